Source: an optimization exercise on an open RTL-to-GDS flow (aim: small area and a short achievable clock period). Production flows keep margins and buffers that such runs may drop. Where RTL was checked, it was by simulation tests only, not by an equivalence proof against the original. Runs are listed by start time; runs that overlapped did not see each other's results, and the first one shown may already differ from the original design. Not every run is shown, and edits may drop behaviour that the tests do not exercise. For runs 1, 2, 4, 7, 8, 13 to 16, 20 to 28, 35 to 37 and 40, only the layout was checked, not whether the RTL still works. No activity file was given, so power comes from the tool's default toggle rates.

<file path="design/flow/design.v">
`timescale 1ns / 1ps
module filter(
    clock,
    reset,
    Data_In,
    Data_Out
    );
    parameter taps        = 32;
    parameter num_bits    = 8;
    parameter input_size  = 8;
    parameter output_size = (2*num_bits) + 1;
    input clock,
          reset;
    input  [input_size - 1:0] Data_In;
    output [output_size - 1:0] Data_Out;
    parameter h0  = 8'b0000_0011;
    parameter h1  = 8'b0000_0010;
    parameter h2  = 8'b0000_0001;
    parameter h3  = 8'b0000_0000;
    parameter h4  = 8'b0000_0000;
    parameter h5  = 8'b0000_0000;
    parameter h6  = 8'b0000_0000;
    parameter h7  = 8'b0000_0000;
    parameter h8  = 8'b0000_0000;
    parameter h9  = 8'b0000_0000;
    parameter h10 = 8'b0000_0100;
    parameter h11 = 8'b0000_1100;
    parameter h12 = 8'b0001_0101;
    parameter h13 = 8'b0001_1110;
    parameter h14 = 8'b0010_0101;
    parameter h15 = 8'b0010_1001;
    parameter h16 = 8'b00101001;
    parameter h17 = 8'b0010_0101;
    parameter h18 = 8'b0001_1110;
    parameter h19 = 8'b0001_0101;
    parameter h20 = 8'b0000_1100;
    parameter h21 = 8'b0000_0100;
    parameter h22 = 8'b0000_0000;
    parameter h23 = 8'b0000_0000;
    parameter h24 = 8'b0000_0000;
    parameter h25 = 8'b0000_0000;
    parameter h26 = 8'b0000_0000;
    parameter h27 = 8'b0000_0000;
    parameter h28 = 8'b0000_0000;
    parameter h29 = 8'b0000_0001;
    parameter h30 = 8'b0000_0010;
    parameter h31 = 8'b0000_0011;
    reg [output_size - 1:0] FIR [1:taps-1];
    assign Data_Out = h0  * Data_In +
                      h1  * FIR[1]  +
                      h2  * FIR[2]  +
                      h3  * FIR[3]  +
                      h4  * FIR[4]  +
                      h5  * FIR[5]  +
                      h6  * FIR[6]  +
                      h7  * FIR[7]  +
                      h8  * FIR[8]  +
                      h9  * FIR[9]  +
                      h10 * FIR[10] +
                      h11 * FIR[11] +
                      h12 * FIR[12] +
                      h13 * FIR[13] +
                      h14 * FIR[14] +
                      h15 * FIR[15] +
                      h16 * FIR[16] +
                      h17 * FIR[17] +
                      h18 * FIR[18] +
                      h19 * FIR[19] +
                      h20 * FIR[20] +
                      h21 * FIR[21] +
                      h22 * FIR[22] +
                      h23 * FIR[23] +
                      h24 * FIR[24] +
                      h25 * FIR[25] +
                      h26 * FIR[26] +
                      h27 * FIR[27] +
                      h28 * FIR[28] +
                      h29 * FIR[29] +
                      h30 * FIR[30] +
                      h31 * FIR[31];
    integer i;
    always @ (posedge clock) begin
        if (reset) begin  
            for (i = 0; i <= taps; i = i + 1) FIR[i] <= 0; 
        end
        else begin
            FIR[1] <= Data_In;
            for (i = 2; i <= taps; i = i + 1) FIR [i] <= FIR[i - 1];
        end
    end                
endmodule
</file>
<file path="design/flow/run.sh">
#!/bin/bash
# synth_recipe.tcl (not shown) runs the flow's synth.tcl, then flattens the netlist and writes it again
# the make line also repeats each setting of config.mk as NAME=value (left out here)
make -C /OpenROAD-flow-scripts/flow DESIGN_CONFIG=/design/flow/config.mk WORK_HOME=/design/flow/orfs CLKGATE_MAP_FILE= SYNTH_SCRIPT=/design/flow/synth_recipe.tcl finish
</file>
<file path="design/flow/config.mk">
export PLATFORM = sky130hd
export DESIGN_NAME = filter
export DESIGN_NICKNAME = filter
export VERILOG_FILES = /design/flow/design.v
export SDC_FILE = /design/flow/constraint.sdc
export NUM_CORES = 4
export LEC_CHECK = 0
export CAP_MARGIN = 20
export CORE_MARGIN = 2
export CORE_UTILIZATION = 40
export SLEW_MARGIN = 20
</file>
<file path="design/flow/constraint.sdc">
create_clock -name core_clock -period 12.5 [get_ports {clock}]
set_input_delay 2.5000 -clock core_clock [delete_from_list [all_inputs] [get_ports {clock}]]
set_output_delay 2.5000 -clock core_clock [all_outputs]
set_load 0.01 [all_outputs]
</file>
==> results of run 1 <==
worst reg2reg max path, delay by kind of cell (launching register included):
kind,cells,cell delay (ps)
flops,1,470
simple gates,1,210
buf+inv,1,170
stage by stage:
step	instances	instance area [µm²]	hold slack [ps]	util, %	worst slack (ps)
detailed placement	2133	18000	422	42.6	9.23
floorplan	1594	17100	414	-	1320
global route	2187	19100	442	45.4	42.5
finish	2187	19100	428	45.4	439
CTS	2186	19000	434	45.1	2.65
global placement	2133	18000	415	42.6	8.37
area by class of cell:
| cell class | instances | area, µm² | area share, % |
|---|---|---|---|
| well taps | 539 | 674 | 3.53 |
| inverters | 412 | 1550 | 8.09 |
| flip-flops and latches | 248 | 4970 | 26.0 |
| multi-input cells | 906 | 10600 | 55.4 |
| repair buffers | 31 | 325 | 1.70 |
| clock inverters | 16 | 258 | 1.35 |
| clock buffers | 35 | 747 | 3.91 |
cell usage after synthesis:
master                       n
sky130_fd_sc_hd__or4b_1      1
sky130_fd_sc_hd__nand3_1     3
sky130_fd_sc_hd__mux2i_1     1
sky130_fd_sc_hd__o41a_1      1
sky130_fd_sc_hd__a211oi_1    7
sky130_fd_sc_hd__a2111o_1    1
sky130_fd_sc_hd__o311ai_0    1
sky130_fd_sc_hd__a22oi_1     1
sky130_fd_sc_hd__buf_2       1
sky130_fd_sc_hd__nor2b_1   184
sky130_fd_sc_hd__o41ai_1     2
sky130_fd_sc_hd__inv_1     412
sky130_fd_sc_hd__o311a_1     2
sky130_fd_sc_hd__o211ai_1    2
sky130_fd_sc_hd__xor2_1     20
sky130_fd_sc_hd__nor4_1      1
sky130_fd_sc_hd__and2_1      1
sky130_fd_sc_hd__nand2b_1    6
sky130_fd_sc_hd__nor2_1     87
sky130_fd_sc_hd__mux2_2      1
sky130_fd_sc_hd__a21boi_0    1
sky130_fd_sc_hd__o21ai_2     1
sky130_fd_sc_hd__nand4_1     4
sky130_fd_sc_hd__nor3_1      7
sky130_fd_sc_hd__clkbuf_1   27
sky130_fd_sc_hd__o22ai_1     2
sky130_fd_sc_hd__o31ai_1     2
sky130_fd_sc_hd__a211o_1     2
sky130_fd_sc_hd__o21a_1      7
sky130_fd_sc_hd__o41ai_2     2
sky130_fd_sc_hd__a21oi_2     1
sky130_fd_sc_hd__o21ai_0    16
sky130_fd_sc_hd__nand2_1    17
sky130_fd_sc_hd__fa_1      269
sky130_fd_sc_hd__a21o_1     16
sky130_fd_sc_hd__xnor2_1    15
sky130_fd_sc_hd__a311oi_1    2
sky130_fd_sc_hd__a21oi_1    17
sky130_fd_sc_hd__dfxtp_1   248
sky130_fd_sc_hd__and3_1      3
sky130_fd_sc_hd__o21bai_1    3
sky130_fd_sc_hd__ha_1      197
metal layers:
| layer | global-route usage, % | share of wire [%] | up-vias |
|---|---|---|---|
| met1 | 23.5 | 47 | 4784 |
| met3 | 1.59 | 3.1 | 32 |
| li1 | - | - | 4798 |
| met4 | 3.84 | 1.7 | 0 |
| met2 | 28.3 | 49 | 127 |
| met5 | 0 | 0 | - |
worst min-delay path by stage:
stage	start	endpoint	slack (ps)	cells after the start
2_1_floorplan	FIR[9][0]	FIR[10][0]	410	1
3_3_place_gp	FIR[25][5]	FIR[26][5]	420	1
3_5_place_dp	FIR[28][6]	FIR[29][6]	420	1
4_1_cts	FIR[7][3]	FIR[8][3]	430	1
5_1_grt	FIR[9][7]	FIR[10][7]	440	1
6_report	FIR[7][3]	FIR[8][3]	430	1
power by group:
group | switching [µW] | leakage, µW | total [µW] | internal (µW)
clock | 351 | 0.000493 | 900 | 549
combinational | 159 | 0.00674 | 280 | 121
sequential | 1.18 | 0.00200 | 796 | 794
placed cells by master, fill, tap and decap left out, types with 4 or more instances in the layout:
cell type and count:
sky130_fd_sc_hd__dfxtp_2 5, sky130_fd_sc_hd__a21oi_1 16, sky130_fd_sc_hd__inv_1 408, sky130_fd_sc_hd__xor2_1 20
sky130_fd_sc_hd__a211oi_1 6, sky130_fd_sc_hd__inv_2 4, sky130_fd_sc_hd__clkinv_2 8, sky130_fd_sc_hd__bufinv_16 6
sky130_fd_sc_hd__nor2_1 84, sky130_fd_sc_hd__xnor2_1 13, sky130_fd_sc_hd__clkdlybuf4s50_1 17, sky130_fd_sc_hd__nor2b_1 184
sky130_fd_sc_hd__ha_1 192, sky130_fd_sc_hd__nand2_1 17, sky130_fd_sc_hd__buf_4 4, sky130_fd_sc_hd__o21ai_0 16
sky130_fd_sc_hd__dfxtp_1 243, sky130_fd_sc_hd__clkbuf_1 5, sky130_fd_sc_hd__nor3_1 7, sky130_fd_sc_hd__a21o_1 16
sky130_fd_sc_hd__fa_1 269, sky130_fd_sc_hd__nand4_1 4, sky130_fd_sc_hd__o21a_1 6, sky130_fd_sc_hd__clkbuf_16 28
sky130_fd_sc_hd__nand2b_1 6, sky130_fd_sc_hd__dlymetal6s2s_1 8
cells by family after synthesis:
group           share of synthesized area, %
fa+ha+maj                               45.9
mux                                    0.124
xor+xnor                                1.79
simple gates                            9.91
compound gates                          3.65
flops                                   29.0
buf+inv                                 9.66
timing repair:
action | in CTS | in global routing
setup endpoints to repair | 5 | 8
setup buffers | 2 | 1
gates resized for setup | 8 | 30
pin swaps | 3 | 5
==> parameters.txt, run 1 <==
Parameter                              Value

Critical path
  Type of element launching the critical path    register
  Timing endpoint of the critical path    Data_Out[15]
  Critical path capture point type    primary output
  Endpoint required time on the critical path    roughly 10000 ps
  Data arrival at the endpoint of the critical path    9560 ps
  R2R setup slack    11560 ps
  Worst Path Max Fanout    5
  Slowest library cell on the worst path    sky130_fd_sc_hd__fa_1
  Cell family with most CP delay    adder cells
  Worst setup path start    FIR[13][0]
  Number of cells on the worst reg-to-reg path    2
  Cell count along the critical path    27
  Worst reg2reg path endpoint    FIR[14][6]
  Delay of the slowest critical-path stage    600 ps
  Crit path kind    reg -> out
  Launching point of the worst reg2reg path    FIR[13][6]
  Total buffers and inverters traversed by the critical path    5
  Most repeated library cell on the critical path    sky130_fd_sc_hd__fa_1

STA
  Actual slew at the worst max-slew pin    942 ps
  Unrepaired setup endpoints after global routing    false
  Post-route fraction of the period consumed by the critical path    between 90% and 100%
  Total setup violations reported at the end of the flow    0
  Final hold violations    0
  Max frequency    82.9 MHz
  Max-slew headroom    37.2%
  Final Slew Violations    0
  Post-Route Setup TNS    0 ps
  Max Clock Skew    8.52 ps
  Final critical delay including setup and external delays    about 12000 ps

Yosys
  Count of distinct cell types in the synthesized netlist    between 40 and 50
  Number of synthesized register bits    248
  Cell types occupying the most area after synthesis    sky130_fd_sc_hd__fa_1 31%, sky130_fd_sc_hd__dfxtp_1 29%, sky130_fd_sc_hd__ha_1 14%
  Fraction of post-synthesis cell area in the top cell type by area    31.5%
  Cells after synthesis    1594
  Count of yosys warnings during synthesis    2
  Mean post-synth cell area    between 10 and 15 µm²
  Sequential area share after synthesis    29.0%
  Cell accounting for the most synthesized area    sky130_fd_sc_hd__fa_1
  Post-Syn Area    between 0.015 and 0.02 mm²

Finish
  Inserted Diodes    0
  Max reg flops    248
  Filler cell count    3919
  Net count, final    2103
  Largest registers    FIR: 248 flops
  Area added between synthesis and finish    11.7%
  Proportion of layout cells with a drive suffix above 1    4.98%
  Register with the most flip-flops    FIR

Worst hold path
  Min-delay worst type    reg -> reg

Placement
  Final HPWL DP    27700 µm
  Global placer's final weighted congestion    0.918
  Number of buffers inserted by port buffering    26

Routing
  Routed length per instance    15.9 µm
  Post-route DRC    0
  ANT nets after route    0
  Via-to-Cell Ratio    4.45
  Number of iterations in the first detailed-routing pass    5
  Total length of routed wires    34800 µm
  DRC marker count from the first detailed-route iteration    378
  Routed via count    9741

Clock network
  Number of hold-repair buffers added at the cts stage    0
  H-tree depth    1
  Clock sink total    roughly 250
  Number of buffers on the longest clock path    3
  TritonCTS clock tree    built
  Clock buffer count from CTS    28
  Clock transition at the registers of the reported paths    roughly 70 ps
  Clk Tree Root Cell    sky130_fd_sc_hd__clkbuf_16
  Clock latency on the worst-skew pair    570 ps

Power and ir drop
  Post-layout total power    1980 µW
  Ratio of total power to cell area    ~100 mW/mm²
  Leakage power    0.00924 µW
  Largest voltage drop on the vdd net    0.102 mV

Outcome
  Outcome  timing/DRC/antenna clean

Floorplan
  Vertical extent of the die    ~210 µm
  Die area    ~0.044 mm²
  Number of rows in the core area    75
  Initial core utilization    40.6%
  Number of placed I/O pins    27
  Placeable core region    between 0.04 and 0.05 mm²
  Die outline width    211 µm

Global route
  First-pass GRT wire length    57500 µm
  Vias in the first global route    10700
  Initial antenna violation count    0
  Total global routing track utilization    16.8%
  Total overflow reported by the global router    0
  Largest net degree at the start of global routing    141

Job
  Maximum Capacitance Violations    0
==> inputs of run 2 (changes only) <==
==> design/flow/design.v (replaced) <==
`timescale 1ns / 1ps
module filter(
    clock,
    reset,
    Data_In,
    Data_Out
    );
    input clock,
          reset;
    input  [7:0] Data_In;
    output [16:0] Data_Out;
    reg  [7:0] x1;
    reg  [7:0] x2;
    reg  [7:0] x3;
    reg  [7:0] x4;
    reg  [7:0] x5;
    reg  [7:0] x6;
    reg  [7:0] x7;
    reg  [7:0] x8;
    reg  [7:0] x9;
    reg  [7:0] x10;
    reg  [7:0] x11;
    reg  [7:0] x12;
    reg  [7:0] x13;
    reg  [7:0] x14;
    reg  [7:0] x15;
    reg  [7:0] x16;
    reg  [7:0] x17;
    reg  [7:0] x18;
    reg  [7:0] x19;
    reg  [7:0] x20;
    reg  [7:0] x21;
    reg  [7:0] x22;
    reg  [7:0] x23;
    reg  [7:0] x24;
    reg  [7:0] x25;
    reg  [7:0] x26;
    reg  [7:0] x27;
    reg  [7:0] x28;
    reg  [7:0] x29;
    reg  [7:0] x30;
    reg  [4:0] age;      
    reg  [16:0] S;       
    always @(posedge clock) begin
        x1 <= Data_In;
        x2 <= x1;
        x3 <= x2;
        x4 <= x3;
        x5 <= x4;
        x6 <= x5;
        x7 <= x6;
        x8 <= x7;
        x9 <= x8;
        x10 <= x9;
        x11 <= x10;
        x12 <= x11;
        x13 <= x12;
        x14 <= x13;
        x15 <= x14;
        x16 <= x15;
        x17 <= x16;
        x18 <= x17;
        x19 <= x18;
        x20 <= x19;
        x21 <= x20;
        x22 <= x21;
        x23 <= x22;
        x24 <= x23;
        x25 <= x24;
        x26 <= x25;
        x27 <= x26;
        x28 <= x27;
        x29 <= x28;
        x30 <= x29;
        if (reset) age <= 5'd0;
        else if (age != 5'd31) age <= age + 5'd1;
    end
    wire [7:0] xm1 = x1 & {8{age >= 5'd1}};
    wire [7:0] xm9 = x9 & {8{age >= 5'd9}};
    wire [7:0] xm10 = x10 & {8{age >= 5'd10}};
    wire [7:0] xm11 = x11 & {8{age >= 5'd11}};
    wire [7:0] xm12 = x12 & {8{age >= 5'd12}};
    wire [7:0] xm13 = x13 & {8{age >= 5'd13}};
    wire [7:0] xm14 = x14 & {8{age >= 5'd14}};
    wire [7:0] xm15 = x15 & {8{age >= 5'd15}};
    wire [7:0] xm16 = x16 & {8{age >= 5'd16}};
    wire [7:0] xm17 = x17 & {8{age >= 5'd17}};
    wire [7:0] xm18 = x18 & {8{age >= 5'd18}};
    wire [7:0] xm19 = x19 & {8{age >= 5'd19}};
    wire [7:0] xm20 = x20 & {8{age >= 5'd20}};
    wire [7:0] xm28 = x28 & {8{age >= 5'd28}};
    wire [7:0] xm29 = x29 & {8{age >= 5'd29}};
    wire [7:0] xm30 = x30 & {8{age >= 5'd30}};
    wire s1;
    wire c2;
    wire s4;
    wire c5;
    wire s7;
    wire c8;
    wire s10;
    wire c11;
    wire s13;
    wire c14;
    wire s16;
    wire c17;
    wire s19;
    wire c20;
    wire s22;
    wire c23;
    wire s25;
    wire c26;
    wire s28;
    wire c29;
    wire s31;
    wire c32;
    wire s34;
    wire c35;
    wire s37;
    wire c38;
    wire s40;
    wire c41;
    wire s43;
    wire c44;
    wire s46;
    wire c47;
    wire s49;
    wire c50;
    wire s52;
    wire c53;
    wire s55;
    wire c56;
    wire s58;
    wire c59;
    wire s61;
    wire c62;
    wire s64;
    wire c65;
    wire s67;
    wire c68;
    wire s70;
    wire c71;
    wire n73;
    wire n74;
    wire n75;
    wire n76;
    wire n77;
    wire n78;
    wire n79;
    wire n80;
    wire n81;
    wire s82;
    wire c83;
    wire s85;
    wire c86;
    wire s88;
    wire c89;
    wire s91;
    wire c92;
    wire s94;
    wire c95;
    wire s97;
    wire c98;
    wire s100;
    wire c101;
    wire s103;
    wire c104;
    wire s106;
    wire c107;
    wire s109;
    wire c110;
    wire s112;
    wire c113;
    wire s115;
    wire c116;
    wire s118;
    wire c119;
    wire s121;
    wire c122;
    wire s124;
    wire c125;
    wire s127;
    wire c128;
    wire s130;
    wire c131;
    wire s133;
    wire c134;
    wire s136;
    wire c137;
    wire s139;
    wire c140;
    wire s142;
    wire c143;
    wire s145;
    wire c146;
    wire s148;
    wire c149;
    wire s151;
    wire c152;
    wire s154;
    wire c155;
    wire s157;
    wire c158;
    wire s160;
    wire c161;
    wire s163;
    wire c164;
    wire s166;
    wire c167;
    wire s169;
    wire c170;
    wire s172;
    wire c173;
    wire s175;
    wire c176;
    wire s178;
    wire c179;
    wire s181;
    wire c182;
    wire s184;
    wire c185;
    wire s187;
    wire c188;
    wire s190;
    wire c191;
    wire s193;
    wire c194;
    wire s196;
    wire c197;
    wire s199;
    wire c200;
    wire s202;
    wire c203;
    wire s205;
    wire c206;
    wire s208;
    wire c209;
    wire s211;
    wire c212;
    wire s214;
    wire c215;
    wire s217;
    wire c218;
    wire s220;
    wire c221;
    wire s223;
    wire c224;
    wire s226;
    wire c227;
    wire s229;
    wire c230;
    wire s232;
    wire c233;
    wire s235;
    wire c236;
    wire s238;
    wire c239;
    wire s241;
    wire c242;
    wire s244;
    wire c245;
    wire s247;
    wire c248;
    wire s250;
    wire c251;
    wire s253;
    wire c254;
    wire s256;
    wire c257;
    wire s259;
    wire c260;
    wire s262;
    wire c263;
    wire s265;
    wire c266;
    wire s268;
    wire c269;
    wire s271;
    wire c272;
    wire s274;
    wire c275;
    wire s277;
    wire c278;
    wire s280;
    wire c281;
    wire s283;
    wire c284;
    wire s286;
    wire c287;
    wire s289;
    wire c290;
    wire s292;
    wire c293;
    wire s295;
    wire c296;
    wire s298;
    wire c299;
    wire s301;
    wire c302;
    wire s304;
    wire c305;
    wire s307;
    wire c308;
    wire s310;
    wire c311;
    wire s313;
    wire c314;
    wire s316;
    wire c317;
    wire s319;
    wire c320;
    wire s322;
    wire c323;
    wire s325;
    wire c326;
    wire s328;
    wire c329;
    wire s331;
    wire c332;
    wire s334;
    wire c335;
    wire s337;
    wire c338;
    wire s340;
    wire c341;
    wire s343;
    wire c344;
    wire s346;
    wire c347;
    wire s349;
    wire c350;
    wire s352;
    wire c353;
    wire s355;
    wire c356;
    wire s358;
    wire c359;
    wire s361;
    wire c362;
    wire s364;
    wire c365;
    wire s367;
    wire c368;
    wire s370;
    wire c371;
    wire s373;
    wire c374;
    wire s376;
    wire c377;
    wire s379;
    wire c380;
    wire s382;
    wire c383;
    wire s385;
    wire c386;
    wire s388;
    wire c389;
    wire s391;
    wire c392;
    wire s394;
    wire c395;
    wire s397;
    wire c398;
    wire s400;
    wire c401;
    wire s403;
    wire c404;
    wire s406;
    wire c407;
    wire s409;
    wire c410;
    wire s412;
    wire c413;
    wire s415;
    wire c416;
    wire s418;
    wire c419;
    wire s421;
    wire c422;
    wire s424;
    wire c425;
    wire s427;
    wire c428;
    wire s430;
    wire c431;
    wire s433;
    wire c434;
    wire s436;
    wire c437;
    wire s439;
    wire c440;
    wire s442;
    wire c443;
    wire s445;
    wire c446;
    wire s448;
    wire c449;
    wire s451;
    wire c452;
    wire s454;
    wire c455;
    wire s457;
    wire c458;
    wire s460;
    wire c461;
    wire s463;
    wire c464;
    wire s466;
    wire c467;
    wire s469;
    wire c470;
    wire s472;
    wire c473;
    wire s475;
    wire c476;
    wire s478;
    wire c479;
    wire s481;
    wire c482;
    wire s484;
    wire c485;
    wire s487;
    wire c488;
    wire s490;
    wire c491;
    wire s493;
    wire c494;
    wire s496;
    wire c497;
    wire s499;
    wire c500;
    wire s502;
    wire c503;
    wire s505;
    wire c506;
    wire s508;
    wire c509;
    wire s511;
    wire c512;
    wire s514;
    wire c515;
    wire s517;
    wire c518;
    wire s520;
    wire c521;
    wire s523;
    wire c524;
    wire s526;
    wire c527;
    wire s529;
    wire c530;
    wire s532;
    wire c533;
    wire s535;
    wire c536;
    wire s538;
    wire c539;
    wire s541;
    wire c542;
    wire s544;
    wire c545;
    wire s547;
    wire c548;
    wire s550;
    wire c551;
    wire s553;
    wire c554;
    wire s556;
    wire c557;
    wire s559;
    wire c560;
    wire s562;
    wire c563;
    wire s565;
    wire c566;
    wire s568;
    wire c569;
    wire s571;
    wire c572;
    wire s574;
    wire c575;
    wire s577;
    wire c578;
    wire s580;
    wire c581;
    wire s583;
    wire c584;
    wire s586;
    wire c587;
    wire s589;
    wire c590;
    wire s592;
    wire c593;
    wire s595;
    wire c596;
    wire s598;
    wire c599;
    wire s601;
    wire c602;
    wire s604;
    wire c605;
    wire s607;
    wire c608;
    wire s610;
    wire c611;
    wire s613;
    wire c614;
    wire s616;
    wire c617;
    wire s619;
    wire c620;
    fir_ha u3 (.a(xm10[0]), .b(xm19[0]), .s(s1), .co(c2));
    fir_fa u6 (.a(xm10[1]), .b(xm19[1]), .c(c2), .s(s4), .co(c5));
    fir_fa u9 (.a(xm10[2]), .b(xm19[2]), .c(c5), .s(s7), .co(c8));
    fir_fa u12 (.a(xm10[3]), .b(xm19[3]), .c(c8), .s(s10), .co(c11));
    fir_fa u15 (.a(xm10[4]), .b(xm19[4]), .c(c11), .s(s13), .co(c14));
    fir_fa u18 (.a(xm10[5]), .b(xm19[5]), .c(c14), .s(s16), .co(c17));
    fir_fa u21 (.a(xm10[6]), .b(xm19[6]), .c(c17), .s(s19), .co(c20));
    fir_fa u24 (.a(xm10[7]), .b(xm19[7]), .c(c20), .s(s22), .co(c23));
    fir_ha u27 (.a(xm11[0]), .b(xm18[0]), .s(s25), .co(c26));
    fir_fa u30 (.a(xm11[1]), .b(xm18[1]), .c(c26), .s(s28), .co(c29));
    fir_fa u33 (.a(xm11[2]), .b(xm18[2]), .c(c29), .s(s31), .co(c32));
    fir_fa u36 (.a(xm11[3]), .b(xm18[3]), .c(c32), .s(s34), .co(c35));
    fir_fa u39 (.a(xm11[4]), .b(xm18[4]), .c(c35), .s(s37), .co(c38));
    fir_fa u42 (.a(xm11[5]), .b(xm18[5]), .c(c38), .s(s40), .co(c41));
    fir_fa u45 (.a(xm11[6]), .b(xm18[6]), .c(c41), .s(s43), .co(c44));
    fir_fa u48 (.a(xm11[7]), .b(xm18[7]), .c(c44), .s(s46), .co(c47));
    fir_ha u51 (.a(xm12[0]), .b(xm17[0]), .s(s49), .co(c50));
    fir_fa u54 (.a(xm12[1]), .b(xm17[1]), .c(c50), .s(s52), .co(c53));
    fir_fa u57 (.a(xm12[2]), .b(xm17[2]), .c(c53), .s(s55), .co(c56));
    fir_fa u60 (.a(xm12[3]), .b(xm17[3]), .c(c56), .s(s58), .co(c59));
    fir_fa u63 (.a(xm12[4]), .b(xm17[4]), .c(c59), .s(s61), .co(c62));
    fir_fa u66 (.a(xm12[5]), .b(xm17[5]), .c(c62), .s(s64), .co(c65));
    fir_fa u69 (.a(xm12[6]), .b(xm17[6]), .c(c65), .s(s67), .co(c68));
    fir_fa u72 (.a(xm12[7]), .b(xm17[7]), .c(c68), .s(s70), .co(c71));
    assign n73 = ~s49;
    assign n74 = ~s52;
    assign n75 = ~s55;
    assign n76 = ~s58;
    assign n77 = ~s61;
    assign n78 = ~s64;
    assign n79 = ~s67;
    assign n80 = ~s70;
    assign n81 = ~c71;
    fir_ha u84 (.a(xm13[0]), .b(xm16[0]), .s(s82), .co(c83));
    fir_fa u87 (.a(xm13[1]), .b(xm16[1]), .c(c83), .s(s85), .co(c86));
    fir_fa u90 (.a(xm13[2]), .b(xm16[2]), .c(c86), .s(s88), .co(c89));
    fir_fa u93 (.a(xm13[3]), .b(xm16[3]), .c(c89), .s(s91), .co(c92));
    fir_fa u96 (.a(xm13[4]), .b(xm16[4]), .c(c92), .s(s94), .co(c95));
    fir_fa u99 (.a(xm13[5]), .b(xm16[5]), .c(c95), .s(s97), .co(c98));
    fir_fa u102 (.a(xm13[6]), .b(xm16[6]), .c(c98), .s(s100), .co(c101));
    fir_fa u105 (.a(xm13[7]), .b(xm16[7]), .c(c101), .s(s103), .co(c104));
    fir_ha u108 (.a(xm14[0]), .b(xm15[0]), .s(s106), .co(c107));
    fir_fa u111 (.a(xm14[1]), .b(xm15[1]), .c(c107), .s(s109), .co(c110));
    fir_fa u114 (.a(xm14[2]), .b(xm15[2]), .c(c110), .s(s112), .co(c113));
    fir_fa u117 (.a(xm14[3]), .b(xm15[3]), .c(c113), .s(s115), .co(c116));
    fir_fa u120 (.a(xm14[4]), .b(xm15[4]), .c(c116), .s(s118), .co(c119));
    fir_fa u123 (.a(xm14[5]), .b(xm15[5]), .c(c119), .s(s121), .co(c122));
    fir_fa u126 (.a(xm14[6]), .b(xm15[6]), .c(c122), .s(s124), .co(c125));
    fir_fa u129 (.a(xm14[7]), .b(xm15[7]), .c(c125), .s(s127), .co(c128));
    fir_fa u132 (.a(xm1[0]), .b(xm28[0]), .c(xm30[0]), .s(s130), .co(c131));
    fir_fa u135 (.a(s25), .b(s82), .c(s106), .s(s133), .co(c134));
    fir_fa u138 (.a(1'b1), .b(xm1[1]), .c(xm28[1]), .s(s136), .co(c137));
    fir_fa u141 (.a(xm29[0]), .b(xm30[1]), .c(xm30[0]), .s(s139), .co(c140));
    fir_fa u144 (.a(c131), .b(n73), .c(s136), .s(s142), .co(c143));
    fir_fa u147 (.a(s139), .b(s28), .c(s85), .s(s145), .co(c146));
    fir_fa u150 (.a(s109), .b(c134), .c(s142), .s(s148), .co(c149));
    fir_fa u153 (.a(s145), .b(s148), .c(Data_In[0]), .s(s151), .co(c152));
    fir_fa u156 (.a(xm1[2]), .b(xm9[0]), .c(xm20[0]), .s(s154), .co(c155));
    fir_fa u159 (.a(xm28[2]), .b(xm29[1]), .c(xm30[2]), .s(s157), .co(c158));
    fir_fa u162 (.a(xm30[1]), .b(s1), .c(s25), .s(s160), .co(c161));
    fir_fa u165 (.a(s82), .b(c137), .c(c140), .s(s163), .co(c164));
    fir_fa u168 (.a(s154), .b(s157), .c(s160), .s(s166), .co(c167));
    fir_fa u171 (.a(n74), .b(s163), .c(c143), .s(s169), .co(c170));
    fir_fa u174 (.a(s31), .b(s88), .c(s112), .s(s172), .co(c173));
    fir_fa u177 (.a(c146), .b(s166), .c(c149), .s(s175), .co(c176));
    fir_fa u180 (.a(s169), .b(s172), .c(s175), .s(s178), .co(c179));
    fir_fa u183 (.a(Data_In[1]), .b(c152), .c(s178), .s(s181), .co(c182));
    fir_fa u186 (.a(xm1[3]), .b(xm9[1]), .c(xm20[1]), .s(s184), .co(c185));
    fir_fa u189 (.a(xm28[3]), .b(xm29[2]), .c(xm30[3]), .s(s187), .co(c188));
    fir_fa u192 (.a(xm30[2]), .b(s1), .c(s106), .s(s190), .co(c191));
    fir_fa u195 (.a(c155), .b(c158), .c(s184), .s(s193), .co(c194));
    fir_fa u198 (.a(s187), .b(s4), .c(s28), .s(s196), .co(c197));
    fir_fa u201 (.a(s85), .b(c161), .c(s190), .s(s199), .co(c200));
    fir_fa u204 (.a(c164), .b(s193), .c(c167), .s(s202), .co(c203));
    fir_fa u207 (.a(s196), .b(n75), .c(s199), .s(s205), .co(c206));
    fir_fa u210 (.a(c170), .b(s34), .c(s91), .s(s208), .co(c209));
    fir_fa u213 (.a(s115), .b(c173), .c(s202), .s(s211), .co(c212));
    fir_fa u216 (.a(s205), .b(c176), .c(Data_In[2]), .s(s214), .co(c215));
    fir_fa u219 (.a(s208), .b(s211), .c(c179), .s(s217), .co(c218));
    fir_fa u222 (.a(s214), .b(c182), .c(s217), .s(s220), .co(c221));
    fir_fa u225 (.a(xm1[4]), .b(xm9[2]), .c(xm20[2]), .s(s223), .co(c224));
    fir_fa u228 (.a(xm28[4]), .b(xm29[3]), .c(xm30[4]), .s(s226), .co(c227));
    fir_fa u231 (.a(xm30[3]), .b(s25), .c(c185), .s(s229), .co(c230));
    fir_fa u234 (.a(c188), .b(s223), .c(s226), .s(s232), .co(c233));
    fir_fa u237 (.a(s4), .b(s109), .c(c191), .s(s235), .co(c236));
    fir_fa u240 (.a(s229), .b(c194), .c(s232), .s(s238), .co(c239));
    fir_fa u243 (.a(s7), .b(s31), .c(s88), .s(s241), .co(c242));
    fir_fa u246 (.a(c197), .b(c200), .c(s235), .s(s244), .co(c245));
    fir_fa u249 (.a(s238), .b(c203), .c(s241), .s(s247), .co(c248));
    fir_fa u252 (.a(n76), .b(c206), .c(s244), .s(s250), .co(c251));
    fir_fa u255 (.a(Data_In[3]), .b(s37), .c(s94), .s(s253), .co(c254));
    fir_fa u258 (.a(s118), .b(c209), .c(c212), .s(s256), .co(c257));
    fir_fa u261 (.a(s247), .b(s250), .c(c215), .s(s259), .co(c260));
    fir_fa u264 (.a(s253), .b(s256), .c(c218), .s(s262), .co(c263));
    fir_fa u267 (.a(s259), .b(s262), .c(c221), .s(s265), .co(c266));
    fir_fa u270 (.a(xm1[5]), .b(xm9[3]), .c(xm20[3]), .s(s268), .co(c269));
    fir_fa u273 (.a(xm28[5]), .b(xm29[4]), .c(xm30[5]), .s(s271), .co(c272));
    fir_fa u276 (.a(xm30[4]), .b(s49), .c(s82), .s(s274), .co(c275));
    fir_fa u279 (.a(s106), .b(c224), .c(c227), .s(s277), .co(c278));
    fir_fa u282 (.a(s268), .b(s271), .c(s28), .s(s280), .co(c281));
    fir_fa u285 (.a(s274), .b(c230), .c(s277), .s(s283), .co(c284));
    fir_fa u288 (.a(c233), .b(s7), .c(s112), .s(s286), .co(c287));
    fir_fa u291 (.a(c236), .b(s280), .c(c239), .s(s289), .co(c290));
    fir_fa u294 (.a(s283), .b(s10), .c(s34), .s(s292), .co(c293));
    fir_fa u297 (.a(s91), .b(c242), .c(c245), .s(s295), .co(c296));
    fir_fa u300 (.a(s286), .b(s289), .c(Data_In[4]), .s(s298), .co(c299));
    fir_fa u303 (.a(c248), .b(s292), .c(n77), .s(s301), .co(c302));
    fir_fa u306 (.a(c251), .b(s295), .c(s298), .s(s304), .co(c305));
    fir_fa u309 (.a(s40), .b(s97), .c(s121), .s(s307), .co(c308));
    fir_fa u312 (.a(c254), .b(c257), .c(s301), .s(s310), .co(c311));
    fir_fa u315 (.a(c260), .b(s304), .c(s307), .s(s313), .co(c314));
    fir_fa u318 (.a(s310), .b(c263), .c(s313), .s(s316), .co(c317));
    fir_fa u321 (.a(xm1[6]), .b(xm9[4]), .c(xm20[4]), .s(s319), .co(c320));
    fir_fa u324 (.a(xm28[6]), .b(xm29[5]), .c(xm30[6]), .s(s322), .co(c323));
    fir_fa u327 (.a(xm30[5]), .b(c269), .c(c272), .s(s325), .co(c326));
    fir_fa u330 (.a(s319), .b(s322), .c(s52), .s(s328), .co(c329));
    fir_fa u333 (.a(s85), .b(s109), .c(c275), .s(s331), .co(c332));
    fir_fa u336 (.a(c278), .b(s325), .c(s31), .s(s334), .co(c335));
    fir_fa u339 (.a(c281), .b(s328), .c(s331), .s(s337), .co(c338));
    fir_fa u342 (.a(c284), .b(s10), .c(s115), .s(s340), .co(c341));
    fir_fa u345 (.a(c287), .b(s334), .c(s337), .s(s343), .co(c344));
    fir_fa u348 (.a(c290), .b(Data_In[5]), .c(s13), .s(s346), .co(c347));
    fir_fa u351 (.a(s37), .b(s94), .c(c293), .s(s349), .co(c350));
    fir_fa u354 (.a(c296), .b(s340), .c(s343), .s(s352), .co(c353));
    fir_fa u357 (.a(c299), .b(s346), .c(s349), .s(s355), .co(c356));
    fir_fa u360 (.a(n78), .b(c302), .c(s352), .s(s358), .co(c359));
    fir_fa u363 (.a(c305), .b(s43), .c(s100), .s(s361), .co(c362));
    fir_fa u366 (.a(s124), .b(c308), .c(s355), .s(s364), .co(c365));
    fir_fa u369 (.a(c311), .b(s358), .c(c314), .s(s367), .co(c368));
    fir_fa u372 (.a(s361), .b(s364), .c(c317), .s(s370), .co(c371));
    fir_fa u375 (.a(xm1[7]), .b(xm9[5]), .c(xm20[5]), .s(s373), .co(c374));
    fir_fa u378 (.a(xm28[7]), .b(xm29[6]), .c(xm30[7]), .s(s376), .co(c377));
    fir_fa u381 (.a(xm30[6]), .b(c320), .c(c323), .s(s379), .co(c380));
    fir_fa u384 (.a(s373), .b(s376), .c(c326), .s(s382), .co(c383));
    fir_fa u387 (.a(s379), .b(s55), .c(s88), .s(s385), .co(c386));
    fir_fa u390 (.a(s112), .b(c329), .c(c332), .s(s388), .co(c389));
    fir_fa u393 (.a(s382), .b(s34), .c(c335), .s(s391), .co(c392));
    fir_fa u396 (.a(c338), .b(s385), .c(s388), .s(s394), .co(c395));
    fir_fa u399 (.a(Data_In[6]), .b(s13), .c(s118), .s(s397), .co(c398));
    fir_fa u402 (.a(c341), .b(s391), .c(c344), .s(s400), .co(c401));
    fir_fa u405 (.a(s394), .b(s16), .c(s40), .s(s403), .co(c404));
    fir_fa u408 (.a(s97), .b(c347), .c(c350), .s(s406), .co(c407));
    fir_fa u411 (.a(s397), .b(c353), .c(s400), .s(s409), .co(c410));
    fir_fa u414 (.a(c356), .b(s403), .c(s406), .s(s412), .co(c413));
    fir_fa u417 (.a(n79), .b(c359), .c(s409), .s(s415), .co(c416));
    fir_fa u420 (.a(s46), .b(s103), .c(s127), .s(s418), .co(c419));
    fir_fa u423 (.a(c362), .b(s412), .c(c365), .s(s421), .co(c422));
    fir_fa u426 (.a(s415), .b(s418), .c(c368), .s(s424), .co(c425));
    fir_fa u429 (.a(s421), .b(c371), .c(s424), .s(s427), .co(c428));
    fir_fa u432 (.a(xm9[6]), .b(xm20[6]), .c(xm29[7]), .s(s430), .co(c431));
    fir_fa u435 (.a(xm30[7]), .b(c374), .c(c377), .s(s433), .co(c434));
    fir_fa u438 (.a(s430), .b(c380), .c(s433), .s(s436), .co(c437));
    fir_fa u441 (.a(c383), .b(s436), .c(s58), .s(s439), .co(c440));
    fir_fa u444 (.a(s91), .b(s115), .c(c386), .s(s442), .co(c443));
    fir_fa u447 (.a(c389), .b(Data_In[7]), .c(s37), .s(s445), .co(c446));
    fir_fa u450 (.a(c392), .b(c395), .c(s439), .s(s448), .co(c449));
    fir_fa u453 (.a(s442), .b(s16), .c(s121), .s(s451), .co(c452));
    fir_fa u456 (.a(c398), .b(s445), .c(c401), .s(s454), .co(c455));
    fir_fa u459 (.a(s448), .b(s19), .c(s43), .s(s457), .co(c458));
    fir_fa u462 (.a(s100), .b(c404), .c(c407), .s(s460), .co(c461));
    fir_fa u465 (.a(s451), .b(c410), .c(s454), .s(s463), .co(c464));
    fir_fa u468 (.a(c47), .b(c104), .c(c128), .s(s466), .co(c467));
    fir_fa u471 (.a(c413), .b(s457), .c(s460), .s(s469), .co(c470));
    fir_fa u474 (.a(n80), .b(s463), .c(c416), .s(s472), .co(c473));
    fir_fa u477 (.a(c419), .b(s466), .c(s469), .s(s475), .co(c476));
    fir_fa u480 (.a(c422), .b(s472), .c(c425), .s(s478), .co(c479));
    fir_fa u483 (.a(s475), .b(c428), .c(s478), .s(s481), .co(c482));
    fir_fa u486 (.a(xm9[7]), .b(xm20[7]), .c(c431), .s(s484), .co(c485));
    fir_fa u489 (.a(c434), .b(s484), .c(c437), .s(s487), .co(c488));
    fir_fa u492 (.a(s487), .b(s61), .c(s94), .s(s490), .co(c491));
    fir_fa u495 (.a(s118), .b(c440), .c(c443), .s(s493), .co(c494));
    fir_fa u498 (.a(s40), .b(c446), .c(c449), .s(s496), .co(c497));
    fir_fa u501 (.a(s490), .b(s493), .c(s19), .s(s499), .co(c500));
    fir_fa u504 (.a(s124), .b(c452), .c(c455), .s(s502), .co(c503));
    fir_fa u507 (.a(s496), .b(s22), .c(s46), .s(s505), .co(c506));
    fir_fa u510 (.a(s103), .b(c458), .c(c461), .s(s508), .co(c509));
    fir_fa u513 (.a(n81), .b(s499), .c(c464), .s(s511), .co(c512));
    fir_fa u516 (.a(s502), .b(c467), .c(s505), .s(s514), .co(c515));
    fir_fa u519 (.a(c470), .b(s508), .c(s511), .s(s517), .co(c518));
    fir_fa u522 (.a(c473), .b(s514), .c(c476), .s(s520), .co(c521));
    fir_fa u525 (.a(s517), .b(c479), .c(s520), .s(s523), .co(c524));
    fir_fa u528 (.a(1'b1), .b(c485), .c(c488), .s(s526), .co(c527));
    fir_fa u531 (.a(s526), .b(s64), .c(s97), .s(s529), .co(c530));
    fir_fa u534 (.a(s121), .b(c491), .c(c494), .s(s532), .co(c533));
    fir_fa u537 (.a(s43), .b(c497), .c(s529), .s(s535), .co(c536));
    fir_fa u540 (.a(s532), .b(c23), .c(c47), .s(s538), .co(c539));
    fir_fa u543 (.a(c104), .b(s22), .c(s127), .s(s541), .co(c542));
    fir_fa u546 (.a(c500), .b(s535), .c(c503), .s(s544), .co(c545));
    fir_fa u549 (.a(c506), .b(s538), .c(c509), .s(s547), .co(c548));
    fir_fa u552 (.a(s541), .b(c512), .c(s544), .s(s550), .co(c551));
    fir_fa u555 (.a(c515), .b(s547), .c(c518), .s(s553), .co(c554));
    fir_fa u558 (.a(s550), .b(c521), .c(s553), .s(s556), .co(c557));
    fir_fa u561 (.a(1'b1), .b(c527), .c(s67), .s(s559), .co(c560));
    fir_fa u564 (.a(s100), .b(s124), .c(c530), .s(s562), .co(c563));
    fir_fa u567 (.a(c533), .b(c23), .c(c128), .s(s565), .co(c566));
    fir_fa u570 (.a(s46), .b(c536), .c(s559), .s(s568), .co(c569));
    fir_fa u573 (.a(s562), .b(c539), .c(c542), .s(s571), .co(c572));
    fir_fa u576 (.a(s565), .b(s568), .c(c545), .s(s574), .co(c575));
    fir_fa u579 (.a(c548), .b(s571), .c(c551), .s(s577), .co(c578));
    fir_fa u582 (.a(s574), .b(c554), .c(s577), .s(s580), .co(c581));
    fir_fa u585 (.a(1'b1), .b(c47), .c(s70), .s(s583), .co(c584));
    fir_fa u588 (.a(s103), .b(s127), .c(c560), .s(s586), .co(c587));
    fir_fa u591 (.a(c563), .b(c566), .c(s583), .s(s589), .co(c590));
    fir_fa u594 (.a(c569), .b(s586), .c(c572), .s(s592), .co(c593));
    fir_fa u597 (.a(s589), .b(c575), .c(s592), .s(s595), .co(c596));
    fir_fa u600 (.a(c578), .b(s595), .c(c581), .s(s598), .co(c599));
    fir_fa u603 (.a(1'b1), .b(c71), .c(c104), .s(s601), .co(c602));
    fir_fa u606 (.a(c128), .b(c584), .c(s601), .s(s604), .co(c605));
    fir_fa u609 (.a(c587), .b(c590), .c(s604), .s(s607), .co(c608));
    fir_fa u612 (.a(c593), .b(s607), .c(c596), .s(s610), .co(c611));
    fir_fa u615 (.a(1'b1), .b(c602), .c(c605), .s(s613), .co(c614));
    fir_fa u618 (.a(c608), .b(s613), .c(c611), .s(s616), .co(c617));
    fir_fa u621 (.a(1'b1), .b(c614), .c(c617), .s(s619), .co(c620));
    wire [16:0] rowA = {1'b1, s619, s616, c599, s598, c557, c524, c482, s481, s427, s367, c266, s265, s220, s181, s151, s130};
    wire [16:0] rowB = {c620, 1'b0, 1'b0, s610, 1'b0, s580, s556, s523, 1'b0, 1'b0, s370, s316, 1'b0, 1'b0, 1'b0, 1'b0, s133};
    wire [16:0] S_next = rowA + rowB;
    always @(posedge clock) begin
        if (reset) S <= 17'd0;
        else       S <= S_next;
    end
    assign Data_Out = S + {Data_In, 1'b0} + Data_In;
endmodule
module fir_fa(input a, input b, input c, output s, output co);
    assign s = a ^ b ^ c;
    assign co = (a & b) | (a & c) | (b & c);
endmodule
module fir_ha(input a, input b, output s, output co);
    assign s = a ^ b;
    assign co = a & b;
endmodule
--- a/design/flow/config.mk
+++ b/design/flow/config.mk
@@ -10,2 +10,3 @@
 export CORE_UTILIZATION = 40
 export SLEW_MARGIN = 20
+export SYNTH_HIERARCHICAL = 1
==> run 2 against run 1 <==
Effect of this change: die area fell by 31%; critical endpoint is now S[16]; combinational power rose by 46%; still clean on timing, DRC and antenna; largest power group is now sequential cells; utilization rose by 0.75 points.
==> parameters.txt, run 2 <==
Parameter                              Value

STA
  Unrepaired setup endpoints after global routing    false (unchanged)
  Max-slew headroom    30.9% (was 37.2%)
  Post-route fraction of the period consumed by the critical path    73.2% (was 96.5%)
  Total setup violations reported at the end of the flow    0 (unchanged)
  Max frequency    109 MHz (was 82.9 MHz)
  Final hold violations    0 (unchanged)
  Final critical delay including setup and external delays    9150 ps (was 12060 ps)
  Final WS setup    3350 ps (was 439 ps)
  Actual slew at the worst max-slew pin    1030 ps (was 942 ps)
  Final Slew Violations    0 (unchanged)
  Max Clock Skew    15.2 ps (was 8.52 ps)
  Post-Route Setup TNS    0 ps (unchanged)

Yosys
  Count of yosys warnings during synthesis    7 (was 2)
  Fraction of post-synthesis cell area in the top cell type by area    45.0% (was 31.5%)
  Most common cell in the netlist    sky130_fd_sc_hd__dfxtp_1 (was sky130_fd_sc_hd__inv_1)
  Cell types occupying the most area after synthesis    sky130_fd_sc_hd__dfxtp_1 45%, sky130_fd_sc_hd__fa_1 36%, sky130_fd_sc_hd__ha_1 3.1% (was sky130_fd_sc_hd__fa_1 31%, sky130_fd_sc_hd__dfxtp_1 29%, sky130_fd_sc_hd__ha_1 14%)
  Cell accounting for the most synthesized area    sky130_fd_sc_hd__dfxtp_1 (was sky130_fd_sc_hd__fa_1)
  Sequential area share after synthesis    45.0% (was 29.0%)
  Ys async rst share    0% (unchanged)
  Most used DFF post-synth    sky130_fd_sc_hd__dfxtp_1 (unchanged)
  Mean post-synth cell area    14.3 µm² (was 10.7 µm²)
  Post-Syn Area    0.0116 mm² (was 0.0171 mm²)
  Number of synthesized register bits    262 (was 248)
  Number of flops mapped to enable cells by yosys    0 (unchanged)
  Most used standard cells in the synthesized netlist    262 x sky130_fd_sc_hd__dfxtp_1, 207 x sky130_fd_sc_hd__fa_1, 56 x sky130_fd_sc_hd__and2_1 (was 412 x sky130_fd_sc_hd__inv_1, 269 x sky130_fd_sc_hd__fa_1, 248 x sky130_fd_sc_hd__dfxtp_1)
  Count of distinct cell types in the synthesized netlist    41 (was 42)
  Cells after synthesis    816 (was 1594)

Routing
  Routed length per instance    17.1 µm (was 15.9 µm)
  ANT nets after route    0 (unchanged)
  Total length of routed wires    21700 µm (was 34800 µm)
  Routed via count    5720 (was 9741)
  Post-route DRC    0 (unchanged)
  Via-to-Cell Ratio    4.51 (was 4.45)
  Number of iterations in the first detailed-routing pass    4 (was 5)
  DRC marker count from the first detailed-route iteration    273 (was 378)

Floorplan
  Die area    0.0305 mm² (was 0.0445 mm²)
  Number of placed I/O pins    27 (unchanged)
  Initial core utilization    40.6% (about the same)
  Number of rows in the core area    62 (was 75)
  Placeable core region    0.0287 mm² (was 0.0421 mm²)
  Die outline width    175 µm (was 211 µm)
  Vertical extent of the die    175 µm (was 211 µm)

Global route
  Total overflow reported by the global router    0 (unchanged)
  Vias in the first global route    6219 (was 10700)
  First-pass GRT wire length    35600 µm (was 57500 µm)
  Largest net degree at the start of global routing    29 (was 141)
  Total global routing track utilization    15.3% (was 16.8%)
  Initial antenna violation count    0 (unchanged)

Critical path
  Slowest library cell on the worst path    sky130_fd_sc_hd__dfxtp_1 (was sky130_fd_sc_hd__fa_1)
  Type of element launching the critical path    register (unchanged)
  Critical path capture point type    register (was primary output)
  Most repeated library cell on the critical path    sky130_fd_sc_hd__fa_1 (unchanged)
  Worst Path Max Fanout    18 (was 5)
  Delay of the slowest critical-path stage    680 ps (was 600 ps)
  Data arrival at the endpoint of the critical path    9560 ps (about the same)
  Crit path kind    reg -> reg (was reg -> out)
  Endpoint required time on the critical path    12910 ps (was 10000 ps)
  Cell-by-cell trace of the critical path    inv_1, ha_1, nor2_1, nand2_1, a31oi_2, nor2b_1, ha_1, fa_1, fa_1, fa_1, fa_1, fa_1, fa_1, fa_1, fa_1, fa_1, fa_1, fa_1, fa_1, fa_1, fa_1, nand4_1, o21ai_1, mux2_1
  Total buffers and inverters traversed by the critical path    1 (was 5)
  Cell family with most CP delay    adder cells (unchanged)

Finish
  Area added between synthesis and finish    13.7% (was 11.7%)
  Filler cell count    2553 (was 3919)
  Number of non-filler instances in the completed layout    1269 (was 2187)
  Net count, final    1113 (was 2103)
  Max reg flops    17 (was 248)
  Register with the most flip-flops    S (was FIR)
  Most frequent standard cell in the layout excluding fill and tap cells    sky130_fd_sc_hd__dfxtp_1 (was sky130_fd_sc_hd__inv_1)
  Proportion of layout cells with a drive suffix above 1    6.21% (was 4.98%)
  Inserted Diodes    0 (unchanged)
  Most frequent cells in the layout    262 x sky130_fd_sc_hd__dfxtp_1, 207 x sky130_fd_sc_hd__fa_1, 56 x sky130_fd_sc_hd__and2_1 (was 408 x sky130_fd_sc_hd__inv_1, 269 x sky130_fd_sc_hd__fa_1, 243 x sky130_fd_sc_hd__dfxtp_1)

Clock network
  TritonCTS clock tree    built (unchanged)
  Clock buffer count from CTS    27 (was 28)
  Post-CTS resize count    0 (was 8)
  Clock latency on the worst-skew pair    530 ps (was 570 ps)
  Clock transition at the registers of the reported paths    60 ps (was 70 ps)
  Number of buffers on the longest clock path    3 (unchanged)
  Buffers inserted by post-CTS timing repair    0 (was 2)
  Clk Tree Root Cell    sky130_fd_sc_hd__clkbuf_16 (unchanged)
  H-tree depth    1 (unchanged)
  Number of hold-repair buffers added at the cts stage    0 (unchanged)
  Clock sink total    262 (was 248)

Worst hold path
  Min-delay worst type    reg -> reg (unchanged)

Placement
  Final HPWL DP    18000 µm (was 27700 µm)
  Worst slack, placed    3340 ps (was 9.23 ps)
  Number of buffers inserted by port buffering    26 (unchanged)
  Placed Cells    1222 (was 2133)
  Global placer's final weighted congestion    0.835 (was 0.918)

Power and ir drop
  Leakage power    0.00606 µW (was 0.00924 µW)
  Ratio of total power to cell area    159 mW/mm² (was 103 mW/mm²)
  Post-layout total power    2110 µW (was 1980 µW)
  Largest voltage drop on the vdd net    0.101 mV (was 0.102 mV)

Outcome
  Outcome  timing/DRC/antenna clean (unchanged)

Job
  Maximum Capacitance Violations    0 (unchanged)
run 2: layout make-up:
cell class | count | area (µm²) | share of cell area [%]
repair buffers | 26 | 260 | 1.97
multi-input cells | 531 | 6310 | 47.7
clock buffers | 34 | 732 | 5.53
clock inverters | 13 | 140 | 1.06
well taps | 384 | 480 | 3.63
inverters | 19 | 71.3 | 0.539
flip-flops and latches | 262 | 5250 | 39.6
run 2: Yosys stat by module, one instance, submodules excluded:
module	area, µm²	flops+latches
fir_ha	12.5	0
fir_fa	20.0	0
filter	7600	262
run 2: report_power, final:
part	total, µW	switching [µW]	internal, µW
Clock	780	322	458
Combinational	409	205	204
Sequential	920	27.0	893
Total	2110	555	1550
run 2: per-stage QoR:
step	utilization, %	cell area (µm²)	hold slack, ps
after floorplan	-	11700	310
after global placement	43.1	12400	310
after detailed placement	43.1	12400	312
after CTS	46.1	13200	320
after global routing	46.1	13200	324
final	46.1	13200	319
run 2: worst paths after layout:
check	startpoint	slack, ps	endpoint	depth (start not counted)
hold / removal	x24[7]	320	x25[7]	0
setup / recovery	age[1]	3350	S[16]	24
setup reg to reg	age[1]	3350	S[16]	24
hold reg to reg	x24[7]	320	x25[7]	0
run 2: routing by layer:
| layer | GRT usage, % | wire, µm | vias to the layer above |
|---|---|---|---|
| li1 | - | - | 2689 |
| met1 | 22.4 | 10200 | 2908 |
| met2 | 23.9 | 10200 | 89 |
| met3 | 2.57 | 812 | 34 |
| met4 | 3.68 | 523 | 0 |
| met5 | 0 | 0 | - |
run 2: kinds of logic (layout without fill, tap and decap cells):
group / count (synthesis) / count (layout) / synth area share (%)
flops: 262 / 262 / 45.0
fa+ha+maj: 236 / 236 / 38.7
simple gates: 216 / 216 / 10.7
compound gates: 42 / 42 / 2.25
buf+inv: 29 / 92 / 0.956
xor+xnor: 27 / 27 / 2.03
mux: 3 / 3 / 0.290
other cells: 1 / 7 / 0.0322
==> inputs of run 3 (changes only) <==
==> design/flow/design.v (replaced) <==
`timescale 1ns / 1ps
module filter(
    clock,
    reset,
    Data_In,
    Data_Out
    );
    input clock,
          reset;
    input  [7:0] Data_In;
    output [16:0] Data_Out;
    reg  [7:0] x1;
    reg  [7:0] x2;
    reg  [7:0] x3;
    reg  [7:0] x4;
    reg  [7:0] x5;
    reg  [7:0] x6;
    reg  [7:0] x7;
    reg  [7:0] x8;
    reg  [7:0] x9;
    reg  [7:0] x10;
    reg  [7:0] x11;
    reg  [7:0] x12;
    reg  [7:0] x13;
    reg  [7:0] x14;
    reg  [7:0] x15;
    reg  [7:0] x16;
    reg  [7:0] x17;
    reg  [7:0] x18;
    reg  [7:0] x19;
    reg  [7:0] x20;
    reg  [7:0] x21;
    reg  [7:0] x22;
    reg  [7:0] x23;
    reg  [7:0] x24;
    reg  [7:0] x25;
    reg  [7:0] x26;
    reg  [7:0] x27;
    reg  [7:0] x28;
    reg  [7:0] x29;
    reg  [7:0] x30;
    reg  [4:0] age;      
    reg  [16:0] S;       
    always @(posedge clock) begin
        x1 <= reset ? 8'd0 : Data_In;
        x2 <= x1;
        x3 <= x2;
        x4 <= x3;
        x5 <= x4;
        x6 <= x5;
        x7 <= x6;
        x8 <= x7;
        x9 <= (reset || age < 5'd8) ? 8'd0 : x8;
        x10 <= reset ? 8'd0 : x9;
        x11 <= reset ? 8'd0 : x10;
        x12 <= reset ? 8'd0 : x11;
        x13 <= reset ? 8'd0 : x12;
        x14 <= reset ? 8'd0 : x13;
        x15 <= reset ? 8'd0 : x14;
        x16 <= reset ? 8'd0 : x15;
        x17 <= reset ? 8'd0 : x16;
        x18 <= reset ? 8'd0 : x17;
        x19 <= reset ? 8'd0 : x18;
        x20 <= reset ? 8'd0 : x19;
        x21 <= x20;
        x22 <= x21;
        x23 <= x22;
        x24 <= x23;
        x25 <= x24;
        x26 <= x25;
        x27 <= x26;
        x28 <= (reset || age < 5'd27) ? 8'd0 : x27;
        x29 <= reset ? 8'd0 : x28;
        x30 <= reset ? 8'd0 : x29;
        if (reset) age <= 5'd0;
        else if (age != 5'd31) age <= age + 5'd1;
    end
    wire s1;
    wire c2;
    wire s4;
    wire c5;
    wire s7;
    wire c8;
    wire s10;
    wire c11;
    wire s13;
    wire c14;
    wire s16;
    wire c17;
    wire s19;
    wire c20;
    wire s22;
    wire c23;
    wire s25;
    wire c26;
    wire s28;
    wire c29;
    wire s31;
    wire c32;
    wire s34;
    wire c35;
    wire s37;
    wire c38;
    wire s40;
    wire c41;
    wire s43;
    wire c44;
    wire s46;
    wire c47;
    wire s49;
    wire c50;
    wire s52;
    wire c53;
    wire s55;
    wire c56;
    wire s58;
    wire c59;
    wire s61;
    wire c62;
    wire s64;
    wire c65;
    wire s67;
    wire c68;
    wire s70;
    wire c71;
    wire n73;
    wire n74;
    wire n75;
    wire n76;
    wire n77;
    wire n78;
    wire n79;
    wire n80;
    wire n81;
    wire s82;
    wire c83;
    wire s85;
    wire c86;
    wire s88;
    wire c89;
    wire s91;
    wire c92;
    wire s94;
    wire c95;
    wire s97;
    wire c98;
    wire s100;
    wire c101;
    wire s103;
    wire c104;
    wire s106;
    wire c107;
    wire s109;
    wire c110;
    wire s112;
    wire c113;
    wire s115;
    wire c116;
    wire s118;
    wire c119;
    wire s121;
    wire c122;
    wire s124;
    wire c125;
    wire s127;
    wire c128;
    wire s130;
    wire c131;
    wire s133;
    wire c134;
    wire s136;
    wire c137;
    wire s139;
    wire c140;
    wire s142;
    wire c143;
    wire s145;
    wire c146;
    wire s148;
    wire c149;
    wire s151;
    wire c152;
    wire s154;
    wire c155;
    wire s157;
    wire c158;
    wire s160;
    wire c161;
    wire s163;
    wire c164;
    wire s166;
    wire c167;
    wire s169;
    wire c170;
    wire s172;
    wire c173;
    wire s175;
    wire c176;
    wire s178;
    wire c179;
    wire s181;
    wire c182;
    wire s184;
    wire c185;
    wire s187;
    wire c188;
    wire s190;
    wire c191;
    wire s193;
    wire c194;
    wire s196;
    wire c197;
    wire s199;
    wire c200;
    wire s202;
    wire c203;
    wire s205;
    wire c206;
    wire s208;
    wire c209;
    wire s211;
    wire c212;
    wire s214;
    wire c215;
    wire s217;
    wire c218;
    wire s220;
    wire c221;
    wire s223;
    wire c224;
    wire s226;
    wire c227;
    wire s229;
    wire c230;
    wire s232;
    wire c233;
    wire s235;
    wire c236;
    wire s238;
    wire c239;
    wire s241;
    wire c242;
    wire s244;
    wire c245;
    wire s247;
    wire c248;
    wire s250;
    wire c251;
    wire s253;
    wire c254;
    wire s256;
    wire c257;
    wire s259;
    wire c260;
    wire s262;
    wire c263;
    wire s265;
    wire c266;
    wire s268;
    wire c269;
    wire s271;
    wire c272;
    wire s274;
    wire c275;
    wire s277;
    wire c278;
    wire s280;
    wire c281;
    wire s283;
    wire c284;
    wire s286;
    wire c287;
    wire s289;
    wire c290;
    wire s292;
    wire c293;
    wire s295;
    wire c296;
    wire s298;
    wire c299;
    wire s301;
    wire c302;
    wire s304;
    wire c305;
    wire s307;
    wire c308;
    wire s310;
    wire c311;
    wire s313;
    wire c314;
    wire s316;
    wire c317;
    wire s319;
    wire c320;
    wire s322;
    wire c323;
    wire s325;
    wire c326;
    wire s328;
    wire c329;
    wire s331;
    wire c332;
    wire s334;
    wire c335;
    wire s337;
    wire c338;
    wire s340;
    wire c341;
    wire s343;
    wire c344;
    wire s346;
    wire c347;
    wire s349;
    wire c350;
    wire s352;
    wire c353;
    wire s355;
    wire c356;
    wire s358;
    wire c359;
    wire s361;
    wire c362;
    wire s364;
    wire c365;
    wire s367;
    wire c368;
    wire s370;
    wire c371;
    wire s373;
    wire c374;
    wire s376;
    wire c377;
    wire s379;
    wire c380;
    wire s382;
    wire c383;
    wire s385;
    wire c386;
    wire s388;
    wire c389;
    wire s391;
    wire c392;
    wire s394;
    wire c395;
    wire s397;
    wire c398;
    wire s400;
    wire c401;
    wire s403;
    wire c404;
    wire s406;
    wire c407;
    wire s409;
    wire c410;
    wire s412;
    wire c413;
    wire s415;
    wire c416;
    wire s418;
    wire c419;
    wire s421;
    wire c422;
    wire s424;
    wire c425;
    wire s427;
    wire c428;
    wire s430;
    wire c431;
    wire s433;
    wire c434;
    wire s436;
    wire c437;
    wire s439;
    wire c440;
    wire s442;
    wire c443;
    wire s445;
    wire c446;
    wire s448;
    wire c449;
    wire s451;
    wire c452;
    wire s454;
    wire c455;
    wire s457;
    wire c458;
    wire s460;
    wire c461;
    wire s463;
    wire c464;
    wire s466;
    wire c467;
    wire s469;
    wire c470;
    wire s472;
    wire c473;
    wire s475;
    wire c476;
    wire s478;
    wire c479;
    wire s481;
    wire c482;
    wire s484;
    wire c485;
    wire s487;
    wire c488;
    wire s490;
    wire c491;
    wire s493;
    wire c494;
    wire s496;
    wire c497;
    wire s499;
    wire c500;
    wire s502;
    wire c503;
    wire s505;
    wire c506;
    wire s508;
    wire c509;
    wire s511;
    wire c512;
    wire s514;
    wire c515;
    wire s517;
    wire c518;
    wire s520;
    wire c521;
    wire s523;
    wire c524;
    wire s526;
    wire c527;
    wire s529;
    wire c530;
    wire s532;
    wire c533;
    wire s535;
    wire c536;
    wire s538;
    wire c539;
    wire s541;
    wire c542;
    wire s544;
    wire c545;
    wire s547;
    wire c548;
    wire s550;
    wire c551;
    wire s553;
    wire c554;
    wire s556;
    wire c557;
    wire s559;
    wire c560;
    wire s562;
    wire c563;
    wire s565;
    wire c566;
    wire s568;
    wire c569;
    wire s571;
    wire c572;
    wire s574;
    wire c575;
    wire s577;
    wire c578;
    wire s580;
    wire c581;
    wire s583;
    wire c584;
    wire s586;
    wire c587;
    wire s589;
    wire c590;
    wire s592;
    wire c593;
    wire s595;
    wire c596;
    wire s598;
    wire c599;
    wire s601;
    wire c602;
    wire s604;
    wire c605;
    wire s607;
    wire c608;
    wire s610;
    wire c611;
    wire s613;
    wire c614;
    wire s616;
    wire c617;
    wire s619;
    wire c620;
    fir_ha u3 (.a(x10[0]), .b(x19[0]), .s(s1), .co(c2));
    fir_fa u6 (.a(x10[1]), .b(x19[1]), .c(c2), .s(s4), .co(c5));
    fir_fa u9 (.a(x10[2]), .b(x19[2]), .c(c5), .s(s7), .co(c8));
    fir_fa u12 (.a(x10[3]), .b(x19[3]), .c(c8), .s(s10), .co(c11));
    fir_fa u15 (.a(x10[4]), .b(x19[4]), .c(c11), .s(s13), .co(c14));
    fir_fa u18 (.a(x10[5]), .b(x19[5]), .c(c14), .s(s16), .co(c17));
    fir_fa u21 (.a(x10[6]), .b(x19[6]), .c(c17), .s(s19), .co(c20));
    fir_fa u24 (.a(x10[7]), .b(x19[7]), .c(c20), .s(s22), .co(c23));
    fir_ha u27 (.a(x11[0]), .b(x18[0]), .s(s25), .co(c26));
    fir_fa u30 (.a(x11[1]), .b(x18[1]), .c(c26), .s(s28), .co(c29));
    fir_fa u33 (.a(x11[2]), .b(x18[2]), .c(c29), .s(s31), .co(c32));
    fir_fa u36 (.a(x11[3]), .b(x18[3]), .c(c32), .s(s34), .co(c35));
    fir_fa u39 (.a(x11[4]), .b(x18[4]), .c(c35), .s(s37), .co(c38));
    fir_fa u42 (.a(x11[5]), .b(x18[5]), .c(c38), .s(s40), .co(c41));
    fir_fa u45 (.a(x11[6]), .b(x18[6]), .c(c41), .s(s43), .co(c44));
    fir_fa u48 (.a(x11[7]), .b(x18[7]), .c(c44), .s(s46), .co(c47));
    fir_ha u51 (.a(x12[0]), .b(x17[0]), .s(s49), .co(c50));
    fir_fa u54 (.a(x12[1]), .b(x17[1]), .c(c50), .s(s52), .co(c53));
    fir_fa u57 (.a(x12[2]), .b(x17[2]), .c(c53), .s(s55), .co(c56));
    fir_fa u60 (.a(x12[3]), .b(x17[3]), .c(c56), .s(s58), .co(c59));
    fir_fa u63 (.a(x12[4]), .b(x17[4]), .c(c59), .s(s61), .co(c62));
    fir_fa u66 (.a(x12[5]), .b(x17[5]), .c(c62), .s(s64), .co(c65));
    fir_fa u69 (.a(x12[6]), .b(x17[6]), .c(c65), .s(s67), .co(c68));
    fir_fa u72 (.a(x12[7]), .b(x17[7]), .c(c68), .s(s70), .co(c71));
    assign n73 = ~s49;
    assign n74 = ~s52;
    assign n75 = ~s55;
    assign n76 = ~s58;
    assign n77 = ~s61;
    assign n78 = ~s64;
    assign n79 = ~s67;
    assign n80 = ~s70;
    assign n81 = ~c71;
    fir_ha u84 (.a(x13[0]), .b(x16[0]), .s(s82), .co(c83));
    fir_fa u87 (.a(x13[1]), .b(x16[1]), .c(c83), .s(s85), .co(c86));
    fir_fa u90 (.a(x13[2]), .b(x16[2]), .c(c86), .s(s88), .co(c89));
    fir_fa u93 (.a(x13[3]), .b(x16[3]), .c(c89), .s(s91), .co(c92));
    fir_fa u96 (.a(x13[4]), .b(x16[4]), .c(c92), .s(s94), .co(c95));
    fir_fa u99 (.a(x13[5]), .b(x16[5]), .c(c95), .s(s97), .co(c98));
    fir_fa u102 (.a(x13[6]), .b(x16[6]), .c(c98), .s(s100), .co(c101));
    fir_fa u105 (.a(x13[7]), .b(x16[7]), .c(c101), .s(s103), .co(c104));
    fir_ha u108 (.a(x14[0]), .b(x15[0]), .s(s106), .co(c107));
    fir_fa u111 (.a(x14[1]), .b(x15[1]), .c(c107), .s(s109), .co(c110));
    fir_fa u114 (.a(x14[2]), .b(x15[2]), .c(c110), .s(s112), .co(c113));
    fir_fa u117 (.a(x14[3]), .b(x15[3]), .c(c113), .s(s115), .co(c116));
    fir_fa u120 (.a(x14[4]), .b(x15[4]), .c(c116), .s(s118), .co(c119));
    fir_fa u123 (.a(x14[5]), .b(x15[5]), .c(c119), .s(s121), .co(c122));
    fir_fa u126 (.a(x14[6]), .b(x15[6]), .c(c122), .s(s124), .co(c125));
    fir_fa u129 (.a(x14[7]), .b(x15[7]), .c(c125), .s(s127), .co(c128));
    fir_fa u132 (.a(x1[0]), .b(x28[0]), .c(x30[0]), .s(s130), .co(c131));
    fir_fa u135 (.a(s25), .b(s82), .c(s106), .s(s133), .co(c134));
    fir_fa u138 (.a(1'b1), .b(x1[1]), .c(x28[1]), .s(s136), .co(c137));
    fir_fa u141 (.a(x29[0]), .b(x30[1]), .c(x30[0]), .s(s139), .co(c140));
    fir_fa u144 (.a(n73), .b(c131), .c(s136), .s(s142), .co(c143));
    fir_fa u147 (.a(s139), .b(s28), .c(s85), .s(s145), .co(c146));
    fir_fa u150 (.a(s109), .b(c134), .c(s142), .s(s148), .co(c149));
    fir_fa u153 (.a(s145), .b(s148), .c(Data_In[0]), .s(s151), .co(c152));
    fir_fa u156 (.a(x1[2]), .b(x9[0]), .c(x20[0]), .s(s154), .co(c155));
    fir_fa u159 (.a(x28[2]), .b(x29[1]), .c(x30[2]), .s(s157), .co(c158));
    fir_fa u162 (.a(x30[1]), .b(s1), .c(s25), .s(s160), .co(c161));
    fir_fa u165 (.a(s82), .b(c137), .c(c140), .s(s163), .co(c164));
    fir_fa u168 (.a(s154), .b(s157), .c(s160), .s(s166), .co(c167));
    fir_fa u171 (.a(n74), .b(c143), .c(s163), .s(s169), .co(c170));
    fir_fa u174 (.a(c146), .b(s31), .c(s88), .s(s172), .co(c173));
    fir_fa u177 (.a(s112), .b(s166), .c(c149), .s(s175), .co(c176));
    fir_fa u180 (.a(s169), .b(s172), .c(s175), .s(s178), .co(c179));
    fir_fa u183 (.a(s178), .b(Data_In[1]), .c(c152), .s(s181), .co(c182));
    fir_fa u186 (.a(x1[3]), .b(x9[1]), .c(x20[1]), .s(s184), .co(c185));
    fir_fa u189 (.a(x28[3]), .b(x29[2]), .c(x30[3]), .s(s187), .co(c188));
    fir_fa u192 (.a(x30[2]), .b(s1), .c(s106), .s(s190), .co(c191));
    fir_fa u195 (.a(c155), .b(c158), .c(s184), .s(s193), .co(c194));
    fir_fa u198 (.a(s187), .b(s4), .c(s28), .s(s196), .co(c197));
    fir_fa u201 (.a(s85), .b(c161), .c(s190), .s(s199), .co(c200));
    fir_fa u204 (.a(c164), .b(s193), .c(s196), .s(s202), .co(c203));
    fir_fa u207 (.a(c167), .b(s199), .c(n75), .s(s205), .co(c206));
    fir_fa u210 (.a(c170), .b(s34), .c(s91), .s(s208), .co(c209));
    fir_fa u213 (.a(s115), .b(c173), .c(s202), .s(s211), .co(c212));
    fir_fa u216 (.a(s205), .b(c176), .c(s208), .s(s214), .co(c215));
    fir_fa u219 (.a(s211), .b(c179), .c(s214), .s(s217), .co(c218));
    fir_fa u222 (.a(Data_In[2]), .b(s217), .c(c182), .s(s220), .co(c221));
    fir_fa u225 (.a(x1[4]), .b(x9[2]), .c(x20[2]), .s(s223), .co(c224));
    fir_fa u228 (.a(x28[4]), .b(x29[3]), .c(x30[4]), .s(s226), .co(c227));
    fir_fa u231 (.a(x30[3]), .b(s25), .c(c185), .s(s229), .co(c230));
    fir_fa u234 (.a(c188), .b(s223), .c(s226), .s(s232), .co(c233));
    fir_fa u237 (.a(s4), .b(s109), .c(c191), .s(s235), .co(c236));
    fir_fa u240 (.a(c194), .b(s229), .c(s232), .s(s238), .co(c239));
    fir_fa u243 (.a(c197), .b(s7), .c(s31), .s(s241), .co(c242));
    fir_fa u246 (.a(s88), .b(s235), .c(c200), .s(s244), .co(c245));
    fir_fa u249 (.a(s238), .b(c203), .c(s241), .s(s247), .co(c248));
    fir_fa u252 (.a(n76), .b(c206), .c(s244), .s(s250), .co(c251));
    fir_fa u255 (.a(s37), .b(s94), .c(s118), .s(s253), .co(c254));
    fir_fa u258 (.a(c209), .b(c212), .c(s247), .s(s256), .co(c257));
    fir_fa u261 (.a(s250), .b(c215), .c(s253), .s(s259), .co(c260));
    fir_fa u264 (.a(Data_In[3]), .b(s256), .c(c218), .s(s262), .co(c263));
    fir_fa u267 (.a(s259), .b(s262), .c(c221), .s(s265), .co(c266));
    fir_fa u270 (.a(x1[5]), .b(x9[3]), .c(x20[3]), .s(s268), .co(c269));
    fir_fa u273 (.a(x28[5]), .b(x29[4]), .c(x30[5]), .s(s271), .co(c272));
    fir_fa u276 (.a(x30[4]), .b(s49), .c(s82), .s(s274), .co(c275));
    fir_fa u279 (.a(s106), .b(c224), .c(c227), .s(s277), .co(c278));
    fir_fa u282 (.a(s268), .b(s271), .c(s28), .s(s280), .co(c281));
    fir_fa u285 (.a(s274), .b(c230), .c(c233), .s(s283), .co(c284));
    fir_fa u288 (.a(s277), .b(c236), .c(s7), .s(s286), .co(c287));
    fir_fa u291 (.a(s112), .b(s280), .c(c239), .s(s289), .co(c290));
    fir_fa u294 (.a(s283), .b(s10), .c(s34), .s(s292), .co(c293));
    fir_fa u297 (.a(s91), .b(c242), .c(c245), .s(s295), .co(c296));
    fir_fa u300 (.a(s286), .b(s289), .c(c248), .s(s298), .co(c299));
    fir_fa u303 (.a(s292), .b(n77), .c(c251), .s(s301), .co(c302));
    fir_fa u306 (.a(s295), .b(s40), .c(s97), .s(s304), .co(c305));
    fir_fa u309 (.a(s121), .b(c254), .c(c257), .s(s307), .co(c308));
    fir_fa u312 (.a(s298), .b(Data_In[4]), .c(s301), .s(s310), .co(c311));
    fir_fa u315 (.a(c260), .b(s304), .c(s307), .s(s313), .co(c314));
    fir_fa u318 (.a(s310), .b(c263), .c(s313), .s(s316), .co(c317));
    fir_fa u321 (.a(x1[6]), .b(x9[4]), .c(x20[4]), .s(s319), .co(c320));
    fir_fa u324 (.a(x28[6]), .b(x29[5]), .c(x30[6]), .s(s322), .co(c323));
    fir_fa u327 (.a(x30[5]), .b(c269), .c(c272), .s(s325), .co(c326));
    fir_fa u330 (.a(s319), .b(s322), .c(s52), .s(s328), .co(c329));
    fir_fa u333 (.a(s85), .b(s109), .c(c275), .s(s331), .co(c332));
    fir_fa u336 (.a(c278), .b(s325), .c(c281), .s(s334), .co(c335));
    fir_fa u339 (.a(s31), .b(s328), .c(s331), .s(s337), .co(c338));
    fir_fa u342 (.a(c284), .b(s10), .c(s115), .s(s340), .co(c341));
    fir_fa u345 (.a(c287), .b(s334), .c(s337), .s(s343), .co(c344));
    fir_fa u348 (.a(c290), .b(s13), .c(s37), .s(s346), .co(c347));
    fir_fa u351 (.a(s94), .b(c293), .c(c296), .s(s349), .co(c350));
    fir_fa u354 (.a(s340), .b(s343), .c(c299), .s(s352), .co(c353));
    fir_fa u357 (.a(s346), .b(n78), .c(c302), .s(s355), .co(c356));
    fir_fa u360 (.a(s349), .b(Data_In[5]), .c(s43), .s(s358), .co(c359));
    fir_fa u363 (.a(s100), .b(s124), .c(c305), .s(s361), .co(c362));
    fir_fa u366 (.a(c308), .b(s352), .c(c311), .s(s364), .co(c365));
    fir_fa u369 (.a(s355), .b(s358), .c(s361), .s(s367), .co(c368));
    fir_fa u372 (.a(c314), .b(s364), .c(s367), .s(s370), .co(c371));
    fir_fa u375 (.a(x1[7]), .b(x9[5]), .c(x20[5]), .s(s373), .co(c374));
    fir_fa u378 (.a(x28[7]), .b(x29[6]), .c(x30[7]), .s(s376), .co(c377));
    fir_fa u381 (.a(x30[6]), .b(c320), .c(c323), .s(s379), .co(c380));
    fir_fa u384 (.a(s373), .b(s376), .c(c326), .s(s382), .co(c383));
    fir_fa u387 (.a(s379), .b(c329), .c(c332), .s(s385), .co(c386));
    fir_fa u390 (.a(s55), .b(s88), .c(s112), .s(s388), .co(c389));
    fir_fa u393 (.a(s382), .b(c335), .c(s34), .s(s391), .co(c392));
    fir_fa u396 (.a(s385), .b(c338), .c(s388), .s(s394), .co(c395));
    fir_fa u399 (.a(s13), .b(s118), .c(c341), .s(s397), .co(c398));
    fir_fa u402 (.a(s391), .b(c344), .c(s394), .s(s400), .co(c401));
    fir_fa u405 (.a(s16), .b(s40), .c(s97), .s(s403), .co(c404));
    fir_fa u408 (.a(c347), .b(c350), .c(s397), .s(s406), .co(c407));
    fir_fa u411 (.a(Data_In[6]), .b(s400), .c(c353), .s(s409), .co(c410));
    fir_fa u414 (.a(s403), .b(n79), .c(c356), .s(s412), .co(c413));
    fir_fa u417 (.a(s406), .b(s46), .c(s103), .s(s415), .co(c416));
    fir_fa u420 (.a(s127), .b(c359), .c(c362), .s(s418), .co(c419));
    fir_fa u423 (.a(s409), .b(c365), .c(s412), .s(s421), .co(c422));
    fir_fa u426 (.a(c368), .b(s415), .c(s418), .s(s424), .co(c425));
    fir_fa u429 (.a(s421), .b(c371), .c(s424), .s(s427), .co(c428));
    fir_fa u432 (.a(x9[6]), .b(x20[6]), .c(x29[7]), .s(s430), .co(c431));
    fir_fa u435 (.a(x30[7]), .b(c374), .c(c377), .s(s433), .co(c434));
    fir_fa u438 (.a(s430), .b(c380), .c(s433), .s(s436), .co(c437));
    fir_fa u441 (.a(c383), .b(s436), .c(c386), .s(s439), .co(c440));
    fir_fa u444 (.a(s58), .b(s91), .c(s115), .s(s442), .co(c443));
    fir_fa u447 (.a(c389), .b(s37), .c(c392), .s(s445), .co(c446));
    fir_fa u450 (.a(c395), .b(s439), .c(s442), .s(s448), .co(c449));
    fir_fa u453 (.a(s16), .b(s121), .c(c398), .s(s451), .co(c452));
    fir_fa u456 (.a(s445), .b(c401), .c(s448), .s(s454), .co(c455));
    fir_fa u459 (.a(Data_In[7]), .b(s19), .c(s43), .s(s457), .co(c458));
    fir_fa u462 (.a(s100), .b(c404), .c(c407), .s(s460), .co(c461));
    fir_fa u465 (.a(s451), .b(s454), .c(c47), .s(s463), .co(c464));
    fir_fa u468 (.a(c104), .b(c128), .c(c410), .s(s466), .co(c467));
    fir_fa u471 (.a(s457), .b(n80), .c(c413), .s(s469), .co(c470));
    fir_fa u474 (.a(s460), .b(c416), .c(c419), .s(s472), .co(c473));
    fir_fa u477 (.a(s463), .b(s466), .c(s469), .s(s475), .co(c476));
    fir_fa u480 (.a(c422), .b(s472), .c(c425), .s(s478), .co(c479));
    fir_fa u483 (.a(s475), .b(c428), .c(s478), .s(s481), .co(c482));
    fir_fa u486 (.a(x9[7]), .b(x20[7]), .c(c431), .s(s484), .co(c485));
    fir_fa u489 (.a(c434), .b(s484), .c(c437), .s(s487), .co(c488));
    fir_fa u492 (.a(s487), .b(c440), .c(s61), .s(s490), .co(c491));
    fir_fa u495 (.a(s94), .b(s118), .c(c443), .s(s493), .co(c494));
    fir_fa u498 (.a(s40), .b(c446), .c(c449), .s(s496), .co(c497));
    fir_fa u501 (.a(s490), .b(s493), .c(s19), .s(s499), .co(c500));
    fir_fa u504 (.a(s124), .b(c452), .c(c455), .s(s502), .co(c503));
    fir_fa u507 (.a(s496), .b(s22), .c(s46), .s(s505), .co(c506));
    fir_fa u510 (.a(s103), .b(c458), .c(n81), .s(s508), .co(c509));
    fir_fa u513 (.a(c461), .b(s499), .c(s502), .s(s511), .co(c512));
    fir_fa u516 (.a(c464), .b(c467), .c(s505), .s(s514), .co(c515));
    fir_fa u519 (.a(c470), .b(s508), .c(s511), .s(s517), .co(c518));
    fir_fa u522 (.a(c473), .b(s514), .c(c476), .s(s520), .co(c521));
    fir_fa u525 (.a(s517), .b(c479), .c(s520), .s(s523), .co(c524));
    fir_fa u528 (.a(1'b1), .b(c485), .c(c488), .s(s526), .co(c527));
    fir_fa u531 (.a(s526), .b(s64), .c(s97), .s(s529), .co(c530));
    fir_fa u534 (.a(s121), .b(c491), .c(c494), .s(s532), .co(c533));
    fir_fa u537 (.a(s43), .b(c497), .c(s529), .s(s535), .co(c536));
    fir_fa u540 (.a(s532), .b(c23), .c(c47), .s(s538), .co(c539));
    fir_fa u543 (.a(c104), .b(s22), .c(s127), .s(s541), .co(c542));
    fir_fa u546 (.a(c500), .b(c503), .c(s535), .s(s544), .co(c545));
    fir_fa u549 (.a(c506), .b(s538), .c(c509), .s(s547), .co(c548));
    fir_fa u552 (.a(s541), .b(c512), .c(s544), .s(s550), .co(c551));
    fir_fa u555 (.a(c515), .b(s547), .c(c518), .s(s553), .co(c554));
    fir_fa u558 (.a(s550), .b(c521), .c(s553), .s(s556), .co(c557));
    fir_fa u561 (.a(1'b1), .b(c527), .c(s67), .s(s559), .co(c560));
    fir_fa u564 (.a(s100), .b(s124), .c(c530), .s(s562), .co(c563));
    fir_fa u567 (.a(c533), .b(c23), .c(c128), .s(s565), .co(c566));
    fir_fa u570 (.a(s46), .b(c536), .c(s559), .s(s568), .co(c569));
    fir_fa u573 (.a(s562), .b(c539), .c(c542), .s(s571), .co(c572));
    fir_fa u576 (.a(s565), .b(s568), .c(c545), .s(s574), .co(c575));
    fir_fa u579 (.a(c548), .b(s571), .c(c551), .s(s577), .co(c578));
    fir_fa u582 (.a(s574), .b(c554), .c(s577), .s(s580), .co(c581));
    fir_fa u585 (.a(1'b1), .b(c47), .c(s70), .s(s583), .co(c584));
    fir_fa u588 (.a(s103), .b(s127), .c(c560), .s(s586), .co(c587));
    fir_fa u591 (.a(c563), .b(c566), .c(c569), .s(s589), .co(c590));
    fir_fa u594 (.a(s583), .b(s586), .c(c572), .s(s592), .co(c593));
    fir_fa u597 (.a(s589), .b(c575), .c(s592), .s(s595), .co(c596));
    fir_fa u600 (.a(c578), .b(s595), .c(c581), .s(s598), .co(c599));
    fir_fa u603 (.a(1'b1), .b(c71), .c(c104), .s(s601), .co(c602));
    fir_fa u606 (.a(c128), .b(c584), .c(c587), .s(s604), .co(c605));
    fir_fa u609 (.a(s601), .b(s604), .c(c590), .s(s607), .co(c608));
    fir_fa u612 (.a(c593), .b(s607), .c(c596), .s(s610), .co(c611));
    fir_fa u615 (.a(1'b1), .b(c602), .c(c605), .s(s613), .co(c614));
    fir_fa u618 (.a(s613), .b(c608), .c(c611), .s(s616), .co(c617));
    fir_fa u621 (.a(1'b1), .b(c614), .c(c617), .s(s619), .co(c620));
    wire [16:0] rowA = {1'b1, s619, s616, c599, s598, c557, c524, c482, s481, s427, c317, c266, s265, s220, s181, s151, s130};
    wire [16:0] rowB = {c620, 1'b0, 1'b0, s610, 1'b0, s580, s556, s523, 1'b0, 1'b0, s370, s316, 1'b0, 1'b0, 1'b0, 1'b0, s133};
    wire [16:0] S_next = rowA + rowB;
    always @(posedge clock) begin
        if (reset) S <= 17'd0;
        else       S <= S_next;
    end
    assign Data_Out = S + {Data_In, 1'b0} + Data_In;
endmodule
module fir_fa(input a, input b, input c, output s, output co);
    assign s = a ^ b ^ c;
    assign co = (a & b) | (a & c) | (b & c);
endmodule
module fir_ha(input a, input b, output s, output co);
    assign s = a ^ b;
    assign co = a & b;
endmodule
==> run 3 against run 2 <==
Effect of this change: clock power rose by 6.7%; first-iteration DRC count fell by 5.5%; clock-buffer cell count rose by 1; sequential power fell by 5.5%; synthesized cell count fell by 2.6%; area after synthesis fell by 1.2%; worst setup slack improved by 900 ps; critical path type is now in -> out; critical endpoint is now Data_Out[11].
==> parameters.txt, run 3 <==
Parameter                              Value

Placement
  Number of buffers inserted by port buffering    26 (unchanged)
  Placed Cells    1198 (was 1222)
  Final HPWL DP    15600 µm (was 18000 µm)
  Global placer's final weighted congestion    0.801 (was 0.835)
  Worst slack, placed    4240 ps (was 3340 ps)

Yosys
  Ys async rst share    0% (unchanged)
  Cells after synthesis    795 (was 816)
  Count of distinct cell types in the synthesized netlist    38 (was 41)
  Fraction of post-synthesis cell area in the top cell type by area    45.6% (was 45.0%)
  Most used standard cells in the synthesized netlist    262 x sky130_fd_sc_hd__dfxtp_1, 207 x sky130_fd_sc_hd__fa_1, 116 x sky130_fd_sc_hd__nor2b_1 (was 262 x sky130_fd_sc_hd__dfxtp_1, 207 x sky130_fd_sc_hd__fa_1, 56 x sky130_fd_sc_hd__and2_1)
  Post-Syn Area    0.0115 mm² (was 0.0116 mm²)
  Number of flops mapped to enable cells by yosys    0 (unchanged)
  Cell types occupying the most area after synthesis    sky130_fd_sc_hd__dfxtp_1 46%, sky130_fd_sc_hd__fa_1 36%, sky130_fd_sc_hd__nor2b_1 6.3% (was sky130_fd_sc_hd__dfxtp_1 45%, sky130_fd_sc_hd__fa_1 36%, sky130_fd_sc_hd__ha_1 3.1%)
  Cell accounting for the most synthesized area    sky130_fd_sc_hd__dfxtp_1 (unchanged)
  Number of synthesized register bits    262 (unchanged)
  Most common cell in the netlist    sky130_fd_sc_hd__dfxtp_1 (unchanged)
  Most used DFF post-synth    sky130_fd_sc_hd__dfxtp_1 (unchanged)
  Mean post-synth cell area    14.5 µm² (was 14.3 µm²)
  Sequential area share after synthesis    45.6% (was 45.0%)
  Count of yosys warnings during synthesis    7 (unchanged)

Critical path
  Crit path kind    in -> out (was reg -> reg)
  Critical path capture point type    primary output (was register)
  Endpoint required time on the critical path    10000 ps (was 12910 ps)
  Cell family with most CP delay    buffers and inverters (was adder cells)
  Number of cells on the worst reg-to-reg path    18 (was 24)
  Worst reg2reg path endpoint    S[15] (was S[16])
  R2R setup slack    5250 ps (was 3350 ps)
  Type of element launching the critical path    primary input (was register)
  Cell-by-cell trace of the critical path    clkdlybuf4s50_1, inv_1, fa_1, inv_1, ha_1, fa_1, a21o_1, a31o_1, a31o_1, nand2_1, xnor2_1, clkdlybuf4s50_1 (was inv_1, ha_1, nor2_1, nand2_1, a31oi_2, nor2b_1, ha_1, fa_1, fa_1, fa_1, fa_1, fa_1, fa_1, fa_1, fa_1, fa_1, fa_1, fa_1, fa_1, fa_1, fa_1, nand4_1, o21ai_1, mux2_1)
  Worst Path Max Fanout    3 (was 18)
  Slowest library cell on the worst path    sky130_fd_sc_hd__clkdlybuf4s50_1 (was sky130_fd_sc_hd__dfxtp_1)
  Delay of the slowest critical-path stage    560 ps (was 680 ps)
  Total buffers and inverters traversed by the critical path    4 (was 1)
  Launching point of the worst reg2reg path    x13[0] (was age[1])
  Data arrival at the endpoint of the critical path    5750 ps (was 9560 ps)

STA
  Unrepaired setup endpoints after global routing    false (unchanged)
  Total setup violations reported at the end of the flow    0 (unchanged)
  Final critical delay including setup and external delays    8250 ps (was 9150 ps)
  Max Clock Skew    11.8 ps (was 15.2 ps)
  Final WS setup    4250 ps (was 3350 ps)
  Max-slew headroom    45.7% (was 30.9%)
  Actual slew at the worst max-slew pin    811 ps (was 1030 ps)
  Post-route fraction of the period consumed by the critical path    66.0% (was 73.2%)
  Max frequency    121 MHz (was 109 MHz)
  Final Slew Violations    0 (unchanged)
  Post-Route Setup TNS    0 ps (unchanged)
  Final hold violations    0 (unchanged)

Floorplan
  Die outline width    174 µm (was 175 µm)
  Number of placed I/O pins    27 (unchanged)
  Initial core utilization    40.3% (was 40.6%)
  Placeable core region    0.0285 mm² (was 0.0287 mm²)
  Die area    0.0301 mm² (was 0.0305 mm²)
  Number of rows in the core area    62 (unchanged)
  Vertical extent of the die    174 µm (was 175 µm)

Clock network
  Number of buffers on the longest clock path    3 (unchanged)
  Post-CTS resize count    0 (unchanged)
  Clock latency on the worst-skew pair    530 ps (about the same)
  Clock buffer count from CTS    26 (was 27)
  Clock sink total    262 (unchanged)
  Clock transition at the registers of the reported paths    60 ps (about the same)
  Number of hold-repair buffers added at the cts stage    0 (unchanged)
  Buffers inserted by post-CTS timing repair    0 (unchanged)
  Clk Tree Root Cell    sky130_fd_sc_hd__clkbuf_16 (unchanged)
  H-tree depth    1 (unchanged)
  TritonCTS clock tree    built (unchanged)

Job
  Maximum Capacitance Violations    0 (unchanged)

Routing
  Number of iterations in the first detailed-routing pass    7 (was 4)
  DRC marker count from the first detailed-route iteration    258 (was 273)
  Via-to-Cell Ratio    4.39 (was 4.51)
  Total length of routed wires    19300 µm (was 21700 µm)
  Routed length per instance    15.5 µm (was 17.1 µm)
  Post-route DRC    0 (unchanged)
  Routed via count    5471 (was 5720)
  ANT nets after route    0 (unchanged)

Finish
  Combined flip-flop and latch cell area    0.00525 mm² (unchanged)
  Multi-input combinational cell area    0.00615 mm² (was 0.00631 mm²)
  Most frequent standard cell in the layout excluding fill and tap cells    sky130_fd_sc_hd__dfxtp_1 (unchanged)
  Number of non-filler instances in the completed layout    1245 (was 1269)
  Max reg flops    17 (unchanged)
  Proportion of layout cells with a drive suffix above 1    5.81% (was 6.21%)
  Inserted Diodes    0 (unchanged)
  Net count, final    1085 (was 1113)
  Most frequent cells in the layout    262 x sky130_fd_sc_hd__dfxtp_1, 207 x sky130_fd_sc_hd__fa_1, 116 x sky130_fd_sc_hd__nor2b_1 (was 262 x sky130_fd_sc_hd__dfxtp_1, 207 x sky130_fd_sc_hd__fa_1, 56 x sky130_fd_sc_hd__and2_1)
  Area added between synthesis and finish    14.3% (was 13.7%)
  Filler cell count    2603 (was 2553)
  Register with the most flip-flops    S (unchanged)

Worst hold path
  End point of the most critical hold path    x3[1] (was x25[7])
  Min-delay worst type    reg -> reg (unchanged)
  Hold Crit Depth    0 (unchanged)
  Hold path startpoint    x2[1] (was x24[7])

Outcome
  Outcome  timing/DRC/antenna clean (unchanged)

Power and ir drop
  Leakage power    0.00593 µW (was 0.00606 µW)
  Ratio of total power to cell area    151 mW/mm² (was 159 mW/mm²)
  Largest voltage drop on the vdd net    0.181 mV (was 0.101 mV)

Global route
  Total overflow reported by the global router    0 (unchanged)
  First-pass GRT wire length    33100 µm (was 35600 µm)
  Total global routing track utilization    14.1% (was 15.3%)
  Vias in the first global route    6046 (was 6219)
  Initial antenna violation count    0 (unchanged)
  Largest net degree at the start of global routing    49 (was 29)
## run 3: metrics by stage
stage	area (µm²)	power [µW]	utilization (%)	hold slack (ps)
final	13200	1980	46.1	322
after global routing	13200	2080	46.1	328
after CTS	13200	2010	46.1	322
after detailed placement	12200	1170	42.8	312
after global placement	12200	1170	42.8	310
after floorplan	11500	1070	-	310
## run 3: final cells by class
class                      count  share of cell area [%]
sequential                   262                    39.9
clock buffer                  35                    5.74
timing repair buffer          29                    2.13
tap                          384                    3.65
inverter                      18                   0.514
clock inverter                12                    1.35
multi-input combinational    505                    46.7
## run 3: worst max path at each step
stage	startpoint	endpoint	slack, ps	depth (start not counted)
2_1_floorplan	Data_In[0]	Data_Out[11]	5480	10
3_3_place_gp	Data_In[1]	Data_Out[11]	4270	12
3_5_place_dp	Data_In[1]	Data_Out[11]	4240	12
4_1_cts	Data_In[1]	Data_Out[11]	4230	12
5_1_grt	Data_In[1]	Data_Out[13]	4070	12
6_report	Data_In[1]	Data_Out[11]	4250	12
## run 3: cell families (layout without fill, tap and decap cells)
family | count (synthesis) | after routing | share of synthesized area (%)
buffers and inverters | 34 | 94 | 1.17
AND/OR/NAND/NOR | 199 | 199 | 9.90
multiplexers | 5 | 5 | 0.468
XOR/XNOR | 28 | 28 | 2.13
adder cells (fa/ha/maj) | 233 | 233 | 38.8
other | 1 | 7 | 0.0326
flip-flops | 262 | 262 | 45.6
AO/OA/AOI/OAI | 33 | 33 | 1.87
## run 3: layer usage
layer,part of all wire [%],GRT usage (%),vias up
li1,-,-,2584
met1,49,20.9,2806
met2,46,21.8,47
met3,2.6,2.13,34
met4,2.3,3.68,0
met5,0,0,-
## run 3: modules after synthesis (local to each module, per instance)
module | cells inside | times used
fir_fa | 1 | 199
filter | 591 | 1
fir_ha | 1 | 5
## run 3: power by group
part	switching, µW	internal, µW	total [µW]
clock	323	509	832
combinational	141	142	283
sequential	11.2	857	869
total	475	1510	1980
==> inputs of run 4 (changes only) <==
==> design/flow/design.v (replaced) <==
`timescale 1ns / 1ps
module filter(
    clock,
    reset,
    Data_In,
    Data_Out
    );
    input clock,
          reset;
    input  [7:0] Data_In;
    output [16:0] Data_Out;
    reg  [7:0] x1;
    reg  [7:0] x2;
    reg  [7:0] x3;
    reg  [7:0] x4;
    reg  [7:0] x5;
    reg  [7:0] x6;
    reg  [7:0] x7;
    reg  [7:0] x8;
    reg  [7:0] x9;
    reg  [7:0] x10;
    reg  [7:0] x11;
    reg  [7:0] x12;
    reg  [7:0] x13;
    reg  [7:0] x14;
    reg  [7:0] x15;
    reg  [7:0] x16;
    reg  [7:0] x17;
    reg  [7:0] x18;
    reg  [7:0] x19;
    reg  [7:0] x20;
    reg  [7:0] x21;
    reg  [7:0] x22;
    reg  [7:0] x23;
    reg  [7:0] x24;
    reg  [7:0] x25;
    reg  [7:0] x26;
    reg  [7:0] x27;
    reg  [7:0] x28;
    reg  [7:0] x29;
    reg  [7:0] x30;
    reg  [4:0] age;      
    reg  [16:0] S;       
    always @(posedge clock) begin
        x1 <= reset ? 8'd0 : Data_In;
        x2 <= x1;
        x3 <= x2;
        x4 <= x3;
        x5 <= x4;
        x6 <= x5;
        x7 <= x6;
        x8 <= x7;
        x9 <= (reset || age < 5'd8) ? 8'd0 : x8;
        x10 <= reset ? 8'd0 : x9;
        x11 <= reset ? 8'd0 : x10;
        x12 <= reset ? 8'd0 : x11;
        x13 <= reset ? 8'd0 : x12;
        x14 <= reset ? 8'd0 : x13;
        x15 <= reset ? 8'd0 : x14;
        x16 <= reset ? 8'd0 : x15;
        x17 <= reset ? 8'd0 : x16;
        x18 <= reset ? 8'd0 : x17;
        x19 <= reset ? 8'd0 : x18;
        x20 <= reset ? 8'd0 : x19;
        x21 <= x20;
        x22 <= x21;
        x23 <= x22;
        x24 <= x23;
        x25 <= x24;
        x26 <= x25;
        x27 <= x26;
        x28 <= (reset || age < 5'd27) ? 8'd0 : x27;
        x29 <= reset ? 8'd0 : x28;
        x30 <= reset ? 8'd0 : x29;
        if (reset) age <= 5'd0;
        else if (age != 5'd31) age <= age + 5'd1;
    end
    wire s1;
    wire c2;
    wire s4;
    wire c5;
    wire s7;
    wire c8;
    wire s10;
    wire c11;
    wire s13;
    wire c14;
    wire s16;
    wire c17;
    wire s19;
    wire c20;
    wire s22;
    wire c23;
    wire s25;
    wire c26;
    wire s28;
    wire c29;
    wire s31;
    wire c32;
    wire s34;
    wire c35;
    wire s37;
    wire c38;
    wire s40;
    wire c41;
    wire s43;
    wire c44;
    wire s46;
    wire c47;
    wire s49;
    wire c50;
    wire s52;
    wire c53;
    wire s55;
    wire c56;
    wire s58;
    wire c59;
    wire n61;
    wire n62;
    wire n63;
    wire n64;
    wire n65;
    wire s66;
    wire c67;
    wire s69;
    wire c70;
    wire s72;
    wire c73;
    wire s75;
    wire c76;
    wire n78;
    wire n79;
    wire n80;
    wire n81;
    wire n82;
    wire s83;
    wire c84;
    wire s86;
    wire c87;
    wire s89;
    wire c90;
    wire s92;
    wire c93;
    wire s95;
    wire c96;
    wire s98;
    wire c99;
    wire s101;
    wire c102;
    wire s104;
    wire c105;
    wire s107;
    wire c108;
    wire s110;
    wire c111;
    wire s113;
    wire c114;
    wire s116;
    wire c117;
    wire s119;
    wire c120;
    wire s122;
    wire c123;
    wire s125;
    wire c126;
    wire s128;
    wire c129;
    wire s131;
    wire c132;
    wire s134;
    wire c135;
    wire s137;
    wire c138;
    wire s140;
    wire c141;
    wire s143;
    wire c144;
    wire s146;
    wire c147;
    wire s149;
    wire c150;
    wire s152;
    wire c153;
    wire s155;
    wire c156;
    wire s158;
    wire c159;
    wire s161;
    wire c162;
    wire s164;
    wire c165;
    wire s167;
    wire c168;
    wire s170;
    wire c171;
    wire s173;
    wire c174;
    wire s176;
    wire c177;
    wire s179;
    wire c180;
    wire s182;
    wire c183;
    wire s185;
    wire c186;
    wire s188;
    wire c189;
    wire s191;
    wire c192;
    wire s194;
    wire c195;
    wire s197;
    wire c198;
    wire s200;
    wire c201;
    wire s203;
    wire c204;
    wire s206;
    wire c207;
    wire s209;
    wire c210;
    wire s212;
    wire c213;
    wire s215;
    wire c216;
    wire s218;
    wire c219;
    wire s221;
    wire c222;
    wire s224;
    wire c225;
    wire s227;
    wire c228;
    wire s230;
    wire c231;
    wire s233;
    wire c234;
    wire s236;
    wire c237;
    wire s239;
    wire c240;
    wire s242;
    wire c243;
    wire s245;
    wire c246;
    wire s248;
    wire c249;
    wire s251;
    wire c252;
    wire s254;
    wire c255;
    wire s257;
    wire c258;
    wire s260;
    wire c261;
    wire s263;
    wire c264;
    wire s266;
    wire c267;
    wire s269;
    wire c270;
    wire s272;
    wire c273;
    wire s275;
    wire c276;
    wire s278;
    wire c279;
    wire s281;
    wire c282;
    wire s284;
    wire c285;
    wire s287;
    wire c288;
    wire s290;
    wire c291;
    wire s293;
    wire c294;
    wire s296;
    wire c297;
    wire s299;
    wire c300;
    wire s302;
    wire c303;
    wire s305;
    wire c306;
    wire s308;
    wire c309;
    wire s311;
    wire c312;
    wire s314;
    wire c315;
    wire s317;
    wire c318;
    wire s320;
    wire c321;
    wire s323;
    wire c324;
    wire s326;
    wire c327;
    wire s329;
    wire c330;
    wire s332;
    wire c333;
    wire s335;
    wire c336;
    wire s338;
    wire c339;
    wire s341;
    wire c342;
    wire s344;
    wire c345;
    wire s347;
    wire c348;
    wire s350;
    wire c351;
    wire s353;
    wire c354;
    wire s356;
    wire c357;
    wire s359;
    wire c360;
    wire s362;
    wire c363;
    wire s365;
    wire c366;
    wire s368;
    wire c369;
    wire s371;
    wire c372;
    wire s374;
    wire c375;
    wire s377;
    wire c378;
    wire s380;
    wire c381;
    wire s383;
    wire c384;
    wire s386;
    wire c387;
    wire s389;
    wire c390;
    wire s392;
    wire c393;
    wire s395;
    wire c396;
    wire s398;
    wire c399;
    wire s401;
    wire c402;
    wire s404;
    wire c405;
    wire s407;
    wire c408;
    wire s410;
    wire c411;
    wire s413;
    wire c414;
    wire s416;
    wire c417;
    wire s419;
    wire c420;
    wire s422;
    wire c423;
    wire s425;
    wire c426;
    wire s428;
    wire c429;
    wire s431;
    wire c432;
    wire s434;
    wire c435;
    wire s437;
    wire c438;
    wire s440;
    wire c441;
    wire s443;
    wire c444;
    wire s446;
    wire c447;
    wire s449;
    wire c450;
    wire s452;
    wire c453;
    wire s455;
    wire c456;
    wire s458;
    wire c459;
    wire s461;
    wire c462;
    wire s464;
    wire c465;
    wire s467;
    wire c468;
    wire s470;
    wire c471;
    wire s473;
    wire c474;
    wire s476;
    wire c477;
    wire s479;
    wire c480;
    wire s482;
    wire c483;
    wire s485;
    wire c486;
    wire s488;
    wire c489;
    wire s491;
    wire c492;
    wire s494;
    wire c495;
    wire s497;
    wire c498;
    wire s500;
    wire c501;
    wire s503;
    wire c504;
    wire s506;
    wire c507;
    wire s509;
    wire c510;
    wire s512;
    wire c513;
    wire s515;
    wire c516;
    wire s518;
    wire c519;
    wire s521;
    wire c522;
    wire s524;
    wire c525;
    wire s527;
    wire c528;
    wire s530;
    wire c531;
    wire s533;
    wire c534;
    wire s536;
    wire c537;
    wire s539;
    wire c540;
    wire s542;
    wire c543;
    wire s545;
    wire c546;
    wire s548;
    wire c549;
    wire s551;
    wire c552;
    wire s554;
    wire c555;
    wire s557;
    wire c558;
    wire s560;
    wire c561;
    wire s563;
    wire c564;
    wire s566;
    wire c567;
    wire s569;
    wire c570;
    wire s572;
    wire c573;
    wire s575;
    wire c576;
    wire s578;
    wire c579;
    wire s581;
    wire c582;
    wire s584;
    wire c585;
    wire s587;
    wire c588;
    wire s590;
    wire c591;
    wire s593;
    wire c594;
    wire s596;
    wire c597;
    wire s599;
    wire c600;
    wire s602;
    wire c603;
    wire s605;
    wire c606;
    wire s608;
    wire c609;
    wire s611;
    wire c612;
    wire s614;
    wire c615;
    wire s617;
    wire c618;
    wire s620;
    wire c621;
    wire s623;
    wire c624;
    wire s626;
    wire c627;
    wire s629;
    wire c630;
    wire s632;
    wire c633;
    wire s635;
    wire c636;
    wire s638;
    wire c639;
    wire s641;
    wire c642;
    wire s644;
    wire c645;
    wire s647;
    wire c648;
    wire s650;
    wire c651;
    wire s653;
    wire c654;
    wire s656;
    wire c657;
    wire s659;
    wire c660;
    wire s662;
    wire c663;
    wire s665;
    wire c666;
    wire s668;
    wire c669;
    fir_ha u3 (.a(x10[0]), .b(x19[0]), .s(s1), .co(c2));
    fir_fa u6 (.a(x10[1]), .b(x19[1]), .c(c2), .s(s4), .co(c5));
    fir_fa u9 (.a(x10[2]), .b(x19[2]), .c(c5), .s(s7), .co(c8));
    fir_fa u12 (.a(x10[3]), .b(x19[3]), .c(c8), .s(s10), .co(c11));
    fir_ha u15 (.a(x10[4]), .b(x19[4]), .s(s13), .co(c14));
    fir_fa u18 (.a(x10[5]), .b(x19[5]), .c(c14), .s(s16), .co(c17));
    fir_fa u21 (.a(x10[6]), .b(x19[6]), .c(c17), .s(s19), .co(c20));
    fir_fa u24 (.a(x10[7]), .b(x19[7]), .c(c20), .s(s22), .co(c23));
    fir_ha u27 (.a(x11[0]), .b(x18[0]), .s(s25), .co(c26));
    fir_fa u30 (.a(x11[1]), .b(x18[1]), .c(c26), .s(s28), .co(c29));
    fir_fa u33 (.a(x11[2]), .b(x18[2]), .c(c29), .s(s31), .co(c32));
    fir_fa u36 (.a(x11[3]), .b(x18[3]), .c(c32), .s(s34), .co(c35));
    fir_ha u39 (.a(x11[4]), .b(x18[4]), .s(s37), .co(c38));
    fir_fa u42 (.a(x11[5]), .b(x18[5]), .c(c38), .s(s40), .co(c41));
    fir_fa u45 (.a(x11[6]), .b(x18[6]), .c(c41), .s(s43), .co(c44));
    fir_fa u48 (.a(x11[7]), .b(x18[7]), .c(c44), .s(s46), .co(c47));
    fir_ha u51 (.a(x12[0]), .b(x17[0]), .s(s49), .co(c50));
    fir_fa u54 (.a(x12[1]), .b(x17[1]), .c(c50), .s(s52), .co(c53));
    fir_fa u57 (.a(x12[2]), .b(x17[2]), .c(c53), .s(s55), .co(c56));
    fir_fa u60 (.a(x12[3]), .b(x17[3]), .c(c56), .s(s58), .co(c59));
    assign n61 = ~s49;
    assign n62 = ~s52;
    assign n63 = ~s55;
    assign n64 = ~s58;
    assign n65 = ~c59;
    fir_ha u68 (.a(x12[4]), .b(x17[4]), .s(s66), .co(c67));
    fir_fa u71 (.a(x12[5]), .b(x17[5]), .c(c67), .s(s69), .co(c70));
    fir_fa u74 (.a(x12[6]), .b(x17[6]), .c(c70), .s(s72), .co(c73));
    fir_fa u77 (.a(x12[7]), .b(x17[7]), .c(c73), .s(s75), .co(c76));
    assign n78 = ~s66;
    assign n79 = ~s69;
    assign n80 = ~s72;
    assign n81 = ~s75;
    assign n82 = ~c76;
    fir_ha u85 (.a(x13[0]), .b(x16[0]), .s(s83), .co(c84));
    fir_fa u88 (.a(x13[1]), .b(x16[1]), .c(c84), .s(s86), .co(c87));
    fir_fa u91 (.a(x13[2]), .b(x16[2]), .c(c87), .s(s89), .co(c90));
    fir_fa u94 (.a(x13[3]), .b(x16[3]), .c(c90), .s(s92), .co(c93));
    fir_ha u97 (.a(x13[4]), .b(x16[4]), .s(s95), .co(c96));
    fir_fa u100 (.a(x13[5]), .b(x16[5]), .c(c96), .s(s98), .co(c99));
    fir_fa u103 (.a(x13[6]), .b(x16[6]), .c(c99), .s(s101), .co(c102));
    fir_fa u106 (.a(x13[7]), .b(x16[7]), .c(c102), .s(s104), .co(c105));
    fir_ha u109 (.a(x14[0]), .b(x15[0]), .s(s107), .co(c108));
    fir_fa u112 (.a(x14[1]), .b(x15[1]), .c(c108), .s(s110), .co(c111));
    fir_fa u115 (.a(x14[2]), .b(x15[2]), .c(c111), .s(s113), .co(c114));
    fir_fa u118 (.a(x14[3]), .b(x15[3]), .c(c114), .s(s116), .co(c117));
    fir_ha u121 (.a(x14[4]), .b(x15[4]), .s(s119), .co(c120));
    fir_fa u124 (.a(x14[5]), .b(x15[5]), .c(c120), .s(s122), .co(c123));
    fir_fa u127 (.a(x14[6]), .b(x15[6]), .c(c123), .s(s125), .co(c126));
    fir_fa u130 (.a(x14[7]), .b(x15[7]), .c(c126), .s(s128), .co(c129));
    fir_fa u133 (.a(x1[0]), .b(x28[0]), .c(x30[0]), .s(s131), .co(c132));
    fir_fa u136 (.a(s25), .b(s83), .c(s107), .s(s134), .co(c135));
    fir_fa u139 (.a(1'b1), .b(x1[1]), .c(x28[1]), .s(s137), .co(c138));
    fir_fa u142 (.a(x29[0]), .b(x30[1]), .c(x30[0]), .s(s140), .co(c141));
    fir_fa u145 (.a(n61), .b(c132), .c(s137), .s(s143), .co(c144));
    fir_fa u148 (.a(s140), .b(s28), .c(s86), .s(s146), .co(c147));
    fir_fa u151 (.a(s110), .b(c135), .c(s143), .s(s149), .co(c150));
    fir_fa u154 (.a(s146), .b(s149), .c(Data_In[0]), .s(s152), .co(c153));
    fir_fa u157 (.a(x1[2]), .b(x9[0]), .c(x20[0]), .s(s155), .co(c156));
    fir_fa u160 (.a(x28[2]), .b(x29[1]), .c(x30[2]), .s(s158), .co(c159));
    fir_fa u163 (.a(x30[1]), .b(s1), .c(s25), .s(s161), .co(c162));
    fir_fa u166 (.a(s83), .b(c138), .c(c141), .s(s164), .co(c165));
    fir_fa u169 (.a(s155), .b(s158), .c(s161), .s(s167), .co(c168));
    fir_fa u172 (.a(n62), .b(c144), .c(s164), .s(s170), .co(c171));
    fir_fa u175 (.a(c147), .b(s31), .c(s89), .s(s173), .co(c174));
    fir_fa u178 (.a(s113), .b(s167), .c(c150), .s(s176), .co(c177));
    fir_fa u181 (.a(s170), .b(s173), .c(s176), .s(s179), .co(c180));
    fir_fa u184 (.a(s179), .b(Data_In[1]), .c(c153), .s(s182), .co(c183));
    fir_fa u187 (.a(x1[3]), .b(x9[1]), .c(x20[1]), .s(s185), .co(c186));
    fir_fa u190 (.a(x28[3]), .b(x29[2]), .c(x30[3]), .s(s188), .co(c189));
    fir_fa u193 (.a(x30[2]), .b(s1), .c(s107), .s(s191), .co(c192));
    fir_fa u196 (.a(c156), .b(c159), .c(s185), .s(s194), .co(c195));
    fir_fa u199 (.a(s188), .b(s4), .c(s28), .s(s197), .co(c198));
    fir_fa u202 (.a(s86), .b(c162), .c(s191), .s(s200), .co(c201));
    fir_fa u205 (.a(c165), .b(s194), .c(s197), .s(s203), .co(c204));
    fir_fa u208 (.a(c168), .b(s200), .c(n63), .s(s206), .co(c207));
    fir_fa u211 (.a(c171), .b(s34), .c(s92), .s(s209), .co(c210));
    fir_fa u214 (.a(s116), .b(c174), .c(s203), .s(s212), .co(c213));
    fir_fa u217 (.a(s206), .b(c177), .c(s209), .s(s215), .co(c216));
    fir_fa u220 (.a(s212), .b(c180), .c(s215), .s(s218), .co(c219));
    fir_fa u223 (.a(Data_In[2]), .b(s218), .c(c183), .s(s221), .co(c222));
    fir_fa u226 (.a(x1[4]), .b(x9[2]), .c(x20[2]), .s(s224), .co(c225));
    fir_fa u229 (.a(x28[4]), .b(x29[3]), .c(x30[4]), .s(s227), .co(c228));
    fir_fa u232 (.a(x30[3]), .b(s25), .c(s37), .s(s230), .co(c231));
    fir_fa u235 (.a(s95), .b(s119), .c(c186), .s(s233), .co(c234));
    fir_fa u238 (.a(c189), .b(s224), .c(s227), .s(s236), .co(c237));
    fir_fa u241 (.a(s4), .b(s110), .c(c192), .s(s239), .co(c240));
    fir_fa u244 (.a(s230), .b(c195), .c(s233), .s(s242), .co(c243));
    fir_fa u247 (.a(s236), .b(c198), .c(s7), .s(s245), .co(c246));
    fir_fa u250 (.a(s31), .b(s89), .c(s239), .s(s248), .co(c249));
    fir_fa u253 (.a(c201), .b(s242), .c(c35), .s(s251), .co(c252));
    fir_fa u256 (.a(c93), .b(c117), .c(c204), .s(s254), .co(c255));
    fir_fa u259 (.a(s245), .b(n64), .c(s248), .s(s257), .co(c258));
    fir_fa u262 (.a(c207), .b(c210), .c(s251), .s(s260), .co(c261));
    fir_fa u265 (.a(c213), .b(s254), .c(s257), .s(s263), .co(c264));
    fir_fa u268 (.a(c216), .b(s260), .c(Data_In[3]), .s(s266), .co(c267));
    fir_fa u271 (.a(s263), .b(c219), .c(s266), .s(s269), .co(c270));
    fir_fa u274 (.a(1'b1), .b(x1[5]), .c(x9[3]), .s(s272), .co(c273));
    fir_fa u277 (.a(x20[3]), .b(x28[5]), .c(x29[4]), .s(s275), .co(c276));
    fir_fa u280 (.a(x30[5]), .b(x30[4]), .c(s49), .s(s278), .co(c279));
    fir_fa u283 (.a(s83), .b(s107), .c(n78), .s(s281), .co(c282));
    fir_fa u286 (.a(c225), .b(c228), .c(s272), .s(s284), .co(c285));
    fir_fa u289 (.a(s275), .b(s28), .c(s40), .s(s287), .co(c288));
    fir_fa u292 (.a(s98), .b(s122), .c(c231), .s(s290), .co(c291));
    fir_fa u295 (.a(s278), .b(c234), .c(c237), .s(s293), .co(c294));
    fir_fa u298 (.a(s281), .b(s284), .c(c240), .s(s296), .co(c297));
    fir_fa u301 (.a(s7), .b(s113), .c(s287), .s(s299), .co(c300));
    fir_fa u304 (.a(s290), .b(c243), .c(s293), .s(s302), .co(c303));
    fir_fa u307 (.a(s10), .b(s34), .c(s92), .s(s305), .co(c306));
    fir_fa u310 (.a(c246), .b(s296), .c(n65), .s(s308), .co(c309));
    fir_fa u313 (.a(c249), .b(s299), .c(s302), .s(s311), .co(c312));
    fir_fa u316 (.a(c252), .b(c255), .c(s305), .s(s314), .co(c315));
    fir_fa u319 (.a(c258), .b(s308), .c(s311), .s(s317), .co(c318));
    fir_fa u322 (.a(c261), .b(s314), .c(Data_In[4]), .s(s320), .co(c321));
    fir_fa u325 (.a(c264), .b(s317), .c(c267), .s(s323), .co(c324));
    fir_fa u328 (.a(s320), .b(c270), .c(s323), .s(s326), .co(c327));
    fir_fa u331 (.a(1'b1), .b(x1[6]), .c(x9[4]), .s(s329), .co(c330));
    fir_fa u334 (.a(x20[4]), .b(x28[6]), .c(x29[5]), .s(s332), .co(c333));
    fir_fa u337 (.a(x30[6]), .b(x30[5]), .c(s13), .s(s335), .co(c336));
    fir_fa u340 (.a(s37), .b(s95), .c(c273), .s(s338), .co(c339));
    fir_fa u343 (.a(c276), .b(s329), .c(s332), .s(s341), .co(c342));
    fir_fa u346 (.a(s52), .b(s86), .c(s110), .s(s344), .co(c345));
    fir_fa u349 (.a(c279), .b(s335), .c(n79), .s(s347), .co(c348));
    fir_fa u352 (.a(c282), .b(c285), .c(s338), .s(s350), .co(c351));
    fir_fa u355 (.a(s341), .b(c288), .c(c291), .s(s353), .co(c354));
    fir_fa u358 (.a(s31), .b(s43), .c(s101), .s(s356), .co(c357));
    fir_fa u361 (.a(s125), .b(s344), .c(s347), .s(s359), .co(c360));
    fir_fa u364 (.a(c294), .b(s350), .c(c11), .s(s362), .co(c363));
    fir_fa u367 (.a(c35), .b(c93), .c(c297), .s(s365), .co(c366));
    fir_fa u370 (.a(s10), .b(s116), .c(s353), .s(s368), .co(c369));
    fir_fa u373 (.a(c300), .b(s356), .c(c303), .s(s371), .co(c372));
    fir_fa u376 (.a(s359), .b(c306), .c(s362), .s(s374), .co(c375));
    fir_fa u379 (.a(c309), .b(s365), .c(s368), .s(s377), .co(c378));
    fir_fa u382 (.a(c312), .b(s371), .c(c315), .s(s380), .co(c381));
    fir_fa u385 (.a(s374), .b(Data_In[5]), .c(s377), .s(s383), .co(c384));
    fir_fa u388 (.a(c318), .b(s380), .c(c321), .s(s386), .co(c387));
    fir_fa u391 (.a(s383), .b(c324), .c(s386), .s(s389), .co(c390));
    fir_fa u394 (.a(1'b1), .b(x1[7]), .c(x9[5]), .s(s392), .co(c393));
    fir_fa u397 (.a(x20[5]), .b(x28[7]), .c(x29[6]), .s(s395), .co(c396));
    fir_fa u400 (.a(x30[7]), .b(x30[6]), .c(s13), .s(s398), .co(c399));
    fir_fa u403 (.a(s119), .b(c330), .c(c333), .s(s401), .co(c402));
    fir_fa u406 (.a(s392), .b(s395), .c(s16), .s(s404), .co(c405));
    fir_fa u409 (.a(s40), .b(s98), .c(c336), .s(s407), .co(c408));
    fir_fa u412 (.a(s398), .b(c339), .c(c342), .s(s410), .co(c411));
    fir_fa u415 (.a(s401), .b(c345), .c(s55), .s(s413), .co(c414));
    fir_fa u418 (.a(s89), .b(s113), .c(s404), .s(s416), .co(c417));
    fir_fa u421 (.a(s407), .b(c348), .c(n80), .s(s419), .co(c420));
    fir_fa u424 (.a(c351), .b(s410), .c(c11), .s(s422), .co(c423));
    fir_fa u427 (.a(c117), .b(c354), .c(s34), .s(s425), .co(c426));
    fir_fa u430 (.a(s46), .b(s104), .c(s128), .s(s428), .co(c429));
    fir_fa u433 (.a(c357), .b(s413), .c(s416), .s(s431), .co(c432));
    fir_fa u436 (.a(c360), .b(s419), .c(c363), .s(s434), .co(c435));
    fir_fa u439 (.a(c366), .b(s422), .c(c369), .s(s437), .co(c438));
    fir_fa u442 (.a(s425), .b(s428), .c(s431), .s(s440), .co(c441));
    fir_fa u445 (.a(c372), .b(c375), .c(s434), .s(s443), .co(c444));
    fir_fa u448 (.a(c378), .b(s437), .c(Data_In[6]), .s(s446), .co(c447));
    fir_fa u451 (.a(s440), .b(c381), .c(s443), .s(s449), .co(c450));
    fir_fa u454 (.a(c384), .b(s446), .c(s449), .s(s452), .co(c453));
    fir_fa u457 (.a(c387), .b(s452), .c(c390), .s(s455), .co(c456));
    fir_fa u460 (.a(1'b1), .b(x9[6]), .c(x20[6]), .s(s458), .co(c459));
    fir_fa u463 (.a(x29[7]), .b(x30[7]), .c(s37), .s(s461), .co(c462));
    fir_fa u466 (.a(c393), .b(c396), .c(s458), .s(s464), .co(c465));
    fir_fa u469 (.a(s16), .b(s122), .c(c399), .s(s467), .co(c468));
    fir_fa u472 (.a(s461), .b(c402), .c(s464), .s(s470), .co(c471));
    fir_fa u475 (.a(c405), .b(c408), .c(s19), .s(s473), .co(c474));
    fir_fa u478 (.a(s43), .b(s101), .c(s467), .s(s476), .co(c477));
    fir_fa u481 (.a(c411), .b(s470), .c(c35), .s(s479), .co(c480));
    fir_fa u484 (.a(c47), .b(c105), .c(c129), .s(s482), .co(c483));
    fir_fa u487 (.a(s58), .b(s92), .c(s116), .s(s485), .co(c486));
    fir_fa u490 (.a(c414), .b(c417), .c(s473), .s(s488), .co(c489));
    fir_fa u493 (.a(n81), .b(s476), .c(c420), .s(s491), .co(c492));
    fir_fa u496 (.a(c423), .b(c426), .c(c429), .s(s494), .co(c495));
    fir_fa u499 (.a(s479), .b(s482), .c(s485), .s(s497), .co(c498));
    fir_fa u502 (.a(c432), .b(s488), .c(s491), .s(s500), .co(c501));
    fir_fa u505 (.a(c435), .b(c438), .c(s494), .s(s503), .co(c504));
    fir_fa u508 (.a(s497), .b(Data_In[7]), .c(c441), .s(s506), .co(c507));
    fir_fa u511 (.a(s500), .b(c444), .c(s503), .s(s509), .co(c510));
    fir_fa u514 (.a(c447), .b(s506), .c(c450), .s(s512), .co(c513));
    fir_fa u517 (.a(s509), .b(s512), .c(c453), .s(s515), .co(c516));
    fir_fa u520 (.a(1'b1), .b(x9[7]), .c(x20[7]), .s(s518), .co(c519));
    fir_fa u523 (.a(s66), .b(s95), .c(s119), .s(s521), .co(c522));
    fir_fa u526 (.a(c459), .b(s518), .c(s40), .s(s524), .co(c525));
    fir_fa u529 (.a(c462), .b(s521), .c(c465), .s(s527), .co(c528));
    fir_fa u532 (.a(c468), .b(s19), .c(s125), .s(s530), .co(c531));
    fir_fa u535 (.a(s524), .b(c471), .c(s527), .s(s533), .co(c534));
    fir_fa u538 (.a(c59), .b(c93), .c(c117), .s(s536), .co(c537));
    fir_fa u541 (.a(s22), .b(s46), .c(s104), .s(s539), .co(c540));
    fir_fa u544 (.a(c474), .b(n82), .c(c477), .s(s542), .co(c543));
    fir_fa u547 (.a(s530), .b(s533), .c(c480), .s(s545), .co(c546));
    fir_fa u550 (.a(c483), .b(c486), .c(s536), .s(s548), .co(c549));
    fir_fa u553 (.a(c489), .b(s539), .c(c492), .s(s551), .co(c552));
    fir_fa u556 (.a(s542), .b(c495), .c(s545), .s(s554), .co(c555));
    fir_fa u559 (.a(c498), .b(s548), .c(c501), .s(s557), .co(c558));
    fir_fa u562 (.a(s551), .b(c504), .c(s554), .s(s560), .co(c561));
    fir_fa u565 (.a(c507), .b(s557), .c(c510), .s(s563), .co(c564));
    fir_fa u568 (.a(s560), .b(c513), .c(s563), .s(s566), .co(c567));
    fir_fa u571 (.a(c519), .b(s69), .c(s98), .s(s569), .co(c570));
    fir_fa u574 (.a(s122), .b(c522), .c(c525), .s(s572), .co(c573));
    fir_fa u577 (.a(s43), .b(s569), .c(c528), .s(s575), .co(c576));
    fir_fa u580 (.a(c23), .b(c47), .c(c105), .s(s578), .co(c579));
    fir_fa u583 (.a(s22), .b(s128), .c(c531), .s(s581), .co(c582));
    fir_fa u586 (.a(s572), .b(c534), .c(s575), .s(s584), .co(c585));
    fir_fa u589 (.a(c537), .b(c540), .c(s578), .s(s587), .co(c588));
    fir_fa u592 (.a(c543), .b(s581), .c(s584), .s(s590), .co(c591));
    fir_fa u595 (.a(c546), .b(c549), .c(s587), .s(s593), .co(c594));
    fir_fa u598 (.a(c552), .b(s590), .c(c555), .s(s596), .co(c597));
    fir_fa u601 (.a(s593), .b(c558), .c(c561), .s(s599), .co(c600));
    fir_fa u604 (.a(s596), .b(s599), .c(c564), .s(s602), .co(c603));
    fir_fa u607 (.a(1'b1), .b(c570), .c(s72), .s(s605), .co(c606));
    fir_fa u610 (.a(s101), .b(s125), .c(c23), .s(s608), .co(c609));
    fir_fa u613 (.a(c129), .b(c573), .c(s46), .s(s611), .co(c612));
    fir_fa u616 (.a(s605), .b(c576), .c(c579), .s(s614), .co(c615));
    fir_fa u619 (.a(c582), .b(s608), .c(s611), .s(s617), .co(c618));
    fir_fa u622 (.a(c585), .b(c588), .c(s614), .s(s620), .co(c621));
    fir_fa u625 (.a(s617), .b(c591), .c(c594), .s(s623), .co(c624));
    fir_fa u628 (.a(s620), .b(c597), .c(s623), .s(s626), .co(c627));
    fir_fa u631 (.a(c600), .b(s626), .c(c603), .s(s629), .co(c630));
    fir_fa u634 (.a(1'b1), .b(c47), .c(s75), .s(s632), .co(c633));
    fir_fa u637 (.a(s104), .b(s128), .c(c606), .s(s635), .co(c636));
    fir_fa u640 (.a(c609), .b(c612), .c(s632), .s(s638), .co(c639));
    fir_fa u643 (.a(s635), .b(c615), .c(c618), .s(s641), .co(c642));
    fir_fa u646 (.a(s638), .b(c621), .c(s641), .s(s644), .co(c645));
    fir_fa u649 (.a(c624), .b(s644), .c(c627), .s(s647), .co(c648));
    fir_fa u652 (.a(1'b1), .b(c76), .c(c105), .s(s650), .co(c651));
    fir_fa u655 (.a(c129), .b(c633), .c(c636), .s(s653), .co(c654));
    fir_fa u658 (.a(s650), .b(c639), .c(s653), .s(s656), .co(c657));
    fir_fa u661 (.a(c642), .b(s656), .c(c645), .s(s659), .co(c660));
    fir_fa u664 (.a(1'b1), .b(c651), .c(c654), .s(s662), .co(c663));
    fir_fa u667 (.a(c657), .b(s662), .c(c660), .s(s665), .co(c666));
    fir_fa u670 (.a(1'b1), .b(c663), .c(c666), .s(s668), .co(c669));
    wire [16:0] rowA = {1'b1, s668, s665, c648, c630, s629, c567, c516, c456, s455, c327, s326, c222, s221, s182, s152, s131};
    wire [16:0] rowB = {c669, 1'b0, 1'b0, s659, s647, 1'b0, s602, s566, s515, 1'b0, s389, 1'b0, s269, 1'b0, 1'b0, 1'b0, s134};
    wire [16:0] S_next = rowA + rowB;
    always @(posedge clock) begin
        if (reset) S <= 17'd0;
        else       S <= S_next;
    end
    assign Data_Out = S + {Data_In, 1'b0} + Data_In;
endmodule
module fir_fa(input a, input b, input c, output s, output co);
    assign s = a ^ b ^ c;
    assign co = (a & b) | (a & c) | (b & c);
endmodule
module fir_ha(input a, input b, output s, output co);
    assign s = a ^ b;
    assign co = a & b;
endmodule
==> run 4 against run 3 <==
Effect of this change: cell count rose by 2.8%; combinational power rose by 35%; fmax fell by 3.0%; clock power rose by 1%; power rose by 5.8%; via count rose by 4.5%; clock-buffer cell count fell by 3; area after synthesis rose by 3.3%; first-iteration DRC count fell by 26%; utilization fell by 0.050 points; critical path depth did not move; largest power group unchanged; highest routed layer unchanged.
==> parameters.txt, run 4 <==
Parameter                              Value

Critical path
  Critical path capture point type    primary output (unchanged)
  Timing endpoint of the critical path    Data_Out[15] (was Data_Out[11])
  Launching point of the worst reg2reg path    x11[0] (was x13[0])
  R2R setup slack    6080 ps (was 5250 ps)
  Endpoint required time on the critical path    10000 ps (about the same)
  Data arrival at the endpoint of the critical path    6000 ps (was 5750 ps)
  Type of element launching the critical path    primary input (unchanged)
  Worst reg2reg path endpoint    S[15] (unchanged)
  Crit path kind    in -> out (unchanged)
  Worst setup path start    Data_In[0] (was Data_In[1])
  Worst Path Max Fanout    4 (was 3)
  Number of cells on the worst reg-to-reg path    17 (was 18)

Power and ir drop
  Clock Power Share    40.1% (was 41.9%)
  Logic gate share of total power    18.2% (was 14.3%)
  Switching power    532 µW (was 475 µW)
  Leakage power    0.00609 µW (was 0.00593 µW)
  Switch share    25.3% (was 23.9%)
  Total internal power    1570 µW (was 1510 µW)
  Ratio of total power to cell area    155 mW/mm² (was 151 mW/mm²)
  Largest voltage drop on the vdd net    0.106 mV (was 0.181 mV)
  Sequential cell fraction of total power    41.8% (was 43.8%)

Clock network
  Clock latency on the worst-skew pair    530 ps (about the same)
  Buffers inserted by post-CTS timing repair    0 (unchanged)
  TritonCTS clock tree    built (unchanged)
  Clock sink total    262 (unchanged)
  Number of buffers on the longest clock path    3 (unchanged)
  Clock buffer count from CTS    26 (unchanged)
  Post-CTS resize count    0 (unchanged)
  Number of hold-repair buffers added at the cts stage    0 (unchanged)
  H-tree depth    1 (unchanged)
  Clock transition at the registers of the reported paths    60 ps (about the same)
  Clk Tree Root Cell    sky130_fd_sc_hd__clkbuf_16 (unchanged)

STA
  Post-route fraction of the period consumed by the critical path    68.0% (was 66.0%)
  Unrepaired setup endpoints after global routing    false (unchanged)
  Final Slew Violations    0 (unchanged)
  Max frequency    118 MHz (was 121 MHz)
  Max-slew headroom    40.5% (was 45.7%)
  Post-Route Setup TNS    0 ps (unchanged)
  Max Clock Skew    11.9 ps (was 11.8 ps)
  Final critical delay including setup and external delays    8500 ps (was 8250 ps)
  Final hold violations    0 (unchanged)
  Final WS setup    4000 ps (was 4250 ps)
  Actual slew at the worst max-slew pin    885 ps (was 811 ps)
  Total setup violations reported at the end of the flow    0 (unchanged)

Global route
  First-pass GRT wire length    33800 µm (was 33100 µm)
  Vias in the first global route    6205 (was 6046)
  Total overflow reported by the global router    0 (unchanged)
  Largest net degree at the start of global routing    79 (was 49)
  Total global routing track utilization    14.2% (was 14.1%)
  Initial antenna violation count    0 (unchanged)

Floorplan
  Initial core utilization    40.3% (about the same)
  Number of placed I/O pins    27 (unchanged)
  Vertical extent of the die    176 µm (was 174 µm)
  Number of rows in the core area    63 (was 62)
  Placeable core region    0.0295 mm² (was 0.0285 mm²)
  Die outline width    176 µm (was 174 µm)
  Die area    0.0311 mm² (was 0.0301 mm²)

Finish
  Inserted Diodes    0 (unchanged)
  Register with the most flip-flops    S (unchanged)
  Filler cell count    2634 (was 2603)
  Proportion of layout cells with a drive suffix above 1    6.63% (was 5.81%)
  Most frequent cells in the layout    262 x sky130_fd_sc_hd__dfxtp_1, 218 x sky130_fd_sc_hd__fa_1, 118 x sky130_fd_sc_hd__nor2b_1 (was 262 x sky130_fd_sc_hd__dfxtp_1, 207 x sky130_fd_sc_hd__fa_1, 116 x sky130_fd_sc_hd__nor2b_1)
  Number of non-filler instances in the completed layout    1280 (was 1245)
  Max reg flops    17 (unchanged)
  Most frequent standard cell in the layout excluding fill and tap cells    sky130_fd_sc_hd__dfxtp_1 (unchanged)
  Net count, final    1130 (was 1085)
  Area added between synthesis and finish    14.2% (was 14.3%)

Yosys
  Cell types occupying the most area after synthesis    sky130_fd_sc_hd__dfxtp_1 44%, sky130_fd_sc_hd__fa_1 37%, sky130_fd_sc_hd__nor2b_1 6.2% (was sky130_fd_sc_hd__dfxtp_1 46%, sky130_fd_sc_hd__fa_1 36%, sky130_fd_sc_hd__nor2b_1 6.3%)
  Cells after synthesis    820 (was 795)
  Number of synthesized register bits    262 (unchanged)
  Most used standard cells in the synthesized netlist    262 x sky130_fd_sc_hd__dfxtp_1, 218 x sky130_fd_sc_hd__fa_1, 118 x sky130_fd_sc_hd__nor2b_1 (was 262 x sky130_fd_sc_hd__dfxtp_1, 207 x sky130_fd_sc_hd__fa_1, 116 x sky130_fd_sc_hd__nor2b_1)
  Count of yosys warnings during synthesis    7 (unchanged)
  Most used DFF post-synth    sky130_fd_sc_hd__dfxtp_1 (unchanged)
  Post-Syn Area    0.0119 mm² (was 0.0115 mm²)
  Sequential area share after synthesis    44.1% (was 45.6%)
  Fraction of post-synthesis cell area in the top cell type by area    44.1% (was 45.6%)
  Count of distinct cell types in the synthesized netlist    40 (was 38)
  Cell accounting for the most synthesized area    sky130_fd_sc_hd__dfxtp_1 (unchanged)
  Number of flops mapped to enable cells by yosys    0 (unchanged)
  Ys async rst share    0% (unchanged)
  Mean post-synth cell area    14.5 µm² (about the same)
  Most common cell in the netlist    sky130_fd_sc_hd__dfxtp_1 (unchanged)

Routing
  ANT nets after route    0 (unchanged)
  Number of iterations in the first detailed-routing pass    4 (was 7)
  Post-route DRC    0 (unchanged)
  Via-to-Cell Ratio    4.47 (was 4.39)
  DRC marker count from the first detailed-route iteration    190 (was 258)
  Total length of routed wires    20200 µm (was 19300 µm)
  Routed via count    5716 (was 5471)
  Routed length per instance    15.8 µm (was 15.5 µm)

Placement
  Final HPWL DP    16100 µm (was 15600 µm)
  Worst slack, placed    4000 ps (was 4240 ps)
  Global placer's final weighted congestion    0.799 (was 0.801)
  Placed Cells    1232 (was 1198)
  Number of buffers inserted by port buffering    26 (unchanged)

Worst hold path
  Hold path startpoint    x26[6] (was x2[1])
  Min-delay worst type    reg -> reg (unchanged)

Outcome
  Outcome  timing/DRC/antenna clean (unchanged)

Job
  Maximum Capacitance Violations    0 (unchanged)
[run 4: layout make-up]
type / instances / area [µm²] / area share [%]
Inverter: 17 / 63.8 / 0.470
Tap cell: 390 / 488 / 3.60
Sequential cell: 262 / 5250 / 38.7
Multi-Input combinational cell: 536 / 6560 / 48.3
Clock inverter: 16 / 230 / 1.70
Clock buffer: 32 / 723 / 5.33
Timing Repair Buffer: 27 / 265 / 1.95
[run 4: power groups by stage]
stage                     combinational (µW)  clock (µW)  sequential [µW]
after floorplan                          263           0              890
after global placement                   379           0              895
after detailed placement                 383           0              895
after CTS                                385         865              877
after global routing                     426         902              879
final                                    381         841              876
[run 4: worst max-delay path, stage by stage]
cell	delay, ps
sky130_fd_sc_hd__clkdlybuf4s50_1	560
sky130_fd_sc_hd__inv_1	100
sky130_fd_sc_hd__fa_1	510
sky130_fd_sc_hd__inv_1	40
sky130_fd_sc_hd__ha_1	220
sky130_fd_sc_hd__fa_1	450
sky130_fd_sc_hd__a211oi_2	260
sky130_fd_sc_hd__nor3_1	120
sky130_fd_sc_hd__o31a_1	330
sky130_fd_sc_hd__o21ai_0	210
sky130_fd_sc_hd__xnor2_1	140
sky130_fd_sc_hd__clkdlybuf4s50_1	550
[run 4: modules after synthesis, one instance, submodules excluded]
module	area, µm²	cells inside	copies in the design	flops+latches
fir_fa	20.0	1	210	0
filter	7550	600	1	262
fir_ha	12.5	1	10	0
[run 4: per-layer routing]
| layer | share of wire, % | wire [µm] | GRT usage (%) |
|---|---|---|---|
| met5 | 0 | 0 | 0 |
| met4 | 1.9 | 382 | 3.17 |
| met3 | 3.2 | 648 | 2.30 |
| met2 | 46 | 9270 | 21.7 |
| met1 | 49 | 9890 | 21.2 |
[run 4: kinds of logic (layout without fill, tap and decap cells)]
group	count (synthesis)	count (layout)	share of synthesized area (%)
buffers and inverters	32	92	1.01
AND/OR/NAND/NOR	196	196	9.47
multiplexers	5	5	0.484
AO/OA/AOI/OAI	47	47	2.78
other	1	11	0.0316
adder cells (fa/ha/maj)	250	250	40.1
flip-flops	262	262	44.1
XOR/XNOR	27	27	1.99
[run 4: worst min path at each step]
| stage | end | slack (ps) | cells after the start |
|---|---|---|---|
| finish | x27[6] | 320 | 0 |
| floorplan | x22[0] | 310 | 0 |
| global route | x24[0] | 330 | 0 |
| global placement | x24[0] | 310 | 0 |
| CTS | x27[6] | 320 | 0 |
| detailed placement | x23[6] | 310 | 0 |
[run 4: metrics by stage]
stage          hold slack (ps)  cell area [µm²]  utilization, %  power, µW
2_1_floorplan              310            11900               -       1150
3_3_place_gp               310            12600            42.8       1270
3_5_place_dp               312            12600            42.8       1280
4_1_cts                    323            13600            46.0       2130
5_1_grt                    330            13600            46.0       2210
6_report                   324            13600            46.0       2100
==> inputs of run 5 (changes only) <==
==> design/flow/design.v: back to that of run 3 <==
--- a/design/flow/config.mk
+++ b/design/flow/config.mk
@@ -9,4 +9,5 @@
 export CORE_MARGIN = 2
 export CORE_UTILIZATION = 40
+export SETUP_SLACK_MARGIN = 5
 export SLEW_MARGIN = 20
 export SYNTH_HIERARCHICAL = 1
==> run 5 against run 4 <==
Effect of this change: cell area fell by 2.1%; via count is 3.8% lower; worst setup slack better by 1100 ps; clock power is 1% lower; fmax up 15%; combinational power fell by 21%; area after synthesis down 3.2%; cell count down 2.2%; largest power group unchanged.
==> parameters.txt, run 5 <==
Parameter                              Value

Routing
  Routed via count    5498 (was 5716)
  ANT nets after route    0 (unchanged)
  Via-to-Cell Ratio    4.39 (was 4.47)
  Post-route DRC    0 (unchanged)
  Total length of routed wires    19600 µm (was 20200 µm)
  Number of iterations in the first detailed-routing pass    7 (was 4)
  Routed length per instance    15.7 µm (was 15.8 µm)
  DRC marker count from the first detailed-route iteration    254 (was 190)

Finish
  Register with the most flip-flops    S (unchanged)
  Most frequent standard cell in the layout excluding fill and tap cells    sky130_fd_sc_hd__dfxtp_1 (unchanged)
  Max reg flops    17 (unchanged)
  Net count, final    1092 (was 1130)
  Utilization after layout    46.5% (was 46.0%)
  Most frequent cells in the layout    262 x sky130_fd_sc_hd__dfxtp_1, 201 x sky130_fd_sc_hd__fa_1, 116 x sky130_fd_sc_hd__nor2b_1 (was 262 x sky130_fd_sc_hd__dfxtp_1, 218 x sky130_fd_sc_hd__fa_1, 118 x sky130_fd_sc_hd__nor2b_1)
  Area added between synthesis and finish    15.5% (was 14.2%)
  Proportion of layout cells with a drive suffix above 1    10.0% (was 6.63%)
  Inserted Diodes    0 (unchanged)

Yosys
  Most common cell in the netlist    sky130_fd_sc_hd__dfxtp_1 (unchanged)
  Cells after synthesis    795 (was 820)
  Count of distinct cell types in the synthesized netlist    38 (was 40)
  Sequential area share after synthesis    45.6% (was 44.1%)
  Mean post-synth cell area    14.5 µm² (about the same)
  Ys async rst share    0% (unchanged)
  Fraction of post-synthesis cell area in the top cell type by area    45.6% (was 44.1%)
  Number of flops mapped to enable cells by yosys    0 (unchanged)
  Number of synthesized register bits    262 (unchanged)
  Post-Syn Area    0.0115 mm² (was 0.0119 mm²)
  Cell types occupying the most area after synthesis    sky130_fd_sc_hd__dfxtp_1 46%, sky130_fd_sc_hd__fa_1 36%, sky130_fd_sc_hd__nor2b_1 6.3% (was sky130_fd_sc_hd__dfxtp_1 44%, sky130_fd_sc_hd__fa_1 37%, sky130_fd_sc_hd__nor2b_1 6.2%)
  Most used DFF post-synth    sky130_fd_sc_hd__dfxtp_1 (unchanged)
  Most used standard cells in the synthesized netlist    262 x sky130_fd_sc_hd__dfxtp_1, 207 x sky130_fd_sc_hd__fa_1, 116 x sky130_fd_sc_hd__nor2b_1 (was 262 x sky130_fd_sc_hd__dfxtp_1, 218 x sky130_fd_sc_hd__fa_1, 118 x sky130_fd_sc_hd__nor2b_1)
  Cell accounting for the most synthesized area    sky130_fd_sc_hd__dfxtp_1 (unchanged)
  Count of yosys warnings during synthesis    7 (unchanged)

Power and ir drop
  Switching power    487 µW (was 532 µW)
  Clock Power Share    41.6% (was 40.1%)
  Total internal power    1520 µW (was 1570 µW)
  Sequential cell fraction of total power    43.4% (was 41.8%)
  Logic gate share of total power    15.1% (was 18.2%)
  Largest voltage drop on the vdd net    0.181 mV (was 0.106 mV)
  Ratio of total power to cell area    151 mW/mm² (was 155 mW/mm²)
  Switch share    24.3% (was 25.3%)
  Leakage power    0.00600 µW (was 0.00609 µW)

STA
  Total setup violations reported at the end of the flow    0 (unchanged)
  Final critical delay including setup and external delays    7430 ps (was 8500 ps)
  Post-route fraction of the period consumed by the critical path    59.4% (was 68.0%)
  Actual slew at the worst max-slew pin    814 ps (was 885 ps)
  Max frequency    135 MHz (was 118 MHz)
  Post-Route Setup TNS    0 ps (unchanged)
  Worst-case hold slack    322 ps (was 324 ps)
  Final Slew Violations    0 (unchanged)
  Max Clock Skew    12.7 ps (was 11.9 ps)
  Final hold violations    0 (unchanged)
  Unrepaired setup endpoints after global routing    true (was false)
  Max-slew headroom    45.5% (was 40.5%)

Clock network
  Clock buffer count from CTS    26 (unchanged)
  Clock sink total    262 (unchanged)
  Clk Tree Root Cell    sky130_fd_sc_hd__clkbuf_16 (unchanged)
  H-tree depth    1 (unchanged)
  TritonCTS clock tree    built (unchanged)
  Number of hold-repair buffers added at the cts stage    0 (unchanged)
  Clock latency on the worst-skew pair    530 ps (about the same)
  Clock transition at the registers of the reported paths    60 ps (about the same)
  Number of buffers on the longest clock path    3 (unchanged)

Worst hold path
  Hold path startpoint    x21[5] (was x26[6])
  Hold Crit Depth    0 (unchanged)
  Min-delay worst type    reg -> reg (unchanged)
  End point of the most critical hold path    x22[5] (was x27[6])

Global route
  Total overflow reported by the global router    0 (unchanged)
  Initial antenna violation count    0 (unchanged)
  Vias in the first global route    6112 (was 6205)
  First-pass GRT wire length    33400 µm (was 33800 µm)
  Largest net degree at the start of global routing    49 (was 79)
  Total global routing track utilization    14.2% (about the same)

Floorplan
  Vertical extent of the die    174 µm (was 176 µm)
  Placeable core region    0.0285 mm² (was 0.0295 mm²)
  Die area    0.0301 mm² (was 0.0311 mm²)
  Number of placed I/O pins    27 (unchanged)
  Die outline width    174 µm (was 176 µm)
  Initial core utilization    40.3% (about the same)
  Number of rows in the core area    62 (was 63)

Job
  Maximum Capacitance Violations    0 (unchanged)

Critical path
  Worst reg2reg path endpoint    S[16] (was S[15])
  Endpoint required time on the critical path    10000 ps (about the same)
  Number of cells on the worst reg-to-reg path    18 (was 17)
  Launching point of the worst reg2reg path    x14[0] (was x11[0])
  Crit path kind    in -> out (unchanged)
  Type of element launching the critical path    primary input (unchanged)
  Worst Path Max Fanout    4 (unchanged)
  Critical path capture point type    primary output (unchanged)
  R2R setup slack    5300 ps (was 6080 ps)
  Data arrival at the endpoint of the critical path    4930 ps (was 6000 ps)

Placement
  Global placer's final weighted congestion    0.801 (was 0.799)
  Final HPWL DP    15600 µm (was 16100 µm)
  Number of buffers inserted by port buffering    26 (unchanged)

Outcome
  Outcome  timing/DRC/antenna clean (unchanged)
[run 5: cell count changes after synthesis, moves of 4 or more]
| cell | change |
|---|---|
| sky130_fd_sc_hd__ha_1 | -6 |
| sky130_fd_sc_hd__nor2_1 | -4 |
| sky130_fd_sc_hd__fa_1 | -11 |
| sky130_fd_sc_hd__o21ai_0 | -5 |
| sky130_fd_sc_hd__nand2_1 | +6 |
[run 5: area by class of cell]
cell class / instances / area, µm²
Multi-Input combinational cell: 505 / 6250
Sequential cell: 262 / 5250
Clock inverter: 12 / 178
Inverter: 18 / 67.6
Fill cell: 2584 / 15300
Timing Repair Buffer: 36 / 309
Tap cell: 384 / 480
Clock buffer: 35 / 756
[run 5: worst max-delay path, stage by stage]
cell                              delay [ps]
sky130_fd_sc_hd__clkdlybuf4s15_2         240
sky130_fd_sc_hd__fa_2                    580
sky130_fd_sc_hd__ha_1                    240
sky130_fd_sc_hd__a21oi_2                 180
sky130_fd_sc_hd__o211ai_1                190
sky130_fd_sc_hd__buf_4                   180
sky130_fd_sc_hd__buf_4                   130
sky130_fd_sc_hd__nor4_2                  160
sky130_fd_sc_hd__nor3_1                   90
sky130_fd_sc_hd__xor2_1                  140
sky130_fd_sc_hd__dlygate4sd2_1           290
[run 5: modules after synthesis, one instance, submodules excluded]
| module | flops+latches | cells |
|---|---|---|
| fir_fa | 0 | 1 |
| filter | 262 | 591 |
| fir_ha | 0 | 1 |
[run 5: timing repair]
item,CTS,global route
resized for setup,49,19
buffers inserted,3,4
setup endpoints to repair,13,12
pin swaps,4,11
[run 5: cell families (layout without fill, tap and decap cells)]
kind of cell / Yosys count / in the layout / synth area share (%)
AOI/OAI and AO/OA: 33 / 33 / 1.87
muxes: 5 / 5 / 0.468
adders and majority gates: 233 / 233 / 38.8
and+or+nand+nor: 199 / 199 / 9.90
buffers and inverters: 34 / 101 / 1.17
DFF: 262 / 262 / 45.6
other: 1 / 7 / 0.0326
xor gates and xnor gates: 28 / 28 / 2.13
[run 5: metrics by stage]
stage	power, µW	instance area, µm²	worst slack (ps)	instances
2_1_floorplan	1070	11500	5480	801
3_3_place_gp	1170	12200	4270	1198
3_5_place_dp	1170	12200	4240	1198
4_1_cts	2020	13200	5000	1248
5_1_grt	2100	13300	4950	1252
6_report	2000	13300	5070	1252
[run 5: worst max path at each step]
| stage | start | endpoint | slack (ps) | depth (start not counted) |
|---|---|---|---|---|
| 2_1_floorplan | Data_In[0] | Data_Out[11] | 5480 | 10 |
| 3_3_place_gp | Data_In[1] | Data_Out[11] | 4270 | 12 |
| 3_5_place_dp | Data_In[1] | Data_Out[11] | 4240 | 12 |
| 4_1_cts | Data_In[3] | Data_Out[6] | 5000 | 10 |
| 5_1_grt | Data_In[3] | Data_Out[10] | 4950 | 9 |
| 6_report | Data_In[2] | Data_Out[8] | 5070 | 11 |
[run 5: power by group through the flow]
stage          sequential (µW)  clock (µW)  combinational [µW]
4_1_cts                    869         855                 297
3_3_place_gp               888           0                 282
5_1_grt                    871         889                 337
3_5_place_dp               888           0                 286
2_1_floorplan              884           0                 191
6_report                   869         832                 302
[run 5: per-layer routing]
| layer | routed length (µm) | up-vias | track usage (%) |
|---|---|---|---|
| li1 | - | 2597 | - |
| met1 | 9520 | 2823 | 21.0 |
| met2 | 9190 | 44 | 22.0 |
| met3 | 469 | 34 | 2.13 |
| met4 | 447 | 0 | 3.68 |
| met5 | 0 | - | 0 |
==> inputs of run 6 (changes only) <==
--- a/design/flow/config.mk
+++ b/design/flow/config.mk
@@ -9,5 +9,5 @@
 export CORE_MARGIN = 2
 export CORE_UTILIZATION = 40
-export SETUP_SLACK_MARGIN = 5
+export CTS_BUF_LIST = sky130_fd_sc_hd__clkbuf_4
 export SLEW_MARGIN = 20
 export SYNTH_HIERARCHICAL = 1
==> run 6 against run 5 <==
Effect of this change: utilization down 0.85 points; synthesized cell count did not move; largest cell class unchanged; power fell by 7.9%; first-iteration DRC count is 17% lower; wire length is 0.69% higher; worst hold slack got worse by 13 ps; non-clock buffer count decreased by 7; clock power down 17%; clock skew is 50 ps higher; sequential cell count is the same; cell area decreased by 1.8%; combinational power decreased by 6%; largest power group unchanged; still clean on timing, DRC and antenna.
==> parameters.txt, run 6 <==
Parameter                              Value

Outcome
  Outcome  timing/DRC/antenna clean (unchanged)

Routing
  Post-route DRC    0 (unchanged)
  Via-to-Cell Ratio    4.37 (was 4.39)
  Routed via count    5743 (was 5498)
  Routed length per instance    15.0 µm (was 15.7 µm)
  Total length of routed wires    19800 µm (was 19600 µm)
  Number of iterations in the first detailed-routing pass    5 (was 7)
  ANT nets after route    0 (unchanged)
  DRC marker count from the first detailed-route iteration    211 (was 254)

Critical path
  Launching point of the worst reg2reg path    x13[0] (was x14[0])
  Worst setup path start    Data_In[1] (was Data_In[2])
  Number of cells on the worst reg-to-reg path    18 (unchanged)
  Crit path kind    in -> out (unchanged)
  Endpoint required time on the critical path    10000 ps (about the same)
  R2R setup slack    5220 ps (was 5300 ps)
  Worst Path Max Fanout    3 (was 4)
  Type of element launching the critical path    primary input (unchanged)
  Timing endpoint of the critical path    Data_Out[11] (was Data_Out[8])
  Critical path capture point type    primary output (unchanged)
  Data arrival at the endpoint of the critical path    5750 ps (was 4930 ps)
  Worst reg2reg path endpoint    S[15] (was S[16])

Yosys
  Cell accounting for the most synthesized area    sky130_fd_sc_hd__dfxtp_1 (unchanged)
  Cells after synthesis    795 (unchanged)
  Ys async rst share    0% (unchanged)
  Most common cell in the netlist    sky130_fd_sc_hd__dfxtp_1 (unchanged)
  Fraction of post-synthesis cell area in the top cell type by area    45.6% (unchanged)
  Mean post-synth cell area    14.5 µm² (unchanged)
  Cell types occupying the most area after synthesis    sky130_fd_sc_hd__dfxtp_1 46%, sky130_fd_sc_hd__fa_1 36%, sky130_fd_sc_hd__nor2b_1 6.3% (unchanged)
  Count of yosys warnings during synthesis    7 (unchanged)
  Number of synthesized register bits    262 (unchanged)
  Sequential area share after synthesis    45.6% (unchanged)
  Count of distinct cell types in the synthesized netlist    38 (unchanged)
  Most used standard cells in the synthesized netlist    262 x sky130_fd_sc_hd__dfxtp_1, 207 x sky130_fd_sc_hd__fa_1, 116 x sky130_fd_sc_hd__nor2b_1 (unchanged)
  Post-Syn Area    0.0115 mm² (unchanged)
  Number of flops mapped to enable cells by yosys    0 (unchanged)
  Most used DFF post-synth    sky130_fd_sc_hd__dfxtp_1 (unchanged)

Clock network
  Number of buffers on the longest clock path    3 (unchanged)
  Clk Tree Root Cell    sky130_fd_sc_hd__clkbuf_4 (was sky130_fd_sc_hd__clkbuf_16)
  Post-CTS resize count    0 (was 49)
  Clock latency on the worst-skew pair    660 ps (was 530 ps)
  Clock buffer count from CTS    66 (was 26)
  Number of hold-repair buffers added at the cts stage    0 (unchanged)
  H-tree depth    3 (was 1)
  Clock sink total    262 (unchanged)
  Clock transition at the registers of the reported paths    60 ps (about the same)
  Buffers inserted by post-CTS timing repair    0 (was 3)
  TritonCTS clock tree    built (unchanged)

STA
  Max frequency    121 MHz (was 135 MHz)
  Post-Route Setup TNS    0 ps (unchanged)
  Unrepaired setup endpoints after global routing    false (was true)
  Max Clock Skew    62.7 ps (was 12.7 ps)
  Actual slew at the worst max-slew pin    844 ps (was 814 ps)
  Final WS setup    4250 ps (was 5070 ps)
  Total setup violations reported at the end of the flow    0 (unchanged)
  Final Slew Violations    0 (unchanged)
  Final hold violations    0 (unchanged)
  Post-route fraction of the period consumed by the critical path    66.0% (was 59.4%)
  Max-slew headroom    43.5% (was 45.5%)
  Final critical delay including setup and external delays    8250 ps (was 7430 ps)

Global route
  Total overflow reported by the global router    0 (unchanged)
  Total global routing track utilization    14.6% (was 14.2%)
  Vias in the first global route    6393 (was 6112)
  First-pass GRT wire length    34000 µm (was 33400 µm)
  Initial antenna violation count    2 (was 0)
  Largest net degree at the start of global routing    49 (unchanged)

Floorplan
  Die area    0.0301 mm² (unchanged)
  Placeable core region    0.0285 mm² (unchanged)
  Number of rows in the core area    62 (unchanged)
  Die outline width    174 µm (unchanged)
  Initial core utilization    40.3% (unchanged)
  Number of placed I/O pins    27 (unchanged)
  Vertical extent of the die    174 µm (unchanged)

Finish
  Filler cell count    2652 (was 2584)
  Most frequent standard cell in the layout excluding fill and tap cells    sky130_fd_sc_hd__dfxtp_1 (unchanged)
  Multi-input combinational cell area    0.00615 mm² (was 0.00625 mm²)
  Most frequent cells in the layout    262 x sky130_fd_sc_hd__dfxtp_1, 207 x sky130_fd_sc_hd__fa_1, 116 x sky130_fd_sc_hd__nor2b_1 (was 262 x sky130_fd_sc_hd__dfxtp_1, 201 x sky130_fd_sc_hd__fa_1, 116 x sky130_fd_sc_hd__nor2b_1)
  Max reg flops    17 (unchanged)
  Net count, final    1125 (was 1092)
  Register with the most flip-flops    S (unchanged)
  Proportion of layout cells with a drive suffix above 1    11.5% (was 10.0%)
  Area added between synthesis and finish    13.3% (was 15.5%)
  Combined flip-flop and latch cell area    0.00525 mm² (unchanged)

Placement
  Final HPWL DP    15600 µm (unchanged)
  Global placer's final weighted congestion    0.801 (unchanged)
  Number of buffers inserted by port buffering    26 (unchanged)
  Worst slack, placed    4240 ps (unchanged)

Power and ir drop
  Ratio of total power to cell area    142 mW/mm² (was 151 mW/mm²)
  Leakage power    0.00597 µW (was 0.00600 µW)
  Largest voltage drop on the vdd net    0.0774 mV (was 0.181 mV)
  Post-layout total power    1850 µW (was 2000 µW)

Worst hold path
  Min-delay worst type    reg -> reg (unchanged)

Job
  Maximum Capacitance Violations    0 (unchanged)
run 6: through the flow:
| stage | instance area, µm² | cells | hold slack, ps | utilization, % |
|---|---|---|---|---|
| floorplan | 11500 | 801 | 310 | - |
| global placement | 12200 | 1198 | 310 | 42.8 |
| detailed placement | 12200 | 1198 | 312 | 42.8 |
| CTS | 13000 | 1313 | 311 | 45.7 |
| global route | 13000 | 1315 | 315 | 45.7 |
| finish | 13000 | 1315 | 309 | 45.7 |
run 6: worst max-delay path: stages:
cell and delay, ps:
sky130_fd_sc_hd__clkdlybuf4s50_1 550, sky130_fd_sc_hd__inv_1 90, sky130_fd_sc_hd__fa_1 480, sky130_fd_sc_hd__inv_1 40, sky130_fd_sc_hd__ha_1 220, sky130_fd_sc_hd__fa_1 410, sky130_fd_sc_hd__a21o_1 200, sky130_fd_sc_hd__a31o_1 240
sky130_fd_sc_hd__a31o_1 260, sky130_fd_sc_hd__nand2_1 90, sky130_fd_sc_hd__xnor2_1 110, sky130_fd_sc_hd__clkdlybuf4s50_1 560
run 6: logic make-up after synthesis:
group,count (synthesis),synth area share (%)
buffers and inverters,34,1.17
AOI/OAI and AO/OA,33,1.87
and+or+nand+nor,199,9.90
DFF,262,45.6
adders and majority gates,233,38.8
other,1,0.0326
xor gates and xnor gates,28,2.13
muxes,5,0.468
run 6: cell type report:
| cell class | count | area share, % |
|---|---|---|
| tap | 384 | 3.68 |
| antenna | 2 | 0.0384 |
| multi-input combinational | 505 | 47.2 |
| sequential | 262 | 40.2 |
| timing repair buffer | 29 | 2.15 |
| clock inverter | 23 | 0.940 |
| clock buffer | 92 | 5.30 |
| inverter | 18 | 0.518 |
run 6: Yosys stat by module, one instance, submodules excluded:
module	area [µm²]	flip-flops and latches	times used
fir_fa	20.0	0	199
fir_ha	12.5	0	5
filter	7460	262	1
run 6: how the worst min path moves through the flow:
stage,startpoint,depth (start not counted),slack (ps),endpoint
after global routing,x6[5],0,320,x7[5]
after CTS,x7[4],0,310,x8[4]
after global placement,x25[4],0,310,x26[4]
final,x2[0],0,310,x3[0]
after detailed placement,x21[6],0,310,x22[6]
after floorplan,x21[0],0,310,x22[0]
run 6: metal layers:
metal	up-vias	part of all wire (%)	track usage, %
li1	2704	-	-
met1	2925	47	20.5
met2	82	47	22.1
met3	32	3.8	3.79
met4	0	2.0	5.29
met5	-	0	0
run 6: power by group:
group          internal, µW  switching, µW  total [µW]
clock network           363            331         694
registers               857           11.1         868
logic                   142            141         283
total                  1360            483        1850
==> inputs of run 7 (changes only) <==
--- a/design/flow/design.v
+++ b/design/flow/design.v
@@ -713,5 +713,59 @@
         else       S <= S_next;
     end
-    assign Data_Out = S + {Data_In, 1'b0} + Data_In;
+    wire [9:0] oa, ob;
+    assign oa[0] = S[0] ^ Data_In[0];
+    assign ob[0] = 1'b0;
+    assign ob[1] = S[0] & Data_In[0];
+    genvar gi;
+    generate for (gi = 1; gi < 8; gi = gi + 1) begin : csa
+        assign oa[gi] = S[gi] ^ Data_In[gi] ^ Data_In[gi-1];
+        assign ob[gi+1] = (S[gi] & Data_In[gi]) | (S[gi] & Data_In[gi-1]) | (Data_In[gi] & Data_In[gi-1]);
+    end endgenerate
+    assign oa[8] = S[8] ^ Data_In[7];
+    assign oa[9] = S[9];
+    assign ob[9] = S[8] & Data_In[7];
+    wire [9:0] g = oa & ob;
+    wire [9:0] p = oa ^ ob;
+    wire G0_2 = g[2] | (p[2] & g[1]);
+    wire P0_2 = p[2] & p[1];
+    wire G0_4 = g[4] | (p[4] & g[3]);
+    wire P0_4 = p[4] & p[3];
+    wire G0_6 = g[6] | (p[6] & g[5]);
+    wire P0_6 = p[6] & p[5];
+    wire G0_8 = g[8] | (p[8] & g[7]);
+    wire P0_8 = p[8] & p[7];
+    wire G1_3 = g[3] | (p[3] & G0_2);
+    wire P1_3 = p[3] & P0_2;
+    wire G1_4 = G0_4 | (P0_4 & G0_2);
+    wire P1_4 = P0_4 & P0_2;
+    wire G1_7 = g[7] | (p[7] & G0_6);
+    wire P1_7 = p[7] & P0_6;
+    wire G1_8 = G0_8 | (P0_8 & G0_6);
+    wire P1_8 = P0_8 & P0_6;
+    wire G2_5 = g[5] | (p[5] & G1_4);
+    wire P2_5 = p[5] & P1_4;
+    wire G2_6 = G0_6 | (P0_6 & G1_4);
+    wire P2_6 = P0_6 & P1_4;
+    wire G2_7 = G1_7 | (P1_7 & G1_4);
+    wire P2_7 = P1_7 & P1_4;
+    wire G2_8 = G1_8 | (P1_8 & G1_4);
+    wire P2_8 = P1_8 & P1_4;
+    wire G3_9 = g[9] | (p[9] & G2_8);
+    wire P3_9 = p[9] & P2_8;
+    wire [10:0] cy;   
+    assign cy[1:0] = 2'b00;
+    assign cy[2] = g[1];
+    assign cy[3] = G0_2;
+    assign cy[4] = G1_3;
+    assign cy[5] = G1_4;
+    assign cy[6] = G2_5;
+    assign cy[7] = G2_6;
+    assign cy[8] = G2_7;
+    assign cy[9] = G2_8;
+    assign cy[10] = G3_9;
+    assign Data_Out[0] = oa[0];
+    assign Data_Out[9:1] = p[9:1] ^ cy[9:1];
+    wire [6:0] hi_inc = S[16:10] + 7'd1;
+    assign Data_Out[16:10] = cy[10] ? hi_inc : S[16:10];
 endmodule
 module fir_fa(input a, input b, input c, output s, output co);
--- a/design/flow/config.mk
+++ b/design/flow/config.mk
@@ -10,4 +10,5 @@
 export CORE_UTILIZATION = 40
 export CTS_BUF_LIST = sky130_fd_sc_hd__clkbuf_4
+export SETUP_SLACK_MARGIN = 5
 export SLEW_MARGIN = 20
 export SYNTH_HIERARCHICAL = 1
==> run 7 against run 6 <==
Effect of this change: power down 0.81%; area after synthesis decreased by 0.42%; critical path depth is 2 higher; sequential share of layout area is 0.070 points higher; utilization rose by 0.79 points; still clean on timing, DRC and antenna; worst setup slack better by 340 ps; synthesized cell count shrank 2.6%; critical path type unchanged; worst hold slack got worse by 17 ps; fmax up 4.3%.
==> parameters.txt, run 7 <==
Parameter                              Value

Yosys
  Most used standard cells in the synthesized netlist    262 x sky130_fd_sc_hd__dfxtp_1, 210 x sky130_fd_sc_hd__fa_1, 116 x sky130_fd_sc_hd__nor2b_1 (was 262 x sky130_fd_sc_hd__dfxtp_1, 207 x sky130_fd_sc_hd__fa_1, 116 x sky130_fd_sc_hd__nor2b_1)
  Fraction of post-synthesis cell area in the top cell type by area    45.8% (was 45.6%)
  Cell types occupying the most area after synthesis    sky130_fd_sc_hd__dfxtp_1 46%, sky130_fd_sc_hd__fa_1 37%, sky130_fd_sc_hd__nor2b_1 6.3% (was sky130_fd_sc_hd__dfxtp_1 46%, sky130_fd_sc_hd__fa_1 36%, sky130_fd_sc_hd__nor2b_1 6.3%)
  Ys async rst share    0% (unchanged)
  Sequential area share after synthesis    45.8% (was 45.6%)
  Number of synthesized register bits    262 (unchanged)
  Count of distinct cell types in the synthesized netlist    41 (was 38)
  Post-Syn Area    0.0115 mm² (about the same)
  Count of yosys warnings during synthesis    7 (unchanged)
  Most common cell in the netlist    sky130_fd_sc_hd__dfxtp_1 (unchanged)
  Most used DFF post-synth    sky130_fd_sc_hd__dfxtp_1 (unchanged)
  Cell accounting for the most synthesized area    sky130_fd_sc_hd__dfxtp_1 (unchanged)
  Number of flops mapped to enable cells by yosys    0 (unchanged)
  Cells after synthesis    774 (was 795)
  Mean post-synth cell area    14.8 µm² (was 14.5 µm²)

STA
  Post-Route Setup TNS    0 ps (unchanged)
  Total setup violations reported at the end of the flow    0 (unchanged)
  Post-route fraction of the period consumed by the critical path    63.3% (was 66.0%)
  Unrepaired setup endpoints after global routing    true (was false)
  Final Slew Violations    0 (unchanged)
  Max frequency    126 MHz (was 121 MHz)
  Final hold violations    0 (unchanged)
  Worst-case hold slack    292 ps (was 309 ps)
  Max-slew headroom    38.9% (was 43.5%)
  Actual slew at the worst max-slew pin    917 ps (was 844 ps)
  Final critical delay including setup and external delays    7910 ps (was 8250 ps)
  Max Clock Skew    49.3 ps (was 62.7 ps)

Finish
  Net count, final    1111 (was 1125)
  Most frequent cells in the layout    262 x sky130_fd_sc_hd__dfxtp_1, 205 x sky130_fd_sc_hd__fa_1, 116 x sky130_fd_sc_hd__nor2b_1 (was 262 x sky130_fd_sc_hd__dfxtp_1, 207 x sky130_fd_sc_hd__fa_1, 116 x sky130_fd_sc_hd__nor2b_1)
  Proportion of layout cells with a drive suffix above 1    15.7% (was 11.5%)
  Register with the most flip-flops    S (unchanged)
  Max reg flops    17 (unchanged)
  Most frequent standard cell in the layout excluding fill and tap cells    sky130_fd_sc_hd__dfxtp_1 (unchanged)
  Area added between synthesis and finish    13.6% (was 13.3%)
  Number of non-filler instances in the completed layout    1289 (was 1315)

Global route
  Initial antenna violation count    1 (was 2)
  Total overflow reported by the global router    0 (unchanged)
  Largest net degree at the start of global routing    91 (was 49)
  Total global routing track utilization    14.2% (was 14.6%)
  First-pass GRT wire length    32900 µm (was 34000 µm)
  Vias in the first global route    6272 (was 6393)

Critical path
  Critical path capture point type    primary output (unchanged)
  Data arrival at the endpoint of the critical path    5410 ps (was 5750 ps)
  Slowest library cell on the worst path    sky130_fd_sc_hd__fa_1 (was sky130_fd_sc_hd__clkdlybuf4s50_1)
  Crit path kind    in -> out (unchanged)
  Worst setup path start    Data_In[0] (was Data_In[1])
  R2R setup slack    5210 ps (was 5220 ps)
  Worst reg2reg path endpoint    S[16] (was S[15])
  Timing endpoint of the critical path    Data_Out[16] (was Data_Out[11])
  Worst Path Max Fanout    5 (was 3)
  Endpoint required time on the critical path    10000 ps (about the same)
  Most repeated library cell on the critical path    sky130_fd_sc_hd__fa_2
  Launching point of the worst reg2reg path    x12[0] (was x13[0])
  Delay of the slowest critical-path stage    470 ps (was 560 ps)
  Cell-by-cell trace of the critical path    buf_8, fa_1, ha_2, fa_2, a21o_1, a22o_1, o31a_1, o21ai_1, nand2b_1, fa_2, nand4_1, nor2_2, xor2_1, buf_2 (was clkdlybuf4s50_1, inv_1, fa_1, inv_1, ha_1, fa_1, a21o_1, a31o_1, a31o_1, nand2_1, xnor2_1, clkdlybuf4s50_1)
  Type of element launching the critical path    primary input (unchanged)
  Number of cells on the worst reg-to-reg path    17 (was 18)

Power and ir drop
  Leakage power    0.00596 µW (was 0.00597 µW)
  Switching power    465 µW (was 483 µW)
  Logic gate share of total power    13.6% (was 15.3%)
  Total internal power    1370 µW (was 1360 µW)
  Sequential cell fraction of total power    47.4% (was 47.0%)
  Largest voltage drop on the vdd net    0.0928 mV (was 0.0774 mV)
  Ratio of total power to cell area    141 mW/mm² (was 142 mW/mm²)
  Switch share    25.4% (was 26.2%)
  Clock Power Share    38.9% (was 37.6%)

Routing
  Length of routed met2 wiring    9170 µm (was 9310 µm)
  Highest signal layer in the routed design    met4 (unchanged)
  ANT nets after route    0 (unchanged)
  Routed via count    5562 (was 5743)
  Metal1 wirelength    9080 µm (was 9310 µm)
  Routed wire length on met3    648 µm (was 757 µm)
  Total length of routed wires    19300 µm (was 19800 µm)
  Number of iterations in the first detailed-routing pass    4 (was 5)
  Routed length per instance    15.0 µm (about the same)
  Via-to-Cell Ratio    4.31 (was 4.37)
  DRC marker count from the first detailed-route iteration    170 (was 211)
  Post-route DRC    0 (unchanged)

Placement
  Number of buffers inserted by port buffering    26 (unchanged)
  Global placer's final weighted congestion    0.793 (was 0.801)
  Placed Cells    1171 (was 1198)
  Final HPWL DP    15200 µm (was 15600 µm)

Clock network
  Clock latency on the worst-skew pair    670 ps (was 660 ps)
  Number of hold-repair buffers added at the cts stage    0 (unchanged)
  Number of buffers on the longest clock path    3 (unchanged)
  Clock sink total    262 (unchanged)
  Clock transition at the registers of the reported paths    60 ps (about the same)
  Clk Tree Root Cell    sky130_fd_sc_hd__clkbuf_4 (unchanged)
  TritonCTS clock tree    built (unchanged)
  H-tree depth    3 (unchanged)
  Clock buffer count from CTS    67 (was 66)

Outcome
  Outcome  timing/DRC/antenna clean (unchanged)

Floorplan
  Die outline width    173 µm (was 174 µm)
  Initial core utilization    40.9% (was 40.3%)
  Die area    0.0300 mm² (was 0.0301 mm²)
  Number of rows in the core area    61 (was 62)
  Number of placed I/O pins    27 (unchanged)
  Vertical extent of the die    173 µm (was 174 µm)
  Placeable core region    0.0280 mm² (was 0.0285 mm²)

Worst hold path
  Min-delay worst type    reg -> reg (unchanged)

Job
  Maximum Capacitance Violations    0 (unchanged)
==> run 7: cell types whose count changed in the layout (fill, tap and decap cells not counted), moves of 3 or more <==
cell / delta
sky130_fd_sc_hd__clkdlybuf4s50_1: -17
sky130_fd_sc_hd__buf_2: +10
sky130_fd_sc_hd__a21oi_1: -7
sky130_fd_sc_hd__nand2_1: -7
sky130_fd_sc_hd__fa_2: +5
sky130_fd_sc_hd__nand3_1: -5
sky130_fd_sc_hd__xnor2_1: -4
sky130_fd_sc_hd__and3_1: -3
sky130_fd_sc_hd__buf_4: +3
sky130_fd_sc_hd__clkinv_1: -3
sky130_fd_sc_hd__inv_1: +3
sky130_fd_sc_hd__nand4_1: +3
==> run 7: cell families after synthesis <==
family          Yosys count  share of synthesized area, %
flops                   262                          45.8
compound gates           24                          1.62
buf+inv                  36                          1.18
xor+xnor                 23                          1.76
mux                       6                         0.633
fa+ha+maj               235                          39.4
simple gates            187                          9.58
other cells               1                        0.0327
==> run 7: how the worst min path moves through the flow <==
stage,start,to,slack (ps),depth (start not counted)
floorplan,x21[0],x22[0],310,0
global placement,x2[1],x3[1],310,0
detailed placement,x22[4],x23[4],310,0
CTS,x21[2],x22[2],280,0
global route,x21[2],x22[2],280,0
finish,x21[2],x22[2],290,0
==> run 7: timing repair <==
item	CTS	global route
pin swaps	14	13
endpoints found under the setup margin	14	13
setup buffers	3	1
gates resized for setup	61	8
gates cloned	0	0
==> run 7: final cells by class <==
| cell class | instances | area [µm²] |
|---|---|---|
| fillers | 2559 | 15000 |
| multi-input cells | 482 | 6120 |
| flip-flops and latches | 262 | 5250 |
| clock buffers | 92 | 691 |
| well taps | 378 | 473 |
| repair buffers | 32 | 262 |
| clock inverters | 21 | 149 |
| inverters | 21 | 78.8 |
| diodes | 1 | 2.50 |
==> run 7: critical path, delay by kind of cell <==
family	cells	cell delay [ps]
and+or+nand+nor	3	300
adders and majority gates	4	1440
buffers and inverters	2	240
xor gates and xnor gates	1	150
AOI/OAI and AO/OA	4	780
==> run 7: Yosys stat by module, one instance, submodules excluded <==
module	copies in the design	cells inside
filter	1	570
fir_fa	199	1
fir_ha	5	1
==> run 7: layer usage <==
layer,GRT usage (%),vias up
li1,-,2627
met1,19.3,2831
met2,21.8,74
met3,3.62,30
met4,5.93,0
met5,0,-
==> run 7: power groups by stage <==
stage | sequential [µW] | clock (µW) | combinational, µW
after global routing | 871 | 788 | 279
after global placement | 888 | 0 | 255
after floorplan | 884 | 0 | 168
after CTS | 869 | 747 | 255
after detailed placement | 888 | 0 | 258
final | 868 | 713 | 249
==> run 7: metrics by stage <==
| stage | setup slack [ps] | total power (µW) | utilization (%) | cell area [µm²] |
|---|---|---|---|---|
| floorplan | 4930 | 1050 | - | 11500 |
| global placement | 3760 | 1140 | 43.5 | 12200 |
| detailed placement | 3720 | 1150 | 43.5 | 12200 |
| CTS | 4500 | 1870 | 46.4 | 13000 |
| global route | 4400 | 1940 | 46.5 | 13000 |
| finish | 4590 | 1830 | 46.5 | 13000 |
## Run 8: large edit since run 7, in outline
design/flow/design.v: 778 -> 828 lines; modules unchanged: 2
  filter: edited, 769 -> 819 lines, shown in part
==> module filter, changes in run 8, first 101 of 1213 lines <==
@@ -115,386 +115,419 @@
     wire s58;
     wire c59;
-    wire s61;
-    wire c62;
-    wire s64;
-    wire c65;
-    wire s67;
-    wire c68;
-    wire s70;
-    wire c71;
-    wire n73;
-    wire n74;
-    wire n75;
-    wire n76;
-    wire n77;
+    wire n61;
+    wire n62;
+    wire n63;
+    wire n64;
+    wire n65;
+    wire s66;
+    wire c67;
+    wire s69;
+    wire c70;
+    wire s72;
+    wire c73;
+    wire s75;
+    wire c76;
     wire n78;
     wire n79;
     wire n80;
     wire n81;
-    wire s82;
-    wire c83;
-    wire s85;
-    wire c86;
-    wire s88;
-    wire c89;
-    wire s91;
-    wire c92;
-    wire s94;
-    wire c95;
-    wire s97;
-    wire c98;
-    wire s100;
-    wire c101;
-    wire s103;
-    wire c104;
-    wire s106;
-    wire c107;
-    wire s109;
-    wire c110;
-    wire s112;
-    wire c113;
-    wire s115;
-    wire c116;
-    wire s118;
-    wire c119;
-    wire s121;
-    wire c122;
-    wire s124;
-    wire c125;
-    wire s127;
-    wire c128;
-    wire s130;
-    wire c131;
-    wire s133;
-    wire c134;
-    wire s136;
-    wire c137;
-    wire s139;
-    wire c140;
-    wire s142;
-    wire c143;
-    wire s145;
-    wire c146;
-    wire s148;
-    wire c149;
-    wire s151;
-    wire c152;
-    wire s154;
-    wire c155;
-    wire s157;
-    wire c158;
-    wire s160;
-    wire c161;
-    wire s163;
-    wire c164;
-    wire s166;
-    wire c167;
-    wire s169;
-    wire c170;
-    wire s172;
-    wire c173;
-    wire s175;
-    wire c176;
-    wire s178;
-    wire c179;
-    wire s181;
-    wire c182;
==> run 8 against run 7 <==
Effect of this change: still clean on timing, DRC and antenna; synthesized cell count up 3.6%; clock-buffer cell count up 6; cell count up 3.3%; die area increased by 2.8%; non-clock buffer count decreased by 1; register-to-register slack improved by 830 ps; largest power group unchanged.
==> parameters.txt, run 8 <==
Parameter                              Value

Finish
  Number of non-filler instances in the completed layout    1332 (was 1289)
  Register with the most flip-flops    S (unchanged)
  Most frequent cells in the layout    262 x sky130_fd_sc_hd__dfxtp_1, 219 x sky130_fd_sc_hd__fa_1, 115 x sky130_fd_sc_hd__nor2b_1 (was 262 x sky130_fd_sc_hd__dfxtp_1, 205 x sky130_fd_sc_hd__fa_1, 116 x sky130_fd_sc_hd__nor2b_1)
  Combined flip-flop and latch cell area    0.00525 mm² (unchanged)
  Net count, final    1157 (was 1111)
  Proportion of layout cells with a drive suffix above 1    15.2% (was 15.7%)
  Most frequent standard cell in the layout excluding fill and tap cells    sky130_fd_sc_hd__dfxtp_1 (unchanged)
  Post-route cell area    0.0134 mm² (was 0.0130 mm²)
  Multi-input combinational cell area    0.00647 mm² (was 0.00612 mm²)
  Max reg flops    17 (unchanged)
  Filler cell count    2646 (was 2559)
  Area added between synthesis and finish    13.7% (was 13.6%)

Critical path
  Worst Path Max Fanout    4 (was 5)
  Type of element launching the critical path    primary input (unchanged)
  Data arrival at the endpoint of the critical path    5460 ps (was 5410 ps)
  Critical path capture point type    primary output (unchanged)
  Endpoint required time on the critical path    10000 ps (about the same)
  Crit path kind    in -> out (unchanged)

STA
  Max Clock Skew    59.1 ps (was 49.3 ps)
  Actual slew at the worst max-slew pin    849 ps (was 917 ps)
  Max frequency    126 MHz (about the same)
  Final critical delay including setup and external delays    7960 ps (was 7910 ps)
  Post-Route Setup TNS    0 ps (unchanged)
  Post-route fraction of the period consumed by the critical path    63.7% (was 63.3%)
  Unrepaired setup endpoints after global routing    true (unchanged)
  Final hold violations    0 (unchanged)
  Total setup violations reported at the end of the flow    0 (unchanged)
  Final Slew Violations    0 (unchanged)
  Max-slew headroom    43.4% (was 38.9%)

Global route
  Met2 Use GR    22.2% (was 21.8%)
  Vias in the first global route    6666 (was 6272)
  Total global routing track utilization    14.8% (was 14.2%)
  Total overflow reported by the global router    0 (unchanged)
  Global-route track usage on met3    3.85% (was 3.62%)
  Largest net degree at the start of global routing    79 (was 91)
  First-pass GRT wire length    34700 µm (was 32900 µm)
  Grt met1 use    20.8% (was 19.3%)
  GRT busiest layer    met2 (unchanged)
  Initial antenna violation count    2 (was 1)

Power and ir drop
  Post-layout total power    1950 µW (was 1830 µW)
  Ratio of total power to cell area    146 mW/mm² (was 141 mW/mm²)
  Leakage power    0.00613 µW (was 0.00596 µW)
  Largest voltage drop on the vdd net    0.0774 mV (was 0.0928 mV)

Floorplan
  Die area    0.0308 mm² (was 0.0300 mm²)
  Number of rows in the core area    62 (was 61)
  Placeable core region    0.0289 mm² (was 0.0280 mm²)
  Die outline width    176 µm (was 173 µm)
  Vertical extent of the die    176 µm (was 173 µm)
  Initial core utilization    40.8% (was 40.9%)
  Number of placed I/O pins    27 (unchanged)

Yosys
  Fraction of the mapped netlist area in adder cells    40.8% (was 39.4%)
  Most common cell in the netlist    sky130_fd_sc_hd__dfxtp_1 (unchanged)
  Count of yosys warnings during synthesis    7 (unchanged)
  Cell accounting for the most synthesized area    sky130_fd_sc_hd__dfxtp_1 (unchanged)
  Largest family of logic cells by synthesized area    adder cells (unchanged)
  Fraction of post-synthesis cell area in the top cell type by area    44.5% (was 45.8%)
  XOR/XNOR Fraction of Synth Area    1.64% (was 1.76%)
  Mux share of post-synthesis cell area    0.361% (was 0.633%)
  Post-Syn Area    0.0118 mm² (was 0.0115 mm²)
  Count of distinct cell types in the synthesized netlist    41 (unchanged)
  Cells after synthesis    802 (was 774)
  Most used DFF post-synth    sky130_fd_sc_hd__dfxtp_1 (unchanged)
  Sequential area share after synthesis    44.5% (was 45.8%)
  Most used standard cells in the synthesized netlist    262 x sky130_fd_sc_hd__dfxtp_1, 221 x sky130_fd_sc_hd__fa_1, 115 x sky130_fd_sc_hd__nor2b_1 (was 262 x sky130_fd_sc_hd__dfxtp_1, 210 x sky130_fd_sc_hd__fa_1, 116 x sky130_fd_sc_hd__nor2b_1)
  Number of synthesized register bits    262 (unchanged)
  Simple-gate share of the synthesized area    9.29% (was 9.58%)
  Cell types occupying the most area after synthesis    sky130_fd_sc_hd__dfxtp_1 45%, sky130_fd_sc_hd__fa_1 38%, sky130_fd_sc_hd__nor2b_1 6.1% (was sky130_fd_sc_hd__dfxtp_1 46%, sky130_fd_sc_hd__fa_1 37%, sky130_fd_sc_hd__nor2b_1 6.3%)
  Ys async rst share    0% (unchanged)
  Synth Area in Compound Gates    2.03% (was 1.62%)
  Number of flops mapped to enable cells by yosys    0 (unchanged)
  Mean post-synth cell area    14.7 µm² (was 14.8 µm²)

Routing
  Via-to-Cell Ratio    4.37 (was 4.31)
  Routed length per instance    15.5 µm (was 15.0 µm)
  Post-route DRC    0 (unchanged)
  Number of iterations in the first detailed-routing pass    4 (unchanged)
  ANT nets after route    0 (unchanged)
  DRC marker count from the first detailed-route iteration    255 (was 170)
  Total length of routed wires    20700 µm (was 19300 µm)
  Routed via count    5827 (was 5562)

Outcome
  Outcome  timing/DRC/antenna clean (unchanged)

Placement
  Placed Cells    1207 (was 1171)
  Cell area after placement    0.0125 mm² (was 0.0122 mm²)
  Final HPWL DP    15900 µm (was 15200 µm)
  Global placer's final weighted congestion    0.775 (was 0.793)
  Number of buffers inserted by port buffering    26 (unchanged)

Clock network
  H-tree depth    3 (unchanged)
  Clock transition at the registers of the reported paths    70 ps (was 60 ps)
  Number of hold-repair buffers added at the cts stage    0 (unchanged)
  Clk Tree Root Cell    sky130_fd_sc_hd__clkbuf_4 (unchanged)
  Clock latency on the worst-skew pair    660 ps (was 670 ps)
  Number of buffers on the longest clock path    3 (unchanged)
  TritonCTS clock tree    built (unchanged)
  Clock buffer count from CTS    66 (was 67)
  Clock sink total    262 (unchanged)

Job
  Maximum Capacitance Violations    0 (unchanged)

Worst hold path
  Min-delay worst type    reg -> reg (unchanged)
-- run 8: cell count changes in the layout (fill, tap and decap cells not counted), moves of 4 or more --
cell | previous run | this run
sky130_fd_sc_hd__fa_1 | 205 | 219
sky130_fd_sc_hd__clkbuf_4 | 92 | 98
sky130_fd_sc_hd__ha_1 | 24 | 29
sky130_fd_sc_hd__conb_1 | 7 | 11
-- run 8: per-stage QoR --
step                hold slack [ps]  setup WS [ps]  util, %
floorplan                       310           4930        -
global placement                310           3630     43.4
detailed placement              312           3620     43.4
CTS                             311           4530     46.4
global route                    317           4400     46.4
finish                          304           4540     46.4
-- run 8: Yosys stat by module, one instance, submodules excluded --
module / cells / times used
filter: 582 / 1
fir_fa: 1 / 210
fir_ha: 1 / 10
-- run 8: per-layer routing --
layer | part of all wire (%) | vias up | wire length (µm)
li1 | - | 2741 | -
met4 | 1.8 | 0 | 375
met2 | 47 | 91 | 9740
met3 | 4.8 | 32 | 990
met1 | 46 | 2963 | 9560
met5 | 0 | - | 0
-- run 8: final timing paths --
kind | from | to | slack [ps] | cells after the start
max reg2reg | x11[0] | S[16] | 6040 | 17
max | Data_In[0] | Data_Out[16] | 4540 | 14
min reg2reg | x7[0] | x8[0] | 300 | 0
min | x7[0] | x8[0] | 300 | 0
-- run 8: worst max-delay path, cell delays in order --
cell,delay [ps]
sky130_fd_sc_hd__buf_8,100
sky130_fd_sc_hd__fa_1,470
sky130_fd_sc_hd__ha_2,190
sky130_fd_sc_hd__fa_2,350
sky130_fd_sc_hd__a21o_1,180
sky130_fd_sc_hd__a22o_1,210
sky130_fd_sc_hd__o31a_1,280
sky130_fd_sc_hd__o21ai_1,140
sky130_fd_sc_hd__nand2b_1,100
sky130_fd_sc_hd__fa_2,400
sky130_fd_sc_hd__and3_4,170
sky130_fd_sc_hd__nand4_1,110
sky130_fd_sc_hd__xnor2_2,120
sky130_fd_sc_hd__buf_2,140
-- run 8: final cells by class --
type	count	share of cell area, %
Antenna cell	2	0.0374
Clock buffer	98	5.49
Clock inverter	21	0.924
Inverter	24	0.672
Multi-Input combinational cell	510	48.3
Sequential cell	262	39.1
Tap cell	384	3.59
Timing Repair Buffer	31	1.87
-- run 8: cells by family after synthesis --
family,count (synthesis)
other,1
multiplexers,4
XOR/XNOR,22
AO/OA/AOI/OAI,33
buffers and inverters,40
flip-flops,262
adder cells (fa/ha/maj),252
AND/OR/NAND/NOR,188
-- run 8: timing repair --
action / in CTS / in global routing
pin swaps: 9 / 5
endpoints found under the hold margin: 0 / 0
gates resized for setup: 62 / 7
buffers inserted: 4 / 0
setup endpoints to repair: 14 / 10
-- run 8: power by group --
group / leakage (µW) / internal [µW] / switching, µW / total [µW]
logic: 0.00349 / 174 / 185 / 359
clock network: 0.000502 / 383 / 336 / 719
registers: 0.00213 / 861 / 15.1 / 876
total: 0.00613 / 1420 / 536 / 1950
==> inputs of run 9 (changes only) <==
==> design/flow/design.v: back to that of run 3 <==
==> design/flow/flow/run.sh (new file) <==
#!/bin/bash
set -euo pipefail
export SETUP_SLACK_MARGIN=6.5
bash standard.sh > standard.log 2>&1
==> design/flow/standard.sh (new file) <==
#!/bin/bash
# synth_recipe.tcl (not shown) runs the flow's synth.tcl, then flattens the netlist and writes it again
# the make line also repeats each setting of config.mk as NAME=value (left out here)
make -C /OpenROAD-flow-scripts/flow DESIGN_CONFIG=/design/flow/config.mk WORK_HOME=/design/flow/orfs CLKGATE_MAP_FILE= SYNTH_SCRIPT=/design/flow/synth_recipe.tcl "${@:-finish}"
--- a/design/flow/config.mk
+++ b/design/flow/config.mk
@@ -10,5 +10,4 @@
 export CORE_UTILIZATION = 40
 export CTS_BUF_LIST = sky130_fd_sc_hd__clkbuf_4
-export SETUP_SLACK_MARGIN = 5
 export SLEW_MARGIN = 20
 export SYNTH_HIERARCHICAL = 1
removed: design/flow/run.sh
==> run 9 against run 8 <==
Effect of this change: via count increased by 2.0%; cell count increased by 1.8%; die area decreased by 2.3%; power decreased by 1.2%; cell area increased by 4.5%; synthesized cell count decreased by 0.87%; critical path depth decreased by 2; worst setup slack improved by 710 ps; non-clock buffer count increased by 46; first-iteration DRC count decreased by 7.5%; sequential cell count unchanged; critical path type unchanged; largest power group unchanged.
==> parameters.txt, run 9 <==
Parameter                              Value

Outcome
  Outcome  timing/DRC/antenna clean (unchanged)

Critical path
  Type of element launching the critical path    primary input (unchanged)
  R2R setup slack    5630 ps (was 6040 ps)
  Data arrival at the endpoint of the critical path    4740 ps (was 5460 ps)
  Endpoint required time on the critical path    10000 ps (about the same)
  Slowest library cell on the worst path    sky130_fd_sc_hd__fa_1 (unchanged)
  Cell-by-cell trace of the critical path    buf_8, inv_4, fa_1, inv_2, ha_4, fa_2, a21o_1, a31o_1, a31o_4, nand2_2, xnor2_2, buf_2 (was buf_8, fa_1, ha_2, fa_2, a21o_1, a22o_1, o31a_1, o21ai_1, nand2b_1, fa_2, and3_4, nand4_1, xnor2_2, buf_2)
  Crit path kind    in -> out (unchanged)
  Delay of the slowest critical-path stage    520 ps (was 470 ps)
  Total buffers and inverters traversed by the critical path    4 (was 2)
  Critical path capture point type    primary output (unchanged)
  Worst Path Max Fanout    3 (was 4)
  Cell family with most CP delay    adder cells (unchanged)

Power and ir drop
  Leakage power    0.00610 µW (was 0.00613 µW)
  Ratio of total power to cell area    138 mW/mm² (was 146 mW/mm²)
  Largest voltage drop on the vdd net    0.0736 mV (was 0.0774 mV)

Routing
  Metal1 wirelength    9710 µm (was 9560 µm)
  Via-to-Cell Ratio    4.38 (was 4.37)
  Post-route DRC    0 (unchanged)
  Routed wire length on met3    802 µm (was 990 µm)
  Total length of routed wires    21100 µm (was 20700 µm)
  DRC marker count from the first detailed-route iteration    236 (was 255)
  Routed via count    5941 (was 5827)
  Highest signal layer in the routed design    met4 (unchanged)
  Routed length per instance    15.6 µm (was 15.5 µm)
  Length of routed met2 wiring    10200 µm (was 9740 µm)
  ANT nets after route    0 (unchanged)
  Number of iterations in the first detailed-routing pass    4 (unchanged)

Global route
  Vias in the first global route    6679 (was 6666)
  Largest net degree at the start of global routing    82 (was 79)
  Initial antenna violation count    1 (was 2)
  Total overflow reported by the global router    0 (unchanged)
  Total global routing track utilization    15.2% (was 14.8%)
  First-pass GRT wire length    35100 µm (was 34700 µm)

Placement
  Global placer's final weighted congestion    0.819 (was 0.775)
  Final HPWL DP    15800 µm (was 15900 µm)
  Number of buffers inserted by port buffering    26 (unchanged)
  Placed Cells    1198 (was 1207)

Floorplan
  Vertical extent of the die    174 µm (was 176 µm)
  Initial core utilization    40.3% (was 40.8%)
  Placeable core region    0.0285 mm² (was 0.0289 mm²)
  Die outline width    174 µm (was 176 µm)
  Die area    0.0301 mm² (was 0.0308 mm²)
  Number of rows in the core area    62 (unchanged)
  Number of placed I/O pins    27 (unchanged)

Yosys
  Cells after synthesis    795 (was 802)
  Number of synthesized register bits    262 (unchanged)
  Fraction of post-synthesis cell area in the top cell type by area    45.6% (was 44.5%)
  Count of distinct cell types in the synthesized netlist    38 (was 41)
  Post-Syn Area    0.0115 mm² (was 0.0118 mm²)
  Cell types occupying the most area after synthesis    sky130_fd_sc_hd__dfxtp_1 46%, sky130_fd_sc_hd__fa_1 36%, sky130_fd_sc_hd__nor2b_1 6.3% (was sky130_fd_sc_hd__dfxtp_1 45%, sky130_fd_sc_hd__fa_1 38%, sky130_fd_sc_hd__nor2b_1 6.1%)
  Most used standard cells in the synthesized netlist    262 x sky130_fd_sc_hd__dfxtp_1, 207 x sky130_fd_sc_hd__fa_1, 116 x sky130_fd_sc_hd__nor2b_1 (was 262 x sky130_fd_sc_hd__dfxtp_1, 221 x sky130_fd_sc_hd__fa_1, 115 x sky130_fd_sc_hd__nor2b_1)
  Count of yosys warnings during synthesis    7 (unchanged)
  Mean post-synth cell area    14.5 µm² (was 14.7 µm²)
  Ys async rst share    0% (unchanged)
  Most common cell in the netlist    sky130_fd_sc_hd__dfxtp_1 (unchanged)
  Most used DFF post-synth    sky130_fd_sc_hd__dfxtp_1 (unchanged)
  Cell accounting for the most synthesized area    sky130_fd_sc_hd__dfxtp_1 (unchanged)
  Number of flops mapped to enable cells by yosys    0 (unchanged)
  Sequential area share after synthesis    45.6% (was 44.5%)

Clock network
  H-tree depth    3 (unchanged)
  Clock sink total    262 (unchanged)
  Clk Tree Root Cell    sky130_fd_sc_hd__clkbuf_4 (unchanged)
  Clock buffer count from CTS    66 (unchanged)
  Clock latency on the worst-skew pair    670 ps (was 660 ps)
  Clock transition at the registers of the reported paths    60 ps (was 70 ps)
  TritonCTS clock tree    built (unchanged)
  Number of buffers on the longest clock path    3 (unchanged)

Finish
  Utilization after layout    49.0% (was 46.4%)
  Register with the most flip-flops    S (unchanged)
  Max reg flops    17 (unchanged)
  Number of non-filler instances in the completed layout    1356 (was 1332)
  Proportion of layout cells with a drive suffix above 1    33.8% (was 15.2%)
  Most frequent cells in the layout    250 x sky130_fd_sc_hd__dfxtp_1, 116 x sky130_fd_sc_hd__nor2b_1, 115 x sky130_fd_sc_hd__fa_1 (was 262 x sky130_fd_sc_hd__dfxtp_1, 219 x sky130_fd_sc_hd__fa_1, 115 x sky130_fd_sc_hd__nor2b_1)
  Most frequent standard cell in the layout excluding fill and tap cells    sky130_fd_sc_hd__dfxtp_1 (unchanged)
  Area added between synthesis and finish    21.7% (was 13.7%)
  Net count, final    1173 (was 1157)
  Filler cell count    2552 (was 2646)
  Combined flip-flop and latch cell area    0.00526 mm² (was 0.00525 mm²)
  Multi-input combinational cell area    0.00677 mm² (was 0.00647 mm²)

STA
  Unrepaired setup endpoints after global routing    true (unchanged)
  Final Slew Violations    0 (unchanged)
  Final hold violations    0 (unchanged)
  Max Clock Skew    47.2 ps (was 59.1 ps)
  Post-route fraction of the period consumed by the critical path    58.0% (was 63.7%)
  Actual slew at the worst max-slew pin    803 ps (was 849 ps)
  Final critical delay including setup and external delays    7240 ps (was 7960 ps)
  Max frequency    138 MHz (was 126 MHz)
  Total setup violations reported at the end of the flow    0 (unchanged)
  Max-slew headroom    46.5% (was 43.4%)
  Post-Route Setup TNS    0 ps (unchanged)

Job
  Maximum Capacitance Violations    0 (unchanged)

Worst hold path
  Min-delay worst type    reg -> reg (unchanged)
[run 9: cell types whose count changed in the layout (fill, tap and decap cells not counted), moves of 8 or more]
cell,before,now
sky130_fd_sc_hd__buf_4,6,40
sky130_fd_sc_hd__ha_4,1,14
sky130_fd_sc_hd__dfxtp_1,262,250
sky130_fd_sc_hd__clkbuf_4,98,89
sky130_fd_sc_hd__buf_6,2,14
sky130_fd_sc_hd__inv_1,23,15
sky130_fd_sc_hd__fa_2,2,92
sky130_fd_sc_hd__fa_1,219,115
sky130_fd_sc_hd__ha_1,29,11
sky130_fd_sc_hd__dfxtp_2,0,12
[run 9: where the power goes]
part	internal, µW	switching, µW
clock	351	332
combinational	191	188
sequential	857	11.9
[run 9: path summary, 6_finish.rpt]
path,to,depth (start not counted),start
max,Data_Out[15],12,Data_In[0]
min,x6[4],0,x5[4]
max reg2reg,S[16],18,x16[0]
min reg2reg,x6[4],0,x5[4]
[run 9: logic make-up after synthesis]
group | share of synthesized area (%)
buffers and inverters | 1.17
AOI/OAI and AO/OA | 1.87
adders and majority gates | 38.8
muxes | 0.468
and+or+nand+nor | 9.90
xor gates and xnor gates | 2.13
other | 0.0326
DFF | 45.6
[run 9: stage by stage]
stage,total power [µW],hold WS (ps),instance area (µm²),worst slack (ps)
floorplan,1090,310,11700,5620
global placement,1180,310,12400,4300
detailed placement,1190,312,12400,4230
CTS,1930,310,13800,5260
global route,2040,316,14000,5180
finish,1930,309,14000,5260
[run 9: area by class of cell]
class	instances	share of cell area (%)
clock buffer	89	4.77
timing repair buffer	77	4.55
sequential	262	37.6
inverter	18	0.554
antenna	1	0.0179
multi-input combinational	505	48.3
tap	384	3.43
clock inverter	20	0.786
[run 9: repair_timing]
action	4_1_cts	5_1_grt
setup endpoints to repair	26	24
gates resized for setup	217	36
hold buffers	0	0
pin swaps	62	47
buffers inserted	38	10
[run 9: per-module statistics from Yosys (local to each module, per instance)]
module  cells inside  times used  flip-flops and latches
filter           591           1                     262
fir_ha             1           5                       0
fir_fa             1         199                       0
[run 9: per-layer routing]
layer | track usage, % | vias to the layer above
met5 | 0 | -
met4 | 5.50 | 0
met3 | 3.55 | 38
met2 | 23.4 | 102
met1 | 21.1 | 3011
li1 | - | 2790
==> inputs of run 10 (changes only) <==
==> design/flow/run.sh (new file) <==
#!/bin/bash
# synth_recipe.tcl (not shown) runs the flow's synth.tcl, then flattens the netlist and writes it again
# the make line also repeats each setting of config.mk as NAME=value (left out here)
make -C /OpenROAD-flow-scripts/flow DESIGN_CONFIG=/design/flow/config.mk WORK_HOME=/design/flow/orfs CLKGATE_MAP_FILE= SYNTH_SCRIPT=/design/flow/synth_recipe.tcl finish
--- a/design/flow/config.mk
+++ b/design/flow/config.mk
@@ -6,8 +6,10 @@
 export NUM_CORES = 4
 export LEC_CHECK = 0
+export ABC_CLOCK_PERIOD_IN_PS = 3000
 export CAP_MARGIN = 20
 export CORE_MARGIN = 2
 export CORE_UTILIZATION = 40
 export CTS_BUF_LIST = sky130_fd_sc_hd__clkbuf_4
+export SETUP_SLACK_MARGIN = 5
 export SLEW_MARGIN = 20
 export SYNTH_HIERARCHICAL = 1
removed: design/flow/flow/run.sh
removed: design/flow/standard.sh
==> run 10 against run 9 <==
Effect of this change: still clean on timing, DRC and antenna; cell count fell by 2.7%; sequential share of layout area rose by 2.4 points; utilization fell by 3.1 points; combinational power fell by 23%; power fell by 4.0%; non-clock buffer count fell by 43; area after synthesis did not move; clock power rose by 1%; register-to-register slack got worse by 360 ps; die area did not move; worst setup slack got worse by 120 ps; largest cell class unchanged.
==> parameters.txt, run 10 <==
Parameter                              Value

Clock network
  H-tree depth    3 (unchanged)
  Clock buffer count from CTS    66 (unchanged)
  Clock latency on the worst-skew pair    660 ps (was 670 ps)
  Clock transition at the registers of the reported paths    60 ps (about the same)
  Number of buffers on the longest clock path    3 (unchanged)
  Number of hold-repair buffers added at the cts stage    0 (unchanged)
  Clk Tree Root Cell    sky130_fd_sc_hd__clkbuf_4 (unchanged)
  Clock sink total    262 (unchanged)
  TritonCTS clock tree    built (unchanged)

Yosys
  Post-Syn Area    0.0115 mm² (unchanged)
  Ys async rst share    0% (unchanged)
  Most common cell in the netlist    sky130_fd_sc_hd__dfxtp_1 (unchanged)
  Mean post-synth cell area    14.5 µm² (unchanged)
  Fraction of post-synthesis cell area in the top cell type by area    45.6% (unchanged)
  Count of distinct cell types in the synthesized netlist    38 (unchanged)
  Cell types occupying the most area after synthesis    sky130_fd_sc_hd__dfxtp_1 46%, sky130_fd_sc_hd__fa_1 36%, sky130_fd_sc_hd__nor2b_1 6.3% (unchanged)
  Cell accounting for the most synthesized area    sky130_fd_sc_hd__dfxtp_1 (unchanged)
  Sequential area share after synthesis    45.6% (unchanged)
  Most used DFF post-synth    sky130_fd_sc_hd__dfxtp_1 (unchanged)
  Number of synthesized register bits    262 (unchanged)
  Cells after synthesis    795 (unchanged)
  Count of yosys warnings during synthesis    7 (unchanged)
  Most used standard cells in the synthesized netlist    262 x sky130_fd_sc_hd__dfxtp_1, 207 x sky130_fd_sc_hd__fa_1, 116 x sky130_fd_sc_hd__nor2b_1 (unchanged)
  Number of flops mapped to enable cells by yosys    0 (unchanged)

Finish
  Proportion of layout cells with a drive suffix above 1    15.1% (was 33.8%)
  Max reg flops    17 (unchanged)
  Filler cell count    2642 (was 2552)
  Most frequent standard cell in the layout excluding fill and tap cells    sky130_fd_sc_hd__dfxtp_1 (unchanged)
  Combined flip-flop and latch cell area    0.00525 mm² (was 0.00526 mm²)
  Area added between synthesis and finish    14.0% (was 21.7%)
  Net count, final    1130 (was 1173)
  Most frequent cells in the layout    262 x sky130_fd_sc_hd__dfxtp_1, 203 x sky130_fd_sc_hd__fa_1, 116 x sky130_fd_sc_hd__nor2b_1 (was 250 x sky130_fd_sc_hd__dfxtp_1, 116 x sky130_fd_sc_hd__nor2b_1, 115 x sky130_fd_sc_hd__fa_1)
  Register with the most flip-flops    S (unchanged)
  Utilization after layout    46.0% (was 49.0%)
  Multi-input combinational cell area    0.00622 mm² (was 0.00677 mm²)

Power and ir drop
  Ratio of total power to cell area    141 mW/mm² (was 138 mW/mm²)
  Largest voltage drop on the vdd net    0.0774 mV (was 0.0736 mV)
  Post-layout total power    1860 µW (was 1930 µW)
  Leakage power    0.00603 µW (was 0.00610 µW)

Critical path
  Launching point of the worst reg2reg path    x11[0] (was x16[0])
  Worst setup path start    Data_In[0] (unchanged)
  Worst Path Max Fanout    3 (unchanged)
  Timing endpoint of the critical path    Data_Out[9] (was Data_Out[15])
  Worst reg2reg path endpoint    S[15] (was S[16])
  R2R setup slack    5270 ps (was 5630 ps)
  Endpoint required time on the critical path    10000 ps (about the same)
  Type of element launching the critical path    primary input (unchanged)
  Data arrival at the endpoint of the critical path    4870 ps (was 4740 ps)
  Number of cells on the worst reg-to-reg path    18 (unchanged)
  Critical path capture point type    primary output (unchanged)
  Crit path kind    in -> out (unchanged)

STA
  Unrepaired setup endpoints after global routing    false (was true)
  Max Clock Skew    62.0 ps (was 47.2 ps)
  Actual slew at the worst max-slew pin    819 ps (was 803 ps)
  Final critical delay including setup and external delays    7370 ps (was 7240 ps)
  Max-slew headroom    45.2% (was 46.5%)
  Final hold violations    0 (unchanged)
  Post-Route Setup TNS    0 ps (unchanged)
  Worst-case hold slack    309 ps (about the same)
  Post-route fraction of the period consumed by the critical path    58.9% (was 58.0%)
  Final Slew Violations    0 (unchanged)
  Max frequency    136 MHz (was 138 MHz)
  Total setup violations reported at the end of the flow    0 (unchanged)

Routing
  Routed length per instance    15.1 µm (was 15.6 µm)
  Post-route DRC    0 (unchanged)
  Number of iterations in the first detailed-routing pass    4 (unchanged)
  ANT nets after route    0 (unchanged)
  Routed via count    5779 (was 5941)
  DRC marker count from the first detailed-route iteration    214 (was 236)
  Total length of routed wires    19900 µm (was 21100 µm)
  Via-to-Cell Ratio    4.38 (about the same)

Global route
  Largest net degree at the start of global routing    49 (was 82)
  Total overflow reported by the global router    0 (unchanged)
  Global-route track usage on met3    3.79% (was 3.55%)
  Grt met1 use    20.7% (was 21.1%)
  Initial antenna violation count    2 (was 1)
  First-pass GRT wire length    34300 µm (was 35100 µm)
  Met2 Use GR    22.3% (was 23.4%)
  GRT busiest layer    met2 (unchanged)
  Total global routing track utilization    14.8% (was 15.2%)
  Vias in the first global route    6467 (was 6679)

Floorplan
  Die outline width    174 µm (unchanged)
  Placeable core region    0.0285 mm² (unchanged)
  Die area    0.0301 mm² (unchanged)
  Number of rows in the core area    62 (unchanged)
  Vertical extent of the die    174 µm (unchanged)
  Number of placed I/O pins    27 (unchanged)
  Initial core utilization    40.3% (unchanged)

Placement
  Final HPWL DP    15600 µm (was 15800 µm)
  Number of buffers inserted by port buffering    26 (unchanged)
  Global placer's final weighted congestion    0.801 (was 0.819)

Worst hold path
  Min-delay worst type    reg -> reg (unchanged)

Outcome
  Outcome  timing/DRC/antenna clean (unchanged)

Job
  Maximum Capacitance Violations    0 (unchanged)
## run 10: cell counts after synthesis
Identical to the previous run, type by type.
## run 10: layout make-up
| cell class | count | area share [%] |
|---|---|---|
| Sequential cell | 262 | 40.0 |
| Tap cell | 384 | 3.66 |
| Timing Repair Buffer | 34 | 2.20 |
| Clock inverter | 23 | 0.935 |
| Clock buffer | 92 | 5.27 |
| Antenna cell | 2 | 0.0382 |
| Multi-Input combinational cell | 505 | 47.4 |
| Inverter | 18 | 0.515 |
## run 10: Yosys stat by module, one instance, submodules excluded
module  copies in the design  cell area (µm²)  cells  flip-flops and latches
filter                     1             7460    591                     262
fir_fa                   199             20.0      1                       0
fir_ha                     5             12.5      1                       0
## run 10: worst min path at each step
stage	slack (ps)	endpoint	cells past startpoint	startpoint
floorplan	310	x22[0]	0	x21[0]
global placement	310	x26[4]	0	x25[4]
detailed placement	310	x22[6]	0	x21[6]
CTS	310	x8[4]	0	x7[4]
global route	320	x7[5]	0	x6[5]
finish	310	x3[0]	0	x2[0]
## run 10: timing repair
item                                   in CTS  in global routing
buffers inserted                            3                  2
pin swaps                                   4                 11
gates resized for setup                    49                 20
cloned                                      0                  0
endpoints found under the hold margin       0                  0
setup endpoints to repair                  13                 12
## run 10: cell families (layout without fill, tap and decap cells)
family          after synthesis  in the layout  share of synthesized area [%]
compound gates               33             33                           1.87
buf+inv                      34            167                           1.17
other cells                   1              9                         0.0326
simple gates                199            199                           9.90
flops                       262            262                           45.6
xor+xnor                     28             28                           2.13
fa+ha+maj                   233            233                           38.8
mux                           5              5                          0.468
## run 10: through the flow
stage,worst slack (ps),instance area (µm²),std cells
global route,5000,13100,1320
floorplan,5480,11500,801
global placement,4270,12200,1198
finish,5130,13100,1320
detailed placement,4240,12200,1198
CTS,5000,13100,1316
## run 10: layer usage
metal	wire length, µm	share of wire (%)
met1	9290	47
met5	0	0
met4	391	2.0
met2	9400	47
met3	832	4.2
## run 10: where the power goes
part	internal, µW	total [µW]	leakage (µW)	switching, µW
combinational	143	293	0.00341	150
sequential	857	868	0.00213	11.1
clock	363	694	0.000492	331
total	1360	1860	0.00603	493
## run 10: critical path, stage by stage
cell,delay [ps]
sky130_fd_sc_hd__clkdlybuf4s15_2,210
sky130_fd_sc_hd__inv_2,50
sky130_fd_sc_hd__fa_1,490
sky130_fd_sc_hd__inv_1,40
sky130_fd_sc_hd__ha_2,200
sky130_fd_sc_hd__fa_2,360
sky130_fd_sc_hd__a21o_1,220
sky130_fd_sc_hd__a31o_1,210
sky130_fd_sc_hd__a21oi_1,180
sky130_fd_sc_hd__xnor2_1,130
sky130_fd_sc_hd__dlygate4sd2_1,280
==> inputs of run 11 (changes only) <==
--- a/design/flow/config.mk
+++ b/design/flow/config.mk
@@ -10,5 +10,7 @@
 export CORE_MARGIN = 2
 export CORE_UTILIZATION = 40
-export CTS_BUF_LIST = sky130_fd_sc_hd__clkbuf_4
+export CTS_BUF_LIST = sky130_fd_sc_hd__clkbuf_16
+export CTS_CLUSTER_DIAMETER = 100
+export CTS_CLUSTER_SIZE = 25
 export SETUP_SLACK_MARGIN = 5
 export SLEW_MARGIN = 20
==> run 11 against run 10 <==
Effect of this change: still clean; cell area decreased by 2.9%; fmax decreased by 0.91%; first-iteration DRC count increased by 14%; sequential power about the same; utilization decreased by 1.3 points; combinational power about the same; synthesized cell count unchanged; worst setup slack got worse by 68 ps; register-to-register slack about the same; largest cell class unchanged.
==> parameters.txt, run 11 <==
Parameter                              Value

Yosys
  Number of synthesized register bits    262 (unchanged)
  Fraction of post-synthesis cell area in the top cell type by area    45.6% (unchanged)
  Count of distinct cell types in the synthesized netlist    38 (unchanged)
  XOR/XNOR Fraction of Synth Area    2.13% (unchanged)
  Sequential area share after synthesis    45.6% (unchanged)
  Count of yosys warnings during synthesis    7 (unchanged)
  Cell types occupying the most area after synthesis    sky130_fd_sc_hd__dfxtp_1 46%, sky130_fd_sc_hd__fa_1 36%, sky130_fd_sc_hd__nor2b_1 6.3% (unchanged)
  Fraction of the mapped netlist area in adder cells    38.8% (unchanged)
  Synth Area in Compound Gates    1.87% (unchanged)
  Mean post-synth cell area    14.5 µm² (unchanged)
  Simple-gate share of the synthesized area    9.90% (unchanged)
  Most common cell in the netlist    sky130_fd_sc_hd__dfxtp_1 (unchanged)
  Most used DFF post-synth    sky130_fd_sc_hd__dfxtp_1 (unchanged)
  Largest family of logic cells by synthesized area    adder cells (unchanged)
  Post-Syn Area    0.0115 mm² (unchanged)
  Ys async rst share    0% (unchanged)
  Cell accounting for the most synthesized area    sky130_fd_sc_hd__dfxtp_1 (unchanged)
  Most used standard cells in the synthesized netlist    262 x sky130_fd_sc_hd__dfxtp_1, 207 x sky130_fd_sc_hd__fa_1, 116 x sky130_fd_sc_hd__nor2b_1 (unchanged)
  Number of flops mapped to enable cells by yosys    0 (unchanged)
  Cells after synthesis    795 (unchanged)
  Mux share of post-synthesis cell area    0.468% (unchanged)

Routing
  Number of iterations in the first detailed-routing pass    4 (unchanged)
  ANT nets after route    0 (unchanged)
  Routed via count    5382 (was 5779)
  Total length of routed wires    19200 µm (was 19900 µm)
  Post-route DRC    0 (unchanged)
  DRC marker count from the first detailed-route iteration    245 (was 214)
  Via-to-Cell Ratio    4.40 (was 4.38)
  Routed length per instance    15.7 µm (was 15.1 µm)

Finish
  Net count, final    1080 (was 1130)
  Filler cell count    2633 (was 2642)
  Combined flip-flop and latch cell area    0.00525 mm² (unchanged)
  Most frequent cells in the layout    262 x sky130_fd_sc_hd__dfxtp_1, 201 x sky130_fd_sc_hd__fa_1, 116 x sky130_fd_sc_hd__nor2b_1 (was 262 x sky130_fd_sc_hd__dfxtp_1, 203 x sky130_fd_sc_hd__fa_1, 116 x sky130_fd_sc_hd__nor2b_1)
  Post-route cell area    0.0127 mm² (was 0.0131 mm²)
  Most frequent standard cell in the layout excluding fill and tap cells    sky130_fd_sc_hd__dfxtp_1 (unchanged)
  Register with the most flip-flops    S (unchanged)
  Inserted Diodes    0 (was 2)
  Multi-input combinational cell area    0.00622 mm² (about the same)
  Proportion of layout cells with a drive suffix above 1    6.80% (was 15.1%)
  Area added between synthesis and finish    10.7% (was 14.0%)
  Max reg flops    17 (unchanged)

Power and ir drop
  Largest voltage drop on the vdd net    0.0738 mV (was 0.0774 mV)
  Ratio of total power to cell area    130 mW/mm² (was 141 mW/mm²)
  Post-layout total power    1660 µW (was 1860 µW)
  Leakage power    0.00575 µW (was 0.00603 µW)

Critical path
  Number of cells on the worst reg-to-reg path    18 (unchanged)
  Most repeated library cell on the critical path    sky130_fd_sc_hd__buf_4
  Delay of the slowest critical-path stage    540 ps (was 490 ps)
  Cell-by-cell trace of the critical path    clkdlybuf4s15_2, fa_1, ha_4, nand3_1, o211ai_1, buf_4, buf_4, nor4_1, nor3_1, xor2_1, clkdlybuf4s15_1 (was clkdlybuf4s15_2, inv_2, fa_1, inv_1, ha_2, fa_2, a21o_1, a31o_1, a21oi_1, xnor2_1, dlygate4sd2_1)
  R2R setup slack    5260 ps (was 5270 ps)
  Data arrival at the endpoint of the critical path    4930 ps (was 4870 ps)
  Type of element launching the critical path    primary input (unchanged)
  Slowest library cell on the worst path    sky130_fd_sc_hd__fa_1 (unchanged)
  Crit path kind    in -> out (unchanged)
  Worst Path Max Fanout    6 (was 3)
  Critical path capture point type    primary output (unchanged)
  Endpoint required time on the critical path    10000 ps (about the same)
  Worst setup path start    Data_In[4] (was Data_In[0])
  Launching point of the worst reg2reg path    x14[0] (was x11[0])
  Worst reg2reg path endpoint    S[16] (was S[15])
  Timing endpoint of the critical path    Data_Out[8] (was Data_Out[9])

STA
  Max-slew headroom    45.0% (was 45.2%)
  Total setup violations reported at the end of the flow    0 (unchanged)
  Final critical delay including setup and external delays    7430 ps (was 7370 ps)
  Final WS setup    5070 ps (was 5130 ps)
  Post-Route Setup TNS    0 ps (unchanged)
  Worst-case hold slack    320 ps (was 309 ps)
  Final hold violations    0 (unchanged)
  Final Slew Violations    0 (unchanged)
  Post-route fraction of the period consumed by the critical path    59.5% (was 58.9%)
  Max frequency    135 MHz (was 136 MHz)
  Unrepaired setup endpoints after global routing    true (was false)
  Actual slew at the worst max-slew pin    822 ps (was 819 ps)
  Max Clock Skew    29.4 ps (was 62.0 ps)

Clock network
  TritonCTS clock tree    built (unchanged)
  Number of buffers on the longest clock path    3 (unchanged)
  Clk Tree Root Cell    sky130_fd_sc_hd__clkbuf_16 (was sky130_fd_sc_hd__clkbuf_4)
  H-tree depth    1 (was 3)
  Clock transition at the registers of the reported paths    90 ps (was 60 ps)
  Clock buffer count from CTS    15 (was 66)
  Clock latency on the worst-skew pair    490 ps (was 660 ps)
  Clock sink total    262 (unchanged)

Placement
  Worst slack, placed    4240 ps (unchanged)
  Cell area after placement    0.0122 mm² (unchanged)
  Number of buffers inserted by port buffering    26 (unchanged)
  Global placer's final weighted congestion    0.801 (unchanged)
  Final HPWL DP    15600 µm (unchanged)

Floorplan
  Die outline width    174 µm (unchanged)
  Die area    0.0301 mm² (unchanged)
  Initial core utilization    40.3% (unchanged)
  Number of rows in the core area    62 (unchanged)
  Placeable core region    0.0285 mm² (unchanged)
  Number of placed I/O pins    27 (unchanged)
  Vertical extent of the die    174 µm (unchanged)

Worst hold path
  Min-delay worst type    reg -> reg (unchanged)

Job
  Maximum Capacitance Violations    0 (unchanged)

Global route
  Largest net degree at the start of global routing    49 (unchanged)
  Initial antenna violation count    0 (was 2)
  Total overflow reported by the global router    0 (unchanged)
  First-pass GRT wire length    33000 µm (was 34300 µm)
  Total global routing track utilization    14.0% (was 14.8%)
  Vias in the first global route    5994 (was 6467)

Outcome
  Outcome  timing/DRC/antenna clean (unchanged)
## run 11: cell counts after synthesis
Identical to the previous run, type by type.
## run 11: final cells by class
| type | instances | area share [%] |
|---|---|---|
| Clock inverter | 3 | 0.354 |
| Timing Repair Buffer | 35 | 2.42 |
| Sequential cell | 262 | 41.2 |
| Tap cell | 384 | 3.77 |
| Clock buffer | 15 | 2.95 |
| Multi-Input combinational cell | 505 | 48.8 |
| Inverter | 18 | 0.530 |
## run 11: metal layers
metal  share of wire, %  track usage (%)
met5                  0                0
met4                1.7             3.12
met3                2.5             1.93
met2                 47             22.1
met1                 49             20.8
## run 11: cells by family after synthesis
group | Yosys count
XOR/XNOR | 28
adder cells (fa/ha/maj) | 233
multiplexers | 5
other | 1
flip-flops | 262
AND/OR/NAND/NOR | 199
AO/OA/AOI/OAI | 33
buffers and inverters | 34
## run 11: where the power goes
| part | total, µW | internal, µW | switching, µW |
|---|---|---|---|
| registers | 868 | 857 | 11.0 |
| logic | 296 | 146 | 151 |
| clock network | 494 | 224 | 269 |
| total | 1660 | 1230 | 431 |
## run 11: critical path, delay by kind of cell
kind,cells,cell delay (ps)
compound gates,1,330
xor+xnor,1,160
fa+ha+maj,2,860
buf+inv,4,770
simple gates,3,320
## run 11: worst min path at each step
stage          startpoint     end  slack (ps)  depth (start not counted)
3_5_place_dp       x21[6]  x22[6]         310                          0
4_1_cts             x6[5]   x7[5]         320                          0
2_1_floorplan      x21[0]  x22[0]         310                          0
3_3_place_gp       x25[4]  x26[4]         310                          0
6_report            x6[5]   x7[5]         320                          0
5_1_grt             x6[5]   x7[5]         330                          0
## run 11: timing repair
item	4_1_cts	5_1_grt
setup endpoints to repair	13	12
setup buffers	3	3
resized for setup	49	19
pin swaps	4	12
hold endpoints to repair	0	0
hold buffers	0	0
## run 11: per-module statistics from Yosys (local to each module, per instance)
module  area (µm²)  cells inside  flops+latches  copies in the design
filter        7460           591            262                     1
fir_ha        12.5             1              0                     5
fir_fa        20.0             1              0                   199
## run 11: through the flow
stage          utilization (%)  cells
6_report                  44.6   1222
5_1_grt                   44.6   1222
4_1_cts                   44.5   1219
3_5_place_dp              42.8   1198
3_3_place_gp              42.8   1198
2_1_floorplan                -    801
==> inputs of run 12 (changes only) <==
--- a/design/flow/config.mk
+++ b/design/flow/config.mk
@@ -10,7 +10,7 @@
 export CORE_MARGIN = 2
 export CORE_UTILIZATION = 40
-export CTS_BUF_LIST = sky130_fd_sc_hd__clkbuf_16
-export CTS_CLUSTER_DIAMETER = 100
-export CTS_CLUSTER_SIZE = 25
+export CTS_BUF_LIST = sky130_fd_sc_hd__clkbuf_8
+export CTS_CLUSTER_DIAMETER = 60
+export CTS_CLUSTER_SIZE = 14
 export SETUP_SLACK_MARGIN = 5
 export SLEW_MARGIN = 20
==> run 12 against run 11 <==
Effect of this change: fmax rose by 0.12%; wire length rose by 1.0%; critical path depth fell by 2; still clean on timing, DRC and antenna; cell area fell by 0.14%; critical endpoint is now Data_Out[10]; cell count rose by 0.98%; critical path type unchanged.
==> parameters.txt, run 12 <==
Parameter                              Value

Yosys
  Cells after synthesis    795 (unchanged)
  Cell accounting for the most synthesized area    sky130_fd_sc_hd__dfxtp_1 (unchanged)
  Mean post-synth cell area    14.5 µm² (unchanged)
  Most used standard cells in the synthesized netlist    262 x sky130_fd_sc_hd__dfxtp_1, 207 x sky130_fd_sc_hd__fa_1, 116 x sky130_fd_sc_hd__nor2b_1 (unchanged)
  Mux share of post-synthesis cell area    0.468% (unchanged)
  Most used DFF post-synth    sky130_fd_sc_hd__dfxtp_1 (unchanged)
  Ys async rst share    0% (unchanged)
  Count of yosys warnings during synthesis    7 (unchanged)
  Synth Area in Compound Gates    1.87% (unchanged)
  Fraction of the mapped netlist area in adder cells    38.8% (unchanged)
  Number of flops mapped to enable cells by yosys    0 (unchanged)
  Number of synthesized register bits    262 (unchanged)
  Cell types occupying the most area after synthesis    sky130_fd_sc_hd__dfxtp_1 46%, sky130_fd_sc_hd__fa_1 36%, sky130_fd_sc_hd__nor2b_1 6.3% (unchanged)
  Most common cell in the netlist    sky130_fd_sc_hd__dfxtp_1 (unchanged)
  Count of distinct cell types in the synthesized netlist    38 (unchanged)
  XOR/XNOR Fraction of Synth Area    2.13% (unchanged)
  Sequential area share after synthesis    45.6% (unchanged)
  Largest family of logic cells by synthesized area    adder cells (unchanged)
  Simple-gate share of the synthesized area    9.90% (unchanged)
  Fraction of post-synthesis cell area in the top cell type by area    45.6% (unchanged)
  Post-Syn Area    0.0115 mm² (unchanged)

Floorplan
  Placeable core region    0.0285 mm² (unchanged)
  Number of placed I/O pins    27 (unchanged)
  Number of rows in the core area    62 (unchanged)
  Initial core utilization    40.3% (unchanged)
  Die outline width    174 µm (unchanged)
  Die area    0.0301 mm² (unchanged)
  Vertical extent of the die    174 µm (unchanged)

Power and ir drop
  Largest voltage drop on the vdd net    0.0846 mV (was 0.0738 mV)
  Switch share    26.6% (was 26.0%)
  Sequential cell fraction of total power    53.5% (was 52.3%)
  Switching power    432 µW (was 431 µW)
  Logic gate share of total power    18.6% (was 17.9%)
  Leakage power    0.00573 µW (was 0.00575 µW)
  Ratio of total power to cell area    128 mW/mm² (was 130 mW/mm²)
  Total internal power    1190 µW (was 1230 µW)
  Clock Power Share    27.9% (was 29.8%)

Clock network
  Clk Tree Root Cell    sky130_fd_sc_hd__clkbuf_8 (was sky130_fd_sc_hd__clkbuf_16)
  Number of buffers on the longest clock path    3 (unchanged)
  Clock latency on the worst-skew pair    550 ps (was 490 ps)
  TritonCTS clock tree    built (unchanged)
  H-tree depth    1 (unchanged)
  Clock sink total    262 (unchanged)
  Clock transition at the registers of the reported paths    90 ps (about the same)
  Clock buffer count from CTS    24 (was 15)

Critical path
  Data arrival at the endpoint of the critical path    4930 ps (about the same)
  Worst Path Max Fanout    5 (was 6)
  Launching point of the worst reg2reg path    x10[0] (was x14[0])
  Worst reg2reg path endpoint    S[16] (unchanged)
  Cell family with most CP delay    adder cells (unchanged)
  Cell-by-cell trace of the critical path    clkdlybuf4s15_2, fa_1, ha_4, nand3_1, o211ai_1, nand2_2, nand2_1, xor2_1, clkdlybuf4s50_1 (was clkdlybuf4s15_2, fa_1, ha_4, nand3_1, o211ai_1, buf_4, buf_4, nor4_1, nor3_1, xor2_1, clkdlybuf4s15_1)
  Endpoint required time on the critical path    10000 ps (about the same)
  R2R setup slack    5290 ps (was 5260 ps)
  Type of element launching the critical path    primary input (unchanged)
  Slowest library cell on the worst path    sky130_fd_sc_hd__clkdlybuf4s50_1 (was sky130_fd_sc_hd__fa_1)
  Total buffers and inverters traversed by the critical path    2 (was 4)
  Crit path kind    in -> out (unchanged)
  Critical path capture point type    primary output (unchanged)
  Delay of the slowest critical-path stage    550 ps (was 540 ps)
  Number of cells on the worst reg-to-reg path    18 (unchanged)

STA
  Actual slew at the worst max-slew pin    853 ps (was 822 ps)
  Max-slew headroom    42.9% (was 45.0%)
  Max Clock Skew    21.7 ps (was 29.4 ps)
  Final Slew Violations    0 (unchanged)
  Total setup violations reported at the end of the flow    0 (unchanged)
  Max frequency    135 MHz (about the same)
  Unrepaired setup endpoints after global routing    true (unchanged)
  Final hold violations    0 (unchanged)
  Post-Route Setup TNS    0 ps (unchanged)
  Final critical delay including setup and external delays    7430 ps (about the same)
  Post-route fraction of the period consumed by the critical path    59.4% (was 59.5%)

Routing
  Total length of routed wires    19400 µm (was 19200 µm)
  Routed via count    5470 (was 5382)
  DRC marker count from the first detailed-route iteration    253 (was 245)
  ANT nets after route    0 (unchanged)
  Post-route DRC    0 (unchanged)
  Routed length per instance    15.7 µm (about the same)
  Number of iterations in the first detailed-routing pass    4 (unchanged)
  Via-to-Cell Ratio    4.43 (was 4.40)

Placement
  Number of buffers inserted by port buffering    26 (unchanged)
  Global placer's final weighted congestion    0.801 (unchanged)
  Final HPWL DP    15600 µm (unchanged)

Worst hold path
  Hold Crit Depth    0 (unchanged)
  End point of the most critical hold path    x24[5] (was x7[5])
  Min-delay worst type    reg -> reg (unchanged)
  Hold path startpoint    x23[5] (was x6[5])

Job
  Maximum Capacitance Violations    0 (unchanged)

Global route
  Largest net degree at the start of global routing    49 (unchanged)
  Total global routing track utilization    14.1% (was 14.0%)
  Vias in the first global route    6098 (was 5994)
  First-pass GRT wire length    33300 µm (was 33000 µm)
  Initial antenna violation count    0 (unchanged)
  Total overflow reported by the global router    0 (unchanged)

Finish
  Proportion of layout cells with a drive suffix above 1    8.35% (was 6.80%)
  Area added between synthesis and finish    10.6% (was 10.7%)
  Most frequent standard cell in the layout excluding fill and tap cells    sky130_fd_sc_hd__dfxtp_1 (unchanged)
  Max reg flops    17 (unchanged)
  Net count, final    1089 (was 1080)
  Inserted Diodes    0 (unchanged)
  Most frequent cells in the layout    262 x sky130_fd_sc_hd__dfxtp_1, 202 x sky130_fd_sc_hd__fa_1, 116 x sky130_fd_sc_hd__nor2b_1 (was 262 x sky130_fd_sc_hd__dfxtp_1, 201 x sky130_fd_sc_hd__fa_1, 116 x sky130_fd_sc_hd__nor2b_1)
  Utilization after layout    44.6% (about the same)
  Register with the most flip-flops    S (unchanged)

Outcome
  Outcome  timing/DRC/antenna clean (unchanged)
run 12: changes by cell type in the layout (fill, tap and decap cells not counted), sizes merged:
cell           change
clkbuf            +10
clkdlybuf4s15      -3
dlygate4sd2        +3
inv                +2
clkdlybuf4s50      +1
clkinv             -1
clkinvlp           +1
dlymetal6s2s       -1
run 12: kinds of logic (layout without fill, tap and decap cells):
kind of cell    count (synthesis)  count (layout)
mux                             5               5
simple gates                  199             199
buf+inv                        34              83
other cells                     1               7
xor+xnor                       28              28
compound gates                 33              33
flops                         262             262
fa+ha+maj                     233             233
run 12: worst reg2reg max path, cell delays in order (launching register included):
cell and delay [ps]:
sky130_fd_sc_hd__dfxtp_1 320, sky130_fd_sc_hd__ha_1 220, sky130_fd_sc_hd__fa_1 430, sky130_fd_sc_hd__fa_1 430, sky130_fd_sc_hd__fa_1 400, sky130_fd_sc_hd__fa_1 410
sky130_fd_sc_hd__fa_1 390, sky130_fd_sc_hd__fa_1 400, sky130_fd_sc_hd__fa_1 530, sky130_fd_sc_hd__fa_1 450, sky130_fd_sc_hd__fa_1 390, sky130_fd_sc_hd__fa_1 460
sky130_fd_sc_hd__fa_1 390, sky130_fd_sc_hd__fa_1 380, sky130_fd_sc_hd__fa_1 380, sky130_fd_sc_hd__fa_1 550, sky130_fd_sc_hd__nand4_1 100, sky130_fd_sc_hd__o21ai_1 150
sky130_fd_sc_hd__mux2_1 330
run 12: power by group through the flow:
stage	combinational [µW]	sequential [µW]	clock, µW
floorplan	191	884	0
detailed placement	286	888	0
global route	337	871	509
finish	302	867	453
CTS	297	868	477
global placement	282	888	0
run 12: how the worst max path moves through the flow:
stage | start | endpoint | slack [ps] | cells past startpoint
6_report | Data_In[3] | Data_Out[10] | 5070 | 9
5_1_grt | Data_In[3] | Data_Out[10] | 4950 | 9
4_1_cts | Data_In[3] | Data_Out[6] | 5000 | 10
3_5_place_dp | Data_In[1] | Data_Out[11] | 4240 | 12
3_3_place_gp | Data_In[1] | Data_Out[11] | 4270 | 12
2_1_floorplan | Data_In[0] | Data_Out[11] | 5480 | 10
run 12: modules after synthesis (local to each module, per instance):
module,area (µm²),flip-flops and latches,cells inside,times used
filter,7460,262,591,1
fir_fa,20.0,0,1,199
fir_ha,12.5,0,1,5
run 12: repair_timing:
item                                    CTS  global route
hold buffers                              0             0
setup buffers                             3             3
gates resized for setup                  49            18
endpoints found under the setup margin   13            12
pin swaps                                 4            10
run 12: through the flow:
step	setup slack [ps]	instance area (µm²)	hold WS, ps	instances	power [µW]
after floorplan	5480	11500	310	801	1070
after CTS	5000	12700	328	1231	1640
after global routing	4950	12700	333	1234	1720
after detailed placement	4240	12200	312	1198	1170
after global placement	4270	12200	310	1198	1170
final	5070	12700	325	1234	1620
run 12: layout make-up:
cell class / instances / area [µm²]
Multi-Input combinational cell: 505 / 6250
Sequential cell: 262 / 5250
Inverter: 18 / 67.6
Clock buffer: 25 / 344
Clock inverter: 5 / 38.8
Fill cell: 2632 / 15800
Tap cell: 384 / 480
Timing Repair Buffer: 35 / 302
run 12: metal layers:
metal	vias to the layer above	wire length, µm	GRT usage [%]
li1	2571	-	-
met1	2830	9340	20.8
met2	44	9220	22.1
met3	25	425	2.04
met4	0	418	3.68
met5	-	0	0
==> inputs of run 13 (changes only) <==
==> design/flow/design.v: back to that of run 4 <==
==> design/flow/flow/run.sh (new file) <==
#!/bin/bash
# The standard layout (standard.sh), except that the port buffers are
# sky130_fd_sc_hd__buf_2 cells instead of the flow's default choice of buffer.
# standard.sh's output goes to standard.log; ORFS's own logs are under orfs/logs.
set -euo pipefail
export BUFFER_PORTS_ARGS="-buffer_cell sky130_fd_sc_hd__buf_2"
bash standard.sh > standard.log 2>&1
==> design/flow/standard.sh (new file) <==
#!/bin/bash
# synth_recipe.tcl (not shown) runs the flow's synth.tcl, then flattens the netlist and writes it again
# the make line also repeats each setting of config.mk as NAME=value (left out here)
make -C /OpenROAD-flow-scripts/flow DESIGN_CONFIG=/design/flow/config.mk WORK_HOME=/design/flow/orfs CLKGATE_MAP_FILE= SYNTH_SCRIPT=/design/flow/synth_recipe.tcl "${@:-finish}"
removed: design/flow/run.sh
==> run 13 against run 12 <==
Effect of this change: cell count rose by 2.6%; sequential share of layout area fell by 0.70 points; first-iteration DRC count fell by 16%; fmax barely moved; still clean on timing, DRC and antenna; die area rose by 3.2%; power rose by 2.5%; wire length rose by 4.3%.
==> parameters.txt, run 13 <==
Parameter                              Value

Outcome
  Outcome  timing/DRC/antenna clean (unchanged)

Yosys
  Post-Syn Area    0.0119 mm² (was 0.0115 mm²)
  Count of distinct cell types in the synthesized netlist    40 (was 38)
  Most used DFF post-synth    sky130_fd_sc_hd__dfxtp_1 (unchanged)
  Number of flops mapped to enable cells by yosys    0 (unchanged)
  Most used standard cells in the synthesized netlist    262 x sky130_fd_sc_hd__dfxtp_1, 218 x sky130_fd_sc_hd__fa_1, 118 x sky130_fd_sc_hd__nor2b_1 (was 262 x sky130_fd_sc_hd__dfxtp_1, 207 x sky130_fd_sc_hd__fa_1, 116 x sky130_fd_sc_hd__nor2b_1)
  Most common cell in the netlist    sky130_fd_sc_hd__dfxtp_1 (unchanged)
  Ys async rst share    0% (unchanged)
  Fraction of post-synthesis cell area in the top cell type by area    44.1% (was 45.6%)
  Cells after synthesis    820 (was 795)
  Mean post-synth cell area    14.5 µm² (about the same)
  Cell types occupying the most area after synthesis    sky130_fd_sc_hd__dfxtp_1 44%, sky130_fd_sc_hd__fa_1 37%, sky130_fd_sc_hd__nor2b_1 6.2% (was sky130_fd_sc_hd__dfxtp_1 46%, sky130_fd_sc_hd__fa_1 36%, sky130_fd_sc_hd__nor2b_1 6.3%)
  Cell accounting for the most synthesized area    sky130_fd_sc_hd__dfxtp_1 (unchanged)
  Count of yosys warnings during synthesis    7 (unchanged)
  Sequential area share after synthesis    44.1% (was 45.6%)
  Number of synthesized register bits    262 (unchanged)

Power and ir drop
  Logic gate share of total power    21.3% (was 18.6%)
  Post-layout total power    1660 µW (was 1620 µW)
  Switch share    28.5% (was 26.6%)
  Clock Power Share    26.0% (was 27.9%)
  Largest voltage drop on the vdd net    0.0674 mV (was 0.0846 mV)
  Leakage power    0.00584 µW (was 0.00573 µW)
  Total internal power    1190 µW (about the same)
  Sequential cell fraction of total power    52.6% (was 53.5%)
  Switching power    473 µW (was 432 µW)
  Ratio of total power to cell area    128 mW/mm² (about the same)

Routing
  Routed wire length on met3    647 µm (was 425 µm)
  Length of routed met2 wiring    9320 µm (was 9220 µm)
  Post-route DRC    0 (unchanged)
  Highest signal layer in the routed design    met4 (unchanged)
  DRC marker count from the first detailed-route iteration    213 (was 253)
  Routed length per instance    16.0 µm (was 15.7 µm)
  Metal1 wirelength    9890 µm (was 9340 µm)
  ANT nets after route    0 (unchanged)
  Via-to-Cell Ratio    4.51 (was 4.43)
  Total length of routed wires    20200 µm (was 19400 µm)
  Number of iterations in the first detailed-routing pass    4 (unchanged)
  Routed via count    5707 (was 5470)

Critical path
  Number of cells on the worst reg-to-reg path    17 (was 18)
  Delay of the slowest critical-path stage    500 ps (was 550 ps)
  R2R setup slack    6060 ps (was 5290 ps)
  Total buffers and inverters traversed by the critical path    4 (was 2)
  Critical path capture point type    primary output (unchanged)
  Data arrival at the endpoint of the critical path    4930 ps (about the same)
  Launching point of the worst reg2reg path    x18[0] (was x10[0])
  Slowest library cell on the worst path    sky130_fd_sc_hd__fa_1 (was sky130_fd_sc_hd__clkdlybuf4s50_1)
  Worst Path Max Fanout    4 (was 5)
  Crit path kind    in -> out (unchanged)
  Type of element launching the critical path    primary input (unchanged)
  Endpoint required time on the critical path    10000 ps (about the same)
  Cell family with most CP delay    adder cells (unchanged)
  Cell count along the critical path    12 (was 9)
  Cell-by-cell trace of the critical path    buf_8, inv_4, fa_1, inv_1, ha_2, fa_2, a211oi_4, nor3_2, o31a_1, o2111ai_2, xnor2_1, buf_2 (was clkdlybuf4s15_2, fa_1, ha_4, nand3_1, o211ai_1, nand2_2, nand2_1, xor2_1, clkdlybuf4s50_1)
  Worst reg2reg path endpoint    S[16] (unchanged)

Placement
  Global placer's final weighted congestion    0.803 (was 0.801)
  Number of buffers inserted by port buffering    26 (unchanged)
  Final HPWL DP    16100 µm (was 15600 µm)

Worst hold path
  Hold path startpoint    x21[4] (was x23[5])
  End point of the most critical hold path    x22[4] (was x24[5])
  Min-delay worst type    reg -> reg (unchanged)
  Hold Crit Depth    0 (unchanged)

STA
  Final Slew Violations    0 (unchanged)
  Total setup violations reported at the end of the flow    0 (unchanged)
  Post-Route Setup TNS    0 ps (unchanged)
  Final hold violations    0 (unchanged)
  Final critical delay including setup and external delays    7430 ps (about the same)
  Actual slew at the worst max-slew pin    738 ps (was 853 ps)
  Max-slew headroom    50.6% (was 42.9%)
  Max Clock Skew    15.1 ps (was 21.7 ps)
  Unrepaired setup endpoints after global routing    false (was true)
  Max frequency    135 MHz (about the same)
  Post-route fraction of the period consumed by the critical path    59.5% (was 59.4%)

Global route
  Total overflow reported by the global router    0 (unchanged)
  Largest net degree at the start of global routing    74 (was 49)
  Vias in the first global route    6227 (was 6098)
  Total global routing track utilization    14.1% (about the same)
  Initial antenna violation count    0 (unchanged)
  First-pass GRT wire length    33700 µm (was 33300 µm)

Finish
  Multi-input combinational cell area    0.00659 mm² (was 0.00625 mm²)
  Net count, final    1133 (was 1089)
  Proportion of layout cells with a drive suffix above 1    9.13% (was 8.35%)
  Register with the most flip-flops    S (unchanged)
  Area added between synthesis and finish    8.92% (was 10.6%)
  Most frequent cells in the layout    262 x sky130_fd_sc_hd__dfxtp_1, 217 x sky130_fd_sc_hd__fa_1, 118 x sky130_fd_sc_hd__nor2b_1 (was 262 x sky130_fd_sc_hd__dfxtp_1, 202 x sky130_fd_sc_hd__fa_1, 116 x sky130_fd_sc_hd__nor2b_1)
  Filler cell count    2719 (was 2632)
  Max reg flops    17 (unchanged)
  Inserted Diodes    0 (unchanged)
  Most frequent standard cell in the layout excluding fill and tap cells    sky130_fd_sc_hd__dfxtp_1 (unchanged)
  Combined flip-flop and latch cell area    0.00525 mm² (unchanged)

Clock network
  Clock buffer count from CTS    23 (was 24)
  Clock transition at the registers of the reported paths    90 ps (about the same)
  Clock sink total    262 (unchanged)
  Clock latency on the worst-skew pair    540 ps (was 550 ps)
  Number of hold-repair buffers added at the cts stage    0 (unchanged)
  H-tree depth    1 (unchanged)
  Number of buffers on the longest clock path    3 (unchanged)
  Clk Tree Root Cell    sky130_fd_sc_hd__clkbuf_8 (unchanged)
  TritonCTS clock tree    built (unchanged)

Floorplan
  Die area    0.0311 mm² (was 0.0301 mm²)
  Initial core utilization    40.3% (about the same)
  Number of rows in the core area    63 (was 62)
  Placeable core region    0.0295 mm² (was 0.0285 mm²)
  Die outline width    176 µm (was 174 µm)
  Number of placed I/O pins    27 (unchanged)
  Vertical extent of the die    176 µm (was 174 µm)

Job
  Maximum Capacitance Violations    0 (unchanged)
[run 13: cell count changes after synthesis, moves of 3 or more]
| cell | previous run | this run |
|---|---|---|
| sky130_fd_sc_hd__a211oi_1 | 0 | 3 |
| sky130_fd_sc_hd__nor2_1 | 26 | 30 |
| sky130_fd_sc_hd__o21ai_0 | 1 | 6 |
| sky130_fd_sc_hd__mux2_1 | 3 | 0 |
| sky130_fd_sc_hd__a31oi_1 | 3 | 6 |
| sky130_fd_sc_hd__ha_1 | 26 | 32 |
| sky130_fd_sc_hd__nand2_1 | 13 | 7 |
| sky130_fd_sc_hd__fa_1 | 207 | 218 |
[run 13: modules after synthesis (local to each module, per instance)]
module / flops+latches / cells inside / area (µm²) / copies in the design
filter: 262 / 600 / 7550 / 1
fir_fa: 0 / 1 / 20.0 / 210
fir_ha: 0 / 1 / 12.5 / 10
[run 13: metrics by stage]
step | util [%] | hold slack (ps) | area [µm²] | setup slack (ps) | cells
final | 43.9 | 322 | 12900 | 5070 | 1266
after global routing | 43.9 | 334 | 12900 | 5000 | 1266
after CTS | 43.7 | 325 | 12900 | 5000 | 1262
after detailed placement | 42.4 | 312 | 12500 | 4890 | 1232
after global placement | 42.4 | 310 | 12500 | 4920 | 1232
after floorplan | - | 310 | 11900 | 5300 | 830
[run 13: metal layers]
metal  up-vias  track usage [%]
met5         -                0
met3        26             2.28
met2        60             21.6
li1       2671                -
met4         0             3.48
met1      2950             21.2
[run 13: logic make-up (layout without fill, tap and decap cells)]
family / Yosys count / count (layout) / synth area share (%)
AOI/OAI and AO/OA: 47 / 47 / 2.78
xor gates and xnor gates: 27 / 27 / 1.99
adders and majority gates: 250 / 250 / 40.1
buffers and inverters: 32 / 78 / 1.01
DFF: 262 / 262 / 44.1
muxes: 5 / 5 / 0.484
other: 1 / 11 / 0.0316
and+or+nand+nor: 196 / 196 / 9.47
[run 13: how the worst max path moves through the flow]
stage | from | endpoint
after global placement | Data_In[0] | Data_Out[13]
final | Data_In[1] | Data_Out[13]
after floorplan | Data_In[0] | Data_Out[13]
after CTS | Data_In[0] | Data_Out[13]
after global routing | Data_In[1] | Data_Out[13]
after detailed placement | Data_In[0] | Data_Out[13]
[run 13: cell type report]
| type | instances | share of cell area (%) |
|---|---|---|
| Multi-Input combinational cell | 536 | 50.9 |
| Sequential cell | 262 | 40.5 |
| Tap cell | 390 | 3.77 |
| Clock buffer | 23 | 2.45 |
| Timing Repair Buffer | 33 | 1.56 |
| Inverter | 17 | 0.512 |
| Clock inverter | 5 | 0.261 |
[run 13: timing repair]
item                                    4_1_cts  5_1_grt
endpoints found under the setup margin        3        4
pin swaps                                     4        7
gates resized for setup                       5       12
buffers inserted                              2        4
[run 13: power groups by stage]
stage / sequential [µW] / combinational (µW) / clock, µW
detailed placement: 894 / 345 / 0
floorplan: 890 / 263 / 0
CTS: 876 / 351 / 454
global route: 879 / 399 / 489
global placement: 895 / 341 / 0
finish: 875 / 355 / 433
==> inputs of run 14 (changes only) <==
--- a/design/flow/design.v
+++ b/design/flow/design.v
@@ -763,5 +763,8 @@
         else       S <= S_next;
     end
-    assign Data_Out = S + {Data_In, 1'b0} + Data_In;
+    fir_out u_out (.s(S), .d(Data_In), .y(Data_Out));
+endmodule
+module fir_out(input [16:0] s, input [7:0] d, output [16:0] y);
+    assign y = s + {d, 1'b0} + d;
 endmodule
 module fir_fa(input a, input b, input c, output s, output co);
==> design/flow/flow/run.sh (replaced) <==
#!/bin/bash
# The standard layout (standard.sh) with two changes: synthesis runs
# flow/synth.tcl (synth_recipe.tcl, but no adder-cell extraction in the output
# adder module), and the port buffers are sky130_fd_sc_hd__buf_2 cells.
# Logs: standard.log here; ORFS's own logs under orfs/logs.
set -euo pipefail
export BUFFER_PORTS_ARGS="-buffer_cell sky130_fd_sc_hd__buf_2"
sed "s#SYNTH_SCRIPT=[^ ]*#SYNTH_SCRIPT=$PWD/flow/synth.tcl#" standard.sh > own_standard.sh
grep -q "SYNTH_SCRIPT=$PWD/flow/synth.tcl" own_standard.sh
bash own_standard.sh > standard.log 2>&1
==> design/flow/flow/synth.tcl (new file) <==
# synth_recipe.tcl (the standard synthesis), except that full and half adders
# are not extracted from the output adder module fir_out, which is left to ABC.
proc synth {args} { yosys synth -nofsm -noshare {*}$args }
proc extract_fa {args} { yosys extract_fa {*}$args filter fir_fa fir_ha }
source $::env(SCRIPTS_DIR)/synth.tcl
# left out here: clear keep_hierarchy, flatten, clean up, hide names made inside functions, write 1_2_yosys.v
==> run 14 against run 13 <==
Effect of this change: still clean; register-to-register slack gained 30 ps; power grew 6.1%; clock power grew 11%; cell area grew 5.3%; clock skew shrank 0.51 ps; fmax grew 1.7%; largest cell class unchanged; highest routed layer unchanged.
==> parameters.txt, run 14 <==
Parameter                              Value

Outcome
  Outcome  timing/DRC/antenna clean (unchanged)

Yosys
  Most used standard cells in the synthesized netlist    262 x sky130_fd_sc_hd__dfxtp_1, 210 x sky130_fd_sc_hd__fa_1, 121 x sky130_fd_sc_hd__nor2b_1 (was 262 x sky130_fd_sc_hd__dfxtp_1, 218 x sky130_fd_sc_hd__fa_1, 118 x sky130_fd_sc_hd__nor2b_1)
  Most used DFF post-synth    sky130_fd_sc_hd__dfxtp_1 (unchanged)
  Sequential area share after synthesis    41.3% (was 44.1%)
  Most common cell in the netlist    sky130_fd_sc_hd__dfxtp_1 (unchanged)
  Post-Syn Area    0.0127 mm² (was 0.0119 mm²)
  Number of flops mapped to enable cells by yosys    0 (unchanged)
  Synth Area in Compound Gates    5.44% (was 2.78%)
  Count of yosys warnings during synthesis    7 (unchanged)
  Mean post-synth cell area    13.0 µm² (was 14.5 µm²)
  XOR/XNOR Fraction of Synth Area    3.29% (was 1.99%)
  Cell types occupying the most area after synthesis    sky130_fd_sc_hd__dfxtp_1 41%, sky130_fd_sc_hd__fa_1 33%, sky130_fd_sc_hd__nor2b_1 6.0% (was sky130_fd_sc_hd__dfxtp_1 44%, sky130_fd_sc_hd__fa_1 37%, sky130_fd_sc_hd__nor2b_1 6.2%)
  Cell accounting for the most synthesized area    sky130_fd_sc_hd__dfxtp_1 (unchanged)
  Count of distinct cell types in the synthesized netlist    71 (was 40)
  Mux share of post-synthesis cell area    0.858% (was 0.484%)
  Number of synthesized register bits    262 (unchanged)
  Cells after synthesis    976 (was 820)
  Fraction of post-synthesis cell area in the top cell type by area    41.3% (was 44.1%)
  Simple-gate share of the synthesized area    11.9% (was 9.47%)
  Largest family of logic cells by synthesized area    adder cells (unchanged)
  Ys async rst share    0% (unchanged)
  Fraction of the mapped netlist area in adder cells    35.2% (was 40.1%)

Clock network
  Clock transition at the registers of the reported paths    90 ps (about the same)
  Clock sink total    262 (unchanged)
  Buffers inserted by post-CTS timing repair    0 (was 2)
  Number of hold-repair buffers added at the cts stage    0 (unchanged)
  Clk Tree Root Cell    sky130_fd_sc_hd__clkbuf_8 (unchanged)
  Post-CTS resize count    0 (was 5)
  H-tree depth    1 (unchanged)
  Clock buffer count from CTS    24 (was 23)
  Clock latency on the worst-skew pair    550 ps (was 540 ps)
  TritonCTS clock tree    built (unchanged)
  Number of buffers on the longest clock path    3 (unchanged)

STA
  Worst-case hold slack    318 ps (was 322 ps)
  Max frequency    137 MHz (was 135 MHz)
  Final hold violations    0 (unchanged)
  Final critical delay including setup and external delays    7310 ps (was 7430 ps)
  Post-route fraction of the period consumed by the critical path    58.5% (was 59.5%)
  Final Slew Violations    0 (unchanged)
  Max Clock Skew    14.5 ps (was 15.1 ps)
  Actual slew at the worst max-slew pin    982 ps (was 738 ps)
  Total setup violations reported at the end of the flow    0 (unchanged)
  Unrepaired setup endpoints after global routing    false (unchanged)
  Post-Route Setup TNS    0 ps (unchanged)
  Max-slew headroom    34.1% (was 50.6%)

Power and ir drop
  Switching power    527 µW (was 473 µW)
  Switch share    29.9% (was 28.5%)
  Logic gate share of total power    21.9% (was 21.3%)
  Total internal power    1240 µW (was 1190 µW)
  Ratio of total power to cell area    129 mW/mm² (was 128 mW/mm²)
  Largest voltage drop on the vdd net    0.0745 mV (was 0.0674 mV)
  Leakage power    0.00597 µW (was 0.00584 µW)
  Sequential cell fraction of total power    50.9% (was 52.6%)
  Clock Power Share    27.2% (was 26.0%)

Floorplan
  Die area    0.0332 mm² (was 0.0311 mm²)
  Number of placed I/O pins    27 (unchanged)
  Initial core utilization    40.4% (was 40.3%)
  Vertical extent of the die    182 µm (was 176 µm)
  Number of rows in the core area    65 (was 63)
  Placeable core region    0.0314 mm² (was 0.0295 mm²)
  Die outline width    182 µm (was 176 µm)

Critical path
  Endpoint required time on the critical path    10000 ps (about the same)
  Type of element launching the critical path    primary input (unchanged)
  Data arrival at the endpoint of the critical path    4810 ps (was 4930 ps)
  Worst Path Max Fanout    19 (was 4)
  Crit path kind    in -> out (unchanged)
  Critical path capture point type    primary output (unchanged)

Global route
  First-pass GRT wire length    36900 µm (was 33700 µm)
  Total global routing track utilization    14.0% (was 14.1%)
  Initial antenna violation count    0 (unchanged)
  Vias in the first global route    7052 (was 6227)
  Largest net degree at the start of global routing    75 (was 74)
  Total overflow reported by the global router    0 (unchanged)

Placement
  Number of buffers inserted by port buffering    26 (unchanged)
  Global placer's final weighted congestion    0.797 (was 0.803)
  Final HPWL DP    17000 µm (was 16100 µm)

Routing
  Routed via count    6694 (was 5707)
  Total length of routed wires    21900 µm (was 20200 µm)
  ANT nets after route    0 (unchanged)
  Via-to-Cell Ratio    4.74 (was 4.51)
  Number of iterations in the first detailed-routing pass    4 (unchanged)
  Post-route DRC    0 (unchanged)
  Routed length per instance    15.5 µm (was 16.0 µm)
  DRC marker count from the first detailed-route iteration    339 (was 213)

Finish
  Inserted Diodes    0 (unchanged)
  Register with the most flip-flops    S (unchanged)
  Net count, final    1245 (was 1133)
  Most frequent cells in the layout    262 x sky130_fd_sc_hd__dfxtp_1, 210 x sky130_fd_sc_hd__fa_1, 121 x sky130_fd_sc_hd__nor2b_1 (was 262 x sky130_fd_sc_hd__dfxtp_1, 217 x sky130_fd_sc_hd__fa_1, 118 x sky130_fd_sc_hd__nor2b_1)
  Area added between synthesis and finish    7.38% (was 8.92%)
  Filler cell count    2927 (was 2719)
  Max reg flops    17 (unchanged)
  Most frequent standard cell in the layout excluding fill and tap cells    sky130_fd_sc_hd__dfxtp_1 (unchanged)
  Proportion of layout cells with a drive suffix above 1    7.52% (was 9.13%)

Job
  Maximum Capacitance Violations    0 (unchanged)

Worst hold path
  Min-delay worst type    reg -> reg (unchanged)
run 14: path summary, 6_finish.rpt:
path / end / from / cells past startpoint / slack (ps)
worst min-delay path: x27[2] / x26[2] / 0 / 320
worst max-delay path: Data_Out[13] / Data_In[2] / 9 / 5190
worst min register to register: x27[2] / x26[2] / 0 / 320
worst max register to register: S[16] / x11[0] / 17 / 6090
run 14: area by class of cell:
class                           instances  area [µm²]  share of cell area (%)
Clock buffer                           25         344                    2.53
Multi-Input combinational cell        669        7240                    53.2
Sequential cell                       262        5250                    38.5
Tap cell                              402         503                    3.69
Clock inverter                          7        75.1                   0.551
Inverter                               20        75.1                   0.551
Timing Repair Buffer                   27         140                    1.03
run 14: Yosys stat by module (local to each module, per instance):
module   copies in the design  flip-flops and latches
fir_fa                    210                       0
fir_ha                     10                       0
filter                      1                     262
fir_out                     1                       0
run 14: stage by stage:
step                utilization, %  total power, µW  cell area (µm²)  setup slack, ps  cells
floorplan                        -             1210            12700             5770    986
global placement              42.1             1300            13200             5300   1380
detailed placement            42.1             1310            13200             5200   1380
CTS                           43.4             1790            13600             5180   1412
global route                  43.4             1870            13600             5030   1412
finish                        43.4             1760            13600             5190   1412
run 14: critical path: stages:
cell                      delay [ps]
sky130_fd_sc_hd__buf_2           220
sky130_fd_sc_hd__o21ai_0         390
sky130_fd_sc_hd__o21ai_0         200
sky130_fd_sc_hd__a211o_1         330
sky130_fd_sc_hd__nor4_2          540
sky130_fd_sc_hd__o31ai_4         200
sky130_fd_sc_hd__nand3_1         140
sky130_fd_sc_hd__xnor2_1         120
sky130_fd_sc_hd__buf_2           150
run 14: power groups by stage:
stage | Clock [µW] | Combinational [µW] | Sequential (µW)
2_1_floorplan | 0 | 321 | 892
3_3_place_gp | 0 | 383 | 917
3_5_place_dp | 0 | 388 | 917
4_1_cts | 498 | 391 | 898
5_1_grt | 533 | 435 | 904
6_report | 479 | 386 | 898
run 14: metal layers:
| metal | vias up | wire length, µm | GRT usage [%] | part of all wire (%) |
|---|---|---|---|---|
| li1 | 3192 | - | - | - |
| met1 | 3410 | 10900 | 21.2 | 50 |
| met2 | 65 | 10100 | 21.6 | 46 |
| met3 | 27 | 567 | 1.92 | 2.6 |
| met4 | 0 | 350 | 2.97 | 1.6 |
| met5 | - | 0 | 0 | 0 |
run 14: cells by family after synthesis:
| family | count (synthesis) |
|---|---|
| muxes | 10 |
| DFF | 262 |
| and+or+nand+nor | 269 |
| xor gates and xnor gates | 46 |
| adders and majority gates | 231 |
| other | 1 |
| buffers and inverters | 55 |
| AOI/OAI and AO/OA | 102 |
==> inputs of run 15 (changes only) <==
--- a/design/flow/design.v
+++ b/design/flow/design.v
@@ -766,5 +766,59 @@
 endmodule
 module fir_out(input [16:0] s, input [7:0] d, output [16:0] y);
-    assign y = s + {d, 1'b0} + d;
+    wire [9:0] oa, ob;
+    assign oa[0] = s[0] ^ d[0];
+    assign ob[0] = 1'b0;
+    assign ob[1] = s[0] & d[0];
+    genvar gi;
+    generate for (gi = 1; gi < 8; gi = gi + 1) begin : csa
+        assign oa[gi] = s[gi] ^ d[gi] ^ d[gi-1];
+        assign ob[gi+1] = (s[gi] & d[gi]) | (s[gi] & d[gi-1]) | (d[gi] & d[gi-1]);
+    end endgenerate
+    assign oa[8] = s[8] ^ d[7];
+    assign oa[9] = s[9];
+    assign ob[9] = s[8] & d[7];
+    wire [9:0] g = oa & ob;
+    wire [9:0] p = oa ^ ob;
+    wire G0_2 = g[2] | (p[2] & g[1]);
+    wire P0_2 = p[2] & p[1];
+    wire G0_4 = g[4] | (p[4] & g[3]);
+    wire P0_4 = p[4] & p[3];
+    wire G0_6 = g[6] | (p[6] & g[5]);
+    wire P0_6 = p[6] & p[5];
+    wire G0_8 = g[8] | (p[8] & g[7]);
+    wire P0_8 = p[8] & p[7];
+    wire G1_3 = g[3] | (p[3] & G0_2);
+    wire P1_3 = p[3] & P0_2;
+    wire G1_4 = G0_4 | (P0_4 & G0_2);
+    wire P1_4 = P0_4 & P0_2;
+    wire G1_7 = g[7] | (p[7] & G0_6);
+    wire P1_7 = p[7] & P0_6;
+    wire G1_8 = G0_8 | (P0_8 & G0_6);
+    wire P1_8 = P0_8 & P0_6;
+    wire G2_5 = g[5] | (p[5] & G1_4);
+    wire P2_5 = p[5] & P1_4;
+    wire G2_6 = G0_6 | (P0_6 & G1_4);
+    wire P2_6 = P0_6 & P1_4;
+    wire G2_7 = G1_7 | (P1_7 & G1_4);
+    wire P2_7 = P1_7 & P1_4;
+    wire G2_8 = G1_8 | (P1_8 & G1_4);
+    wire P2_8 = P1_8 & P1_4;
+    wire G3_9 = g[9] | (p[9] & G2_8);
+    wire P3_9 = p[9] & P2_8;
+    wire [10:0] cy;   
+    assign cy[1:0] = 2'b00;
+    assign cy[2] = g[1];
+    assign cy[3] = G0_2;
+    assign cy[4] = G1_3;
+    assign cy[5] = G1_4;
+    assign cy[6] = G2_5;
+    assign cy[7] = G2_6;
+    assign cy[8] = G2_7;
+    assign cy[9] = G2_8;
+    assign cy[10] = G3_9;
+    assign y[0] = oa[0];
+    assign y[9:1] = p[9:1] ^ cy[9:1];
+    wire [6:0] hi_inc = s[16:10] + 7'd1;
+    assign y[16:10] = cy[10] ? hi_inc : s[16:10];
 endmodule
 module fir_fa(input a, input b, input c, output s, output co);
==> run 15 against run 14 <==
Effect of this change: critical path depth grew 1; largest power group unchanged; sequential share of layout area grew 0.67 points; non-clock buffer count grew 1; worst hold slack gained 5.0 ps; global-route usage shrank 0.10 points; sequential cell count is the same; synthesized cell count shrank 4.0%; utilization grew 0.37 points.
==> parameters.txt, run 15 <==
Parameter                              Value

Floorplan
  Number of rows in the core area    64 (was 65)
  Placeable core region    0.0306 mm² (was 0.0314 mm²)
  Die area    0.0326 mm² (was 0.0332 mm²)
  Vertical extent of the die    180 µm (was 182 µm)
  Number of placed I/O pins    27 (unchanged)
  Initial core utilization    40.7% (was 40.4%)
  Die outline width    180 µm (was 182 µm)

Finish
  Most frequent cells in the layout    262 x sky130_fd_sc_hd__dfxtp_1, 210 x sky130_fd_sc_hd__fa_1, 123 x sky130_fd_sc_hd__nor2b_1 (was 262 x sky130_fd_sc_hd__dfxtp_1, 210 x sky130_fd_sc_hd__fa_1, 121 x sky130_fd_sc_hd__nor2b_1)
  Net count, final    1210 (was 1245)
  Area added between synthesis and finish    7.52% (was 7.38%)
  Filler cell count    2851 (was 2927)
  Register with the most flip-flops    S (unchanged)
  Multi-input combinational cell area    0.00704 mm² (was 0.00724 mm²)
  Max reg flops    17 (unchanged)
  Utilization after layout    43.8% (was 43.4%)
  Number of non-filler instances in the completed layout    1370 (was 1412)
  Most frequent standard cell in the layout excluding fill and tap cells    sky130_fd_sc_hd__dfxtp_1 (unchanged)
  Proportion of layout cells with a drive suffix above 1    7.71% (was 7.52%)
  Combined flip-flop and latch cell area    0.00525 mm² (unchanged)

Global route
  First-pass GRT wire length    36100 µm (was 36900 µm)
  Total global routing track utilization    13.9% (was 14.0%)
  Initial antenna violation count    0 (unchanged)
  Total overflow reported by the global router    0 (unchanged)
  Largest net degree at the start of global routing    60 (was 75)
  Vias in the first global route    6777 (was 7052)

Clock network
  Number of buffers on the longest clock path    3 (unchanged)
  Buffers inserted by post-CTS timing repair    0 (unchanged)
  Clock latency on the worst-skew pair    570 ps (was 550 ps)
  Post-CTS resize count    0 (unchanged)
  Number of hold-repair buffers added at the cts stage    0 (unchanged)
  Clock buffer count from CTS    24 (unchanged)
  Clock sink total    262 (unchanged)
  Clk Tree Root Cell    sky130_fd_sc_hd__clkbuf_8 (unchanged)
  Clock transition at the registers of the reported paths    90 ps (about the same)
  TritonCTS clock tree    built (unchanged)
  H-tree depth    1 (unchanged)

Placement
  Worst slack, placed    5300 ps (was 5200 ps)
  Final HPWL DP    16900 µm (was 17000 µm)
  Placed Cells    1339 (was 1380)
  Global placer's final weighted congestion    0.813 (was 0.797)
  Number of buffers inserted by port buffering    26 (unchanged)

Yosys
  Mean post-synth cell area    13.3 µm² (was 13.0 µm²)
  Largest family of logic cells by synthesized area    adder cells (unchanged)
  Cells after synthesis    937 (was 976)
  Fraction of the mapped netlist area in adder cells    35.9% (was 35.2%)
  Ys async rst share    0% (unchanged)
  Fraction of post-synthesis cell area in the top cell type by area    42.1% (was 41.3%)
  Post-Syn Area    0.0125 mm² (was 0.0127 mm²)
  Most used DFF post-synth    sky130_fd_sc_hd__dfxtp_1 (unchanged)
  Most common cell in the netlist    sky130_fd_sc_hd__dfxtp_1 (unchanged)
  Sequential area share after synthesis    42.1% (was 41.3%)
  Most used standard cells in the synthesized netlist    262 x sky130_fd_sc_hd__dfxtp_1, 210 x sky130_fd_sc_hd__fa_1, 123 x sky130_fd_sc_hd__nor2b_1 (was 262 x sky130_fd_sc_hd__dfxtp_1, 210 x sky130_fd_sc_hd__fa_1, 121 x sky130_fd_sc_hd__nor2b_1)
  Count of yosys warnings during synthesis    7 (unchanged)
  Number of flops mapped to enable cells by yosys    0 (unchanged)
  Simple-gate share of the synthesized area    11.3% (was 11.9%)
  Synth Area in Compound Gates    5.06% (was 5.44%)
  Number of synthesized register bits    262 (unchanged)
  Cell accounting for the most synthesized area    sky130_fd_sc_hd__dfxtp_1 (unchanged)
  Count of distinct cell types in the synthesized netlist    63 (was 71)
  Mux share of post-synthesis cell area    0.884% (was 0.858%)
  Cell types occupying the most area after synthesis    sky130_fd_sc_hd__dfxtp_1 42%, sky130_fd_sc_hd__fa_1 34%, sky130_fd_sc_hd__nor2b_1 6.2% (was sky130_fd_sc_hd__dfxtp_1 41%, sky130_fd_sc_hd__fa_1 33%, sky130_fd_sc_hd__nor2b_1 6.0%)
  XOR/XNOR Fraction of Synth Area    3.01% (was 3.29%)

STA
  Final critical delay including setup and external delays    7230 ps (was 7310 ps)
  Actual slew at the worst max-slew pin    898 ps (was 982 ps)
  Final hold violations    0 (unchanged)
  Post-Route Setup TNS    0 ps (unchanged)
  Post-route fraction of the period consumed by the critical path    57.8% (was 58.5%)
  Total setup violations reported at the end of the flow    0 (unchanged)
  Unrepaired setup endpoints after global routing    false (unchanged)
  Final WS setup    5270 ps (was 5190 ps)
  Max-slew headroom    39.7% (was 34.1%)
  Max Clock Skew    22.2 ps (was 14.5 ps)
  Max frequency    138 MHz (was 137 MHz)
  Final Slew Violations    0 (unchanged)

Critical path
  Crit path kind    in -> out (unchanged)
  Type of element launching the critical path    primary input (unchanged)
  Data arrival at the endpoint of the critical path    4730 ps (was 4810 ps)
  Worst Path Max Fanout    13 (was 19)
  Critical path capture point type    primary output (unchanged)
  Endpoint required time on the critical path    10000 ps (about the same)

Power and ir drop
  Leakage power    0.00591 µW (was 0.00597 µW)
  Largest voltage drop on the vdd net    0.0964 mV (was 0.0745 mV)
  Ratio of total power to cell area    127 mW/mm² (was 129 mW/mm²)

Outcome
  Outcome  timing/DRC/antenna clean (unchanged)

Routing
  DRC marker count from the first detailed-route iteration    273 (was 339)
  Routed via count    6460 (was 6694)
  Post-route DRC    0 (unchanged)
  Total length of routed wires    21300 µm (was 21900 µm)
  Routed length per instance    15.6 µm (was 15.5 µm)
  Via-to-Cell Ratio    4.72 (was 4.74)
  Number of iterations in the first detailed-routing pass    4 (unchanged)
  ANT nets after route    0 (unchanged)

Job
  Maximum Capacitance Violations    0 (unchanged)

Worst hold path
  Min-delay worst type    reg -> reg (unchanged)
## run 15: cell count changes in the layout (fill, tap and decap cells not counted), moves of 3 or more
cell	delta
sky130_fd_sc_hd__o21ai_0	-7
sky130_fd_sc_hd__nor2_1	-6
sky130_fd_sc_hd__xnor2_1	-6
sky130_fd_sc_hd__and2_1	-4
sky130_fd_sc_hd__nand3_1	-4
sky130_fd_sc_hd__nand4_1	+4
sky130_fd_sc_hd__a211o_1	-3
sky130_fd_sc_hd__nand2b_1	+3
sky130_fd_sc_hd__xor2_1	+3
## run 15: cell type report
type | count | share of cell area [%]
Clock buffer | 25 | 2.57
Clock inverter | 5 | 0.336
Timing Repair Buffer | 28 | 1.10
Antenna cell | 1 | 0.0187
Sequential cell | 262 | 39.2
Inverter | 19 | 0.533
Tap cell | 396 | 3.70
Multi-Input combinational cell | 634 | 52.6
## run 15: per-layer routing
metal  wire, µm  track usage (%)  vias up
li1           -                -     3056
met1      10700             21.1     3293
met2       9360             20.6       77
met3        656             2.18       34
met4        561             4.16        0
met5          0                0        -
## run 15: where the power goes
group,leakage [µW],internal (µW),switching [µW]
combinational,0.00358,156,198
sequential,0.00213,860,29.8
clock,0.000195,185,275
## run 15: modules after synthesis, one instance, submodules excluded
module	flops+latches	area, µm²
filter	262	6880
fir_out	0	1240
fir_fa	0	20.0
fir_ha	0	12.5
## run 15: final timing paths
kind / startpoint / end / slack, ps / cells past startpoint
hold reg to reg: x25[0] / x26[0] / 320 / 0
setup / recovery: Data_In[1] / Data_Out[8] / 5270 / 10
setup reg to reg: x11[4] / S[15] / 6090 / 16
hold / removal: x25[0] / x26[0] / 320 / 0
## run 15: stage by stage
stage | total power [µW] | instance area [µm²] | hold slack (ps)
6_report | 1700 | 13400 | 323
5_1_grt | 1810 | 13400 | 327
4_1_cts | 1730 | 13400 | 325
3_5_place_dp | 1270 | 13000 | 312
3_3_place_gp | 1260 | 13000 | 310
2_1_floorplan | 1180 | 12500 | 310
## run 15: kinds of logic (layout without fill, tap and decap cells)
kind of cell             Yosys count  after routing
adder cells (fa/ha/maj)          232            232
AO/OA/AOI/OAI                     89             89
XOR/XNOR                          42             42
AND/OR/NAND/NOR                  250            250
multiplexers                      10             10
other                              1             12
flip-flops                       262            262
buffers and inverters             51             77
## run 15: worst max-delay path, stage by stage
cell and delay (ps):
sky130_fd_sc_hd__buf_2 240, sky130_fd_sc_hd__o21ai_0 240, sky130_fd_sc_hd__a32oi_1 410, sky130_fd_sc_hd__o21ai_0 260, sky130_fd_sc_hd__a21oi_1 170, sky130_fd_sc_hd__o221ai_1 230
sky130_fd_sc_hd__a21o_1 210, sky130_fd_sc_hd__a21oi_1 160, sky130_fd_sc_hd__xor2_1 150, sky130_fd_sc_hd__buf_2 140
==> inputs of run 16 (changes only) <==
--- a/design/flow/design.v
+++ b/design/flow/design.v
@@ -763,62 +763,5 @@
         else       S <= S_next;
     end
-    fir_out u_out (.s(S), .d(Data_In), .y(Data_Out));
-endmodule
-module fir_out(input [16:0] s, input [7:0] d, output [16:0] y);
-    wire [9:0] oa, ob;
-    assign oa[0] = s[0] ^ d[0];
-    assign ob[0] = 1'b0;
-    assign ob[1] = s[0] & d[0];
-    genvar gi;
-    generate for (gi = 1; gi < 8; gi = gi + 1) begin : csa
-        assign oa[gi] = s[gi] ^ d[gi] ^ d[gi-1];
-        assign ob[gi+1] = (s[gi] & d[gi]) | (s[gi] & d[gi-1]) | (d[gi] & d[gi-1]);
-    end endgenerate
-    assign oa[8] = s[8] ^ d[7];
-    assign oa[9] = s[9];
-    assign ob[9] = s[8] & d[7];
-    wire [9:0] g = oa & ob;
-    wire [9:0] p = oa ^ ob;
-    wire G0_2 = g[2] | (p[2] & g[1]);
-    wire P0_2 = p[2] & p[1];
-    wire G0_4 = g[4] | (p[4] & g[3]);
-    wire P0_4 = p[4] & p[3];
-    wire G0_6 = g[6] | (p[6] & g[5]);
-    wire P0_6 = p[6] & p[5];
-    wire G0_8 = g[8] | (p[8] & g[7]);
-    wire P0_8 = p[8] & p[7];
-    wire G1_3 = g[3] | (p[3] & G0_2);
-    wire P1_3 = p[3] & P0_2;
-    wire G1_4 = G0_4 | (P0_4 & G0_2);
-    wire P1_4 = P0_4 & P0_2;
-    wire G1_7 = g[7] | (p[7] & G0_6);
-    wire P1_7 = p[7] & P0_6;
-    wire G1_8 = G0_8 | (P0_8 & G0_6);
-    wire P1_8 = P0_8 & P0_6;
-    wire G2_5 = g[5] | (p[5] & G1_4);
-    wire P2_5 = p[5] & P1_4;
-    wire G2_6 = G0_6 | (P0_6 & G1_4);
-    wire P2_6 = P0_6 & P1_4;
-    wire G2_7 = G1_7 | (P1_7 & G1_4);
-    wire P2_7 = P1_7 & P1_4;
-    wire G2_8 = G1_8 | (P1_8 & G1_4);
-    wire P2_8 = P1_8 & P1_4;
-    wire G3_9 = g[9] | (p[9] & G2_8);
-    wire P3_9 = p[9] & P2_8;
-    wire [10:0] cy;   
-    assign cy[1:0] = 2'b00;
-    assign cy[2] = g[1];
-    assign cy[3] = G0_2;
-    assign cy[4] = G1_3;
-    assign cy[5] = G1_4;
-    assign cy[6] = G2_5;
-    assign cy[7] = G2_6;
-    assign cy[8] = G2_7;
-    assign cy[9] = G2_8;
-    assign cy[10] = G3_9;
-    assign y[0] = oa[0];
-    assign y[9:1] = p[9:1] ^ cy[9:1];
-    wire [6:0] hi_inc = s[16:10] + 7'd1;
-    assign y[16:10] = cy[10] ? hi_inc : s[16:10];
+    assign Data_Out = S + {Data_In, 1'b0} + Data_In;
 endmodule
 module fir_fa(input a, input b, input c, output s, output co);
==> design/flow/flow/run.sh (replaced) <==
#!/bin/bash
# The standard layout (standard.sh), except that the port buffers are
# sky130_fd_sc_hd__buf_2 cells instead of the flow's default choice of buffer,
# and timing repair aims for more setup slack than config.mk may ask for.
# standard.sh's output goes to standard.log; ORFS's own logs are under orfs/logs.
set -euo pipefail
export SETUP_SLACK_MARGIN=6.0
export BUFFER_PORTS_ARGS="-buffer_cell sky130_fd_sc_hd__buf_2"
bash standard.sh > standard.log 2>&1
--- a/design/flow/config.mk
+++ b/design/flow/config.mk
@@ -13,5 +13,4 @@
 export CTS_CLUSTER_DIAMETER = 60
 export CTS_CLUSTER_SIZE = 14
-export SETUP_SLACK_MARGIN = 5
 export SLEW_MARGIN = 20
 export SYNTH_HIERARCHICAL = 1
removed: design/flow/flow/synth.tcl
==> run 16 against run 15 <==
Effect of this change: still clean; power up 4.5%; clock power is essentially flat; combinational power up 26%; die area decreased by 4.5%; cell area down 0.29%; via count fell by 11%; synthesized cell count down 12%; register-to-register slack improved by 130 ps; first-iteration DRC count fell by 14%; cell count shrank 6.7%; critical endpoint is now Data_Out[13]; largest cell class unchanged; largest power group unchanged.
==> parameters.txt, run 16 <==
Parameter                              Value

Outcome
  Outcome  timing/DRC/antenna clean (unchanged)

Critical path
  R2R setup slack    6220 ps (was 6090 ps)
  Critical path capture point type    primary output (unchanged)
  Crit path kind    in -> out (unchanged)
  Data arrival at the endpoint of the critical path    4910 ps (was 4730 ps)
  Worst setup path start    Data_In[0] (was Data_In[1])
  Type of element launching the critical path    primary input (unchanged)
  Endpoint required time on the critical path    10000 ps (about the same)
  Worst Path Max Fanout    4 (was 13)
  Launching point of the worst reg2reg path    x11[0] (was x11[4])

STA
  Max-slew headroom    37.1% (was 39.7%)
  Max frequency    135 MHz (was 138 MHz)
  Unrepaired setup endpoints after global routing    true (was false)
  Post-Route Setup TNS    0 ps (unchanged)
  Final hold violations    0 (unchanged)
  Post-route fraction of the period consumed by the critical path    59.3% (was 57.8%)
  Final Slew Violations    0 (unchanged)
  Actual slew at the worst max-slew pin    937 ps (was 898 ps)
  Max Clock Skew    13.8 ps (was 22.2 ps)
  Total setup violations reported at the end of the flow    0 (unchanged)
  Final critical delay including setup and external delays    7410 ps (was 7230 ps)

Clock network
  Clock latency on the worst-skew pair    550 ps (was 570 ps)
  Clk Tree Root Cell    sky130_fd_sc_hd__clkbuf_8 (unchanged)
  Clock transition at the registers of the reported paths    90 ps (about the same)
  H-tree depth    1 (unchanged)
  Number of hold-repair buffers added at the cts stage    0 (unchanged)
  Clock buffer count from CTS    23 (was 24)
  Number of buffers on the longest clock path    3 (unchanged)
  Clock sink total    262 (unchanged)
  TritonCTS clock tree    built (unchanged)

Floorplan
  Number of rows in the core area    63 (was 64)
  Initial core utilization    40.3% (was 40.7%)
  Die area    0.0311 mm² (was 0.0326 mm²)
  Placeable core region    0.0295 mm² (was 0.0306 mm²)
  Number of placed I/O pins    27 (unchanged)
  Die outline width    176 µm (was 180 µm)
  Vertical extent of the die    176 µm (was 180 µm)

Yosys
  Most common cell in the netlist    sky130_fd_sc_hd__dfxtp_1 (unchanged)
  Cell accounting for the most synthesized area    sky130_fd_sc_hd__dfxtp_1 (unchanged)
  Number of flops mapped to enable cells by yosys    0 (unchanged)
  Most used standard cells in the synthesized netlist    262 x sky130_fd_sc_hd__dfxtp_1, 218 x sky130_fd_sc_hd__fa_1, 118 x sky130_fd_sc_hd__nor2b_1 (was 262 x sky130_fd_sc_hd__dfxtp_1, 210 x sky130_fd_sc_hd__fa_1, 123 x sky130_fd_sc_hd__nor2b_1)
  Sequential area share after synthesis    44.1% (was 42.1%)
  Cell types occupying the most area after synthesis    sky130_fd_sc_hd__dfxtp_1 44%, sky130_fd_sc_hd__fa_1 37%, sky130_fd_sc_hd__nor2b_1 6.2% (was sky130_fd_sc_hd__dfxtp_1 42%, sky130_fd_sc_hd__fa_1 34%, sky130_fd_sc_hd__nor2b_1 6.2%)
  Fraction of post-synthesis cell area in the top cell type by area    44.1% (was 42.1%)
  Mean post-synth cell area    14.5 µm² (was 13.3 µm²)
  Most used DFF post-synth    sky130_fd_sc_hd__dfxtp_1 (unchanged)
  Ys async rst share    0% (unchanged)
  Post-Syn Area    0.0119 mm² (was 0.0125 mm²)
  Count of yosys warnings during synthesis    7 (unchanged)
  Cells after synthesis    820 (was 937)
  Number of synthesized register bits    262 (unchanged)
  Count of distinct cell types in the synthesized netlist    40 (was 63)

Routing
  Routed via count    5755 (was 6460)
  Post-route DRC    0 (unchanged)
  ANT nets after route    0 (unchanged)
  Number of iterations in the first detailed-routing pass    5 (was 4)
  Total length of routed wires    20700 µm (was 21300 µm)
  DRC marker count from the first detailed-route iteration    235 (was 273)
  Routed length per instance    16.2 µm (was 15.6 µm)
  Via-to-Cell Ratio    4.50 (was 4.72)

Global route
  Grt met1 use    21.3% (was 21.1%)
  Total overflow reported by the global router    0 (unchanged)
  Vias in the first global route    6436 (was 6777)
  Largest net degree at the start of global routing    74 (was 60)
  GRT busiest layer    met2 (was met1)
  Met2 Use GR    22.4% (was 20.6%)
  First-pass GRT wire length    34500 µm (was 36100 µm)
  Total global routing track utilization    14.4% (was 13.9%)
  Global-route track usage on met3    2.13% (was 2.18%)
  Initial antenna violation count    0 (unchanged)

Finish
  Number of non-filler instances in the completed layout    1278 (was 1370)
  Max reg flops    17 (unchanged)
  Proportion of layout cells with a drive suffix above 1    14.8% (was 7.71%)
  Most frequent cells in the layout    261 x sky130_fd_sc_hd__dfxtp_1, 209 x sky130_fd_sc_hd__fa_1, 117 x sky130_fd_sc_hd__nor2b_1 (was 262 x sky130_fd_sc_hd__dfxtp_1, 210 x sky130_fd_sc_hd__fa_1, 123 x sky130_fd_sc_hd__nor2b_1)
  Area added between synthesis and finish    12.4% (was 7.52%)
  Most frequent standard cell in the layout excluding fill and tap cells    sky130_fd_sc_hd__dfxtp_1 (unchanged)
  Inserted Diodes    0 (was 1)
  Net count, final    1144 (was 1210)
  Register with the most flip-flops    S (unchanged)

Placement
  Placed Cells    1232 (was 1339)
  Final HPWL DP    16400 µm (was 16900 µm)
  Number of buffers inserted by port buffering    26 (unchanged)
  Global placer's final weighted congestion    0.818 (was 0.813)

Power and ir drop
  Ratio of total power to cell area    133 mW/mm² (was 127 mW/mm²)
  Leakage power    0.00591 µW (about the same)
  Post-layout total power    1780 µW (was 1700 µW)
  Largest voltage drop on the vdd net    0.0793 mV (was 0.0964 mV)

Worst hold path
  Hold path startpoint    x23[4] (was x25[0])
  Min-delay worst type    reg -> reg (unchanged)

Job
  Maximum Capacitance Violations    0 (unchanged)
[run 16: cell count changes after synthesis, sizes merged, moves of 6 or more]
cell / previous run / this run
o21ai: 21 / 8
nand2: 32 / 7
a21oi: 24 / 12
fa: 210 / 218
buf: 10 / 1
xor2: 19 / 13
xnor2: 23 / 14
ha: 21 / 32
clkbuf: 22 / 14
[run 16: cell families (layout without fill, tap and decap cells)]
group	Yosys count	in the layout	share of synthesized area [%]
DFF	262	262	44.1
other	1	11	0.0316
xor gates and xnor gates	27	27	1.99
AOI/OAI and AO/OA	47	47	2.78
buffers and inverters	32	90	1.01
and+or+nand+nor	196	196	9.47
adders and majority gates	250	250	40.1
muxes	5	5	0.484
[run 16: worst paths after layout]
kind                  endpoint  cells after the start
setup / recovery  Data_Out[13]                     12
hold / removal          x24[4]                      0
setup reg to reg         S[14]                     17
hold reg to reg         x24[4]                      0
[run 16: area by class of cell]
type                       instances  area (µm²)
fill                            2693       16100
multi-input combinational        536        6840
sequential                       262        5250
tap                              390         488
clock buffer                      24         330
timing repair buffer              44         315
inverter                          17        73.8
clock inverter                     5        57.6
[run 16: power breakdown]
group	total, µW	switching [µW]	internal (µW)	leakage, µW
Clock	459	263	196	0.000196
Combinational	446	230	216	0.00358
Sequential	876	16.2	860	0.00213
[run 16: critical path: stages]
cell,delay [ps]
sky130_fd_sc_hd__buf_8,80
sky130_fd_sc_hd__inv_4,30
sky130_fd_sc_hd__fa_1,510
sky130_fd_sc_hd__inv_2,50
sky130_fd_sc_hd__ha_4,150
sky130_fd_sc_hd__fa_2,370
sky130_fd_sc_hd__a211oi_4,260
sky130_fd_sc_hd__nor3_2,100
sky130_fd_sc_hd__o31a_1,350
sky130_fd_sc_hd__o2111ai_2,230
sky130_fd_sc_hd__xnor2_2,130
sky130_fd_sc_hd__buf_2,140
[run 16: Yosys stat by module, one instance, submodules excluded]
module / times used / cells / area [µm²] / flops+latches
filter: 1 / 600 / 7550 / 262
fir_fa: 210 / 1 / 20.0 / 0
fir_ha: 10 / 1 / 12.5 / 0
[run 16: what timing repair did]
action / in CTS / in global routing
setup buffers: 11 / 6
resized for setup: 20 / 40
cloned: 0 / 0
pin swaps: 17 / 15
endpoints found under the setup margin: 15 / 19
[run 16: per-stage QoR]
stage	instance area [µm²]	hold WS [ps]	worst slack, ps	utilization, %
after detailed placement	12600	312	4940	42.7
after floorplan	12000	310	5400	-
after CTS	13200	325	5110	44.6
after global routing	13400	329	4990	45.3
final	13400	322	5090	45.3
after global placement	12600	310	4970	42.7
[run 16: per-layer routing]
| metal | vias to the layer above | share of wire, % | routed length (µm) |
|---|---|---|---|
| met3 | 24 | 2.7 | 563 |
| met4 | 0 | 1.9 | 398 |
| met2 | 50 | 46 | 9620 |
| met5 | - | 0 | 0 |
| li1 | 2685 | - | - |
| met1 | 2996 | 49 | 10200 |
==> inputs of run 17 (changes only) <==
--- a/design/flow/design.v
+++ b/design/flow/design.v
@@ -763,5 +763,133 @@
         else       S <= S_next;
     end
-    assign Data_Out = S + {Data_In, 1'b0} + Data_In;
+    wire [9:0] oa, ob, og, op;
+    wire [7:1] oe;
+    fir_xor2 u_a0 (.a(S[0]), .b(Data_In[0]), .y(oa[0]));
+    fir_and2 u_b1 (.a(S[0]), .b(Data_In[0]), .y(ob[1]));
+    fir_xor2 u_e1 (.a(Data_In[1]), .b(Data_In[0]), .y(oe[1]));
+    fir_xor2 u_a1 (.a(S[1]), .b(oe[1]), .y(oa[1]));
+    fir_maj3 u_b2 (.a(S[1]), .b(Data_In[1]), .c(Data_In[0]), .y(ob[2]));
+    fir_xor2 u_e2 (.a(Data_In[2]), .b(Data_In[1]), .y(oe[2]));
+    fir_xor2 u_a2 (.a(S[2]), .b(oe[2]), .y(oa[2]));
+    fir_maj3 u_b3 (.a(S[2]), .b(Data_In[2]), .c(Data_In[1]), .y(ob[3]));
+    fir_xor2 u_e3 (.a(Data_In[3]), .b(Data_In[2]), .y(oe[3]));
+    fir_xor2 u_a3 (.a(S[3]), .b(oe[3]), .y(oa[3]));
+    fir_maj3 u_b4 (.a(S[3]), .b(Data_In[3]), .c(Data_In[2]), .y(ob[4]));
+    fir_xor2 u_e4 (.a(Data_In[4]), .b(Data_In[3]), .y(oe[4]));
+    fir_xor2 u_a4 (.a(S[4]), .b(oe[4]), .y(oa[4]));
+    fir_maj3 u_b5 (.a(S[4]), .b(Data_In[4]), .c(Data_In[3]), .y(ob[5]));
+    fir_xor2 u_e5 (.a(Data_In[5]), .b(Data_In[4]), .y(oe[5]));
+    fir_xor2 u_a5 (.a(S[5]), .b(oe[5]), .y(oa[5]));
+    fir_maj3 u_b6 (.a(S[5]), .b(Data_In[5]), .c(Data_In[4]), .y(ob[6]));
+    fir_xor2 u_e6 (.a(Data_In[6]), .b(Data_In[5]), .y(oe[6]));
+    fir_xor2 u_a6 (.a(S[6]), .b(oe[6]), .y(oa[6]));
+    fir_maj3 u_b7 (.a(S[6]), .b(Data_In[6]), .c(Data_In[5]), .y(ob[7]));
+    fir_xor2 u_e7 (.a(Data_In[7]), .b(Data_In[6]), .y(oe[7]));
+    fir_xor2 u_a7 (.a(S[7]), .b(oe[7]), .y(oa[7]));
+    fir_maj3 u_b8 (.a(S[7]), .b(Data_In[7]), .c(Data_In[6]), .y(ob[8]));
+    fir_xor2 u_a8 (.a(S[8]), .b(Data_In[7]), .y(oa[8]));
+    fir_and2 u_b9 (.a(S[8]), .b(Data_In[7]), .y(ob[9]));
+    assign oa[9] = S[9];
+    assign ob[0] = 1'b0;
+    assign og[0] = 1'b0;
+    assign op[0] = 1'b0;
+    fir_and2 u_g1 (.a(oa[1]), .b(ob[1]), .y(og[1]));
+    fir_xor2 u_p1 (.a(oa[1]), .b(ob[1]), .y(op[1]));
+    fir_and2 u_g2 (.a(oa[2]), .b(ob[2]), .y(og[2]));
+    fir_xor2 u_p2 (.a(oa[2]), .b(ob[2]), .y(op[2]));
+    fir_and2 u_g3 (.a(oa[3]), .b(ob[3]), .y(og[3]));
+    fir_xor2 u_p3 (.a(oa[3]), .b(ob[3]), .y(op[3]));
+    fir_and2 u_g4 (.a(oa[4]), .b(ob[4]), .y(og[4]));
+    fir_xor2 u_p4 (.a(oa[4]), .b(ob[4]), .y(op[4]));
+    fir_and2 u_g5 (.a(oa[5]), .b(ob[5]), .y(og[5]));
+    fir_xor2 u_p5 (.a(oa[5]), .b(ob[5]), .y(op[5]));
+    fir_and2 u_g6 (.a(oa[6]), .b(ob[6]), .y(og[6]));
+    fir_xor2 u_p6 (.a(oa[6]), .b(ob[6]), .y(op[6]));
+    fir_and2 u_g7 (.a(oa[7]), .b(ob[7]), .y(og[7]));
+    fir_xor2 u_p7 (.a(oa[7]), .b(ob[7]), .y(op[7]));
+    fir_and2 u_g8 (.a(oa[8]), .b(ob[8]), .y(og[8]));
+    fir_xor2 u_p8 (.a(oa[8]), .b(ob[8]), .y(op[8]));
+    fir_and2 u_g9 (.a(oa[9]), .b(ob[9]), .y(og[9]));
+    fir_xor2 u_p9 (.a(oa[9]), .b(ob[9]), .y(op[9]));
+    wire G0_2;
+    fir_ao21 u_G0_2 (.a(og[2]), .b(op[2]), .c(og[1]), .y(G0_2));
+    wire G0_4;
+    fir_ao21 u_G0_4 (.a(og[4]), .b(op[4]), .c(og[3]), .y(G0_4));
+    wire P0_4;
+    fir_and2 u_P0_4 (.a(op[4]), .b(op[3]), .y(P0_4));
+    wire G0_6;
+    fir_ao21 u_G0_6 (.a(og[6]), .b(op[6]), .c(og[5]), .y(G0_6));
+    wire P0_6;
+    fir_and2 u_P0_6 (.a(op[6]), .b(op[5]), .y(P0_6));
+    wire G0_8;
+    fir_ao21 u_G0_8 (.a(og[8]), .b(op[8]), .c(og[7]), .y(G0_8));
+    wire P0_8;
+    fir_and2 u_P0_8 (.a(op[8]), .b(op[7]), .y(P0_8));
+    wire G1_3;
+    fir_ao21 u_G1_3 (.a(og[3]), .b(op[3]), .c(G0_2), .y(G1_3));
+    wire G1_4;
+    fir_ao21 u_G1_4 (.a(G0_4), .b(P0_4), .c(G0_2), .y(G1_4));
+    wire G1_7;
+    fir_ao21 u_G1_7 (.a(og[7]), .b(op[7]), .c(G0_6), .y(G1_7));
+    wire P1_7;
+    fir_and2 u_P1_7 (.a(op[7]), .b(P0_6), .y(P1_7));
+    wire G1_8;
+    fir_ao21 u_G1_8 (.a(G0_8), .b(P0_8), .c(G0_6), .y(G1_8));
+    wire P1_8;
+    fir_and2 u_P1_8 (.a(P0_8), .b(P0_6), .y(P1_8));
+    wire G2_5;
+    fir_ao21 u_G2_5 (.a(og[5]), .b(op[5]), .c(G1_4), .y(G2_5));
+    wire G2_6;
+    fir_ao21 u_G2_6 (.a(G0_6), .b(P0_6), .c(G1_4), .y(G2_6));
+    wire G2_7;
+    fir_ao21 u_G2_7 (.a(G1_7), .b(P1_7), .c(G1_4), .y(G2_7));
+    wire G2_8;
+    fir_ao21 u_G2_8 (.a(G1_8), .b(P1_8), .c(G1_4), .y(G2_8));
+    wire G3_9;
+    fir_ao21 u_G3_9 (.a(og[9]), .b(op[9]), .c(G2_8), .y(G3_9));
+    wire [10:1] cy;   
+    assign cy[1] = 1'b0;
+    assign cy[2] = og[1];
+    assign cy[3] = G0_2;
+    assign cy[4] = G1_3;
+    assign cy[5] = G1_4;
+    assign cy[6] = G2_5;
+    assign cy[7] = G2_6;
+    assign cy[8] = G2_7;
+    assign cy[9] = G2_8;
+    assign cy[10] = G3_9;
+    assign Data_Out[0] = oa[0];
+    assign Data_Out[1] = op[1];
+    fir_xor2 u_y2 (.a(op[2]), .b(cy[2]), .y(Data_Out[2]));
+    fir_xor2 u_y3 (.a(op[3]), .b(cy[3]), .y(Data_Out[3]));
+    fir_xor2 u_y4 (.a(op[4]), .b(cy[4]), .y(Data_Out[4]));
+    fir_xor2 u_y5 (.a(op[5]), .b(cy[5]), .y(Data_Out[5]));
+    fir_xor2 u_y6 (.a(op[6]), .b(cy[6]), .y(Data_Out[6]));
+    fir_xor2 u_y7 (.a(op[7]), .b(cy[7]), .y(Data_Out[7]));
+    fir_xor2 u_y8 (.a(op[8]), .b(cy[8]), .y(Data_Out[8]));
+    fir_xor2 u_y9 (.a(op[9]), .b(cy[9]), .y(Data_Out[9]));
+    wire [6:0] hi_inc = S[16:10] + 7'd1;
+    fir_mux2 u_y10 (.a(S[10]), .b(hi_inc[0]), .s(cy[10]), .y(Data_Out[10]));
+    fir_mux2 u_y11 (.a(S[11]), .b(hi_inc[1]), .s(cy[10]), .y(Data_Out[11]));
+    fir_mux2 u_y12 (.a(S[12]), .b(hi_inc[2]), .s(cy[10]), .y(Data_Out[12]));
+    fir_mux2 u_y13 (.a(S[13]), .b(hi_inc[3]), .s(cy[10]), .y(Data_Out[13]));
+    fir_mux2 u_y14 (.a(S[14]), .b(hi_inc[4]), .s(cy[10]), .y(Data_Out[14]));
+    fir_mux2 u_y15 (.a(S[15]), .b(hi_inc[5]), .s(cy[10]), .y(Data_Out[15]));
+    fir_mux2 u_y16 (.a(S[16]), .b(hi_inc[6]), .s(cy[10]), .y(Data_Out[16]));
+endmodule
+module fir_xor2(input a, input b, output y);
+    assign y = a ^ b;
+endmodule
+module fir_and2(input a, input b, output y);
+    assign y = a & b;
+endmodule
+module fir_maj3(input a, input b, input c, output y);
+    assign y = (a & b) | (a & c) | (b & c);
+endmodule
+module fir_ao21(input a, input b, input c, output y);
+    assign y = a | (b & c);
+endmodule
+module fir_mux2(input a, input b, input s, output y);
+    assign y = s ? b : a;
 endmodule
 module fir_fa(input a, input b, input c, output s, output co);
==> design/flow/flow/run.sh (replaced) <==
#!/bin/bash
# The standard layout (standard.sh), except that the port buffers are
# sky130_fd_sc_hd__buf_2 cells instead of the flow's default choice of buffer.
# standard.sh's output goes to standard.log; ORFS's own logs are under orfs/logs.
set -euo pipefail
export BUFFER_PORTS_ARGS="-buffer_cell sky130_fd_sc_hd__buf_2"
bash standard.sh > standard.log 2>&1
--- a/design/flow/config.mk
+++ b/design/flow/config.mk
@@ -13,4 +13,5 @@
 export CTS_CLUSTER_DIAMETER = 60
 export CTS_CLUSTER_SIZE = 14
+export SETUP_SLACK_MARGIN = 5
 export SLEW_MARGIN = 20
 export SYNTH_HIERARCHICAL = 1
==> run 17 against run 16 <==
Effect of this change: highest routed layer unchanged; clock power is 3% lower; critical path depth is 2 lower; cell area is 3.1% lower; worst setup slack better by 220 ps; synthesized cell count is 1.3% higher; combinational power is 21% lower; sequential power hardly changed; cell count is 0.63% lower; wire length is 4.4% lower; fmax is 3.1% higher; largest power group unchanged.
==> parameters.txt, run 17 <==
Parameter                              Value

Outcome
  Outcome  timing/DRC/antenna clean (unchanged)

Floorplan
  Die area    0.0313 mm² (was 0.0311 mm²)
  Number of rows in the core area    63 (unchanged)
  Die outline width    177 µm (was 176 µm)
  Number of placed I/O pins    27 (unchanged)
  Placeable core region    0.0296 mm² (was 0.0295 mm²)
  Vertical extent of the die    177 µm (was 176 µm)
  Initial core utilization    40.5% (was 40.3%)

STA
  Final Slew Violations    0 (unchanged)
  Total setup violations reported at the end of the flow    0 (unchanged)
  Max frequency    139 MHz (was 135 MHz)
  Final hold violations    0 (unchanged)
  Actual slew at the worst max-slew pin    930 ps (was 937 ps)
  Final critical delay including setup and external delays    7180 ps (was 7410 ps)
  Max Clock Skew    16.7 ps (was 13.8 ps)
  Post-route fraction of the period consumed by the critical path    57.5% (was 59.3%)
  Unrepaired setup endpoints after global routing    false (was true)
  Post-Route Setup TNS    0 ps (unchanged)
  Max-slew headroom    37.5% (was 37.1%)

Critical path
  Delay of the slowest critical-path stage    320 ps (was 510 ps)
  Total buffers and inverters traversed by the critical path    2 (was 4)
  Cell family with most CP delay    compound AO/OA/AOI/OAI gates (was adder cells)
  Data arrival at the endpoint of the critical path    4680 ps (was 4910 ps)
  Worst Path Max Fanout    7 (was 4)
  Endpoint required time on the critical path    10000 ps (about the same)
  Slowest library cell on the worst path    sky130_fd_sc_hd__mux2_4 (was sky130_fd_sc_hd__fa_1)
  Cell-by-cell trace of the critical path    buf_2, xor2_1, xor2_1, xor2_1, a21o_1, a21o_1, a21o_1, a21o_2, mux2_4, buf_2 (was buf_8, inv_4, fa_1, inv_2, ha_4, fa_2, a211oi_4, nor3_2, o31a_1, o2111ai_2, xnor2_2, buf_2)
  Critical path capture point type    primary output (unchanged)
  Crit path kind    in -> out (unchanged)
  Type of element launching the critical path    primary input (unchanged)

Routing
  Number of iterations in the first detailed-routing pass    4 (was 5)
  Total length of routed wires    19800 µm (was 20700 µm)
  Routed length per instance    15.6 µm (was 16.2 µm)
  Via-to-Cell Ratio    4.41 (was 4.50)
  Post-route DRC    0 (unchanged)
  Routed via count    5606 (was 5755)
  ANT nets after route    0 (unchanged)
  DRC marker count from the first detailed-route iteration    223 (was 235)

Clock network
  Clock sink total    262 (unchanged)
  Clk Tree Root Cell    sky130_fd_sc_hd__clkbuf_8 (unchanged)
  H-tree depth    1 (unchanged)
  Clock buffer count from CTS    23 (unchanged)
  Number of buffers on the longest clock path    3 (unchanged)
  Clock transition at the registers of the reported paths    90 ps (about the same)
  Clock latency on the worst-skew pair    550 ps (about the same)
  TritonCTS clock tree    built (unchanged)
  Buffers inserted by post-CTS timing repair    0 (was 11)
  Number of hold-repair buffers added at the cts stage    0 (unchanged)
  Post-CTS resize count    0 (was 20)

Finish
  Filler cell count    2709 (was 2693)
  Area added between synthesis and finish    8.01% (was 12.4%)
  Inserted Diodes    0 (unchanged)
  Most frequent cells in the layout    262 x sky130_fd_sc_hd__dfxtp_1, 210 x sky130_fd_sc_hd__fa_1, 119 x sky130_fd_sc_hd__nor2b_1 (was 261 x sky130_fd_sc_hd__dfxtp_1, 209 x sky130_fd_sc_hd__fa_1, 117 x sky130_fd_sc_hd__nor2b_1)
  Most frequent standard cell in the layout excluding fill and tap cells    sky130_fd_sc_hd__dfxtp_1 (unchanged)
  Proportion of layout cells with a drive suffix above 1    8.86% (was 14.8%)
  Multi-input combinational cell area    0.00666 mm² (was 0.00684 mm²)
  Max reg flops    17 (unchanged)
  Net count, final    1118 (was 1144)
  Combined flip-flop and latch cell area    0.00525 mm² (about the same)
  Register with the most flip-flops    S (unchanged)

Yosys
  Cell types occupying the most area after synthesis    sky130_fd_sc_hd__dfxtp_1 44%, sky130_fd_sc_hd__fa_1 35%, sky130_fd_sc_hd__nor2b_1 6.2% (was sky130_fd_sc_hd__dfxtp_1 44%, sky130_fd_sc_hd__fa_1 37%, sky130_fd_sc_hd__nor2b_1 6.2%)
  Most used DFF post-synth    sky130_fd_sc_hd__dfxtp_1 (unchanged)
  Number of flops mapped to enable cells by yosys    0 (unchanged)
  Cell accounting for the most synthesized area    sky130_fd_sc_hd__dfxtp_1 (unchanged)
  Most common cell in the netlist    sky130_fd_sc_hd__dfxtp_1 (unchanged)
  Count of yosys warnings during synthesis    7 (unchanged)
  Post-Syn Area    0.0120 mm² (was 0.0119 mm²)
  Count of distinct cell types in the synthesized netlist    41 (was 40)
  Most used standard cells in the synthesized netlist    262 x sky130_fd_sc_hd__dfxtp_1, 210 x sky130_fd_sc_hd__fa_1, 119 x sky130_fd_sc_hd__nor2b_1 (was 262 x sky130_fd_sc_hd__dfxtp_1, 218 x sky130_fd_sc_hd__fa_1, 118 x sky130_fd_sc_hd__nor2b_1)
  Number of synthesized register bits    262 (unchanged)
  Sequential area share after synthesis    43.8% (was 44.1%)
  Ys async rst share    0% (unchanged)
  Cells after synthesis    831 (was 820)
  Fraction of post-synthesis cell area in the top cell type by area    43.8% (was 44.1%)
  Mean post-synth cell area    14.4 µm² (was 14.5 µm²)

Global route
  Total global routing track utilization    13.8% (was 14.4%)
  Total overflow reported by the global router    0 (unchanged)
  Initial antenna violation count    0 (unchanged)
  Largest net degree at the start of global routing    75 (was 74)
  Vias in the first global route    6203 (was 6436)
  First-pass GRT wire length    33300 µm (was 34500 µm)

Power and ir drop
  Ratio of total power to cell area    129 mW/mm² (was 133 mW/mm²)
  Largest voltage drop on the vdd net    0.0797 mV (was 0.0793 mV)
  Leakage power    0.00593 µW (was 0.00591 µW)
  Post-layout total power    1670 µW (was 1780 µW)

Job
  Maximum Capacitance Violations    0 (unchanged)

Placement
  Number of buffers inserted by port buffering    26 (unchanged)
  Global placer's final weighted congestion    0.813 (was 0.818)
  Final HPWL DP    15600 µm (was 16400 µm)

Worst hold path
  Min-delay worst type    reg -> reg (unchanged)
-- run 17: cell count changes after synthesis, sizes merged, moves of 8 or more --
cell  delta
a21o     +9
ha      -10
fa       -8
nor2     -8
and2    +15
xor2    +30
-- run 17: area by class of cell --
type                    instances  area share (%)
flip-flops and latches        262            40.5
clock buffers                  24            2.55
well taps                     390            3.77
clock inverters                 5           0.261
repair buffers                 27            1.08
multi-input cells             550            51.4
inverters                      12           0.348
-- run 17: cell families (layout without fill, tap and decap cells) --
family	after synthesis	in the layout	share of synthesized area, %
xor gates and xnor gates	51	51	3.73
DFF	262	262	43.8
adders and majority gates	239	239	38.1
AOI/OAI and AO/OA	33	33	2.03
and+or+nand+nor	203	203	9.96
muxes	13	13	1.44
buffers and inverters	29	68	0.971
other	1	11	0.0313
-- run 17: per-module statistics from Yosys (local to each module, per instance) --
module	cells	copies in the design	cell area, µm²
fir_fa	1	210	20.0
fir_mux2	1	7	15.0
fir_and2	1	16	6.26
fir_xor2	1	33	8.76
filter	535	1	6980
fir_maj3	1	7	11.3
fir_ha	1	10	12.5
fir_ao21	1	13	7.51
-- run 17: routing by layer --
metal	vias to the layer above	track usage, %	part of all wire [%]
met5	-	0	0
li1	2673	-	-
met3	28	2.41	3.3
met2	53	21.0	45
met1	2852	20.5	49
met4	0	3.51	2.1
-- run 17: stage by stage --
step	util [%]	hold slack [ps]	setup WS, ps	cells	area [µm²]
2_1_floorplan	-	310	5760	841	12000
5_1_grt	43.8	330	5070	1270	12900
3_5_place_dp	42.5	312	5160	1241	12600
6_report	43.8	321	5320	1270	12900
4_1_cts	43.8	323	5160	1270	12900
3_3_place_gp	42.5	310	5250	1241	12600
-- run 17: where the power goes --
group          internal, µW  total, µW  switching [µW]
Combinational           166        352             186
Sequential              860        877            17.1
Clock                   176        445             269
-- run 17: worst paths after layout --
check | startpoint | end | slack, ps | depth (start not counted)
max | Data_In[1] | Data_Out[13] | 5320 | 10
min | x26[7] | x27[7] | 320 | 0
max reg2reg | x18[0] | S[16] | 5940 | 17
min reg2reg | x26[7] | x27[7] | 320 | 0
==> inputs of run 18 (changes only) <==
==> design/flow/flow/run.sh (replaced) <==
#!/bin/bash
# The standard layout (standard.sh), except that the port buffers are
# sky130_fd_sc_hd__buf_2 cells instead of the flow's default choice of buffer,
# and timing repair aims for more setup slack than config.mk may ask for.
# standard.sh's output goes to standard.log; ORFS's own logs are under orfs/logs.
set -euo pipefail
export SETUP_SLACK_MARGIN=5.8
export BUFFER_PORTS_ARGS="-buffer_cell sky130_fd_sc_hd__buf_2"
bash standard.sh > standard.log 2>&1
--- a/design/flow/config.mk
+++ b/design/flow/config.mk
@@ -13,5 +13,4 @@
 export CTS_CLUSTER_DIAMETER = 60
 export CTS_CLUSTER_SIZE = 14
-export SETUP_SLACK_MARGIN = 5
 export SLEW_MARGIN = 20
 export SYNTH_HIERARCHICAL = 1
==> run 18 against run 17 <==
Effect of this change: sequential power hardly changed; highest routed layer unchanged; fmax is 3.7% higher; largest cell class unchanged; critical path type unchanged; combinational power is 22% higher; die area stayed put; cell area is 3.3% higher.
==> parameters.txt, run 18 <==
Parameter                              Value

Clock network
  Clock latency on the worst-skew pair    540 ps (was 550 ps)
  Clk Tree Root Cell    sky130_fd_sc_hd__clkbuf_8 (unchanged)
  Clock sink total    262 (unchanged)
  TritonCTS clock tree    built (unchanged)
  Number of buffers on the longest clock path    3 (unchanged)
  H-tree depth    1 (unchanged)
  Clock transition at the registers of the reported paths    80 ps (was 90 ps)
  Clock buffer count from CTS    24 (was 23)
  Number of hold-repair buffers added at the cts stage    0 (unchanged)

Floorplan
  Die outline width    177 µm (unchanged)
  Vertical extent of the die    177 µm (unchanged)
  Number of rows in the core area    63 (unchanged)
  Number of placed I/O pins    27 (unchanged)
  Placeable core region    0.0296 mm² (unchanged)
  Initial core utilization    40.5% (unchanged)
  Die area    0.0313 mm² (unchanged)

Placement
  Final HPWL DP    16000 µm (was 15600 µm)
  Global placer's final weighted congestion    0.808 (was 0.813)
  Number of buffers inserted by port buffering    26 (unchanged)

STA
  Max frequency    144 MHz (was 139 MHz)
  Post-route fraction of the period consumed by the critical path    55.4% (was 57.5%)
  Post-Route Setup TNS    0 ps (unchanged)
  Unrepaired setup endpoints after global routing    true (was false)
  Worst-case hold slack    327 ps (was 321 ps)
  Max-slew headroom    41.3% (was 37.5%)
  Final Slew Violations    0 (unchanged)
  Final critical delay including setup and external delays    6930 ps (was 7180 ps)
  Max Clock Skew    18.5 ps (was 16.7 ps)
  Total setup violations reported at the end of the flow    0 (unchanged)
  Final hold violations    0 (unchanged)
  Actual slew at the worst max-slew pin    874 ps (was 930 ps)

Routing
  ANT nets after route    0 (unchanged)
  Routed length per instance    15.8 µm (was 15.6 µm)
  Total length of routed wires    20400 µm (was 19800 µm)
  Number of iterations in the first detailed-routing pass    4 (unchanged)
  DRC marker count from the first detailed-route iteration    230 (was 223)
  Via-to-Cell Ratio    4.45 (was 4.41)
  Post-route DRC    0 (unchanged)
  Routed via count    5740 (was 5606)

Worst hold path
  Hold path startpoint    x26[3] (was x26[7])
  Min-delay worst type    reg -> reg (unchanged)

Global route
  First-pass GRT wire length    34100 µm (was 33300 µm)
  Initial antenna violation count    0 (unchanged)
  Vias in the first global route    6320 (was 6203)
  Total overflow reported by the global router    0 (unchanged)
  Largest net degree at the start of global routing    82 (was 75)
  Total global routing track utilization    14.1% (was 13.8%)

Yosys
  Most used standard cells in the synthesized netlist    262 x sky130_fd_sc_hd__dfxtp_1, 210 x sky130_fd_sc_hd__fa_1, 119 x sky130_fd_sc_hd__nor2b_1 (unchanged)
  Mean post-synth cell area    14.4 µm² (unchanged)
  Post-Syn Area    0.0120 mm² (unchanged)
  Most used DFF post-synth    sky130_fd_sc_hd__dfxtp_1 (unchanged)
  Count of distinct cell types in the synthesized netlist    41 (unchanged)
  Cell accounting for the most synthesized area    sky130_fd_sc_hd__dfxtp_1 (unchanged)
  Number of synthesized register bits    262 (unchanged)
  Sequential area share after synthesis    43.8% (unchanged)
  Most common cell in the netlist    sky130_fd_sc_hd__dfxtp_1 (unchanged)
  Ys async rst share    0% (unchanged)
  Count of yosys warnings during synthesis    7 (unchanged)
  Fraction of post-synthesis cell area in the top cell type by area    43.8% (unchanged)
  Cells after synthesis    831 (unchanged)
  Number of flops mapped to enable cells by yosys    0 (unchanged)
  Cell types occupying the most area after synthesis    sky130_fd_sc_hd__dfxtp_1 44%, sky130_fd_sc_hd__fa_1 35%, sky130_fd_sc_hd__nor2b_1 6.2% (unchanged)

Critical path
  Crit path kind    in -> out (unchanged)
  Data arrival at the endpoint of the critical path    4430 ps (was 4680 ps)
  Critical path capture point type    primary output (unchanged)
  R2R setup slack    6090 ps (was 5940 ps)
  Worst Path Max Fanout    7 (unchanged)
  Endpoint required time on the critical path    10000 ps (about the same)
  Worst setup path start    Data_In[6] (was Data_In[1])
  Launching point of the worst reg2reg path    x11[0] (was x18[0])
  Type of element launching the critical path    primary input (unchanged)

Power and ir drop
  Leakage power    0.00611 µW (was 0.00593 µW)
  Largest voltage drop on the vdd net    0.0822 mV (was 0.0797 mV)
  Ratio of total power to cell area    134 mW/mm² (was 129 mW/mm²)

Finish
  Inserted Diodes    0 (unchanged)
  Most frequent cells in the layout    262 x sky130_fd_sc_hd__dfxtp_1, 210 x sky130_fd_sc_hd__fa_1, 119 x sky130_fd_sc_hd__nor2b_1 (unchanged)
  Utilization after layout    45.2% (was 43.8%)
  Area added between synthesis and finish    11.6% (was 8.01%)
  Most frequent standard cell in the layout excluding fill and tap cells    sky130_fd_sc_hd__dfxtp_1 (unchanged)
  Proportion of layout cells with a drive suffix above 1    12.7% (was 8.86%)
  Max reg flops    17 (unchanged)
  Net count, final    1138 (was 1118)
  Register with the most flip-flops    S (unchanged)

Outcome
  Outcome  timing/DRC/antenna clean (unchanged)

Job
  Maximum Capacitance Violations    0 (unchanged)
-- run 18: cell counts after synthesis --
Identical to the previous run, type by type.
-- run 18: Yosys stat by module (local to each module, per instance), a selection --
| module | cells inside | times used | cell area [µm²] |
|---|---|---|---|
| filter | 535 | 1 | 6980 |
| fir_fa | 1 | 210 | 20.0 |
| fir_ha | 1 | 10 | 12.5 |
| fir_ao21 | 1 | 13 | 7.51 |
| fir_and2 | 1 | 16 | 6.26 |
| fir_xor2 | 1 | 33 | 8.76 |
-- run 18: through the flow --
stage	setup slack [ps]	total power, µW	area, µm²	cells
final	5570	1790	13400	1291
after global routing	5490	1890	13400	1291
after CTS	5560	1780	13200	1283
after detailed placement	5280	1250	12600	1241
after global placement	5360	1250	12600	1241
after floorplan	5830	1160	12000	841
-- run 18: critical path, cell delays in order --
cell and delay [ps]:
sky130_fd_sc_hd__buf_12 120, sky130_fd_sc_hd__xor2_4 180, sky130_fd_sc_hd__xor2_2 190, sky130_fd_sc_hd__xor2_2 170, sky130_fd_sc_hd__a21o_1 220, sky130_fd_sc_hd__a21o_1 190, sky130_fd_sc_hd__a21o_1 180, sky130_fd_sc_hd__a21o_4 260
sky130_fd_sc_hd__mux2_4 310, sky130_fd_sc_hd__buf_6 120
-- run 18: worst paths after layout --
path | to | cells after the start
min | x27[3] | 0
max reg2reg | S[13] | 16
min reg2reg | x27[3] | 0
max | Data_Out[11] | 10
-- run 18: final cells by class --
cell class | instances | area [µm²]
Clock buffer | 26 | 358
Inverter | 12 | 45.0
Tap cell | 390 | 488
Timing Repair Buffer | 46 | 415
Sequential cell | 262 | 5250
Fill cell | 2660 | 16200
Clock inverter | 5 | 65.1
Multi-Input combinational cell | 550 | 6750
-- run 18: cell families (layout without fill, tap and decap cells) --
family,count (synthesis),after routing,synth area share (%)
simple gates,203,203,9.96
flops,262,262,43.8
compound gates,33,33,2.03
other cells,1,11,0.0313
buf+inv,29,89,0.971
xor+xnor,51,51,3.73
fa+ha+maj,239,239,38.1
mux,13,13,1.44
-- run 18: metal layers --
layer / GRT usage [%] / part of all wire, % / vias to the layer above
met1: 20.9 / 48 / 2960
met3: 2.17 / 2.5 / 27
met5: 0 / 0 / -
li1: - / - / 2704
met2: 21.9 / 47 / 49
met4: 3.17 / 1.8 / 0
-- run 18: what timing repair did --
item | CTS | global route
setup endpoints to repair | 11 | 13
gates cloned | 0 | 0
buffers inserted | 11 | 8
resized for setup | 24 | 26
pin swaps | 19 | 20
-- run 18: where the power goes --
| group | switching, µW | total [µW] | leakage, µW | internal [µW] |
|---|---|---|---|---|
| combinational | 206 | 428 | 0.00376 | 222 |
| sequential | 18.1 | 878 | 0.00213 | 860 |
| clock | 271 | 483 | 0.000212 | 212 |
| total | 495 | 1790 | 0.00611 | 1290 |
==> inputs of run 19 (changes only) <==
--- a/design/flow/flow/run.sh
+++ b/design/flow/flow/run.sh
@@ -5,5 +5,5 @@
 # standard.sh's output goes to standard.log; ORFS's own logs are under orfs/logs.
 set -euo pipefail
-export SETUP_SLACK_MARGIN=5.8
+export SETUP_SLACK_MARGIN=5.5
 export BUFFER_PORTS_ARGS="-buffer_cell sky130_fd_sc_hd__buf_2"
 bash standard.sh > standard.log 2>&1
==> run 19 against run 18 <==
Effect of this change: critical path depth unchanged; area after synthesis stayed put; sequential power barely moved; non-clock buffer count down 11; combinational power decreased by 9.1%; sequential share of layout area rose by 0.73 points; largest cell class unchanged; highest routed layer unchanged.
==> parameters.txt, run 19 <==
Parameter                              Value

Yosys
  XOR/XNOR Fraction of Synth Area    3.73% (unchanged)
  Number of synthesized register bits    262 (unchanged)
  Most used standard cells in the synthesized netlist    262 x sky130_fd_sc_hd__dfxtp_1, 210 x sky130_fd_sc_hd__fa_1, 119 x sky130_fd_sc_hd__nor2b_1 (unchanged)
  Sequential area share after synthesis    43.8% (unchanged)
  Post-Syn Area    0.0120 mm² (unchanged)
  Mux share of post-synthesis cell area    1.44% (unchanged)
  Largest family of logic cells by synthesized area    adder cells (unchanged)
  Cells after synthesis    831 (unchanged)
  Most common cell in the netlist    sky130_fd_sc_hd__dfxtp_1 (unchanged)
  Fraction of the mapped netlist area in adder cells    38.1% (unchanged)
  Cell accounting for the most synthesized area    sky130_fd_sc_hd__dfxtp_1 (unchanged)
  Synth Area in Compound Gates    2.03% (unchanged)
  Count of distinct cell types in the synthesized netlist    41 (unchanged)
  Count of yosys warnings during synthesis    7 (unchanged)
  Mean post-synth cell area    14.4 µm² (unchanged)
  Most used DFF post-synth    sky130_fd_sc_hd__dfxtp_1 (unchanged)
  Cell types occupying the most area after synthesis    sky130_fd_sc_hd__dfxtp_1 44%, sky130_fd_sc_hd__fa_1 35%, sky130_fd_sc_hd__nor2b_1 6.2% (unchanged)
  Simple-gate share of the synthesized area    9.96% (unchanged)
  Ys async rst share    0% (unchanged)
  Number of flops mapped to enable cells by yosys    0 (unchanged)
  Fraction of post-synthesis cell area in the top cell type by area    43.8% (unchanged)

Clock network
  Clock transition at the registers of the reported paths    90 ps (was 80 ps)
  Clk Tree Root Cell    sky130_fd_sc_hd__clkbuf_8 (unchanged)
  Clock latency on the worst-skew pair    550 ps (was 540 ps)
  Clock buffer count from CTS    23 (was 24)
  TritonCTS clock tree    built (unchanged)
  Clock sink total    262 (unchanged)
  H-tree depth    1 (unchanged)
  Number of buffers on the longest clock path    3 (unchanged)

Global route
  Largest net degree at the start of global routing    75 (was 82)
  Total overflow reported by the global router    0 (unchanged)
  Initial antenna violation count    0 (unchanged)
  Total global routing track utilization    14.0% (was 14.1%)
  First-pass GRT wire length    33600 µm (was 34100 µm)
  Vias in the first global route    6259 (was 6320)

Routing
  Routed via count    5632 (was 5740)
  Total length of routed wires    20000 µm (was 20400 µm)
  Routed length per instance    15.7 µm (was 15.8 µm)
  DRC marker count from the first detailed-route iteration    187 (was 230)
  ANT nets after route    0 (unchanged)
  Via-to-Cell Ratio    4.41 (was 4.45)
  Post-route DRC    0 (unchanged)
  Number of iterations in the first detailed-routing pass    4 (unchanged)

STA
  Post-Route Setup TNS    0 ps (unchanged)
  Final critical delay including setup and external delays    6960 ps (was 6930 ps)
  Final hold violations    0 (unchanged)
  Max Clock Skew    16.2 ps (was 18.5 ps)
  Max frequency    144 MHz (about the same)
  Unrepaired setup endpoints after global routing    true (unchanged)
  Actual slew at the worst max-slew pin    933 ps (was 874 ps)
  Final Slew Violations    0 (unchanged)
  Max-slew headroom    37.3% (was 41.3%)
  Post-route fraction of the period consumed by the critical path    55.7% (was 55.4%)
  Total setup violations reported at the end of the flow    0 (unchanged)

Finish
  Area added between synthesis and finish    9.60% (was 11.6%)
  Most frequent cells in the layout    262 x sky130_fd_sc_hd__dfxtp_1, 210 x sky130_fd_sc_hd__fa_1, 119 x sky130_fd_sc_hd__nor2b_1 (unchanged)
  Register with the most flip-flops    S (unchanged)
  Proportion of layout cells with a drive suffix above 1    10.4% (was 12.7%)
  Max reg flops    17 (unchanged)
  Inserted Diodes    0 (unchanged)
  Net count, final    1126 (was 1138)
  Most frequent standard cell in the layout excluding fill and tap cells    sky130_fd_sc_hd__dfxtp_1 (unchanged)

Power and ir drop
  Ratio of total power to cell area    130 mW/mm² (was 134 mW/mm²)
  Post-layout total power    1710 µW (was 1790 µW)
  Largest voltage drop on the vdd net    0.0796 mV (was 0.0822 mV)
  Leakage power    0.00600 µW (was 0.00611 µW)

Placement
  Final HPWL DP    15600 µm (was 16000 µm)
  Global placer's final weighted congestion    0.813 (was 0.808)
  Number of buffers inserted by port buffering    26 (unchanged)

Critical path
  Type of element launching the critical path    primary input (unchanged)
  Critical path capture point type    primary output (unchanged)
  Worst Path Max Fanout    7 (unchanged)
  Worst setup path start    Data_In[6] (unchanged)
  Launching point of the worst reg2reg path    x18[0] (was x11[0])
  Endpoint required time on the critical path    10000 ps (about the same)
  Crit path kind    in -> out (unchanged)
  Data arrival at the endpoint of the critical path    4460 ps (was 4430 ps)

Job
  Maximum Capacitance Violations    0 (unchanged)

Floorplan
  Die area    0.0313 mm² (unchanged)
  Vertical extent of the die    177 µm (unchanged)
  Initial core utilization    40.5% (unchanged)
  Placeable core region    0.0296 mm² (unchanged)
  Number of rows in the core area    63 (unchanged)
  Number of placed I/O pins    27 (unchanged)
  Die outline width    177 µm (unchanged)

Outcome
  Outcome  timing/DRC/antenna clean (unchanged)

Worst hold path
  Min-delay worst type    reg -> reg (unchanged)
  Hold path startpoint    x26[7] (was x26[3])
run 19: through the flow:
stage / std cells / hold slack (ps) / util (%) / area, µm² / setup WS (ps)
floorplan: 841 / 310 / - / 12000 / 5760
CTS: 1275 / 323 / 44.1 / 13000 / 5500
global route: 1278 / 330 / 44.4 / 13100 / 5410
finish: 1278 / 321 / 44.4 / 13100 / 5540
global placement: 1241 / 310 / 42.5 / 12600 / 5250
detailed placement: 1241 / 312 / 42.5 / 12600 / 5160
run 19: area by class of cell:
type	instances	area, µm²
Clock inverter	5	33.8
Inverter	12	45.0
Clock buffer	24	330
Sequential cell	262	5250
Fill cell	2695	16400
Tap cell	390	488
Multi-Input combinational cell	550	6700
Timing Repair Buffer	35	289
run 19: cell families after synthesis:
logic type      count (synthesis)
flops                         262
fa+ha+maj                     239
simple gates                  203
xor+xnor                       51
compound gates                 33
buf+inv                        29
mux                            13
other cells                     1
run 19: worst max-delay path, stage by stage:
cell                     delay (ps)
sky130_fd_sc_hd__buf_4          150
sky130_fd_sc_hd__xor2_2         170
sky130_fd_sc_hd__xor2_1         230
sky130_fd_sc_hd__xor2_1         150
sky130_fd_sc_hd__a21o_1         230
sky130_fd_sc_hd__a21o_1         160
sky130_fd_sc_hd__a21o_1         180
sky130_fd_sc_hd__a21o_4         260
sky130_fd_sc_hd__mux2_4         310
sky130_fd_sc_hd__buf_6          120
run 19: layer usage:
layer	GRT usage, %	up-vias	routed length (µm)
met3	2.38	28	707
met1	20.6	2855	9740
li1	-	2685	-
met5	0	-	0
met2	21.4	64	9170
met4	3.51	0	417
run 19: power by group:
| part | total (µW) | switching, µW | internal (µW) | leakage [µW] |
|---|---|---|---|---|
| Combinational | 389 | 195 | 194 | 0.00368 |
| Clock | 445 | 269 | 176 | 0.000190 |
| Sequential | 878 | 17.5 | 860 | 0.00213 |
run 19: path summary, 6_finish.rpt:
kind                  end  slack [ps]  cells past startpoint
max          Data_Out[14]        5540                     10
min                x27[7]         320                      0
max reg2reg         S[16]        5940                     17
min reg2reg        x27[7]         320                      0
run 19: timing repair:
item,in CTS,in global routing
setup buffers,5,3
setup endpoints to repair,7,7
hold buffers,0,0
pin swaps,10,16
gates resized for setup,15,16
cloned,0,0
hold endpoints to repair,0,0
run 19: per-module statistics from Yosys (local to each module, per instance):
| module | cells inside | cell area, µm² |
|---|---|---|
| filter | 535 | 6980 |
| fir_fa | 1 | 20.0 |
| fir_mux2 | 1 | 15.0 |
| fir_ha | 1 | 12.5 |
| fir_maj3 | 1 | 11.3 |
| fir_xor2 | 1 | 8.76 |
| fir_ao21 | 1 | 7.51 |
| fir_and2 | 1 | 6.26 |
==> inputs of run 20 (changes only) <==
--- a/design/flow/design.v
+++ b/design/flow/design.v
@@ -766,50 +766,13 @@
     wire [7:1] oe;
     fir_xor2 u_a0 (.a(S[0]), .b(Data_In[0]), .y(oa[0]));
-    fir_and2 u_b1 (.a(S[0]), .b(Data_In[0]), .y(ob[1]));
-    fir_xor2 u_e1 (.a(Data_In[1]), .b(Data_In[0]), .y(oe[1]));
-    fir_xor2 u_a1 (.a(S[1]), .b(oe[1]), .y(oa[1]));
-    fir_maj3 u_b2 (.a(S[1]), .b(Data_In[1]), .c(Data_In[0]), .y(ob[2]));
-    fir_xor2 u_e2 (.a(Data_In[2]), .b(Data_In[1]), .y(oe[2]));
-    fir_xor2 u_a2 (.a(S[2]), .b(oe[2]), .y(oa[2]));
-    fir_maj3 u_b3 (.a(S[2]), .b(Data_In[2]), .c(Data_In[1]), .y(ob[3]));
-    fir_xor2 u_e3 (.a(Data_In[3]), .b(Data_In[2]), .y(oe[3]));
-    fir_xor2 u_a3 (.a(S[3]), .b(oe[3]), .y(oa[3]));
-    fir_maj3 u_b4 (.a(S[3]), .b(Data_In[3]), .c(Data_In[2]), .y(ob[4]));
-    fir_xor2 u_e4 (.a(Data_In[4]), .b(Data_In[3]), .y(oe[4]));
-    fir_xor2 u_a4 (.a(S[4]), .b(oe[4]), .y(oa[4]));
-    fir_maj3 u_b5 (.a(S[4]), .b(Data_In[4]), .c(Data_In[3]), .y(ob[5]));
-    fir_xor2 u_e5 (.a(Data_In[5]), .b(Data_In[4]), .y(oe[5]));
-    fir_xor2 u_a5 (.a(S[5]), .b(oe[5]), .y(oa[5]));
-    fir_maj3 u_b6 (.a(S[5]), .b(Data_In[5]), .c(Data_In[4]), .y(ob[6]));
-    fir_xor2 u_e6 (.a(Data_In[6]), .b(Data_In[5]), .y(oe[6]));
-    fir_xor2 u_a6 (.a(S[6]), .b(oe[6]), .y(oa[6]));
-    fir_maj3 u_b7 (.a(S[6]), .b(Data_In[6]), .c(Data_In[5]), .y(ob[7]));
-    fir_xor2 u_e7 (.a(Data_In[7]), .b(Data_In[6]), .y(oe[7]));
-    fir_xor2 u_a7 (.a(S[7]), .b(oe[7]), .y(oa[7]));
-    fir_maj3 u_b8 (.a(S[7]), .b(Data_In[7]), .c(Data_In[6]), .y(ob[8]));
-    fir_xor2 u_a8 (.a(S[8]), .b(Data_In[7]), .y(oa[8]));
-    fir_and2 u_b9 (.a(S[8]), .b(Data_In[7]), .y(ob[9]));
-    assign oa[9] = S[9];
-    assign ob[0] = 1'b0;
-    assign og[0] = 1'b0;
-    assign op[0] = 1'b0;
-    fir_and2 u_g1 (.a(oa[1]), .b(ob[1]), .y(og[1]));
-    fir_xor2 u_p1 (.a(oa[1]), .b(ob[1]), .y(op[1]));
-    fir_and2 u_g2 (.a(oa[2]), .b(ob[2]), .y(og[2]));
-    fir_xor2 u_p2 (.a(oa[2]), .b(ob[2]), .y(op[2]));
-    fir_and2 u_g3 (.a(oa[3]), .b(ob[3]), .y(og[3]));
-    fir_xor2 u_p3 (.a(oa[3]), .b(ob[3]), .y(op[3]));
-    fir_and2 u_g4 (.a(oa[4]), .b(ob[4]), .y(og[4]));
-    fir_xor2 u_p4 (.a(oa[4]), .b(ob[4]), .y(op[4]));
-    fir_and2 u_g5 (.a(oa[5]), .b(ob[5]), .y(og[5]));
-    fir_xor2 u_p5 (.a(oa[5]), .b(ob[5]), .y(op[5]));
-    fir_and2 u_g6 (.a(oa[6]), .b(ob[6]), .y(og[6]));
-    fir_xor2 u_p6 (.a(oa[6]), .b(ob[6]), .y(op[6]));
-    fir_and2 u_g7 (.a(oa[7]), .b(ob[7]), .y(og[7]));
-    fir_xor2 u_p7 (.a(oa[7]), .b(ob[7]), .y(op[7]));
-    fir_and2 u_g8 (.a(oa[8]), .b(ob[8]), .y(og[8]));
-    fir_xor2 u_p8 (.a(oa[8]), .b(ob[8]), .y(op[8]));
-    fir_and2 u_g9 (.a(oa[9]), .b(ob[9]), .y(og[9]));
-    fir_xor2 u_p9 (.a(oa[9]), .b(ob[9]), .y(op[9]));
+    fir_pg1 u_pg1 (.s1(S[1]), .s0(S[0]), .d1(Data_In[1]), .d0(Data_In[0]), .p(op[1]), .g(og[1]));
+    fir_pg u_pg2 (.s1(S[2]), .s0(S[1]), .d2(Data_In[2]), .d1(Data_In[1]), .d0(Data_In[0]), .p(op[2]), .g(og[2]));
+    fir_pg u_pg3 (.s1(S[3]), .s0(S[2]), .d2(Data_In[3]), .d1(Data_In[2]), .d0(Data_In[1]), .p(op[3]), .g(og[3]));
+    fir_pg u_pg4 (.s1(S[4]), .s0(S[3]), .d2(Data_In[4]), .d1(Data_In[3]), .d0(Data_In[2]), .p(op[4]), .g(og[4]));
+    fir_pg u_pg5 (.s1(S[5]), .s0(S[4]), .d2(Data_In[5]), .d1(Data_In[4]), .d0(Data_In[3]), .p(op[5]), .g(og[5]));
+    fir_pg u_pg6 (.s1(S[6]), .s0(S[5]), .d2(Data_In[6]), .d1(Data_In[5]), .d0(Data_In[4]), .p(op[6]), .g(og[6]));
+    fir_pg u_pg7 (.s1(S[7]), .s0(S[6]), .d2(Data_In[7]), .d1(Data_In[6]), .d0(Data_In[5]), .p(op[7]), .g(og[7]));
+    fir_pg8 u_pg8 (.s1(S[8]), .s0(S[7]), .d1(Data_In[7]), .d0(Data_In[6]), .p(op[8]), .g(og[8]));
+    fir_pg9 u_pg9 (.s1(S[9]), .s0(S[8]), .d0(Data_In[7]), .p(op[9]), .g(og[9]));
     wire G0_2;
     fir_ao21 u_G0_2 (.a(og[2]), .b(op[2]), .c(og[1]), .y(G0_2));
@@ -878,4 +841,27 @@
     fir_mux2 u_y16 (.a(S[16]), .b(hi_inc[6]), .s(cy[10]), .y(Data_Out[16]));
 endmodule
+module fir_pg(input s1, input s0, input d2, input d1, input d0, output p, output g);
+    wire a = s1 ^ d2 ^ d1;
+    wire b = (s0 & d1) | (s0 & d0) | (d1 & d0);
+    assign p = a ^ b;
+    assign g = a & b;
+endmodule
+module fir_pg1(input s1, input s0, input d1, input d0, output p, output g);
+    wire a = s1 ^ d1 ^ d0;
+    wire b = s0 & d0;
+    assign p = a ^ b;
+    assign g = a & b;
+endmodule
+module fir_pg8(input s1, input s0, input d1, input d0, output p, output g);
+    wire a = s1 ^ d1;
+    wire b = (s0 & d1) | (s0 & d0) | (d1 & d0);
+    assign p = a ^ b;
+    assign g = a & b;
+endmodule
+module fir_pg9(input s1, input s0, input d0, output p, output g);
+    wire b = s0 & d0;
+    assign p = s1 ^ b;
+    assign g = s1 & b;
+endmodule
 module fir_xor2(input a, input b, output y);
     assign y = a ^ b;
==> run 20 against run 19 <==
Effect of this change: clock skew increased by 0.87 ps; largest power group unchanged; sequential share of layout area about the same; sequential cell count unchanged; critical endpoint unchanged.
==> parameters.txt, run 20 <==
Parameter                              Value

Job
  Maximum Capacitance Violations    0 (unchanged)

Floorplan
  Number of rows in the core area    63 (unchanged)
  Placeable core region    0.0296 mm² (unchanged)
  Initial core utilization    40.6% (was 40.5%)
  Number of placed I/O pins    27 (unchanged)
  Die area    0.0314 mm² (was 0.0313 mm²)
  Vertical extent of the die    177 µm (about the same)
  Die outline width    177 µm (about the same)

Yosys
  Most used standard cells in the synthesized netlist    262 x sky130_fd_sc_hd__dfxtp_1, 210 x sky130_fd_sc_hd__fa_1, 119 x sky130_fd_sc_hd__nor2b_1 (unchanged)
  Cell types occupying the most area after synthesis    sky130_fd_sc_hd__dfxtp_1 44%, sky130_fd_sc_hd__fa_1 35%, sky130_fd_sc_hd__nor2b_1 6.2% (unchanged)
  Mean post-synth cell area    14.7 µm² (was 14.4 µm²)
  Fraction of post-synthesis cell area in the top cell type by area    43.7% (was 43.8%)
  Sequential area share after synthesis    43.7% (was 43.8%)
  Most used DFF post-synth    sky130_fd_sc_hd__dfxtp_1 (unchanged)
  Number of synthesized register bits    262 (unchanged)
  Cell accounting for the most synthesized area    sky130_fd_sc_hd__dfxtp_1 (unchanged)
  Ys async rst share    0% (unchanged)
  Count of distinct cell types in the synthesized netlist    44 (was 41)
  Most common cell in the netlist    sky130_fd_sc_hd__dfxtp_1 (unchanged)
  Cells after synthesis    815 (was 831)
  Post-Syn Area    0.0120 mm² (about the same)
  Number of flops mapped to enable cells by yosys    0 (unchanged)
  Count of yosys warnings during synthesis    7 (unchanged)

Clock network
  Number of hold-repair buffers added at the cts stage    0 (unchanged)
  Clock buffer count from CTS    23 (unchanged)
  Number of buffers on the longest clock path    3 (unchanged)
  Clock transition at the registers of the reported paths    80 ps (was 90 ps)
  TritonCTS clock tree    built (unchanged)
  Clk Tree Root Cell    sky130_fd_sc_hd__clkbuf_8 (unchanged)
  H-tree depth    1 (unchanged)
  Clock sink total    262 (unchanged)
  Clock latency on the worst-skew pair    550 ps (about the same)

Critical path
  Cell family with most CP delay    adder cells (was compound AO/OA/AOI/OAI gates)
  Most repeated library cell on the critical path    sky130_fd_sc_hd__and2_1 (was sky130_fd_sc_hd__a21o_1)
  Endpoint required time on the critical path    10000 ps (about the same)
  Worst Path Max Fanout    7 (unchanged)
  Type of element launching the critical path    primary input (unchanged)
  Delay of the slowest critical-path stage    370 ps (was 310 ps)
  Crit path kind    in -> out (unchanged)
  Launching point of the worst reg2reg path    x11[0] (was x18[0])
  Total buffers and inverters traversed by the critical path    2 (unchanged)
  Cell-by-cell trace of the critical path    buf_2, maj3_1, ha_1, and2_1, and2_1, a21o_1, a21o_4, mux2_4, buf_6 (was buf_4, xor2_2, xor2_1, xor2_1, a21o_1, a21o_1, a21o_1, a21o_4, mux2_4, buf_6)
  Slowest library cell on the worst path    sky130_fd_sc_hd__maj3_1 (was sky130_fd_sc_hd__mux2_4)
  Critical path capture point type    primary output (unchanged)
  Data arrival at the endpoint of the critical path    4570 ps (was 4460 ps)
  Worst setup path start    Data_In[4] (was Data_In[6])

Global route
  Initial antenna violation count    0 (unchanged)
  First-pass GRT wire length    33300 µm (was 33600 µm)
  Total global routing track utilization    13.8% (was 14.0%)
  Largest net degree at the start of global routing    75 (unchanged)
  Total overflow reported by the global router    0 (unchanged)
  Vias in the first global route    6166 (was 6259)

Power and ir drop
  Largest voltage drop on the vdd net    0.0825 mV (was 0.0796 mV)
  Logic gate share of total power    23.1% (was 22.7%)
  Switch share    27.4% (was 28.1%)
  Switching power    474 µW (was 481 µW)
  Sequential cell fraction of total power    50.6% (was 51.3%)
  Post-layout total power    1730 µW (was 1710 µW)
  Ratio of total power to cell area    132 mW/mm² (was 130 mW/mm²)
  Total internal power    1260 µW (was 1230 µW)
  Clock Power Share    26.3% (was 26.0%)
  Leakage power    0.00601 µW (was 0.00600 µW)

Finish
  Register with the most flip-flops    S (unchanged)
  Proportion of layout cells with a drive suffix above 1    9.66% (was 10.4%)
  Filler cell count    2657 (was 2695)
  Post-route cell area    0.0131 mm² (about the same)
  Utilization after layout    44.4% (about the same)
  Inserted Diodes    0 (unchanged)
  Net count, final    1118 (was 1126)
  Most frequent standard cell in the layout excluding fill and tap cells    sky130_fd_sc_hd__dfxtp_1 (unchanged)
  Area added between synthesis and finish    9.50% (was 9.60%)
  Most frequent cells in the layout    262 x sky130_fd_sc_hd__dfxtp_1, 210 x sky130_fd_sc_hd__fa_1, 119 x sky130_fd_sc_hd__nor2b_1 (unchanged)
  Max reg flops    17 (unchanged)

Routing
  Number of iterations in the first detailed-routing pass    4 (unchanged)
  DRC marker count from the first detailed-route iteration    214 (was 187)
  Total length of routed wires    20000 µm (about the same)
  Routed via count    5619 (was 5632)
  Post-route DRC    0 (unchanged)
  ANT nets after route    0 (unchanged)
  Via-to-Cell Ratio    4.46 (was 4.41)
  Routed length per instance    15.9 µm (was 15.7 µm)

STA
  Max frequency    141 MHz (was 144 MHz)
  Actual slew at the worst max-slew pin    970 ps (was 933 ps)
  Max-slew headroom    34.9% (was 37.3%)
  Final hold violations    0 (unchanged)
  Post-Route Setup TNS    0 ps (unchanged)
  Max Clock Skew    17.1 ps (was 16.2 ps)
  Unrepaired setup endpoints after global routing    true (unchanged)
  Total setup violations reported at the end of the flow    0 (unchanged)
  Final Slew Violations    0 (unchanged)
  Final critical delay including setup and external delays    7070 ps (was 6960 ps)
  Post-route fraction of the period consumed by the critical path    56.6% (was 55.7%)

Placement
  Final HPWL DP    15900 µm (was 15600 µm)
  Global placer's final weighted congestion    0.796 (was 0.813)
  Cell area after placement    0.0126 mm² (about the same)
  Number of buffers inserted by port buffering    26 (unchanged)

Worst hold path
  Min-delay worst type    reg -> reg (unchanged)
  Hold path startpoint    x25[4] (was x26[7])

Outcome
  Outcome  timing/DRC/antenna clean (unchanged)
## run 20: changes by cell type after synthesis, sizes merged
cell / delta
xor2: -23
and2: -9
ha: +9
xor3: +7
## run 20: worst paths after layout
check | depth (start not counted) | endpoint | slack, ps
setup / recovery | 9 | Data_Out[14] | 5430
hold / removal | 0 | x26[4] | 320
setup reg to reg | 17 | S[16] | 5940
hold reg to reg | 0 | x26[4] | 320
## run 20: metal layers
metal	wire, µm	part of all wire [%]	vias up	GRT usage (%)
li1	-	-	2650	-
met1	9750	49	2887	20.3
met2	9240	46	57	21.4
met3	654	3.3	25	2.08
met4	362	1.8	0	3.37
met5	0	0	-	0
## run 20: cell type report
type	count	area, µm²	share of cell area, %
clock buffers	23	317	2.41
clock inverters	5	58.8	0.448
inverters	12	45.0	0.343
multi-input cells	534	6720	51.2
flip-flops and latches	262	5250	39.9
well taps	390	488	3.72
repair buffers	34	262	1.99
## run 20: repair_timing
action | in CTS | in global routing
setup buffers | 6 | 1
endpoints found under the hold margin | 0 | 0
pin swaps | 13 | 5
gates cloned | 0 | 0
resized for setup | 22 | 0
setup endpoints to repair | 7 | 7
## run 20: worst register-to-register path, stage by stage (launching register included)
cell                      delay (ps)
sky130_fd_sc_hd__dfxtp_1         320
sky130_fd_sc_hd__ha_1            200
sky130_fd_sc_hd__fa_1            590
sky130_fd_sc_hd__fa_1            470
sky130_fd_sc_hd__fa_1            440
sky130_fd_sc_hd__fa_1            430
sky130_fd_sc_hd__fa_1            430
sky130_fd_sc_hd__fa_1            480
sky130_fd_sc_hd__fa_1            390
sky130_fd_sc_hd__fa_1            470
sky130_fd_sc_hd__fa_1            420
sky130_fd_sc_hd__fa_1            380
sky130_fd_sc_hd__ha_1            360
sky130_fd_sc_hd__nand2_1          90
sky130_fd_sc_hd__o21ai_0         400
sky130_fd_sc_hd__nand3_1         130
sky130_fd_sc_hd__o31ai_1          90
sky130_fd_sc_hd__mux2_2          360
## run 20: logic make-up (layout without fill, tap and decap cells)
kind of cell               Yosys count  count (layout)  share of synthesized area, %
other                                1              11                        0.0313
muxes                               13              13                          1.44
xor gates and xnor gates            35              35                          3.43
AOI/OAI and AO/OA                   33              33                          2.02
adders and majority gates          248             248                          38.9
buffers and inverters               29              74                         0.970
DFF                                262             262                          43.7
and+or+nand+nor                    194             194                          9.48
## run 20: per-module statistics from Yosys, one instance, submodules excluded
module    flip-flops and latches  cells inside  area, µm²
fir_ao21                       0             1       7.51
fir_mux2                       0             1       15.0
fir_ha                         0             1       12.5
fir_pg1                        0             3       43.8
fir_pg8                        0             3       32.5
fir_pg                         0             3       46.3
fir_pg9                        0             2       18.8
fir_and2                       0             1       6.26
fir_xor2                       0             1       8.76
filter                       262           535       6980
fir_fa                         0             1       20.0
## run 20: stage by stage
step                setup WS (ps)  std cells  hold WS [ps]
global route                 5360       1260           321
detailed placement           5110       1225           312
finish                       5430       1260           321
floorplan                    5600        825           310
global placement             5170       1225           310
CTS                          5400       1259           315
## run 20: power by group through the flow
stage | logic, µW | clock network, µW | registers, µW
2_1_floorplan | 277 | 0 | 892
3_3_place_gp | 357 | 0 | 898
3_5_place_dp | 361 | 0 | 898
4_1_cts | 402 | 478 | 879
5_1_grt | 444 | 508 | 882
6_report | 400 | 455 | 878
==> inputs of run 21 (changes only) <==
==> design/flow/flow/run.sh (replaced) <==
#!/bin/bash
# The standard layout (standard.sh) with three changes: synthesis runs
# flow/synth.tcl (synth_recipe.tcl without adder-cell extraction in the output
# adder's small modules), the port buffers are sky130_fd_sc_hd__buf_2 cells,
# and timing repair aims for more setup slack than config.mk may ask for.
# Logs: standard.log here; ORFS's own logs under orfs/logs.
set -euo pipefail
export SETUP_SLACK_MARGIN=5.5
export BUFFER_PORTS_ARGS="-buffer_cell sky130_fd_sc_hd__buf_2"
sed "s#SYNTH_SCRIPT=[^ ]*#SYNTH_SCRIPT=$PWD/flow/synth.tcl#" standard.sh > own_standard.sh
grep -q "SYNTH_SCRIPT=$PWD/flow/synth.tcl" own_standard.sh
bash own_standard.sh > standard.log 2>&1
==> design/flow/flow/synth.tcl (new file) <==
# synth_recipe.tcl (the standard synthesis), except that full and half adder
# cells are extracted only in filter, fir_fa and fir_ha: the one-cell modules
# of the output adder and its fir_pg* modules are left to ABC as they are.
proc synth {args} { yosys synth -nofsm -noshare {*}$args }
proc extract_fa {args} { yosys extract_fa {*}$args filter fir_fa fir_ha }
source $::env(SCRIPTS_DIR)/synth.tcl
# left out here: clear keep_hierarchy, flatten, clean up, hide names made inside functions, write 1_2_yosys.v
==> run 21 against run 20 <==
Effect of this change: register-to-register slack improved by 40 ps; sequential power increased by 0.8%; first-iteration DRC count increased by 14%; combinational power decreased by 8.5%; clock skew increased by 2.3 ps; area after synthesis increased by 0.70%; worst setup slack improved by 140 ps; fmax increased by 2.0%; sequential share of layout area decreased by 0.22 points; critical endpoint is now Data_Out[12]; largest cell class unchanged.
==> parameters.txt, run 21 <==
Parameter                              Value

Critical path
  Cell-by-cell trace of the critical path    buf_4, nand3b_1, o21ai_2, xnor2_2, a21o_1, a21o_4, a21o_1, a21o_4, mux2_4, buf_2 (was buf_2, maj3_1, ha_1, and2_1, and2_1, a21o_1, a21o_4, mux2_4, buf_6)
  R2R setup slack    5980 ps (was 5940 ps)
  Slowest library cell on the worst path    sky130_fd_sc_hd__mux2_4 (was sky130_fd_sc_hd__maj3_1)
  Type of element launching the critical path    primary input (unchanged)
  Crit path kind    in -> out (unchanged)
  Delay of the slowest critical-path stage    300 ps (was 370 ps)
  Endpoint required time on the critical path    10000 ps (about the same)
  Data arrival at the endpoint of the critical path    4440 ps (was 4570 ps)
  Critical path capture point type    primary output (unchanged)
  Worst Path Max Fanout    9 (was 7)
  Number of cells on the worst reg-to-reg path    17 (unchanged)

Floorplan
  Number of rows in the core area    63 (unchanged)
  Initial core utilization    40.6% (about the same)
  Number of placed I/O pins    27 (unchanged)
  Die outline width    178 µm (was 177 µm)
  Die area    0.0316 mm² (was 0.0314 mm²)
  Placeable core region    0.0297 mm² (was 0.0296 mm²)
  Vertical extent of the die    178 µm (was 177 µm)

Placement
  Global placer's final weighted congestion    0.793 (was 0.796)
  Number of buffers inserted by port buffering    26 (unchanged)
  Final HPWL DP    16100 µm (was 15900 µm)
  Placed Cells    1255 (was 1225)

Yosys
  Ys async rst share    0% (unchanged)
  Cell types occupying the most area after synthesis    sky130_fd_sc_hd__dfxtp_1 43%, sky130_fd_sc_hd__fa_1 35%, sky130_fd_sc_hd__nor2b_1 6.2% (was sky130_fd_sc_hd__dfxtp_1 44%, sky130_fd_sc_hd__fa_1 35%, sky130_fd_sc_hd__nor2b_1 6.2%)
  Fraction of post-synthesis cell area in the top cell type by area    43.4% (was 43.7%)
  Count of yosys warnings during synthesis    7 (unchanged)
  Cells after synthesis    844 (was 815)
  Most common cell in the netlist    sky130_fd_sc_hd__dfxtp_1 (unchanged)
  Mean post-synth cell area    14.3 µm² (was 14.7 µm²)
  Count of distinct cell types in the synthesized netlist    45 (was 44)
  Sequential area share after synthesis    43.4% (was 43.7%)
  Post-Syn Area    0.0121 mm² (was 0.0120 mm²)
  Most used standard cells in the synthesized netlist    262 x sky130_fd_sc_hd__dfxtp_1, 210 x sky130_fd_sc_hd__fa_1, 120 x sky130_fd_sc_hd__nor2b_1 (was 262 x sky130_fd_sc_hd__dfxtp_1, 210 x sky130_fd_sc_hd__fa_1, 119 x sky130_fd_sc_hd__nor2b_1)
  Most used DFF post-synth    sky130_fd_sc_hd__dfxtp_1 (unchanged)
  Number of flops mapped to enable cells by yosys    0 (unchanged)
  Number of synthesized register bits    262 (unchanged)
  Cell accounting for the most synthesized area    sky130_fd_sc_hd__dfxtp_1 (unchanged)

STA
  Post-Route Setup TNS    0 ps (unchanged)
  Max frequency    144 MHz (was 141 MHz)
  Max-slew headroom    40.5% (was 34.9%)
  Post-route fraction of the period consumed by the critical path    55.5% (was 56.6%)
  Worst-case hold slack    326 ps (was 321 ps)
  Unrepaired setup endpoints after global routing    false (was true)
  Final hold violations    0 (unchanged)
  Final critical delay including setup and external delays    6940 ps (was 7070 ps)
  Actual slew at the worst max-slew pin    886 ps (was 970 ps)
  Total setup violations reported at the end of the flow    0 (unchanged)
  Max Clock Skew    19.4 ps (was 17.1 ps)
  Final Slew Violations    0 (unchanged)

Finish
  Most frequent standard cell in the layout excluding fill and tap cells    sky130_fd_sc_hd__dfxtp_1 (unchanged)
  Net count, final    1137 (was 1118)
  Utilization after layout    44.4% (about the same)
  Inserted Diodes    0 (unchanged)
  Area added between synthesis and finish    9.35% (was 9.50%)
  Register with the most flip-flops    S (unchanged)
  Filler cell count    2701 (was 2657)
  Max reg flops    17 (unchanged)
  Proportion of layout cells with a drive suffix above 1    11.5% (was 9.66%)
  Number of non-filler instances in the completed layout    1288 (was 1260)
  Most frequent cells in the layout    262 x sky130_fd_sc_hd__dfxtp_1, 210 x sky130_fd_sc_hd__fa_1, 120 x sky130_fd_sc_hd__nor2b_1 (was 262 x sky130_fd_sc_hd__dfxtp_1, 210 x sky130_fd_sc_hd__fa_1, 119 x sky130_fd_sc_hd__nor2b_1)

Global route
  Initial antenna violation count    0 (unchanged)
  Largest net degree at the start of global routing    56 (was 75)
  First-pass GRT wire length    33500 µm (was 33300 µm)
  Total overflow reported by the global router    0 (unchanged)
  Vias in the first global route    6287 (was 6166)
  Total global routing track utilization    13.8% (about the same)

Worst hold path
  Min-delay worst type    reg -> reg (unchanged)
  Hold Crit Depth    0 (unchanged)

Routing
  Number of iterations in the first detailed-routing pass    4 (unchanged)
  Routed via count    5814 (was 5619)
  Via-to-Cell Ratio    4.51 (was 4.46)
  DRC marker count from the first detailed-route iteration    243 (was 214)
  Total length of routed wires    20100 µm (was 20000 µm)
  ANT nets after route    0 (unchanged)
  Routed length per instance    15.6 µm (was 15.9 µm)
  Post-route DRC    0 (unchanged)

Clock network
  Clock sink total    262 (unchanged)
  TritonCTS clock tree    built (unchanged)
  Number of buffers on the longest clock path    3 (unchanged)
  Number of hold-repair buffers added at the cts stage    0 (unchanged)
  Clock latency on the worst-skew pair    540 ps (was 550 ps)
  Clk Tree Root Cell    sky130_fd_sc_hd__clkbuf_8 (unchanged)
  Clock buffer count from CTS    24 (was 23)
  Clock transition at the registers of the reported paths    80 ps (about the same)
  H-tree depth    1 (unchanged)

Outcome
  Outcome  timing/DRC/antenna clean (unchanged)

Power and ir drop
  Largest voltage drop on the vdd net    0.0772 mV (was 0.0825 mV)
  Leakage power    0.00599 µW (was 0.00601 µW)
  Ratio of total power to cell area    129 mW/mm² (was 132 mW/mm²)

Job
  Maximum Capacitance Violations    0 (unchanged)
[run 21: kinds of logic after synthesis]
group / Yosys count / synth area share [%]
adder cells (fa/ha/maj): 232 / 37.1
XOR/XNOR: 43 / 3.49
buffers and inverters: 29 / 0.963
AO/OA/AOI/OAI: 53 / 3.18
multiplexers: 14 / 1.51
AND/OR/NAND/NOR: 210 / 10.3
other: 1 / 0.0311
flip-flops: 262 / 43.4
[run 21: per-module statistics from Yosys (local to each module, per instance), excerpt]
| module | flip-flops and latches | area (µm²) | cells | times used |
|---|---|---|---|---|
| fir_mux2 | 0 | 15.0 | 1 | 7 |
| fir_ha | 0 | 12.5 | 1 | 10 |
| fir_xor2 | 0 | 8.76 | 1 | 9 |
| fir_pg1 | 0 | 30.0 | 4 | 1 |
| fir_fa | 0 | 20.0 | 1 | 210 |
| fir_pg8 | 0 | 46.3 | 6 | 1 |
| fir_pg | 0 | 60.1 | 7 | 6 |
[run 21: metal layers]
metal / routed length (µm) / part of all wire, % / global-route usage (%) / vias to the layer above
met5: 0 / 0 / 0 / -
met4: 375 / 1.9 / 3.14 / 0
met3: 585 / 2.9 / 2.19 / 26
met2: 9360 / 47 / 21.7 / 52
met1: 9790 / 49 / 20.1 / 2988
li1: - / - / - / 2748
[run 21: report_power, final]
group	leakage [µW]	switching (µW)	total [µW]	internal [µW]
Sequential	0.00213	25.0	885	860
Clock	0.000197	269	455	186
Combinational	0.00366	186	366	180
[run 21: final timing paths]
kind | start | endpoint
worst max-delay path | Data_In[1] | Data_Out[12]
worst min-delay path | x25[2] | x26[2]
worst max register to register | x11[0] | S[16]
worst min register to register | x25[2] | x26[2]
[run 21: timing repair]
action | 4_1_cts | 5_1_grt
endpoints found under the setup margin | 7 | 7
setup buffers | 0 | 4
resized for setup | 2 | 20
pin swaps | 0 | 8
[run 21: metrics by stage]
stage                     cell area, µm²  power [µW]  setup slack [ps]
after floorplan                    12100        1170              5920
after global placement             12700        1250              5430
after detailed placement           12700        1250              5340
after CTS                          13100        1710              5510
after global routing               13200        1810              5500
final                              13200        1710              5560
[run 21: worst max-delay path: cells and delay by family]
kind / cells / cell delay (ps)
compound gates: 5 / 1020
buf+inv: 2 / 300
mux: 1 / 300
simple gates: 1 / 200
xor+xnor: 1 / 100
[run 21: final cells by class]
class / count / area, µm² / area share, %
Inverter: 12 / 45.0 / 0.341
Tap cell: 390 / 488 / 3.70
Sequential cell: 262 / 5250 / 39.7
Timing Repair Buffer: 32 / 188 / 1.42
Clock inverter: 4 / 38.8 / 0.294
Multi-Input combinational cell: 563 / 6860 / 51.9
Clock buffer: 25 / 344 / 2.61
## Run 22: large edit since run 21, in outline
design/flow/design.v: 888 -> 903 lines; modules unchanged: 11
  filter: edited, 841 -> 856 lines, shown in part
==> module filter, changes in run 22, first 33 of 364 lines <==
@@ -525,19 +525,29 @@
     wire s668;
     wire c669;
+    wire s671;
+    wire c672;
+    wire s674;
+    wire c675;
+    wire s677;
+    wire c678;
+    wire s680;
+    wire c681;
+    wire s683;
+    wire c684;
     fir_ha u3 (.a(x10[0]), .b(x19[0]), .s(s1), .co(c2));
     fir_fa u6 (.a(x10[1]), .b(x19[1]), .c(c2), .s(s4), .co(c5));
     fir_fa u9 (.a(x10[2]), .b(x19[2]), .c(c5), .s(s7), .co(c8));
-    fir_fa u12 (.a(x10[3]), .b(x19[3]), .c(c8), .s(s10), .co(c11));
-    fir_ha u15 (.a(x10[4]), .b(x19[4]), .s(s13), .co(c14));
+    fir_ha u12 (.a(x10[3]), .b(x19[3]), .s(s10), .co(c11));
+    fir_fa u15 (.a(x10[4]), .b(x19[4]), .c(c11), .s(s13), .co(c14));
     fir_fa u18 (.a(x10[5]), .b(x19[5]), .c(c14), .s(s16), .co(c17));
-    fir_fa u21 (.a(x10[6]), .b(x19[6]), .c(c17), .s(s19), .co(c20));
+    fir_ha u21 (.a(x10[6]), .b(x19[6]), .s(s19), .co(c20));
     fir_fa u24 (.a(x10[7]), .b(x19[7]), .c(c20), .s(s22), .co(c23));
     fir_ha u27 (.a(x11[0]), .b(x18[0]), .s(s25), .co(c26));
     fir_fa u30 (.a(x11[1]), .b(x18[1]), .c(c26), .s(s28), .co(c29));
     fir_fa u33 (.a(x11[2]), .b(x18[2]), .c(c29), .s(s31), .co(c32));
-    fir_fa u36 (.a(x11[3]), .b(x18[3]), .c(c32), .s(s34), .co(c35));
-    fir_ha u39 (.a(x11[4]), .b(x18[4]), .s(s37), .co(c38));
+    fir_ha u36 (.a(x11[3]), .b(x18[3]), .s(s34), .co(c35));
+    fir_fa u39 (.a(x11[4]), .b(x18[4]), .c(c35), .s(s37), .co(c38));
     fir_fa u42 (.a(x11[5]), .b(x18[5]), .c(c38), .s(s40), .co(c41));
-    fir_fa u45 (.a(x11[6]), .b(x18[6]), .c(c41), .s(s43), .co(c44));
==> run 22 against run 21 <==
Effect of this change: still clean; cell count stayed put; sequential cell count stayed put; clock skew is 1.9 ps higher; combinational power is 2% higher; non-clock buffer count is 4 lower; critical path type unchanged.
==> parameters.txt, run 22 <==
Parameter                              Value

Outcome
  Outcome  timing/DRC/antenna clean (unchanged)

Floorplan
  Die outline width    179 µm (was 178 µm)
  Number of rows in the core area    63 (unchanged)
  Number of placed I/O pins    27 (unchanged)
  Placeable core region    0.0299 mm² (was 0.0297 mm²)
  Die area    0.0319 mm² (was 0.0316 mm²)
  Initial core utilization    40.8% (was 40.6%)
  Vertical extent of the die    179 µm (was 178 µm)

Power and ir drop
  Ratio of total power to cell area    130 mW/mm² (was 129 mW/mm²)
  Total internal power    1240 µW (was 1230 µW)
  Sequential cell fraction of total power    51.2% (was 51.9%)
  Clock Power Share    27.2% (was 26.7%)
  Switching power    483 µW (was 480 µW)
  Switch share    28.0% (was 28.1%)
  Leakage power    0.00598 µW (was 0.00599 µW)
  Post-layout total power    1730 µW (was 1710 µW)
  Logic gate share of total power    21.6% (was 21.4%)
  Largest voltage drop on the vdd net    0.133 mV (was 0.0772 mV)

Clock network
  Clock transition at the registers of the reported paths    90 ps (was 80 ps)
  Number of buffers on the longest clock path    3 (unchanged)
  H-tree depth    1 (unchanged)
  Clock buffer count from CTS    23 (was 24)
  Clock latency on the worst-skew pair    540 ps (about the same)
  Buffers inserted by post-CTS timing repair    0 (unchanged)
  Clock sink total    262 (unchanged)
  TritonCTS clock tree    built (unchanged)
  Number of hold-repair buffers added at the cts stage    0 (unchanged)
  Clk Tree Root Cell    sky130_fd_sc_hd__clkbuf_8 (unchanged)

Yosys
  Mean post-synth cell area    14.4 µm² (was 14.3 µm²)
  Most common cell in the netlist    sky130_fd_sc_hd__dfxtp_1 (unchanged)
  Cell accounting for the most synthesized area    sky130_fd_sc_hd__dfxtp_1 (unchanged)
  Cell types occupying the most area after synthesis    sky130_fd_sc_hd__dfxtp_1 43%, sky130_fd_sc_hd__fa_1 35%, sky130_fd_sc_hd__nor2b_1 6.2% (unchanged)
  Most used DFF post-synth    sky130_fd_sc_hd__dfxtp_1 (unchanged)
  Sequential area share after synthesis    43.0% (was 43.4%)
  Post-Syn Area    0.0122 mm² (was 0.0121 mm²)
  Ys async rst share    0% (unchanged)
  Most used standard cells in the synthesized netlist    262 x sky130_fd_sc_hd__dfxtp_1, 213 x sky130_fd_sc_hd__fa_1, 120 x sky130_fd_sc_hd__nor2b_1 (was 262 x sky130_fd_sc_hd__dfxtp_1, 210 x sky130_fd_sc_hd__fa_1, 120 x sky130_fd_sc_hd__nor2b_1)
  Cells after synthesis    850 (was 844)
  Fraction of post-synthesis cell area in the top cell type by area    43.0% (was 43.4%)
  Number of synthesized register bits    262 (unchanged)
  Count of yosys warnings during synthesis    7 (unchanged)
  Number of flops mapped to enable cells by yosys    0 (unchanged)
  Count of distinct cell types in the synthesized netlist    50 (was 45)

STA
  Post-Route Setup TNS    0 ps (unchanged)
  Final critical delay including setup and external delays    6910 ps (was 6940 ps)
  Final Slew Violations    0 (unchanged)
  Max frequency    145 MHz (was 144 MHz)
  Final hold violations    0 (unchanged)
  Post-route fraction of the period consumed by the critical path    55.3% (was 55.5%)
  Actual slew at the worst max-slew pin    914 ps (was 886 ps)
  Total setup violations reported at the end of the flow    0 (unchanged)
  Unrepaired setup endpoints after global routing    false (unchanged)
  Final WS setup    5590 ps (was 5560 ps)
  Max-slew headroom    39.1% (was 40.5%)
  Max Clock Skew    21.3 ps (was 19.4 ps)

Critical path
  Slowest library cell on the worst path    sky130_fd_sc_hd__mux2_4 (unchanged)
  Cell family with most CP delay    compound AO/OA/AOI/OAI gates (unchanged)
  Timing endpoint of the critical path    Data_Out[14] (was Data_Out[12])
  Cell-by-cell trace of the critical path    buf_2, xnor2_2, xnor2_2, and2_1, a21o_4, a21o_1, a21o_4, mux2_4, buf_2 (was buf_4, nand3b_1, o21ai_2, xnor2_2, a21o_1, a21o_4, a21o_1, a21o_4, mux2_4, buf_2)
  Worst reg2reg path endpoint    S[15] (was S[16])
  Data arrival at the endpoint of the critical path    4410 ps (was 4440 ps)
  Launching point of the worst reg2reg path    x11[3] (was x11[0])
  R2R setup slack    5940 ps (was 5980 ps)
  Number of cells on the worst reg-to-reg path    15 (was 17)
  Type of element launching the critical path    primary input (unchanged)
  Crit path kind    in -> out (unchanged)
  Endpoint required time on the critical path    10000 ps (about the same)
  Delay of the slowest critical-path stage    300 ps (about the same)
  Critical path capture point type    primary output (unchanged)
  Cell count along the critical path    9 (was 10)
  Worst Path Max Fanout    9 (unchanged)
  Total buffers and inverters traversed by the critical path    2 (unchanged)
  Worst setup path start    Data_In[4] (was Data_In[1])

Finish
  Max reg flops    17 (unchanged)
  Most frequent cells in the layout    262 x sky130_fd_sc_hd__dfxtp_1, 213 x sky130_fd_sc_hd__fa_1, 120 x sky130_fd_sc_hd__nor2b_1 (was 262 x sky130_fd_sc_hd__dfxtp_1, 210 x sky130_fd_sc_hd__fa_1, 120 x sky130_fd_sc_hd__nor2b_1)
  Net count, final    1143 (was 1137)
  Area added between synthesis and finish    8.61% (was 9.35%)
  Number of non-filler instances in the completed layout    1288 (unchanged)
  Inserted Diodes    0 (unchanged)
  Post-route cell area    0.0133 mm² (was 0.0132 mm²)
  Register with the most flip-flops    S (unchanged)
  Most frequent standard cell in the layout excluding fill and tap cells    sky130_fd_sc_hd__dfxtp_1 (unchanged)
  Proportion of layout cells with a drive suffix above 1    9.80% (was 11.5%)

Routing
  Routed length per instance    16.3 µm (was 15.6 µm)
  Routed via count    5889 (was 5814)
  DRC marker count from the first detailed-route iteration    236 (was 243)
  Number of iterations in the first detailed-routing pass    4 (unchanged)
  ANT nets after route    0 (unchanged)
  Via-to-Cell Ratio    4.57 (was 4.51)
  Post-route DRC    0 (unchanged)
  Total length of routed wires    21000 µm (was 20100 µm)

Global route
  Total overflow reported by the global router    0 (unchanged)
  Total global routing track utilization    14.2% (was 13.8%)
  Initial antenna violation count    0 (unchanged)
  Largest net degree at the start of global routing    95 (was 56)
  First-pass GRT wire length    34300 µm (was 33500 µm)
  Vias in the first global route    6316 (was 6287)

Placement
  Global placer's final weighted congestion    0.797 (was 0.793)
  Final HPWL DP    16900 µm (was 16100 µm)
  Placed Cells    1261 (was 1255)
  Number of buffers inserted by port buffering    26 (unchanged)
  Worst slack, placed    5330 ps (was 5340 ps)
  Cell area after placement    0.0128 mm² (was 0.0127 mm²)

Job
  Maximum Capacitance Violations    0 (unchanged)

Worst hold path
  Min-delay worst type    reg -> reg (unchanged)
## run 22: changes by cell type after synthesis, sizes merged, moves of 2 or more
cell   previous run  this run
a31o              3         0
a21oi             5         3
ha               22        24
nand2            11         4
a31oi             3         1
xor2             20        18
fa              210       213
nor3              2         5
## run 22: area by class of cell
cell class	instances	area, µm²
fill	2681	16600
multi-input combinational	569	6930
sequential	262	5250
tap	390	488
clock buffer	23	317
timing repair buffer	28	155
clock inverter	4	75.1
inverter	12	45.0
## run 22: what timing repair did
| action | 4_1_cts | 5_1_grt |
|---|---|---|
| pin swaps | 0 | 1 |
| setup endpoints to repair | 7 | 7 |
| resized for setup | 2 | 8 |
## run 22: worst min-delay path by stage
stage	slack, ps	start	cells after the start	endpoint
2_1_floorplan	310	x21[0]	0	x22[0]
3_3_place_gp	310	x3[2]	0	x4[2]
3_5_place_dp	310	x21[0]	0	x22[0]
4_1_cts	330	x7[5]	0	x8[5]
5_1_grt	330	x21[1]	0	x22[1]
6_report	330	x23[7]	0	x24[7]
## run 22: logic make-up (layout without fill, tap and decap cells)
kind of cell / count (synthesis) / after routing / synth area share (%)
buf+inv: 29 / 67 / 0.954
flops: 262 / 262 / 43.0
mux: 14 / 14 / 1.48
other cells: 1 / 11 / 0.0307
compound gates: 57 / 57 / 3.59
xor+xnor: 41 / 41 / 3.31
simple gates: 209 / 209 / 10.2
fa+ha+maj: 237 / 237 / 37.4
## run 22: per-stage QoR
stage / hold slack, ps / utilization, %
after floorplan: 310 / -
after global placement: 310 / 42.9
after detailed placement: 312 / 42.9
after CTS: 329 / 44.2
after global routing: 334 / 44.4
final: 327 / 44.4
## run 22: metal layers
metal	up-vias	global-route usage (%)	part of all wire [%]
met1	3018	21.0	49
met4	0	3.01	1.8
met2	54	21.7	46
met3	25	2.58	3.6
met5	-	0	0
li1	2792	-	-
## run 22: per-module statistics from Yosys (local to each module, per instance), excerpt
module    times used  cell area [µm²]
fir_and2           5             6.26
fir_xor2           9             8.76
fir_pg9            1             20.0
fir_fa           213             20.0
fir_ha            12             12.5
fir_mux2           7             15.0
fir_pg1            1             30.0
## run 22: power groups by stage
stage | Sequential (µW) | Combinational (µW) | Clock (µW)
2_1_floorplan | 897 | 276 | 0
4_1_cts | 884 | 367 | 490
5_1_grt | 889 | 413 | 521
3_3_place_gp | 903 | 359 | 0
6_report | 884 | 374 | 470
3_5_place_dp | 903 | 364 | 0
==> inputs of run 23 (changes only) <==
--- a/design/flow/flow/run.sh
+++ b/design/flow/flow/run.sh
@@ -6,5 +6,5 @@
 # Logs: standard.log here; ORFS's own logs under orfs/logs.
 set -euo pipefail
-export SETUP_SLACK_MARGIN=5.5
+export SETUP_SLACK_MARGIN=5.9
 export BUFFER_PORTS_ARGS="-buffer_cell sky130_fd_sc_hd__buf_2"
 sed "s#SYNTH_SCRIPT=[^ ]*#SYNTH_SCRIPT=$PWD/flow/synth.tcl#" standard.sh > own_standard.sh
==> run 23 against run 22 <==
Effect of this change: sequential share of layout area decreased by 0.99 points; cell area increased by 2.6%; global-route usage increased by 0.27 points; worst hold slack got worse by 0.61 ps; critical path type unchanged; critical endpoint is now Data_Out[15]; highest routed layer unchanged.
==> parameters.txt, run 23 <==
Parameter                              Value

Routing
  Total length of routed wires    21500 µm (was 21000 µm)
  Routed wire length on met3    748 µm (was 764 µm)
  Routed via count    6001 (was 5889)
  Number of iterations in the first detailed-routing pass    4 (unchanged)
  Length of routed met2 wiring    10100 µm (was 9690 µm)
  Metal1 wirelength    10300 µm (was 10200 µm)
  ANT nets after route    0 (unchanged)
  Routed length per instance    16.4 µm (was 16.3 µm)
  Highest signal layer in the routed design    met4 (unchanged)
  Via-to-Cell Ratio    4.59 (was 4.57)
  Post-route DRC    0 (unchanged)
  DRC marker count from the first detailed-route iteration    253 (was 236)

Worst hold path
  Hold path startpoint    x23[7] (unchanged)
  End point of the most critical hold path    x24[7] (unchanged)
  Hold Crit Depth    0 (unchanged)
  Min-delay worst type    reg -> reg (unchanged)

Global route
  First-pass GRT wire length    35000 µm (was 34300 µm)
  Largest net degree at the start of global routing    95 (unchanged)
  Vias in the first global route    6464 (was 6316)
  Total global routing track utilization    14.4% (was 14.2%)
  Total overflow reported by the global router    0 (unchanged)
  Initial antenna violation count    0 (unchanged)

Floorplan
  Placeable core region    0.0299 mm² (unchanged)
  Number of rows in the core area    63 (unchanged)
  Initial core utilization    40.8% (unchanged)
  Die area    0.0319 mm² (unchanged)
  Number of placed I/O pins    27 (unchanged)
  Vertical extent of the die    179 µm (unchanged)
  Die outline width    179 µm (unchanged)

Yosys
  Number of flops mapped to enable cells by yosys    0 (unchanged)
  Cell accounting for the most synthesized area    sky130_fd_sc_hd__dfxtp_1 (unchanged)
  Sequential area share after synthesis    43.0% (unchanged)
  Most used DFF post-synth    sky130_fd_sc_hd__dfxtp_1 (unchanged)
  Mean post-synth cell area    14.4 µm² (unchanged)
  Fraction of post-synthesis cell area in the top cell type by area    43.0% (unchanged)
  Count of yosys warnings during synthesis    7 (unchanged)
  Count of distinct cell types in the synthesized netlist    50 (unchanged)
  Number of synthesized register bits    262 (unchanged)
  Cell types occupying the most area after synthesis    sky130_fd_sc_hd__dfxtp_1 43%, sky130_fd_sc_hd__fa_1 35%, sky130_fd_sc_hd__nor2b_1 6.2% (unchanged)
  Cells after synthesis    850 (unchanged)
  Most used standard cells in the synthesized netlist    262 x sky130_fd_sc_hd__dfxtp_1, 213 x sky130_fd_sc_hd__fa_1, 120 x sky130_fd_sc_hd__nor2b_1 (unchanged)
  Post-Syn Area    0.0122 mm² (unchanged)
  Most common cell in the netlist    sky130_fd_sc_hd__dfxtp_1 (unchanged)
  Ys async rst share    0% (unchanged)

Critical path
  Worst reg2reg path endpoint    S[15] (unchanged)
  Critical path capture point type    primary output (unchanged)
  R2R setup slack    6090 ps (was 5940 ps)
  Most repeated library cell on the critical path    sky130_fd_sc_hd__a21o_1
  Cell-by-cell trace of the critical path    buf_12, nand3b_1, o21ai_4, xnor2_2, a21o_1, a21o_1, a21o_1, a21o_4, mux2_4, buf_6 (was buf_2, xnor2_2, xnor2_2, and2_1, a21o_4, a21o_1, a21o_4, mux2_4, buf_2)
  Launching point of the worst reg2reg path    x18[3] (was x11[3])
  Worst Path Max Fanout    8 (was 9)
  Number of cells on the worst reg-to-reg path    16 (was 15)
  Slowest library cell on the worst path    sky130_fd_sc_hd__mux2_4 (unchanged)
  Type of element launching the critical path    primary input (unchanged)
  Crit path kind    in -> out (unchanged)
  Endpoint required time on the critical path    10000 ps (about the same)
  Delay of the slowest critical-path stage    310 ps (was 300 ps)
  Worst setup path start    Data_In[1] (was Data_In[4])
  Data arrival at the endpoint of the critical path    4310 ps (was 4410 ps)

Outcome
  Outcome  timing/DRC/antenna clean (unchanged)

STA
  Max frequency    147 MHz (was 145 MHz)
  Post-Route Setup TNS    0 ps (unchanged)
  Total setup violations reported at the end of the flow    0 (unchanged)
  Final hold violations    0 (unchanged)
  Max-slew headroom    38.6% (was 39.1%)
  Worst-case hold slack    326 ps (was 327 ps)
  Unrepaired setup endpoints after global routing    true (was false)
  Final Slew Violations    0 (unchanged)
  Max Clock Skew    18.1 ps (was 21.3 ps)
  Post-route fraction of the period consumed by the critical path    54.5% (was 55.3%)
  Final critical delay including setup and external delays    6810 ps (was 6910 ps)
  Actual slew at the worst max-slew pin    921 ps (was 914 ps)

Finish
  Inserted Diodes    0 (unchanged)
  Register with the most flip-flops    S (unchanged)
  Area added between synthesis and finish    11.4% (was 8.61%)
  Max reg flops    17 (unchanged)
  Most frequent cells in the layout    261 x sky130_fd_sc_hd__dfxtp_1, 209 x sky130_fd_sc_hd__fa_1, 120 x sky130_fd_sc_hd__nor2b_1 (was 262 x sky130_fd_sc_hd__dfxtp_1, 213 x sky130_fd_sc_hd__fa_1, 120 x sky130_fd_sc_hd__nor2b_1)
  Net count, final    1161 (was 1143)
  Proportion of layout cells with a drive suffix above 1    13.1% (was 9.80%)
  Most frequent standard cell in the layout excluding fill and tap cells    sky130_fd_sc_hd__dfxtp_1 (unchanged)

Clock network
  Clock transition at the registers of the reported paths    90 ps (about the same)
  Clock sink total    262 (unchanged)
  Clk Tree Root Cell    sky130_fd_sc_hd__clkbuf_8 (unchanged)
  Number of buffers on the longest clock path    3 (unchanged)
  Number of hold-repair buffers added at the cts stage    0 (unchanged)
  Clock latency on the worst-skew pair    530 ps (was 540 ps)
  Clock buffer count from CTS    23 (unchanged)
  TritonCTS clock tree    built (unchanged)
  H-tree depth    1 (unchanged)

Placement
  Number of buffers inserted by port buffering    26 (unchanged)
  Global placer's final weighted congestion    0.797 (unchanged)
  Final HPWL DP    16900 µm (unchanged)

Power and ir drop
  Leakage power    0.00612 µW (was 0.00598 µW)
  Ratio of total power to cell area    131 mW/mm² (was 130 mW/mm²)
  Largest voltage drop on the vdd net    0.133 mV (about the same)

Job
  Maximum Capacitance Violations    0 (unchanged)
## run 23: cell types whose count changed in the layout (fill, tap and decap cells not counted), sizes merged
| cell | change |
|---|---|
| buf | +20 |
| clkbuf | -2 |
## run 23: through the flow
step | power [µW] | worst slack [ps] | instances | util, % | area [µm²]
global route | 1880 | 5590 | 1306 | 45.5 | 13600
CTS | 1780 | 5660 | 1295 | 44.9 | 13400
floorplan | 1170 | 5920 | 860 | - | 12200
detailed placement | 1270 | 5330 | 1261 | 42.9 | 12800
global placement | 1260 | 5420 | 1261 | 42.9 | 12800
finish | 1780 | 5690 | 1306 | 45.5 | 13600
## run 23: logic make-up after synthesis
family,Yosys count,share of synthesized area [%]
fa+ha+maj,237,37.4
flops,262,43.0
simple gates,209,10.2
other cells,1,0.0307
mux,14,1.48
xor+xnor,41,3.31
compound gates,57,3.59
buf+inv,29,0.954
## run 23: timing repair
action                                 4_1_cts  5_1_grt
endpoints found under the hold margin        0        0
gates resized for setup                     32       19
pin swaps                                    9        7
setup endpoints to repair                    7       16
setup buffers                                7       11
## run 23: cell type report
| cell class | instances | area, µm² |
|---|---|---|
| Clock inverter | 4 | 75.1 |
| Multi-Input combinational cell | 569 | 7040 |
| Timing Repair Buffer | 46 | 387 |
| Inverter | 12 | 45.0 |
| Fill cell | 2652 | 16300 |
| Sequential cell | 262 | 5250 |
| Tap cell | 390 | 488 |
| Clock buffer | 23 | 317 |
## run 23: power by group
group / leakage, µW / switching (µW) / internal, µW
logic: 0.00379 / 212 / 217
clock network: 0.000194 / 260 / 209
registers: 0.00213 / 26.0 / 860
total: 0.00612 / 497 / 1290
## run 23: per-module statistics from Yosys (local to each module, per instance), a selection
module	area, µm²	cells inside
fir_xor2	8.76	1
fir_ao21	7.51	1
filter	7020	536
fir_fa	20.0	1
fir_and2	6.26	1
fir_pg1	30.0	4
fir_pg8	46.3	6
fir_pg9	20.0	3
## run 23: worst max path at each step
stage / cells after the start / end / slack, ps
global route: 10 / Data_Out[15] / 5590
global placement: 10 / Data_Out[16] / 5420
CTS: 10 / Data_Out[14] / 5660
floorplan: 8 / Data_Out[10] / 5920
finish: 10 / Data_Out[15] / 5690
detailed placement: 10 / Data_Out[14] / 5330
## run 23: metal layers
metal,vias to the layer above,track usage (%)
li1,2827,-
met1,3081,21.2
met2,68,22.5
met3,25,2.58
met4,0,3.01
met5,-,0
## run 23: critical path: cells and delay by family
family | cells | cell delay (ps)
buffers and inverters | 2 | 230
AO/OA/AOI/OAI | 5 | 940
XOR/XNOR | 1 | 100
AND/OR/NAND/NOR | 1 | 210
multiplexers | 1 | 310
==> inputs of run 24 (changes only) <==
--- a/design/flow/design.v
+++ b/design/flow/design.v
@@ -588,5 +588,5 @@
     fir_fa u133 (.a(x1[0]), .b(x28[0]), .c(x30[0]), .s(s131), .co(c132));
     fir_fa u136 (.a(s25), .b(s83), .c(s107), .s(s134), .co(c135));
-    fir_fa u139 (.a(1'b1), .b(x1[1]), .c(x28[1]), .s(s137), .co(c138));
+    fir_fa1 u139 (.a(x1[1]), .b(x28[1]), .s(s137), .co(c138));
     fir_fa u142 (.a(x29[0]), .b(x30[1]), .c(x30[0]), .s(s140), .co(c141));
     fir_fa u145 (.a(n61), .b(c132), .c(s137), .s(s143), .co(c144));
@@ -633,5 +633,5 @@
     fir_fa u268 (.a(s260), .b(Data_In[3]), .c(c219), .s(s266), .co(c267));
     fir_fa u271 (.a(s263), .b(c222), .c(s266), .s(s269), .co(c270));
-    fir_fa u274 (.a(1'b1), .b(x1[5]), .c(x9[3]), .s(s272), .co(c273));
+    fir_fa1 u274 (.a(x1[5]), .b(x9[3]), .s(s272), .co(c273));
     fir_fa u277 (.a(x20[3]), .b(x28[5]), .c(x29[4]), .s(s275), .co(c276));
     fir_fa u280 (.a(x30[5]), .b(x30[4]), .c(s10), .s(s278), .co(c279));
@@ -653,5 +653,5 @@
     fir_fa u328 (.a(c264), .b(s320), .c(s323), .s(s326), .co(c327));
     fir_fa u331 (.a(c267), .b(s326), .c(c270), .s(s329), .co(c330));
-    fir_fa u334 (.a(1'b1), .b(x1[6]), .c(x9[4]), .s(s332), .co(c333));
+    fir_fa1 u334 (.a(x1[6]), .b(x9[4]), .s(s332), .co(c333));
     fir_fa u337 (.a(x20[4]), .b(x28[6]), .c(x29[5]), .s(s335), .co(c336));
     fir_fa u340 (.a(x30[6]), .b(x30[5]), .c(s10), .s(s338), .co(c339));
@@ -675,5 +675,5 @@
     fir_fa u394 (.a(c324), .b(s386), .c(s389), .s(s392), .co(c393));
     fir_fa u397 (.a(c327), .b(s392), .c(c330), .s(s395), .co(c396));
-    fir_fa u400 (.a(1'b1), .b(x1[7]), .c(x9[5]), .s(s398), .co(c399));
+    fir_fa1 u400 (.a(x1[7]), .b(x9[5]), .s(s398), .co(c399));
     fir_fa u403 (.a(x20[5]), .b(x28[7]), .c(x29[6]), .s(s401), .co(c402));
     fir_fa u406 (.a(x30[7]), .b(x30[6]), .c(s34), .s(s404), .co(c405));
@@ -697,5 +697,5 @@
     fir_fa u460 (.a(c387), .b(s452), .c(c390), .s(s458), .co(c459));
     fir_fa u463 (.a(s455), .b(c393), .c(s458), .s(s461), .co(c462));
-    fir_fa u466 (.a(1'b1), .b(x9[6]), .c(x20[6]), .s(s464), .co(c465));
+    fir_fa1 u466 (.a(x9[6]), .b(x20[6]), .s(s464), .co(c465));
     fir_fa u469 (.a(x29[7]), .b(x30[7]), .c(s19), .s(s467), .co(c468));
     fir_fa u472 (.a(s43), .b(c399), .c(c402), .s(s470), .co(c471));
@@ -718,5 +718,5 @@
     fir_fa u523 (.a(c456), .b(s515), .c(s518), .s(s521), .co(c522));
     fir_fa u526 (.a(c459), .b(s521), .c(c462), .s(s524), .co(c525));
-    fir_fa u529 (.a(1'b1), .b(x9[7]), .c(x20[7]), .s(s527), .co(c528));
+    fir_fa1 u529 (.a(x9[7]), .b(x20[7]), .s(s527), .co(c528));
     fir_fa u532 (.a(s19), .b(s66), .c(s95), .s(s530), .co(c531));
     fir_fa u535 (.a(s119), .b(c465), .c(s527), .s(s533), .co(c534));
@@ -749,5 +749,5 @@
     fir_fa u616 (.a(s608), .b(c570), .c(c573), .s(s614), .co(c615));
     fir_fa u619 (.a(s611), .b(s614), .c(c576), .s(s617), .co(c618));
-    fir_fa u622 (.a(1'b1), .b(c23), .c(s46), .s(s620), .co(c621));
+    fir_fa1 u622 (.a(c23), .b(s46), .s(s620), .co(c621));
     fir_fa u625 (.a(c582), .b(c585), .c(c588), .s(s623), .co(c624));
     fir_fa u628 (.a(s72), .b(s101), .c(s125), .s(s626), .co(c627));
@@ -758,5 +758,5 @@
     fir_fa u643 (.a(s635), .b(c609), .c(s638), .s(s641), .co(c642));
     fir_fa u646 (.a(c612), .b(s641), .c(c615), .s(s644), .co(c645));
-    fir_fa u649 (.a(1'b1), .b(c47), .c(c621), .s(s647), .co(c648));
+    fir_fa1 u649 (.a(c47), .b(c621), .s(s647), .co(c648));
     fir_fa u652 (.a(c624), .b(s75), .c(s104), .s(s650), .co(c651));
     fir_fa u655 (.a(s128), .b(c627), .c(s647), .s(s653), .co(c654));
@@ -764,11 +764,11 @@
     fir_fa u661 (.a(s653), .b(c636), .c(s656), .s(s659), .co(c660));
     fir_fa u664 (.a(c639), .b(s659), .c(c642), .s(s662), .co(c663));
-    fir_fa u667 (.a(1'b1), .b(c76), .c(c105), .s(s665), .co(c666));
+    fir_fa1 u667 (.a(c76), .b(c105), .s(s665), .co(c666));
     fir_fa u670 (.a(c129), .b(c648), .c(c651), .s(s668), .co(c669));
     fir_fa u673 (.a(s665), .b(c654), .c(c657), .s(s671), .co(c672));
     fir_fa u676 (.a(s668), .b(c660), .c(s671), .s(s674), .co(c675));
-    fir_fa u679 (.a(1'b1), .b(c666), .c(c669), .s(s677), .co(c678));
+    fir_fa1 u679 (.a(c666), .b(c669), .s(s677), .co(c678));
     fir_fa u682 (.a(c672), .b(s677), .c(c675), .s(s680), .co(c681));
-    fir_fa u685 (.a(1'b1), .b(c678), .c(c681), .s(s683), .co(c684));
+    fir_fa1 u685 (.a(c678), .b(c681), .s(s683), .co(c684));
     wire [16:0] rowA = {1'b1, s683, s680, c663, c645, c618, c579, c525, s524, c396, s395, s329, s269, c183, s182, s152, s131};
     wire [16:0] rowB = {c684, 1'b0, 1'b0, s674, s662, s644, s617, s578, 1'b0, s461, 1'b0, 1'b0, 1'b0, s221, 1'b0, 1'b0, s134};
@@ -894,4 +894,8 @@
     assign y = s ? b : a;
 endmodule
+module fir_fa1(input a, input b, output s, output co);
+    assign s = ~(a ^ b);
+    assign co = a | b;
+endmodule
 module fir_fa(input a, input b, input c, output s, output co);
     assign s = a ^ b ^ c;
--- a/design/flow/flow/run.sh
+++ b/design/flow/flow/run.sh
@@ -6,5 +6,5 @@
 # Logs: standard.log here; ORFS's own logs under orfs/logs.
 set -euo pipefail
-export SETUP_SLACK_MARGIN=5.9
+export SETUP_SLACK_MARGIN=5.5
 export BUFFER_PORTS_ARGS="-buffer_cell sky130_fd_sc_hd__buf_2"
 sed "s#SYNTH_SCRIPT=[^ ]*#SYNTH_SCRIPT=$PWD/flow/synth.tcl#" standard.sh > own_standard.sh
--- a/design/flow/flow/synth.tcl
+++ b/design/flow/flow/synth.tcl
@@ -1,4 +1,4 @@
 # synth_recipe.tcl (the standard synthesis), except that full and half adder
-# cells are extracted only in filter, fir_fa and fir_ha: the one-cell modules
+# cells are extracted only in filter, fir_fa and fir_ha: the one-cell modules,
 # of the output adder and its fir_pg* modules are left to ABC as they are.
 proc synth {args} { yosys synth -nofsm -noshare {*}$args }
==> run 24 against run 23 <==
Effect of this change: first-iteration DRC count increased by 4.3%; clock-buffer cell count up 2; via count decreased by 0.25%; wire length is 1.7% lower; still clean; worst setup slack lost 110 ps; area after synthesis fell by 0.48%; clock skew is 3.1 ps higher; combinational power decreased by 28%; utilization decreased by 1.0 points; global-route usage shrank 0.14 points.
==> parameters.txt, run 24 <==
Parameter                              Value

Clock network
  H-tree depth    1 (unchanged)
  Clock sink total    262 (unchanged)
  Clock latency on the worst-skew pair    560 ps (was 530 ps)
  TritonCTS clock tree    built (unchanged)
  Clock buffer count from CTS    25 (was 23)
  Number of buffers on the longest clock path    3 (unchanged)
  Clock transition at the registers of the reported paths    90 ps (about the same)
  Clk Tree Root Cell    sky130_fd_sc_hd__clkbuf_8 (unchanged)

STA
  Actual slew at the worst max-slew pin    980 ps (was 921 ps)
  Final Slew Violations    0 (unchanged)
  Max frequency    145 MHz (was 147 MHz)
  Post-route fraction of the period consumed by the critical path    55.3% (was 54.5%)
  Final critical delay including setup and external delays    6910 ps (was 6810 ps)
  Post-Route Setup TNS    0 ps (unchanged)
  Final hold violations    0 (unchanged)
  Total setup violations reported at the end of the flow    0 (unchanged)
  Max-slew headroom    34.2% (was 38.6%)
  Max Clock Skew    21.2 ps (was 18.1 ps)
  Unrepaired setup endpoints after global routing    false (was true)

Floorplan
  Die area    0.0318 mm² (was 0.0319 mm²)
  Vertical extent of the die    178 µm (was 179 µm)
  Number of placed I/O pins    27 (unchanged)
  Initial core utilization    40.7% (was 40.8%)
  Number of rows in the core area    63 (unchanged)
  Placeable core region    0.0298 mm² (was 0.0299 mm²)
  Die outline width    178 µm (was 179 µm)

Yosys
  Number of synthesized register bits    262 (unchanged)
  Cell accounting for the most synthesized area    sky130_fd_sc_hd__dfxtp_1 (unchanged)
  Number of flops mapped to enable cells by yosys    0 (unchanged)
  Cell types occupying the most area after synthesis    sky130_fd_sc_hd__dfxtp_1 43%, sky130_fd_sc_hd__fa_1 33%, sky130_fd_sc_hd__nor2b_1 6.2% (was sky130_fd_sc_hd__dfxtp_1 43%, sky130_fd_sc_hd__fa_1 35%, sky130_fd_sc_hd__nor2b_1 6.2%)
  Post-Syn Area    0.0121 mm² (was 0.0122 mm²)
  Most common cell in the netlist    sky130_fd_sc_hd__dfxtp_1 (unchanged)
  Most used DFF post-synth    sky130_fd_sc_hd__dfxtp_1 (unchanged)
  Mean post-synth cell area    14.1 µm² (was 14.4 µm²)
  Ys async rst share    0% (unchanged)
  Fraction of post-synthesis cell area in the top cell type by area    43.2% (was 43.0%)
  Sequential area share after synthesis    43.2% (was 43.0%)
  Cells after synthesis    860 (was 850)
  Most used standard cells in the synthesized netlist    262 x sky130_fd_sc_hd__dfxtp_1, 202 x sky130_fd_sc_hd__fa_1, 120 x sky130_fd_sc_hd__nor2b_1 (was 262 x sky130_fd_sc_hd__dfxtp_1, 213 x sky130_fd_sc_hd__fa_1, 120 x sky130_fd_sc_hd__nor2b_1)
  Count of distinct cell types in the synthesized netlist    50 (unchanged)
  Count of yosys warnings during synthesis    7 (unchanged)

Critical path
  Total buffers and inverters traversed by the critical path    2 (unchanged)
  Endpoint required time on the critical path    10000 ps (about the same)
  Cell-by-cell trace of the critical path    buf_2, nand2b_4, o21ai_2, xnor2_2, a21o_1, a21o_1, a21o_1, a21o_4, mux2_4, buf_2 (was buf_12, nand3b_1, o21ai_4, xnor2_2, a21o_1, a21o_1, a21o_1, a21o_4, mux2_4, buf_6)
  Worst Path Max Fanout    8 (unchanged)
  Cell family with most CP delay    compound AO/OA/AOI/OAI gates (unchanged)
  Most repeated library cell on the critical path    sky130_fd_sc_hd__a21o_1 (unchanged)
  Delay of the slowest critical-path stage    300 ps (was 310 ps)
  Slowest library cell on the worst path    sky130_fd_sc_hd__mux2_4 (unchanged)
  Crit path kind    in -> out (unchanged)
  Data arrival at the endpoint of the critical path    4410 ps (was 4310 ps)
  Critical path capture point type    primary output (unchanged)
  Type of element launching the critical path    primary input (unchanged)

Power and ir drop
  Switch share    27.7% (was 27.9%)
  Ratio of total power to cell area    127 mW/mm² (was 131 mW/mm²)
  Clock Power Share    29.5% (was 26.3%)
  Switching power    468 µW (was 497 µW)
  Largest voltage drop on the vdd net    0.0875 mV (was 0.133 mV)
  Total internal power    1220 µW (was 1290 µW)
  Sequential cell fraction of total power    52.2% (was 49.7%)
  Logic gate share of total power    18.3% (was 24.0%)
  Leakage power    0.00592 µW (was 0.00612 µW)

Finish
  Area added between synthesis and finish    9.17% (was 11.4%)
  Register with the most flip-flops    S (unchanged)
  Most frequent standard cell in the layout excluding fill and tap cells    sky130_fd_sc_hd__dfxtp_1 (unchanged)
  Most frequent cells in the layout    262 x sky130_fd_sc_hd__dfxtp_1, 202 x sky130_fd_sc_hd__fa_1, 120 x sky130_fd_sc_hd__nor2b_1 (was 261 x sky130_fd_sc_hd__dfxtp_1, 209 x sky130_fd_sc_hd__fa_1, 120 x sky130_fd_sc_hd__nor2b_1)
  Max reg flops    17 (unchanged)
  Net count, final    1139 (was 1161)
  Proportion of layout cells with a drive suffix above 1    11.1% (was 13.1%)
  Inserted Diodes    0 (unchanged)
  Number of non-filler instances in the completed layout    1301 (was 1306)
  Post-route cell area    0.0133 mm² (was 0.0136 mm²)

Global route
  Total global routing track utilization    14.3% (was 14.4%)
  Total overflow reported by the global router    0 (unchanged)
  Vias in the first global route    6474 (was 6464)
  Initial antenna violation count    0 (unchanged)
  Largest net degree at the start of global routing    82 (was 95)
  First-pass GRT wire length    34600 µm (was 35000 µm)

Routing
  Number of iterations in the first detailed-routing pass    4 (unchanged)
  Total length of routed wires    21100 µm (was 21500 µm)
  Metal1 wirelength    10200 µm (was 10300 µm)
  Length of routed met2 wiring    9660 µm (was 10100 µm)
  DRC marker count from the first detailed-route iteration    264 (was 253)
  ANT nets after route    0 (unchanged)
  Post-route DRC    0 (unchanged)
  Highest signal layer in the routed design    met4 (unchanged)
  Routed length per instance    16.2 µm (was 16.4 µm)
  Routed wire length on met3    819 µm (was 748 µm)
  Routed via count    5986 (was 6001)
  Via-to-Cell Ratio    4.60 (was 4.59)

Placement
  Cell area after placement    0.0127 mm² (was 0.0128 mm²)
  Global placer's final weighted congestion    0.822 (was 0.797)
  Number of buffers inserted by port buffering    26 (unchanged)
  Placed Cells    1261 (unchanged)
  Final HPWL DP    16800 µm (was 16900 µm)

Job
  Maximum Capacitance Violations    0 (unchanged)

Outcome
  Outcome  timing/DRC/antenna clean (unchanged)

Worst hold path
  Min-delay worst type    reg -> reg (unchanged)
[run 24: layer usage]
metal	vias up	GRT usage (%)
li1	2835	-
met5	-	0
met1	3047	21.2
met2	72	22.2
met4	0	3.39
met3	32	2.05
[run 24: layout make-up]
type,count,area (µm²)
fillers,2699,16500
multi-input cells,569,6840
flip-flops and latches,262,5250
well taps,390,488
clock buffers,25,344
repair buffers,33,196
clock inverters,10,96.3
inverters,12,45.0
[run 24: kinds of logic after synthesis]
| group | synth area share, % |
|---|---|
| adders and majority gates | 35.8 |
| muxes | 1.48 |
| xor gates and xnor gates | 4.12 |
| and+or+nand+nor | 10.9 |
| AOI/OAI and AO/OA | 3.61 |
| DFF | 43.2 |
| buffers and inverters | 0.958 |
[run 24: final timing paths]
| check | slack [ps] | cells after the start | to | from |
|---|---|---|---|---|
| worst max-delay path | 5590 | 10 | Data_Out[16] | Data_In[0] |
| worst min-delay path | 310 | 0 | x22[3] | x21[3] |
| worst max register to register | 5950 | 15 | S[15] | x11[3] |
| worst min register to register | 310 | 0 | x22[3] | x21[3] |
[run 24: what timing repair did]
action | in CTS | in global routing
resized for setup | 2 | 14
hold buffers | 0 | 0
endpoints found under the hold margin | 0 | 0
buffers inserted | 1 | 4
pin swaps | 1 | 8
endpoints found under the setup margin | 7 | 7
[run 24: through the flow]
stage	util [%]	total power, µW	setup WS [ps]	hold WS (ps)
final	44.5	1690	5590	314
after global routing	44.5	1770	5490	313
after CTS	44.2	1700	5530	309
after detailed placement	42.6	1200	5300	312
after global placement	42.6	1190	5410	310
after floorplan	-	1120	5920	310
[run 24: modules after synthesis, one instance, submodules excluded]
module / cells inside / flip-flops and latches
fir_pg1: 4 / 0
fir_and2: 1 / 0
fir_pg: 7 / 0
fir_mux2: 1 / 0
fir_pg9: 3 / 0
fir_ao21: 1 / 0
fir_fa: 1 / 0
fir_pg8: 6 / 0
fir_fa1: 2 / 0
fir_ha: 1 / 0
filter: 535 / 262
fir_xor2: 1 / 0
[run 24: power groups by stage]
stage                     Combinational [µW]  Sequential [µW]  Clock, µW
after floorplan                          224              894          0
after global placement                   292              900          0
after detailed placement                 297              900          0
after CTS                                303              881        513
after global routing                     341              884        544
final                                    309              880        497
==> inputs of run 25 (changes only) <==
--- a/design/flow/flow/run.sh
+++ b/design/flow/flow/run.sh
@@ -6,5 +6,5 @@
 # Logs: standard.log here; ORFS's own logs under orfs/logs.
 set -euo pipefail
-export SETUP_SLACK_MARGIN=5.5
+export SETUP_SLACK_MARGIN=5.2
 export BUFFER_PORTS_ARGS="-buffer_cell sky130_fd_sc_hd__buf_2"
 sed "s#SYNTH_SCRIPT=[^ ]*#SYNTH_SCRIPT=$PWD/flow/synth.tcl#" standard.sh > own_standard.sh
==> run 25 against run 24 <==
Effect of this change: worst hold slack lost 3.6 ps; power shrank 0.76%; combinational power shrank 4%; largest cell class unchanged.
==> parameters.txt, run 25 <==
Parameter                              Value

Outcome
  Outcome  timing/DRC/antenna clean (unchanged)

STA
  Max Clock Skew    24.5 ps (was 21.2 ps)
  Post-route fraction of the period consumed by the critical path    56.7% (was 55.3%)
  Max-slew headroom    34.1% (was 34.2%)
  Max frequency    141 MHz (was 145 MHz)
  Unrepaired setup endpoints after global routing    false (unchanged)
  Post-Route Setup TNS    0 ps (unchanged)
  Total setup violations reported at the end of the flow    0 (unchanged)
  Final Slew Violations    0 (unchanged)
  Final critical delay including setup and external delays    7090 ps (was 6910 ps)
  Final hold violations    0 (unchanged)
  Actual slew at the worst max-slew pin    980 ps (about the same)

Power and ir drop
  Ratio of total power to cell area    127 mW/mm² (about the same)
  Leakage power    0.00585 µW (was 0.00592 µW)
  Switching power    464 µW (was 468 µW)
  Largest voltage drop on the vdd net    0.0875 mV (about the same)
  Clock Power Share    29.7% (was 29.5%)
  Sequential cell fraction of total power    52.6% (was 52.2%)
  Total internal power    1210 µW (was 1220 µW)
  Logic gate share of total power    17.7% (was 18.3%)
  Switch share    27.7% (about the same)

Floorplan
  Vertical extent of the die    178 µm (unchanged)
  Die area    0.0318 mm² (unchanged)
  Number of rows in the core area    63 (unchanged)
  Number of placed I/O pins    27 (unchanged)
  Die outline width    178 µm (unchanged)
  Placeable core region    0.0298 mm² (unchanged)
  Initial core utilization    40.7% (unchanged)

Yosys
  Number of synthesized register bits    262 (unchanged)
  Mean post-synth cell area    14.1 µm² (unchanged)
  Post-Syn Area    0.0121 mm² (unchanged)
  Cells after synthesis    860 (unchanged)
  Most used DFF post-synth    sky130_fd_sc_hd__dfxtp_1 (unchanged)
  Ys async rst share    0% (unchanged)
  Most common cell in the netlist    sky130_fd_sc_hd__dfxtp_1 (unchanged)
  Number of flops mapped to enable cells by yosys    0 (unchanged)
  Cell accounting for the most synthesized area    sky130_fd_sc_hd__dfxtp_1 (unchanged)
  Cell types occupying the most area after synthesis    sky130_fd_sc_hd__dfxtp_1 43%, sky130_fd_sc_hd__fa_1 33%, sky130_fd_sc_hd__nor2b_1 6.2% (unchanged)
  Fraction of post-synthesis cell area in the top cell type by area    43.2% (unchanged)
  Count of distinct cell types in the synthesized netlist    50 (unchanged)
  Count of yosys warnings during synthesis    7 (unchanged)
  Most used standard cells in the synthesized netlist    262 x sky130_fd_sc_hd__dfxtp_1, 202 x sky130_fd_sc_hd__fa_1, 120 x sky130_fd_sc_hd__nor2b_1 (unchanged)
  Sequential area share after synthesis    43.2% (unchanged)

Finish
  Combined flip-flop and latch cell area    0.00525 mm² (unchanged)
  Inserted Diodes    0 (unchanged)
  Max reg flops    17 (unchanged)
  Register with the most flip-flops    S (unchanged)
  Most frequent standard cell in the layout excluding fill and tap cells    sky130_fd_sc_hd__dfxtp_1 (unchanged)
  Proportion of layout cells with a drive suffix above 1    9.82% (was 11.1%)
  Utilization after layout    44.1% (was 44.5%)
  Area added between synthesis and finish    8.29% (was 9.17%)
  Post-route cell area    0.0131 mm² (was 0.0133 mm²)
  Filler cell count    2709 (was 2699)
  Most frequent cells in the layout    262 x sky130_fd_sc_hd__dfxtp_1, 202 x sky130_fd_sc_hd__fa_1, 120 x sky130_fd_sc_hd__nor2b_1 (unchanged)
  Multi-input combinational cell area    0.00678 mm² (was 0.00684 mm²)
  Net count, final    1134 (was 1139)

Placement
  Number of buffers inserted by port buffering    26 (unchanged)
  Global placer's final weighted congestion    0.822 (unchanged)
  Cell area after placement    0.0127 mm² (unchanged)
  Final HPWL DP    16800 µm (unchanged)

Critical path
  Launching point of the worst reg2reg path    x18[3] (was x11[3])
  Data arrival at the endpoint of the critical path    4590 ps (was 4410 ps)
  Cell family with most CP delay    compound AO/OA/AOI/OAI gates (unchanged)
  Slowest library cell on the worst path    sky130_fd_sc_hd__mux2_4 (unchanged)
  Worst setup path start    Data_In[2] (was Data_In[0])
  Delay of the slowest critical-path stage    320 ps (was 300 ps)
  Type of element launching the critical path    primary input (unchanged)
  Crit path kind    in -> out (unchanged)
  Total buffers and inverters traversed by the critical path    2 (unchanged)
  Endpoint required time on the critical path    10000 ps (about the same)
  Cell-by-cell trace of the critical path    buf_2, nand3b_1, o21ai_2, xnor2_1, and2_1, a21o_1, a21o_1, a21o_2, mux2_4, buf_2 (was buf_2, nand2b_4, o21ai_2, xnor2_2, a21o_1, a21o_1, a21o_1, a21o_4, mux2_4, buf_2)
  Worst Path Max Fanout    9 (was 8)
  Critical path capture point type    primary output (unchanged)

Worst hold path
  Min-delay worst type    reg -> reg (unchanged)
  Hold path startpoint    x21[3] (unchanged)

Routing
  DRC marker count from the first detailed-route iteration    268 (was 264)
  Post-route DRC    0 (unchanged)
  Total length of routed wires    21000 µm (was 21100 µm)
  Number of iterations in the first detailed-routing pass    4 (unchanged)
  ANT nets after route    0 (unchanged)
  Routed via count    5960 (was 5986)
  Routed length per instance    16.2 µm (about the same)
  Via-to-Cell Ratio    4.60 (about the same)

Clock network
  Number of buffers on the longest clock path    3 (unchanged)
  TritonCTS clock tree    built (unchanged)
  Clock latency on the worst-skew pair    560 ps (about the same)
  Clk Tree Root Cell    sky130_fd_sc_hd__clkbuf_8 (unchanged)
  Clock transition at the registers of the reported paths    90 ps (about the same)
  H-tree depth    1 (unchanged)
  Clock buffer count from CTS    25 (unchanged)
  Clock sink total    262 (unchanged)

Global route
  Total global routing track utilization    14.3% (about the same)
  Largest net degree at the start of global routing    82 (unchanged)
  Vias in the first global route    6471 (was 6474)
  Total overflow reported by the global router    0 (unchanged)
  Initial antenna violation count    0 (unchanged)
  First-pass GRT wire length    34600 µm (about the same)

Job
  Maximum Capacitance Violations    0 (unchanged)
run 25: cell counts after synthesis:
Identical to the previous run, type by type.
run 25: worst register-to-register path: stages (launching register included):
cell,delay [ps]
sky130_fd_sc_hd__dfxtp_1,340
sky130_fd_sc_hd__ha_1,400
sky130_fd_sc_hd__fa_1,600
sky130_fd_sc_hd__fa_1,460
sky130_fd_sc_hd__fa_1,520
sky130_fd_sc_hd__fa_1,430
sky130_fd_sc_hd__fa_1,400
sky130_fd_sc_hd__fa_1,480
sky130_fd_sc_hd__fa_1,400
sky130_fd_sc_hd__fa_1,420
sky130_fd_sc_hd__fa_1,390
sky130_fd_sc_hd__ha_1,370
sky130_fd_sc_hd__nand4_1,200
sky130_fd_sc_hd__a2111oi_0,620
sky130_fd_sc_hd__a221oi_1,130
sky130_fd_sc_hd__mux2_2,310
run 25: layout make-up:
cell class,instances,share of cell area [%]
clock buffers,25,2.62
inverters,12,0.343
multi-input cells,569,51.6
flip-flops and latches,262,39.9
clock inverters,10,0.733
well taps,390,3.71
repair buffers,28,1.12
run 25: power by group through the flow:
stage / clock network (µW) / registers (µW) / logic (µW)
3_5_place_dp: 0 / 900 / 297
6_report: 497 / 880 / 296
5_1_grt: 544 / 884 / 328
2_1_floorplan: 0 / 894 / 224
3_3_place_gp: 0 / 900 / 292
4_1_cts: 513 / 881 / 299
run 25: what timing repair did:
item,CTS,global route
buffers inserted,0,0
hold buffers,0,0
endpoints found under the setup margin,0,7
resized for setup,0,1
run 25: cells by family (layout without fill, tap and decap cells):
family	after synthesis	in the layout	synth area share, %
xor+xnor	52	52	4.12
buf+inv	29	75	0.958
mux	14	14	1.48
compound gates	57	57	3.61
fa+ha+maj	226	226	35.8
flops	262	262	43.2
simple gates	220	220	10.9
run 25: worst paths after layout:
check                           cells past startpoint  slack, ps            to
worst min register to register                      0        310        x22[3]
worst max-delay path                               10       5410  Data_Out[16]
worst min-delay path                                0        310        x22[3]
worst max register to register                     15       5930         S[15]
run 25: layer usage:
layer / vias to the layer above / wire length [µm] / track usage [%]
met2: 58 / 9570 / 22.2
met3: 31 / 596 / 2.05
met4: 0 / 456 / 3.39
met5: - / 0 / 0
met1: 3047 / 10400 / 21.1
li1: 2824 / - / -
run 25: Yosys stat by module, one instance, submodules excluded:
module / cells / copies in the design
fir_fa: 1 / 202
fir_mux2: 1 / 7
fir_pg9: 3 / 1
fir_xor2: 1 / 9
fir_ha: 1 / 12
fir_pg1: 4 / 1
fir_ao21: 1 / 13
fir_and2: 1 / 5
fir_pg8: 6 / 1
filter: 535 / 1
fir_fa1: 2 / 11
fir_pg: 7 / 6
run 25: through the flow:
stage	std cells	setup slack [ps]	power (µW)	hold WS (ps)
after floorplan	860	5920	1120	310
after global placement	1261	5410	1190	310
after detailed placement	1261	5300	1200	312
after CTS	1296	5290	1690	309
after global routing	1296	5220	1760	313
final	1296	5410	1670	311
==> run 26: too many edits to list; what changed since run 25 <==
design/flow/design.v: 907 -> 883 lines; modules unchanged: 12
  filter: edited, 856 -> 832 lines, shown in part
==> module filter, changes in run 26, first 32 of 373 lines <==
@@ -519,35 +519,19 @@
     wire s659;
     wire c660;
-    wire s662;
-    wire c663;
-    wire s665;
-    wire c666;
-    wire s668;
-    wire c669;
-    wire s671;
-    wire c672;
-    wire s674;
-    wire c675;
-    wire s677;
-    wire c678;
-    wire s680;
-    wire c681;
-    wire s683;
-    wire c684;
     fir_ha u3 (.a(x10[0]), .b(x19[0]), .s(s1), .co(c2));
     fir_fa u6 (.a(x10[1]), .b(x19[1]), .c(c2), .s(s4), .co(c5));
     fir_fa u9 (.a(x10[2]), .b(x19[2]), .c(c5), .s(s7), .co(c8));
-    fir_ha u12 (.a(x10[3]), .b(x19[3]), .s(s10), .co(c11));
-    fir_fa u15 (.a(x10[4]), .b(x19[4]), .c(c11), .s(s13), .co(c14));
+    fir_fa u12 (.a(x10[3]), .b(x19[3]), .c(c8), .s(s10), .co(c11));
+    fir_ha u15 (.a(x10[4]), .b(x19[4]), .s(s13), .co(c14));
     fir_fa u18 (.a(x10[5]), .b(x19[5]), .c(c14), .s(s16), .co(c17));
-    fir_ha u21 (.a(x10[6]), .b(x19[6]), .s(s19), .co(c20));
+    fir_fa u21 (.a(x10[6]), .b(x19[6]), .c(c17), .s(s19), .co(c20));
     fir_fa u24 (.a(x10[7]), .b(x19[7]), .c(c20), .s(s22), .co(c23));
     fir_ha u27 (.a(x11[0]), .b(x18[0]), .s(s25), .co(c26));
     fir_fa u30 (.a(x11[1]), .b(x18[1]), .c(c26), .s(s28), .co(c29));
--- a/design/flow/flow/run.sh
+++ b/design/flow/flow/run.sh
@@ -6,5 +6,5 @@
 # Logs: standard.log here; ORFS's own logs under orfs/logs.
 set -euo pipefail
-export SETUP_SLACK_MARGIN=5.2
+export SETUP_SLACK_MARGIN=5.5
 export BUFFER_PORTS_ARGS="-buffer_cell sky130_fd_sc_hd__buf_2"
 sed "s#SYNTH_SCRIPT=[^ ]*#SYNTH_SCRIPT=$PWD/flow/synth.tcl#" standard.sh > own_standard.sh
==> run 26 against run 25 <==
Effect of this change: still clean; via count is 0.23% higher; area after synthesis decreased by 0.35%; clock-buffer cell count increased by 1; die area fell by 0.34%; cell count grew 0.93%; clock skew fell by 3.7 ps; critical endpoint is now Data_Out[10]; highest routed layer unchanged.
==> parameters.txt, run 26 <==
Parameter                              Value

Outcome
  Outcome  timing/DRC/antenna clean (unchanged)

Placement
  Number of buffers inserted by port buffering    26 (unchanged)
  Global placer's final weighted congestion    0.840 (was 0.822)
  Final HPWL DP    16900 µm (was 16800 µm)
  Worst slack, placed    5340 ps (was 5300 ps)
  Cell area after placement    0.0126 mm² (was 0.0127 mm²)

Clock network
  TritonCTS clock tree    built (unchanged)
  Clock sink total    262 (unchanged)
  Clk Tree Root Cell    sky130_fd_sc_hd__clkbuf_8 (unchanged)
  Clock transition at the registers of the reported paths    80 ps (was 90 ps)
  Clock latency on the worst-skew pair    560 ps (about the same)
  Number of hold-repair buffers added at the cts stage    0 (unchanged)
  H-tree depth    1 (unchanged)
  Number of buffers on the longest clock path    3 (unchanged)
  Clock buffer count from CTS    25 (unchanged)

STA
  Max Clock Skew    20.8 ps (was 24.5 ps)
  Total setup violations reported at the end of the flow    0 (unchanged)
  Max-slew headroom    37.1% (was 34.1%)
  Unrepaired setup endpoints after global routing    true (was false)
  Post-route fraction of the period consumed by the critical path    55.4% (was 56.7%)
  Max frequency    145 MHz (was 141 MHz)
  Post-Route Setup TNS    0 ps (unchanged)
  Final critical delay including setup and external delays    6920 ps (was 7090 ps)
  Actual slew at the worst max-slew pin    936 ps (was 980 ps)
  Final Slew Violations    0 (unchanged)
  Final WS setup    5580 ps (was 5410 ps)
  Final hold violations    0 (unchanged)
  Worst-case hold slack    324 ps (was 311 ps)

Worst hold path
  Hold path startpoint    x5[4] (was x21[3])
  Min-delay worst type    reg -> reg (unchanged)

Global route
  Largest net degree at the start of global routing    63 (was 82)
  First-pass GRT wire length    34300 µm (was 34600 µm)
  Initial antenna violation count    0 (unchanged)
  Vias in the first global route    6355 (was 6471)
  Total global routing track utilization    14.2% (was 14.3%)
  Total overflow reported by the global router    0 (unchanged)

Finish
  Proportion of layout cells with a drive suffix above 1    11.0% (was 9.82%)
  Post-route cell area    0.0133 mm² (was 0.0131 mm²)
  Register with the most flip-flops    S (unchanged)
  Most frequent cells in the layout    262 x sky130_fd_sc_hd__dfxtp_1, 194 x sky130_fd_sc_hd__fa_1, 119 x sky130_fd_sc_hd__nor2b_1 (was 262 x sky130_fd_sc_hd__dfxtp_1, 202 x sky130_fd_sc_hd__fa_1, 120 x sky130_fd_sc_hd__nor2b_1)
  Max reg flops    17 (unchanged)
  Most frequent standard cell in the layout excluding fill and tap cells    sky130_fd_sc_hd__dfxtp_1 (unchanged)
  Net count, final    1140 (was 1134)
  Area added between synthesis and finish    9.63% (was 8.29%)

Yosys
  Cell types occupying the most area after synthesis    sky130_fd_sc_hd__dfxtp_1 43%, sky130_fd_sc_hd__fa_1 32%, sky130_fd_sc_hd__nor2b_1 6.2% (was sky130_fd_sc_hd__dfxtp_1 43%, sky130_fd_sc_hd__fa_1 33%, sky130_fd_sc_hd__nor2b_1 6.2%)
  Count of yosys warnings during synthesis    7 (unchanged)
  Ys async rst share    0% (unchanged)
  Number of flops mapped to enable cells by yosys    0 (unchanged)
  Sequential area share after synthesis    43.4% (was 43.2%)
  Fraction of the mapped netlist area in adder cells    35.0% (was 35.8%)
  Cell accounting for the most synthesized area    sky130_fd_sc_hd__dfxtp_1 (unchanged)
  Most used DFF post-synth    sky130_fd_sc_hd__dfxtp_1 (unchanged)
  Count of distinct cell types in the synthesized netlist    53 (was 50)
  Number of synthesized register bits    262 (unchanged)
  Simple-gate share of the synthesized area    11.3% (was 10.9%)
  Mux share of post-synthesis cell area    1.30% (was 1.48%)
  Most used standard cells in the synthesized netlist    262 x sky130_fd_sc_hd__dfxtp_1, 196 x sky130_fd_sc_hd__fa_1, 119 x sky130_fd_sc_hd__nor2b_1 (was 262 x sky130_fd_sc_hd__dfxtp_1, 202 x sky130_fd_sc_hd__fa_1, 120 x sky130_fd_sc_hd__nor2b_1)
  XOR/XNOR Fraction of Synth Area    4.21% (was 4.12%)
  Synth Area in Compound Gates    3.74% (was 3.61%)
  Largest family of logic cells by synthesized area    adder cells (unchanged)
  Fraction of post-synthesis cell area in the top cell type by area    43.4% (was 43.2%)
  Post-Syn Area    0.0121 mm² (about the same)
  Cells after synthesis    871 (was 860)
  Most common cell in the netlist    sky130_fd_sc_hd__dfxtp_1 (unchanged)
  Mean post-synth cell area    13.9 µm² (was 14.1 µm²)

Floorplan
  Placeable core region    0.0297 mm² (was 0.0298 mm²)
  Die area    0.0317 mm² (was 0.0318 mm²)
  Die outline width    178 µm (about the same)
  Vertical extent of the die    178 µm (about the same)
  Number of placed I/O pins    27 (unchanged)
  Initial core utilization    40.7% (about the same)
  Number of rows in the core area    63 (unchanged)

Critical path
  Delay of the slowest critical-path stage    300 ps (was 320 ps)
  Critical path capture point type    primary output (unchanged)
  Endpoint required time on the critical path    10000 ps (about the same)
  Worst Path Max Fanout    9 (unchanged)
  Type of element launching the critical path    primary input (unchanged)
  Slowest library cell on the worst path    sky130_fd_sc_hd__mux2_4 (unchanged)
  Worst setup path start    Data_In[1] (was Data_In[2])
  Launching point of the worst reg2reg path    x14[3] (was x18[3])
  Data arrival at the endpoint of the critical path    4420 ps (was 4590 ps)
  Crit path kind    in -> out (unchanged)
  Cell-by-cell trace of the critical path    buf_6, nand3b_1, o21ai_4, xnor2_2, a21o_1, a21o_4, a21o_1, a21o_4, mux2_4, buf_2 (was buf_2, nand3b_1, o21ai_2, xnor2_1, and2_1, a21o_1, a21o_1, a21o_2, mux2_4, buf_2)

Job
  Maximum Capacitance Violations    0 (unchanged)

Routing
  Via-to-Cell Ratio    4.57 (was 4.60)
  Routed via count    5974 (was 5960)
  Post-route DRC    0 (unchanged)
  DRC marker count from the first detailed-route iteration    295 (was 268)
  Number of iterations in the first detailed-routing pass    4 (unchanged)
  Total length of routed wires    20900 µm (was 21000 µm)
  Routed length per instance    16.0 µm (was 16.2 µm)
  ANT nets after route    0 (unchanged)

Power and ir drop
  Largest voltage drop on the vdd net    0.0836 mV (was 0.0875 mV)
  Post-layout total power    1810 µW (was 1670 µW)
  Ratio of total power to cell area    136 mW/mm² (was 127 mW/mm²)
  Leakage power    0.00585 µW (about the same)
run 26: cell count changes in the layout (fill, tap and decap cells not counted), moves of 5 or more:
| cell | before | now |
|---|---|---|
| sky130_fd_sc_hd__buf_2 | 25 | 15 |
| sky130_fd_sc_hd__fa_1 | 202 | 194 |
| sky130_fd_sc_hd__a21oi_1 | 3 | 10 |
| sky130_fd_sc_hd__buf_6 | 0 | 7 |
| sky130_fd_sc_hd__nand2_1 | 4 | 10 |
| sky130_fd_sc_hd__buf_4 | 3 | 8 |
run 26: path summary, 6_finish.rpt:
kind,end,slack [ps],cells past startpoint
worst min-delay path,x6[4],320,0
worst min register to register,x6[4],320,0
worst max register to register,S[16],5850,16
worst max-delay path,Data_Out[10],5580,10
run 26: routing by layer:
layer	track usage (%)	vias up	part of all wire, %
li1	-	2856	-
met1	21.7	3024	49
met2	21.3	69	45
met3	2.23	25	4.1
met4	3.24	0	1.6
met5	0	-	0
run 26: repair_timing:
item | 4_1_cts | 5_1_grt
gates resized for setup | 2 | 25
hold endpoints to repair | 0 | 0
pin swaps | 0 | 7
setup buffers | 0 | 3
setup endpoints to repair | 7 | 8
run 26: kinds of logic after synthesis:
family                   Yosys count
flip-flops                       262
AND/OR/NAND/NOR                  228
adder cells (fa/ha/maj)          221
AO/OA/AOI/OAI                     63
XOR/XNOR                          53
buffers and inverters             32
multiplexers                      12
run 26: metrics by stage:
step | cells | utilization (%)
floorplan | 871 | -
global placement | 1269 | 42.6
detailed placement | 1269 | 42.6
CTS | 1304 | 44.1
global route | 1307 | 44.6
finish | 1308 | 44.6
run 26: where the power goes:
group / total, µW / internal [µW] / leakage (µW) / switching [µW]
logic: 415 / 209 / 0.00349 / 206
registers: 893 / 864 / 0.00213 / 28.3
clock network: 497 / 217 / 0.000230 / 281
total: 1810 / 1290 / 0.00585 / 515
run 26: modules after synthesis, one instance, submodules excluded:
module	cells inside	flops+latches	copies in the design	cell area [µm²]
fir_pg	7	0	6	60.1
fir_mux2	1	0	7	15.0
fir_pg1	4	0	1	30.0
fir_and2	1	0	5	6.26
filter	554	262	1	7120
fir_fa1	2	0	11	15.0
fir_pg9	3	0	1	20.0
fir_ha	1	0	10	12.5
fir_pg8	6	0	1	46.3
fir_xor2	1	0	9	8.76
fir_fa	1	0	196	20.0
fir_ao21	1	0	13	7.51
run 26: final cells by class:
type | instances | area [µm²]
antenna | 1 | 2.50
clock buffer | 26 | 358
clock inverter | 9 | 96.3
fill | 2645 | 16500
inverter | 12 | 45.0
multi-input combinational | 577 | 6810
sequential | 262 | 5250
tap | 390 | 488
timing repair buffer | 31 | 221
run 26: worst max-delay path: cells and delay by family:
kind	cells	cell delay (ps)
AOI/OAI and AO/OA	5	1040
xor gates and xnor gates	1	90
buffers and inverters	2	260
muxes	1	300
and+or+nand+nor	1	220
==> inputs of run 27 (changes only) <==
==> design/flow/design.v: back to that of run 24 <==
--- a/design/flow/flow/run.sh
+++ b/design/flow/flow/run.sh
@@ -3,8 +3,10 @@
 # flow/synth.tcl (synth_recipe.tcl without adder-cell extraction in the output
 # adder's small modules), the port buffers are sky130_fd_sc_hd__buf_2 cells,
-# and timing repair aims for more setup slack than config.mk may ask for.
+# timing repair aims for more setup slack than config.mk may ask for, and
+# clock tree synthesis inserts no dummy loads.
 # Logs: standard.log here; ORFS's own logs under orfs/logs.
 set -euo pipefail
 export SETUP_SLACK_MARGIN=5.5
+export CTS_ARGS="-sink_clustering_enable -repair_clock_nets -dont_use_dummy_load -sink_clustering_size 14 -sink_clustering_max_diameter 60 -buf_list sky130_fd_sc_hd__clkbuf_8"
 export BUFFER_PORTS_ARGS="-buffer_cell sky130_fd_sc_hd__buf_2"
 sed "s#SYNTH_SCRIPT=[^ ]*#SYNTH_SCRIPT=$PWD/flow/synth.tcl#" standard.sh > own_standard.sh
==> run 27 against run 26 <==
Effect of this change: non-clock buffer count increased by 2; global-route usage about the same; sequential cell count unchanged; critical path type unchanged; critical endpoint is now Data_Out[16]; largest power group unchanged.
==> parameters.txt, run 27 <==
Parameter                              Value

Finish
  Register with the most flip-flops    S (unchanged)
  Most frequent cells in the layout    262 x sky130_fd_sc_hd__dfxtp_1, 202 x sky130_fd_sc_hd__fa_1, 120 x sky130_fd_sc_hd__nor2b_1 (was 262 x sky130_fd_sc_hd__dfxtp_1, 194 x sky130_fd_sc_hd__fa_1, 119 x sky130_fd_sc_hd__nor2b_1)
  Proportion of layout cells with a drive suffix above 1    10.2% (was 11.0%)
  Number of non-filler instances in the completed layout    1291 (was 1308)
  Inserted Diodes    0 (was 1)
  Net count, final    1139 (was 1140)
  Area added between synthesis and finish    8.38% (was 9.63%)
  Max reg flops    17 (unchanged)
  Most frequent standard cell in the layout excluding fill and tap cells    sky130_fd_sc_hd__dfxtp_1 (unchanged)

Power and ir drop
  Post-layout total power    1630 µW (was 1810 µW)
  Ratio of total power to cell area    124 mW/mm² (was 136 mW/mm²)
  Switch share    27.1% (was 28.5%)
  Logic gate share of total power    19.0% (was 23.0%)
  Largest voltage drop on the vdd net    0.0819 mV (was 0.0836 mV)
  Total internal power    1190 µW (was 1290 µW)
  Switching power    441 µW (was 515 µW)
  Leakage power    0.00587 µW (was 0.00585 µW)
  Sequential cell fraction of total power    54.1% (was 49.5%)
  Clock Power Share    26.9% (was 27.5%)

STA
  Post-Route Setup TNS    0 ps (unchanged)
  Final hold violations    0 (unchanged)
  Final Slew Violations    0 (unchanged)
  Unrepaired setup endpoints after global routing    false (was true)
  Max frequency    145 MHz (about the same)
  Total setup violations reported at the end of the flow    0 (unchanged)
  Max Clock Skew    47.2 ps (was 20.8 ps)
  Max-slew headroom    34.2% (was 37.1%)
  Worst-case hold slack    300 ps (was 324 ps)
  Final critical delay including setup and external delays    6910 ps (was 6920 ps)
  Post-route fraction of the period consumed by the critical path    55.3% (was 55.4%)
  Actual slew at the worst max-slew pin    979 ps (was 936 ps)
  Final WS setup    5590 ps (was 5580 ps)

Placement
  Placed Cells    1261 (was 1269)
  Number of buffers inserted by port buffering    26 (unchanged)
  Final HPWL DP    16800 µm (was 16900 µm)
  Global placer's final weighted congestion    0.822 (was 0.840)
  Worst slack, placed    5300 ps (was 5340 ps)

Yosys
  Number of synthesized register bits    262 (unchanged)
  Count of yosys warnings during synthesis    7 (unchanged)
  Mean post-synth cell area    14.1 µm² (was 13.9 µm²)
  Ys async rst share    0% (unchanged)
  Post-Syn Area    0.0121 mm² (about the same)
  Most common cell in the netlist    sky130_fd_sc_hd__dfxtp_1 (unchanged)
  Count of distinct cell types in the synthesized netlist    50 (was 53)
  Most used DFF post-synth    sky130_fd_sc_hd__dfxtp_1 (unchanged)
  Cells after synthesis    860 (was 871)
  Number of flops mapped to enable cells by yosys    0 (unchanged)
  Most used standard cells in the synthesized netlist    262 x sky130_fd_sc_hd__dfxtp_1, 202 x sky130_fd_sc_hd__fa_1, 120 x sky130_fd_sc_hd__nor2b_1 (was 262 x sky130_fd_sc_hd__dfxtp_1, 196 x sky130_fd_sc_hd__fa_1, 119 x sky130_fd_sc_hd__nor2b_1)
  Fraction of post-synthesis cell area in the top cell type by area    43.2% (was 43.4%)
  Cell accounting for the most synthesized area    sky130_fd_sc_hd__dfxtp_1 (unchanged)
  Cell types occupying the most area after synthesis    sky130_fd_sc_hd__dfxtp_1 43%, sky130_fd_sc_hd__fa_1 33%, sky130_fd_sc_hd__nor2b_1 6.2% (was sky130_fd_sc_hd__dfxtp_1 43%, sky130_fd_sc_hd__fa_1 32%, sky130_fd_sc_hd__nor2b_1 6.2%)
  Sequential area share after synthesis    43.2% (was 43.4%)

Clock network
  Clock buffer count from CTS    25 (unchanged)
  Clock latency on the worst-skew pair    570 ps (was 560 ps)
  Clock sink total    262 (unchanged)
  Clock transition at the registers of the reported paths    90 ps (was 80 ps)
  Number of buffers on the longest clock path    3 (unchanged)
  TritonCTS clock tree    built (unchanged)
  Clk Tree Root Cell    sky130_fd_sc_hd__clkbuf_8 (unchanged)
  Number of hold-repair buffers added at the cts stage    0 (unchanged)
  H-tree depth    1 (unchanged)

Routing
  Routed wire length on met3    722 µm (was 866 µm)
  Routed via count    5967 (was 5974)
  Length of routed met2 wiring    9640 µm (was 9470 µm)
  Number of iterations in the first detailed-routing pass    4 (unchanged)
  Routed length per instance    16.3 µm (was 16.0 µm)
  ANT nets after route    0 (unchanged)
  Via-to-Cell Ratio    4.62 (was 4.57)
  Post-route DRC    0 (unchanged)
  Total length of routed wires    21000 µm (was 20900 µm)
  Highest signal layer in the routed design    met4 (unchanged)
  Metal1 wirelength    10200 µm (about the same)
  DRC marker count from the first detailed-route iteration    309 (was 295)

Critical path
  Timing endpoint of the critical path    Data_Out[16] (was Data_Out[10])
  Cell family with most CP delay    compound AO/OA/AOI/OAI gates (unchanged)
  Data arrival at the endpoint of the critical path    4410 ps (was 4420 ps)
  Slowest library cell on the worst path    sky130_fd_sc_hd__mux2_4 (unchanged)
  Endpoint required time on the critical path    10000 ps (about the same)
  Most repeated library cell on the critical path    sky130_fd_sc_hd__a21o_1
  Type of element launching the critical path    primary input (unchanged)
  Worst reg2reg path endpoint    S[15] (was S[16])
  Worst Path Max Fanout    8 (was 9)
  Cell count along the critical path    10 (unchanged)
  Number of cells on the worst reg-to-reg path    15 (was 16)
  R2R setup slack    5900 ps (was 5850 ps)
  Crit path kind    in -> out (unchanged)
  Cell-by-cell trace of the critical path    buf_2, nand2b_4, o21ai_2, xnor2_2, a21o_1, a21o_1, a21o_1, a21o_4, mux2_4, buf_2 (was buf_6, nand3b_1, o21ai_4, xnor2_2, a21o_1, a21o_4, a21o_1, a21o_4, mux2_4, buf_2)
  Delay of the slowest critical-path stage    300 ps (about the same)
  Worst setup path start    Data_In[0] (was Data_In[1])
  Critical path capture point type    primary output (unchanged)
  Total buffers and inverters traversed by the critical path    2 (unchanged)
  Launching point of the worst reg2reg path    x18[3] (was x14[3])

Global route
  Initial antenna violation count    0 (unchanged)
  First-pass GRT wire length    34500 µm (was 34300 µm)
  Largest net degree at the start of global routing    82 (was 63)
  Total global routing track utilization    14.2% (about the same)
  Total overflow reported by the global router    0 (unchanged)
  Vias in the first global route    6462 (was 6355)

Floorplan
  Number of rows in the core area    63 (unchanged)
  Die outline width    178 µm (about the same)
  Vertical extent of the die    178 µm (about the same)
  Die area    0.0318 mm² (was 0.0317 mm²)
  Number of placed I/O pins    27 (unchanged)
  Placeable core region    0.0298 mm² (was 0.0297 mm²)
  Initial core utilization    40.7% (about the same)

Worst hold path
  Min-delay worst type    reg -> reg (unchanged)

Job
  Maximum Capacitance Violations    0 (unchanged)

Outcome
  Outcome  timing/DRC/antenna clean (unchanged)
-- run 27: changes by cell type after synthesis, moves of 3 or more --
cell	before	now
sky130_fd_sc_hd__mux2_2	0	3
sky130_fd_sc_hd__nand2_1	10	4
sky130_fd_sc_hd__a21oi_1	10	3
sky130_fd_sc_hd__fa_1	196	202
-- run 27: cell type report --
| cell class | count | area, µm² |
|---|---|---|
| fillers | 2701 | 16600 |
| flip-flops and latches | 262 | 5250 |
| multi-input cells | 569 | 6840 |
| clock buffers | 25 | 344 |
| inverters | 12 | 45.0 |
| well taps | 390 | 488 |
| repair buffers | 33 | 196 |
-- run 27: worst min-delay path by stage --
| stage | startpoint | end | slack, ps | cells after the start |
|---|---|---|---|---|
| final | x21[3] | x22[3] | 300 | 0 |
| after global routing | x26[4] | x27[4] | 300 | 0 |
| after CTS | x21[3] | x22[3] | 300 | 0 |
| after detailed placement | x21[3] | x22[3] | 310 | 0 |
| after global placement | x25[6] | x26[6] | 310 | 0 |
| after floorplan | x21[0] | x22[0] | 310 | 0 |
-- run 27: repair_timing --
action | in CTS | in global routing
endpoints found under the setup margin | 7 | 7
setup buffers | 1 | 4
pin swaps | 1 | 8
gates resized for setup | 2 | 14
gates cloned | 0 | 0
-- run 27: cells by family (layout without fill, tap and decap cells) --
kind of cell / Yosys count / after routing / synth area share (%)
muxes: 14 / 14 / 1.48
buffers and inverters: 29 / 70 / 0.958
and+or+nand+nor: 220 / 220 / 10.9
DFF: 262 / 262 / 43.2
adders and majority gates: 226 / 226 / 35.8
AOI/OAI and AO/OA: 57 / 57 / 3.61
xor gates and xnor gates: 52 / 52 / 4.12
-- run 27: power by group through the flow --
stage	Sequential, µW	Clock [µW]	Combinational (µW)
2_1_floorplan	894	0	224
3_3_place_gp	900	0	292
3_5_place_dp	900	0	297
4_1_cts	881	453	302
5_1_grt	884	483	341
6_report	880	437	309
-- run 27: per-module statistics from Yosys, one instance, submodules excluded, a selection --
module    times used  cells  flops+latches
filter             1    535            262
fir_pg             6      7              0
fir_ha            12      1              0
fir_and2           5      1              0
fir_pg1            1      4              0
fir_pg8            1      6              0
fir_mux2           7      1              0
fir_ao21          13      1              0
fir_fa           202      1              0
fir_fa1           11      2              0
fir_pg9            1      3              0
-- run 27: metal layers --
| layer | track usage, % | up-vias |
|---|---|---|
| met4 | 3.42 | 0 |
| met1 | 21.1 | 3052 |
| met2 | 22.2 | 62 |
| met5 | 0 | - |
| met3 | 2.05 | 31 |
| li1 | - | 2822 |
-- run 27: stage by stage --
stage	cell area [µm²]	utilization [%]
after floorplan	12100	-
after global placement	12700	42.6
after detailed placement	12700	42.6
after CTS	13100	43.8
after global routing	13200	44.2
final	13200	44.2
==> inputs of run 28 (changes only) <==
--- a/design/flow/flow/run.sh
+++ b/design/flow/flow/run.sh
@@ -8,5 +8,5 @@
 set -euo pipefail
 export SETUP_SLACK_MARGIN=5.5
-export CTS_ARGS="-sink_clustering_enable -repair_clock_nets -dont_use_dummy_load -sink_clustering_size 14 -sink_clustering_max_diameter 60 -buf_list sky130_fd_sc_hd__clkbuf_8"
+export CTS_ARGS="-sink_clustering_enable -repair_clock_nets -dont_use_dummy_load -sink_clustering_size 30 -sink_clustering_max_diameter 80 -buf_list sky130_fd_sc_hd__clkbuf_16"
 export BUFFER_PORTS_ARGS="-buffer_cell sky130_fd_sc_hd__buf_2"
 sed "s#SYNTH_SCRIPT=[^ ]*#SYNTH_SCRIPT=$PWD/flow/synth.tcl#" standard.sh > own_standard.sh
==> run 28 against run 27 <==
Effect of this change: clock-buffer cell count shrank 12; wire length shrank 0.47%; worst setup slack improved by 3.9 ps; cell area decreased by 0.14%; area after synthesis is the same; synthesized cell count stayed put; clock skew increased by 11 ps; cell count shrank 0.93%; critical path type unchanged; largest cell class unchanged.
==> parameters.txt, run 28 <==
Parameter                              Value

Outcome
  Outcome  timing/DRC/antenna clean (unchanged)

Power and ir drop
  Leakage power    0.00585 µW (was 0.00587 µW)
  Ratio of total power to cell area    124 mW/mm² (about the same)
  Largest voltage drop on the vdd net    0.0684 mV (was 0.0819 mV)

Routing
  ANT nets after route    0 (unchanged)
  DRC marker count from the first detailed-route iteration    277 (was 309)
  Total length of routed wires    20900 µm (was 21000 µm)
  Routed length per instance    16.4 µm (was 16.3 µm)
  Via-to-Cell Ratio    4.63 (was 4.62)
  Routed via count    5922 (was 5967)
  Number of iterations in the first detailed-routing pass    4 (unchanged)
  Post-route DRC    0 (unchanged)

Finish
  Most frequent standard cell in the layout excluding fill and tap cells    sky130_fd_sc_hd__dfxtp_1 (unchanged)
  Filler cell count    2702 (was 2701)
  Area added between synthesis and finish    8.22% (was 8.38%)
  Most frequent cells in the layout    262 x sky130_fd_sc_hd__dfxtp_1, 202 x sky130_fd_sc_hd__fa_1, 120 x sky130_fd_sc_hd__nor2b_1 (unchanged)
  Inserted Diodes    0 (unchanged)
  Max reg flops    17 (unchanged)
  Net count, final    1127 (was 1139)
  Register with the most flip-flops    S (unchanged)
  Proportion of layout cells with a drive suffix above 1    9.00% (was 10.2%)
  Utilization after layout    44.1% (was 44.2%)

Yosys
  Cell types occupying the most area after synthesis    sky130_fd_sc_hd__dfxtp_1 43%, sky130_fd_sc_hd__fa_1 33%, sky130_fd_sc_hd__nor2b_1 6.2% (unchanged)
  Number of flops mapped to enable cells by yosys    0 (unchanged)
  Cells after synthesis    860 (unchanged)
  Most used DFF post-synth    sky130_fd_sc_hd__dfxtp_1 (unchanged)
  Most common cell in the netlist    sky130_fd_sc_hd__dfxtp_1 (unchanged)
  Number of synthesized register bits    262 (unchanged)
  Fraction of the mapped netlist area in adder cells    35.8% (unchanged)
  Count of yosys warnings during synthesis    7 (unchanged)
  Count of distinct cell types in the synthesized netlist    50 (unchanged)
  Ys async rst share    0% (unchanged)
  Cell accounting for the most synthesized area    sky130_fd_sc_hd__dfxtp_1 (unchanged)
  Most used standard cells in the synthesized netlist    262 x sky130_fd_sc_hd__dfxtp_1, 202 x sky130_fd_sc_hd__fa_1, 120 x sky130_fd_sc_hd__nor2b_1 (unchanged)
  Mean post-synth cell area    14.1 µm² (unchanged)
  Synth Area in Compound Gates    3.61% (unchanged)
  Post-Syn Area    0.0121 mm² (unchanged)
  Largest family of logic cells by synthesized area    adder cells (unchanged)
  Sequential area share after synthesis    43.2% (unchanged)
  XOR/XNOR Fraction of Synth Area    4.12% (unchanged)
  Simple-gate share of the synthesized area    10.9% (unchanged)
  Mux share of post-synthesis cell area    1.48% (unchanged)
  Fraction of post-synthesis cell area in the top cell type by area    43.2% (unchanged)

Worst hold path
  Hold path startpoint    x21[3] (unchanged)
  Min-delay worst type    reg -> reg (unchanged)

Floorplan
  Die outline width    178 µm (unchanged)
  Die area    0.0318 mm² (unchanged)
  Number of rows in the core area    63 (unchanged)
  Number of placed I/O pins    27 (unchanged)
  Vertical extent of the die    178 µm (unchanged)
  Initial core utilization    40.7% (unchanged)
  Placeable core region    0.0298 mm² (unchanged)

STA
  Final Slew Violations    0 (unchanged)
  Max-slew headroom    33.3% (was 34.2%)
  Unrepaired setup endpoints after global routing    false (unchanged)
  Actual slew at the worst max-slew pin    993 ps (was 979 ps)
  Max Clock Skew    58.0 ps (was 47.2 ps)
  Total setup violations reported at the end of the flow    0 (unchanged)
  Post-route fraction of the period consumed by the critical path    55.3% (about the same)
  Final critical delay including setup and external delays    6910 ps (about the same)
  Post-Route Setup TNS    0 ps (unchanged)
  Final hold violations    0 (unchanged)
  Max frequency    145 MHz (about the same)

Global route
  Largest net degree at the start of global routing    82 (unchanged)
  Total overflow reported by the global router    0 (unchanged)
  Total global routing track utilization    14.2% (about the same)
  First-pass GRT wire length    34300 µm (was 34500 µm)
  Initial antenna violation count    0 (unchanged)
  Vias in the first global route    6412 (was 6462)

Critical path
  Launching point of the worst reg2reg path    x11[3] (was x18[3])
  Critical path capture point type    primary output (unchanged)
  Endpoint required time on the critical path    10000 ps (about the same)
  Data arrival at the endpoint of the critical path    4410 ps (about the same)
  Worst setup path start    Data_In[5] (was Data_In[0])
  Type of element launching the critical path    primary input (unchanged)
  Crit path kind    in -> out (unchanged)
  Worst Path Max Fanout    9 (was 8)

Clock network
  Clock sink total    262 (unchanged)
  TritonCTS clock tree    built (unchanged)
  H-tree depth    1 (unchanged)
  Number of buffers on the longest clock path    3 (unchanged)
  Clock transition at the registers of the reported paths    100 ps (was 90 ps)
  Clock buffer count from CTS    13 (was 25)
  Clk Tree Root Cell    sky130_fd_sc_hd__clkbuf_16 (was sky130_fd_sc_hd__clkbuf_8)
  Number of hold-repair buffers added at the cts stage    0 (unchanged)
  Clock latency on the worst-skew pair    500 ps (was 570 ps)

Placement
  Number of buffers inserted by port buffering    26 (unchanged)
  Final HPWL DP    16800 µm (unchanged)
  Global placer's final weighted congestion    0.822 (unchanged)

Job
  Maximum Capacitance Violations    0 (unchanged)
## run 28: cell counts after synthesis
Identical to the previous run, type by type.
## run 28: where the power goes
group | leakage (µW) | internal, µW | switching [µW]
registers | 0.00213 | 859 | 21.7
logic | 0.00355 | 149 | 160
clock network | 0.000160 | 188 | 246
## run 28: cell type report
class | count | area (µm²) | share of cell area [%]
flip-flops and latches | 262 | 5250 | 39.9
repair buffers | 33 | 196 | 1.49
inverters | 12 | 45.0 | 0.343
well taps | 390 | 488 | 3.71
clock buffers | 13 | 325 | 2.48
multi-input cells | 569 | 6840 | 52.1
## run 28: final timing paths
kind,to,slack [ps],cells past startpoint
worst max-delay path,Data_Out[16],5590,10
worst min-delay path,x22[3],310,0
worst max register to register,S[15],5870,15
worst min register to register,x22[3],310,0
## run 28: critical path, cell delays in order
cell	delay [ps]
sky130_fd_sc_hd__buf_2	210
sky130_fd_sc_hd__nand3b_1	180
sky130_fd_sc_hd__o21ai_2	70
sky130_fd_sc_hd__xnor2_1	160
sky130_fd_sc_hd__a21o_1	230
sky130_fd_sc_hd__a21o_1	160
sky130_fd_sc_hd__a21o_1	180
sky130_fd_sc_hd__a21o_4	270
sky130_fd_sc_hd__mux2_4	300
sky130_fd_sc_hd__buf_2	140
## run 28: Yosys stat by module, one instance, submodules excluded
| module | copies in the design | flops+latches |
|---|---|---|
| fir_pg1 | 1 | 0 |
| fir_xor2 | 9 | 0 |
| fir_ao21 | 13 | 0 |
| fir_and2 | 5 | 0 |
| fir_fa1 | 11 | 0 |
| fir_pg9 | 1 | 0 |
| filter | 1 | 262 |
| fir_pg | 6 | 0 |
| fir_ha | 12 | 0 |
| fir_mux2 | 7 | 0 |
| fir_fa | 202 | 0 |
| fir_pg8 | 1 | 0 |
## run 28: per-stage QoR
step / worst slack [ps] / hold slack, ps / area [µm²] / total power [µW] / cells
2_1_floorplan: 5920 / 310 / 12100 / 1120 / 860
3_3_place_gp: 5410 / 310 / 12700 / 1190 / 1261
3_5_place_dp: 5300 / 312 / 12700 / 1200 / 1261
4_1_cts: 5530 / 312 / 13000 / 1640 / 1275
5_1_grt: 5490 / 317 / 13100 / 1700 / 1279
6_report: 5590 / 313 / 13100 / 1620 / 1279
## run 28: repair_timing
action | 4_1_cts | 5_1_grt
setup endpoints to repair | 7 | 7
setup buffers | 1 | 4
gates resized for setup | 2 | 14
pin swaps | 1 | 8
## run 28: routing by layer
| layer | GRT usage, % | vias up | routed length [µm] | share of wire (%) |
|---|---|---|---|---|
| met3 | 1.81 | 16 | 511 | 2.4 |
| met1 | 21.1 | 3063 | 10300 | 49 |
| met5 | 0 | - | 0 | 0 |
| met2 | 22.3 | 43 | 9780 | 47 |
| met4 | 2.78 | 0 | 340 | 1.6 |
| li1 | - | 2800 | - | - |
## run 28: logic make-up after synthesis
logic type | after synthesis
buf+inv | 29
simple gates | 220
flops | 262
mux | 14
xor+xnor | 52
fa+ha+maj | 226
compound gates | 57
==> inputs of run 29 (changes only) <==
--- a/design/flow/design.v
+++ b/design/flow/design.v
@@ -885,7 +885,4 @@
     assign y = a & b;
 endmodule
-module fir_maj3(input a, input b, input c, output y);
-    assign y = (a & b) | (a & c) | (b & c);
-endmodule
 module fir_ao21(input a, input b, input c, output y);
     assign y = a | (b & c);
--- a/design/flow/flow/run.sh
+++ b/design/flow/flow/run.sh
@@ -1,8 +1,10 @@
 #!/bin/bash
-# The standard layout (standard.sh) with three changes: synthesis runs
-# flow/synth.tcl (synth_recipe.tcl without adder-cell extraction in the output
-# adder's small modules), the port buffers are sky130_fd_sc_hd__buf_2 cells,
-# timing repair aims for more setup slack than config.mk may ask for, and
-# clock tree synthesis inserts no dummy loads.
+# The standard layout (standard.sh) with four changes:
+#  - synthesis runs flow/synth.tcl: synth_recipe.tcl, except that adder cells
+#    are not extracted inside the output adder's small modules;
+#  - the port buffers are sky130_fd_sc_hd__buf_2 cells;
+#  - timing repair aims for more setup slack than config.mk may ask for;
+#  - clock tree synthesis uses clkbuf_16 clusters of up to 30 sinks and
+#    inserts no dummy loads.
 # Logs: standard.log here; ORFS's own logs under orfs/logs.
 set -euo pipefail
==> run 29 against run 28 <==
Effect of this change: utilization is the same; first-iteration DRC count is the same; power is the same; area after synthesis is the same; sequential cell count is the same; worst hold slack is the same; sequential power is essentially flat; cell count is the same; worst setup slack is the same; fmax is the same; still clean on timing, DRC and antenna.
==> parameters.txt, run 29 <==
Parameter                              Value

Critical path
  Data arrival at the endpoint of the critical path    4410 ps (about the same)
  Crit path kind    in -> out (unchanged)
  Launching point of the worst reg2reg path    x11[3] (unchanged)
  Worst Path Max Fanout    9 (unchanged)
  Endpoint required time on the critical path    10000 ps (about the same)
  Worst setup path start    Data_In[5] (unchanged)
  Type of element launching the critical path    primary input (unchanged)
  Critical path capture point type    primary output (unchanged)

Yosys
  Cell types occupying the most area after synthesis    sky130_fd_sc_hd__dfxtp_1 43%, sky130_fd_sc_hd__fa_1 33%, sky130_fd_sc_hd__nor2b_1 6.2% (unchanged)
  Fraction of post-synthesis cell area in the top cell type by area    43.2% (unchanged)
  Most common cell in the netlist    sky130_fd_sc_hd__dfxtp_1 (unchanged)
  Count of distinct cell types in the synthesized netlist    50 (unchanged)
  Post-Syn Area    0.0121 mm² (unchanged)
  Number of flops mapped to enable cells by yosys    0 (unchanged)
  Most used DFF post-synth    sky130_fd_sc_hd__dfxtp_1 (unchanged)
  Mean post-synth cell area    14.1 µm² (unchanged)
  Ys async rst share    0% (unchanged)
  Most used standard cells in the synthesized netlist    262 x sky130_fd_sc_hd__dfxtp_1, 202 x sky130_fd_sc_hd__fa_1, 120 x sky130_fd_sc_hd__nor2b_1 (unchanged)
  Sequential area share after synthesis    43.2% (unchanged)
  Cell accounting for the most synthesized area    sky130_fd_sc_hd__dfxtp_1 (unchanged)
  Cells after synthesis    860 (unchanged)
  Number of synthesized register bits    262 (unchanged)
  Count of yosys warnings during synthesis    7 (unchanged)

Routing
  ANT nets after route    0 (unchanged)
  Number of iterations in the first detailed-routing pass    4 (unchanged)
  Routed via count    5922 (unchanged)
  Via-to-Cell Ratio    4.63 (unchanged)
  Post-route DRC    0 (unchanged)
  Routed length per instance    16.4 µm (unchanged)
  DRC marker count from the first detailed-route iteration    277 (unchanged)
  Total length of routed wires    20900 µm (unchanged)

STA
  Unrepaired setup endpoints after global routing    false (unchanged)
  Total setup violations reported at the end of the flow    0 (unchanged)
  Final Slew Violations    0 (unchanged)
  Post-Route Setup TNS    0 ps (unchanged)
  Max frequency    145 MHz (unchanged)
  Actual slew at the worst max-slew pin    993 ps (unchanged)
  Max-slew headroom    33.3% (unchanged)
  Max Clock Skew    58.0 ps (unchanged)
  Final critical delay including setup and external delays    6910 ps (unchanged)
  Final WS setup    5590 ps (unchanged)
  Post-route fraction of the period consumed by the critical path    55.3% (unchanged)
  Final hold violations    0 (unchanged)

Finish
  Combined flip-flop and latch cell area    0.00525 mm² (unchanged)
  Most frequent cells in the layout    262 x sky130_fd_sc_hd__dfxtp_1, 202 x sky130_fd_sc_hd__fa_1, 120 x sky130_fd_sc_hd__nor2b_1 (unchanged)
  Most frequent standard cell in the layout excluding fill and tap cells    sky130_fd_sc_hd__dfxtp_1 (unchanged)
  Max reg flops    17 (unchanged)
  Inserted Diodes    0 (unchanged)
  Number of non-filler instances in the completed layout    1279 (unchanged)
  Filler cell count    2702 (unchanged)
  Utilization after layout    44.1% (unchanged)
  Proportion of layout cells with a drive suffix above 1    9.00% (unchanged)
  Post-route cell area    0.0131 mm² (unchanged)
  Multi-input combinational cell area    0.00684 mm² (unchanged)
  Net count, final    1127 (unchanged)
  Register with the most flip-flops    S (unchanged)
  Area added between synthesis and finish    8.22% (unchanged)

Placement
  Global placer's final weighted congestion    0.822 (unchanged)
  Cell area after placement    0.0127 mm² (unchanged)
  Placed Cells    1261 (unchanged)
  Number of buffers inserted by port buffering    26 (unchanged)
  Worst slack, placed    5300 ps (unchanged)
  Final HPWL DP    16800 µm (unchanged)

Job
  Maximum Capacitance Violations    0 (unchanged)

Worst hold path
  Hold path startpoint    x21[3] (unchanged)
  Min-delay worst type    reg -> reg (unchanged)

Global route
  First-pass GRT wire length    34300 µm (unchanged)
  Largest net degree at the start of global routing    82 (unchanged)
  Vias in the first global route    6412 (unchanged)
  Total global routing track utilization    14.2% (unchanged)
  Total overflow reported by the global router    0 (unchanged)
  Initial antenna violation count    0 (unchanged)

Clock network
  Clock transition at the registers of the reported paths    100 ps (about the same)
  H-tree depth    1 (unchanged)
  Clock latency on the worst-skew pair    500 ps (about the same)
  Clk Tree Root Cell    sky130_fd_sc_hd__clkbuf_16 (unchanged)
  Clock buffer count from CTS    13 (unchanged)
  TritonCTS clock tree    built (unchanged)
  Clock sink total    262 (unchanged)
  Number of buffers on the longest clock path    3 (unchanged)

Floorplan
  Number of rows in the core area    63 (unchanged)
  Initial core utilization    40.7% (unchanged)
  Placeable core region    0.0298 mm² (unchanged)
  Vertical extent of the die    178 µm (unchanged)
  Number of placed I/O pins    27 (unchanged)
  Die outline width    178 µm (unchanged)
  Die area    0.0318 mm² (unchanged)

Power and ir drop
  Switch share    26.3% (unchanged)
  Leakage power    0.00585 µW (unchanged)
  Total internal power    1200 µW (unchanged)
  Switching power    428 µW (unchanged)
  Largest voltage drop on the vdd net    0.0684 mV (unchanged)
  Ratio of total power to cell area    124 mW/mm² (unchanged)
  Sequential cell fraction of total power    54.2% (about the same)
  Clock Power Share    26.7% (about the same)
  Logic gate share of total power    19.1% (about the same)

Outcome
  Outcome  timing/DRC/antenna clean (unchanged)
==> run 29: power by group through the flow <==
stage / sequential, µW / clock, µW / combinational, µW
2_1_floorplan: 894 / 0 / 224
3_3_place_gp: 900 / 0 / 292
3_5_place_dp: 900 / 0 / 297
4_1_cts: 881 / 452 / 302
5_1_grt: 885 / 479 / 341
6_report: 880 / 434 / 309
==> run 29: logic make-up after synthesis <==
kind of cell               after synthesis  share of synthesized area (%)
AOI/OAI and AO/OA                       57                           3.61
buffers and inverters                   29                          0.958
xor gates and xnor gates                52                           4.12
muxes                                   14                           1.48
DFF                                    262                           43.2
and+or+nand+nor                        220                           10.9
adders and majority gates              226                           35.8
==> run 29: critical path: stages <==
cell and delay [ps]:
sky130_fd_sc_hd__buf_2 210, sky130_fd_sc_hd__nand3b_1 180, sky130_fd_sc_hd__o21ai_2 70, sky130_fd_sc_hd__xnor2_1 160
sky130_fd_sc_hd__a21o_1 230, sky130_fd_sc_hd__a21o_1 160, sky130_fd_sc_hd__a21o_1 180, sky130_fd_sc_hd__a21o_4 270
sky130_fd_sc_hd__mux2_4 300, sky130_fd_sc_hd__buf_2 140
==> run 29: what timing repair did <==
item / 4_1_cts / 5_1_grt
setup endpoints to repair: 7 / 7
pin swaps: 1 / 8
setup buffers: 1 / 4
gates resized for setup: 2 / 14
hold buffers: 0 / 0
==> run 29: path summary, 6_finish.rpt <==
check	to	slack (ps)	cells past startpoint
min	x22[3]	310	0
min reg2reg	x22[3]	310	0
max	Data_Out[16]	5590	10
max reg2reg	S[15]	5870	15
==> run 29: layout make-up <==
class | instances | share of cell area [%]
Clock buffer | 13 | 2.48
Inverter | 12 | 0.343
Multi-Input combinational cell | 569 | 52.1
Sequential cell | 262 | 39.9
Tap cell | 390 | 3.71
Timing Repair Buffer | 33 | 1.49
==> run 29: stage by stage <==
| step | power [µW] | hold WS (ps) |
|---|---|---|
| CTS | 1640 | 312 |
| global route | 1700 | 317 |
| finish | 1620 | 313 |
| global placement | 1190 | 310 |
| floorplan | 1120 | 310 |
| detailed placement | 1200 | 312 |
==> run 29: layer usage <==
layer | GRT usage [%] | wire (µm) | vias up
li1 | - | - | 2800
met3 | 1.81 | 511 | 16
met1 | 21.1 | 10300 | 3063
met4 | 2.78 | 340 | 0
met2 | 22.3 | 9780 | 43
met5 | 0 | 0 | -
==> run 29: Yosys stat by module, one instance, submodules excluded <==
module	flip-flops and latches	cell area, µm²	copies in the design	cells inside
fir_pg1	0	30.0	1	4
fir_fa	0	20.0	202	1
filter	262	7010	1	535
fir_and2	0	6.26	5	1
fir_pg	0	60.1	6	7
fir_xor2	0	8.76	9	1
fir_pg8	0	46.3	1	6
fir_pg9	0	20.0	1	3
fir_mux2	0	15.0	7	1
fir_fa1	0	15.0	11	2
fir_ha	0	12.5	12	1
fir_ao21	0	7.51	13	1
==> inputs of run 30 (changes only) <==
--- a/design/flow/flow/run.sh
+++ b/design/flow/flow/run.sh
@@ -9,5 +9,5 @@
 # Logs: standard.log here; ORFS's own logs under orfs/logs.
 set -euo pipefail
-export SETUP_SLACK_MARGIN=5.5
+export SETUP_SLACK_MARGIN=5.7
 export CTS_ARGS="-sink_clustering_enable -repair_clock_nets -dont_use_dummy_load -sink_clustering_size 30 -sink_clustering_max_diameter 80 -buf_list sky130_fd_sc_hd__clkbuf_16"
 export BUFFER_PORTS_ARGS="-buffer_cell sky130_fd_sc_hd__buf_2"
==> run 30 against run 29 <==
Effect of this change: global-route usage increased by 0.13 points; combinational power increased by about 10%; power up 2.1%; die area unchanged; fmax up 1.3%; clock skew is 1.2 ps lower; clock power about the same; critical path type unchanged; highest routed layer unchanged.
==> parameters.txt, run 30 <==
Parameter                              Value

Clock network
  Clock sink total    262 (unchanged)
  Number of hold-repair buffers added at the cts stage    0 (unchanged)
  Number of buffers on the longest clock path    3 (unchanged)
  H-tree depth    1 (unchanged)
  Clock buffer count from CTS    13 (unchanged)
  TritonCTS clock tree    built (unchanged)
  Clk Tree Root Cell    sky130_fd_sc_hd__clkbuf_16 (unchanged)
  Clock latency on the worst-skew pair    500 ps (about the same)
  Clock transition at the registers of the reported paths    100 ps (about the same)

STA
  Unrepaired setup endpoints after global routing    true (was false)
  Max frequency    147 MHz (was 145 MHz)
  Post-route fraction of the period consumed by the critical path    54.6% (was 55.3%)
  Max Clock Skew    56.7 ps (was 58.0 ps)
  Actual slew at the worst max-slew pin    993 ps (about the same)
  Final Slew Violations    0 (unchanged)
  Post-Route Setup TNS    0 ps (unchanged)
  Total setup violations reported at the end of the flow    0 (unchanged)
  Final hold violations    0 (unchanged)
  Max-slew headroom    33.3% (about the same)
  Final critical delay including setup and external delays    6820 ps (was 6910 ps)

Critical path
  Most repeated library cell on the critical path    sky130_fd_sc_hd__a21o_1 (unchanged)
  Type of element launching the critical path    primary input (unchanged)
  Data arrival at the endpoint of the critical path    4320 ps (was 4410 ps)
  Worst Path Max Fanout    7 (was 9)
  Slowest library cell on the worst path    sky130_fd_sc_hd__mux2_4 (unchanged)
  R2R setup slack    5870 ps (about the same)
  Endpoint required time on the critical path    10000 ps (about the same)
  Crit path kind    in -> out (unchanged)
  Cell-by-cell trace of the critical path    buf_12, nand3b_1, o21ai_4, xnor2_2, a21o_1, a21o_1, a21o_1, a21o_4, mux2_4, buf_6 (was buf_2, nand3b_1, o21ai_2, xnor2_1, a21o_1, a21o_1, a21o_1, a21o_4, mux2_4, buf_2)
  Critical path capture point type    primary output (unchanged)
  Delay of the slowest critical-path stage    320 ps (was 300 ps)

Global route
  GRT busiest layer    met2 (unchanged)
  Global-route track usage on met3    1.81% (unchanged)
  Met2 Use GR    22.8% (was 22.3%)
  Vias in the first global route    6485 (was 6412)
  Total overflow reported by the global router    0 (unchanged)
  First-pass GRT wire length    34600 µm (was 34300 µm)
  Total global routing track utilization    14.3% (was 14.2%)
  Grt met1 use    21.1% (about the same)
  Initial antenna violation count    0 (unchanged)
  Largest net degree at the start of global routing    82 (unchanged)

Yosys
  Largest family of logic cells by synthesized area    adder cells (unchanged)
  Ys async rst share    0% (unchanged)
  Number of flops mapped to enable cells by yosys    0 (unchanged)
  Number of synthesized register bits    262 (unchanged)
  Cells after synthesis    860 (unchanged)
  Sequential area share after synthesis    43.2% (unchanged)
  Mean post-synth cell area    14.1 µm² (unchanged)
  Post-Syn Area    0.0121 mm² (unchanged)
  Mux share of post-synthesis cell area    1.48% (unchanged)
  Most common cell in the netlist    sky130_fd_sc_hd__dfxtp_1 (unchanged)
  Count of yosys warnings during synthesis    7 (unchanged)
  Simple-gate share of the synthesized area    10.9% (unchanged)
  Fraction of the mapped netlist area in adder cells    35.8% (unchanged)
  Count of distinct cell types in the synthesized netlist    50 (unchanged)
  Fraction of post-synthesis cell area in the top cell type by area    43.2% (unchanged)
  Cell types occupying the most area after synthesis    sky130_fd_sc_hd__dfxtp_1 43%, sky130_fd_sc_hd__fa_1 33%, sky130_fd_sc_hd__nor2b_1 6.2% (unchanged)
  XOR/XNOR Fraction of Synth Area    4.12% (unchanged)
  Most used standard cells in the synthesized netlist    262 x sky130_fd_sc_hd__dfxtp_1, 202 x sky130_fd_sc_hd__fa_1, 120 x sky130_fd_sc_hd__nor2b_1 (unchanged)
  Cell accounting for the most synthesized area    sky130_fd_sc_hd__dfxtp_1 (unchanged)
  Synth Area in Compound Gates    3.61% (unchanged)
  Most used DFF post-synth    sky130_fd_sc_hd__dfxtp_1 (unchanged)

Power and ir drop
  Logic gate share of total power    20.5% (was 19.1%)
  Ratio of total power to cell area    124 mW/mm² (about the same)
  Switching power    437 µW (was 428 µW)
  Leakage power    0.00594 µW (was 0.00585 µW)
  Sequential cell fraction of total power    53.3% (was 54.2%)
  Clock Power Share    26.2% (was 26.7%)
  Switch share    26.3% (about the same)
  Largest voltage drop on the vdd net    0.0686 mV (was 0.0684 mV)
  Total internal power    1220 µW (was 1200 µW)

Floorplan
  Die area    0.0318 mm² (unchanged)
  Placeable core region    0.0298 mm² (unchanged)
  Number of placed I/O pins    27 (unchanged)
  Number of rows in the core area    63 (unchanged)
  Initial core utilization    40.7% (unchanged)
  Vertical extent of the die    178 µm (unchanged)
  Die outline width    178 µm (unchanged)

Placement
  Placed Cells    1261 (unchanged)
  Number of buffers inserted by port buffering    26 (unchanged)
  Final HPWL DP    16800 µm (unchanged)
  Global placer's final weighted congestion    0.822 (unchanged)

Finish
  Filler cell count    2681 (was 2702)
  Net count, final    1134 (was 1127)
  Most frequent standard cell in the layout excluding fill and tap cells    sky130_fd_sc_hd__dfxtp_1 (unchanged)
  Register with the most flip-flops    S (unchanged)
  Number of non-filler instances in the completed layout    1286 (was 1279)
  Most frequent cells in the layout    262 x sky130_fd_sc_hd__dfxtp_1, 201 x sky130_fd_sc_hd__fa_1, 120 x sky130_fd_sc_hd__nor2b_1 (was 262 x sky130_fd_sc_hd__dfxtp_1, 202 x sky130_fd_sc_hd__fa_1, 120 x sky130_fd_sc_hd__nor2b_1)
  Max reg flops    17 (unchanged)
  Inserted Diodes    0 (unchanged)
  Area added between synthesis and finish    10.2% (was 8.22%)
  Proportion of layout cells with a drive suffix above 1    10.3% (was 9.00%)

Routing
  ANT nets after route    0 (unchanged)
  Post-route DRC    0 (unchanged)
  Routed via count    5964 (was 5922)
  Routed length per instance    16.5 µm (was 16.4 µm)
  DRC marker count from the first detailed-route iteration    264 (was 277)
  Via-to-Cell Ratio    4.64 (was 4.63)
  Total length of routed wires    21200 µm (was 20900 µm)
  Number of iterations in the first detailed-routing pass    4 (unchanged)

Worst hold path
  Min-delay worst type    reg -> reg (unchanged)

Outcome
  Outcome  timing/DRC/antenna clean (unchanged)

Job
  Maximum Capacitance Violations    0 (unchanged)
## run 30: cell counts after synthesis
Identical to the previous run, type by type.
## run 30: cells by family (layout without fill, tap and decap cells)
| kind of cell | count (synthesis) | after routing |
|---|---|---|
| flip-flops | 262 | 262 |
| adder cells (fa/ha/maj) | 226 | 226 |
| AND/OR/NAND/NOR | 220 | 220 |
| AO/OA/AOI/OAI | 57 | 57 |
| XOR/XNOR | 52 | 52 |
| buffers and inverters | 29 | 65 |
| multiplexers | 14 | 14 |
## run 30: worst paths after layout
kind	start	endpoint	cells after the start
max	Data_In[1]	Data_Out[13]	10
min reg2reg	x21[3]	x22[3]	0
min	x21[3]	x22[3]	0
max reg2reg	x11[3]	S[15]	15
## run 30: metrics by stage
| step | hold slack, ps | area [µm²] | utilization [%] | setup WS [ps] | power, µW |
|---|---|---|---|---|---|
| 2_1_floorplan | 310 | 12100 | - | 5920 | 1120 |
| 5_1_grt | 317 | 13400 | 44.9 | 5610 | 1740 |
| 4_1_cts | 312 | 13200 | 44.4 | 5640 | 1660 |
| 3_3_place_gp | 310 | 12700 | 42.6 | 5410 | 1190 |
| 3_5_place_dp | 312 | 12700 | 42.6 | 5300 | 1200 |
| 6_report | 314 | 13400 | 44.9 | 5680 | 1660 |
## run 30: what timing repair did
| action | CTS | global route |
|---|---|---|
| resized for setup | 29 | 16 |
| endpoints found under the setup margin | 7 | 9 |
| pin swaps | 9 | 12 |
| setup buffers | 6 | 5 |
| gates cloned | 0 | 1 |
## run 30: power groups by stage
| stage | clock (µW) | sequential (µW) | combinational, µW |
|---|---|---|---|
| finish | 434 | 883 | 340 |
| global route | 479 | 887 | 373 |
| CTS | 452 | 882 | 327 |
| detailed placement | 0 | 900 | 297 |
| global placement | 0 | 900 | 292 |
| floorplan | 0 | 894 | 224 |
## run 30: worst max-delay path: cells and delay by family
family / cells / cell delay, ps
multiplexers: 1 / 320
AO/OA/AOI/OAI: 5 / 970
XOR/XNOR: 1 / 90
buffers and inverters: 2 / 230
AND/OR/NAND/NOR: 1 / 210
## run 30: routing by layer
layer,part of all wire [%],wire (µm)
met1,48,10300
met2,47,9960
met3,2.9,623
met4,1.6,340
met5,0,0
## run 30: layout make-up
type | instances | area [µm²] | share of cell area (%)
inverter | 12 | 45.0 | 0.337
multi-input combinational | 569 | 6920 | 51.7
sequential | 262 | 5250 | 39.2
tap | 390 | 488 | 3.65
clock buffer | 13 | 325 | 2.43
timing repair buffer | 40 | 360 | 2.69
## run 30: Yosys stat by module (local to each module, per instance)
module,cells,flops+latches
filter,535,262
fir_pg,7,0
fir_pg8,6,0
fir_pg1,4,0
fir_fa,1,0
fir_pg9,3,0
fir_fa1,2,0
fir_mux2,1,0
fir_ha,1,0
fir_xor2,1,0
fir_ao21,1,0
fir_and2,1,0
==> inputs of run 31 (changes only) <==
--- a/design/flow/flow/run.sh
+++ b/design/flow/flow/run.sh
@@ -9,5 +9,5 @@
 # Logs: standard.log here; ORFS's own logs under orfs/logs.
 set -euo pipefail
-export SETUP_SLACK_MARGIN=5.7
+export SETUP_SLACK_MARGIN=5.5
 export CTS_ARGS="-sink_clustering_enable -repair_clock_nets -dont_use_dummy_load -sink_clustering_size 30 -sink_clustering_max_diameter 80 -buf_list sky130_fd_sc_hd__clkbuf_16"
 export BUFFER_PORTS_ARGS="-buffer_cell sky130_fd_sc_hd__buf_2"
--- a/design/flow/config.mk
+++ b/design/flow/config.mk
@@ -9,8 +9,6 @@
 export CAP_MARGIN = 20
 export CORE_MARGIN = 2
-export CORE_UTILIZATION = 40
-export CTS_BUF_LIST = sky130_fd_sc_hd__clkbuf_8
-export CTS_CLUSTER_DIAMETER = 60
-export CTS_CLUSTER_SIZE = 14
+export CORE_UTILIZATION = 60
+export PLACE_DENSITY = 0.7
 export SLEW_MARGIN = 20
 export SYNTH_HIERARCHICAL = 1
==> run 31 against run 30 <==
Effect of this change: sequential cell count is the same; utilization increased by 20 points; power fell by 1.6%; cell area decreased by 3.2%; worst hold slack worse by 12 ps; clock skew decreased by 3.5 ps; first-iteration DRC count is 1.5% lower; sequential power is essentially flat; fmax decreased by 1.8%; synthesized cell count stayed put; wire length grew 0.77%; clock power is essentially flat.
==> parameters.txt, run 31 <==
Parameter                              Value

Placement
  Final HPWL DP    17400 µm (was 16800 µm)
  Number of buffers inserted by port buffering    26 (unchanged)
  Cell area after placement    0.0126 mm² (was 0.0127 mm²)
  Placed Cells    1141 (was 1261)
  Worst slack, placed    5310 ps (was 5300 ps)
  Global placer's final weighted congestion    0.850 (was 0.822)

Power and ir drop
  Total internal power    1200 µW (was 1220 µW)
  Logic gate share of total power    19.4% (was 20.5%)
  Leakage power    0.00582 µW (was 0.00594 µW)
  Switching power    433 µW (was 437 µW)
  Largest voltage drop on the vdd net    0.0953 mV (was 0.0686 mV)
  Switch share    26.5% (was 26.3%)
  Clock Power Share    26.5% (was 26.2%)
  Sequential cell fraction of total power    54.1% (was 53.3%)
  Post-layout total power    1630 µW (was 1660 µW)
  Ratio of total power to cell area    126 mW/mm² (was 124 mW/mm²)

Routing
  Total length of routed wires    21300 µm (was 21200 µm)
  Via-to-Cell Ratio    5.25 (was 4.64)
  Routed via count    6078 (was 5964)
  ANT nets after route    0 (unchanged)
  Number of iterations in the first detailed-routing pass    4 (unchanged)
  Post-route DRC    0 (unchanged)
  Metal1 wirelength    9260 µm (was 10300 µm)
  DRC marker count from the first detailed-route iteration    260 (was 264)
  Length of routed met2 wiring    11000 µm (was 9960 µm)
  Highest signal layer in the routed design    met4 (unchanged)
  Routed wire length on met3    590 µm (was 623 µm)
  Routed length per instance    18.4 µm (was 16.5 µm)

Finish
  Combined flip-flop and latch cell area    0.00525 mm² (unchanged)
  Number of non-filler instances in the completed layout    1158 (was 1286)
  Most frequent cells in the layout    262 x sky130_fd_sc_hd__dfxtp_1, 202 x sky130_fd_sc_hd__fa_1, 120 x sky130_fd_sc_hd__nor2b_1 (was 262 x sky130_fd_sc_hd__dfxtp_1, 201 x sky130_fd_sc_hd__fa_1, 120 x sky130_fd_sc_hd__nor2b_1)
  Post-route cell area    0.0130 mm² (was 0.0134 mm²)
  Proportion of layout cells with a drive suffix above 1    8.56% (was 10.3%)
  Inserted Diodes    0 (unchanged)
  Most frequent standard cell in the layout excluding fill and tap cells    sky130_fd_sc_hd__dfxtp_1 (unchanged)
  Area added between synthesis and finish    6.73% (was 10.2%)
  Filler cell count    1544 (was 2681)
  Register with the most flip-flops    S (unchanged)
  Net count, final    1126 (was 1134)
  Max reg flops    17 (unchanged)
  Multi-input combinational cell area    0.00682 mm² (was 0.00692 mm²)

STA
  Max Clock Skew    53.3 ps (was 56.7 ps)
  Max frequency    144 MHz (was 147 MHz)
  Actual slew at the worst max-slew pin    906 ps (was 993 ps)
  Final hold violations    0 (unchanged)
  Final critical delay including setup and external delays    6950 ps (was 6820 ps)
  Max-slew headroom    39.2% (was 33.3%)
  Final Slew Violations    0 (unchanged)
  Unrepaired setup endpoints after global routing    false (was true)
  Final WS setup    5550 ps (was 5680 ps)
  Post-route fraction of the period consumed by the critical path    55.6% (was 54.6%)
  Total setup violations reported at the end of the flow    0 (unchanged)
  Post-Route Setup TNS    0 ps (unchanged)

Global route
  Vias in the first global route    6920 (was 6485)
  Largest net degree at the start of global routing    73 (was 82)
  First-pass GRT wire length    35600 µm (was 34600 µm)
  Total global routing track utilization    21.3% (was 14.3%)
  Total overflow reported by the global router    0 (unchanged)
  Initial antenna violation count    0 (unchanged)

Worst hold path
  Min-delay worst type    reg -> reg (unchanged)

Critical path
  Endpoint required time on the critical path    10000 ps (about the same)
  Worst Path Max Fanout    9 (was 7)
  Data arrival at the endpoint of the critical path    4450 ps (was 4320 ps)
  Critical path capture point type    primary output (unchanged)
  Crit path kind    in -> out (unchanged)
  Type of element launching the critical path    primary input (unchanged)

Floorplan
  Vertical extent of the die    146 µm (was 178 µm)
  Number of placed I/O pins    27 (unchanged)
  Die outline width    146 µm (was 178 µm)
  Die area    0.0214 mm² (was 0.0318 mm²)
  Placeable core region    0.0200 mm² (was 0.0298 mm²)
  Initial core utilization    60.6% (was 40.7%)
  Number of rows in the core area    52 (was 63)

Yosys
  Count of distinct cell types in the synthesized netlist    50 (unchanged)
  Count of yosys warnings during synthesis    7 (unchanged)
  Most used DFF post-synth    sky130_fd_sc_hd__dfxtp_1 (unchanged)
  Cells after synthesis    860 (unchanged)
  Number of synthesized register bits    262 (unchanged)
  Post-Syn Area    0.0121 mm² (unchanged)
  Mean post-synth cell area    14.1 µm² (unchanged)
  Most common cell in the netlist    sky130_fd_sc_hd__dfxtp_1 (unchanged)
  Ys async rst share    0% (unchanged)
  Fraction of post-synthesis cell area in the top cell type by area    43.2% (unchanged)
  Number of flops mapped to enable cells by yosys    0 (unchanged)
  Sequential area share after synthesis    43.2% (unchanged)
  Cell types occupying the most area after synthesis    sky130_fd_sc_hd__dfxtp_1 43%, sky130_fd_sc_hd__fa_1 33%, sky130_fd_sc_hd__nor2b_1 6.2% (unchanged)
  Cell accounting for the most synthesized area    sky130_fd_sc_hd__dfxtp_1 (unchanged)
  Most used standard cells in the synthesized netlist    262 x sky130_fd_sc_hd__dfxtp_1, 202 x sky130_fd_sc_hd__fa_1, 120 x sky130_fd_sc_hd__nor2b_1 (unchanged)

Clock network
  H-tree depth    1 (unchanged)
  Clock latency on the worst-skew pair    500 ps (about the same)
  Number of buffers on the longest clock path    3 (unchanged)
  Clock buffer count from CTS    13 (unchanged)
  Clk Tree Root Cell    sky130_fd_sc_hd__clkbuf_16 (unchanged)
  TritonCTS clock tree    built (unchanged)
  Clock sink total    262 (unchanged)
  Clock transition at the registers of the reported paths    110 ps (was 100 ps)

Job
  Maximum Capacitance Violations    0 (unchanged)

Outcome
  Outcome  timing/DRC/antenna clean (unchanged)
==> run 31: changes by cell type in the layout (fill, tap and decap cells not counted), sizes merged <==
cell    before  now
buf         38   28
clkbuf      15   17
==> run 31: modules after synthesis (local to each module, per instance) <==
module    area (µm²)  flip-flops and latches
fir_pg1         30.0                       0
fir_mux2        15.0                       0
fir_fa1         15.0                       0
fir_pg8         46.3                       0
fir_xor2        8.76                       0
fir_ha          12.5                       0
fir_pg          60.1                       0
fir_and2        6.26                       0
filter          7010                     262
fir_pg9         20.0                       0
fir_ao21        7.51                       0
fir_fa          20.0                       0
==> run 31: area by class of cell <==
| class | count | share of cell area (%) |
|---|---|---|
| multi-input combinational | 569 | 52.6 |
| tap | 270 | 2.61 |
| timing repair buffer | 32 | 1.45 |
| clock buffer | 13 | 2.51 |
| inverter | 12 | 0.348 |
| sequential | 262 | 40.5 |
==> run 31: worst paths after layout <==
kind | startpoint | end | slack (ps) | cells after the start
max reg2reg | x11[3] | S[16] | 5910 | 15
min | x21[3] | x22[3] | 300 | 0
min reg2reg | x21[3] | x22[3] | 300 | 0
max | Data_In[1] | Data_Out[14] | 5550 | 10
==> run 31: kinds of logic (layout without fill, tap and decap cells) <==
kind of cell,Yosys count,after routing,synth area share (%)
compound gates,57,57,3.61
xor+xnor,52,52,4.12
fa+ha+maj,226,226,35.8
buf+inv,29,57,0.958
flops,262,262,43.2
mux,14,14,1.48
simple gates,220,220,10.9
==> run 31: per-stage QoR <==
stage                     util (%)  hold slack [ps]
after global placement        62.7              310
after floorplan                  -              310
final                         64.7              302
after global routing          64.7              322
after detailed placement      62.7              312
after CTS                     64.4              297
==> run 31: what timing repair did <==
| item | CTS | global route |
|---|---|---|
| endpoints found under the setup margin | 7 | 7 |
| setup buffers | 1 | 3 |
| resized for setup | 2 | 8 |
| pin swaps | 1 | 5 |
| hold buffers | 0 | 0 |
==> run 31: worst max-delay path, cell delays in order <==
cell and delay, ps:
sky130_fd_sc_hd__clkbuf_4 160, sky130_fd_sc_hd__nand3b_1 210, sky130_fd_sc_hd__o21ai_2 120, sky130_fd_sc_hd__xnor2_2 110, sky130_fd_sc_hd__a21o_1 200, sky130_fd_sc_hd__a21o_1 200
sky130_fd_sc_hd__a21o_1 210, sky130_fd_sc_hd__a21o_4 270, sky130_fd_sc_hd__mux2_4 310, sky130_fd_sc_hd__buf_2 140
==> run 31: metal layers <==
layer | track usage (%) | vias up
met5 | 0 | -
met4 | 4.85 | 0
met3 | 2.63 | 27
met2 | 36.5 | 63
met1 | 29.7 | 3198
li1 | - | 2790
==> run 31: power groups by stage <==
stage	logic [µW]	registers [µW]	clock network, µW
4_1_cts	306	883	445
6_report	316	883	432
3_3_place_gp	289	900	0
2_1_floorplan	224	894	0
5_1_grt	346	886	472
3_5_place_dp	301	902	0
==> inputs of run 32 (changes only) <==
--- a/design/flow/config.mk
+++ b/design/flow/config.mk
@@ -9,6 +9,6 @@
 export CAP_MARGIN = 20
 export CORE_MARGIN = 2
-export CORE_UTILIZATION = 60
-export PLACE_DENSITY = 0.7
+export CORE_UTILIZATION = 75
+export PLACE_DENSITY = 0.85
 export SLEW_MARGIN = 20
 export SYNTH_HIERARCHICAL = 1
==> run 32 against run 31 <==
Effect of this change: still clean; wire length up 5.5%; worst hold slack better by 25 ps; critical path depth unchanged; non-clock buffer count is 4 lower; register-to-register slack is essentially flat; area after synthesis unchanged; critical path type unchanged; critical endpoint is now Data_Out[11]; largest power group unchanged; highest routed layer unchanged.
==> parameters.txt, run 32 <==
Parameter                              Value

Finish
  Max reg flops    17 (unchanged)
  Combined flip-flop and latch cell area    0.00525 mm² (unchanged)
  Most frequent cells in the layout    262 x sky130_fd_sc_hd__dfxtp_1, 202 x sky130_fd_sc_hd__fa_1, 120 x sky130_fd_sc_hd__nor2b_1 (unchanged)
  Most frequent standard cell in the layout excluding fill and tap cells    sky130_fd_sc_hd__dfxtp_1 (unchanged)
  Inserted Diodes    0 (unchanged)
  Filler cell count    825 (was 1544)
  Number of non-filler instances in the completed layout    1100 (was 1158)
  Area added between synthesis and finish    5.96% (was 6.73%)
  Multi-input combinational cell area    0.00682 mm² (about the same)
  Register with the most flip-flops    S (unchanged)
  Post-route cell area    0.0129 mm² (was 0.0130 mm²)
  Net count, final    1122 (was 1126)
  Proportion of layout cells with a drive suffix above 1    8.26% (was 8.56%)

Clock network
  Clock transition at the registers of the reported paths    100 ps (was 110 ps)
  Clk Tree Root Cell    sky130_fd_sc_hd__clkbuf_16 (unchanged)
  TritonCTS clock tree    built (unchanged)
  Clock latency on the worst-skew pair    480 ps (was 500 ps)
  Number of buffers on the longest clock path    3 (unchanged)
  Clock buffer count from CTS    13 (unchanged)
  Clock sink total    262 (unchanged)
  H-tree depth    1 (unchanged)

Worst hold path
  End point of the most critical hold path    x27[7] (was x22[3])
  Hold Crit Depth    0 (unchanged)
  Hold path startpoint    x26[7] (was x21[3])
  Min-delay worst type    reg -> reg (unchanged)

Yosys
  Count of yosys warnings during synthesis    7 (unchanged)
  Mux share of post-synthesis cell area    1.48% (unchanged)
  Most used standard cells in the synthesized netlist    262 x sky130_fd_sc_hd__dfxtp_1, 202 x sky130_fd_sc_hd__fa_1, 120 x sky130_fd_sc_hd__nor2b_1 (unchanged)
  Ys async rst share    0% (unchanged)
  Simple-gate share of the synthesized area    10.9% (unchanged)
  Largest family of logic cells by synthesized area    adder cells (unchanged)
  XOR/XNOR Fraction of Synth Area    4.12% (unchanged)
  Synth Area in Compound Gates    3.61% (unchanged)
  Cell accounting for the most synthesized area    sky130_fd_sc_hd__dfxtp_1 (unchanged)
  Fraction of post-synthesis cell area in the top cell type by area    43.2% (unchanged)
  Sequential area share after synthesis    43.2% (unchanged)
  Most used DFF post-synth    sky130_fd_sc_hd__dfxtp_1 (unchanged)
  Count of distinct cell types in the synthesized netlist    50 (unchanged)
  Post-Syn Area    0.0121 mm² (unchanged)
  Cells after synthesis    860 (unchanged)
  Mean post-synth cell area    14.1 µm² (unchanged)
  Number of synthesized register bits    262 (unchanged)
  Cell types occupying the most area after synthesis    sky130_fd_sc_hd__dfxtp_1 43%, sky130_fd_sc_hd__fa_1 33%, sky130_fd_sc_hd__nor2b_1 6.2% (unchanged)
  Most common cell in the netlist    sky130_fd_sc_hd__dfxtp_1 (unchanged)
  Number of flops mapped to enable cells by yosys    0 (unchanged)
  Fraction of the mapped netlist area in adder cells    35.8% (unchanged)

Power and ir drop
  Largest voltage drop on the vdd net    0.116 mV (was 0.0953 mV)
  Leakage power    0.00580 µW (was 0.00582 µW)
  Clock Power Share    26.6% (was 26.5%)
  Switching power    430 µW (was 433 µW)
  Logic gate share of total power    19.1% (was 19.4%)
  Ratio of total power to cell area    126 mW/mm² (about the same)
  Total internal power    1190 µW (was 1200 µW)
  Sequential cell fraction of total power    54.3% (was 54.1%)
  Switch share    26.5% (about the same)

STA
  Max Clock Skew    43.8 ps (was 53.3 ps)
  Total setup violations reported at the end of the flow    0 (unchanged)
  Unrepaired setup endpoints after global routing    false (unchanged)
  Final Slew Violations    0 (unchanged)
  Post-Route Setup TNS    0 ps (unchanged)
  Max-slew headroom    39.5% (was 39.2%)
  Max frequency    145 MHz (was 144 MHz)
  Final WS setup    5590 ps (was 5550 ps)
  Actual slew at the worst max-slew pin    901 ps (was 906 ps)
  Final hold violations    0 (unchanged)
  Post-route fraction of the period consumed by the critical path    55.3% (was 55.6%)
  Final critical delay including setup and external delays    6910 ps (was 6950 ps)

Global route
  Total global routing track utilization    28.0% (was 21.3%)
  Initial antenna violation count    0 (unchanged)
  Vias in the first global route    7201 (was 6920)
  Largest net degree at the start of global routing    88 (was 73)
  Total overflow reported by the global router    0 (unchanged)
  First-pass GRT wire length    37300 µm (was 35600 µm)

Critical path
  Worst Path Max Fanout    9 (unchanged)
  Worst setup path start    Data_In[2] (was Data_In[1])
  Endpoint required time on the critical path    10000 ps (about the same)
  Data arrival at the endpoint of the critical path    4410 ps (was 4450 ps)
  Launching point of the worst reg2reg path    x13[0] (was x11[3])
  Worst reg2reg path endpoint    S[16] (unchanged)
  Number of cells on the worst reg-to-reg path    15 (unchanged)
  R2R setup slack    5920 ps (was 5910 ps)
  Type of element launching the critical path    primary input (unchanged)
  Crit path kind    in -> out (unchanged)
  Critical path capture point type    primary output (unchanged)

Routing
  Total length of routed wires    22500 µm (was 21300 µm)
  ANT nets after route    0 (unchanged)
  Routed via count    6277 (was 6078)
  Number of iterations in the first detailed-routing pass    4 (unchanged)
  DRC marker count from the first detailed-route iteration    297 (was 260)
  Routed length per instance    20.5 µm (was 18.4 µm)
  Via-to-Cell Ratio    5.71 (was 5.25)
  Post-route DRC    0 (unchanged)

Floorplan
  Die outline width    131 µm (was 146 µm)
  Vertical extent of the die    131 µm (was 146 µm)
  Number of rows in the core area    46 (was 52)
  Number of placed I/O pins    27 (unchanged)
  Initial core utilization    76.7% (was 60.6%)
  Placeable core region    0.0158 mm² (was 0.0200 mm²)
  Die area    0.0172 mm² (was 0.0214 mm²)

Outcome
  Outcome  timing/DRC/antenna clean (unchanged)

Placement
  Global placer's final weighted congestion    0.866 (was 0.850)
  Placed Cells    1086 (was 1141)
  Final HPWL DP    17200 µm (was 17400 µm)
  Cell area after placement    0.0125 mm² (was 0.0126 mm²)
  Number of buffers inserted by port buffering    26 (unchanged)
  Worst slack, placed    5350 ps (was 5310 ps)

Job
  Maximum Capacitance Violations    0 (unchanged)
run 32: cell counts after synthesis:
Identical to the previous run, type by type.
run 32: kinds of logic (layout without fill, tap and decap cells):
family                   after synthesis  count (layout)
AND/OR/NAND/NOR                      220             220
XOR/XNOR                              52              52
buffers and inverters                 29              53
multiplexers                          14              14
flip-flops                           262             262
adder cells (fa/ha/maj)              226             226
AO/OA/AOI/OAI                         57              57
run 32: metrics by stage:
stage / hold WS (ps) / power (µW) / util, %
2_1_floorplan: 310 / 1120 / -
3_3_place_gp: 311 / 1180 / 78.9
3_5_place_dp: 312 / 1200 / 78.9
4_1_cts: 335 / 1620 / 81.0
5_1_grt: 340 / 1690 / 81.3
6_report: 327 / 1620 / 81.3
run 32: timing repair:
action | in CTS | in global routing
gates resized for setup | 2 | 8
setup endpoints to repair | 7 | 9
hold buffers | 0 | 0
cloned | 0 | 0
pin swaps | 0 | 1
setup buffers | 0 | 1
run 32: worst max-delay path: stages:
cell	delay (ps)
sky130_fd_sc_hd__clkbuf_4	170
sky130_fd_sc_hd__nand3b_1	210
sky130_fd_sc_hd__o21ai_2	90
sky130_fd_sc_hd__xnor2_1	120
sky130_fd_sc_hd__and2_1	180
sky130_fd_sc_hd__a21o_4	250
sky130_fd_sc_hd__a21o_1	190
sky130_fd_sc_hd__a21o_4	260
sky130_fd_sc_hd__mux2_4	300
sky130_fd_sc_hd__buf_2	140
run 32: power by group through the flow:
| stage | Combinational (µW) | Clock [µW] | Sequential (µW) |
|---|---|---|---|
| after floorplan | 224 | 0 | 894 |
| after global placement | 284 | 0 | 899 |
| after detailed placement | 297 | 0 | 901 |
| after CTS | 301 | 438 | 882 |
| after global routing | 339 | 465 | 885 |
| final | 310 | 431 | 882 |
run 32: layout make-up:
class / instances / area share (%)
tap: 216 / 2.10
timing repair buffer: 28 / 1.21
clock buffer: 13 / 2.53
inverter: 12 / 0.350
sequential: 262 / 40.8
multi-input combinational: 569 / 53.0
run 32: worst max-delay path by stage:
stage,end,slack [ps],cells after the start
floorplan,Data_Out[10],5920,8
global placement,Data_Out[16],5480,10
detailed placement,Data_Out[11],5350,10
CTS,Data_Out[11],5520,10
global route,Data_Out[10],5500,10
finish,Data_Out[11],5590,10
run 32: per-module statistics from Yosys, one instance, submodules excluded:
module / times used / flip-flops and latches / cells / area (µm²)
fir_pg9: 1 / 0 / 3 / 20.0
filter: 1 / 262 / 535 / 7010
fir_ha: 12 / 0 / 1 / 12.5
fir_fa: 202 / 0 / 1 / 20.0
fir_and2: 5 / 0 / 1 / 6.26
fir_pg: 6 / 0 / 7 / 60.1
fir_fa1: 11 / 0 / 2 / 15.0
fir_pg8: 1 / 0 / 6 / 46.3
fir_pg1: 1 / 0 / 4 / 30.0
fir_ao21: 13 / 0 / 1 / 7.51
fir_mux2: 7 / 0 / 1 / 15.0
fir_xor2: 9 / 0 / 1 / 8.76
run 32: routing by layer:
metal / routed length [µm] / GRT usage (%) / share of wire, % / vias to the layer above
met1: 8960 / 36.6 / 40 / 3300
met5: 0 / 0 / 0 / -
met2: 12100 / 50.1 / 54 / 138
met4: 738 / 8.09 / 3.3 / 0
li1: - / - / - / 2785
met3: 702 / 3.09 / 3.1 / 54
==> inputs of run 33 (changes only) <==
--- a/design/flow/config.mk
+++ b/design/flow/config.mk
@@ -9,6 +9,6 @@
 export CAP_MARGIN = 20
 export CORE_MARGIN = 2
-export CORE_UTILIZATION = 75
-export PLACE_DENSITY = 0.85
+export CORE_UTILIZATION = 85
+export PLACE_DENSITY = 0.93
 export SLEW_MARGIN = 20
 export SYNTH_HIERARCHICAL = 1
==> run 33 against run 32 <==
Effect of this change: the run now fails in global routing; synthesized cell count unchanged; area after synthesis stayed put.
==> parameters.txt, run 33 <==
Parameter                              Value

Outcome
  Outcome    aborted with a tool error (was timing/DRC/antenna clean)
  Fail Step    global routing
  Stop err    [ERROR GRT-0232] Routing congestion too high. Check the congestion heatmap in the GUI.

Yosys
  Post-Syn Area    0.0121 mm² (unchanged)
  Cell accounting for the most synthesized area    sky130_fd_sc_hd__dfxtp_1 (unchanged)
  Cell types occupying the most area after synthesis    sky130_fd_sc_hd__dfxtp_1 43%, sky130_fd_sc_hd__fa_1 33%, sky130_fd_sc_hd__nor2b_1 6.2% (unchanged)
  Number of synthesized register bits    262 (unchanged)
  Ys async rst share    0% (unchanged)
  Sequential area share after synthesis    43.2% (unchanged)
  Most common cell in the netlist    sky130_fd_sc_hd__dfxtp_1 (unchanged)
  Most used standard cells in the synthesized netlist    262 x sky130_fd_sc_hd__dfxtp_1, 202 x sky130_fd_sc_hd__fa_1, 120 x sky130_fd_sc_hd__nor2b_1 (unchanged)
  Count of yosys warnings during synthesis    7 (unchanged)
  Mean post-synth cell area    14.1 µm² (unchanged)
  Most used DFF post-synth    sky130_fd_sc_hd__dfxtp_1 (unchanged)
  Fraction of post-synthesis cell area in the top cell type by area    43.2% (unchanged)
  Cells after synthesis    860 (unchanged)
  Number of flops mapped to enable cells by yosys    0 (unchanged)
  Count of distinct cell types in the synthesized netlist    50 (unchanged)

Placement
  Global placer's final weighted congestion    0.928 (was 0.866)
  Final HPWL DP    21600 µm (was 17200 µm)
  Cell area after placement    0.0124 mm² (was 0.0125 mm²)
  Number of buffers inserted by port buffering    26 (unchanged)
  Worst slack, placed    5240 ps (was 5350 ps)

Clock network
  H-tree depth    1 (unchanged)
  Clock sink total    262 (unchanged)
  Buffers inserted by post-CTS timing repair    0 (unchanged)
  Clock buffer count from CTS    13 (unchanged)
  Number of buffers on the longest clock path    3 (unchanged)
  Number of hold-repair buffers added at the cts stage    0 (unchanged)
  Post-CTS resize count    8 (was 2)
  Clk Tree Root Cell    sky130_fd_sc_hd__clkbuf_16 (unchanged)

Floorplan
  Number of placed I/O pins    27 (unchanged)
  Die outline width    124 µm (was 131 µm)
  Initial core utilization    87.1% (was 76.7%)
  Vertical extent of the die    124 µm (was 131 µm)
  Number of rows in the core area    43 (was 46)

Global route
  Total overflow reported by the global router    91
  Total global routing track utilization    60.5%
  Largest net degree at the start of global routing    85

STA
  Grt repair worst endpoint    S[15]$_SDFF_PP0_/D
  Pin type at the end of the worst path    register data pin
==> run 33: cell counts after synthesis <==
No cell type changed its count.
==> run 33: how the worst max path moves through the flow <==
stage | end | slack (ps) | start
floorplan | Data_Out[10] | 5920 | Data_In[0]
global placement | Data_Out[16] | 5460 | Data_In[3]
detailed placement | Data_Out[14] | 5240 | Data_In[3]
CTS | Data_Out[14] | 5480 | Data_In[2]
==> run 33: logic make-up after synthesis <==
group	count (synthesis)	synth area share (%)
fa+ha+maj	226	35.8
mux	14	1.48
flops	262	43.2
compound gates	57	3.61
xor+xnor	52	4.12
buf+inv	29	0.958
simple gates	220	10.9
==> run 33: layer usage <==
metal  overflow  GRT usage [%]
met1          0           60.3
met2         49           87.0
met3          0           31.9
met4         42           62.3
met5          0           1.39
==> run 33: Yosys stat by module (local to each module, per instance), a selection <==
| module | cell area (µm²) | cells | flip-flops and latches | times used |
|---|---|---|---|---|
| fir_and2 | 6.26 | 1 | 0 | 5 |
| fir_fa | 20.0 | 1 | 0 | 202 |
| fir_pg8 | 46.3 | 6 | 0 | 1 |
| fir_fa1 | 15.0 | 2 | 0 | 11 |
| fir_ha | 12.5 | 1 | 0 | 12 |
| fir_pg9 | 20.0 | 3 | 0 | 1 |
| fir_ao21 | 7.51 | 1 | 0 | 13 |
==> run 33: power groups by stage <==
stage / sequential [µW] / combinational [µW] / clock [µW]
CTS: 885 / 329 / 437
global placement: 899 / 282 / 0
detailed placement: 902 / 309 / 0
floorplan: 894 / 224 / 0
==> run 33: per-stage QoR <==
stage | std cells | utilization (%)
floorplan | 860 | -
global placement | 1050 | 89.2
detailed placement | 1050 | 89.2
CTS | 1063 | 91.8
==> inputs of run 34 (changes only) <==
--- a/design/flow/flow/run.sh
+++ b/design/flow/flow/run.sh
@@ -9,5 +9,5 @@
 # Logs: standard.log here; ORFS's own logs under orfs/logs.
 set -euo pipefail
-export SETUP_SLACK_MARGIN=5.5
+export SETUP_SLACK_MARGIN=5.62
 export CTS_ARGS="-sink_clustering_enable -repair_clock_nets -dont_use_dummy_load -sink_clustering_size 30 -sink_clustering_max_diameter 80 -buf_list sky130_fd_sc_hd__clkbuf_16"
 export BUFFER_PORTS_ARGS="-buffer_cell sky130_fd_sc_hd__buf_2"
--- a/design/flow/config.mk
+++ b/design/flow/config.mk
@@ -9,6 +9,6 @@
 export CAP_MARGIN = 20
 export CORE_MARGIN = 2
-export CORE_UTILIZATION = 85
-export PLACE_DENSITY = 0.93
+export CORE_UTILIZATION = 75
+export PLACE_DENSITY = 0.85
 export SLEW_MARGIN = 20
 export SYNTH_HIERARCHICAL = 1
==> run 34 against run 33 <==
Effect of this change: the run now finishes clean; area after synthesis did not move; synthesized cell count did not move.
==> parameters.txt, run 34 <==
Parameter                              Value

Routing
  Routed via count    6345
  Via-to-Cell Ratio    5.72
  ANT nets after route    0
  Number of iterations in the first detailed-routing pass    4
  Total length of routed wires    23100 µm
  Routed length per instance    slightly above 20 µm
  DRC marker count from the first detailed-route iteration    301
  Post-route DRC    0

Yosys
  Sequential area share after synthesis    43.2% (unchanged)
  Count of distinct cell types in the synthesized netlist    50 (unchanged)
  Cells after synthesis    860 (unchanged)
  Count of yosys warnings during synthesis    7 (unchanged)
  Number of synthesized register bits    262 (unchanged)
  Most used DFF post-synth    sky130_fd_sc_hd__dfxtp_1 (unchanged)
  Ys async rst share    0% (unchanged)
  Fraction of post-synthesis cell area in the top cell type by area    43.2% (unchanged)
  Number of flops mapped to enable cells by yosys    0 (unchanged)
  Mean post-synth cell area    14.1 µm² (unchanged)
  Most common cell in the netlist    sky130_fd_sc_hd__dfxtp_1 (unchanged)
  Cell types occupying the most area after synthesis    sky130_fd_sc_hd__dfxtp_1 43%, sky130_fd_sc_hd__fa_1 33%, sky130_fd_sc_hd__nor2b_1 6.2% (unchanged)
  Post-Syn Area    0.0121 mm² (unchanged)
  Cell accounting for the most synthesized area    sky130_fd_sc_hd__dfxtp_1 (unchanged)
  Most used standard cells in the synthesized netlist    262 x sky130_fd_sc_hd__dfxtp_1, 202 x sky130_fd_sc_hd__fa_1, 120 x sky130_fd_sc_hd__nor2b_1 (unchanged)

Floorplan
  Number of rows in the core area    46 (was 43)
  Initial core utilization    76.7% (was 87.1%)
  Vertical extent of the die    131 µm (was 124 µm)
  Placeable core region    0.0158 mm²
  Die outline width    131 µm (was 124 µm)
  Number of placed I/O pins    27 (unchanged)
  Die area    between 0.015 and 0.02 mm²

STA
  Final hold violations    0
  Max-slew headroom    38.5%
  Final critical delay including setup and external delays    6830 ps
  Unrepaired setup endpoints after global routing    true
  Total setup violations reported at the end of the flow    0
  Post-Route Setup TNS    0 ps
  Final Slew Violations    0
  Actual slew at the worst max-slew pin    916 ps
  Max frequency    approximately 150 MHz
  Post-route fraction of the period consumed by the critical path    54.7%
  Max Clock Skew    between 40 and 50 ps

Worst hold path
  Min-delay worst type    reg -> reg

Power and ir drop
  Largest voltage drop on the vdd net    ~0.12 mV
  Ratio of total power to cell area    roughly 130 mW/mm²
  Leakage power    just under 0.006 µW

Finish
  Most frequent cells in the layout    262 x sky130_fd_sc_hd__dfxtp_1, 202 x sky130_fd_sc_hd__fa_1, 120 x sky130_fd_sc_hd__nor2b_1
  Utilization after layout    82.8%
  Inserted Diodes    0
  Proportion of layout cells with a drive suffix above 1    a little over 10%
  Max reg flops    17
  Area added between synthesis and finish    7.99%
  Multi-input combinational cell area    0.00693 mm²
  Number of non-filler instances in the completed layout    1109
  Combined flip-flop and latch cell area    between 0.005 and 0.006 mm²
  Register with the most flip-flops    S
  Most frequent standard cell in the layout excluding fill and tap cells    sky130_fd_sc_hd__dfxtp_1
  Net count, final    1131
  Filler cell count    791

Critical path
  Cell family with most CP delay    compound AO/OA/AOI/OAI gates
  Endpoint required time on the critical path    10000 ps
  Crit path kind    in -> out
  Delay of the slowest critical-path stage    310 ps
  Critical path capture point type    primary output
  Slowest library cell on the worst path    sky130_fd_sc_hd__mux2_4
  Cell-by-cell trace of the critical path    buf_4, xnor2_2, o211ai_1, o21ai_1, a21o_1, a21o_4, a21o_1, a21o_4, mux2_4, buf_6
  Type of element launching the critical path    primary input
  Data arrival at the endpoint of the critical path    between 4000 and 5000 ps
  Total buffers and inverters traversed by the critical path    2
  Worst Path Max Fanout    9

Global route
  Initial antenna violation count    0
  First-pass GRT wire length    37500 µm
  Total global routing track utilization    between 20% and 30%
  Total overflow reported by the global router    0
  Vias in the first global route    a little over 7000
  Largest net degree at the start of global routing    88

Clock network
  TritonCTS clock tree    built
  Clock transition at the registers of the reported paths    100 ps
  Clock latency on the worst-skew pair    approximately 480 ps
  Number of hold-repair buffers added at the cts stage    0 (unchanged)
  Clock buffer count from CTS    13 (unchanged)
  Clock sink total    262 (unchanged)
  Number of buffers on the longest clock path    3 (unchanged)
  H-tree depth    1 (unchanged)
  Clk Tree Root Cell    sky130_fd_sc_hd__clkbuf_16 (unchanged)

Outcome
  Outcome  timing/DRC/antenna clean (was aborted with a tool error)

Placement
  Placed Cells    1086 (was 1050)
  Global placer's final weighted congestion    0.866 (was 0.928)
  Number of buffers inserted by port buffering    26 (unchanged)
  Final HPWL DP    17200 µm (was 21600 µm)

Job
  Maximum Capacitance Violations    0
run 34: cell counts after synthesis:
No cell type changed its count.
run 34: report_power, final:
part | total, µW | leakage, µW | internal [µW] | switching [µW]
clock network | 432 | 0.000160 | 188 | 245
logic | 355 | 0.00362 | 178 | 177
registers | 884 | 0.00213 | 859 | 25.5
total | 1670 | 0.00591 | 1220 | 447
run 34: layout make-up:
class / instances / share of cell area [%]
clock buffers: 13 / 2.48
flip-flops and latches: 262 / 40.0
inverters: 12 / 0.344
repair buffers: 37 / 2.28
multi-input cells: 569 / 52.8
well taps: 216 / 2.06
run 34: stage by stage:
stage | hold slack [ps] | setup slack, ps | cell area [µm²] | power (µW)
2_1_floorplan | 310 | 5920 | 12100 | 1120
3_3_place_gp | 311 | 5480 | 12500 | 1180
3_5_place_dp | 312 | 5350 | 12500 | 1200
4_1_cts | 335 | 5620 | 12900 | 1630
5_1_grt | 340 | 5580 | 13100 | 1740
6_report | 328 | 5670 | 13100 | 1670
run 34: what timing repair did:
item,4_1_cts,5_1_grt
pin swaps,8,11
endpoints found under the setup margin,7,10
buffers inserted,4,6
resized for setup,11,33
run 34: routing by layer:
metal  GRT usage (%)  wire (µm)  vias to the layer above
li1                -          -                     2804
met1            36.8       9120                     3345
met4            8.15        687                        0
met2            50.5      12500                      137
met3            3.24        733                       59
met5               0          0                        -
run 34: cells by family (layout without fill, tap and decap cells):
kind of cell	Yosys count	after routing	synth area share, %
XOR/XNOR	52	52	4.12
adder cells (fa/ha/maj)	226	226	35.8
multiplexers	14	14	1.48
flip-flops	262	262	43.2
AND/OR/NAND/NOR	220	220	10.9
buffers and inverters	29	62	0.958
AO/OA/AOI/OAI	57	57	3.61
run 34: per-module statistics from Yosys, one instance, submodules excluded, a selection:
module    times used  flops+latches  area (µm²)  cells
filter             1            262        7010    535
fir_pg             6              0        60.1      7
fir_pg8            1              0        46.3      6
fir_pg1            1              0        30.0      4
fir_fa           202              0        20.0      1
fir_mux2           7              0        15.0      1
fir_fa1           11              0        15.0      2
fir_ha            12              0        12.5      1
fir_xor2           9              0        8.76      1
run 34: final timing paths:
path	cells after the start	to	startpoint	slack, ps
worst max-delay path	10	Data_Out[15]	Data_In[2]	5670
worst min-delay path	0	x27[7]	x26[7]	330
worst max register to register	15	S[14]	x13[0]	5900
worst min register to register	0	x27[7]	x26[7]	330
run 34: worst register-to-register path, cell delays in order, from the launching register on:
cell	delay [ps]
sky130_fd_sc_hd__dfxtp_1	330
sky130_fd_sc_hd__ha_1	220
sky130_fd_sc_hd__fa_1	710
sky130_fd_sc_hd__fa_1	500
sky130_fd_sc_hd__fa_1	410
sky130_fd_sc_hd__fa_1	400
sky130_fd_sc_hd__fa_1	490
sky130_fd_sc_hd__fa_1	540
sky130_fd_sc_hd__fa_1	440
sky130_fd_sc_hd__fa_1	420
sky130_fd_sc_hd__fa_1	380
sky130_fd_sc_hd__ha_1	300
sky130_fd_sc_hd__a311oi_2	650
sky130_fd_sc_hd__nor4b_1	120
sky130_fd_sc_hd__a211oi_1	220
sky130_fd_sc_hd__mux2_2	350
==> inputs of run 35 (changes only) <==
--- a/design/flow/design.v
+++ b/design/flow/design.v
@@ -791,68 +791,73 @@
     fir_pg9 u_pg9 (.s1(S[9]), .s0(S[8]), .d0(Data_In[7]), .p(op[9]), .g(og[9]));
     wire G0_2;
-    fir_ao21 u_G0_2 (.a(og[2]), .b(op[2]), .c(og[1]), .y(G0_2));
+    fir_aoi21 u_G0_2 (.a(og[2]), .b(op[2]), .c(og[1]), .y(G0_2));
     wire G0_4;
-    fir_ao21 u_G0_4 (.a(og[4]), .b(op[4]), .c(og[3]), .y(G0_4));
+    fir_aoi21 u_G0_4 (.a(og[4]), .b(op[4]), .c(og[3]), .y(G0_4));
     wire P0_4;
-    fir_and2 u_P0_4 (.a(op[4]), .b(op[3]), .y(P0_4));
+    fir_nand2 u_P0_4 (.a(op[4]), .b(op[3]), .y(P0_4));
     wire G0_6;
-    fir_ao21 u_G0_6 (.a(og[6]), .b(op[6]), .c(og[5]), .y(G0_6));
+    fir_aoi21 u_G0_6 (.a(og[6]), .b(op[6]), .c(og[5]), .y(G0_6));
     wire P0_6;
-    fir_and2 u_P0_6 (.a(op[6]), .b(op[5]), .y(P0_6));
+    fir_nand2 u_P0_6 (.a(op[6]), .b(op[5]), .y(P0_6));
     wire G0_8;
-    fir_ao21 u_G0_8 (.a(og[8]), .b(op[8]), .c(og[7]), .y(G0_8));
+    fir_aoi21 u_G0_8 (.a(og[8]), .b(op[8]), .c(og[7]), .y(G0_8));
     wire P0_8;
-    fir_and2 u_P0_8 (.a(op[8]), .b(op[7]), .y(P0_8));
+    fir_nand2 u_P0_8 (.a(op[8]), .b(op[7]), .y(P0_8));
+    wire n_og3;
+    fir_inv u_n_og3 (.a(og[3]), .y(n_og3));
+    wire n_op3;
+    fir_inv u_n_op3 (.a(op[3]), .y(n_op3));
     wire G1_3;
-    fir_ao21 u_G1_3 (.a(og[3]), .b(op[3]), .c(G0_2), .y(G1_3));
+    fir_oai21 u_G1_3 (.a(n_og3), .b(n_op3), .c(G0_2), .y(G1_3));
     wire G1_4;
-    fir_ao21 u_G1_4 (.a(G0_4), .b(P0_4), .c(G0_2), .y(G1_4));
+    fir_oai21 u_G1_4 (.a(G0_4), .b(P0_4), .c(G0_2), .y(G1_4));
+    wire n_og7;
+    fir_inv u_n_og7 (.a(og[7]), .y(n_og7));
+    wire n_op7;
+    fir_inv u_n_op7 (.a(op[7]), .y(n_op7));
     wire G1_7;
-    fir_ao21 u_G1_7 (.a(og[7]), .b(op[7]), .c(G0_6), .y(G1_7));
+    fir_oai21 u_G1_7 (.a(n_og7), .b(n_op7), .c(G0_6), .y(G1_7));
     wire P1_7;
-    fir_and2 u_P1_7 (.a(op[7]), .b(P0_6), .y(P1_7));
+    fir_nor2 u_P1_7 (.a(n_op7), .b(P0_6), .y(P1_7));
     wire G1_8;
-    fir_ao21 u_G1_8 (.a(G0_8), .b(P0_8), .c(G0_6), .y(G1_8));
+    fir_oai21 u_G1_8 (.a(G0_8), .b(P0_8), .c(G0_6), .y(G1_8));
     wire P1_8;
-    fir_and2 u_P1_8 (.a(P0_8), .b(P0_6), .y(P1_8));
+    fir_nor2 u_P1_8 (.a(P0_8), .b(P0_6), .y(P1_8));
     wire G2_5;
-    fir_ao21 u_G2_5 (.a(og[5]), .b(op[5]), .c(G1_4), .y(G2_5));
+    fir_aoi21 u_G2_5 (.a(og[5]), .b(op[5]), .c(G1_4), .y(G2_5));
+    wire n_G0_6;
+    fir_inv u_n_G0_6 (.a(G0_6), .y(n_G0_6));
+    wire n_P0_6;
+    fir_inv u_n_P0_6 (.a(P0_6), .y(n_P0_6));
     wire G2_6;
-    fir_ao21 u_G2_6 (.a(G0_6), .b(P0_6), .c(G1_4), .y(G2_6));
+    fir_aoi21 u_G2_6 (.a(n_G0_6), .b(n_P0_6), .c(G1_4), .y(G2_6));
     wire G2_7;
-    fir_ao21 u_G2_7 (.a(G1_7), .b(P1_7), .c(G1_4), .y(G2_7));
+    fir_aoi21 u_G2_7 (.a(G1_7), .b(P1_7), .c(G1_4), .y(G2_7));
     wire G2_8;
-    fir_ao21 u_G2_8 (.a(G1_8), .b(P1_8), .c(G1_4), .y(G2_8));
+    fir_aoi21 u_G2_8 (.a(G1_8), .b(P1_8), .c(G1_4), .y(G2_8));
+    wire n_og9;
+    fir_inv u_n_og9 (.a(og[9]), .y(n_og9));
+    wire n_op9;
+    fir_inv u_n_op9 (.a(op[9]), .y(n_op9));
     wire G3_9;
-    fir_ao21 u_G3_9 (.a(og[9]), .b(op[9]), .c(G2_8), .y(G3_9));
-    wire [10:1] cy;   
-    assign cy[1] = 1'b0;
-    assign cy[2] = og[1];
-    assign cy[3] = G0_2;
-    assign cy[4] = G1_3;
-    assign cy[5] = G1_4;
-    assign cy[6] = G2_5;
-    assign cy[7] = G2_6;
-    assign cy[8] = G2_7;
-    assign cy[9] = G2_8;
-    assign cy[10] = G3_9;
+    fir_oai21 u_G3_9 (.a(n_og9), .b(n_op9), .c(G2_8), .y(G3_9));
     assign Data_Out[0] = oa[0];
     assign Data_Out[1] = op[1];
-    fir_xor2 u_y2 (.a(op[2]), .b(cy[2]), .y(Data_Out[2]));
-    fir_xor2 u_y3 (.a(op[3]), .b(cy[3]), .y(Data_Out[3]));
-    fir_xor2 u_y4 (.a(op[4]), .b(cy[4]), .y(Data_Out[4]));
-    fir_xor2 u_y5 (.a(op[5]), .b(cy[5]), .y(Data_Out[5]));
-    fir_xor2 u_y6 (.a(op[6]), .b(cy[6]), .y(Data_Out[6]));
-    fir_xor2 u_y7 (.a(op[7]), .b(cy[7]), .y(Data_Out[7]));
-    fir_xor2 u_y8 (.a(op[8]), .b(cy[8]), .y(Data_Out[8]));
-    fir_xor2 u_y9 (.a(op[9]), .b(cy[9]), .y(Data_Out[9]));
+    fir_xor2 u_y2 (.a(op[2]), .b(og[1]), .y(Data_Out[2]));
+    fir_xnor2 u_y3 (.a(op[3]), .b(G0_2), .y(Data_Out[3]));
+    fir_xor2 u_y4 (.a(op[4]), .b(G1_3), .y(Data_Out[4]));
+    fir_xor2 u_y5 (.a(op[5]), .b(G1_4), .y(Data_Out[5]));
+    fir_xnor2 u_y6 (.a(op[6]), .b(G2_5), .y(Data_Out[6]));
+    fir_xnor2 u_y7 (.a(op[7]), .b(G2_6), .y(Data_Out[7]));
+    fir_xnor2 u_y8 (.a(op[8]), .b(G2_7), .y(Data_Out[8]));
+    fir_xnor2 u_y9 (.a(op[9]), .b(G2_8), .y(Data_Out[9]));
     wire [6:0] hi_inc = S[16:10] + 7'd1;
-    fir_mux2 u_y10 (.a(S[10]), .b(hi_inc[0]), .s(cy[10]), .y(Data_Out[10]));
-    fir_mux2 u_y11 (.a(S[11]), .b(hi_inc[1]), .s(cy[10]), .y(Data_Out[11]));
-    fir_mux2 u_y12 (.a(S[12]), .b(hi_inc[2]), .s(cy[10]), .y(Data_Out[12]));
-    fir_mux2 u_y13 (.a(S[13]), .b(hi_inc[3]), .s(cy[10]), .y(Data_Out[13]));
-    fir_mux2 u_y14 (.a(S[14]), .b(hi_inc[4]), .s(cy[10]), .y(Data_Out[14]));
-    fir_mux2 u_y15 (.a(S[15]), .b(hi_inc[5]), .s(cy[10]), .y(Data_Out[15]));
-    fir_mux2 u_y16 (.a(S[16]), .b(hi_inc[6]), .s(cy[10]), .y(Data_Out[16]));
+    fir_mux2 u_y10 (.a(S[10]), .b(hi_inc[0]), .s(G3_9), .y(Data_Out[10]));
+    fir_mux2 u_y11 (.a(S[11]), .b(hi_inc[1]), .s(G3_9), .y(Data_Out[11]));
+    fir_mux2 u_y12 (.a(S[12]), .b(hi_inc[2]), .s(G3_9), .y(Data_Out[12]));
+    fir_mux2 u_y13 (.a(S[13]), .b(hi_inc[3]), .s(G3_9), .y(Data_Out[13]));
+    fir_mux2 u_y14 (.a(S[14]), .b(hi_inc[4]), .s(G3_9), .y(Data_Out[14]));
+    fir_mux2 u_y15 (.a(S[15]), .b(hi_inc[5]), .s(G3_9), .y(Data_Out[15]));
+    fir_mux2 u_y16 (.a(S[16]), .b(hi_inc[6]), .s(G3_9), .y(Data_Out[16]));
 endmodule
 module fir_pg(input s1, input s0, input d2, input d1, input d0, output p, output g);
@@ -882,13 +887,25 @@
     assign y = a ^ b;
 endmodule
-module fir_and2(input a, input b, output y);
-    assign y = a & b;
-endmodule
-module fir_ao21(input a, input b, input c, output y);
-    assign y = a | (b & c);
-endmodule
 module fir_mux2(input a, input b, input s, output y);
     assign y = s ? b : a;
 endmodule
+module fir_xnor2(input a, input b, output y);
+    assign y = ~(a ^ b);
+endmodule
+module fir_aoi21(input a, input b, input c, output y);
+    assign y = ~(a | (b & c));
+endmodule
+module fir_oai21(input a, input b, input c, output y);
+    assign y = ~(a & (b | c));
+endmodule
+module fir_nand2(input a, input b, output y);
+    assign y = ~(a & b);
+endmodule
+module fir_nor2(input a, input b, output y);
+    assign y = ~(a | b);
+endmodule
+module fir_inv(input a, output y);
+    assign y = ~a;
+endmodule
 module fir_fa1(input a, input b, output s, output co);
     assign s = ~(a ^ b);
--- a/design/flow/flow/run.sh
+++ b/design/flow/flow/run.sh
@@ -9,5 +9,5 @@
 # Logs: standard.log here; ORFS's own logs under orfs/logs.
 set -euo pipefail
-export SETUP_SLACK_MARGIN=5.62
+export SETUP_SLACK_MARGIN=5.5
 export CTS_ARGS="-sink_clustering_enable -repair_clock_nets -dont_use_dummy_load -sink_clustering_size 30 -sink_clustering_max_diameter 80 -buf_list sky130_fd_sc_hd__clkbuf_16"
 export BUFFER_PORTS_ARGS="-buffer_cell sky130_fd_sc_hd__buf_2"
==> run 35 against run 34 <==
Effect of this change: sequential power is essentially flat; sequential share of layout area is 0.33 points higher; cell area fell by 0.82%; synthesized cell count increased by 0.93%; clock power grew 4%; cell count is 0.45% higher; die area grew 0.12%; area after synthesis increased by 0.12%; wire length rose by 0.52%; fmax is 0.99% lower; worst hold slack improved by 1.0 ps; sequential cell count unchanged.
==> parameters.txt, run 35 <==
Parameter                              Value

Clock network
  TritonCTS clock tree    built (unchanged)
  Clk Tree Root Cell    sky130_fd_sc_hd__clkbuf_16 (unchanged)
  Number of hold-repair buffers added at the cts stage    0 (unchanged)
  Clock buffer count from CTS    14 (was 13)
  Clock transition at the registers of the reported paths    100 ps (about the same)
  Clock latency on the worst-skew pair    500 ps (was 480 ps)
  Number of buffers on the longest clock path    3 (unchanged)
  H-tree depth    1 (unchanged)
  Clock sink total    262 (unchanged)

STA
  Actual slew at the worst max-slew pin    1060 ps (was 916 ps)
  Unrepaired setup endpoints after global routing    false (was true)
  Total setup violations reported at the end of the flow    0 (unchanged)
  Final critical delay including setup and external delays    6900 ps (was 6830 ps)
  Max frequency    145 MHz (was 146 MHz)
  Max Clock Skew    60.9 ps (was 42.9 ps)
  Post-Route Setup TNS    0 ps (unchanged)
  Final Slew Violations    0 (unchanged)
  Final hold violations    0 (unchanged)
  Max-slew headroom    28.5% (was 38.5%)
  Post-route fraction of the period consumed by the critical path    55.2% (was 54.7%)

Finish
  Most frequent cells in the layout    262 x sky130_fd_sc_hd__dfxtp_1, 202 x sky130_fd_sc_hd__fa_1, 120 x sky130_fd_sc_hd__nor2b_1 (unchanged)
  Register with the most flip-flops    S (unchanged)
  Number of non-filler instances in the completed layout    1114 (was 1109)
  Inserted Diodes    0 (unchanged)
  Most frequent standard cell in the layout excluding fill and tap cells    sky130_fd_sc_hd__dfxtp_1 (unchanged)
  Combined flip-flop and latch cell area    0.00525 mm² (unchanged)
  Max reg flops    17 (unchanged)
  Filler cell count    866 (was 791)
  Multi-input combinational cell area    0.00686 mm² (was 0.00693 mm²)
  Proportion of layout cells with a drive suffix above 1    10.5% (was 10.2%)
  Area added between synthesis and finish    6.97% (was 7.99%)
  Net count, final    1136 (was 1131)

Global route
  First-pass GRT wire length    38200 µm (was 37500 µm)
  Total global routing track utilization    29.0% (was 28.2%)
  Largest net degree at the start of global routing    73 (was 88)
  Vias in the first global route    7370 (was 7268)
  Total overflow reported by the global router    0 (unchanged)
  Initial antenna violation count    0 (unchanged)

Power and ir drop
  Ratio of total power to cell area    129 mW/mm² (was 128 mW/mm²)
  Largest voltage drop on the vdd net    0.120 mV (was 0.116 mV)
  Leakage power    0.00579 µW (was 0.00591 µW)

Yosys
  Count of yosys warnings during synthesis    7 (unchanged)
  Sequential area share after synthesis    43.1% (was 43.2%)
  Cell types occupying the most area after synthesis    sky130_fd_sc_hd__dfxtp_1 43%, sky130_fd_sc_hd__fa_1 33%, sky130_fd_sc_hd__nor2b_1 6.2% (unchanged)
  Most used standard cells in the synthesized netlist    262 x sky130_fd_sc_hd__dfxtp_1, 202 x sky130_fd_sc_hd__fa_1, 120 x sky130_fd_sc_hd__nor2b_1 (unchanged)
  Simple-gate share of the synthesized area    10.7% (was 10.9%)
  Synth Area in Compound Gates    3.58% (was 3.61%)
  Number of flops mapped to enable cells by yosys    0 (unchanged)
  Count of distinct cell types in the synthesized netlist    51 (was 50)
  Post-Syn Area    0.0122 mm² (was 0.0121 mm²)
  Mux share of post-synthesis cell area    1.48% (about the same)
  XOR/XNOR Fraction of Synth Area    4.12% (about the same)
  Number of synthesized register bits    262 (unchanged)
  Largest family of logic cells by synthesized area    adder cells (unchanged)
  Cells after synthesis    868 (was 860)
  Cell accounting for the most synthesized area    sky130_fd_sc_hd__dfxtp_1 (unchanged)
  Ys async rst share    0% (unchanged)
  Fraction of post-synthesis cell area in the top cell type by area    43.1% (was 43.2%)
  Most used DFF post-synth    sky130_fd_sc_hd__dfxtp_1 (unchanged)
  Fraction of the mapped netlist area in adder cells    35.7% (was 35.8%)
  Mean post-synth cell area    14.0 µm² (was 14.1 µm²)
  Most common cell in the netlist    sky130_fd_sc_hd__dfxtp_1 (unchanged)

Floorplan
  Initial core utilization    76.5% (was 76.7%)
  Placeable core region    0.0159 mm² (was 0.0158 mm²)
  Number of placed I/O pins    27 (unchanged)
  Die area    0.0172 mm² (about the same)
  Die outline width    131 µm (about the same)
  Number of rows in the core area    46 (unchanged)
  Vertical extent of the die    131 µm (about the same)

Routing
  DRC marker count from the first detailed-route iteration    338 (was 301)
  Post-route DRC    0 (unchanged)
  Length of routed met2 wiring    12400 µm (was 12500 µm)
  Routed via count    6256 (was 6345)
  Highest signal layer in the routed design    met4 (unchanged)
  Number of iterations in the first detailed-routing pass    4 (unchanged)
  ANT nets after route    0 (unchanged)
  Routed wire length on met3    943 µm (was 733 µm)
  Total length of routed wires    23200 µm (was 23100 µm)
  Via-to-Cell Ratio    5.62 (was 5.72)
  Routed length per instance    20.8 µm (about the same)
  Metal1 wirelength    8830 µm (was 9120 µm)

Critical path
  Data arrival at the endpoint of the critical path    4400 ps (was 4330 ps)
  Endpoint required time on the critical path    10000 ps (about the same)
  Delay of the slowest critical-path stage    300 ps (was 310 ps)
  Crit path kind    in -> out (unchanged)
  Worst Path Max Fanout    9 (unchanged)
  Slowest library cell on the worst path    sky130_fd_sc_hd__mux2_4 (unchanged)
  Type of element launching the critical path    primary input (unchanged)
  Cell-by-cell trace of the critical path    buf_2, nand2b_1, o21ai_2, xnor2_2, nand2_2, o21ai_4, a21oi_4, o21ai_4, buf_12, mux2_4, buf_2 (was buf_4, xnor2_2, o211ai_1, o21ai_1, a21o_1, a21o_4, a21o_1, a21o_4, mux2_4, buf_6)
  Critical path capture point type    primary output (unchanged)

Worst hold path
  Min-delay worst type    reg -> reg (unchanged)

Placement
  Placed Cells    1094 (was 1086)
  Global placer's final weighted congestion    0.894 (was 0.866)
  Number of buffers inserted by port buffering    26 (unchanged)
  Final HPWL DP    17900 µm (was 17200 µm)

Job
  Maximum Capacitance Violations    0 (unchanged)

Outcome
  Outcome  timing/DRC/antenna clean (unchanged)
run 35: changes by cell type in the layout (fill, tap and decap cells not counted), moves of 4 or more:
cell                      change
sky130_fd_sc_hd__buf_2       +14
sky130_fd_sc_hd__a21o_1      -11
sky130_fd_sc_hd__buf_4        -9
sky130_fd_sc_hd__buf_6        -9
sky130_fd_sc_hd__inv_1        +8
sky130_fd_sc_hd__a21oi_2      +7
sky130_fd_sc_hd__xnor2_1      +5
sky130_fd_sc_hd__xor2_1       -5
sky130_fd_sc_hd__o21ai_2      +4
run 35: power by group:
| group | switching (µW) | internal [µW] | total (µW) |
|---|---|---|---|
| combinational | 188 | 161 | 349 |
| clock | 246 | 201 | 448 |
| sequential | 23.3 | 859 | 882 |
| total | 457 | 1220 | 1680 |
run 35: final cells by class:
cell class              instances  area share, %
repair buffers                 33           1.54
inverters                      20          0.577
clock buffers                  14           2.69
multi-input cells             569           52.8
flip-flops and latches        262           40.3
well taps                     216           2.08
run 35: worst paths after layout:
kind	start	endpoint	slack (ps)	depth (start not counted)
min	x4[5]	x5[5]	330	0
min reg2reg	x4[5]	x5[5]	330	0
max	Data_In[2]	Data_Out[11]	5600	11
max reg2reg	x13[0]	S[14]	5840	15
run 35: cell families after synthesis:
logic type / count (synthesis)
buffers and inverters: 37
AND/OR/NAND/NOR: 220
multiplexers: 14
adder cells (fa/ha/maj): 226
AO/OA/AOI/OAI: 57
XOR/XNOR: 52
flip-flops: 262
run 35: through the flow:
stage                     setup WS [ps]  cell area [µm²]  util (%)  hold slack [ps]  total power (µW)
after global routing               5490            13000      81.9              332              1740
after global placement             5140            12500      78.7              311              1190
after CTS                          5500            12900      81.2              333              1660
after floorplan                    5690            12200         -              310              1130
final                              5600            13000      81.9              329              1680
after detailed placement           4990            12500      78.7              312              1210
run 35: worst max-delay path, delay by kind of cell:
family                    cells  cell delay (ps)
AOI/OAI and AO/OA             4              560
buffers and inverters         3              480
muxes                         1              300
and+or+nand+nor               2              280
xor gates and xnor gates      1              270
run 35: per-layer routing:
layer  GRT usage (%)  vias up
met5               0        -
met1            36.7     3231
li1                -     2819
met2            52.0      140
met3            3.78       66
met4            10.3        0
run 35: timing repair:
action,in CTS,in global routing
resized for setup,5,11
setup buffers,1,5
pin swaps,1,2
endpoints found under the setup margin,7,9
cloned,0,0
run 35: modules after synthesis (local to each module, per instance), excerpt:
module	copies in the design	flops+latches	cells	area [µm²]
filter	1	262	535	7010
fir_pg	6	0	7	60.1
fir_pg8	1	0	6	46.3
fir_fa	202	0	1	20.0
fir_pg9	1	0	3	20.0
fir_fa1	11	0	2	15.0
fir_mux2	7	0	1	15.0
fir_ha	12	0	1	12.5
fir_aoi21	8	0	1	8.76
fir_oai21	5	0	1	5.00
fir_nand2	3	0	1	3.75
fir_nor2	2	0	1	3.75
==> inputs of run 36 (changes only) <==
--- a/design/flow/flow/run.sh
+++ b/design/flow/flow/run.sh
@@ -9,5 +9,5 @@
 # Logs: standard.log here; ORFS's own logs under orfs/logs.
 set -euo pipefail
-export SETUP_SLACK_MARGIN=5.5
+export SETUP_SLACK_MARGIN=5.75
 export CTS_ARGS="-sink_clustering_enable -repair_clock_nets -dont_use_dummy_load -sink_clustering_size 30 -sink_clustering_max_diameter 80 -buf_list sky130_fd_sc_hd__clkbuf_16"
 export BUFFER_PORTS_ARGS="-buffer_cell sky130_fd_sc_hd__buf_2"
==> run 36 against run 35 <==
Effect of this change: register-to-register slack gained 80 ps; cell area grew 2.3%; area after synthesis did not move; cell count up 0.99%; worst hold slack lost 30 ps.
==> parameters.txt, run 36 <==
Parameter                              Value

Outcome
  Outcome  timing/DRC/antenna clean (unchanged)

Yosys
  Count of yosys warnings during synthesis    7 (unchanged)
  XOR/XNOR Fraction of Synth Area    4.12% (unchanged)
  Cell accounting for the most synthesized area    sky130_fd_sc_hd__dfxtp_1 (unchanged)
  Most common cell in the netlist    sky130_fd_sc_hd__dfxtp_1 (unchanged)
  Post-Syn Area    0.0122 mm² (unchanged)
  Number of synthesized register bits    262 (unchanged)
  Cell types occupying the most area after synthesis    sky130_fd_sc_hd__dfxtp_1 43%, sky130_fd_sc_hd__fa_1 33%, sky130_fd_sc_hd__nor2b_1 6.2% (unchanged)
  Sequential area share after synthesis    43.1% (unchanged)
  Fraction of post-synthesis cell area in the top cell type by area    43.1% (unchanged)
  Cells after synthesis    868 (unchanged)
  Mean post-synth cell area    14.0 µm² (unchanged)
  Fraction of the mapped netlist area in adder cells    35.7% (unchanged)
  Count of distinct cell types in the synthesized netlist    51 (unchanged)
  Simple-gate share of the synthesized area    10.7% (unchanged)
  Ys async rst share    0% (unchanged)
  Number of flops mapped to enable cells by yosys    0 (unchanged)
  Mux share of post-synthesis cell area    1.48% (unchanged)
  Synth Area in Compound Gates    3.58% (unchanged)
  Largest family of logic cells by synthesized area    adder cells (unchanged)
  Most used standard cells in the synthesized netlist    262 x sky130_fd_sc_hd__dfxtp_1, 202 x sky130_fd_sc_hd__fa_1, 120 x sky130_fd_sc_hd__nor2b_1 (unchanged)
  Most used DFF post-synth    sky130_fd_sc_hd__dfxtp_1 (unchanged)

Routing
  Post-route DRC    0 (unchanged)
  Number of iterations in the first detailed-routing pass    5 (was 4)
  Via-to-Cell Ratio    5.79 (was 5.62)
  Routed via count    6515 (was 6256)
  Total length of routed wires    24800 µm (was 23200 µm)
  DRC marker count from the first detailed-route iteration    449 (was 338)
  ANT nets after route    0 (unchanged)
  Routed length per instance    22.1 µm (was 20.8 µm)

STA
  Max Clock Skew    46.7 ps (was 60.9 ps)
  Max frequency    146 MHz (was 145 MHz)
  Actual slew at the worst max-slew pin    1000 ps (was 1060 ps)
  Final Slew Violations    0 (unchanged)
  Unrepaired setup endpoints after global routing    true (was false)
  Final hold violations    0 (unchanged)
  Total setup violations reported at the end of the flow    0 (unchanged)
  Final critical delay including setup and external delays    6870 ps (was 6900 ps)
  Max-slew headroom    32.7% (was 28.5%)
  Post-Route Setup TNS    0 ps (unchanged)
  Post-route fraction of the period consumed by the critical path    55.0% (was 55.2%)

Global route
  Initial antenna violation count    0 (unchanged)
  Vias in the first global route    7409 (was 7370)
  Largest net degree at the start of global routing    76 (was 73)
  Total global routing track utilization    29.6% (was 29.0%)
  Total overflow reported by the global router    0 (unchanged)
  First-pass GRT wire length    39100 µm (was 38200 µm)

Power and ir drop
  Leakage power    0.00588 µW (was 0.00579 µW)
  Largest voltage drop on the vdd net    0.144 mV (was 0.120 mV)
  Ratio of total power to cell area    130 mW/mm² (was 129 mW/mm²)

Floorplan
  Initial core utilization    76.5% (unchanged)
  Number of rows in the core area    46 (unchanged)
  Die outline width    131 µm (unchanged)
  Die area    0.0172 mm² (unchanged)
  Placeable core region    0.0159 mm² (unchanged)
  Number of placed I/O pins    27 (unchanged)
  Vertical extent of the die    131 µm (unchanged)

Finish
  Max reg flops    17 (unchanged)
  Most frequent standard cell in the layout excluding fill and tap cells    sky130_fd_sc_hd__dfxtp_1 (unchanged)
  Proportion of layout cells with a drive suffix above 1    12.9% (was 10.5%)
  Combined flip-flop and latch cell area    0.00525 mm² (unchanged)
  Most frequent cells in the layout    262 x sky130_fd_sc_hd__dfxtp_1, 199 x sky130_fd_sc_hd__fa_1, 120 x sky130_fd_sc_hd__nor2b_1 (was 262 x sky130_fd_sc_hd__dfxtp_1, 202 x sky130_fd_sc_hd__fa_1, 120 x sky130_fd_sc_hd__nor2b_1)
  Net count, final    1147 (was 1136)
  Register with the most flip-flops    S (unchanged)
  Filler cell count    767 (was 866)
  Multi-input combinational cell area    0.00701 mm² (was 0.00686 mm²)
  Inserted Diodes    0 (unchanged)
  Area added between synthesis and finish    9.42% (was 6.97%)
  Utilization after layout    83.7% (was 81.9%)

Critical path
  Delay of the slowest critical-path stage    300 ps (about the same)
  Endpoint required time on the critical path    10000 ps (about the same)
  Data arrival at the endpoint of the critical path    4370 ps (was 4400 ps)
  Slowest library cell on the worst path    sky130_fd_sc_hd__mux2_4 (unchanged)
  Cell-by-cell trace of the critical path    buf_4, nand3b_1, o21ai_2, xnor2_2, nand2_2, nor2_2, a21oi_4, o21ai_4, buf_12, mux2_4, buf_6 (was buf_2, nand2b_1, o21ai_2, xnor2_2, nand2_2, o21ai_4, a21oi_4, o21ai_4, buf_12, mux2_4, buf_2)
  Critical path capture point type    primary output (unchanged)
  Worst Path Max Fanout    9 (unchanged)
  Crit path kind    in -> out (unchanged)
  Type of element launching the critical path    primary input (unchanged)
  Total buffers and inverters traversed by the critical path    3 (unchanged)
  Cell family with most CP delay    simple AND/OR/NAND/NOR gates (was compound AO/OA/AOI/OAI gates)

Clock network
  Number of hold-repair buffers added at the cts stage    0 (unchanged)
  Clk Tree Root Cell    sky130_fd_sc_hd__clkbuf_16 (unchanged)
  Clock sink total    262 (unchanged)
  Clock transition at the registers of the reported paths    110 ps (was 100 ps)
  H-tree depth    1 (unchanged)
  Clock latency on the worst-skew pair    480 ps (was 500 ps)
  Clock buffer count from CTS    13 (was 14)
  Number of buffers on the longest clock path    3 (unchanged)
  TritonCTS clock tree    built (unchanged)

Placement
  Global placer's final weighted congestion    0.878 (was 0.894)
  Final HPWL DP    18000 µm (was 17900 µm)
  Number of buffers inserted by port buffering    26 (unchanged)

Worst hold path
  Min-delay worst type    reg -> reg (unchanged)

Job
  Maximum Capacitance Violations    0 (unchanged)
run 36: cell count changes in the layout (fill, tap and decap cells not counted), sizes merged:
| cell | delta |
|---|---|
| buf | +13 |
| clkbuf | -2 |
run 36: timing repair:
item	CTS	global route
pin swaps	11	6
gates resized for setup	38	19
endpoints found under the setup margin	8	10
buffers inserted	9	9
run 36: cell type report:
cell class,count,area share [%]
Inverter,20,0.564
Tap cell,216,2.03
Sequential cell,262,39.4
Clock buffer,13,2.45
Timing Repair Buffer,45,2.85
Multi-Input combinational cell,569,52.7
run 36: logic make-up after synthesis:
| family | Yosys count |
|---|---|
| adder cells (fa/ha/maj) | 226 |
| multiplexers | 14 |
| buffers and inverters | 37 |
| AO/OA/AOI/OAI | 57 |
| flip-flops | 262 |
| XOR/XNOR | 52 |
| AND/OR/NAND/NOR | 220 |
run 36: Yosys stat by module, one instance, submodules excluded, excerpt:
module | flops+latches | cells | area, µm² | times used
fir_xor2 | 0 | 1 | 8.76 | 4
filter | 262 | 535 | 7010 | 1
fir_inv | 0 | 1 | 3.75 | 8
fir_xnor2 | 0 | 1 | 8.76 | 5
fir_fa1 | 0 | 2 | 15.0 | 11
fir_mux2 | 0 | 1 | 15.0 | 7
fir_pg9 | 0 | 3 | 20.0 | 1
fir_ha | 0 | 1 | 12.5 | 12
fir_aoi21 | 0 | 1 | 8.76 | 8
fir_nor2 | 0 | 1 | 3.75 | 2
fir_oai21 | 0 | 1 | 5.00 | 5
fir_fa | 0 | 1 | 20.0 | 202
fir_pg8 | 0 | 6 | 46.3 | 1
run 36: where the power goes:
group          internal [µW]  total [µW]  switching (µW)
clock                    188         432             244
combinational            195         413             218
sequential               859         885            26.6
run 36: routing by layer:
layer  part of all wire [%]  wire length (µm)  GRT usage (%)
met1                     38              9550           37.7
met2                     54             13500           53.7
met3                    3.4               850           4.13
met4                    3.7               915           7.97
met5                      0                 0              0
run 36: final timing paths:
kind,from,end,slack (ps),depth (start not counted)
max,Data_In[4],Data_Out[12],5630,11
min,x2[0],x3[0],300,0
max reg2reg,x16[0],S[16],5920,15
min reg2reg,x2[0],x3[0],300,0
run 36: metrics by stage:
stage,total power (µW),instance area [µm²],instances,hold slack [ps],setup WS (ps)
final,1730,13300,1125,299,5630
after global routing,1790,13300,1125,305,5580
after CTS,1680,13100,1116,303,5740
after detailed placement,1210,12500,1094,312,5170
after global placement,1190,12500,1094,310,5320
after floorplan,1130,12200,868,310,5810
==> inputs of run 37 (changes only) <==
--- a/design/flow/flow/run.sh
+++ b/design/flow/flow/run.sh
@@ -9,5 +9,5 @@
 # Logs: standard.log here; ORFS's own logs under orfs/logs.
 set -euo pipefail
-export SETUP_SLACK_MARGIN=5.75
+export SETUP_SLACK_MARGIN=5.95
 export CTS_ARGS="-sink_clustering_enable -repair_clock_nets -dont_use_dummy_load -sink_clustering_size 30 -sink_clustering_max_diameter 80 -buf_list sky130_fd_sc_hd__clkbuf_16"
 export BUFFER_PORTS_ARGS="-buffer_cell sky130_fd_sc_hd__buf_2"
==> run 37 against run 36 <==
Effect of this change: largest power group unchanged; sequential cell count is the same; area after synthesis is the same; worst hold slack better by 3.7 ps; highest routed layer unchanged; worst setup slack improved by 6.6 ps; die area unchanged.
==> parameters.txt, run 37 <==
Parameter                              Value

Outcome
  Outcome  timing/DRC/antenna clean (unchanged)

Floorplan
  Number of rows in the core area    46 (unchanged)
  Number of placed I/O pins    27 (unchanged)
  Die outline width    131 µm (unchanged)
  Vertical extent of the die    131 µm (unchanged)
  Die area    0.0172 mm² (unchanged)
  Placeable core region    0.0159 mm² (unchanged)
  Initial core utilization    76.5% (unchanged)

STA
  Max Clock Skew    68.8 ps (was 46.7 ps)
  Final hold violations    0 (unchanged)
  Post-route fraction of the period consumed by the critical path    54.9% (was 55.0%)
  Total setup violations reported at the end of the flow    0 (unchanged)
  Max frequency    146 MHz (about the same)
  Final Slew Violations    0 (unchanged)
  Actual slew at the worst max-slew pin    810 ps (was 1000 ps)
  Unrepaired setup endpoints after global routing    true (unchanged)
  Final critical delay including setup and external delays    6860 ps (was 6870 ps)
  Post-Route Setup TNS    0 ps (unchanged)
  Worst-case hold slack    303 ps (was 299 ps)
  Max-slew headroom    46.0% (was 32.7%)

Routing
  Post-route DRC    0 (unchanged)
  ANT nets after route    0 (unchanged)
  Total length of routed wires    27300 µm (was 24800 µm)
  Routed via count    6748 (was 6515)
  Number of iterations in the first detailed-routing pass    5 (unchanged)
  Routed length per instance    24.0 µm (was 22.1 µm)
  Via-to-Cell Ratio    5.93 (was 5.79)
  DRC marker count from the first detailed-route iteration    436 (was 449)

Clock network
  Clock transition at the registers of the reported paths    100 ps (was 110 ps)
  H-tree depth    1 (unchanged)
  Clk Tree Root Cell    sky130_fd_sc_hd__clkbuf_16 (unchanged)
  TritonCTS clock tree    built (unchanged)
  Number of hold-repair buffers added at the cts stage    0 (unchanged)
  Number of buffers on the longest clock path    3 (unchanged)
  Clock sink total    262 (unchanged)
  Clock latency on the worst-skew pair    500 ps (was 480 ps)
  Clock buffer count from CTS    13 (unchanged)

Critical path
  Cell-by-cell trace of the critical path    buf_12, nand3b_1, o21ai_4, xnor2_2, a21oi_2, o21ai_4, a21oi_4, o21ai_4, buf_12, mux2_4, buf_6 (was buf_4, nand3b_1, o21ai_2, xnor2_2, nand2_2, nor2_2, a21oi_4, o21ai_4, buf_12, mux2_4, buf_6)
  Type of element launching the critical path    primary input (unchanged)
  Delay of the slowest critical-path stage    310 ps (was 300 ps)
  Critical path capture point type    primary output (unchanged)
  Most repeated library cell on the critical path    sky130_fd_sc_hd__o21ai_4
  Total buffers and inverters traversed by the critical path    3 (unchanged)
  Number of cells on the worst reg-to-reg path    15 (unchanged)
  Cell count along the critical path    11 (unchanged)
  Cell family with most CP delay    compound AO/OA/AOI/OAI gates (was simple AND/OR/NAND/NOR gates)
  Slowest library cell on the worst path    sky130_fd_sc_hd__mux2_4 (unchanged)
  Crit path kind    in -> out (unchanged)
  Worst Path Max Fanout    9 (unchanged)
  Endpoint required time on the critical path    10000 ps (about the same)
  R2R setup slack    6050 ps (was 5920 ps)
  Data arrival at the endpoint of the critical path    4360 ps (was 4370 ps)

Placement
  Number of buffers inserted by port buffering    26 (unchanged)
  Global placer's final weighted congestion    0.876 (was 0.878)
  Final HPWL DP    17500 µm (was 18000 µm)

Yosys
  Count of distinct cell types in the synthesized netlist    51 (unchanged)
  Mean post-synth cell area    14.0 µm² (unchanged)
  Cell accounting for the most synthesized area    sky130_fd_sc_hd__dfxtp_1 (unchanged)
  Number of synthesized register bits    262 (unchanged)
  Most used DFF post-synth    sky130_fd_sc_hd__dfxtp_1 (unchanged)
  Fraction of post-synthesis cell area in the top cell type by area    43.1% (unchanged)
  Sequential area share after synthesis    43.1% (unchanged)
  Ys async rst share    0% (unchanged)
  Count of yosys warnings during synthesis    7 (unchanged)
  Most used standard cells in the synthesized netlist    262 x sky130_fd_sc_hd__dfxtp_1, 202 x sky130_fd_sc_hd__fa_1, 120 x sky130_fd_sc_hd__nor2b_1 (unchanged)
  Post-Syn Area    0.0122 mm² (unchanged)
  Cells after synthesis    868 (unchanged)
  Most common cell in the netlist    sky130_fd_sc_hd__dfxtp_1 (unchanged)
  Number of flops mapped to enable cells by yosys    0 (unchanged)
  Cell types occupying the most area after synthesis    sky130_fd_sc_hd__dfxtp_1 43%, sky130_fd_sc_hd__fa_1 33%, sky130_fd_sc_hd__nor2b_1 6.2% (unchanged)

Finish
  Max reg flops    17 (unchanged)
  Register with the most flip-flops    S (unchanged)
  Inserted Diodes    0 (unchanged)
  Area added between synthesis and finish    11.4% (was 9.42%)
  Net count, final    1159 (was 1147)
  Most frequent standard cell in the layout excluding fill and tap cells    sky130_fd_sc_hd__dfxtp_1 (unchanged)
  Proportion of layout cells with a drive suffix above 1    16.3% (was 12.9%)
  Most frequent cells in the layout    259 x sky130_fd_sc_hd__dfxtp_1, 191 x sky130_fd_sc_hd__fa_1, 120 x sky130_fd_sc_hd__nor2b_1 (was 262 x sky130_fd_sc_hd__dfxtp_1, 199 x sky130_fd_sc_hd__fa_1, 120 x sky130_fd_sc_hd__nor2b_1)
  Filler cell count    745 (was 767)

Worst hold path
  Min-delay worst type    reg -> reg (unchanged)
  Hold Crit Depth    0 (unchanged)

Power and ir drop
  Switching power    509 µW (was 488 µW)
  Sequential cell fraction of total power    49.7% (was 51.2%)
  Switch share    28.5% (was 28.2%)
  Largest voltage drop on the vdd net    0.120 mV (was 0.144 mV)
  Clock Power Share    24.5% (was 25.0%)
  Ratio of total power to cell area    132 mW/mm² (was 130 mW/mm²)
  Logic gate share of total power    25.8% (was 23.9%)
  Total internal power    1280 µW (was 1240 µW)
  Leakage power    0.00595 µW (was 0.00588 µW)

Global route
  First-pass GRT wire length    39000 µm (was 39100 µm)
  Largest net degree at the start of global routing    79 (was 76)
  Total overflow reported by the global router    0 (unchanged)
  Initial antenna violation count    0 (unchanged)
  Total global routing track utilization    29.6% (about the same)
  Vias in the first global route    7370 (was 7409)

Job
  Maximum Capacitance Violations    0 (unchanged)
[run 37: final timing paths]
check                       to  startpoint
setup / recovery  Data_Out[11]  Data_In[1]
hold reg to reg          x4[4]       x3[4]
hold / removal           x4[4]       x3[4]
setup reg to reg         S[16]      x15[0]
[run 37: worst register-to-register path, cell delays in order, from the launching register on]
cell and delay, ps:
sky130_fd_sc_hd__dfxtp_1 400, sky130_fd_sc_hd__ha_2 250, sky130_fd_sc_hd__fa_2 510, sky130_fd_sc_hd__buf_4 190, sky130_fd_sc_hd__fa_1 570, sky130_fd_sc_hd__fa_1 460
sky130_fd_sc_hd__fa_1 430, sky130_fd_sc_hd__fa_1 500, sky130_fd_sc_hd__fa_1 470, sky130_fd_sc_hd__fa_1 570, sky130_fd_sc_hd__fa_1 460, sky130_fd_sc_hd__ha_4 310
sky130_fd_sc_hd__nand4_1 180, sky130_fd_sc_hd__or4_4 560, sky130_fd_sc_hd__o211ai_2 90, sky130_fd_sc_hd__mux2_1 330
[run 37: layout make-up]
class	instances	area [µm²]	area share [%]
clock buffers	13	325	2.40
inverters	20	75.1	0.554
multi-input cells	569	7110	52.5
flip-flops and latches	262	5250	38.8
well taps	216	270	2.00
repair buffers	57	513	3.79
[run 37: routing by layer]
metal / track usage [%] / wire length [µm] / vias up
li1: - / - / 2865
met1: 37.4 / 9890 / 3514
met2: 53.3 / 14700 / 271
met3: 3.55 / 1220 / 98
met4: 10.7 / 1460 / 0
met5: 0 / 0 / -
[run 37: modules after synthesis, one instance, submodules excluded, a selection]
module | cells | cell area [µm²]
fir_fa | 1 | 20.0
fir_nor2 | 1 | 3.75
fir_pg | 7 | 60.1
fir_fa1 | 2 | 15.0
fir_inv | 1 | 3.75
fir_xnor2 | 1 | 8.76
fir_ha | 1 | 12.5
fir_mux2 | 1 | 15.0
fir_nand2 | 1 | 3.75
[run 37: per-stage QoR]
stage | cells | area, µm² | total power, µW | setup slack (ps) | util (%)
floorplan | 868 | 12200 | 1130 | 5960 | -
global placement | 1094 | 12500 | 1200 | 5510 | 78.8
detailed placement | 1094 | 12500 | 1210 | 5380 | 78.8
CTS | 1120 | 13200 | 1700 | 5730 | 83.0
global route | 1137 | 13500 | 1840 | 5570 | 85.2
finish | 1137 | 13500 | 1790 | 5640 | 85.2
[run 37: kinds of logic (layout without fill, tap and decap cells)]
family                     Yosys count  in the layout  synth area share [%]
DFF                                262            262                  43.1
adders and majority gates          226            226                  35.7
and+or+nand+nor                    220            220                  10.7
AOI/OAI and AO/OA                   57             57                  3.58
xor gates and xnor gates            52             52                  4.12
buffers and inverters               37             90                  1.20
muxes                               14             14                  1.48
[run 37: timing repair]
action | 4_1_cts | 5_1_grt
pin swaps | 13 | 20
cloned | 0 | 0
buffers inserted | 13 | 17
gates resized for setup | 43 | 48
setup endpoints to repair | 13 | 15
[run 37: power by group through the flow]
stage / Sequential, µW / Combinational (µW) / Clock, µW
after global placement: 899 / 298 / 0
after CTS: 884 / 376 / 436
after detailed placement: 901 / 312 / 0
final: 888 / 461 / 437
after global routing: 891 / 485 / 468
after floorplan: 894 / 238 / 0
==> inputs of run 38 (changes only) <==
--- a/design/flow/design.v
+++ b/design/flow/design.v
@@ -840,6 +840,4 @@
     wire n_op9;
     fir_inv u_n_op9 (.a(op[9]), .y(n_op9));
-    wire G3_9;
-    fir_oai21 u_G3_9 (.a(n_og9), .b(n_op9), .c(G2_8), .y(G3_9));
     assign Data_Out[0] = oa[0];
     assign Data_Out[1] = op[1];
@@ -852,12 +850,25 @@
     fir_xnor2 u_y8 (.a(op[8]), .b(G2_7), .y(Data_Out[8]));
     fir_xnor2 u_y9 (.a(op[9]), .b(G2_8), .y(Data_Out[9]));
-    wire [6:0] hi_inc = S[16:10] + 7'd1;
-    fir_mux2 u_y10 (.a(S[10]), .b(hi_inc[0]), .s(G3_9), .y(Data_Out[10]));
-    fir_mux2 u_y11 (.a(S[11]), .b(hi_inc[1]), .s(G3_9), .y(Data_Out[11]));
-    fir_mux2 u_y12 (.a(S[12]), .b(hi_inc[2]), .s(G3_9), .y(Data_Out[12]));
-    fir_mux2 u_y13 (.a(S[13]), .b(hi_inc[3]), .s(G3_9), .y(Data_Out[13]));
-    fir_mux2 u_y14 (.a(S[14]), .b(hi_inc[4]), .s(G3_9), .y(Data_Out[14]));
-    fir_mux2 u_y15 (.a(S[15]), .b(hi_inc[5]), .s(G3_9), .y(Data_Out[15]));
-    fir_mux2 u_y16 (.a(S[16]), .b(hi_inc[6]), .s(G3_9), .y(Data_Out[16]));
+    wire [6:0] hi_t;   
+    assign hi_t[0] = 1'b1;   
+    assign hi_t[1] = &S[10:10];
+    assign hi_t[2] = &S[11:10];
+    assign hi_t[3] = &S[12:10];
+    assign hi_t[4] = &S[13:10];
+    assign hi_t[5] = &S[14:10];
+    assign hi_t[6] = &S[15:10];
+    wire G3_9_d0;
+    fir_oai21 u_G3_9_d0 (.a(n_og9), .b(n_op9), .c(G2_8), .y(G3_9_d0));
+    fir_xor2 u_y10 (.a(S[10]), .b(G3_9_d0), .y(Data_Out[10]));
+    fir_flip u_y11 (.s(S[11]), .c(G3_9_d0), .t(hi_t[1]), .y(Data_Out[11]));
+    wire G3_9_d1;
+    fir_oai21 u_G3_9_d1 (.a(n_og9), .b(n_op9), .c(G2_8), .y(G3_9_d1));
+    fir_flip u_y12 (.s(S[12]), .c(G3_9_d1), .t(hi_t[2]), .y(Data_Out[12]));
+    fir_flip u_y13 (.s(S[13]), .c(G3_9_d1), .t(hi_t[3]), .y(Data_Out[13]));
+    wire G3_9_d2;
+    fir_oai21 u_G3_9_d2 (.a(n_og9), .b(n_op9), .c(G2_8), .y(G3_9_d2));
+    fir_flip u_y14 (.s(S[14]), .c(G3_9_d2), .t(hi_t[4]), .y(Data_Out[14]));
+    fir_flip u_y15 (.s(S[15]), .c(G3_9_d2), .t(hi_t[5]), .y(Data_Out[15]));
+    fir_flip u_y16 (.s(S[16]), .c(G3_9_d2), .t(hi_t[6]), .y(Data_Out[16]));
 endmodule
 module fir_pg(input s1, input s0, input d2, input d1, input d0, output p, output g);
@@ -887,7 +898,4 @@
     assign y = a ^ b;
 endmodule
-module fir_mux2(input a, input b, input s, output y);
-    assign y = s ? b : a;
-endmodule
 module fir_xnor2(input a, input b, output y);
     assign y = ~(a ^ b);
@@ -908,4 +916,7 @@
     assign y = ~a;
 endmodule
+module fir_flip(input s, input c, input t, output y);
+    assign y = s ^ (c & t);
+endmodule
 module fir_fa1(input a, input b, output s, output co);
     assign s = ~(a ^ b);
--- a/design/flow/flow/run.sh
+++ b/design/flow/flow/run.sh
@@ -9,5 +9,5 @@
 # Logs: standard.log here; ORFS's own logs under orfs/logs.
 set -euo pipefail
-export SETUP_SLACK_MARGIN=5.95
+export SETUP_SLACK_MARGIN=5.75
 export CTS_ARGS="-sink_clustering_enable -repair_clock_nets -dont_use_dummy_load -sink_clustering_size 30 -sink_clustering_max_diameter 80 -buf_list sky130_fd_sc_hd__clkbuf_16"
 export BUFFER_PORTS_ARGS="-buffer_cell sky130_fd_sc_hd__buf_2"
==> run 38 against run 37 <==
Effect of this change: area after synthesis down 0.51%; sequential cell count did not move; worst setup slack better by 86 ps; first-iteration DRC count is 16% lower.
==> parameters.txt, run 38 <==
Parameter                              Value

Critical path
  Type of element launching the critical path    primary input (unchanged)
  Data arrival at the endpoint of the critical path    4280 ps (was 4360 ps)
  Worst Path Max Fanout    9 (unchanged)
  Critical path capture point type    primary output (unchanged)
  Number of cells on the worst reg-to-reg path    15 (unchanged)
  Timing endpoint of the critical path    Data_Out[8] (was Data_Out[11])
  Worst setup path start    Data_In[2] (was Data_In[1])
  Endpoint required time on the critical path    10000 ps (about the same)
  Worst reg2reg path endpoint    S[15] (was S[16])
  Launching point of the worst reg2reg path    x18[3] (was x15[0])
  R2R setup slack    6040 ps (was 6050 ps)
  Crit path kind    in -> out (unchanged)

Yosys
  Fraction of post-synthesis cell area in the top cell type by area    43.4% (was 43.1%)
  Sequential area share after synthesis    43.4% (was 43.1%)
  Count of distinct cell types in the synthesized netlist    44 (was 51)
  Cell types occupying the most area after synthesis    sky130_fd_sc_hd__dfxtp_1 43%, sky130_fd_sc_hd__fa_1 33%, sky130_fd_sc_hd__nor2b_1 6.2% (unchanged)
  Most common cell in the netlist    sky130_fd_sc_hd__dfxtp_1 (unchanged)
  Number of synthesized register bits    262 (unchanged)
  Cell accounting for the most synthesized area    sky130_fd_sc_hd__dfxtp_1 (unchanged)
  Post-Syn Area    0.0121 mm² (was 0.0122 mm²)
  Most used standard cells in the synthesized netlist    262 x sky130_fd_sc_hd__dfxtp_1, 202 x sky130_fd_sc_hd__fa_1, 120 x sky130_fd_sc_hd__nor2b_1 (unchanged)
  Ys async rst share    0% (unchanged)
  Most used DFF post-synth    sky130_fd_sc_hd__dfxtp_1 (unchanged)
  Number of flops mapped to enable cells by yosys    0 (unchanged)
  Cells after synthesis    868 (unchanged)
  Mean post-synth cell area    13.9 µm² (was 14.0 µm²)
  Count of yosys warnings during synthesis    7 (unchanged)

STA
  Max Clock Skew    66.3 ps (was 68.8 ps)
  Post-route fraction of the period consumed by the critical path    54.2% (was 54.9%)
  Actual slew at the worst max-slew pin    1000 ps (was 810 ps)
  Max frequency    148 MHz (was 146 MHz)
  Post-Route Setup TNS    0 ps (unchanged)
  Final Slew Violations    0 (unchanged)
  Worst-case hold slack    301 ps (was 303 ps)
  Final WS setup    5720 ps (was 5640 ps)
  Final hold violations    0 (unchanged)
  Max-slew headroom    32.7% (was 46.0%)
  Unrepaired setup endpoints after global routing    false (was true)
  Final critical delay including setup and external delays    6780 ps (was 6860 ps)
  Total setup violations reported at the end of the flow    0 (unchanged)

Routing
  Routed length per instance    21.5 µm (was 24.0 µm)
  Routed via count    6452 (was 6748)
  Post-route DRC    0 (unchanged)
  Total length of routed wires    24000 µm (was 27300 µm)
  DRC marker count from the first detailed-route iteration    365 (was 436)
  ANT nets after route    0 (unchanged)
  Number of iterations in the first detailed-routing pass    4 (was 5)
  Via-to-Cell Ratio    5.78 (was 5.93)

Power and ir drop
  Logic gate share of total power    21.2% (was 25.8%)
  Clock Power Share    25.8% (was 24.5%)
  Switch share    27.9% (was 28.5%)
  Leakage power    0.00580 µW (was 0.00595 µW)
  Largest voltage drop on the vdd net    0.115 mV (was 0.120 mV)
  Ratio of total power to cell area    128 mW/mm² (was 132 mW/mm²)
  Switching power    464 µW (was 509 µW)
  Sequential cell fraction of total power    53.0% (was 49.7%)
  Total internal power    1200 µW (was 1280 µW)

Floorplan
  Vertical extent of the die    131 µm (about the same)
  Number of rows in the core area    46 (unchanged)
  Placeable core region    0.0158 mm² (was 0.0159 mm²)
  Number of placed I/O pins    27 (unchanged)
  Die outline width    131 µm (about the same)
  Die area    0.0172 mm² (about the same)
  Initial core utilization    76.4% (was 76.5%)

Placement
  Number of buffers inserted by port buffering    26 (unchanged)
  Worst slack, placed    5210 ps (was 5380 ps)
  Final HPWL DP    17500 µm (about the same)
  Placed Cells    1094 (unchanged)
  Global placer's final weighted congestion    0.890 (was 0.876)

Global route
  Vias in the first global route    7219 (was 7370)
  Largest net degree at the start of global routing    74 (was 79)
  First-pass GRT wire length    36700 µm (was 39000 µm)
  Initial antenna violation count    1 (was 0)
  Total global routing track utilization    28.9% (was 29.6%)
  Total overflow reported by the global router    0 (unchanged)

Finish
  Utilization after layout    82.3% (was 85.2%)
  Proportion of layout cells with a drive suffix above 1    10.8% (was 16.3%)
  Area added between synthesis and finish    7.74% (was 11.4%)
  Inserted Diodes    0 (unchanged)
  Net count, final    1138 (was 1159)
  Number of non-filler instances in the completed layout    1117 (was 1137)
  Register with the most flip-flops    S (unchanged)
  Most frequent cells in the layout    262 x sky130_fd_sc_hd__dfxtp_1, 202 x sky130_fd_sc_hd__fa_1, 120 x sky130_fd_sc_hd__nor2b_1 (was 259 x sky130_fd_sc_hd__dfxtp_1, 191 x sky130_fd_sc_hd__fa_1, 120 x sky130_fd_sc_hd__nor2b_1)
  Most frequent standard cell in the layout excluding fill and tap cells    sky130_fd_sc_hd__dfxtp_1 (unchanged)
  Max reg flops    17 (unchanged)

Outcome
  Outcome  timing/DRC/antenna clean (unchanged)

Clock network
  Number of hold-repair buffers added at the cts stage    0 (unchanged)
  Clock transition at the registers of the reported paths    110 ps (was 100 ps)
  Clock sink total    262 (unchanged)
  TritonCTS clock tree    built (unchanged)
  Clock buffer count from CTS    13 (unchanged)
  Number of buffers on the longest clock path    3 (unchanged)
  Clk Tree Root Cell    sky130_fd_sc_hd__clkbuf_16 (unchanged)
  H-tree depth    1 (unchanged)
  Clock latency on the worst-skew pair    500 ps (about the same)

Worst hold path
  Min-delay worst type    reg -> reg (unchanged)
  Hold Crit Depth    0 (unchanged)

Job
  Maximum Capacitance Violations    0 (unchanged)
run 38: worst max-delay path, cell delays in order:
cell	delay [ps]
sky130_fd_sc_hd__buf_4	160
sky130_fd_sc_hd__xnor2_4	220
sky130_fd_sc_hd__o211ai_1	140
sky130_fd_sc_hd__o21ai_1	220
sky130_fd_sc_hd__a21oi_4	90
sky130_fd_sc_hd__o21ai_4	240
sky130_fd_sc_hd__buf_4	190
sky130_fd_sc_hd__a21oi_2	70
sky130_fd_sc_hd__xnor2_1	250
sky130_fd_sc_hd__buf_2	200
run 38: how the worst min path moves through the flow:
| stage | startpoint | endpoint | slack (ps) |
|---|---|---|---|
| 2_1_floorplan | x21[0] | x22[0] | 310 |
| 3_3_place_gp | x26[7] | x27[7] | 310 |
| 3_5_place_dp | x22[0] | x23[0] | 310 |
| 4_1_cts | x23[5] | x24[5] | 300 |
| 5_1_grt | x23[5] | x24[5] | 320 |
| 6_report | x23[5] | x24[5] | 300 |
run 38: Yosys stat by module (local to each module, per instance), a selection:
module / flip-flops and latches / copies in the design / area, µm²
fir_fa1: 0 / 11 / 15.0
fir_ha: 0 / 12 / 12.5
fir_nor2: 0 / 2 / 3.75
fir_oai21: 0 / 7 / 5.00
fir_pg1: 0 / 1 / 30.0
fir_xnor2: 0 / 5 / 8.76
fir_xor2: 0 / 5 / 8.76
run 38: timing repair:
item | 4_1_cts | 5_1_grt
resized for setup | 10 | 30
pin swaps | 2 | 19
buffers inserted | 2 | 8
endpoints found under the setup margin | 12 | 8
run 38: kinds of logic (layout without fill, tap and decap cells):
kind of cell    count (synthesis)  in the layout  share of synthesized area (%)
simple gates                  226            226                           11.1
fa+ha+maj                     225            225                           35.8
flops                         262            262                           43.4
xor+xnor                       54             54                           4.28
compound gates                 59             59                           3.69
buf+inv                        35             68                           1.15
mux                             7              7                          0.621
run 38: layout make-up:
class / count / area [µm²]
Clock buffer: 13 / 325
Fill cell: 790 / 2800
Inverter: 18 / 67.6
Multi-Input combinational cell: 571 / 6880
Sequential cell: 262 / 5250
Tap cell: 216 / 270
Timing Repair Buffer: 37 / 244
run 38: power by group through the flow:
stage                     logic (µW)  clock network (µW)  registers, µW
after floorplan                  207                   0            893
after global placement           264                   0            898
after detailed placement         278                   0            899
after CTS                        295                 436            882
after global routing             376                 466            886
final                            352                 430            883
run 38: layer usage:
layer	part of all wire (%)	GRT usage (%)	wire length [µm]
met1	39	35.9	9300
met2	53	52.2	12800
met3	3.7	4.60	898
met4	4.0	9.14	950
met5	0.054	0	13
run 38: stage by stage:
step	area (µm²)	power [µW]
floorplan	12100	1100
global placement	12400	1160
detailed placement	12400	1180
CTS	12800	1610
global route	13000	1730
finish	13000	1670
==> inputs of run 39 (changes only) <==
--- a/design/flow/flow/run.sh
+++ b/design/flow/flow/run.sh
@@ -9,5 +9,5 @@
 # Logs: standard.log here; ORFS's own logs under orfs/logs.
 set -euo pipefail
-export SETUP_SLACK_MARGIN=5.75
+export SETUP_SLACK_MARGIN=5.5
 export CTS_ARGS="-sink_clustering_enable -repair_clock_nets -dont_use_dummy_load -sink_clustering_size 30 -sink_clustering_max_diameter 80 -buf_list sky130_fd_sc_hd__clkbuf_16"
 export BUFFER_PORTS_ARGS="-buffer_cell sky130_fd_sc_hd__buf_2"
==> run 39 against run 38 <==
Effect of this change: still clean on timing, DRC and antenna; wire length shrank 5.6%; synthesized cell count stayed put; first-iteration DRC count decreased by 21%; power decreased by 3.0%; largest cell class unchanged.
==> parameters.txt, run 39 <==
Parameter                              Value

Floorplan
  Number of placed I/O pins    27 (unchanged)
  Die area    0.0172 mm² (unchanged)
  Number of rows in the core area    46 (unchanged)
  Initial core utilization    76.4% (unchanged)
  Placeable core region    0.0158 mm² (unchanged)
  Die outline width    131 µm (unchanged)
  Vertical extent of the die    131 µm (unchanged)

Global route
  Largest net degree at the start of global routing    74 (unchanged)
  Total overflow reported by the global router    0 (unchanged)
  Initial antenna violation count    0 (was 1)
  First-pass GRT wire length    36400 µm (was 36700 µm)
  Total global routing track utilization    28.6% (was 28.9%)
  Vias in the first global route    7163 (was 7219)

Yosys
  Number of flops mapped to enable cells by yosys    0 (unchanged)
  Sequential area share after synthesis    43.4% (unchanged)
  Count of distinct cell types in the synthesized netlist    44 (unchanged)
  Post-Syn Area    0.0121 mm² (unchanged)
  Cells after synthesis    868 (unchanged)
  Simple-gate share of the synthesized area    11.1% (unchanged)
  Most common cell in the netlist    sky130_fd_sc_hd__dfxtp_1 (unchanged)
  Mean post-synth cell area    13.9 µm² (unchanged)
  Synth Area in Compound Gates    3.69% (unchanged)
  Cell types occupying the most area after synthesis    sky130_fd_sc_hd__dfxtp_1 43%, sky130_fd_sc_hd__fa_1 33%, sky130_fd_sc_hd__nor2b_1 6.2% (unchanged)
  XOR/XNOR Fraction of Synth Area    4.28% (unchanged)
  Fraction of post-synthesis cell area in the top cell type by area    43.4% (unchanged)
  Cell accounting for the most synthesized area    sky130_fd_sc_hd__dfxtp_1 (unchanged)
  Fraction of the mapped netlist area in adder cells    35.8% (unchanged)
  Largest family of logic cells by synthesized area    adder cells (unchanged)
  Count of yosys warnings during synthesis    7 (unchanged)
  Ys async rst share    0% (unchanged)
  Number of synthesized register bits    262 (unchanged)
  Mux share of post-synthesis cell area    0.621% (unchanged)
  Most used standard cells in the synthesized netlist    262 x sky130_fd_sc_hd__dfxtp_1, 202 x sky130_fd_sc_hd__fa_1, 120 x sky130_fd_sc_hd__nor2b_1 (unchanged)
  Most used DFF post-synth    sky130_fd_sc_hd__dfxtp_1 (unchanged)

Clock network
  Clock sink total    262 (unchanged)
  Clock latency on the worst-skew pair    500 ps (about the same)
  Clock transition at the registers of the reported paths    110 ps (about the same)
  Clk Tree Root Cell    sky130_fd_sc_hd__clkbuf_16 (unchanged)
  TritonCTS clock tree    built (unchanged)
  Number of hold-repair buffers added at the cts stage    0 (unchanged)
  Number of buffers on the longest clock path    3 (unchanged)
  Clock buffer count from CTS    13 (unchanged)
  H-tree depth    1 (unchanged)

Power and ir drop
  Switching power    437 µW (was 464 µW)
  Sequential cell fraction of total power    54.5% (was 53.0%)
  Total internal power    1180 µW (was 1200 µW)
  Switch share    27.1% (was 27.9%)
  Leakage power    0.00573 µW (was 0.00580 µW)
  Ratio of total power to cell area    126 mW/mm² (was 128 mW/mm²)
  Largest voltage drop on the vdd net    0.115 mV (about the same)
  Logic gate share of total power    18.8% (was 21.2%)
  Clock Power Share    26.6% (was 25.8%)

Critical path
  Type of element launching the critical path    primary input (unchanged)
  Delay of the slowest critical-path stage    240 ps (was 250 ps)
  Critical path capture point type    primary output (unchanged)
  Data arrival at the endpoint of the critical path    4320 ps (was 4280 ps)
  Slowest library cell on the worst path    sky130_fd_sc_hd__xnor2_2 (was sky130_fd_sc_hd__xnor2_1)
  Worst Path Max Fanout    9 (unchanged)
  Cell-by-cell trace of the critical path    buf_2, nand3b_1, o21ai_2, xnor2_2, nand2_1, o21ai_4, a21oi_2, o21ai_2, nand2_1, xnor2_1, buf_2 (was buf_4, xnor2_4, o211ai_1, o21ai_1, a21oi_4, o21ai_4, buf_4, a21oi_2, xnor2_1, buf_2)
  Crit path kind    in -> out (unchanged)
  R2R setup slack    6050 ps (was 6040 ps)
  Endpoint required time on the critical path    10000 ps (about the same)

Finish
  Filler cell count    856 (was 790)
  Most frequent standard cell in the layout excluding fill and tap cells    sky130_fd_sc_hd__dfxtp_1 (unchanged)
  Inserted Diodes    0 (unchanged)
  Net count, final    1133 (was 1138)
  Most frequent cells in the layout    262 x sky130_fd_sc_hd__dfxtp_1, 202 x sky130_fd_sc_hd__fa_1, 120 x sky130_fd_sc_hd__nor2b_1 (unchanged)
  Utilization after layout    81.1% (was 82.3%)
  Proportion of layout cells with a drive suffix above 1    8.82% (was 10.8%)
  Area added between synthesis and finish    6.18% (was 7.74%)
  Register with the most flip-flops    S (unchanged)
  Max reg flops    17 (unchanged)

Placement
  Global placer's final weighted congestion    0.890 (unchanged)
  Number of buffers inserted by port buffering    26 (unchanged)
  Final HPWL DP    17500 µm (unchanged)

STA
  Max-slew headroom    30.5% (was 32.7%)
  Post-route fraction of the period consumed by the critical path    54.6% (was 54.2%)
  Actual slew at the worst max-slew pin    1030 ps (was 1000 ps)
  Max Clock Skew    66.6 ps (was 66.3 ps)
  Total setup violations reported at the end of the flow    0 (unchanged)
  Final Slew Violations    0 (unchanged)
  Final critical delay including setup and external delays    6820 ps (was 6780 ps)
  Max frequency    147 MHz (was 148 MHz)
  Final hold violations    0 (unchanged)
  Post-Route Setup TNS    0 ps (unchanged)
  Unrepaired setup endpoints after global routing    false (unchanged)

Routing
  ANT nets after route    0 (unchanged)
  Number of iterations in the first detailed-routing pass    4 (unchanged)
  Post-route DRC    0 (unchanged)
  DRC marker count from the first detailed-route iteration    287 (was 365)
  Total length of routed wires    22600 µm (was 24000 µm)
  Routed length per instance    20.3 µm (was 21.5 µm)
  Routed via count    6240 (was 6452)
  Via-to-Cell Ratio    5.61 (was 5.78)

Worst hold path
  Min-delay worst type    reg -> reg (unchanged)

Outcome
  Outcome  timing/DRC/antenna clean (unchanged)

Job
  Maximum Capacitance Violations    0 (unchanged)
## run 39: final timing paths
check | endpoint | cells after the start | startpoint
setup / recovery | Data_Out[15] | 11 | Data_In[3]
hold / removal | x24[5] | 0 | x23[5]
setup reg to reg | S[15] | 15 | x18[3]
hold reg to reg | x24[5] | 0 | x23[5]
## run 39: what timing repair did
item                       in CTS  in global routing
pin swaps                       0                  1
setup buffers                   0                  5
hold endpoints to repair        0                  0
setup endpoints to repair       7                  7
gates resized for setup         3                  4
## run 39: worst max-delay path, delay by kind of cell
kind | cells | cell delay [ps]
compound gates | 4 | 660
xor+xnor | 2 | 380
buf+inv | 2 | 360
simple gates | 3 | 420
## run 39: area by class of cell
| class | count | area [µm²] | area share (%) |
|---|---|---|---|
| clock buffers | 13 | 325 | 2.53 |
| multi-input cells | 571 | 6760 | 52.6 |
| inverters | 18 | 67.6 | 0.526 |
| well taps | 216 | 270 | 2.10 |
| repair buffers | 32 | 178 | 1.38 |
| flip-flops and latches | 262 | 5250 | 40.8 |
## run 39: cell families after synthesis
| group | Yosys count |
|---|---|
| multiplexers | 7 |
| buffers and inverters | 35 |
| adder cells (fa/ha/maj) | 225 |
| AO/OA/AOI/OAI | 59 |
| flip-flops | 262 |
| XOR/XNOR | 54 |
| AND/OR/NAND/NOR | 226 |
## run 39: modules after synthesis, one instance, submodules excluded, a selection
module     cells  copies in the design  flops+latches
filter       527                     1            262
fir_aoi21      1                     8              0
fir_fa         1                   202              0
fir_fa1        2                    11              0
fir_ha         1                    12              0
fir_inv        1                     8              0
fir_nand2      1                     3              0
fir_oai21      1                     7              0
fir_pg         7                     6              0
fir_pg1        4                     1              0
fir_pg8        6                     1              0
fir_xor2       1                     5              0
## run 39: metrics by stage
step | area, µm² | setup WS [ps] | hold slack, ps | std cells | power, µW
6_report | 12800 | 5680 | 305 | 1112 | 1620
5_1_grt | 12800 | 5510 | 312 | 1112 | 1680
4_1_cts | 12800 | 5540 | 301 | 1107 | 1600
3_5_place_dp | 12400 | 5210 | 312 | 1094 | 1180
3_3_place_gp | 12400 | 5430 | 310 | 1094 | 1160
2_1_floorplan | 12100 | 5900 | 310 | 868 | 1100
## run 39: routing by layer
| metal | vias up | GRT usage, % | part of all wire [%] |
|---|---|---|---|
| met2 | 157 | 51.8 | 54 |
| met1 | 3227 | 35.8 | 39 |
| met4 | 0 | 8.64 | 3.2 |
| met5 | - | 0 | 0 |
| met3 | 63 | 4.44 | 4.2 |
| li1 | 2793 | - | - |
## run 39: power by group through the flow
stage,clock (µW),sequential (µW),combinational (µW)
2_1_floorplan,0,893,207
3_3_place_gp,0,898,264
3_5_place_dp,0,899,278
4_1_cts,436,881,284
5_1_grt,467,885,330
6_report,430,881,304
--- run 40: outline of the changes from run 39 ---
design/flow/design.v: 932 -> 917 lines; modules unchanged: 15
  filter: edited, 872 -> 857 lines, shown in part
==> module filter, changes in run 40, first 33 of 364 lines <==
@@ -525,29 +525,19 @@
     wire s668;
     wire c669;
-    wire s671;
-    wire c672;
-    wire s674;
-    wire c675;
-    wire s677;
-    wire c678;
-    wire s680;
-    wire c681;
-    wire s683;
-    wire c684;
     fir_ha u3 (.a(x10[0]), .b(x19[0]), .s(s1), .co(c2));
     fir_fa u6 (.a(x10[1]), .b(x19[1]), .c(c2), .s(s4), .co(c5));
     fir_fa u9 (.a(x10[2]), .b(x19[2]), .c(c5), .s(s7), .co(c8));
-    fir_ha u12 (.a(x10[3]), .b(x19[3]), .s(s10), .co(c11));
-    fir_fa u15 (.a(x10[4]), .b(x19[4]), .c(c11), .s(s13), .co(c14));
+    fir_fa u12 (.a(x10[3]), .b(x19[3]), .c(c8), .s(s10), .co(c11));
+    fir_ha u15 (.a(x10[4]), .b(x19[4]), .s(s13), .co(c14));
     fir_fa u18 (.a(x10[5]), .b(x19[5]), .c(c14), .s(s16), .co(c17));
-    fir_ha u21 (.a(x10[6]), .b(x19[6]), .s(s19), .co(c20));
+    fir_fa u21 (.a(x10[6]), .b(x19[6]), .c(c17), .s(s19), .co(c20));
     fir_fa u24 (.a(x10[7]), .b(x19[7]), .c(c20), .s(s22), .co(c23));
     fir_ha u27 (.a(x11[0]), .b(x18[0]), .s(s25), .co(c26));
     fir_fa u30 (.a(x11[1]), .b(x18[1]), .c(c26), .s(s28), .co(c29));
     fir_fa u33 (.a(x11[2]), .b(x18[2]), .c(c29), .s(s31), .co(c32));
-    fir_ha u36 (.a(x11[3]), .b(x18[3]), .s(s34), .co(c35));
-    fir_fa u39 (.a(x11[4]), .b(x18[4]), .c(c35), .s(s37), .co(c38));
+    fir_fa u36 (.a(x11[3]), .b(x18[3]), .c(c32), .s(s34), .co(c35));
+    fir_ha u39 (.a(x11[4]), .b(x18[4]), .s(s37), .co(c38));
     fir_fa u42 (.a(x11[5]), .b(x18[5]), .c(c38), .s(s40), .co(c41));
-    fir_ha u45 (.a(x11[6]), .b(x18[6]), .s(s43), .co(c44));
==> run 40 against run 39 <==
Effect of this change: wire length decreased by 0.29%; via count increased by 0.29%; global-route usage increased by 0.28 points; clock-buffer cell count unchanged; worst hold slack improved by 30 ps; clock skew decreased by 12 ps; sequential share of layout area increased by 0.24 points; worst setup slack got worse by 63 ps; register-to-register slack got worse by 230 ps; combinational power increased by 17%; largest power group unchanged.
==> parameters.txt, run 40 <==
Parameter                              Value

STA
  Worst-case hold slack    335 ps (was 305 ps)
  Final WS setup    5620 ps (was 5680 ps)
  Final Slew Violations    0 (unchanged)
  Final hold violations    0 (unchanged)

Outcome
  Outcome  timing/DRC/antenna clean (unchanged)

Power and ir drop
  Post-layout total power    1670 µW (was 1620 µW)
  Ratio of total power to cell area    131 mW/mm² (was 126 mW/mm²)
  Leakage power    0.00566 µW (was 0.00573 µW)

Floorplan
  Die area    0.0170 mm² (was 0.0172 mm²)
  Number of placed I/O pins    27 (unchanged)
  Vertical extent of the die    131 µm (about the same)

Placement
  Number of buffers inserted by port buffering    26 (unchanged)
  Worst slack, placed    5210 ps (about the same)
  Global placer's final weighted congestion    0.851 (was 0.890)

Yosys
  Fraction of the mapped netlist area in adder cells    35.4% (was 35.8%)
  Count of distinct cell types in the synthesized netlist    46 (was 44)
  Most used DFF post-synth    sky130_fd_sc_hd__dfxtp_1 (unchanged)
  Number of flops mapped to enable cells by yosys    0 (unchanged)
  Fraction of post-synthesis cell area in the top cell type by area    43.7% (was 43.4%)

Clock network
  Clk Tree Root Cell    sky130_fd_sc_hd__clkbuf_16 (unchanged)
  Number of hold-repair buffers added at the cts stage    0 (unchanged)
  Number of buffers on the longest clock path    3 (unchanged)

Finish
  Utilization after layout    81.0% (was 81.1%)
  Inserted Diodes    0 (unchanged)

Critical path
  R2R setup slack    5820 ps (was 6050 ps)
  Slowest library cell on the worst path    sky130_fd_sc_hd__o21ai_4 (was sky130_fd_sc_hd__xnor2_2)
  Delay of the slowest critical-path stage    310 ps (was 240 ps)
  Data arrival at the endpoint of the critical path    4380 ps (was 4320 ps)
  Crit path kind    in -> out (unchanged)
  Timing endpoint of the critical path    Data_Out[15] (unchanged)

Global route
  Vias in the first global route    7169 (was 7163)

Worst hold path
  End point of the most critical hold path    x25[0] (was x24[5])

Routing
  Total length of routed wires    22600 µm (about the same)
  DRC marker count from the first detailed-route iteration    268 (was 287)
run 40: cell count changes in the layout (fill, tap and decap cells not counted), sizes merged, moves of 3 or more:
cell    previous run  this run
fa               202       199
o211ai            10         6
xnor2             39        42
nand2             16        19
nor2              21        25
and4               3         0
inv               18        21
run 40: repair_timing:
item	in CTS	in global routing
buffers inserted	0	5
pin swaps	0	3
setup endpoints to repair	7	8
gates resized for setup	4	7
run 40: cell type report:
| cell class | instances | area (µm²) |
|---|---|---|
| fill | 879 | 3000 |
| multi-input combinational | 570 | 6670 |
| clock buffer | 13 | 325 |
| sequential | 262 | 5250 |
| tap | 216 | 270 |
| timing repair buffer | 32 | 178 |
| inverter | 21 | 78.8 |
run 40: power breakdown:
group | internal [µW] | total (µW) | switching, µW
clock | 188 | 427 | 240
sequential | 863 | 887 | 24.4
combinational | 154 | 357 | 203
total | 1200 | 1670 | 467
run 40: per-layer routing:
layer	wire length (µm)	GRT usage, %
met5	0	0
met4	1030	13.0
met1	8630	36.0
met3	873	3.79
met2	12000	51.1

-- separate check: timing with driven ports --
The results above use ideal ports. As a check the final layouts listed here were re-extracted and re-timed, cells and wires unchanged.
Step 1: set_driving_cell puts a clkbuf_16 on clock and a buf_2 on each other input, an assumption about the parent block.
Step 2 adds t to the input delays and takes it off the output delays; t is the mean of the earliest and latest rising clock arrival at the registers after step 1. Input paths then give back, and output paths get back, about the clock's delay inside the block.
a / b / c = no drivers / after step 1 / after step 2; a / b = the first two.
run	t, ns	setup WS [ns]	worst slew at a driven data input, ns	pins driven straight from the clock port
run 1	0.619	0.439 / 0.388 / 0.421	0.05	1
run 2	0.566	3.350 / 3.350 / 3.350	0.03	1
run 3	0.570	4.254 / 4.228 / 4.228	0.05	1
run 4	0.573	3.996 / 3.963 / 3.963	0.03	1
run 5	0.571	5.075 / 5.052 / 5.052	0.05	1
run 6	0.672	4.254 / 4.228 / 4.228	0.05	1
run 7	0.684	4.591 / 4.551 / 4.551	0.05	1
run 8	0.674	4.542 / 4.497 / 4.497	0.06	1
run 9	0.690	5.256 / 5.198 / 5.198	0.07	1
run 10	0.673	5.133 / 5.109 / 5.109	0.05	1
run 11	0.525	5.066 / 5.046 / 5.046	0.05	1
run 12	0.580	5.075 / 5.054 / 5.054	0.05	1
run 13	0.579	5.068 / 5.019 / 5.019	0.06	1
run 14	0.588	5.189 / 5.164 / 5.164	0.03	1
run 15	0.597	5.275 / 5.251 / 5.251	0.03	1
run 16	0.583	5.092 / 5.040 / 5.040	0.05	1
run 17	0.585	5.315 / 5.286 / 5.286	0.04	1
run 18	0.574	5.573 / 5.527 / 5.527	0.07	1
run 19	0.585	5.540 / 5.501 / 5.501	0.08	1
run 20	0.581	5.427 / 5.369 / 5.369	0.06	1
run 21	0.580	5.565 / 5.535 / 5.535	0.03	1
run 22	0.567	5.593 / 5.571 / 5.571	0.03	1
run 23	0.565	5.692 / 5.644 / 5.644	0.06	1
run 24	0.599	5.587 / 5.562 / 5.562	0.04	1
run 25	0.600	5.415 / 5.391 / 5.391	0.03	1
run 26	0.598	5.580 / 5.547 / 5.547	0.04	1
run 27	0.585	5.588 / 5.563 / 5.563	0.04	1
run 28	0.515	5.592 / 5.571 / 5.571	0.04	1
run 29	0.515	5.592 / 5.571 / 5.571	0.04	1
run 30	0.516	5.677 / 5.630 / 5.630	0.10	1
run 31	0.516	5.553 / 5.532 / 5.532	0.03	1
run 32	0.505	5.585 / 5.556 / 5.556	0.03	1
run 34	0.506	5.667 / 5.628 / 5.628	0.07	1
run 35	0.506	5.599 / 5.570 / 5.570	0.04	1
run 36	0.504	5.630 / 5.602 / 5.602	0.07	1
run 37	0.512	5.637 / 5.589 / 5.589	0.07	1
run 38	0.508	5.723 / 5.693 / 5.693	0.05	1
run 39	0.508	5.680 / 5.658 / 5.658	0.03	1
run 40	0.508	5.617 / 5.596 / 5.596	0.03	1
After both steps setup and hold are still met in every run listed.
